Source: an optimization exercise on an open RTL-to-GDS flow (aim: small area and a short achievable clock period). Production flows keep margins and buffers that such runs may drop. Where RTL was checked, it was by simulation tests only, not by an equivalence proof against the original. The runs stand in the order in which they began. Some may have run side by side, so a run need not build on the results above it, and the first need not be the original design. The series may have gaps, and a smaller design here may also do less where the tests do not look. Only the layout flow was run in runs 2 to 10; the RTL was not checked for function there. The flow treats the clock pin as an ideal source. Dropping or thinning the clock tree relies on that and would not hold on a real chip. No activity file was given, so power comes from the tool's default toggle rates.

==> design.v <==
`timescale 1 ns / 1 ns
module CLZ_STAGE0
          (i_WORD,
           i_RESULT,
           o_WORD,
           o_RESULT);
  input   [1:0] i_WORD;   
  input   [7:0] i_RESULT;   
  output  o_WORD;   
  output  [7:0] o_RESULT;   
  wire HighPart_out1;   
  wire Logical_Operator_out1;
  wire LowPart_out1;   
  wire Multiport_Switch_out1;   
  wire [7:0] Bit_Set_out1;   
  wire [7:0] Multiport_Switch1_out1;   
  assign HighPart_out1 = i_WORD[1];
  assign Logical_Operator_out1 =  ~ HighPart_out1;
  assign LowPart_out1 = i_WORD[0];
  assign Multiport_Switch_out1 = (Logical_Operator_out1 == 1'b0 ? HighPart_out1 :
              LowPart_out1);
  assign o_WORD = Multiport_Switch_out1;
  assign Bit_Set_out1 = i_RESULT | 8'b00000001;
  assign Multiport_Switch1_out1 = (Logical_Operator_out1 == 1'b0 ? i_RESULT :
              Bit_Set_out1);
  assign o_RESULT = Multiport_Switch1_out1;
endmodule   
`timescale 1 ns / 1 ns
module CLZ_STAGE1
          (i_WORD,
           i_RESULT,
           o_WORD,
           o_RESULT);
  input   [3:0] i_WORD;   
  input   [7:0] i_RESULT;   
  output  [1:0] o_WORD;   
  output  [7:0] o_RESULT;   
  wire [1:0] HighPart_out1;   
  wire Bit_Reduce_out1;   
  wire Logical_Operator_out1;
  wire [1:0] LowPart_out1;   
  wire [1:0] Multiport_Switch_out1;   
  wire [7:0] Bit_Set_out1;   
  wire [7:0] Multiport_Switch1_out1;   
  assign HighPart_out1 = i_WORD[3:2];
  assign Bit_Reduce_out1 = (|HighPart_out1[1:0]);
  assign Logical_Operator_out1 =  ~ Bit_Reduce_out1;
  assign LowPart_out1 = i_WORD[1:0];
  assign Multiport_Switch_out1 = (Logical_Operator_out1 == 1'b0 ? HighPart_out1 :
              LowPart_out1);
  assign o_WORD = Multiport_Switch_out1;
  assign Bit_Set_out1 = i_RESULT | 8'b00000010;
  assign Multiport_Switch1_out1 = (Logical_Operator_out1 == 1'b0 ? i_RESULT :
              Bit_Set_out1);
  assign o_RESULT = Multiport_Switch1_out1;
endmodule   
`timescale 1 ns / 1 ns
module CLZ_STAGE2
          (i_WORD,
           i_RESULT,
           o_WORD,
           o_RESULT);
  input   [7:0] i_WORD;   
  input   [7:0] i_RESULT;   
  output  [3:0] o_WORD;   
  output  [7:0] o_RESULT;   
  wire [3:0] HighPart_out1;   
  wire Bit_Reduce_out1;   
  wire Logical_Operator_out1;
  wire [3:0] LowPart_out1;   
  wire [3:0] Multiport_Switch_out1;   
  wire [7:0] Bit_Set_out1;   
  wire [7:0] Multiport_Switch1_out1;   
  assign HighPart_out1 = i_WORD[7:4];
  assign Bit_Reduce_out1 = (|HighPart_out1[3:0]);
  assign Logical_Operator_out1 =  ~ Bit_Reduce_out1;
  assign LowPart_out1 = i_WORD[3:0];
  assign Multiport_Switch_out1 = (Logical_Operator_out1 == 1'b0 ? HighPart_out1 :
              LowPart_out1);
  assign o_WORD = Multiport_Switch_out1;
  assign Bit_Set_out1 = i_RESULT | 8'b00000100;
  assign Multiport_Switch1_out1 = (Logical_Operator_out1 == 1'b0 ? i_RESULT :
              Bit_Set_out1);
  assign o_RESULT = Multiport_Switch1_out1;
endmodule   
`timescale 1 ns / 1 ns
module CLZ_STAGE3
          (i_WORD,
           i_RESULT,
           o_WORD,
           o_RESULT);
  input   [15:0] i_WORD;   
  input   [7:0] i_RESULT;   
  output  [7:0] o_WORD;   
  output  [7:0] o_RESULT;   
  wire [7:0] HighPart_out1;   
  wire Bit_Reduce_out1;   
  wire Logical_Operator_out1;
  wire [7:0] LowPart_out1;   
  wire [7:0] Multiport_Switch_out1;   
  wire [7:0] Bit_Set_out1;   
  wire [7:0] Multiport_Switch1_out1;   
  assign HighPart_out1 = i_WORD[15:8];
  assign Bit_Reduce_out1 = (|HighPart_out1[7:0]);
  assign Logical_Operator_out1 =  ~ Bit_Reduce_out1;
  assign LowPart_out1 = i_WORD[7:0];
  assign Multiport_Switch_out1 = (Logical_Operator_out1 == 1'b0 ? HighPart_out1 :
              LowPart_out1);
  assign o_WORD = Multiport_Switch_out1;
  assign Bit_Set_out1 = i_RESULT | 8'b00001000;
  assign Multiport_Switch1_out1 = (Logical_Operator_out1 == 1'b0 ? i_RESULT :
              Bit_Set_out1);
  assign o_RESULT = Multiport_Switch1_out1;
endmodule   
`timescale 1 ns / 1 ns
module CLZ_STAGE4
          (i_WORD,
           i_RESULT,
           o_WORD,
           o_RESULT);
  input   [31:0] i_WORD;   
  input   [7:0] i_RESULT;   
  output  [15:0] o_WORD;   
  output  [7:0] o_RESULT;   
  wire [15:0] HighPart_out1;   
  wire Bit_Reduce_out1;   
  wire Logical_Operator_out1;
  wire [15:0] LowPart_out1;   
  wire [15:0] Multiport_Switch_out1;   
  wire [7:0] Bit_Set_out1;   
  wire [7:0] Multiport_Switch1_out1;   
  assign HighPart_out1 = i_WORD[31:16];
  assign Bit_Reduce_out1 = (|HighPart_out1[15:0]);
  assign Logical_Operator_out1 =  ~ Bit_Reduce_out1;
  assign LowPart_out1 = i_WORD[15:0];
  assign Multiport_Switch_out1 = (Logical_Operator_out1 == 1'b0 ? HighPart_out1 :
              LowPart_out1);
  assign o_WORD = Multiport_Switch_out1;
  assign Bit_Set_out1 = i_RESULT | 8'b00010000;
  assign Multiport_Switch1_out1 = (Logical_Operator_out1 == 1'b0 ? i_RESULT :
              Bit_Set_out1);
  assign o_RESULT = Multiport_Switch1_out1;
endmodule   
`timescale 1 ns / 1 ns
module CLZ_STAGE5
          (i_WORD,
           i_RESULT,
           o_WORD,
           o_RESULT);
  input   [63:0] i_WORD;   
  input   [7:0] i_RESULT;   
  output  [31:0] o_WORD;   
  output  [7:0] o_RESULT;   
  wire [31:0] HighPart_out1;   
  wire Bit_Reduce_out1;   
  wire Logical_Operator_out1;
  wire [31:0] LowPart_out1;   
  wire [31:0] Multiport_Switch_out1;   
  wire [7:0] Bit_Set_out1;   
  wire [7:0] Multiport_Switch1_out1;   
  assign HighPart_out1 = i_WORD[63:32];
  assign Bit_Reduce_out1 = (|HighPart_out1[31:0]);
  assign Logical_Operator_out1 =  ~ Bit_Reduce_out1;
  assign LowPart_out1 = i_WORD[31:0];
  assign Multiport_Switch_out1 = (Logical_Operator_out1 == 1'b0 ? HighPart_out1 :
              LowPart_out1);
  assign o_WORD = Multiport_Switch_out1;
  assign Bit_Set_out1 = i_RESULT | 8'b00100000;
  assign Multiport_Switch1_out1 = (Logical_Operator_out1 == 1'b0 ? i_RESULT :
              Bit_Set_out1);
  assign o_RESULT = Multiport_Switch1_out1;
endmodule   
`timescale 1 ns / 1 ns
module CLZ_STAGE6
          (i_WORD,
           i_RESULT,
           o_WORD,
           o_RESULT);
  input   [127:0] i_WORD;   
  input   [7:0] i_RESULT;   
  output  [63:0] o_WORD;   
  output  [7:0] o_RESULT;   
  wire [63:0] HighPart_out1;   
  wire Bit_Reduce_out1;   
  wire Logical_Operator_out1;
  wire [63:0] LowPart_out1;   
  wire [63:0] Multiport_Switch_out1;   
  wire [7:0] Bit_Set_out1;   
  wire [7:0] Multiport_Switch1_out1;   
  assign HighPart_out1 = i_WORD[127:64];
  assign Bit_Reduce_out1 = (|HighPart_out1[63:0]);
  assign Logical_Operator_out1 =  ~ Bit_Reduce_out1;
  assign LowPart_out1 = i_WORD[63:0];
  assign Multiport_Switch_out1 = (Logical_Operator_out1 == 1'b0 ? HighPart_out1 :
              LowPart_out1);
  assign o_WORD = Multiport_Switch_out1;
  assign Bit_Set_out1 = i_RESULT | 8'b01000000;
  assign Multiport_Switch1_out1 = (Logical_Operator_out1 == 1'b0 ? i_RESULT :
              Bit_Set_out1);
  assign o_RESULT = Multiport_Switch1_out1;
endmodule   
`timescale 1 ns / 1 ns
module CLZ
          (i_CLK,
           i_RSTn,
           enb,
           i_VALID_1,
           i_DATA,
           o_VALID,
           o_CLZ,
           o_DATA);
  input   i_CLK;
  input   i_RSTn;
  input   enb;
  input   i_VALID_1;
  input   [127:0] i_DATA;   
  output  o_VALID;
  output  [7:0] o_CLZ;   
  output  [127:0] o_DATA;   
  reg  [0:7] Delay_reg;   
  wire [0:7] Delay_reg_next;   
  wire Delay_out1;
  reg [15:0] i_DATA_1;   
  wire [7:0] Constant_out1;   
  wire [63:0] CLZ_STAGE6_out1;   
  wire [7:0] CLZ_STAGE6_out2;   
  reg [63:0] Delay2_out1;   
  reg [7:0] Delay3_out1;   
  wire [31:0] CLZ_STAGE5_out1;   
  wire [7:0] CLZ_STAGE5_out2;   
  reg [31:0] Delay4_out1;   
  reg [7:0] Delay5_out1;   
  wire [15:0] CLZ_STAGE4_out1;   
  wire [7:0] CLZ_STAGE4_out2;   
  reg [15:0] Delay6_out1;   
  reg [7:0] Delay7_out1;   
  wire [7:0] CLZ_STAGE3_out1;   
  wire [7:0] CLZ_STAGE3_out2;   
  reg [7:0] Delay8_out1;   
  reg [7:0] Delay9_out1;   
  wire [3:0] CLZ_STAGE2_out1;   
  wire [7:0] CLZ_STAGE2_out2;   
  reg [3:0] Delay10_out1;   
  reg [7:0] Delay11_out1;   
  wire [1:0] CLZ_STAGE1_out1;   
  wire [7:0] CLZ_STAGE1_out2;   
  reg [1:0] Delay12_out1;   
  reg [7:0] Delay13_out1;   
  wire CLZ_STAGE0_out1;   
  wire [7:0] CLZ_STAGE0_out2;   
  wire Logical_Operator_out1;
  wire [7:0] Add_1;   
  wire [7:0] Add_out1;   
  reg [7:0] Delay14_out1;   
  reg [15:0] reduced_reg [0:6];   
  wire [15:0] reduced_reg_next [0:6];   
  wire [127:0] i_DATA_2;   
  always @(posedge i_CLK or negedge i_RSTn)
    begin : Delay_process
      if (i_RSTn == 1'b0) begin
        Delay_reg[0] <= 1'b0;
        Delay_reg[1] <= 1'b0;
        Delay_reg[2] <= 1'b0;
        Delay_reg[3] <= 1'b0;
        Delay_reg[4] <= 1'b0;
        Delay_reg[5] <= 1'b0;
        Delay_reg[6] <= 1'b0;
        Delay_reg[7] <= 1'b0;
      end
      else begin
        if (enb) begin
          Delay_reg[0] <= Delay_reg_next[0];
          Delay_reg[1] <= Delay_reg_next[1];
          Delay_reg[2] <= Delay_reg_next[2];
          Delay_reg[3] <= Delay_reg_next[3];
          Delay_reg[4] <= Delay_reg_next[4];
          Delay_reg[5] <= Delay_reg_next[5];
          Delay_reg[6] <= Delay_reg_next[6];
          Delay_reg[7] <= Delay_reg_next[7];
        end
      end
    end
  assign Delay_out1 = Delay_reg[7];
  assign Delay_reg_next[0] = i_VALID_1;
  assign Delay_reg_next[1] = Delay_reg[0];
  assign Delay_reg_next[2] = Delay_reg[1];
  assign Delay_reg_next[3] = Delay_reg[2];
  assign Delay_reg_next[4] = Delay_reg[3];
  assign Delay_reg_next[5] = Delay_reg[4];
  assign Delay_reg_next[6] = Delay_reg[5];
  assign Delay_reg_next[7] = Delay_reg[6];
  assign o_VALID = Delay_out1;
  always @(posedge i_CLK or negedge i_RSTn)
    begin : reduced_process
      if (i_RSTn == 1'b0) begin
        i_DATA_1 <= 16'h0000;
      end
      else begin
        if (enb) begin
          i_DATA_1 <= i_DATA[15:0];
        end
      end
    end
  assign Constant_out1 = 8'b00000000;
  CLZ_STAGE6 u_CLZ_STAGE6 (.i_WORD({112'b0, i_DATA_1}),   
                           .i_RESULT(Constant_out1),   
                           .o_WORD(CLZ_STAGE6_out1),   
                           .o_RESULT(CLZ_STAGE6_out2)   
                           );
  always @(posedge i_CLK or negedge i_RSTn)
    begin : Delay2_process
      if (i_RSTn == 1'b0) begin
        Delay2_out1 <= 64'h0000000000000000;
      end
      else begin
        if (enb) begin
          Delay2_out1 <= CLZ_STAGE6_out1;
        end
      end
    end
  always @(posedge i_CLK or negedge i_RSTn)
    begin : Delay3_process
      if (i_RSTn == 1'b0) begin
        Delay3_out1 <= 8'b00000000;
      end
      else begin
        if (enb) begin
          Delay3_out1 <= CLZ_STAGE6_out2;
        end
      end
    end
  CLZ_STAGE5 u_CLZ_STAGE5 (.i_WORD(Delay2_out1),   
                           .i_RESULT(Delay3_out1),   
                           .o_WORD(CLZ_STAGE5_out1),   
                           .o_RESULT(CLZ_STAGE5_out2)   
                           );
  always @(posedge i_CLK or negedge i_RSTn)
    begin : Delay4_process
      if (i_RSTn == 1'b0) begin
        Delay4_out1 <= 32'b00000000000000000000000000000000;
      end
      else begin
        if (enb) begin
          Delay4_out1 <= CLZ_STAGE5_out1;
        end
      end
    end
  always @(posedge i_CLK or negedge i_RSTn)
    begin : Delay5_process
      if (i_RSTn == 1'b0) begin
        Delay5_out1 <= 8'b00000000;
      end
      else begin
        if (enb) begin
          Delay5_out1 <= CLZ_STAGE5_out2;
        end
      end
    end
  CLZ_STAGE4 u_CLZ_STAGE4 (.i_WORD(Delay4_out1),   
                           .i_RESULT(Delay5_out1),   
                           .o_WORD(CLZ_STAGE4_out1),   
                           .o_RESULT(CLZ_STAGE4_out2)   
                           );
  always @(posedge i_CLK or negedge i_RSTn)
    begin : Delay6_process
      if (i_RSTn == 1'b0) begin
        Delay6_out1 <= 16'b0000000000000000;
      end
      else begin
        if (enb) begin
          Delay6_out1 <= CLZ_STAGE4_out1;
        end
      end
    end
  always @(posedge i_CLK or negedge i_RSTn)
    begin : Delay7_process
      if (i_RSTn == 1'b0) begin
        Delay7_out1 <= 8'b00000000;
      end
      else begin
        if (enb) begin
          Delay7_out1 <= CLZ_STAGE4_out2;
        end
      end
    end
  CLZ_STAGE3 u_CLZ_STAGE3 (.i_WORD(Delay6_out1),   
                           .i_RESULT(Delay7_out1),   
                           .o_WORD(CLZ_STAGE3_out1),   
                           .o_RESULT(CLZ_STAGE3_out2)   
                           );
  always @(posedge i_CLK or negedge i_RSTn)
    begin : Delay8_process
      if (i_RSTn == 1'b0) begin
        Delay8_out1 <= 8'b00000000;
      end
      else begin
        if (enb) begin
          Delay8_out1 <= CLZ_STAGE3_out1;
        end
      end
    end
  always @(posedge i_CLK or negedge i_RSTn)
    begin : Delay9_process
      if (i_RSTn == 1'b0) begin
        Delay9_out1 <= 8'b00000000;
      end
      else begin
        if (enb) begin
          Delay9_out1 <= CLZ_STAGE3_out2;
        end
      end
    end
  CLZ_STAGE2 u_CLZ_STAGE2 (.i_WORD(Delay8_out1),   
                           .i_RESULT(Delay9_out1),   
                           .o_WORD(CLZ_STAGE2_out1),   
                           .o_RESULT(CLZ_STAGE2_out2)   
                           );
  always @(posedge i_CLK or negedge i_RSTn)
    begin : Delay10_process
      if (i_RSTn == 1'b0) begin
        Delay10_out1 <= 4'b0000;
      end
      else begin
        if (enb) begin
          Delay10_out1 <= CLZ_STAGE2_out1;
        end
      end
    end
  always @(posedge i_CLK or negedge i_RSTn)
    begin : Delay11_process
      if (i_RSTn == 1'b0) begin
        Delay11_out1 <= 8'b00000000;
      end
      else begin
        if (enb) begin
          Delay11_out1 <= CLZ_STAGE2_out2;
        end
      end
    end
  CLZ_STAGE1 u_CLZ_STAGE1 (.i_WORD(Delay10_out1),   
                           .i_RESULT(Delay11_out1),   
                           .o_WORD(CLZ_STAGE1_out1),   
                           .o_RESULT(CLZ_STAGE1_out2)   
                           );
  always @(posedge i_CLK or negedge i_RSTn)
    begin : Delay12_process
      if (i_RSTn == 1'b0) begin
        Delay12_out1 <= 2'b00;
      end
      else begin
        if (enb) begin
          Delay12_out1 <= CLZ_STAGE1_out1;
        end
      end
    end
  always @(posedge i_CLK or negedge i_RSTn)
    begin : Delay13_process
      if (i_RSTn == 1'b0) begin
        Delay13_out1 <= 8'b00000000;
      end
      else begin
        if (enb) begin
          Delay13_out1 <= CLZ_STAGE1_out2;
        end
      end
    end
  CLZ_STAGE0 u_CLZ_STAGE0 (.i_WORD(Delay12_out1),   
                           .i_RESULT(Delay13_out1),   
                           .o_WORD(CLZ_STAGE0_out1),   
                           .o_RESULT(CLZ_STAGE0_out2)   
                           );
  assign Logical_Operator_out1 =  ~ CLZ_STAGE0_out1;
  assign Add_1 = {7'b0, Logical_Operator_out1};
  assign Add_out1 = Add_1 + CLZ_STAGE0_out2;
  always @(posedge i_CLK or negedge i_RSTn)
    begin : Delay14_process
      if (i_RSTn == 1'b0) begin
        Delay14_out1 <= 8'b00000000;
      end
      else begin
        if (enb) begin
          Delay14_out1 <= Add_out1;
        end
      end
    end
  assign o_CLZ = Delay14_out1;
  always @(posedge i_CLK or negedge i_RSTn)
    begin : reduced_1_process
      if (i_RSTn == 1'b0) begin
        reduced_reg[0] <= 16'h0000;
        reduced_reg[1] <= 16'h0000;
        reduced_reg[2] <= 16'h0000;
        reduced_reg[3] <= 16'h0000;
        reduced_reg[4] <= 16'h0000;
        reduced_reg[5] <= 16'h0000;
        reduced_reg[6] <= 16'h0000;
      end
      else begin
        if (enb) begin
          reduced_reg[0] <= reduced_reg_next[0];
          reduced_reg[1] <= reduced_reg_next[1];
          reduced_reg[2] <= reduced_reg_next[2];
          reduced_reg[3] <= reduced_reg_next[3];
          reduced_reg[4] <= reduced_reg_next[4];
          reduced_reg[5] <= reduced_reg_next[5];
          reduced_reg[6] <= reduced_reg_next[6];
        end
      end
    end
  assign i_DATA_2 = {112'b0, reduced_reg[6]};
  assign reduced_reg_next[0] = i_DATA_1;
  assign reduced_reg_next[1] = reduced_reg[0];
  assign reduced_reg_next[2] = reduced_reg[1];
  assign reduced_reg_next[3] = reduced_reg[2];
  assign reduced_reg_next[4] = reduced_reg[3];
  assign reduced_reg_next[5] = reduced_reg[4];
  assign reduced_reg_next[6] = reduced_reg[5];
  assign o_DATA = i_DATA_2;
endmodule   
`timescale 1 ns / 1 ns
module Log2Table
          (i_CLK,
           enb,
           In1,
           Out1);
  input   i_CLK;
  input   enb;
  input   [4:0] In1;   
  output  [9:0] Out1;   
  wire [4:0] alpha1_D_Lookup_Table_k;   
  wire [9:0] alpha1_D_Lookup_Table_1 [0:31];   
  wire [9:0] alpha1_D_Lookup_Table_out1;   
  reg [9:0] alpha1_D_Lookup_Table_out1_1;   
  assign alpha1_D_Lookup_Table_1[0] = 10'b0000000000;
  assign alpha1_D_Lookup_Table_1[1] = 10'b0000101101;
  assign alpha1_D_Lookup_Table_1[2] = 10'b0001011010;
  assign alpha1_D_Lookup_Table_1[3] = 10'b0010000100;
  assign alpha1_D_Lookup_Table_1[4] = 10'b0010101110;
  assign alpha1_D_Lookup_Table_1[5] = 10'b0011010110;
  assign alpha1_D_Lookup_Table_1[6] = 10'b0011111110;
  assign alpha1_D_Lookup_Table_1[7] = 10'b0100100100;
  assign alpha1_D_Lookup_Table_1[8] = 10'b0101001010;
  assign alpha1_D_Lookup_Table_1[9] = 10'b0101101110;
  assign alpha1_D_Lookup_Table_1[10] = 10'b0110010010;
  assign alpha1_D_Lookup_Table_1[11] = 10'b0110110100;
  assign alpha1_D_Lookup_Table_1[12] = 10'b0111010110;
  assign alpha1_D_Lookup_Table_1[13] = 10'b0111111000;
  assign alpha1_D_Lookup_Table_1[14] = 10'b1000011000;
  assign alpha1_D_Lookup_Table_1[15] = 10'b1000111000;
  assign alpha1_D_Lookup_Table_1[16] = 10'b1001010111;
  assign alpha1_D_Lookup_Table_1[17] = 10'b1001110101;
  assign alpha1_D_Lookup_Table_1[18] = 10'b1010010011;
  assign alpha1_D_Lookup_Table_1[19] = 10'b1010110001;
  assign alpha1_D_Lookup_Table_1[20] = 10'b1011001101;
  assign alpha1_D_Lookup_Table_1[21] = 10'b1011101001;
  assign alpha1_D_Lookup_Table_1[22] = 10'b1100000101;
  assign alpha1_D_Lookup_Table_1[23] = 10'b1100100000;
  assign alpha1_D_Lookup_Table_1[24] = 10'b1100111011;
  assign alpha1_D_Lookup_Table_1[25] = 10'b1101010101;
  assign alpha1_D_Lookup_Table_1[26] = 10'b1101101111;
  assign alpha1_D_Lookup_Table_1[27] = 10'b1110001000;
  assign alpha1_D_Lookup_Table_1[28] = 10'b1110100001;
  assign alpha1_D_Lookup_Table_1[29] = 10'b1110111001;
  assign alpha1_D_Lookup_Table_1[30] = 10'b1111010001;
  assign alpha1_D_Lookup_Table_1[31] = 10'b1111101001;
  assign alpha1_D_Lookup_Table_k = (In1 == 5'b00000 ? 5'b00000 :
              (In1 == 5'b11111 ? 5'b11111 :
              In1));
  assign alpha1_D_Lookup_Table_out1 = alpha1_D_Lookup_Table_1[alpha1_D_Lookup_Table_k];
  always @(posedge i_CLK)
    begin : PipelineRegister_process
      if (enb) begin
        alpha1_D_Lookup_Table_out1_1 <= alpha1_D_Lookup_Table_out1;
      end
    end
  assign Out1 = alpha1_D_Lookup_Table_out1_1;
endmodule   
`timescale 1 ns / 1 ns
module LOG2_FIXED_POINT
          (i_CLK,
           i_RSTn,
           i_VALID,
           i_DATA_VALID,
           i_DATA,
           o_VALID,
           o_LOG2_VALID,
           o_LOG2);
  input   i_CLK;
  input   i_RSTn;
  input   i_VALID;
  input   i_DATA_VALID;
  input   [15:0] i_DATA;   
  output  o_VALID;
  output  o_LOG2_VALID;
  output  signed [18:0] o_LOG2;   
  wire enb;
  wire [15:0] UintCast_out1;   
  wire [127:0] Data_Type_Conversion_out1;   
  wire CLZ_out1;
  wire [7:0] CLZ_out2;   
  wire [127:0] CLZ_out3;   
  reg  [0:1] delayMatch1_reg;   
  wire [0:1] delayMatch1_reg_next;   
  wire Delay_out1;
  wire [7:0] Constant_out1;   
  wire signed [8:0] Subtract_1;   
  wire signed [8:0] Subtract_2;   
  wire signed [8:0] Subtract_out1;   
  reg signed [8:0] Subtract_out1_1;   
  wire [127:0] Shift_Arithmetic_out1;   
  wire [127:0] Bit_Shift_out1;   
  wire [4:0] Data_Type_Conversion2_out1;   
  wire [9:0] Log2Table_out1;   
  wire signed [18:0] Add_add_cast;   
  wire signed [18:0] Add_add_cast_1;   
  wire signed [18:0] Add_out1;   
  wire signed [18:0] Data_Type_Conversion1_out1;   
  reg signed [18:0] Delay1_out1;   
  assign UintCast_out1 = i_DATA;
  assign Data_Type_Conversion_out1 = {112'b0, UintCast_out1};
  CLZ u_CLZ (.i_CLK(i_CLK),
             .i_RSTn(i_RSTn),
             .enb(i_VALID),
             .i_VALID_1(i_DATA_VALID),
             .i_DATA(Data_Type_Conversion_out1),   
             .o_VALID(CLZ_out1),
             .o_CLZ(CLZ_out2),   
             .o_DATA(CLZ_out3)   
             );
  assign enb = i_VALID;
  always @(posedge i_CLK or negedge i_RSTn)
    begin : delayMatch1_process
      if (i_RSTn == 1'b0) begin
        delayMatch1_reg[0] <= 1'b0;
        delayMatch1_reg[1] <= 1'b0;
      end
      else begin
        if (enb) begin
          delayMatch1_reg[0] <= delayMatch1_reg_next[0];
          delayMatch1_reg[1] <= delayMatch1_reg_next[1];
        end
      end
    end
  assign Delay_out1 = delayMatch1_reg[1];
  assign delayMatch1_reg_next[0] = CLZ_out1;
  assign delayMatch1_reg_next[1] = delayMatch1_reg[0];
  assign o_LOG2_VALID = Delay_out1;
  assign Constant_out1 = 8'b01111000;
  assign Subtract_1 = {1'b0, Constant_out1};
  assign Subtract_2 = {1'b0, CLZ_out2};
  assign Subtract_out1 = Subtract_1 - Subtract_2;
  always @(posedge i_CLK or negedge i_RSTn)
    begin : delayMatch_process
      if (i_RSTn == 1'b0) begin
        Subtract_out1_1 <= 9'sb000000000;
      end
      else begin
        if (enb) begin
          Subtract_out1_1 <= Subtract_out1;
        end
      end
    end
  assign Shift_Arithmetic_out1 = CLZ_out3 <<< CLZ_out2;
  assign Bit_Shift_out1 = Shift_Arithmetic_out1 >> 8'd122;
  assign Data_Type_Conversion2_out1 = Bit_Shift_out1[4:0];
  Log2Table u_Log2Table (.i_CLK(i_CLK),
                         .enb(i_VALID),
                         .In1(Data_Type_Conversion2_out1),   
                         .Out1(Log2Table_out1)   
                         );
  assign Add_add_cast = {Subtract_out1_1, 10'b0000000000};
  assign Add_add_cast_1 = {9'b0, Log2Table_out1};
  assign Add_out1 = Add_add_cast + Add_add_cast_1;
  assign Data_Type_Conversion1_out1 = Add_out1;
  always @(posedge i_CLK or negedge i_RSTn)
    begin : Delay1_process
      if (i_RSTn == 1'b0) begin
        Delay1_out1 <= 19'sb0000000000000000000;
      end
      else begin
        if (enb) begin
          Delay1_out1 <= Data_Type_Conversion1_out1;
        end
      end
    end
  assign o_LOG2 = Delay1_out1;
  assign o_VALID = i_VALID;
endmodule   
==> run.sh <==
#!/bin/bash
# synth_recipe.tcl (not shown) runs the flow's synth.tcl, then flattens the netlist and writes it again
# the make line also repeats each setting of config.mk as NAME=value (left out here)
make -C /OpenROAD-flow-scripts/flow DESIGN_CONFIG=/design/flow/config.mk WORK_HOME=/design/flow/orfs CLKGATE_MAP_FILE= SYNTH_SCRIPT=/design/flow/synth_recipe.tcl finish
==> config.mk <==
export PLATFORM = sky130hd
export DESIGN_NAME = LOG2_FIXED_POINT
export DESIGN_NICKNAME = LOG2_FIXED_POINT
export VERILOG_FILES = /design/flow/design.v
export SDC_FILE = /design/flow/constraint.sdc
export NUM_CORES = 4
export LEC_CHECK = 0
export CAP_MARGIN = 20
export CORE_MARGIN = 2
export CORE_UTILIZATION = 40
export SLEW_MARGIN = 20
==> constraint.sdc <==
create_clock -name core_clock -period 4.0 [get_ports {i_CLK}]
set_input_delay 0.8000 -clock core_clock [delete_from_list [all_inputs] [get_ports {i_CLK}]]
set_output_delay 0.8000 -clock core_clock [all_outputs]
set_load 0.01 [all_outputs]
==> flow_metrics.py, run 1 <==
metrics = {
    "run_status": {
        "status": "complete, no violations",
    },
    "sta": {
        "post_route_setup_tns_ps": 0,
        "max_slew_margin": 0.334,
        "period_minus_slack_ps": 3180,
        "worst_pin_slew_ps": 999,
        "max_freq_mhz": 315,
        "setup_viol_count_final": 0,
        "skew_ps": 19.2,
        "grt_setup_unrepaired": "false",
        "period_share": 0.794,
        "hold_ws_ps": 306,
        "hold_viol_final": 0,
        "timing.final.max_slew_violations": 0,
    },
    "drt": {
        "detailedRoute.firstPassIterationCount": 5,
        "drt_first_iter_violations": 307,
        "route.vias.total": 5332,
        "detail_route.wl_per_cell_um": 17.8,
        "routed_wl_um": 17600,
        "detail_route.vias_per_cell": 5.41,
        "remaining_drc_errors": 0,
        "antenna_left": 0,
    },
    "critical_path": {
        "cp_data_required_time_ps": 4250,
        "reg2regPathDepth": 6,
        "timing.critical_path.arrival_ps": 3430,
        "r2r-end": "u_Log2Table.alpha1_D_Lookup_Table_out1_1[6]",
        "slack_of_the_worst_reg_to_reg_path_ps": 820,
        "timing_worst_setup_path_type": "flip-flop to flip-flop",
        "crit-reg2reg-launch": "u_CLZ.Delay14_out1[0]",
        "path_max_fanout": 20,
        "worstSetupStartpointType": "flip-flop",
        "endpoint_class_of_the_critical_path": "flip-flop",
    },
    "power_and_ir_drop": {
        "power.share.sequential": 0.432,
        "static_leak_uw": 0.00443,
        "power_switching_uw": 2230,
        "clock_power_share": 0.301,
        "ir_worst_vdd_v": 0.000383,
        "comb_power_share": 0.267,
        "internal_power_uw": 5150,
        "pwr_density_cell_nw_per_um2": 690,
        "switching_share": 0.302,
    },
    "die": {
        "die_w_um": 156,
        "i_o_pins": 41,
        "die_area_um2": 24300,
        "floorplan.initialDensity": 0.408,
        "placement_rows": 55,
        "coreArea_um2": 22600,
        "die_height_um": 156,
    },
    "global_route": {
        "grt_overflow": 0,
        "grtUsageTotal": 0.148,
        "via_count_of_the_first_global_routing_pass": 5491,
        "grt_pass1_wl_um": 29400,
        "antenna_violations_before_repair": 0,
        "largest_net_degree_at_the_start_of_global_routing": 92,
    },
    "synthesis": {
        "asyncSetResetFlopFracSynth": 0.952,
        "netlist.area_leader.share": 0.542,
        "leading_area_contributor_after_synthesis": "sky130_fd_sc_hd__dfrtp_1",
        "netlist_top_cells_area": "sky130_fd_sc_hd__dfrtp_1, sky130_fd_sc_hd__mux2_2, sky130_fd_sc_hd__edfxtp_1",
        "mappedNetlistNets": 672,
        "synth_ff_type": "sky130_fd_sc_hd__dfrtp_1",
        "synth_warnings": 4,
        "synthCells": 650,
        "syn_area_per_cell_um2": 14.2,
        "seq_area_frac_synth": 0.574,
        "yosys.cell_types.count": 81,
        "synth_seq_cells": 210,
        "number_of_synthesized_flops_with_an_enable_pin": 10,
        "syn_area_um2": 9240,
    },
    "clock_network": {
        "clk-insertion-delay-late_ps": 530,
        "cts_post_setup_buffers_inserted": 0,
        "cts_num_sinks": 210,
        "cts.reportedPaths.clkPinSlew_ps": 60,
        "cts_max_level": 1,
        "numCtsBuffers": 24,
        "cts_hold_repair.buffers": 0,
        "cts_repair_resize_count": 0,
        "clk_root_buffer_cell": "sky130_fd_sc_hd__clkbuf_16",
        "cts.path.max_buffers": 3,
        "tritoncts": "yes",
    },
    "layout": {
        "drive_above_1_share": 0.347,
        "insertedDiodeCount": 0,
        "mostFrequentLayoutCell": "sky130_fd_sc_hd__dfrtp_1",
        "largest_reg_flops": 112,
        "design.final.nets": 705,
        "most-common-layout-cells": "sky130_fd_sc_hd__dfrtp_1, sky130_fd_sc_hd__mux2_2, sky130_fd_sc_hd__clkdlybuf4s50_1, sky130_fd_sc_hd__clkbuf_16, sky130_fd_sc_hd__nor2_1",
        "area_delta_synth_final_pct": 15.7,
    },
    "min_path": {
        "holdCritPathClass": "input port to async pin",
    },
    "place": {
        "gp_congestion": 0.777,
        "port-buffer-count": 40,
        "dp_hpwl_um": 11600,
    },
    "job": {
        "cap_violations": 0,
    },
}
==> critical path: stages (launching register included) <==
cell	delay (ps)
sky130_fd_sc_hd__dfrtp_1	860
sky130_fd_sc_hd__mux4_2	620
sky130_fd_sc_hd__a22oi_2	280
sky130_fd_sc_hd__o211a_1	530
sky130_fd_sc_hd__nor4_1	140
sky130_fd_sc_hd__a2111oi_1	380
sky130_fd_sc_hd__a211oi_1	90
==> stage by stage <==
stage	area, um^2	instances	utilization	setup slack (ps)	power [uW]
final	10700	985	0.472	823	7380
after floorplan	9240	650	-	1590	4550
after CTS	10700	985	0.472	809	7460
after global routing	10700	985	0.472	561	7810
after detailed placement	9860	942	0.436	828	5210
after global placement	9860	942	0.436	821	5190
==> power by group through the flow <==
stage               sequential, uW  combinational (uW)  clock (uW)
floorplan                     3050                1500           0
global route                  3270                2150        2380
CTS                           3200                1980        2280
finish                        3190                1970        2230
detailed placement            3240                1970           0
global placement              3230                1960           0
==> synth_stat cells (4+ instances only) <==
library cell               count
sky130_fd_sc_hd__a211oi_1      7
sky130_fd_sc_hd__a21o_1       10
sky130_fd_sc_hd__a21oi_1      16
sky130_fd_sc_hd__a221o_1      12
sky130_fd_sc_hd__and2_1       12
sky130_fd_sc_hd__buf_2         5
sky130_fd_sc_hd__buf_4         4
sky130_fd_sc_hd__clkbuf_1     27
sky130_fd_sc_hd__dfrtp_1     200
sky130_fd_sc_hd__edfxtp_1     10
sky130_fd_sc_hd__inv_1         8
sky130_fd_sc_hd__mux2_2      163
sky130_fd_sc_hd__mux4_2        8
sky130_fd_sc_hd__nand2_1      14
sky130_fd_sc_hd__nand2b_1      6
sky130_fd_sc_hd__nand3_1       7
sky130_fd_sc_hd__nand3b_1      4
sky130_fd_sc_hd__nor2_1       20
sky130_fd_sc_hd__nor2b_1       4
sky130_fd_sc_hd__nor4_1        4
sky130_fd_sc_hd__o21ai_0      11
sky130_fd_sc_hd__o21ai_1       6
sky130_fd_sc_hd__xnor2_1       8
==> metal layers <==
layer / up-vias / wire, um / global-route usage
met5: - / 0 / 0
met4: 0 / 491 / 0.0467
met3: 37 / 543 / 0.0233
met2: 107 / 8660 / 0.256
met1: 2710 / 7850 / 0.191
li1: 2478 / - / -
==> worst max-delay path by stage <==
stage                                                             end  slack (ps)                   from
after global placement    u_Log2Table.alpha1_D_Lookup_Table_out1_1[4]         820  u_CLZ.Delay14_out1[0]
after CTS                 u_Log2Table.alpha1_D_Lookup_Table_out1_1[4]         810  u_CLZ.Delay14_out1[0]
after floorplan           u_Log2Table.alpha1_D_Lookup_Table_out1_1[4]        1590  u_CLZ.Delay14_out1[0]
after global routing      u_Log2Table.alpha1_D_Lookup_Table_out1_1[4]         560  u_CLZ.Delay14_out1[0]
after detailed placement  u_Log2Table.alpha1_D_Lookup_Table_out1_1[4]         830  u_CLZ.Delay14_out1[0]
final                     u_Log2Table.alpha1_D_Lookup_Table_out1_1[6]         820  u_CLZ.Delay14_out1[0]
==> cell families after synthesis <==
family,count (synthesis),synth area share
DFF,210,0.574
muxes,178,0.229
AOI/OAI and AO/OA,105,0.0972
and+or+nand+nor,95,0.0597
buffers and inverters,49,0.0264
xor gates and xnor gates,11,0.0104
adders and majority gates,2,0.00271
==> cell type report <==
cell class,count,area (um^2)
Clock inverter,9,131
Timing Repair Buffer,48,478
Multi-Input combinational cell,391,3690
Fill cell,1956,11900
Clock buffer,34,698
Inverter,8,30.0
Tap cell,285,357
Sequential cell,210,5310
==> inputs of run 2 (changes only) <==
==> design.v (replaced) <==
module LOG2_FIXED_POINT
          (i_CLK,
           i_RSTn,
           i_VALID,
           i_DATA_VALID,
           i_DATA,
           o_VALID,
           o_LOG2_VALID,
           o_LOG2);
  input   i_CLK;
  input   i_RSTn;
  input   i_VALID;
  input   i_DATA_VALID;
  input   [15:0] i_DATA;   
  output  o_VALID;
  output  o_LOG2_VALID;
  output  signed [18:0] o_LOG2;   
  wire [15:0] x  = i_DATA;
  wire        s8 = ~|x[15:8];
  wire [15:3] y1 = s8 ? {x[7:0], 5'b0} : x[15:3];
  wire        s4 = ~|y1[15:12];
  wire [15:7] y2 = s4 ? y1[11:3] : y1[15:7];
  wire        s2 = ~|y2[15:14];
  wire [15:9] y3 = s2 ? y2[13:7] : y2[15:9];
  reg  [15:9] r_y3;    
  reg  [3:1]  r_p;     
  reg         r_vld;   
  always @(posedge i_CLK or negedge i_RSTn)
    if (!i_RSTn)
      r_vld <= 1'b0;
    else if (i_VALID)
      r_vld <= i_DATA_VALID;
  always @(posedge i_CLK)
    if (i_VALID) begin
      r_y3 <= y3;
      r_p  <= {~s8, ~s4, ~s2};
    end
  wire        s1   = ~r_y3[15];
  wire [4:0]  m    = s1 ? r_y3[13:9] : r_y3[14:10];
  wire        zero = s1 & ~r_y3[14];
  wire [3:0]  p    = {r_p, r_y3[15]};
  reg  [9:0]  t;
  always @* begin
    case (m)
      5'd0:  t = 10'd0;    5'd1:  t = 10'd45;   5'd2:  t = 10'd90;   5'd3:  t = 10'd132;
      5'd4:  t = 10'd174;  5'd5:  t = 10'd214;  5'd6:  t = 10'd254;  5'd7:  t = 10'd292;
      5'd8:  t = 10'd330;  5'd9:  t = 10'd366;  5'd10: t = 10'd402;  5'd11: t = 10'd436;
      5'd12: t = 10'd470;  5'd13: t = 10'd504;  5'd14: t = 10'd536;  5'd15: t = 10'd568;
      5'd16: t = 10'd599;  5'd17: t = 10'd629;  5'd18: t = 10'd659;  5'd19: t = 10'd689;
      5'd20: t = 10'd717;  5'd21: t = 10'd745;  5'd22: t = 10'd773;  5'd23: t = 10'd800;
      5'd24: t = 10'd827;  5'd25: t = 10'd853;  5'd26: t = 10'd879;  5'd27: t = 10'd904;
      5'd28: t = 10'd929;  5'd29: t = 10'd953;  5'd30: t = 10'd977;  default: t = 10'd1001;
    endcase
  end
  wire [4:0] ip = zero ? 5'b11000 : {1'b0, p} - 5'd7;
  assign o_LOG2       = {{4{ip[4]}}, ip, t};
  assign o_LOG2_VALID = r_vld;
  assign o_VALID      = i_VALID;
endmodule   
==> flow/run.sh (new file) <==
#!/bin/bash
# Own layout flow: synthesis with an area-oriented ABC script, then the standard flow's
# standard ORFS layout from that netlist, with minimum-size port buffers.
set -euo pipefail
here=$(pwd)
YOSYS=$FLOW_HOME/../tools/install/yosys/bin/yosys
LIB=$FLOW_HOME/platforms/sky130hd/lib/sky130_fd_sc_hd__tt_025C_1v80.lib
DU="-dont_use *probe* -dont_use *lpflow* -dont_use *clkdly* -dont_use *dlygate* -dont_use *dlymetal*"
mkdir -p syn
cat > syn/synth.ys <<EOS
read_liberty -lib $LIB
read_verilog -defer $FLOW_DESIGN
hierarchy -check -top $FLOW_TOP
synth -flatten -nofsm -noshare -top $FLOW_TOP
opt -purge
dfflibmap -liberty $LIB $DU
opt
abc -script $here/flow/area.abc -liberty $LIB $DU
setundef -zero
splitnets
opt_clean -purge
hilomap -singleton -hicell sky130_fd_sc_hd__conb_1 HI -locell sky130_fd_sc_hd__conb_1 LO
insbuf -buf sky130_fd_sc_hd__buf_1 A X
rename -hide w:*\$func\$*
check -assert -mapped
tee -o $here/syn/stat.txt stat -liberty $LIB
write_verilog -noattr -nohex -nodec $here/syn/netlist.v
EOS
$YOSYS -l syn/yosys.log -q syn/synth.ys > /dev/null
bash standard.sh SYNTH_NETLIST_FILES=$here/syn/netlist.v \
  "BUFFER_PORTS_ARGS=-buffer_cell sky130_fd_sc_hd__buf_1" \
  ${FLOW_EXTRA:-} finish > standard.log 2>&1
==> flow/area.abc (new file) <==
strash
&get -n
&deepsyn -T 60
&put
dch -f
map -a
topo
==> standard.sh (new file) <==
#!/bin/bash
# synth_recipe.tcl (not shown) runs the flow's synth.tcl, then flattens the netlist and writes it again
# the make line also repeats each setting of config.mk as NAME=value (left out here)
make -C /OpenROAD-flow-scripts/flow DESIGN_CONFIG=/design/flow/config.mk WORK_HOME=/design/flow/orfs CLKGATE_MAP_FILE= SYNTH_SCRIPT=/design/flow/synth_recipe.tcl "${@:-finish}"
--- a/config.mk
+++ b/config.mk
@@ -8,4 +8,4 @@
 export CAP_MARGIN = 20
 export CORE_MARGIN = 2
-export CORE_UTILIZATION = 40
+export CORE_UTILIZATION = 20
 export SLEW_MARGIN = 20
removed: run.sh
==> flow_metrics.py, run 2 <==
metrics = {
    "clock_network": {
        "cts_max_level": 1,
        "cts.path.max_buffers": 2,
        "cts.reportedPaths.clkPinSlew_ps": 50,
        "clk-insertion-delay-late_ps": 230,
        "tritoncts": "yes",
        "numCtsBuffers": 3,
        "cts_hold_repair.buffers": 0,
        "cts_post_setup_buffers_inserted": 0,
        "cts_repair_resize_count": 0,
        "cts_num_sinks": 11,
        "clk_root_buffer_cell": "sky130_fd_sc_hd__clkbuf_8",
    },
    "sta": {
        "max_slew_margin": 0.741,
        "hold_ws_ps": 321,
        "period_share": 0.887,
        "timing.final.max_slew_violations": 0,
        "max_freq_mhz": 282,
        "period_minus_slack_ps": 3550,
        "grt_setup_unrepaired": "false",
        "post_route_setup_tns_ps": 0,
        "hold_viol_final": 0,
        "worst_pin_slew_ps": 385,
        "setup_viol_count_final": 0,
        "skew_ps": 0,
    },
    "layout": {
        "most-common-layout-cells": "sky130_fd_sc_hd__buf_1, sky130_fd_sc_hd__clkinv_1, sky130_fd_sc_hd__nand2_1, sky130_fd_sc_hd__nor2_1, sky130_fd_sc_hd__a21oi_1",
        "fillerInstances": 512,
        "area_delta_synth_final_pct": 27.9,
        "finalInstanceArea_um2": 1220,
        "mostFrequentLayoutCell": "sky130_fd_sc_hd__buf_1",
        "design.final.nets": 212,
        "drive_above_1_share": 0.0471,
        "insertedDiodeCount": 0,
    },
    "global_route": {
        "antenna_violations_before_repair": 0,
        "grtUsageTotal": 0.0913,
        "grt_pass1_wl_um": 3910,
        "via_count_of_the_first_global_routing_pass": 981,
        "grt_overflow": 0,
        "largest_net_degree_at_the_start_of_global_routing": 13,
    },
    "drt": {
        "remaining_drc_errors": 0,
        "route.vias.total": 1085,
        "routed_wl_um": 2280,
        "detailedRoute.firstPassIterationCount": 4,
        "detail_route.vias_per_cell": 4.43,
        "drt_first_iter_violations": 47,
        "detail_route.wl_per_cell_um": 9.30,
        "antenna_left": 0,
    },
    "place": {
        "instance_area_at_placement_um2": 1180,
        "dp_hpwl_um": 1970,
        "gp_congestion": 0.828,
        "port-buffer-count": 40,
    },
    "die": {
        "placement_rows": 25,
        "floorplan.initialDensity": 0.205,
        "coreArea_um2": 4660,
        "i_o_pins": 41,
        "die_w_um": 73.1,
        "die_area_um2": 5350,
        "die_height_um": 73.1,
    },
    "synthesis": {
        "synthCells": 149,
        "mappedNetlistNets": 169,
        "syn_area_per_cell_um2": 6.42,
        "syn_area_um2": 956,
        "synth_warnings": 0,
    },
    "power_and_ir_drop": {
        "static_leak_uw": 0.000441,
        "pwr_density_cell_nw_per_um2": 362,
        "ir_worst_vdd_v": 0.0000737,
    },
    "critical_path": {
        "timing.critical_path.arrival_ps": 2750,
        "path_max_fanout": 11,
        "timing_worst_setup_path_type": "flip-flop to output port",
        "worstSetupStartpointType": "flip-flop",
        "cp_data_required_time_ps": 3200,
        "endpoint_class_of_the_critical_path": "output port",
    },
    "job": {
        "cap_violations": 0,
    },
    "min_path": {
        "holdCritPathClass": "input port to async pin",
    },
    "run_status": {
        "status": "complete, no violations",
    },
}
## run 2: metal layers
metal,GRT usage,vias to the layer above,routed length (um)
li1,-,576,-
met1,0.118,471,997
met2,0.152,36,1130
met3,0.00414,2,116
met4,0.0494,0,34
met5,0,-,0
## run 2: final timing paths
check,startpoint,to,slack [ps],cells after the start
hold reg to reg,flip-flop,flip-flop,510,1
min in group core_clock,flip-flop,flip-flop,510,1
max in group asynchronous,i_RSTn,async pin,3580,1
setup reg to reg,flip-flop,flip-flop,3260,1
setup / recovery,flip-flop,o_LOG2[8],450,12
hold / removal,i_RSTn,async pin,320,1
## run 2: power breakdown
| part | switching [uW] | leakage, uW | total (uW) | internal [uW] |
|---|---|---|---|---|
| registers | 7.55 | 0.000110 | 146 | 138 |
| logic | 124 | 0.000308 | 190 | 65.9 |
| clock network | 36.8 | 0.0000228 | 106 | 69.5 |
| total | 168 | 0.000441 | 442 | 274 |
## run 2: final cells by class
cell class / count / area [um^2] / area share
clock buffers: 4 / 45.0 / 0.0368
multi-input cells: 107 / 514 / 0.421
repair buffers: 43 / 173 / 0.141
well taps: 54 / 67.6 / 0.0553
flip-flops and latches: 11 / 325 / 0.266
inverters: 26 / 97.6 / 0.0798
## run 2: metrics by stage
stage / utilization / std cells / worst slack [ps] / power (uW)
2_1_floorplan: - / 149 / 1040 / 275
3_3_place_gp: 0.253 / 241 / 566 / 337
3_5_place_dp: 0.253 / 241 / 596 / 338
4_1_cts: 0.262 / 245 / 329 / 447
5_1_grt: 0.262 / 245 / 67.0 / 482
6_report: 0.262 / 245 / 451 / 442
## run 2: critical path, cell delays in order (launching register included)
cell and delay [ps]:
sky130_fd_sc_hd__edfxtp_1 510, sky130_fd_sc_hd__clkinv_1 210, sky130_fd_sc_hd__nor2_1 180, sky130_fd_sc_hd__a21oi_1 70, sky130_fd_sc_hd__or2_2 270, sky130_fd_sc_hd__nand2_1 160, sky130_fd_sc_hd__clkinv_1 160, sky130_fd_sc_hd__a21oi_1 160
sky130_fd_sc_hd__clkinv_1 100, sky130_fd_sc_hd__o21ai_1 250, sky130_fd_sc_hd__nand2_1 100, sky130_fd_sc_hd__xor2_1 170, sky130_fd_sc_hd__buf_1 170
==> inputs of run 3 (changes only) <==
--- a/design.v
+++ b/design.v
@@ -16,13 +16,19 @@
   output  o_LOG2_VALID;
   output  signed [18:0] o_LOG2;   
-  wire [15:0] x  = i_DATA;
-  wire        s8 = ~|x[15:8];
-  wire [15:3] y1 = s8 ? {x[7:0], 5'b0} : x[15:3];
-  wire        s4 = ~|y1[15:12];
-  wire [15:7] y2 = s4 ? y1[11:3] : y1[15:7];
-  wire        s2 = ~|y2[15:14];
-  wire [15:9] y3 = s2 ? y2[13:7] : y2[15:9];
-  reg  [15:9] r_y3;    
-  reg  [3:1]  r_p;     
+  wire [15:0] x = i_DATA;
+  wire        p3 = |x[15:8];
+  wire [7:0]  h  = p3 ? x[15:8] : x[7:0];      
+  wire        p2 = |h[7:4];
+  wire [3:0]  q  = p2 ? h[7:4] : h[3:0];       
+  wire        p1 = |q[3:2];
+  wire        p0 = p1 ? q[3] : q[1];
+  wire        zero = ~p3 & ~p2 & ~p1 & ~p0 & ~q[0];
+  wire [15:3] y1 = p3 ? x[15:3] : {x[7:0], 5'b0};
+  wire [15:7] y2 = p2 ? y1[15:7] : y1[11:3];
+  wire [14:9] y3 = p1 ? y2[14:9] : y2[12:7];
+  wire [4:0]  m  = p0 ? y3[14:10] : y3[13:9];
+  wire [4:0]  ip = zero ? 5'b11000 : {1'b0, p3, p2, p1, p0} - 5'd7;
+  reg  [4:0]  r_m;     
+  reg  [4:0]  r_ip;    
   reg         r_vld;   
   always @(posedge i_CLK or negedge i_RSTn)
@@ -33,14 +39,10 @@
   always @(posedge i_CLK)
     if (i_VALID) begin
-      r_y3 <= y3;
-      r_p  <= {~s8, ~s4, ~s2};
+      r_m  <= m;
+      r_ip <= ip;
     end
-  wire        s1   = ~r_y3[15];
-  wire [4:0]  m    = s1 ? r_y3[13:9] : r_y3[14:10];
-  wire        zero = s1 & ~r_y3[14];
-  wire [3:0]  p    = {r_p, r_y3[15]};
   reg  [9:0]  t;
   always @* begin
-    case (m)
+    case (r_m)
       5'd0:  t = 10'd0;    5'd1:  t = 10'd45;   5'd2:  t = 10'd90;   5'd3:  t = 10'd132;
       5'd4:  t = 10'd174;  5'd5:  t = 10'd214;  5'd6:  t = 10'd254;  5'd7:  t = 10'd292;
@@ -53,6 +55,5 @@
     endcase
   end
-  wire [4:0] ip = zero ? 5'b11000 : {1'b0, p} - 5'd7;
-  assign o_LOG2       = {{4{ip[4]}}, ip, t};
+  assign o_LOG2       = {{4{r_ip[4]}}, r_ip, t};
   assign o_LOG2_VALID = r_vld;
   assign o_VALID      = i_VALID;
--- a/config.mk
+++ b/config.mk
@@ -9,3 +9,4 @@
 export CORE_MARGIN = 2
 export CORE_UTILIZATION = 20
+export CTS_BUF_LIST = sky130_fd_sc_hd__clkbuf_2 sky130_fd_sc_hd__clkbuf_4
 export SLEW_MARGIN = 20
==> flow_metrics.py, run 3 <==
metrics = {
    "critical_path": {
        "worstSetupStartpointType": "input port",
        "path_max_fanout": 7,
        "endpoint_class_of_the_critical_path": "flip-flop",
        "timing_worst_setup_path_type": "input port to flip-flop",
        "cp_data_required_time_ps": 4210,
        "timing.critical_path.arrival_ps": 3770,
    },
    "layout": {
        "most-common-layout-cells": "sky130_fd_sc_hd__buf_1, sky130_fd_sc_hd__nor2_1, sky130_fd_sc_hd__clkinv_1, sky130_fd_sc_hd__nand2_1, sky130_fd_sc_hd__buf_4",
        "mostFrequentLayoutCell": "sky130_fd_sc_hd__buf_1",
        "finalNonFillerCells": 296,
        "fillerInstances": 676,
        "design.final.nets": 242,
        "finalInstanceArea_um2": 1600,
        "insertedDiodeCount": 0,
        "fin_util": 0.276,
        "drive_above_1_share": 0.154,
        "area_delta_synth_final_pct": 35.4,
    },
    "synthesis": {
        "mappedNetlistNets": 184,
        "synthCells": 164,
        "syn_area_um2": 1180,
        "synth_warnings": 0,
        "syn_area_per_cell_um2": 7.22,
    },
    "clock_network": {
        "cts_max_level": 1,
        "cts.reportedPaths.clkPinSlew_ps": 120,
        "tritoncts": "yes",
        "cts_num_sinks": 21,
        "cts_hold_repair.buffers": 0,
        "numCtsBuffers": 3,
        "cts.path.max_buffers": 2,
        "clk-insertion-delay-late_ps": 310,
        "clk_root_buffer_cell": "sky130_fd_sc_hd__clkbuf_4",
    },
    "die": {
        "placement_rows": 28,
        "floorplan.initialDensity": 0.204,
        "die_w_um": 80.9,
        "die_height_um": 80.9,
        "i_o_pins": 41,
        "die_area_um2": 6550,
        "coreArea_um2": 5820,
    },
    "drt": {
        "detail_route.vias_per_cell": 4.05,
        "drt_first_iter_violations": 49,
        "antenna_left": 0,
        "met3_wirelength_um": 144,
        "met1_length_um": 1260,
        "top_signal_layer_used": "met4",
        "remaining_drc_errors": 0,
        "routed-wl-met2_um": 1220,
        "detailedRoute.firstPassIterationCount": 4,
        "routed_wl_um": 2660,
        "detail_route.wl_per_cell_um": 8.97,
        "route.vias.total": 1199,
    },
    "global_route": {
        "grtUsageTotal": 0.0871,
        "via_count_of_the_first_global_routing_pass": 1069,
        "antenna_violations_before_repair": 0,
        "largest_net_degree_at_the_start_of_global_routing": 13,
        "grt_pass1_wl_um": 4590,
        "grt_overflow": 0,
    },
    "place": {
        "port-buffer-count": 40,
        "instance_area_at_placement_um2": 1560,
        "dp_hpwl_um": 2250,
        "place_inst": 292,
        "gp_congestion": 0.923,
    },
    "min_path": {
        "holdCritPathClass": "input port to async pin",
    },
    "power_and_ir_drop": {
        "pwr_density_cell_nw_per_um2": 364,
        "static_leak_uw": 0.000592,
        "ir_worst_vdd_v": 0.000126,
    },
    "sta": {
        "setup_viol_count_final": 0,
        "period_share": 0.891,
        "max_slew_margin": 0.644,
        "period_minus_slack_ps": 3560,
        "timing.final.max_slew_violations": 0,
        "worst_pin_slew_ps": 533,
        "post_route_setup_tns_ps": 0,
        "hold_viol_final": 0,
        "hold_ws_ps": 226,
        "skew_ps": 11.3,
        "max_freq_mhz": 281,
    },
    "job": {
        "cap_violations": 0,
    },
    "run_status": {
        "status": "complete, no violations",
    },
}
-- run 3: cell count changes in the layout (fill, tap and decap cells not counted), sizes merged, moves of 3 or more --
cell,before,now
nor2,23,29
nor3,2,5
a211oi,0,6
a21oi,22,15
dfxtp,0,10
buf,43,58
-- run 3: path summary, 6_finish.rpt --
check / from / endpoint / slack (ps) / cells after the start
hold reg to reg: flip-flop / flip-flop / 520 / 1
max in group asynchronous: i_RSTn / async pin / 3680 / 1
min in group core_clock: flip-flop / flip-flop / 520 / 1
setup / recovery: i_DATA[15] / flip-flop / 440 / 20
setup reg to reg: flip-flop / flip-flop / 2120 / 10
hold / removal: i_RSTn / async pin / 230 / 1
-- run 3: timing repair --
item | in CTS | in global routing
gates resized for setup | 0 | 9
endpoints found under the setup margin | 0 | 4
buffers inserted | 0 | 0
-- run 3: critical path, stage by stage --
cell,delay (ps)
sky130_fd_sc_hd__buf_1,140
sky130_fd_sc_hd__nor3_1,80
sky130_fd_sc_hd__nand3_1,120
sky130_fd_sc_hd__clkinv_1,210
sky130_fd_sc_hd__a21oi_1,270
sky130_fd_sc_hd__o21ai_1,140
sky130_fd_sc_hd__nor2_2,230
sky130_fd_sc_hd__mux2i_1,260
sky130_fd_sc_hd__nand2_1,70
sky130_fd_sc_hd__nand2_1,70
sky130_fd_sc_hd__nand2_1,60
sky130_fd_sc_hd__o21ai_1,230
sky130_fd_sc_hd__clkinv_1,170
sky130_fd_sc_hd__nor2_1,150
sky130_fd_sc_hd__nor2_1,90
sky130_fd_sc_hd__nor2_1,190
sky130_fd_sc_hd__nor3_2,70
sky130_fd_sc_hd__nor2_1,150
sky130_fd_sc_hd__xor2_1,200
sky130_fd_sc_hd__a21oi_1,90
-- run 3: through the flow --
stage	total power [uW]	setup WS [ps]
2_1_floorplan	399	43.9
3_3_place_gp	484	51.6
3_5_place_dp	486	-79.0
4_1_cts	592	267
5_1_grt	637	-6.43
6_report	584	438
-- run 3: final cells by class --
class	count	area [um^2]	share of cell area
clock buffer	3	22.5	0.0141
timing repair buffer	58	285	0.178
multi-input combinational	110	564	0.352
sequential	21	526	0.328
inverter	28	106	0.0664
clock inverter	1	5.00	0.00312
tap	75	93.8	0.0585
-- run 3: report_power, final --
part           internal, uW  switching, uW  total [uW]
Combinational          82.7            123         206
Sequential              266           9.15         275
Clock                  37.3           65.6         103
-- run 3: routing by layer --
metal	up-vias	global-route usage
met2	27	0.145
met5	-	0
li1	657	-
met3	4	0.0167
met4	0	0.0254
met1	511	0.115
==> inputs of run 4 (changes only) <==
==> design.v (replaced) <==
module LOG2_FIXED_POINT
          (i_CLK,
           i_RSTn,
           i_VALID,
           i_DATA_VALID,
           i_DATA,
           o_VALID,
           o_LOG2_VALID,
           o_LOG2);
  input   i_CLK;
  input   i_RSTn;
  input   i_VALID;
  input   i_DATA_VALID;
  input   [15:0] i_DATA;   
  output  o_VALID;
  output  o_LOG2_VALID;
  output  signed [18:0] o_LOG2;   
  wire [15:0] x = i_DATA;
  wire        p3 = |x[15:8];
  wire [15:3] y1 = p3 ? x[15:3] : {x[7:0], 5'b0};
  wire        p2 = |y1[15:12];
  wire [15:7] y2 = p2 ? y1[15:7] : y1[11:3];
  wire        p1 = |y2[15:14];
  wire [15:9] y3 = p1 ? y2[15:9] : y2[13:7];
  wire        p0 = y3[15];
  wire [4:0]  m  = p0 ? y3[14:10] : y3[13:9];
  wire        zero = ~p0 & ~y3[14];
  wire [4:0]  ip = zero ? 5'b11000 : {1'b0, p3, p2, p1, p0} - 5'd7;
  reg  [4:0]  r_m;     
  reg  [4:0]  r_ip;    
  reg         r_vld;   
  always @(posedge i_CLK or negedge i_RSTn)
    if (!i_RSTn)
      r_vld <= 1'b0;
    else if (i_VALID)
      r_vld <= i_DATA_VALID;
  always @(posedge i_CLK)
    if (i_VALID) begin
      r_m  <= m;
      r_ip <= ip;
    end
  localparam [31:0] TBIT0 = 32'hf77f0002;
  localparam [31:0] TBIT1 = 32'h05051774;
  localparam [31:0] TBIT2 = 32'h06531afa;
  localparam [31:0] TBIT3 = 32'had30e356;
  localparam [31:0] TBIT4 = 32'h630ffc64;
  localparam [31:0] TBIT5 = 32'hb5aaaad2;
  localparam [31:0] TBIT6 = 32'hc6333364;
  localparam [31:0] TBIT7 = 32'hf83c3c78;
  localparam [31:0] TBIT8 = 32'hffc03f80;
  localparam [31:0] TBIT9 = 32'hffffc000;
  wire [9:0] t = {TBIT9[r_m], TBIT8[r_m], TBIT7[r_m], TBIT6[r_m], TBIT5[r_m],
                  TBIT4[r_m], TBIT3[r_m], TBIT2[r_m], TBIT1[r_m], TBIT0[r_m]};
  assign o_LOG2       = {{4{r_ip[4]}}, r_ip, t};
  assign o_LOG2_VALID = r_vld;
  assign o_VALID      = i_VALID;
endmodule   
==> flow/area.abc (replaced) <==
strash; &get -n; &deepsyn -T 30; &put; dch -f; map -D 1600; topo; buffer -p; upsize -D 1600; dnsize -D 1600; topo
--- a/config.mk
+++ b/config.mk
@@ -9,4 +9,3 @@
 export CORE_MARGIN = 2
 export CORE_UTILIZATION = 20
-export CTS_BUF_LIST = sky130_fd_sc_hd__clkbuf_2 sky130_fd_sc_hd__clkbuf_4
 export SLEW_MARGIN = 20
==> flow_metrics.py, run 4 <==
metrics = {
    "sta": {
        "hold_viol_final": 0,
        "max_slew_margin": 0.576,
        "max_freq_mhz": 315,
        "grt_setup_unrepaired": "false",
        "period_share": 0.795,
        "setup_viol_count_final": 0,
        "post_route_setup_tns_ps": 0,
        "setup_slack_ps": 822,
        "period_minus_slack_ps": 3180,
        "timing.final.max_slew_violations": 0,
        "worst_pin_slew_ps": 637,
        "skew_ps": 0,
    },
    "clock_network": {
        "cts_post_setup_buffers_inserted": 0,
        "cts_max_level": 1,
        "cts.path.max_buffers": 2,
        "numCtsBuffers": 3,
        "clk_root_buffer_cell": "sky130_fd_sc_hd__clkbuf_8",
        "clk-insertion-delay-late_ps": 240,
        "tritoncts": "yes",
        "cts.reportedPaths.clkPinSlew_ps": 50,
        "cts_num_sinks": 11,
        "cts_hold_repair.buffers": 0,
        "cts_repair_resize_count": 0,
    },
    "drt": {
        "drt_first_iter_violations": 32,
        "detail_route.vias_per_cell": 4.51,
        "route.vias.total": 1019,
        "antenna_left": 0,
        "routed_wl_um": 2340,
        "remaining_drc_errors": 0,
        "detailedRoute.firstPassIterationCount": 4,
        "detail_route.wl_per_cell_um": 10.3,
    },
    "power_and_ir_drop": {
        "static_leak_uw": 0.000471,
        "pwr_density_cell_nw_per_um2": 348,
        "ir_worst_vdd_v": 0.0000683,
    },
    "die": {
        "floorplan.initialDensity": 0.205,
        "die_w_um": 72.8,
        "i_o_pins": 41,
        "die_height_um": 72.8,
        "die_area_um2": 5300,
        "coreArea_um2": 4630,
        "placement_rows": 25,
    },
    "global_route": {
        "antenna_violations_before_repair": 0,
        "grt_pass1_wl_um": 3930,
        "via_count_of_the_first_global_routing_pass": 928,
        "grtUsageTotal": 0.0939,
        "grt_overflow": 0,
        "largest_net_degree_at_the_start_of_global_routing": 13,
    },
    "synthesis": {
        "syn_area_um2": 947,
        "synthCells": 134,
        "syn_area_per_cell_um2": 7.07,
        "synth_warnings": 0,
        "mappedNetlistNets": 154,
    },
    "layout": {
        "insertedDiodeCount": 0,
        "area_delta_synth_final_pct": 24.6,
        "most-common-layout-cells": "sky130_fd_sc_hd__buf_1, sky130_fd_sc_hd__nor2_1, sky130_fd_sc_hd__a21oi_1, sky130_fd_sc_hd__inv_1, sky130_fd_sc_hd__nand2_1",
        "mostFrequentLayoutCell": "sky130_fd_sc_hd__buf_1",
        "drive_above_1_share": 0.0814,
        "design.final.nets": 193,
    },
    "critical_path": {
        "slack_of_the_worst_reg_to_reg_path_ps": 3260,
        "cp_data_required_time_ps": 3200,
        "crit_path_end": "o_LOG2[1]",
        "worstSetupStartpointType": "flip-flop",
        "timing.critical_path.arrival_ps": 2380,
        "endpoint_class_of_the_critical_path": "output port",
        "reg2regPathDepth": 1,
        "path_max_fanout": 6,
        "timing_worst_setup_path_type": "flip-flop to output port",
    },
    "run_status": {
        "status": "complete, no violations",
    },
    "job": {
        "cap_violations": 0,
    },
    "min_path": {
        "holdCritPathClass": "input port to async pin",
    },
    "place": {
        "port-buffer-count": 40,
        "place_ws_ps": 971,
        "gp_congestion": 0.840,
        "dp_hpwl_um": 1950,
    },
}
[run 4: changes by cell type in the layout (fill, tap and decap cells not counted), sizes merged, moves of 5 or more]
cell / previous run / this run
nand2: 25 / 14
inv: 1 / 20
nor2: 29 / 24
dfxtp: 10 / 0
a21oi: 15 / 23
o21ai: 17 / 11
clkinv: 28 / 0
buf: 58 / 40
[run 4: worst min-delay path by stage]
| stage | slack (ps) | start | depth (start not counted) | to |
|---|---|---|---|---|
| after detailed placement | 500 | flip-flop | 1 | flip-flop |
| after global routing | 310 | i_RSTn | 1 | async pin |
| after global placement | 490 | flip-flop | 1 | flip-flop |
| final | 310 | i_RSTn | 1 | async pin |
| after CTS | 310 | i_RSTn | 1 | async pin |
| after floorplan | 500 | i_RSTn | 0 | async pin |
[run 4: metal layers]
| layer | up-vias | routed length [um] | global-route usage |
|---|---|---|---|
| met5 | - | 0 | 0 |
| met4 | 0 | 69 | 0.0638 |
| met3 | 6 | 107 | 0.00967 |
| met2 | 34 | 1110 | 0.159 |
| met1 | 443 | 1050 | 0.112 |
| li1 | 536 | - | - |
[run 4: where the power goes]
part           internal, uW  leakage (uW)  switching (uW)
clock                  70.0     0.0000228            42.2
sequential              140      0.000109            10.6
combinational          51.5      0.000339            97.0
total                   261      0.000471             150
[run 4: metrics by stage]
step	instances	utilization	power [uW]	area (um^2)	hold slack, ps
2_1_floorplan	134	-	251	947	504
3_3_place_gp	222	0.245	300	1130	490
3_5_place_dp	222	0.245	301	1130	501
4_1_cts	226	0.255	414	1180	311
5_1_grt	226	0.255	441	1180	309
6_report	226	0.255	411	1180	312
[run 4: cell type report]
cell class | count | area [um^2]
Clock buffer | 4 | 45.0
Fill cell | 534 | 3450
Inverter | 20 | 75.1
Multi-Input combinational cell | 97 | 517
Sequential cell | 11 | 325
Tap cell | 54 | 67.6
Timing Repair Buffer | 40 | 150
[run 4: worst max-delay path, stage by stage (launching register included)]
cell	delay, ps
sky130_fd_sc_hd__edfxtp_1	460
sky130_fd_sc_hd__inv_1	180
sky130_fd_sc_hd__nor2_1	90
sky130_fd_sc_hd__nor2_1	160
sky130_fd_sc_hd__nand2_1	120
sky130_fd_sc_hd__nor2_1	130
sky130_fd_sc_hd__inv_1	50
sky130_fd_sc_hd__nand2_1	90
sky130_fd_sc_hd__inv_1	60
sky130_fd_sc_hd__nand2_1	110
sky130_fd_sc_hd__nor2_1	70
sky130_fd_sc_hd__o21ai_0	140
sky130_fd_sc_hd__nand3_1	110
sky130_fd_sc_hd__o221a_2	230
sky130_fd_sc_hd__buf_1	120
==> inputs of run 5 (changes only) <==
--- a/design.v
+++ b/design.v
@@ -16,5 +16,5 @@
   output  o_LOG2_VALID;
   output  signed [18:0] o_LOG2;   
-  wire [15:0] x = i_DATA;
+  wire [15:0] x  = i_DATA;
   wire        p3 = |x[15:8];
   wire [15:3] y1 = p3 ? x[15:3] : {x[7:0], 5'b0};
@@ -23,10 +23,6 @@
   wire        p1 = |y2[15:14];
   wire [15:9] y3 = p1 ? y2[15:9] : y2[13:7];
-  wire        p0 = y3[15];
-  wire [4:0]  m  = p0 ? y3[14:10] : y3[13:9];
-  wire        zero = ~p0 & ~y3[14];
-  wire [4:0]  ip = zero ? 5'b11000 : {1'b0, p3, p2, p1, p0} - 5'd7;
-  reg  [4:0]  r_m;     
-  reg  [4:0]  r_ip;    
+  reg  [15:9] r_y3;    
+  reg  [3:1]  r_p;     
   reg         r_vld;   
   always @(posedge i_CLK or negedge i_RSTn)
@@ -37,7 +33,11 @@
   always @(posedge i_CLK)
     if (i_VALID) begin
-      r_m  <= m;
-      r_ip <= ip;
+      r_y3 <= y3;
+      r_p  <= {p3, p2, p1};
     end
+  wire        p0   = r_y3[15];
+  wire [4:0]  r_m  = p0 ? r_y3[14:10] : r_y3[13:9];    
+  wire        zero = ~p0 & ~r_y3[14];
+  wire [4:0]  r_ip = zero ? 5'b11000 : {1'b0, r_p, p0} - 5'd7;
   localparam [31:0] TBIT0 = 32'hf77f0002;
   localparam [31:0] TBIT1 = 32'h05051774;
==> flow_metrics.py, run 5 <==
metrics = {
    "run_status": {
        "status": "complete, no violations",
    },
    "die": {
        "i_o_pins": 41,
        "floorplan.initialDensity": 0.210,
        "placement_rows": 25,
        "coreArea_um2": 4790,
        "die_area_um2": 5610,
        "die_height_um": 74.9,
        "die_w_um": 74.9,
    },
    "sta": {
        "worst_pin_slew_ps": 611,
        "setup_viol_count_final": 0,
        "grt_setup_unrepaired": "false",
        "max_freq_mhz": 279,
        "skew_ps": 0,
        "timing.final.max_slew_violations": 0,
        "max_slew_margin": 0.593,
        "post_route_setup_tns_ps": 0,
        "period_share": 0.897,
        "period_minus_slack_ps": 3590,
        "setup_slack_ps": 413,
        "hold_viol_final": 0,
        "hold_ws_ps": 326,
    },
    "layout": {
        "finalNonFillerCells": 261,
        "most-common-layout-cells": "sky130_fd_sc_hd__buf_1, sky130_fd_sc_hd__nand2_1, sky130_fd_sc_hd__inv_1, sky130_fd_sc_hd__o21ai_0",
        "insertedDiodeCount": 0,
        "mostFrequentLayoutCell": "sky130_fd_sc_hd__buf_1",
        "drive_above_1_share": 0.0928,
        "design.final.nets": 215,
        "finalInstanceArea_um2": 1320,
        "area_delta_synth_final_pct": 30.7,
    },
    "place": {
        "dp_hpwl_um": 2080,
        "place_ws_ps": 411,
        "place_inst": 254,
        "instance_area_at_placement_um2": 1230,
        "port-buffer-count": 40,
        "gp_congestion": 0.928,
    },
    "drt": {
        "drt_first_iter_violations": 122,
        "detail_route.vias_per_cell": 4.40,
        "remaining_drc_errors": 0,
        "antenna_left": 0,
        "detail_route.wl_per_cell_um": 9.59,
        "detailedRoute.firstPassIterationCount": 6,
        "route.vias.total": 1149,
        "routed_wl_um": 2500,
    },
    "clock_network": {
        "cts_num_sinks": 11,
        "clk-insertion-delay-late_ps": 230,
        "cts.reportedPaths.clkPinSlew_ps": 50,
        "clk_root_buffer_cell": "sky130_fd_sc_hd__clkbuf_8",
        "cts_max_level": 1,
        "cts.path.max_buffers": 2,
        "cts_hold_repair.buffers": 0,
        "tritoncts": "yes",
        "numCtsBuffers": 3,
    },
    "global_route": {
        "global_routing_met2_resource_utilization": 0.159,
        "largest_net_degree_at_the_start_of_global_routing": 17,
        "grt_overflow": 0,
        "grt_pass1_wl_um": 4110,
        "grtUsageTotal": 0.0917,
        "grt_busiest_layer": "met2",
        "grtUsageMet3": 0.0134,
        "antenna_violations_before_repair": 0,
        "grt_util_met1": 0.117,
        "via_count_of_the_first_global_routing_pass": 1006,
    },
    "power_and_ir_drop": {
        "ir_worst_vdd_v": 0.000122,
        "pwr_density_cell_nw_per_um2": 363,
        "static_leak_uw": 0.000561,
    },
    "synthesis": {
        "syn_area_per_cell_um2": 6.66,
        "syn_area_um2": 1010,
        "synthCells": 151,
        "synth_warnings": 0,
        "mappedNetlistNets": 171,
    },
    "critical_path": {
        "endpoint_class_of_the_critical_path": "output port",
        "path_max_fanout": 7,
        "timing_worst_setup_path_type": "flip-flop to output port",
        "cp_data_required_time_ps": 3200,
        "worstSetupStartpointType": "flip-flop",
        "slack_of_the_worst_reg_to_reg_path_ps": 3260,
        "reg2regPathDepth": 1,
        "timing.critical_path.arrival_ps": 2790,
    },
    "min_path": {
        "holdCritPathClass": "input port to async pin",
    },
    "job": {
        "cap_violations": 0,
    },
}
run 5: cell count changes in the layout (fill, tap and decap cells not counted), sizes merged, moves of 3 or more:
cell   delta
nand2    +15
inv       +3
nor2      -7
o21ai     +9
buf       +4
a21oi     -8
run 5: power by group:
group	leakage [uW]	switching [uW]	internal, uW
clock	0.0000228	36.0	69.5
sequential	0.000110	8.17	138
combinational	0.000428	145	80.5
run 5: repair_timing:
action                     CTS  global route
buffers inserted             0             3
resized for setup            0             4
setup endpoints to repair    0             2
run 5: critical path, stage by stage (launching register included):
cell                       delay, ps
sky130_fd_sc_hd__edfxtp_1        490
sky130_fd_sc_hd__clkbuf_2        220
sky130_fd_sc_hd__buf_4           140
sky130_fd_sc_hd__inv_1            50
sky130_fd_sc_hd__a21boi_0        170
sky130_fd_sc_hd__buf_4           170
sky130_fd_sc_hd__a41oi_1          50
sky130_fd_sc_hd__o21ai_1         260
sky130_fd_sc_hd__nand2_1         150
sky130_fd_sc_hd__nand2_1          80
sky130_fd_sc_hd__nand3_1         110
sky130_fd_sc_hd__nand2_1          90
sky130_fd_sc_hd__nor2_1           40
sky130_fd_sc_hd__o21ai_1         140
sky130_fd_sc_hd__nand3_1          90
sky130_fd_sc_hd__a21oi_1         120
sky130_fd_sc_hd__buf_1           170
run 5: stage by stage:
step | total power [uW] | utilization
after detailed placement | 365 | 0.258
final | 477 | 0.275
after floorplan | 293 | -
after global placement | 365 | 0.258
after global routing | 516 | 0.275
after CTS | 473 | 0.267
run 5: cell type report:
type / count / area, um^2
Fill cell: 552 / 3470
Multi-Input combinational cell: 111 / 589
Sequential cell: 11 / 325
Timing Repair Buffer: 45 / 185
Inverter: 23 / 86.3
Tap cell: 67 / 83.8
Clock buffer: 4 / 45.0
run 5: metal layers:
layer / vias up / wire length [um]
li1: 598 / -
met1: 499 / 1060
met2: 44 / 1250
met3: 8 / 162
met4: 0 / 28
met5: - / 0
run 5: worst paths after layout:
| check | from | endpoint |
|---|---|---|
| max | flip-flop | o_LOG2[0] |
| min in group core_clock | flip-flop | flip-flop |
| min reg2reg | flip-flop | flip-flop |
| min | i_RSTn | async pin |
| max in group asynchronous | i_RSTn | async pin |
| max reg2reg | flip-flop | flip-flop |
==> inputs of run 6 (changes only) <==
==> design.v (replaced) <==
module LOG2_NORM (x, m, ip);
  input  [15:0] x;
  output [4:0]  m;     
  output [4:0]  ip;    
  wire        a3 = |x[15:12];
  wire        a2 = |x[11:8];
  wire        a1 = |x[7:4];
  wire        a0 = |x[3:0];
  wire [15:7] w  = a3 ? x[15:7] :
                   a2 ? x[11:3] :
                   a1 ? {x[7:0], 1'b0} : {x[3:0], 5'b0};
  assign      m  = w[15] ? w[14:10] :
                   w[14] ? w[13:9] :
                   w[13] ? w[12:8] : w[11:7];
  wire        p3 = a3 | a2;
  wire        p2 = a3 | (~a2 & a1);
  wire        p1 = w[15] | w[14];
  wire        p0 = w[15] | (~w[14] & w[13]);
  wire        zero = ~(a3 | a2 | a1 | a0);
  assign ip = zero ? 5'b11000 : {1'b0, p3, p2, p1, p0} - 5'd7;
endmodule   
module LOG2_TABLE (m, t);
  input  [4:0] m;
  output [9:0] t;
  localparam [31:0] TBIT0 = 32'hf77f0002;
  localparam [31:0] TBIT1 = 32'h05051774;
  localparam [31:0] TBIT2 = 32'h06531afa;
  localparam [31:0] TBIT3 = 32'had30e356;
  localparam [31:0] TBIT4 = 32'h630ffc64;
  localparam [31:0] TBIT5 = 32'hb5aaaad2;
  localparam [31:0] TBIT6 = 32'hc6333364;
  localparam [31:0] TBIT7 = 32'hf83c3c78;
  localparam [31:0] TBIT8 = 32'hffc03f80;
  localparam [31:0] TBIT9 = 32'hffffc000;
  assign t = {TBIT9[m], TBIT8[m], TBIT7[m], TBIT6[m], TBIT5[m],
              TBIT4[m], TBIT3[m], TBIT2[m], TBIT1[m], TBIT0[m]};
endmodule   
module LOG2_FIXED_POINT
          (i_CLK,
           i_RSTn,
           i_VALID,
           i_DATA_VALID,
           i_DATA,
           o_VALID,
           o_LOG2_VALID,
           o_LOG2);
  input   i_CLK;
  input   i_RSTn;
  input   i_VALID;
  input   i_DATA_VALID;
  input   [15:0] i_DATA;   
  output  o_VALID;
  output  o_LOG2_VALID;
  output  signed [18:0] o_LOG2;   
  wire [4:0] m;       
  wire [4:0] ip;      
  wire [9:0] t;       
  LOG2_NORM u_norm (.x(i_DATA), .m(m), .ip(ip));
  reg  [4:0] r_m;
  reg  [4:0] r_ip;
  reg        r_vld;   
  always @(posedge i_CLK or negedge i_RSTn)
    if (!i_RSTn)
      r_vld <= 1'b0;
    else if (i_VALID)
      r_vld <= i_DATA_VALID;
  always @(posedge i_CLK)
    if (i_VALID) begin
      r_m  <= m;
      r_ip <= ip;
    end
  LOG2_TABLE u_table (.m(r_m), .t(t));
  assign o_LOG2       = {{4{r_ip[4]}}, r_ip, t};
  assign o_LOG2_VALID = r_vld;
  assign o_VALID      = i_VALID;
endmodule   
==> flow/area.abc (replaced) <==
strash; dc2; dch -f; map -D 1000; topo; buffer -p; upsize -D 1000; dnsize -D 1000; topo
==> flow_metrics.py, run 6 <==
metrics = {
    "run_status": {
        "status": "complete, no violations",
    },
    "min_path": {
        "holdCritPathClass": "input port to async pin",
    },
    "clock_network": {
        "cts.reportedPaths.clkPinSlew_ps": 50,
        "cts_hold_repair.buffers": 0,
        "cts_post_setup_buffers_inserted": 0,
        "cts_max_level": 1,
        "clk-insertion-delay-late_ps": 230,
        "cts_num_sinks": 11,
        "tritoncts": "yes",
        "numCtsBuffers": 3,
        "cts_repair_resize_count": 0,
        "cts.path.max_buffers": 2,
        "clk_root_buffer_cell": "sky130_fd_sc_hd__clkbuf_8",
    },
    "layout": {
        "finalInstanceArea_um2": 1330,
        "mostFrequentLayoutCell": "sky130_fd_sc_hd__buf_1",
        "most-common-layout-cells": "sky130_fd_sc_hd__buf_1, sky130_fd_sc_hd__nor2_1, sky130_fd_sc_hd__a21oi_1, sky130_fd_sc_hd__nand2_1, sky130_fd_sc_hd__inv_1",
        "area_delta_synth_final_pct": 23.9,
        "design.final.nets": 218,
        "drive_above_1_share": 0.0660,
        "insertedDiodeCount": 0,
        "fin_util": 0.259,
    },
    "die": {
        "die_area_um2": 5960,
        "die_w_um": 77.2,
        "floorplan.initialDensity": 0.209,
        "die_height_um": 77.2,
        "placement_rows": 26,
        "coreArea_um2": 5140,
        "i_o_pins": 41,
    },
    "drt": {
        "antenna_left": 0,
        "remaining_drc_errors": 0,
        "route.vias.total": 1264,
        "detail_route.wl_per_cell_um": 10.9,
        "routed_wl_um": 2920,
        "detailedRoute.firstPassIterationCount": 4,
        "detail_route.vias_per_cell": 4.73,
        "drt_first_iter_violations": 71,
    },
    "place": {
        "instance_area_at_placement_um2": 1280,
        "dp_hpwl_um": 2320,
        "gp_congestion": 0.899,
        "port-buffer-count": 40,
    },
    "critical_path": {
        "timing_worst_setup_path_type": "flip-flop to output port",
        "cp_data_required_time_ps": 3200,
        "endpoint_class_of_the_critical_path": "output port",
        "crit_path_end": "o_LOG2[7]",
        "slack_of_the_worst_reg_to_reg_path_ps": 3260,
        "reg2regPathDepth": 1,
        "path_max_fanout": 10,
        "timing.critical_path.arrival_ps": 1870,
        "worstSetupStartpointType": "flip-flop",
    },
    "global_route": {
        "largest_net_degree_at_the_start_of_global_routing": 14,
        "via_count_of_the_first_global_routing_pass": 1152,
        "grtUsageTotal": 0.0973,
        "grt_pass1_wl_um": 4930,
        "grt_overflow": 0,
        "antenna_violations_before_repair": 0,
    },
    "synthesis": {
        "synthCells": 160,
        "synth_warnings": 0,
        "syn_area_um2": 1070,
        "mappedNetlistNets": 180,
        "syn_area_per_cell_um2": 6.70,
    },
    "power_and_ir_drop": {
        "pwr_density_cell_nw_per_um2": 308,
        "finalPower_uw": 409,
        "ir_worst_vdd_v": 0.000104,
        "static_leak_uw": 0.000473,
    },
    "sta": {
        "setup_viol_count_final": 0,
        "grt_setup_unrepaired": "false",
        "period_share": 0.667,
        "timing.final.max_slew_violations": 0,
        "post_route_setup_tns_ps": 0,
        "hold_ws_ps": 321,
        "max_freq_mhz": 375,
        "hold_viol_final": 0,
        "period_minus_slack_ps": 2670,
        "max_slew_margin": 0.586,
        "worst_pin_slew_ps": 621,
        "skew_ps": 0,
    },
    "job": {
        "cap_violations": 0,
    },
}
==> run 6: cell types whose count changed in the layout (fill, tap and decap cells not counted), sizes merged, moves of 4 or more <==
cell / before / now
nor3: 3 / 7
a21oi: 15 / 29
inv: 23 / 15
nor2: 17 / 35
a22oi: 0 / 6
nand2: 29 / 17
buf: 44 / 40
o21ai: 20 / 10
==> run 6: how the worst min path moves through the flow <==
stage | slack (ps) | from | end | cells after the start
3_5_place_dp | 500 | flip-flop | flip-flop | 1
4_1_cts | 310 | i_RSTn | async pin | 1
3_3_place_gp | 490 | flip-flop | flip-flop | 1
6_report | 320 | i_RSTn | async pin | 1
5_1_grt | 320 | i_RSTn | async pin | 1
2_1_floorplan | 500 | i_RSTn | async pin | 0
==> run 6: report_power, final <==
part           total (uW)  internal [uW]  switching, uW
registers             152            139           13.1
logic                 151           51.5           99.4
clock network         106           69.5           36.3
total                 409            260            149
==> run 6: routing by layer <==
layer  track usage  wire [um]  part of all wire
met1         0.127       1370              0.47
met2         0.159       1290              0.44
met3        0.0118        209             0.072
met4        0.0464         46             0.016
met5             0          0                 0
==> run 6: layout make-up <==
class                   instances  area, um^2
inverters                      16        60.1
multi-input cells             126         661
fillers                       598        3810
well taps                      70        87.6
repair buffers                 40         150
clock buffers                   4        45.0
flip-flops and latches         11         325
==> run 6: per-stage QoR <==
step           cells  setup WS (ps)
6_report         267           1330
5_1_grt          267           1180
4_1_cts          267           1370
3_5_place_dp     263           1190
3_3_place_gp     263           1210
2_1_floorplan    160           1840
==> run 6: critical path, cell delays in order, from the launching register on <==
cell and delay, ps:
sky130_fd_sc_hd__edfxtp_1 550, sky130_fd_sc_hd__clkinv_1 320, sky130_fd_sc_hd__nor2_1 270, sky130_fd_sc_hd__a221oi_1 120
sky130_fd_sc_hd__nor3_1 190, sky130_fd_sc_hd__buf_1 180
==> inputs of run 7 (changes only) <==
--- a/flow/run.sh
+++ b/flow/run.sh
@@ -1,5 +1,6 @@
 #!/bin/bash
-# Own layout flow: synthesis with an area-oriented ABC script, then the standard flow's
-# standard ORFS layout from that netlist, with minimum-size port buffers.
+# Own layout flow: synthesis with a delay-targeted ABC script, then the standard flow's
+# standard ORFS layout from that netlist, with minimum-size port buffers and a
+# small clock tree.
 set -euo pipefail
 here=$(pwd)
@@ -28,5 +29,7 @@
 EOS
 $YOSYS -l syn/yosys.log -q syn/synth.ys > /dev/null
+CK=sky130_fd_sc_hd__clkbuf_4
 bash standard.sh SYNTH_NETLIST_FILES=$here/syn/netlist.v \
   "BUFFER_PORTS_ARGS=-buffer_cell sky130_fd_sc_hd__buf_1" \
-  ${FLOW_EXTRA:-} finish > standard.log 2>&1
+  "CTS_ARGS=-sink_clustering_enable -repair_clock_nets -buf_list $CK -root_buf $CK -sink_clustering_size 30 -sink_clustering_max_diameter 300 -dont_use_dummy_load" \
+  finish > standard.log 2>&1
==> flow_metrics.py, run 7 <==
metrics = {
    "synthesis": {
        "syn_area_per_cell_um2": 6.70,
        "synthCells": 160,
        "mappedNetlistNets": 180,
        "syn_area_um2": 1070,
        "synth_warnings": 0,
    },
    "layout": {
        "finalInstanceArea_um2": 1310,
        "fin_util": 0.254,
        "most-common-layout-cells": "sky130_fd_sc_hd__buf_1, sky130_fd_sc_hd__nor2_1, sky130_fd_sc_hd__a21oi_1, sky130_fd_sc_hd__nand2_1, sky130_fd_sc_hd__inv_1",
        "drive_above_1_share": 0.0663,
        "finalNonFillerCells": 266,
        "area_delta_synth_final_pct": 21.8,
        "design.final.nets": 218,
        "mostFrequentLayoutCell": "sky130_fd_sc_hd__buf_1",
        "insertedDiodeCount": 0,
    },
    "die": {
        "coreArea_um2": 5140,
        "die_area_um2": 5960,
        "floorplan.initialDensity": 0.209,
        "die_height_um": 77.2,
        "i_o_pins": 41,
        "die_w_um": 77.2,
        "placement_rows": 26,
    },
    "clock_network": {
        "tritoncts": "yes",
        "cts.reportedPaths.clkPinSlew_ps": 60,
        "cts_num_sinks": 11,
        "cts.path.max_buffers": 2,
        "numCtsBuffers": 3,
        "clk_root_buffer_cell": "sky130_fd_sc_hd__clkbuf_4",
        "cts_repair_resize_count": 0,
        "cts_hold_repair.buffers": 0,
        "clk-insertion-delay-late_ps": 260,
        "cts_post_setup_buffers_inserted": 0,
        "cts_max_level": 1,
    },
    "global_route": {
        "largest_net_degree_at_the_start_of_global_routing": 14,
        "grt_overflow": 0,
        "antenna_violations_before_repair": 0,
        "via_count_of_the_first_global_routing_pass": 1156,
        "grt_pass1_wl_um": 4910,
        "grtUsageTotal": 0.0961,
    },
    "drt": {
        "drt_first_iter_violations": 60,
        "detail_route.wl_per_cell_um": 10.9,
        "remaining_drc_errors": 0,
        "route.vias.total": 1261,
        "antenna_left": 0,
        "detailedRoute.firstPassIterationCount": 4,
        "detail_route.vias_per_cell": 4.74,
        "routed_wl_um": 2890,
    },
    "critical_path": {
        "timing_worst_setup_path_type": "flip-flop to output port",
        "slack_of_the_worst_reg_to_reg_path_ps": 3260,
        "endpoint_class_of_the_critical_path": "output port",
        "worstSetupStartpointType": "flip-flop",
        "path_max_fanout": 10,
        "timing.critical_path.arrival_ps": 1890,
        "cp_data_required_time_ps": 3200,
    },
    "sta": {
        "post_route_setup_tns_ps": 0,
        "grt_setup_unrepaired": "false",
        "period_share": 0.673,
        "timing.final.max_slew_violations": 0,
        "worst_pin_slew_ps": 601,
        "max_freq_mhz": 371,
        "max_slew_margin": 0.600,
        "skew_ps": 0,
        "hold_viol_final": 0,
        "setup_viol_count_final": 0,
        "period_minus_slack_ps": 2690,
    },
    "job": {
        "cap_violations": 0,
    },
    "place": {
        "place_inst": 263,
        "gp_congestion": 0.899,
        "port-buffer-count": 40,
        "dp_hpwl_um": 2320,
        "instance_area_at_placement_um2": 1280,
    },
    "run_status": {
        "status": "complete, no violations",
    },
    "power_and_ir_drop": {
        "static_leak_uw": 0.000464,
        "pwr_density_cell_nw_per_um2": 282,
        "ir_worst_vdd_v": 0.0000851,
        "finalPower_uw": 369,
    },
    "min_path": {
        "holdCritPathClass": "input port to async pin",
    },
}
run 7: cell types whose count changed in the layout (fill, tap and decap cells not counted), sizes merged:
| cell | before | now |
|---|---|---|
| clkbuf | 4 | 3 |
run 7: path summary, 6_finish.rpt:
check | start | end | depth (start not counted)
hold reg to reg | flip-flop | flip-flop | 1
min in group core_clock | flip-flop | flip-flop | 1
max in group asynchronous | i_RSTn | async pin | 1
setup reg to reg | flip-flop | flip-flop | 1
hold / removal | i_RSTn | async pin | 1
setup / recovery | flip-flop | o_LOG2[7] | 5
run 7: layer usage:
metal / GRT usage / vias to the layer above / wire length, um / part of all wire
met5: 0 / - / 0 / 0
met4: 0.0411 / 0 / 34 / 0.012
met3: 0.0118 / 6 / 229 / 0.079
met2: 0.159 / 58 / 1290 / 0.45
met1: 0.125 / 548 / 1330 / 0.46
li1: - / 649 / - / -
run 7: layout make-up:
cell class                      instances  area (um^2)
Inverter                               16         60.1
Clock buffer                            3         22.5
Sequential cell                        11          325
Fill cell                             602         3830
Timing Repair Buffer                   40          150
Multi-Input combinational cell        126          661
Tap cell                               70         87.6
run 7: report_power, final:
part	total, uW	switching (uW)	internal [uW]
Sequential	152	13.1	139
Clock	66.5	31.9	34.6
Combinational	150	99.0	51.5
run 7: per-stage QoR:
step                worst slack, ps  hold slack, ps
floorplan                      1840             504
global placement               1210             490
detailed placement             1190             503
CTS                            1330             278
global route                   1140             283
finish                         1310             289
run 7: worst max-delay path, cell delays in order (launching register included):
cell                       delay, ps
sky130_fd_sc_hd__edfxtp_1        550
sky130_fd_sc_hd__clkinv_1        320
sky130_fd_sc_hd__nor2_1          270
sky130_fd_sc_hd__a221oi_1        120
sky130_fd_sc_hd__nor3_1          190
sky130_fd_sc_hd__buf_1           180
==> inputs of run 8 (changes only) <==
--- a/config.mk
+++ b/config.mk
@@ -8,4 +8,5 @@
 export CAP_MARGIN = 20
 export CORE_MARGIN = 2
-export CORE_UTILIZATION = 20
+export CORE_UTILIZATION = 45
+export PLACE_DENSITY = 0.7
 export SLEW_MARGIN = 20
==> flow_metrics.py, run 8 <==
metrics = {
    "clock_network": {
        "cts_hold_repair.buffers": 0,
        "clk-insertion-delay-late_ps": 250,
        "cts_num_sinks": 11,
        "cts_post_setup_buffers_inserted": 0,
        "cts_repair_resize_count": 0,
        "clk_root_buffer_cell": "sky130_fd_sc_hd__clkbuf_4",
        "cts.reportedPaths.clkPinSlew_ps": 60,
        "cts.path.max_buffers": 2,
        "tritoncts": "yes",
        "numCtsBuffers": 3,
        "cts_max_level": 1,
    },
    "critical_path": {
        "endpoint_class_of_the_critical_path": "output port",
        "cp_data_required_time_ps": 3200,
        "worstSetupStartpointType": "flip-flop",
        "timing.critical_path.arrival_ps": 2000,
        "worst_path_largest_cell_delay_ps": 560,
        "worst_path_max_delay_cell": "sky130_fd_sc_hd__edfxtp_1",
        "path_max_fanout": 10,
        "path_cells": "clkinv_1 -> nor2_1 -> a221oi_1 -> nor3_1 -> buf_1",
        "timing_worst_setup_path_type": "flip-flop to output port",
    },
    "layout": {
        "drive_above_1_share": 0.0711,
        "design.final.nets": 219,
        "mostFrequentLayoutCell": "sky130_fd_sc_hd__buf_1",
        "insertedDiodeCount": 0,
        "area_delta_synth_final_pct": 17.6,
        "fin_util": 0.565,
        "most-common-layout-cells": "sky130_fd_sc_hd__buf_1, sky130_fd_sc_hd__nor2_1, sky130_fd_sc_hd__a21oi_1, sky130_fd_sc_hd__nand2_1, sky130_fd_sc_hd__inv_1",
    },
    "job": {
        "cap_violations": 0,
    },
    "die": {
        "floorplan.initialDensity": 0.480,
        "i_o_pins": 41,
        "coreArea_um2": 2230,
        "die_area_um2": 2790,
        "placement_rows": 17,
        "die_height_um": 52.8,
        "die_w_um": 52.8,
    },
    "min_path": {
        "holdCritPathClass": "input port to async pin",
    },
    "power_and_ir_drop": {
        "pwr_density_cell_nw_per_um2": 295,
        "power_switching_uw": 147,
        "ir_worst_vdd_v": 0.000214,
        "static_leak_uw": 0.000469,
        "comb_power_share": 0.408,
        "power.share.sequential": 0.410,
        "internal_power_uw": 225,
        "clock_power_share": 0.181,
        "switching_share": 0.394,
    },
    "sta": {
        "skew_ps": 0,
        "setup_slack_ps": 1200,
        "max_freq_mhz": 358,
        "max_slew_margin": 0.668,
        "setup_viol_count_final": 0,
        "period_share": 0.699,
        "grt_setup_unrepaired": "false",
        "period_minus_slack_ps": 2800,
        "post_route_setup_tns_ps": 0,
        "hold_viol_final": 0,
        "timing.final.max_slew_violations": 0,
        "worst_pin_slew_ps": 497,
    },
    "drt": {
        "antenna_left": 0,
        "detail_route.vias_per_cell": 5.73,
        "routed_wl_um": 2910,
        "detail_route.wl_per_cell_um": 12.9,
        "detailedRoute.firstPassIterationCount": 4,
        "drt_first_iter_violations": 62,
        "remaining_drc_errors": 0,
        "route.vias.total": 1290,
    },
    "synthesis": {
        "syn_area_um2": 1070,
        "synth_warnings": 0,
        "syn_area_per_cell_um2": 6.70,
        "synthCells": 160,
        "mappedNetlistNets": 180,
    },
    "global_route": {
        "grtUsageTotal": 0.224,
        "via_count_of_the_first_global_routing_pass": 1085,
        "grt_overflow": 0,
        "antenna_violations_before_repair": 0,
        "grt_pass1_wl_um": 4690,
        "largest_net_degree_at_the_start_of_global_routing": 14,
    },
    "place": {
        "dp_hpwl_um": 2240,
        "port-buffer-count": 40,
        "place_ws_ps": 1240,
        "gp_congestion": 0.969,
    },
    "run_status": {
        "status": "complete, no violations",
    },
}
run 8: worst paths after layout:
check                           from        end  slack (ps)  depth (start not counted)
max                        flip-flop  o_LOG2[7]        1200                          5
min                           i_RSTn  async pin         300                          1
max reg2reg                flip-flop  flip-flop        3260                          1
min reg2reg                flip-flop  flip-flop         510                          1
max in group asynchronous     i_RSTn  async pin        3610                          1
min in group core_clock    flip-flop  flip-flop         510                          1
run 8: final cells by class:
class | count | area (um^2)
Fill cell | 238 | 972
Multi-Input combinational cell | 126 | 661
Sequential cell | 11 | 325
Timing Repair Buffer | 41 | 158
Inverter | 16 | 60.1
Tap cell | 28 | 35.0
Clock buffer | 3 | 22.5
run 8: critical path: cells and delay by family, from the launching register on:
family                 cells  cell delay [ps]
buffers and inverters      2              510
DFF                        1              560
AOI/OAI and AO/OA          1              130
and+or+nand+nor            2              550
run 8: power groups by stage:
stage	Clock, uW	Sequential (uW)	Combinational [uW]
global placement	0	154	147
detailed placement	0	155	149
floorplan	0	154	99.0
global route	75.2	155	170
CTS	69.0	152	150
finish	67.5	153	152
run 8: metal layers:
layer  routed length [um]  part of all wire  vias up  GRT usage
li1                     -                 -      650          -
met1                 1240              0.43      576      0.283
met2                 1500              0.52       64      0.400
met3                  172             0.059        0     0.0429
met4                    0                 0        0     0.0342
met5                    0                 0        -          0
run 8: stage by stage:
step	std cells	total power (uW)	area (um^2)	hold WS, ps
floorplan	160	253	1070	504
global placement	222	301	1240	487
detailed placement	222	304	1240	508
CTS	225	371	1260	293
global route	225	400	1260	287
finish	225	372	1260	296
==> inputs of run 9 (changes only) <==
==> flow/area.abc (replaced) <==
strash; dc2; dch -f; map -a; topo
--- a/config.mk
+++ b/config.mk
@@ -8,5 +8,5 @@
 export CAP_MARGIN = 20
 export CORE_MARGIN = 2
-export CORE_UTILIZATION = 45
-export PLACE_DENSITY = 0.7
+export CORE_UTILIZATION = 20
+export SETUP_SLACK_MARGIN = 1.3
 export SLEW_MARGIN = 20
==> flow_metrics.py, run 9 <==
metrics = {
    "run_status": {
        "status": "complete, no violations",
    },
    "sta": {
        "timing.final.max_slew_violations": 0,
        "grt_setup_unrepaired": "false",
        "hold_viol_final": 0,
        "setup_viol_count_final": 0,
        "worst_pin_slew_ps": 565,
        "max_freq_mhz": 392,
        "hold_ws_ps": 292,
        "post_route_setup_tns_ps": 0,
        "skew_ps": 0,
        "period_share": 0.638,
        "max_slew_margin": 0.624,
        "period_minus_slack_ps": 2550,
    },
    "layout": {
        "fillerInstances": 560,
        "fin_util": 0.273,
        "design.final.nets": 223,
        "drive_above_1_share": 0.134,
        "area_delta_synth_final_pct": 34.4,
        "insertedDiodeCount": 0,
        "most-common-layout-cells": "sky130_fd_sc_hd__buf_1, sky130_fd_sc_hd__nor2_1, sky130_fd_sc_hd__a21oi_1, sky130_fd_sc_hd__clkinv_1",
        "mostFrequentLayoutCell": "sky130_fd_sc_hd__buf_1",
        "finalNonFillerCells": 271,
    },
    "power_and_ir_drop": {
        "clock_power_share": 0.174,
        "switching_share": 0.382,
        "pwr_density_cell_nw_per_um2": 276,
        "power_switching_uw": 145,
        "ir_worst_vdd_v": 0.0000868,
        "static_leak_uw": 0.000462,
        "power.share.sequential": 0.386,
        "comb_power_share": 0.440,
        "internal_power_uw": 236,
    },
    "clock_network": {
        "tritoncts": "yes",
        "cts_max_level": 1,
        "numCtsBuffers": 3,
        "clk_root_buffer_cell": "sky130_fd_sc_hd__clkbuf_4",
        "clk-insertion-delay-late_ps": 260,
        "cts.reportedPaths.clkPinSlew_ps": 60,
        "cts.path.max_buffers": 2,
        "cts_hold_repair.buffers": 0,
        "cts_num_sinks": 11,
    },
    "drt": {
        "remaining_drc_errors": 0,
        "detail_route.vias_per_cell": 4.59,
        "route.vias.total": 1245,
        "antenna_left": 0,
        "routed_wl_um": 2810,
        "detailedRoute.firstPassIterationCount": 4,
        "drt_first_iter_violations": 44,
        "detail_route.wl_per_cell_um": 10.4,
    },
    "global_route": {
        "largest_net_degree_at_the_start_of_global_routing": 13,
        "via_count_of_the_first_global_routing_pass": 1031,
        "grt_pass1_wl_um": 4310,
        "grtUsageTotal": 0.0930,
        "antenna_violations_before_repair": 0,
        "grt_overflow": 0,
    },
    "critical_path": {
        "timing_worst_setup_path_type": "flip-flop to output port",
        "path_max_fanout": 6,
        "path_cells": "clkinv_1 -> nor2_2 -> inv_2 -> nor2_1 -> clkinv_1 -> a32oi_1 -> buf_1",
        "worst_path_max_delay_cell": "sky130_fd_sc_hd__edfxtp_1",
        "endpoint_class_of_the_critical_path": "output port",
        "cp_data_required_time_ps": 3200,
        "critPathMostFrequentCell": "sky130_fd_sc_hd__clkinv_1",
        "worst_path_largest_cell_delay_ps": 400,
        "worstSetupStartpointType": "flip-flop",
        "timing.critical_path.arrival_ps": 1750,
    },
    "synthesis": {
        "synth_warnings": 0,
        "syn_area_per_cell_um2": 6.75,
        "synthCells": 152,
        "mappedNetlistNets": 172,
        "syn_area_um2": 1030,
    },
    "die": {
        "coreArea_um2": 5040,
        "floorplan.initialDensity": 0.203,
        "i_o_pins": 41,
        "placement_rows": 26,
        "die_height_um": 75.6,
        "die_area_um2": 5720,
        "die_w_um": 75.6,
    },
    "place": {
        "dp_hpwl_um": 2160,
        "port-buffer-count": 40,
        "place_inst": 258,
        "gp_congestion": 0.868,
    },
    "job": {
        "cap_violations": 0,
    },
    "min_path": {
        "holdCritPathClass": "input port to async pin",
    },
}
## run 9: what timing repair did
action | in CTS | in global routing
buffers inserted | 1 | 9
pin swaps | 1 | 1
gates resized for setup | 2 | 5
setup endpoints to repair | 8 | 13
## run 9: worst paths after layout
check,start,endpoint,slack (ps),depth (start not counted)
worst max-delay path,flip-flop,o_LOG2[6],1450,7
worst min register to register,flip-flop,flip-flop,510,1
worst max register to register,flip-flop,flip-flop,3260,1
worst min-delay path,i_RSTn,async pin,290,1
min in group core_clock,flip-flop,flip-flop,510,1
max in group asynchronous,i_RSTn,async pin,3610,1
## run 9: per-stage QoR
stage                     setup WS (ps)  area, um^2  total power, uW
after floorplan                    1330        1040              250
after global placement              941        1270              301
after detailed placement            881        1270              300
after CTS                          1290        1300              371
after global routing               1310        1380              413
final                              1450        1380              381
## run 9: layout make-up
cell class / count / area, um^2 / area share
tap: 70 / 87.6 / 0.0635
inverter: 21 / 85.1 / 0.0617
timing repair buffer: 51 / 233 / 0.169
sequential: 11 / 325 / 0.236
multi-input combinational: 115 / 626 / 0.454
clock buffer: 3 / 22.5 / 0.0163
## run 9: metal layers
metal / vias up / GRT usage / wire (um)
met3: 2 / 0.00794 / 142
met1: 552 / 0.125 / 1320
li1: 652 / - / -
met2: 39 / 0.161 / 1330
met5: - / 0 / 0
met4: 0 / 0.0234 / 15
## run 9: critical path, delay by kind of cell (launching register included)
kind	cells	cell delay [ps]
buffers and inverters	4	550
flip-flops	1	400
AND/OR/NAND/NOR	2	350
AO/OA/AOI/OAI	1	190
## run 9: power by group through the flow
stage	clock (uW)	sequential, uW	combinational (uW)
5_1_grt	74.4	148	191
3_3_place_gp	0	155	146
3_5_place_dp	0	155	145
6_report	66.3	147	168
4_1_cts	70.3	151	149
2_1_floorplan	0	154	95.7
==> inputs of run 10 (changes only) <==
==> flow/area.abc (replaced) <==
strash; dc2; dch -f; map -D 1000; topo; buffer -p; upsize -D 1000; dnsize -D 1000; topo
--- a/config.mk
+++ b/config.mk
@@ -9,4 +9,4 @@
 export CORE_MARGIN = 2
 export CORE_UTILIZATION = 20
-export SETUP_SLACK_MARGIN = 1.3
+export SETUP_SLACK_MARGIN = 1.6
 export SLEW_MARGIN = 20
==> flow_metrics.py, run 10 <==
metrics = {
    "power_and_ir_drop": {
        "ir_worst_vdd_v": 0.0000866,
        "static_leak_uw": 0.000560,
        "pwr_density_cell_nw_per_um2": 275,
    },
    "global_route": {
        "grtUsageTotal": 0.0998,
        "largest_net_degree_at_the_start_of_global_routing": 14,
        "grt_pass1_wl_um": 5110,
        "via_count_of_the_first_global_routing_pass": 1199,
        "antenna_violations_before_repair": 0,
        "grt_overflow": 0,
    },
    "clock_network": {
        "cts.reportedPaths.clkPinSlew_ps": 60,
        "tritoncts": "yes",
        "clk-insertion-delay-late_ps": 260,
        "cts_hold_repair.buffers": 0,
        "cts.path.max_buffers": 2,
        "numCtsBuffers": 3,
        "cts_num_sinks": 11,
        "clk_root_buffer_cell": "sky130_fd_sc_hd__clkbuf_4",
        "cts_max_level": 1,
    },
    "layout": {
        "design.final.nets": 232,
        "multi_input_area_um2": 743,
        "ff_latch_area_um2": 325,
        "most-common-layout-cells": "sky130_fd_sc_hd__buf_1, sky130_fd_sc_hd__a21oi_1, sky130_fd_sc_hd__nor2_1, sky130_fd_sc_hd__nand2_1, sky130_fd_sc_hd__buf_4",
        "area_delta_synth_final_pct": 40.8,
        "fin_util": 0.294,
        "finalInstanceArea_um2": 1510,
        "fillerInstances": 593,
        "mostFrequentLayoutCell": "sky130_fd_sc_hd__buf_1",
        "drive_above_1_share": 0.252,
        "insertedDiodeCount": 0,
    },
    "sta": {
        "setup_slack_ps": 1610,
        "period_share": 0.597,
        "timing.final.max_slew_violations": 0,
        "worst_pin_slew_ps": 615,
        "post_route_setup_tns_ps": 0,
        "skew_ps": 0,
        "grt_setup_unrepaired": "true",
        "hold_viol_final": 0,
        "setup_viol_count_final": 0,
        "hold_ws_ps": 289,
        "period_minus_slack_ps": 2390,
        "max_slew_margin": 0.590,
        "max_freq_mhz": 419,
    },
    "critical_path": {
        "crit_path_end": "o_LOG2[6]",
        "timing.critical_path.arrival_ps": 1590,
        "critPathMostFrequentCell": "sky130_fd_sc_hd__inv_2",
        "path_max_fanout": 6,
        "number_of_gates_on_the_worst_path_with_buffers_counted": 7,
        "worst_path_largest_cell_delay_ps": 430,
        "timing_worst_setup_path_type": "flip-flop to output port",
        "critPathBufInv": 4,
        "reg2regPathDepth": 1,
        "worstSetupStartpointType": "flip-flop",
        "cp_data_required_time_ps": 3200,
        "path_cells": "inv_2 -> nor2_4 -> inv_2 -> nor2_2 -> inv_1 -> a32oi_1 -> buf_2",
        "endpoint_class_of_the_critical_path": "output port",
        "slack_of_the_worst_reg_to_reg_path_ps": 3260,
        "worst_path_dominant_cell_family": "flip-flops",
        "worst_path_max_delay_cell": "sky130_fd_sc_hd__edfxtp_1",
    },
    "drt": {
        "drt_first_iter_violations": 63,
        "remaining_drc_errors": 0,
        "antenna_left": 0,
        "detail_route.wl_per_cell_um": 11.6,
        "routed_wl_um": 3260,
        "route.vias.total": 1340,
        "detail_route.vias_per_cell": 4.79,
        "detailedRoute.firstPassIterationCount": 4,
    },
    "place": {
        "instance_area_at_placement_um2": 1280,
        "place_ws_ps": 1190,
        "gp_congestion": 0.899,
        "port-buffer-count": 40,
        "dp_hpwl_um": 2320,
    },
    "die": {
        "i_o_pins": 41,
        "die_height_um": 77.2,
        "die_w_um": 77.2,
        "coreArea_um2": 5140,
        "placement_rows": 26,
        "die_area_um2": 5960,
        "floorplan.initialDensity": 0.209,
    },
    "synthesis": {
        "synth_warnings": 0,
        "syn_area_per_cell_um2": 6.70,
        "synthCells": 160,
        "mappedNetlistNets": 180,
        "syn_area_um2": 1070,
    },
    "job": {
        "cap_violations": 0,
    },
    "run_status": {
        "status": "complete, no violations",
    },
    "min_path": {
        "holdCritPathClass": "input port to async pin",
    },
}
==> run 10: changes by cell type in the layout (fill, tap and decap cells not counted), sizes merged, moves of 2 or more <==
cell | before | now
inv | 2 | 15
a221o | 3 | 1
nor2 | 29 | 35
clkinv | 18 | 1
a21oi | 27 | 29
nor4 | 4 | 2
o21a | 2 | 0
nand2 | 9 | 17
clkbuf | 3 | 6
==> run 10: where the power goes <==
| part | internal (uW) | switching, uW |
|---|---|---|
| combinational | 78.2 | 124 |
| clock | 34.7 | 32.4 |
| sequential | 139 | 7.17 |
==> run 10: worst min path at each step <==
| stage | end | slack [ps] |
|---|---|---|
| after detailed placement | flip-flop | 500 |
| after CTS | async pin | 280 |
| after global placement | flip-flop | 490 |
| after floorplan | async pin | 500 |
| final | async pin | 290 |
| after global routing | async pin | 280 |
==> run 10: layout make-up <==
class,count,area share
Multi-Input combinational cell,126,0.492
Sequential cell,11,0.215
Timing Repair Buffer,54,0.179
Tap cell,70,0.0580
Inverter,16,0.0406
Clock buffer,3,0.0149
==> run 10: what timing repair did <==
| item | CTS | global route |
|---|---|---|
| gates resized for setup | 5 | 33 |
| pin swaps | 0 | 6 |
| buffers inserted | 6 | 8 |
| endpoints found under the hold margin | 0 | 0 |
| endpoints found under the setup margin | 14 | 14 |
==> run 10: through the flow <==
step                std cells  total power (uW)
global placement          263               304
finish                    280               415
floorplan                 160               253
global route              280               448
CTS                       272               384
detailed placement        263               304
==> run 10: per-layer routing <==
layer	global-route usage	routed length, um	vias up
met5	0	0	-
met4	0.0375	54	0
met1	0.129	1410	598
met2	0.169	1580	59
met3	0.0118	210	8
li1	-	-	675
==> inputs of run 11 (changes only) <==
--- a/design.v
+++ b/design.v
@@ -1,5 +1,5 @@
-module LOG2_NORM (x, m, ip);
+module LOG2_NORM (x, mn, ip);
   input  [15:0] x;
-  output [4:0]  m;     
+  output [4:0]  mn;    
   output [4:0]  ip;    
   wire        a3 = |x[15:12];
@@ -10,7 +10,8 @@
                    a2 ? x[11:3] :
                    a1 ? {x[7:0], 1'b0} : {x[3:0], 5'b0};
-  assign      m  = w[15] ? w[14:10] :
+  wire [4:0]  m  = w[15] ? w[14:10] :
                    w[14] ? w[13:9] :
                    w[13] ? w[12:8] : w[11:7];
+  assign      mn = ~m;
   wire        p3 = a3 | a2;
   wire        p2 = a3 | (~a2 & a1);
@@ -20,7 +21,8 @@
   assign ip = zero ? 5'b11000 : {1'b0, p3, p2, p1, p0} - 5'd7;
 endmodule   
-module LOG2_TABLE (m, t);
-  input  [4:0] m;
+module LOG2_TABLE (mn, t);
+  input  [4:0] mn;    
   output [9:0] t;
+  wire   [4:0] m = ~mn;
   localparam [31:0] TBIT0 = 32'hf77f0002;
   localparam [31:0] TBIT1 = 32'h05051774;
@@ -53,9 +55,9 @@
   output  o_LOG2_VALID;
   output  signed [18:0] o_LOG2;   
-  wire [4:0] m;       
+  wire [4:0] mn;      
   wire [4:0] ip;      
   wire [9:0] t;       
-  LOG2_NORM u_norm (.x(i_DATA), .m(m), .ip(ip));
-  reg  [4:0] r_m;
+  LOG2_NORM u_norm (.x(i_DATA), .mn(mn), .ip(ip));
+  reg  [4:0] r_mn;
   reg  [4:0] r_ip;
   reg        r_vld;   
@@ -67,8 +69,8 @@
   always @(posedge i_CLK)
     if (i_VALID) begin
-      r_m  <= m;
+      r_mn <= mn;
       r_ip <= ip;
     end
-  LOG2_TABLE u_table (.m(r_m), .t(t));
+  LOG2_TABLE u_table (.mn(r_mn), .t(t));
   assign o_LOG2       = {{4{r_ip[4]}}, r_ip, t};
   assign o_LOG2_VALID = r_vld;
--- a/flow/run.sh
+++ b/flow/run.sh
@@ -1,6 +1,7 @@
 #!/bin/bash
-# Own layout flow: synthesis with a delay-targeted ABC script, then the standard flow's
-# standard ORFS layout from that netlist, with minimum-size port buffers and a
-# small clock tree.
+# Own layout flow. Synthesis: LOG2_NORM is taken as the cell netlist in
+# flow/norm_cells.v (the same function as rtl/CLZ.v), LOG2_TABLE is mapped by
+# ABC for speed, then the design is flattened. Layout: the standard ORFS
+# flow from that netlist, with minimum-size port buffers and a small clock tree.
 set -euo pipefail
 here=$(pwd)
@@ -12,10 +13,13 @@
 read_liberty -lib $LIB
 read_verilog -defer $FLOW_DESIGN
+read_verilog -defer -overwrite $here/flow/norm_cells.v
 hierarchy -check -top $FLOW_TOP
-synth -flatten -nofsm -noshare -top $FLOW_TOP
+synth -nofsm -noshare -top $FLOW_TOP
 opt -purge
 dfflibmap -liberty $LIB $DU
 opt
-abc -script $here/flow/area.abc -liberty $LIB $DU
+abc -script $here/flow/table.abc -liberty $LIB $DU LOG2_TABLE
+abc -script $here/flow/top.abc -liberty $LIB $DU $FLOW_TOP
+flatten
 setundef -zero
 splitnets
==> flow/norm_cells.v (new file) <==
// Generated by gen/gen_norm.py: LOG2_NORM as sky130_fd_sc_hd cells.
module LOG2_NORM (x, mn, ip);
  input  [15:0] x;
  output [4:0]  mn;
  output [4:0]  ip;
  wire a1, a2, a3, c3, h1, h2, h3, l1, l2, l3, ma0, ma1, ma2, ma3, ma4, mb0, mb1, mb2, mb3, mb4, p2, p3, s0, s1, s2, s3, t0, t1, t2, w12, w13, w14, w15, wa12, wa13, wa14, wa15, wb12, wb13, wb14, wb15, wn10, wn11, wn12, wn13, wn14, wn7, wn8, wn9, z0;
  sky130_fd_sc_hd__nor2_1 u_h3 (.A(x[15]), .B(x[14]), .Y(h3));
  sky130_fd_sc_hd__nor2_1 u_l3 (.A(x[13]), .B(x[12]), .Y(l3));
  sky130_fd_sc_hd__nand2_1 u_a3 (.A(h3), .B(l3), .Y(a3));
  sky130_fd_sc_hd__nor2_1 u_h2 (.A(x[11]), .B(x[10]), .Y(h2));
  sky130_fd_sc_hd__nor2_1 u_l2 (.A(x[9]), .B(x[8]), .Y(l2));
  sky130_fd_sc_hd__nand2_1 u_a2 (.A(h2), .B(l2), .Y(a2));
  sky130_fd_sc_hd__nor2_1 u_h1 (.A(x[7]), .B(x[6]), .Y(h1));
  sky130_fd_sc_hd__nor2_1 u_l1 (.A(x[5]), .B(x[4]), .Y(l1));
  sky130_fd_sc_hd__nand2_1 u_a1 (.A(h1), .B(l1), .Y(a1));
  sky130_fd_sc_hd__nor4_1 u_z0 (.A(x[3]), .B(x[2]), .C(x[1]), .D(x[0]), .Y(z0));
  sky130_fd_sc_hd__buf_1 u_s3 (.A(a3), .X(s3));
  sky130_fd_sc_hd__nor2b_1 u_s2 (.A(a3), .B_N(a2), .Y(s2));
  sky130_fd_sc_hd__nor3b_1 u_s1 (.A(a3), .B(a2), .C_N(a1), .Y(s1));
  sky130_fd_sc_hd__nor3_1 u_s0 (.A(a3), .B(a2), .C(a1), .Y(s0));
  sky130_fd_sc_hd__or2_0 u_p3 (.A(a3), .B(a2), .X(p3));
  sky130_fd_sc_hd__or2_0 u_p2 (.A(a3), .B(s1), .X(p2));
  sky130_fd_sc_hd__a22oi_1 u_wa15 (.A1(s3), .A2(x[15]), .B1(s2), .B2(x[11]), .Y(wa15));
  sky130_fd_sc_hd__a22oi_1 u_wb15 (.A1(s1), .A2(x[7]), .B1(s0), .B2(x[3]), .Y(wb15));
  sky130_fd_sc_hd__nand2_1 u_w15 (.A(wa15), .B(wb15), .Y(w15));
  sky130_fd_sc_hd__a22oi_1 u_wa14 (.A1(s3), .A2(x[14]), .B1(s2), .B2(x[10]), .Y(wa14));
  sky130_fd_sc_hd__a22oi_1 u_wb14 (.A1(s1), .A2(x[6]), .B1(s0), .B2(x[2]), .Y(wb14));
  sky130_fd_sc_hd__nand2_1 u_w14 (.A(wa14), .B(wb14), .Y(w14));
  sky130_fd_sc_hd__a22oi_1 u_wa13 (.A1(s3), .A2(x[13]), .B1(s2), .B2(x[9]), .Y(wa13));
  sky130_fd_sc_hd__a22oi_1 u_wb13 (.A1(s1), .A2(x[5]), .B1(s0), .B2(x[1]), .Y(wb13));
  sky130_fd_sc_hd__nand2_1 u_w13 (.A(wa13), .B(wb13), .Y(w13));
  sky130_fd_sc_hd__a22oi_1 u_wa12 (.A1(s3), .A2(x[12]), .B1(s2), .B2(x[8]), .Y(wa12));
  sky130_fd_sc_hd__a22oi_1 u_wb12 (.A1(s1), .A2(x[4]), .B1(s0), .B2(x[0]), .Y(wb12));
  sky130_fd_sc_hd__nand2_1 u_w12 (.A(wa12), .B(wb12), .Y(w12));
  sky130_fd_sc_hd__a222oi_1 u_wn11 (.A1(s3), .A2(x[11]), .B1(s2), .B2(x[7]), .C1(s1), .C2(x[3]), .Y(wn11));
  sky130_fd_sc_hd__a222oi_1 u_wn10 (.A1(s3), .A2(x[10]), .B1(s2), .B2(x[6]), .C1(s1), .C2(x[2]), .Y(wn10));
  sky130_fd_sc_hd__a222oi_1 u_wn9 (.A1(s3), .A2(x[9]), .B1(s2), .B2(x[5]), .C1(s1), .C2(x[1]), .Y(wn9));
  sky130_fd_sc_hd__a222oi_1 u_wn8 (.A1(s3), .A2(x[8]), .B1(s2), .B2(x[4]), .C1(s1), .C2(x[0]), .Y(wn8));
  sky130_fd_sc_hd__a22oi_1 u_wn7 (.A1(s3), .A2(x[7]), .B1(s2), .B2(x[3]), .Y(wn7));
  sky130_fd_sc_hd__inv_1 u_wn14 (.A(w14), .Y(wn14));
  sky130_fd_sc_hd__inv_1 u_wn13 (.A(w13), .Y(wn13));
  sky130_fd_sc_hd__inv_1 u_wn12 (.A(w12), .Y(wn12));
  sky130_fd_sc_hd__nor2_1 u_t2 (.A(w15), .B(wn14), .Y(t2));
  sky130_fd_sc_hd__nor3_1 u_t1 (.A(w15), .B(w14), .C(wn13), .Y(t1));
  sky130_fd_sc_hd__nor3_1 u_t0 (.A(w15), .B(w14), .C(w13), .Y(t0));
  sky130_fd_sc_hd__a22oi_1 u_ma4 (.A1(w15), .A2(wn14), .B1(t2), .B2(wn13), .Y(ma4));
  sky130_fd_sc_hd__a22oi_1 u_mb4 (.A1(t1), .A2(wn12), .B1(t0), .B2(wn11), .Y(mb4));
  sky130_fd_sc_hd__nand2_1 u_mn4 (.A(ma4), .B(mb4), .Y(mn[4]));
  sky130_fd_sc_hd__a22oi_1 u_ma3 (.A1(w15), .A2(wn13), .B1(t2), .B2(wn12), .Y(ma3));
  sky130_fd_sc_hd__a22oi_1 u_mb3 (.A1(t1), .A2(wn11), .B1(t0), .B2(wn10), .Y(mb3));
  sky130_fd_sc_hd__nand2_1 u_mn3 (.A(ma3), .B(mb3), .Y(mn[3]));
  sky130_fd_sc_hd__a22oi_1 u_ma2 (.A1(w15), .A2(wn12), .B1(t2), .B2(wn11), .Y(ma2));
  sky130_fd_sc_hd__a22oi_1 u_mb2 (.A1(t1), .A2(wn10), .B1(t0), .B2(wn9), .Y(mb2));
  sky130_fd_sc_hd__nand2_1 u_mn2 (.A(ma2), .B(mb2), .Y(mn[2]));
  sky130_fd_sc_hd__a22oi_1 u_ma1 (.A1(w15), .A2(wn11), .B1(t2), .B2(wn10), .Y(ma1));
  sky130_fd_sc_hd__a22oi_1 u_mb1 (.A1(t1), .A2(wn9), .B1(t0), .B2(wn8), .Y(mb1));
  sky130_fd_sc_hd__nand2_1 u_mn1 (.A(ma1), .B(mb1), .Y(mn[1]));
  sky130_fd_sc_hd__a22oi_1 u_ma0 (.A1(w15), .A2(wn10), .B1(t2), .B2(wn9), .Y(ma0));
  sky130_fd_sc_hd__a22oi_1 u_mb0 (.A1(t1), .A2(wn8), .B1(t0), .B2(wn7), .Y(mb0));
  sky130_fd_sc_hd__nand2_1 u_mn0 (.A(ma0), .B(mb0), .Y(mn[0]));
  sky130_fd_sc_hd__and2_0 u_c3 (.A(p2), .B(w15), .X(c3));
  sky130_fd_sc_hd__nor2_1 u_ip4 (.A(p3), .B(c3), .Y(ip[4]));
  sky130_fd_sc_hd__xnor2_1 u_ip3 (.A(p3), .B(c3), .Y(ip[3]));
  sky130_fd_sc_hd__xor2_1 u_ip2 (.A(p2), .B(w15), .X(ip[2]));
  sky130_fd_sc_hd__nor2_1 u_ip1 (.A(w15), .B(t0), .Y(ip[1]));
  sky130_fd_sc_hd__a211oi_1 u_ip0 (.A1(s0), .A2(z0), .B1(w15), .C1(t1), .Y(ip[0]));
endmodule
==> flow/table.abc (new file) <==
strash; dch -f; map -D 400; topo; buffer -p; upsize -D 400; dnsize -D 400; topo
==> flow/top.abc (new file) <==
strash; dch -f; map -D 1000; topo
--- a/config.mk
+++ b/config.mk
@@ -9,4 +9,4 @@
 export CORE_MARGIN = 2
 export CORE_UTILIZATION = 20
-export SETUP_SLACK_MARGIN = 1.6
+export SETUP_SLACK_MARGIN = 1.7
 export SLEW_MARGIN = 20
removed: flow/area.abc
==> flow_metrics.py, run 11 <==
metrics = {
    "run_status": {
        "status": "complete, no violations",
    },
    "place": {
        "port-buffer-count": 40,
        "place_inst": 250,
        "gp_congestion": 0.849,
        "dp_hpwl_um": 2200,
    },
    "layout": {
        "ff_latch_area_um2": 325,
        "design.final.nets": 234,
        "insertedDiodeCount": 0,
        "fillerInstances": 568,
        "area_delta_synth_final_pct": 68.0,
        "most-common-layout-cells": "sky130_fd_sc_hd__nand2_1, sky130_fd_sc_hd__buf_4, sky130_fd_sc_hd__buf_1, sky130_fd_sc_hd__a22oi_1",
        "multi_input_area_um2": 876,
        "finalNonFillerCells": 282,
        "drive_above_1_share": 0.448,
        "fin_util": 0.348,
        "mostFrequentLayoutCell": "sky130_fd_sc_hd__nand2_1",
    },
    "global_route": {
        "grtUsageTotal": 0.0995,
        "global_routing_met2_resource_utilization": 0.163,
        "grt_util_met1": 0.129,
        "grt_overflow": 0,
        "largest_net_degree_at_the_start_of_global_routing": 15,
        "grt_busiest_layer": "met2",
        "via_count_of_the_first_global_routing_pass": 1152,
        "grtUsageMet3": 0.00824,
        "grt_pass1_wl_um": 4980,
        "antenna_violations_before_repair": 0,
    },
    "synthesis": {
        "synthCells": 156,
        "synth_warnings": 0,
        "syn_area_um2": 1070,
        "syn_area_per_cell_um2": 6.83,
        "mappedNetlistNets": 176,
    },
    "drt": {
        "detailedRoute.firstPassIterationCount": 8,
        "routed_wl_um": 3700,
        "detail_route.wl_per_cell_um": 13.1,
        "remaining_drc_errors": 0,
        "antenna_left": 0,
        "detail_route.vias_per_cell": 4.98,
        "route.vias.total": 1405,
        "drt_first_iter_violations": 104,
    },
    "critical_path": {
        "cp_data_required_time_ps": 4120,
        "endpoint_class_of_the_critical_path": "flip-flop",
        "path_max_fanout": 6,
        "worstSetupStartpointType": "input port",
        "timing_worst_setup_path_type": "input port to flip-flop",
        "critPathLaunch": "i_DATA[12]",
        "worst_path_max_delay_cell": "sky130_fd_sc_hd__a222oi_1",
        "critPathBufInv": 3,
        "worst_path_largest_cell_delay_ps": 690,
        "slack_of_the_worst_reg_to_reg_path_ps": 3260,
        "path_cells": "buf_6 -> nor2_4 -> nand2_4 -> buf_4 -> buf_4 -> a222oi_1 -> a22oi_1 -> nand2_1",
        "critPathMostFrequentCell": "sky130_fd_sc_hd__buf_4",
        "timing.critical_path.arrival_ps": 2420,
        "worst_path_dominant_cell_family": "compound AO/OA/AOI/OAI gates",
    },
    "clock_network": {
        "cts.path.max_buffers": 2,
        "clk-insertion-delay-late_ps": 250,
        "cts_max_level": 1,
        "cts.reportedPaths.clkPinSlew_ps": 50,
        "clk_root_buffer_cell": "sky130_fd_sc_hd__clkbuf_4",
        "cts_num_sinks": 11,
        "tritoncts": "yes",
        "numCtsBuffers": 3,
        "cts_hold_repair.buffers": 0,
    },
    "power_and_ir_drop": {
        "power.share.sequential": 0.309,
        "pwr_density_cell_nw_per_um2": 272,
        "static_leak_uw": 0.000738,
        "ir_worst_vdd_v": 0.0000713,
        "finalPower_uw": 488,
        "switching_share": 0.398,
        "clock_power_share": 0.134,
        "power_switching_uw": 194,
        "comb_power_share": 0.557,
        "internal_power_uw": 294,
    },
    "die": {
        "i_o_pins": 41,
        "die_area_um2": 5930,
        "die_w_um": 77.0,
        "placement_rows": 26,
        "floorplan.initialDensity": 0.207,
        "coreArea_um2": 5140,
        "die_height_um": 77.0,
    },
    "sta": {
        "skew_ps": 0,
        "setup_viol_count_final": 0,
        "max_freq_mhz": 434,
        "grt_setup_unrepaired": "true",
        "hold_viol_final": 0,
        "post_route_setup_tns_ps": 0,
        "hold_ws_ps": 306,
        "period_minus_slack_ps": 2300,
        "timing.final.max_slew_violations": 0,
        "max_slew_margin": 0.485,
        "worst_pin_slew_ps": 772,
        "period_share": 0.575,
    },
    "min_path": {
        "holdCritPathClass": "input port to async pin",
    },
    "job": {
        "cap_violations": 0,
    },
}
## run 11: changes by cell type in the layout (fill, tap and decap cells not counted), moves of 9 or more
cell	previous run	this run
sky130_fd_sc_hd__buf_4	12	25
sky130_fd_sc_hd__nor2_1	24	9
sky130_fd_sc_hd__buf_1	34	22
sky130_fd_sc_hd__a21oi_1	28	3
sky130_fd_sc_hd__nand2_1	15	27
sky130_fd_sc_hd__a22oi_1	6	15
## run 11: cell type report
cell class                      count  area share
Tap cell                           70      0.0489
Sequential cell                    11       0.182
Clock buffer                        3      0.0126
Inverter                            9      0.0203
Timing Repair Buffer               69       0.247
Multi-Input combinational cell    120       0.489
## run 11: repair_timing
item,CTS,global route
endpoints found under the setup margin,17,19
buffers inserted,9,20
cloned,0,0
pin swaps,2,24
gates resized for setup,4,100
## run 11: per-stage QoR
stage	instance area (um^2)	worst slack [ps]
floorplan	1100	1700
global placement	1270	1200
detailed placement	1270	1180
CTS	1380	1700
global route	1790	1600
finish	1790	1700
## run 11: per-layer routing
| metal | up-vias | share of wire | wire, um |
|---|---|---|---|
| li1 | 679 | - | - |
| met1 | 639 | 0.37 | 1360 |
| met2 | 73 | 0.54 | 1990 |
| met3 | 14 | 0.070 | 260 |
| met4 | 0 | 0.025 | 91 |
| met5 | - | 0 | 0 |
## run 11: final timing paths
| check | to | cells after the start |
|---|---|---|
| max | flip-flop | 8 |
| min | async pin | 1 |
| max reg2reg | flip-flop | 1 |
| min reg2reg | flip-flop | 1 |
| max in group asynchronous | async pin | 1 |
| min in group core_clock | flip-flop | 1 |
## run 11: power by group through the flow
stage          registers (uW)  clock network (uW)  logic [uW]
3_5_place_dp              161                   0         159
2_1_floorplan             160                   0         119
6_report                  151                65.5         271
5_1_grt                   153                76.1         295
3_3_place_gp              161                   0         159
4_1_cts                   152                70.7         179
==> inputs of run 12 (changes only) <==
--- a/flow/run.sh
+++ b/flow/run.sh
@@ -37,3 +37,4 @@
   "BUFFER_PORTS_ARGS=-buffer_cell sky130_fd_sc_hd__buf_1" \
   "CTS_ARGS=-sink_clustering_enable -repair_clock_nets -buf_list $CK -root_buf $CK -sink_clustering_size 30 -sink_clustering_max_diameter 300 -dont_use_dummy_load" \
+  POST_CTS_TCL=$here/flow/post_cts.tcl \
   finish > standard.log 2>&1
==> flow/post_cts.tcl (new file) <==
# After CTS: the design has only a few flip-flops, so drive all of them from
# the root clock buffer and remove the buffers CTS placed below it.
set block [ord::get_db_block]
set root [$block findInst clkbuf_0_i_CLK]
if { $root != "NULL" } {
  set rootnet [[$root findITerm X] getNet]
  foreach inst [$block getInsts] {
    if { $inst == $root } { continue }
    if { ![string match "sky130_fd_sc_hd__clkbuf_*" [[$inst getMaster] getName]] } { continue }
    set in_net [[$inst findITerm A] getNet]
    if { $in_net != $rootnet } { continue }
    set out_net [[$inst findITerm X] getNet]
    foreach it [$out_net getITerms] {
      if { [$it getInst] == $inst } { continue }
      $it disconnect
      $it connect $rootnet
    }
    puts "post_cts: removed clock buffer [$inst getName]"
    odb::dbInst_destroy $inst
    odb::dbNet_destroy $out_net
  }
  estimate_parasitics -placement
  report_clock_skew
}
--- a/config.mk
+++ b/config.mk
@@ -9,4 +9,4 @@
 export CORE_MARGIN = 2
 export CORE_UTILIZATION = 20
-export SETUP_SLACK_MARGIN = 1.7
+export SETUP_SLACK_MARGIN = 1.4
 export SLEW_MARGIN = 20
==> flow_metrics.py, run 12 <==
metrics = {
    "die": {
        "die_w_um": 77.0,
        "floorplan.initialDensity": 0.207,
        "placement_rows": 26,
        "die_area_um2": 5930,
        "i_o_pins": 41,
        "die_height_um": 77.0,
        "coreArea_um2": 5140,
    },
    "drt": {
        "detail_route.vias_per_cell": 4.94,
        "remaining_drc_errors": 0,
        "routed_wl_um": 2830,
        "detailedRoute.firstPassIterationCount": 5,
        "route.vias.total": 1245,
        "detail_route.wl_per_cell_um": 11.2,
        "drt_first_iter_violations": 91,
        "antenna_left": 0,
    },
    "sta": {
        "skew_ps": 0,
        "max_slew_margin": 0.535,
        "setup_viol_count_final": 0,
        "post_route_setup_tns_ps": 0,
        "period_minus_slack_ps": 2430,
        "hold_viol_final": 0,
        "max_freq_mhz": 411,
        "timing.final.max_slew_violations": 0,
        "hold_ws_ps": 386,
        "worst_pin_slew_ps": 698,
        "grt_setup_unrepaired": "false",
        "period_share": 0.608,
    },
    "global_route": {
        "grt_util_met1": 0.120,
        "grtUsageTotal": 0.0938,
        "global_routing_met2_resource_utilization": 0.166,
        "antenna_violations_before_repair": 0,
        "grt_overflow": 0,
        "grt_pass1_wl_um": 4540,
        "via_count_of_the_first_global_routing_pass": 1028,
        "grt_busiest_layer": "met2",
        "largest_net_degree_at_the_start_of_global_routing": 16,
        "grtUsageMet3": 0.00235,
    },
    "critical_path": {
        "endpoint_class_of_the_critical_path": "flip-flop",
        "cp_data_required_time_ps": 3920,
        "path_max_fanout": 14,
        "worstSetupStartpointType": "input port",
        "timing.critical_path.arrival_ps": 2350,
        "timing_worst_setup_path_type": "input port to flip-flop",
    },
    "place": {
        "dp_hpwl_um": 2150,
        "port-buffer-count": 40,
        "gp_congestion": 0.850,
    },
    "layout": {
        "most-common-layout-cells": "sky130_fd_sc_hd__buf_1, sky130_fd_sc_hd__nand2_1, sky130_fd_sc_hd__a22oi_1, sky130_fd_sc_hd__nor2_1, sky130_fd_sc_hd__edfxtp_1",
        "multi_input_area_um2": 692,
        "insertedDiodeCount": 0,
        "fillerInstances": 620,
        "drive_above_1_share": 0.0659,
        "fin_util": 0.254,
        "area_delta_synth_final_pct": 22.3,
        "design.final.nets": 204,
        "ff_latch_area_um2": 325,
        "mostFrequentLayoutCell": "sky130_fd_sc_hd__buf_1",
    },
    "power_and_ir_drop": {
        "internal_power_uw": 210,
        "clock_power_share": 0.098,
        "power.share.sequential": 0.449,
        "static_leak_uw": 0.000485,
        "comb_power_share": 0.453,
        "pwr_density_cell_nw_per_um2": 272,
        "ir_worst_vdd_v": 0.0000773,
        "switching_share": 0.408,
        "power_switching_uw": 145,
    },
    "clock_network": {
        "cts.reportedPaths.clkPinSlew_ps": 90,
        "cts_num_sinks": 11,
        "clk-insertion-delay-late_ps": 160,
    },
    "synthesis": {
        "synth_warnings": 0,
        "syn_area_um2": 1070,
        "syn_area_per_cell_um2": 6.83,
        "mappedNetlistNets": 176,
        "synthCells": 156,
    },
    "run_status": {
        "status": "complete, no violations",
    },
    "min_path": {
        "holdCritPathClass": "input port to async pin",
    },
    "job": {
        "cap_violations": 0,
    },
}
[run 12: power groups by stage]
stage	clock network, uW	logic [uW]	registers [uW]
after global placement	0	157	162
after detailed placement	0	157	162
after floorplan	0	117	160
after global routing	40.8	180	162
final	34.6	160	159
[run 12: final timing paths]
kind	startpoint	endpoint	slack, ps	depth (start not counted)
setup / recovery	i_DATA[13]	flip-flop	1570	9
hold / removal	i_RSTn	async pin	390	1
setup reg to reg	flip-flop	flip-flop	3260	1
hold reg to reg	flip-flop	flip-flop	520	1
max in group asynchronous	i_RSTn	async pin	3510	1
min in group core_clock	flip-flop	flip-flop	520	1
[run 12: worst max-delay path: stages]
cell	delay (ps)
sky130_fd_sc_hd__buf_1	90
sky130_fd_sc_hd__nor2_1	160
sky130_fd_sc_hd__nand2_2	230
sky130_fd_sc_hd__nor3b_4	300
sky130_fd_sc_hd__a22oi_1	150
sky130_fd_sc_hd__nand2_2	220
sky130_fd_sc_hd__nor3_2	120
sky130_fd_sc_hd__a22oi_1	210
sky130_fd_sc_hd__nand2_1	80
[run 12: metrics by stage]
step | cells | setup WS, ps | cell area [um^2] | total power, uW
2_1_floorplan | 156 | 1550 | 1070 | 277
6_report | 252 | 1570 | 1300 | 354
3_3_place_gp | 250 | 952 | 1250 | 319
5_1_grt | 252 | 1440 | 1300 | 383
3_5_place_dp | 250 | 977 | 1250 | 319
[run 12: area by class of cell]
class	instances	area share
tap	70	0.0672
sequential	11	0.250
multi-input combinational	120	0.531
inverter	9	0.0259
clock buffer	1	0.00576
timing repair buffer	41	0.121
[run 12: layer usage]
| metal | wire, um | up-vias |
|---|---|---|
| li1 | - | 613 |
| met1 | 1200 | 565 |
| met2 | 1400 | 65 |
| met3 | 194 | 2 |
| met4 | 40 | 0 |
| met5 | 0 | - |
==> inputs of run 13 (changes only) <==
--- a/flow/run.sh
+++ b/flow/run.sh
@@ -10,4 +10,9 @@
 DU="-dont_use *probe* -dont_use *lpflow* -dont_use *clkdly* -dont_use *dlygate* -dont_use *dlymetal*"
 mkdir -p syn
+# The standard synthesis, run only for the names it gives the flip-flops:
+# ours are renamed to match (flow/regnames.py), pairing them by their Q nets.
+sed "s#$here/orfs#$here/refsyn#g" standard.sh > refsyn.sh
+bash refsyn.sh synth > refsyn.log 2>&1
+REF=$here/refsyn/results/sky130hd/LOG2_FIXED_POINT/base/1_2_yosys.v
 cat > syn/synth.ys <<EOS
 read_liberty -lib $LIB
@@ -33,6 +38,7 @@
 EOS
 $YOSYS -l syn/yosys.log -q syn/synth.ys > /dev/null
+python3 flow/regnames.py $REF syn/netlist.v syn/netlist_named.v > syn/regnames.log
 CK=sky130_fd_sc_hd__clkbuf_4
-bash standard.sh SYNTH_NETLIST_FILES=$here/syn/netlist.v \
+bash standard.sh SYNTH_NETLIST_FILES=$here/syn/netlist_named.v \
   "BUFFER_PORTS_ARGS=-buffer_cell sky130_fd_sc_hd__buf_1" \
   "CTS_ARGS=-sink_clustering_enable -repair_clock_nets -buf_list $CK -root_buf $CK -sink_clustering_size 30 -sink_clustering_max_diameter 300 -dont_use_dummy_load" \
==> flow/regnames.py (new file) <==
#!/usr/bin/env python3
"""Give the flip-flops of our netlist the instance names the standard
synthesis gives them, pairing them by the net on their Q pin.

usage: regnames.py STANDARD_NETLIST OUR_NETLIST OUT_NETLIST
"""
import re, sys

INST = re.compile(r'^(\s*)(sky130_fd_sc_hd__(\w+))\s+(\\\S+|\S+)\s*\((.*?)\);', re.M | re.S)

def norm(net):
    return net.strip().lstrip('\\').replace(' ', '')

def flops(text):
    out = {}
    for m in INST.finditer(text):
        typ = m.group(3)
        if not re.match(r'e?df', typ):
            continue
        q = re.search(r'\.Q\(\s*(.*?)\s*\)', m.group(5), re.S)
        out[norm(q.group(1))] = (m.group(4), typ, m)
    return out

std = flops(open(sys.argv[1]).read())
ours_text = open(sys.argv[2]).read()
ours = flops(ours_text)
if set(std) != set(ours):
    sys.exit(f"flip-flops differ: standard {sorted(std)} ours {sorted(ours)}")
pieces, last = [], 0
for q, (name, typ, m) in sorted(ours.items(), key=lambda kv: kv[1][2].start()):
    sname, styp, _ = std[q]
    if re.sub(r'_\d+$', '', styp) != re.sub(r'_\d+$', '', typ):
        sys.exit(f"flip-flop on {q}: standard cell {styp}, ours {typ}")
    new = sname if sname.startswith('\\') else sname
    if new.startswith('\\'):
        new = new + ' '
    pieces.append(ours_text[last:m.start(4)])
    pieces.append(new)
    last = m.end(4)
    print(f"{name} -> {sname} ({q})")
pieces.append(ours_text[last:])
open(sys.argv[3], 'w').write(''.join(pieces))
==> flow_metrics.py, run 13 <==
metrics = {
    "critical_path": {
        "r2r-end": "r_vld",
        "cp_data_required_time_ps": 4030,
        "path_max_fanout": 7,
        "timing.critical_path.arrival_ps": 2510,
        "crit-reg2reg-launch": "r_vld",
        "worstSetupStartpointType": "input port",
        "timing_worst_setup_path_type": "input port to flip-flop",
        "slack_of_the_worst_reg_to_reg_path_ps": 3250,
        "reg2regPathDepth": 1,
        "endpoint_class_of_the_critical_path": "flip-flop",
    },
    "drt": {
        "detail_route.wl_per_cell_um": 11.2,
        "route.vias.total": 1237,
        "drt_first_iter_violations": 93,
        "routed_wl_um": 2890,
        "detail_route.vias_per_cell": 4.79,
        "detailedRoute.firstPassIterationCount": 5,
        "remaining_drc_errors": 0,
        "antenna_left": 0,
    },
    "synthesis": {
        "syn_area_per_cell_um2": 6.83,
        "syn_area_um2": 1070,
        "synth_warnings": 0,
        "synthCells": 156,
        "mappedNetlistNets": 176,
    },
    "place": {
        "port-buffer-count": 40,
        "gp_congestion": 0.798,
        "place_ws_ps": 954,
        "dp_hpwl_um": 2130,
    },
    "run_status": {
        "status": "complete, no violations",
    },
    "clock_network": {
        "cts_num_sinks": 11,
        "clk-insertion-delay-late_ps": 160,
        "cts.reportedPaths.clkPinSlew_ps": 100,
    },
    "die": {
        "placement_rows": 26,
        "die_height_um": 77.0,
        "coreArea_um2": 5140,
        "die_w_um": 77.0,
        "die_area_um2": 5930,
        "floorplan.initialDensity": 0.207,
        "i_o_pins": 41,
    },
    "sta": {
        "skew_ps": 0,
        "max_slew_margin": 0.575,
        "worst_pin_slew_ps": 638,
        "period_share": 0.621,
        "hold_ws_ps": 385,
        "timing.final.max_slew_violations": 0,
        "max_freq_mhz": 402,
        "setup_slack_ps": 1520,
        "post_route_setup_tns_ps": 0,
        "period_minus_slack_ps": 2480,
        "hold_viol_final": 0,
        "grt_setup_unrepaired": "false",
        "setup_viol_count_final": 0,
    },
    "layout": {
        "most-common-layout-cells": "sky130_fd_sc_hd__buf_1, sky130_fd_sc_hd__nand2_1, sky130_fd_sc_hd__a22oi_1, sky130_fd_sc_hd__nor2_1, sky130_fd_sc_hd__edfxtp_1",
        "area_delta_synth_final_pct": 27.1,
        "drive_above_1_share": 0.0957,
        "design.final.nets": 210,
        "insertedDiodeCount": 0,
        "mostFrequentLayoutCell": "sky130_fd_sc_hd__buf_1",
    },
    "min_path": {
        "holdCritPathClass": "input port to async pin",
    },
    "global_route": {
        "grt_overflow": 0,
        "via_count_of_the_first_global_routing_pass": 1051,
        "grtUsageTotal": 0.0934,
        "antenna_violations_before_repair": 0,
        "largest_net_degree_at_the_start_of_global_routing": 16,
        "grt_pass1_wl_um": 4600,
    },
    "power_and_ir_drop": {
        "pwr_density_cell_nw_per_um2": 265,
        "static_leak_uw": 0.000518,
        "ir_worst_vdd_v": 0.0000650,
        "finalPower_uw": 359,
    },
    "job": {
        "cap_violations": 0,
    },
}
==> run 13: cell types whose count changed in the layout (fill, tap and decap cells not counted) <==
cell                     before  now
sky130_fd_sc_hd__buf_4        1    7
sky130_fd_sc_hd__nor3_4       1    2
sky130_fd_sc_hd__nor3_2       2    1
==> run 13: routing by layer <==
| layer | track usage | wire length, um |
|---|---|---|
| met3 | 0.00471 | 178 |
| met5 | 0 | 0 |
| met4 | 0.0268 | 27 |
| met1 | 0.115 | 1250 |
| met2 | 0.175 | 1430 |
==> run 13: critical path: stages <==
cell,delay (ps)
sky130_fd_sc_hd__buf_1,120
sky130_fd_sc_hd__nor2_1,160
sky130_fd_sc_hd__nand2_1,130
sky130_fd_sc_hd__nor3b_4,190
sky130_fd_sc_hd__buf_4,150
sky130_fd_sc_hd__a22oi_1,190
sky130_fd_sc_hd__nand2_2,150
sky130_fd_sc_hd__nor3_2,390
sky130_fd_sc_hd__a22oi_1,120
sky130_fd_sc_hd__nand2_1,110
==> run 13: area by class of cell <==
cell class,instances,area (um^2)
fillers,612,3780
multi-input cells,120,698
flip-flops and latches,11,325
well taps,70,87.6
inverters,9,33.8
repair buffers,47,203
clock buffers,1,7.51
==> run 13: how the worst max path moves through the flow <==
stage | slack, ps | to | from
floorplan | 1550 | r_mn[2] | i_DATA[13]
global placement | 940 | r_mn[1] | i_DATA[13]
detailed placement | 950 | r_mn[0] | i_DATA[13]
global route | 1350 | r_mn[3] | i_DATA[7]
finish | 1520 | r_mn[0] | i_DATA[7]
==> run 13: through the flow <==
| stage | util | cells | instance area (um^2) |
|---|---|---|---|
| floorplan | - | 156 | 1070 |
| global placement | 0.243 | 250 | 1250 |
| detailed placement | 0.243 | 250 | 1250 |
| global route | 0.264 | 258 | 1360 |
| finish | 0.264 | 258 | 1360 |
==> run 13: where the power goes <==
group / total [uW] / leakage (uW) / switching, uW / internal, uW
combinational: 165 / 0.000405 / 105 / 60.4
clock: 35.0 / 0.00000460 / 23.0 / 12.0
sequential: 159 / 0.000109 / 18.5 / 140
total: 359 / 0.000518 / 146 / 213
==> inputs of run 14 (changes only) <==
--- a/flow/norm_cells.v
+++ b/flow/norm_cells.v
@@ -4,5 +4,5 @@
   output [4:0]  mn;
   output [4:0]  ip;
-  wire a1, a2, a3, c3, h1, h2, h3, l1, l2, l3, ma0, ma1, ma2, ma3, ma4, mb0, mb1, mb2, mb3, mb4, p2, p3, s0, s1, s2, s3, t0, t1, t2, w12, w13, w14, w15, wa12, wa13, wa14, wa15, wb12, wb13, wb14, wb15, wn10, wn11, wn12, wn13, wn14, wn7, wn8, wn9, z0;
+  wire a1, a2, a3, c3, h1, h2, h3, l1, l2, l3, ma0, ma1, ma2, ma3, ma4, mb0, mb1, mb2, mb3, mb4, p2, p3, s0, s1, s2, s3, t0, t1, t2, w12, w13, w14, w15, wa12, wa13, wa14, wa15, wb12, wb13, wb14, wb15, wn10, wn11, wn12, wn13, wn14, wn7, wn8, wn9, z0, za1, za2, za3;
   sky130_fd_sc_hd__nor2_1 u_h3 (.A(x[15]), .B(x[14]), .Y(h3));
   sky130_fd_sc_hd__nor2_1 u_l3 (.A(x[13]), .B(x[12]), .Y(l3));
@@ -15,8 +15,11 @@
   sky130_fd_sc_hd__nand2_1 u_a1 (.A(h1), .B(l1), .Y(a1));
   sky130_fd_sc_hd__nor4_1 u_z0 (.A(x[3]), .B(x[2]), .C(x[1]), .D(x[0]), .Y(z0));
+  sky130_fd_sc_hd__and2_0 u_za3 (.A(h3), .B(l3), .X(za3));
+  sky130_fd_sc_hd__and2_0 u_za2 (.A(h2), .B(l2), .X(za2));
+  sky130_fd_sc_hd__and2_0 u_za1 (.A(h1), .B(l1), .X(za1));
   sky130_fd_sc_hd__buf_1 u_s3 (.A(a3), .X(s3));
-  sky130_fd_sc_hd__nor2b_1 u_s2 (.A(a3), .B_N(a2), .Y(s2));
-  sky130_fd_sc_hd__nor3b_1 u_s1 (.A(a3), .B(a2), .C_N(a1), .Y(s1));
-  sky130_fd_sc_hd__nor3_1 u_s0 (.A(a3), .B(a2), .C(a1), .Y(s0));
+  sky130_fd_sc_hd__and2_0 u_s2 (.A(za3), .B(a2), .X(s2));
+  sky130_fd_sc_hd__and3_1 u_s1 (.A(za3), .B(za2), .C(a1), .X(s1));
+  sky130_fd_sc_hd__and3_1 u_s0 (.A(za3), .B(za2), .C(za1), .X(s0));
   sky130_fd_sc_hd__or2_0 u_p3 (.A(a3), .B(a2), .X(p3));
   sky130_fd_sc_hd__or2_0 u_p2 (.A(a3), .B(s1), .X(p2));
@@ -41,7 +44,7 @@
   sky130_fd_sc_hd__inv_1 u_wn13 (.A(w13), .Y(wn13));
   sky130_fd_sc_hd__inv_1 u_wn12 (.A(w12), .Y(wn12));
-  sky130_fd_sc_hd__nor2_1 u_t2 (.A(w15), .B(wn14), .Y(t2));
-  sky130_fd_sc_hd__nor3_1 u_t1 (.A(w15), .B(w14), .C(wn13), .Y(t1));
-  sky130_fd_sc_hd__nor3_1 u_t0 (.A(w15), .B(w14), .C(w13), .Y(t0));
+  sky130_fd_sc_hd__and2b_1 u_t2 (.A_N(w15), .B(w14), .X(t2));
+  sky130_fd_sc_hd__and3b_1 u_t1 (.A_N(w15), .B(wn14), .C(w13), .X(t1));
+  sky130_fd_sc_hd__and3b_1 u_t0 (.A_N(w15), .B(wn14), .C(wn13), .X(t0));
   sky130_fd_sc_hd__a22oi_1 u_ma4 (.A1(w15), .A2(wn14), .B1(t2), .B2(wn13), .Y(ma4));
   sky130_fd_sc_hd__a22oi_1 u_mb4 (.A1(t1), .A2(wn12), .B1(t0), .B2(wn11), .Y(mb4));
==> flow_metrics.py, run 14 <==
metrics = {
    "die": {
        "coreArea_um2": 5200,
        "placement_rows": 26,
        "floorplan.initialDensity": 0.211,
        "die_w_um": 78.0,
        "die_area_um2": 6090,
        "i_o_pins": 41,
        "die_height_um": 78.0,
    },
    "global_route": {
        "grt_pass1_wl_um": 4620,
        "grtUsageTotal": 0.0953,
        "antenna_violations_before_repair": 0,
        "largest_net_degree_at_the_start_of_global_routing": 16,
        "grt_overflow": 0,
        "via_count_of_the_first_global_routing_pass": 1068,
    },
    "drt": {
        "route.vias.total": 1246,
        "top_signal_layer_used": "met4",
        "detail_route.vias_per_cell": 4.91,
        "drt_first_iter_violations": 94,
        "met3_wirelength_um": 221,
        "antenna_left": 0,
        "detailedRoute.firstPassIterationCount": 5,
        "routed-wl-met2_um": 1350,
        "routed_wl_um": 2880,
        "met1_length_um": 1290,
        "detail_route.wl_per_cell_um": 11.3,
        "remaining_drc_errors": 0,
    },
    "sta": {
        "max_slew_margin": 0.576,
        "post_route_setup_tns_ps": 0,
        "timing.final.max_slew_violations": 0,
        "setup_viol_count_final": 0,
        "max_freq_mhz": 413,
        "grt_setup_unrepaired": "false",
        "setup_slack_ps": 1580,
        "worst_pin_slew_ps": 637,
        "period_minus_slack_ps": 2420,
        "period_share": 0.605,
        "hold_viol_final": 0,
        "skew_ps": 0,
    },
    "layout": {
        "area_delta_synth_final_pct": 17.4,
        "drive_above_1_share": 0.0380,
        "most-common-layout-cells": "sky130_fd_sc_hd__buf_1, sky130_fd_sc_hd__nand2_1, sky130_fd_sc_hd__a22oi_1, sky130_fd_sc_hd__nor2_1, sky130_fd_sc_hd__edfxtp_1",
        "ff_latch_area_um2": 325,
        "fillerInstances": 624,
        "insertedDiodeCount": 0,
        "design.final.nets": 206,
        "multi_input_area_um2": 682,
        "mostFrequentLayoutCell": "sky130_fd_sc_hd__buf_1",
    },
    "place": {
        "place_ws_ps": 1190,
        "gp_congestion": 0.845,
        "dp_hpwl_um": 2200,
        "port-buffer-count": 40,
    },
    "clock_network": {
        "cts_num_sinks": 11,
        "clk-insertion-delay-late_ps": 170,
        "cts.reportedPaths.clkPinSlew_ps": 120,
    },
    "synthesis": {
        "syn_area_per_cell_um2": 6.89,
        "synth_warnings": 0,
        "syn_area_um2": 1100,
        "mappedNetlistNets": 179,
        "synthCells": 159,
    },
    "critical_path": {
        "endpoint_class_of_the_critical_path": "flip-flop",
        "cp_data_required_time_ps": 3940,
        "path_max_fanout": 12,
        "timing_worst_setup_path_type": "input port to flip-flop",
        "timing.critical_path.arrival_ps": 2360,
        "worstSetupStartpointType": "input port",
    },
    "min_path": {
        "holdCritPathClass": "input port to async pin",
    },
    "run_status": {
        "status": "complete, no violations",
    },
    "power_and_ir_drop": {
        "static_leak_uw": 0.000484,
        "pwr_density_cell_nw_per_um2": 280,
        "ir_worst_vdd_v": 0.0000964,
    },
    "job": {
        "cap_violations": 0,
    },
}
run 14: cell types whose count changed in the layout (fill, tap and decap cells not counted), sizes merged:
cell / delta
nor2: -1
and2b: +1
and3: +2
and2: +4
nor3: -3
nor2b: -1
and3b: +2
buf: -7
nor3b: -1
run 14: worst paths after layout:
| kind | slack, ps | endpoint | cells past startpoint | startpoint |
|---|---|---|---|---|
| max in group asynchronous | 3540 | r_vld | 1 | i_RSTn |
| worst min register to register | 520 | r_vld | 1 | r_vld |
| min in group core_clock | 520 | r_vld | 1 | r_vld |
| worst min-delay path | 360 | r_vld | 1 | i_RSTn |
| worst max-delay path | 1580 | r_mn[2] | 9 | i_DATA[9] |
| worst max register to register | 3260 | r_vld | 1 | r_vld |
run 14: cell type report:
class	instances	share of cell area
multi-input cells	123	0.530
clock buffers	1	0.00584
repair buffers	40	0.117
well taps	70	0.0681
inverters	9	0.0263
flip-flops and latches	11	0.253
run 14: routing by layer:
layer,GRT usage,up-vias
met5,0,-
met4,0.0105,0
met3,0.0138,2
met2,0.166,63
met1,0.129,558
li1,-,623
run 14: worst max-delay path, stage by stage:
cell	delay, ps
sky130_fd_sc_hd__buf_1	100
sky130_fd_sc_hd__nor2_1	160
sky130_fd_sc_hd__and2_0	150
sky130_fd_sc_hd__and3_2	280
sky130_fd_sc_hd__a22oi_1	120
sky130_fd_sc_hd__nand2_2	190
sky130_fd_sc_hd__and3b_1	270
sky130_fd_sc_hd__a22oi_1	210
sky130_fd_sc_hd__nand2_1	80
run 14: power breakdown:
group,internal [uW],switching (uW),leakage (uW)
registers,140,18.3,0.000109
clock network,12.0,28.9,0.00000460
logic,57.7,102,0.000371
run 14: metrics by stage:
step / power, uW / hold slack, ps / cell area, um^2 / utilization / cells
global route: 389 / 347 / 1290 / 0.247 / 254
global placement: 320 / 494 / 1270 / 0.245 / 253
detailed placement: 320 / 494 / 1270 / 0.245 / 253
floorplan: 277 / 504 / 1100 / - / 159
finish: 360 / 361 / 1290 / 0.247 / 254
==> inputs of run 15 (changes only) <==
--- a/config.mk
+++ b/config.mk
@@ -9,4 +9,4 @@
 export CORE_MARGIN = 2
 export CORE_UTILIZATION = 20
-export SETUP_SLACK_MARGIN = 1.4
+export SETUP_SLACK_MARGIN = 1.55
 export SLEW_MARGIN = 20
==> flow_metrics.py, run 15 <==
metrics = {
    "drt": {
        "route.vias.total": 1264,
        "drt_first_iter_violations": 88,
        "routed_wl_um": 2980,
        "antenna_left": 0,
        "remaining_drc_errors": 0,
        "detailedRoute.firstPassIterationCount": 4,
        "detail_route.wl_per_cell_um": 11.5,
        "detail_route.vias_per_cell": 4.88,
    },
    "layout": {
        "finalInstanceArea_um2": 1330,
        "mostFrequentLayoutCell": "sky130_fd_sc_hd__buf_1",
        "most-common-layout-cells": "sky130_fd_sc_hd__buf_1, sky130_fd_sc_hd__nand2_1, sky130_fd_sc_hd__a22oi_1, sky130_fd_sc_hd__nor2_1, sky130_fd_sc_hd__edfxtp_1",
        "design.final.nets": 211,
        "ff_latch_area_um2": 325,
        "fillerInstances": 624,
        "insertedDiodeCount": 0,
        "area_delta_synth_final_pct": 21.2,
        "drive_above_1_share": 0.0688,
        "multi_input_area_um2": 687,
    },
    "critical_path": {
        "r2r-end": "r_vld",
        "worstSetupStartpointType": "input port",
        "crit_path_end": "r_mn[4]",
        "timing.critical_path.arrival_ps": 2280,
        "timing_worst_setup_path_type": "input port to flip-flop",
        "reg2regPathDepth": 1,
        "endpoint_class_of_the_critical_path": "flip-flop",
        "cp_data_required_time_ps": 3920,
        "critPathLaunch": "i_DATA[9]",
        "path_max_fanout": 9,
        "slack_of_the_worst_reg_to_reg_path_ps": 3260,
        "crit-reg2reg-launch": "r_vld",
    },
    "synthesis": {
        "synth_warnings": 0,
        "synthCells": 159,
        "syn_area_per_cell_um2": 6.89,
        "mappedNetlistNets": 179,
        "syn_area_um2": 1100,
    },
    "global_route": {
        "largest_net_degree_at_the_start_of_global_routing": 13,
        "antenna_violations_before_repair": 0,
        "grt_overflow": 0,
        "grt_pass1_wl_um": 4660,
        "via_count_of_the_first_global_routing_pass": 1084,
        "grtUsageTotal": 0.0960,
    },
    "power_and_ir_drop": {
        "finalPower_uw": 366,
        "ir_worst_vdd_v": 0.0000925,
        "static_leak_uw": 0.000506,
        "pwr_density_cell_nw_per_um2": 276,
    },
    "sta": {
        "timing.final.max_slew_violations": 0,
        "period_share": 0.589,
        "grt_setup_unrepaired": "false",
        "max_freq_mhz": 424,
        "max_slew_margin": 0.546,
        "post_route_setup_tns_ps": 0,
        "period_minus_slack_ps": 2360,
        "setup_viol_count_final": 0,
        "setup_slack_ps": 1640,
        "skew_ps": 0,
        "hold_viol_final": 0,
        "worst_pin_slew_ps": 681,
    },
    "place": {
        "port-buffer-count": 40,
        "instance_area_at_placement_um2": 1270,
        "dp_hpwl_um": 2200,
        "gp_congestion": 0.845,
        "place_ws_ps": 1190,
    },
    "die": {
        "coreArea_um2": 5200,
        "die_height_um": 78.0,
        "die_w_um": 78.0,
        "placement_rows": 26,
        "floorplan.initialDensity": 0.211,
        "i_o_pins": 41,
        "die_area_um2": 6090,
    },
    "job": {
        "cap_violations": 0,
    },
    "min_path": {
        "holdCritPathClass": "input port to async pin",
    },
    "clock_network": {
        "cts.reportedPaths.clkPinSlew_ps": 110,
        "cts_num_sinks": 11,
        "clk-insertion-delay-late_ps": 170,
    },
    "run_status": {
        "status": "complete, no violations",
    },
}
==> run 15: area by class of cell <==
class / count / area share
Tap cell: 70 / 0.0659
Sequential cell: 11 / 0.245
Timing Repair Buffer: 45 / 0.141
Multi-Input combinational cell: 123 / 0.517
Clock buffer: 1 / 0.00565
Inverter: 9 / 0.0254
==> run 15: through the flow <==
stage / cells / utilization / hold WS [ps]
after floorplan: 159 / - / 504
after global placement: 253 / 0.245 / 494
after detailed placement: 253 / 0.245 / 494
after global routing: 259 / 0.255 / 347
final: 259 / 0.255 / 367
==> run 15: per-layer routing <==
layer / vias to the layer above / part of all wire / global-route usage
met5: - / 0 / 0
met4: 0 / 0.0047 / 0.0105
met3: 2 / 0.064 / 0.0138
met2: 57 / 0.48 / 0.170
met1: 571 / 0.45 / 0.128
li1: 634 / - / -
==> run 15: power by group <==
part | switching [uW] | leakage (uW) | internal [uW] | total, uW
registers | 14.7 | 0.000109 | 140 | 155
logic | 109 | 0.000393 | 63.7 | 172
clock network | 27.1 | 0.00000460 | 12.0 | 39.1
==> run 15: worst min-delay path by stage <==
stage / startpoint / endpoint / slack [ps] / cells after the start
after floorplan: i_RSTn / r_vld / 500 / 0
after global placement: r_vld / r_vld / 490 / 1
after detailed placement: r_vld / r_vld / 490 / 1
after global routing: i_RSTn / r_vld / 350 / 1
final: i_RSTn / r_vld / 370 / 1
==> run 15: critical path, stage by stage <==
cell	delay (ps)
sky130_fd_sc_hd__buf_1	100
sky130_fd_sc_hd__nor2_1	160
sky130_fd_sc_hd__and2_0	160
sky130_fd_sc_hd__and3_4	240
sky130_fd_sc_hd__a22oi_1	110
sky130_fd_sc_hd__nand2_2	140
sky130_fd_sc_hd__and3b_1	260
sky130_fd_sc_hd__a22oi_1	210
sky130_fd_sc_hd__nand2_1	100
==> inputs of run 16 (changes only) <==
--- a/flow/run.sh
+++ b/flow/run.sh
@@ -42,5 +42,5 @@
 bash standard.sh SYNTH_NETLIST_FILES=$here/syn/netlist_named.v \
   "BUFFER_PORTS_ARGS=-buffer_cell sky130_fd_sc_hd__buf_1" \
-  "CTS_ARGS=-sink_clustering_enable -repair_clock_nets -buf_list $CK -root_buf $CK -sink_clustering_size 30 -sink_clustering_max_diameter 300 -dont_use_dummy_load" \
+  "CTS_ARGS=-sink_clustering_enable -repair_clock_nets -buf_list $CK -root_buf sky130_fd_sc_hd__clkbuf_8 -sink_clustering_size 30 -sink_clustering_max_diameter 300 -dont_use_dummy_load" \
   POST_CTS_TCL=$here/flow/post_cts.tcl \
   finish > standard.log 2>&1
--- a/config.mk
+++ b/config.mk
@@ -9,4 +9,4 @@
 export CORE_MARGIN = 2
 export CORE_UTILIZATION = 20
-export SETUP_SLACK_MARGIN = 1.55
+export SETUP_SLACK_MARGIN = 1.4
 export SLEW_MARGIN = 20
==> flow_metrics.py, run 16 <==
metrics = {
    "layout": {
        "drive_above_1_share": 0.0484,
        "finalInstanceArea_um2": 1310,
        "most-common-layout-cells": "sky130_fd_sc_hd__buf_1, sky130_fd_sc_hd__nand2_1, sky130_fd_sc_hd__a22oi_1, sky130_fd_sc_hd__nor2_1, sky130_fd_sc_hd__edfxtp_1",
        "area_delta_synth_final_pct": 19.3,
        "design.final.nets": 208,
        "insertedDiodeCount": 0,
        "mostFrequentLayoutCell": "sky130_fd_sc_hd__buf_1",
    },
    "run_status": {
        "status": "complete, no violations",
    },
    "die": {
        "die_w_um": 78.0,
        "die_area_um2": 6090,
        "placement_rows": 26,
        "coreArea_um2": 5200,
        "i_o_pins": 41,
        "die_height_um": 78.0,
        "floorplan.initialDensity": 0.211,
    },
    "global_route": {
        "grt_pass1_wl_um": 4520,
        "via_count_of_the_first_global_routing_pass": 1053,
        "grt_overflow": 0,
        "largest_net_degree_at_the_start_of_global_routing": 16,
        "grtUsageTotal": 0.0924,
        "antenna_violations_before_repair": 0,
    },
    "sta": {
        "worst_pin_slew_ps": 618,
        "max_freq_mhz": 411,
        "hold_ws_ps": 414,
        "hold_viol_final": 0,
        "period_share": 0.608,
        "post_route_setup_tns_ps": 0,
        "skew_ps": 0,
        "timing.final.max_slew_violations": 0,
        "grt_setup_unrepaired": "false",
        "max_slew_margin": 0.588,
        "period_minus_slack_ps": 2430,
        "setup_viol_count_final": 0,
    },
    "critical_path": {
        "worstSetupStartpointType": "input port",
        "cp_data_required_time_ps": 3880,
        "path_max_fanout": 9,
        "timing_worst_setup_path_type": "input port to flip-flop",
        "slack_of_the_worst_reg_to_reg_path_ps": 3260,
        "endpoint_class_of_the_critical_path": "flip-flop",
        "reg2regPathDepth": 1,
        "timing.critical_path.arrival_ps": 2310,
    },
    "synthesis": {
        "syn_area_um2": 1100,
        "synth_warnings": 0,
        "syn_area_per_cell_um2": 6.89,
        "synthCells": 159,
        "mappedNetlistNets": 179,
    },
    "place": {
        "gp_congestion": 0.845,
        "port-buffer-count": 40,
        "instance_area_at_placement_um2": 1270,
        "dp_hpwl_um": 2200,
    },
    "drt": {
        "drt_first_iter_violations": 78,
        "antenna_left": 0,
        "routed_wl_um": 2810,
        "detail_route.wl_per_cell_um": 11.0,
        "route.vias.total": 1236,
        "detail_route.vias_per_cell": 4.83,
        "detailedRoute.firstPassIterationCount": 4,
        "remaining_drc_errors": 0,
    },
    "job": {
        "cap_violations": 0,
    },
    "clock_network": {
        "cts_num_sinks": 11,
        "clk-insertion-delay-late_ps": 130,
        "cts.reportedPaths.clkPinSlew_ps": 70,
    },
    "power_and_ir_drop": {
        "pwr_density_cell_nw_per_um2": 283,
        "finalPower_uw": 370,
        "static_leak_uw": 0.000497,
        "ir_worst_vdd_v": 0.0000989,
    },
    "min_path": {
        "holdCritPathClass": "input port to async pin",
    },
}
[run 16: cell count changes in the layout (fill, tap and decap cells not counted)]
cell                       before  now
sky130_fd_sc_hd__buf_4          5    2
sky130_fd_sc_hd__and3_1         0    1
sky130_fd_sc_hd__and3_4         1    0
sky130_fd_sc_hd__clkbuf_4       1    0
sky130_fd_sc_hd__clkbuf_8       0    1
[run 16: path summary, 6_finish.rpt]
kind / to / from
max: r_mn[4] / i_DATA[9]
min: r_vld / i_RSTn
max reg2reg: r_vld / r_vld
min reg2reg: r_vld / r_vld
max in group asynchronous: r_vld / i_RSTn
min in group core_clock: r_vld / r_vld
[run 16: cell type report]
| class | count | area (um^2) |
|---|---|---|
| Tap cell | 70 | 87.6 |
| Timing Repair Buffer | 42 | 165 |
| Sequential cell | 11 | 325 |
| Multi-Input combinational cell | 123 | 682 |
| Clock buffer | 1 | 13.8 |
| Fill cell | 620 | 3900 |
| Inverter | 9 | 33.8 |
[run 16: through the flow]
stage,worst slack [ps],instances,util
after floorplan,1560,159,-
after global placement,1230,253,0.245
after detailed placement,1190,253,0.245
after global routing,1450,256,0.251
final,1570,256,0.251
[run 16: worst max-delay path, stage by stage]
cell and delay, ps:
sky130_fd_sc_hd__buf_1 100, sky130_fd_sc_hd__nor2_1 160, sky130_fd_sc_hd__and2_0 150, sky130_fd_sc_hd__and3_2 280, sky130_fd_sc_hd__a22oi_1 120, sky130_fd_sc_hd__nand2_2 150, sky130_fd_sc_hd__and3b_1 250, sky130_fd_sc_hd__a22oi_1 200
sky130_fd_sc_hd__nand2_1 90
[run 16: per-layer routing]
metal,GRT usage,share of wire
met1,0.127,0.47
met4,0.00526,0
met5,0,0
met3,0.0138,0.062
met2,0.161,0.47
[run 16: report_power, final]
part           internal [uW]  switching (uW)  leakage (uW)  total [uW]
registers                140            18.3      0.000109         159
logic                   59.4             103      0.000380         162
clock network           22.8            26.3    0.00000719        49.1
total                    223             147      0.000497         370
==> inputs of run 17 (changes only) <==
--- a/config.mk
+++ b/config.mk
@@ -8,5 +8,5 @@
 export CAP_MARGIN = 20
 export CORE_MARGIN = 2
-export CORE_UTILIZATION = 20
+export CORE_UTILIZATION = 35
 export SETUP_SLACK_MARGIN = 1.4
 export SLEW_MARGIN = 20
==> flow_metrics.py, run 17 <==
metrics = {
    "drt": {
        "antenna_left": 0,
        "routed-wl-met2_um": 1540,
        "met3_wirelength_um": 167,
        "route.vias.total": 1275,
        "detail_route.vias_per_cell": 5.54,
        "drt_first_iter_violations": 86,
        "met1_length_um": 1150,
        "routed_wl_um": 2870,
        "detail_route.wl_per_cell_um": 12.5,
        "detailedRoute.firstPassIterationCount": 6,
        "top_signal_layer_used": "met4",
        "remaining_drc_errors": 0,
    },
    "place": {
        "place_ws_ps": 1180,
        "dp_hpwl_um": 2200,
        "gp_congestion": 0.897,
        "instance_area_at_placement_um2": 1240,
        "place_inst": 227,
        "port-buffer-count": 40,
    },
    "die": {
        "die_height_um": 60.0,
        "placement_rows": 20,
        "floorplan.initialDensity": 0.362,
        "coreArea_um2": 3030,
        "i_o_pins": 41,
        "die_w_um": 60.0,
        "die_area_um2": 3600,
    },
    "run_status": {
        "status": "complete, no violations",
    },
    "critical_path": {
        "path_cells": "buf_1 -> nor2_1 -> and2_0 -> and3_2 -> a22oi_1 -> nand2_1 -> inv_1 -> and3b_1 -> a22oi_1 -> nand2_1",
        "worst_path_dominant_cell_family": "simple AND/OR/NAND/NOR gates",
        "r2r-end": "r_vld",
        "reg2regPathDepth": 1,
        "worst_path_largest_cell_delay_ps": 280,
        "cp_data_required_time_ps": 3890,
        "timing_worst_setup_path_type": "input port to flip-flop",
        "critPathBufInv": 2,
        "path_max_fanout": 9,
        "number_of_gates_on_the_worst_path_with_buffers_counted": 10,
        "critPathLaunch": "i_DATA[11]",
        "slack_of_the_worst_reg_to_reg_path_ps": 3260,
        "worstSetupStartpointType": "input port",
        "worst_path_max_delay_cell": "sky130_fd_sc_hd__and3_2",
        "timing.critical_path.arrival_ps": 2300,
        "endpoint_class_of_the_critical_path": "flip-flop",
        "crit-reg2reg-launch": "r_vld",
    },
    "layout": {
        "insertedDiodeCount": 0,
        "finalInstanceArea_um2": 1270,
        "area_delta_synth_final_pct": 16.3,
        "most-common-layout-cells": "sky130_fd_sc_hd__buf_1, sky130_fd_sc_hd__nand2_1, sky130_fd_sc_hd__a22oi_1, sky130_fd_sc_hd__nor2_1, sky130_fd_sc_hd__edfxtp_1",
        "mostFrequentLayoutCell": "sky130_fd_sc_hd__buf_1",
        "finalNonFillerCells": 230,
        "drive_above_1_share": 0.0484,
        "design.final.nets": 208,
        "fillerInstances": 339,
    },
    "sta": {
        "hold_viol_final": 0,
        "post_route_setup_tns_ps": 0,
        "skew_ps": 0,
        "grt_setup_unrepaired": "false",
        "timing.final.max_slew_violations": 0,
        "setup_slack_ps": 1580,
        "setup_viol_count_final": 0,
        "max_freq_mhz": 414,
        "period_minus_slack_ps": 2420,
        "max_slew_margin": 0.592,
        "worst_pin_slew_ps": 613,
        "period_share": 0.604,
    },
    "synthesis": {
        "syn_area_um2": 1100,
        "syn_area_per_cell_um2": 6.89,
        "synth_warnings": 0,
        "mappedNetlistNets": 179,
        "synthCells": 159,
    },
    "global_route": {
        "grt_pass1_wl_um": 4670,
        "largest_net_degree_at_the_start_of_global_routing": 16,
        "grt_overflow": 0,
        "grtUsageTotal": 0.172,
        "antenna_violations_before_repair": 0,
        "via_count_of_the_first_global_routing_pass": 1141,
    },
    "clock_network": {
        "cts.reportedPaths.clkPinSlew_ps": 70,
        "clk-insertion-delay-late_ps": 130,
        "cts_num_sinks": 11,
    },
    "min_path": {
        "holdCritPathClass": "input port to async pin",
    },
    "power_and_ir_drop": {
        "ir_worst_vdd_v": 0.000186,
        "finalPower_uw": 370,
        "pwr_density_cell_nw_per_um2": 290,
        "static_leak_uw": 0.000497,
    },
    "job": {
        "cap_violations": 0,
    },
}
## run 17: cell counts in the layout (fill, tap and decap cells not counted)
No cell type changed its count.
## run 17: per-stage QoR
stage	util	hold WS (ps)
floorplan	-	504
global placement	0.410	488
detailed placement	0.410	505
global route	0.421	403
finish	0.421	414
## run 17: layout make-up
cell class                      count  area, um^2  area share
Sequential cell                    11         325       0.255
Multi-Input combinational cell    123         682       0.535
Timing Repair Buffer               42         165       0.130
Tap cell                           44        55.1      0.0432
Inverter                            9        33.8      0.0265
Clock buffer                        1        13.8      0.0108
## run 17: metal layers
metal  vias up  track usage
li1        625            -
met5         -            0
met4         0       0.0286
met1       590        0.203
met2        56        0.335
met3         4       0.0130
## run 17: power by group
part           internal (uW)  switching (uW)
clock network           22.8            25.3
registers                140            19.2
logic                   59.4             103
## run 17: how the worst max path moves through the flow
stage,end,slack (ps)
final,r_mn[0],1580
after global routing,r_mn[3],1440
after detailed placement,r_mn[4],1180
after global placement,r_mn[1],1270
after floorplan,r_mn[2],1560
==> inputs of run 18 (changes only) <==
--- a/config.mk
+++ b/config.mk
@@ -8,5 +8,5 @@
 export CAP_MARGIN = 20
 export CORE_MARGIN = 2
-export CORE_UTILIZATION = 35
-export SETUP_SLACK_MARGIN = 1.4
+export CORE_UTILIZATION = 20
+export SETUP_SLACK_MARGIN = 1.2
 export SLEW_MARGIN = 20
==> flow_metrics.py, run 18 <==
metrics = {
    "sta": {
        "hold_viol_final": 0,
        "max_freq_mhz": 390,
        "max_slew_margin": 0.585,
        "grt_setup_unrepaired": "false",
        "setup_viol_count_final": 0,
        "worst_pin_slew_ps": 622,
        "timing.final.max_slew_violations": 0,
        "post_route_setup_tns_ps": 0,
        "skew_ps": 0,
        "hold_ws_ps": 414,
        "period_share": 0.641,
        "setup_slack_ps": 1440,
        "period_minus_slack_ps": 2560,
    },
    "power_and_ir_drop": {
        "clock_power_share": 0.133,
        "switching_share": 0.399,
        "power.share.sequential": 0.432,
        "comb_power_share": 0.435,
        "internal_power_uw": 221,
        "static_leak_uw": 0.000487,
        "pwr_density_cell_nw_per_um2": 285,
        "power_switching_uw": 147,
        "ir_worst_vdd_v": 0.0000977,
    },
    "global_route": {
        "largest_net_degree_at_the_start_of_global_routing": 16,
        "antenna_violations_before_repair": 0,
        "via_count_of_the_first_global_routing_pass": 1053,
        "grt_util_met1": 0.127,
        "grtUsageMet3": 0.0138,
        "grt_busiest_layer": "met2",
        "global_routing_met2_resource_utilization": 0.161,
        "grtUsageTotal": 0.0924,
        "grt_pass1_wl_um": 4520,
        "grt_overflow": 0,
    },
    "drt": {
        "detail_route.vias_per_cell": 4.90,
        "remaining_drc_errors": 0,
        "antenna_left": 0,
        "detailedRoute.firstPassIterationCount": 6,
        "route.vias.total": 1244,
        "routed_wl_um": 2790,
        "drt_first_iter_violations": 65,
        "detail_route.wl_per_cell_um": 11.0,
    },
    "critical_path": {
        "path_max_fanout": 12,
        "worst_path_max_delay_cell": "sky130_fd_sc_hd__and3_1",
        "timing_worst_setup_path_type": "input port to flip-flop",
        "endpoint_class_of_the_critical_path": "flip-flop",
        "worstSetupStartpointType": "input port",
        "critPathMostFrequentCell": "sky130_fd_sc_hd__a22oi_1",
        "cp_data_required_time_ps": 3890,
        "timing.critical_path.arrival_ps": 2450,
        "worst_path_largest_cell_delay_ps": 340,
        "path_cells": "buf_1 -> nor2_1 -> and2_0 -> and3_1 -> a22oi_1 -> nand2_2 -> and3b_1 -> a22oi_1 -> nand2_1",
    },
    "die": {
        "die_w_um": 78.0,
        "floorplan.initialDensity": 0.211,
        "die_area_um2": 6090,
        "die_height_um": 78.0,
        "i_o_pins": 41,
        "coreArea_um2": 5200,
        "placement_rows": 26,
    },
    "place": {
        "port-buffer-count": 40,
        "place_ws_ps": 1190,
        "gp_congestion": 0.845,
        "dp_hpwl_um": 2200,
    },
    "synthesis": {
        "mappedNetlistNets": 179,
        "synthCells": 159,
        "synth_warnings": 0,
        "syn_area_per_cell_um2": 6.89,
        "syn_area_um2": 1100,
    },
    "layout": {
        "ff_latch_area_um2": 325,
        "fin_util": 0.248,
        "most-common-layout-cells": "sky130_fd_sc_hd__buf_1, sky130_fd_sc_hd__nand2_1, sky130_fd_sc_hd__a22oi_1, sky130_fd_sc_hd__nor2_1, sky130_fd_sc_hd__edfxtp_1",
        "drive_above_1_share": 0.0272,
        "multi_input_area_um2": 679,
        "design.final.nets": 206,
        "area_delta_synth_final_pct": 17.7,
        "mostFrequentLayoutCell": "sky130_fd_sc_hd__buf_1",
        "fillerInstances": 627,
        "insertedDiodeCount": 0,
    },
    "clock_network": {
        "cts_num_sinks": 11,
        "clk-insertion-delay-late_ps": 130,
        "cts.reportedPaths.clkPinSlew_ps": 70,
    },
    "run_status": {
        "status": "complete, no violations",
    },
    "min_path": {
        "holdCritPathClass": "input port to async pin",
    },
    "job": {
        "cap_violations": 0,
    },
}
## run 18: cell type report
| type | instances | share of cell area |
|---|---|---|
| Tap cell | 70 | 0.0679 |
| Clock buffer | 1 | 0.0107 |
| Multi-Input combinational cell | 123 | 0.527 |
| Inverter | 9 | 0.0262 |
| Sequential cell | 11 | 0.252 |
| Timing Repair Buffer | 40 | 0.116 |
## run 18: critical path, delay by kind of cell
kind	cells	cell delay (ps)
simple gates	6	1190
compound gates	2	360
buf+inv	1	100
## run 18: power groups by stage
stage	Sequential (uW)	Clock [uW]	Combinational [uW]
final	159	49.0	160
after detailed placement	161	0	159
after global routing	162	56.5	180
after floorplan	160	0	118
after global placement	161	0	159
## run 18: through the flow
stage / area [um^2] / instances / total power, uW
3_3_place_gp: 1270 / 253 / 320
2_1_floorplan: 1100 / 159 / 277
6_report: 1290 / 254 / 368
5_1_grt: 1290 / 254 / 398
3_5_place_dp: 1270 / 253 / 320
## run 18: worst paths after layout
check | start | depth (start not counted) | slack, ps | to
min in group core_clock | r_vld | 1 | 510 | r_vld
min reg2reg | r_vld | 1 | 510 | r_vld
max | i_DATA[9] | 9 | 1440 | r_mn[2]
max in group asynchronous | i_RSTn | 1 | 3490 | r_vld
min | i_RSTn | 1 | 410 | r_vld
max reg2reg | r_vld | 1 | 3260 | r_vld
## run 18: routing by layer
layer  share of wire  vias to the layer above
met5               0                        -
met4               0                        0
met3           0.071                        0
met2            0.46                       59
met1            0.46                      561
li1                -                      624
==> inputs of run 19 (changes only) <==
--- a/config.mk
+++ b/config.mk
@@ -9,4 +9,3 @@
 export CORE_MARGIN = 2
 export CORE_UTILIZATION = 20
-export SETUP_SLACK_MARGIN = 1.2
 export SLEW_MARGIN = 20
==> flow_metrics.py, run 19 <==
metrics = {
    "drt": {
        "routed_wl_um": 2780,
        "detail_route.wl_per_cell_um": 11.0,
        "drt_first_iter_violations": 65,
        "detail_route.vias_per_cell": 4.91,
        "remaining_drc_errors": 0,
        "antenna_left": 0,
        "detailedRoute.firstPassIterationCount": 6,
        "route.vias.total": 1246,
    },
    "critical_path": {
        "worst_path_dominant_cell_family": "simple AND/OR/NAND/NOR gates",
        "cp_data_required_time_ps": 3890,
        "critPathLaunch": "i_DATA[15]",
        "slack_of_the_worst_reg_to_reg_path_ps": 3260,
        "r2r-end": "r_vld",
        "worst_path_max_delay_cell": "sky130_fd_sc_hd__and2_0",
        "reg2regPathDepth": 1,
        "critPathBufInv": 1,
        "path_max_fanout": 12,
        "timing.critical_path.arrival_ps": 2570,
        "timing_worst_setup_path_type": "input port to flip-flop",
        "worstSetupStartpointType": "input port",
        "path_cells": "buf_1 -> nor2_1 -> and2_0 -> and2_0 -> a22oi_1 -> nand2_1 -> and3b_1 -> a22oi_1 -> nand2_1",
        "endpoint_class_of_the_critical_path": "flip-flop",
        "crit-reg2reg-launch": "r_vld",
        "worst_path_largest_cell_delay_ps": 390,
    },
    "die": {
        "floorplan.initialDensity": 0.211,
        "die_area_um2": 6090,
        "coreArea_um2": 5200,
        "die_height_um": 78.0,
        "placement_rows": 26,
        "die_w_um": 78.0,
        "i_o_pins": 41,
    },
    "global_route": {
        "grtUsageTotal": 0.0924,
        "via_count_of_the_first_global_routing_pass": 1053,
        "antenna_violations_before_repair": 0,
        "largest_net_degree_at_the_start_of_global_routing": 16,
        "grt_pass1_wl_um": 4520,
        "grt_overflow": 0,
    },
    "power_and_ir_drop": {
        "static_leak_uw": 0.000486,
        "pwr_density_cell_nw_per_um2": 285,
        "ir_worst_vdd_v": 0.0000976,
    },
    "place": {
        "dp_hpwl_um": 2200,
        "instance_area_at_placement_um2": 1270,
        "port-buffer-count": 40,
        "place_ws_ps": 1190,
        "gp_congestion": 0.845,
    },
    "clock_network": {
        "clk-insertion-delay-late_ps": 130,
        "cts_num_sinks": 11,
        "cts.reportedPaths.clkPinSlew_ps": 70,
    },
    "sta": {
        "post_route_setup_tns_ps": 0,
        "period_share": 0.669,
        "skew_ps": 0,
        "period_minus_slack_ps": 2680,
        "max_slew_margin": 0.575,
        "worst_pin_slew_ps": 637,
        "grt_setup_unrepaired": "false",
        "max_freq_mhz": 373,
        "timing.final.max_slew_violations": 0,
        "hold_viol_final": 0,
        "setup_slack_ps": 1320,
        "setup_viol_count_final": 0,
    },
    "layout": {
        "finalInstanceArea_um2": 1290,
        "design.final.nets": 206,
        "fillerInstances": 628,
        "mostFrequentLayoutCell": "sky130_fd_sc_hd__buf_1",
        "insertedDiodeCount": 0,
        "area_delta_synth_final_pct": 17.5,
        "drive_above_1_share": 0.0217,
        "most-common-layout-cells": "sky130_fd_sc_hd__buf_1, sky130_fd_sc_hd__nand2_1, sky130_fd_sc_hd__a22oi_1, sky130_fd_sc_hd__nor2_1, sky130_fd_sc_hd__edfxtp_1",
    },
    "synthesis": {
        "synth_warnings": 0,
        "mappedNetlistNets": 179,
        "synthCells": 159,
        "syn_area_per_cell_um2": 6.89,
        "syn_area_um2": 1100,
    },
    "run_status": {
        "status": "complete, no violations",
    },
    "job": {
        "cap_violations": 0,
    },
    "min_path": {
        "holdCritPathClass": "input port to async pin",
    },
}
run 19: cell types whose count changed in the layout (fill, tap and decap cells not counted):
cell                      before  now
sky130_fd_sc_hd__and2_0        4    5
sky130_fd_sc_hd__and2_1        1    0
sky130_fd_sc_hd__nand2_1      37   38
sky130_fd_sc_hd__nand2_2       1    0
run 19: where the power goes:
part	leakage [uW]	internal, uW	switching [uW]	total [uW]
Clock	0.00000719	22.8	26.2	49.0
Combinational	0.000370	57.5	102	159
Sequential	0.000109	140	18.8	159
run 19: worst max path at each step:
stage	endpoint	slack [ps]	cells past startpoint
detailed placement	r_mn[2]	1190	9
finish	r_mn[2]	1320	9
global placement	r_mn[0]	1230	9
floorplan	r_mn[2]	1560	8
global route	r_mn[3]	1110	9
run 19: per-layer routing:
metal	track usage	vias up	routed length, um
met1	0.127	573	1320
met4	0.00526	0	0
met2	0.161	51	1300
met3	0.0138	0	161
li1	-	622	-
met5	0	-	0
run 19: stage by stage:
step	hold WS, ps	cells	utilization	total power (uW)
after floorplan	504	159	-	277
final	414	254	0.247	367
after detailed placement	494	253	0.245	320
after global routing	406	254	0.247	398
after global placement	494	253	0.245	320
run 19: cell type report:
type,count,area [um^2],area share
Inverter,9,33.8,0.0262
Tap cell,70,87.6,0.0680
Sequential cell,11,325,0.253
Multi-Input combinational cell,123,677,0.526
Timing Repair Buffer,40,150,0.117
Clock buffer,1,13.8,0.0107
==> inputs of run 20 (changes only) <==
--- a/config.mk
+++ b/config.mk
@@ -9,3 +9,4 @@
 export CORE_MARGIN = 2
 export CORE_UTILIZATION = 20
+export SETUP_SLACK_MARGIN = 1.6
 export SLEW_MARGIN = 20
==> flow_metrics.py, run 20 <==
metrics = {
    "synthesis": {
        "syn_area_um2": 1100,
        "mappedNetlistNets": 179,
        "synthCells": 159,
        "syn_area_per_cell_um2": 6.89,
        "synth_warnings": 0,
    },
    "power_and_ir_drop": {
        "switching_share": 0.399,
        "pwr_density_cell_nw_per_um2": 276,
        "internal_power_uw": 229,
        "clock_power_share": 0.132,
        "ir_worst_vdd_v": 0.000138,
        "power.share.sequential": 0.409,
        "power_switching_uw": 152,
        "static_leak_uw": 0.000536,
        "comb_power_share": 0.459,
    },
    "die": {
        "die_area_um2": 6090,
        "floorplan.initialDensity": 0.211,
        "placement_rows": 26,
        "i_o_pins": 41,
        "coreArea_um2": 5200,
        "die_w_um": 78.0,
        "die_height_um": 78.0,
    },
    "critical_path": {
        "timing_worst_setup_path_type": "input port to flip-flop",
        "endpoint_class_of_the_critical_path": "flip-flop",
        "timing.critical_path.arrival_ps": 2220,
        "cp_data_required_time_ps": 3890,
        "worstSetupStartpointType": "input port",
        "path_max_fanout": 6,
    },
    "run_status": {
        "status": "complete, no violations",
    },
    "drt": {
        "detail_route.wl_per_cell_um": 11.8,
        "antenna_left": 0,
        "detailedRoute.firstPassIterationCount": 5,
        "route.vias.total": 1286,
        "remaining_drc_errors": 0,
        "routed_wl_um": 3090,
        "detail_route.vias_per_cell": 4.91,
        "drt_first_iter_violations": 130,
    },
    "clock_network": {
        "clk-insertion-delay-late_ps": 130,
        "cts_num_sinks": 11,
        "cts.reportedPaths.clkPinSlew_ps": 70,
    },
    "place": {
        "port-buffer-count": 40,
        "place_ws_ps": 1320,
        "gp_congestion": 0.834,
        "dp_hpwl_um": 2210,
    },
    "job": {
        "cap_violations": 0,
    },
    "sta": {
        "max_freq_mhz": 429,
        "setup_slack_ps": 1670,
        "setup_viol_count_final": 0,
        "hold_viol_final": 0,
        "grt_setup_unrepaired": "false",
        "worst_pin_slew_ps": 706,
        "max_slew_margin": 0.529,
        "period_minus_slack_ps": 2330,
        "period_share": 0.583,
        "timing.final.max_slew_violations": 0,
        "post_route_setup_tns_ps": 0,
        "skew_ps": 0,
        "hold_ws_ps": 413,
    },
    "global_route": {
        "via_count_of_the_first_global_routing_pass": 1087,
        "grt_overflow": 0,
        "largest_net_degree_at_the_start_of_global_routing": 13,
        "grt_pass1_wl_um": 4930,
        "grtUsageTotal": 0.0990,
        "antenna_violations_before_repair": 0,
    },
    "layout": {
        "drive_above_1_share": 0.141,
        "insertedDiodeCount": 0,
        "most-common-layout-cells": "sky130_fd_sc_hd__nand2_1, sky130_fd_sc_hd__buf_1, sky130_fd_sc_hd__a22oi_1, sky130_fd_sc_hd__nor2_1, sky130_fd_sc_hd__edfxtp_1",
        "fillerInstances": 608,
        "area_delta_synth_final_pct": 26.3,
        "mostFrequentLayoutCell": "sky130_fd_sc_hd__nand2_1",
        "design.final.nets": 214,
        "fin_util": 0.266,
    },
    "min_path": {
        "holdCritPathClass": "input port to async pin",
    },
}
==> run 20: changes by cell type in the layout (fill, tap and decap cells not counted), moves of 3 or more <==
cell                       before  now
sky130_fd_sc_hd__buf_4          0    7
sky130_fd_sc_hd__nor2_1        14   10
sky130_fd_sc_hd__nor2_2         0    4
sky130_fd_sc_hd__buf_1         40   37
sky130_fd_sc_hd__and2_0         5    2
sky130_fd_sc_hd__clkbuf_2       0    3
==> run 20: worst paths after layout <==
check	startpoint	end	slack, ps	cells past startpoint
worst min register to register	r_vld	r_vld	510	1
worst max-delay path	i_DATA[13]	r_mn[1]	1670	10
worst max register to register	r_vld	r_vld	3260	1
max in group asynchronous	i_RSTn	r_vld	3490	1
worst min-delay path	i_RSTn	r_vld	410	1
min in group core_clock	r_vld	r_vld	510	1
==> run 20: layout make-up <==
type                       instances  area, um^2  share of cell area
multi-input combinational        124         717               0.518
tap                               70        87.6              0.0633
timing repair buffer              47         206               0.149
inverter                           9        33.8              0.0244
clock buffer                       1        13.8             0.00995
sequential                        11         325               0.235
==> run 20: per-layer routing <==
metal | part of all wire | wire (um) | GRT usage
met1 | 0.46 | 1430 | 0.141
met2 | 0.48 | 1480 | 0.168
met4 | 0.0045 | 14 | 0.0105
met3 | 0.054 | 166 | 0.00920
met5 | 0 | 0 | 0
==> run 20: power by group through the flow <==
stage               logic (uW)  clock network (uW)  registers, uW
finish                     175                50.5            156
global placement           160                   0            162
floorplan                  118                   0            160
global route               198                55.1            159
detailed placement         159                   0            161
==> run 20: per-stage QoR <==
stage	area, um^2	total power (uW)	std cells
finish	1380	382	262
global placement	1280	321	253
global route	1380	411	262
detailed placement	1280	321	253
floorplan	1100	278	159
==> run 20: worst max-delay path, cell delays in order <==
cell and delay (ps):
sky130_fd_sc_hd__buf_1 80, sky130_fd_sc_hd__nor2_1 150, sky130_fd_sc_hd__and2_1 190, sky130_fd_sc_hd__and3_2 260
sky130_fd_sc_hd__a22oi_1 80, sky130_fd_sc_hd__nand2_1 90, sky130_fd_sc_hd__inv_1 70, sky130_fd_sc_hd__and3b_2 250
sky130_fd_sc_hd__a22oi_1 190, sky130_fd_sc_hd__nand2_1 70
==> inputs of run 21 (changes only) <==
--- a/config.mk
+++ b/config.mk
@@ -9,4 +9,4 @@
 export CORE_MARGIN = 2
 export CORE_UTILIZATION = 20
-export SETUP_SLACK_MARGIN = 1.6
+export SETUP_SLACK_MARGIN = 1.75
 export SLEW_MARGIN = 20
==> flow_metrics.py, run 21 <==
metrics = {
    "critical_path": {
        "cp_data_required_time_ps": 3890,
        "timing.critical_path.arrival_ps": 2200,
        "timing_worst_setup_path_type": "input port to flip-flop",
        "worstSetupStartpointType": "input port",
        "reg2regPathDepth": 1,
        "endpoint_class_of_the_critical_path": "flip-flop",
        "slack_of_the_worst_reg_to_reg_path_ps": 3260,
        "path_max_fanout": 7,
    },
    "layout": {
        "area_delta_synth_final_pct": 47.4,
        "insertedDiodeCount": 0,
        "most-common-layout-cells": "sky130_fd_sc_hd__nand2_1, sky130_fd_sc_hd__buf_1, sky130_fd_sc_hd__buf_4, sky130_fd_sc_hd__a22oi_1",
        "multi_input_area_um2": 813,
        "mostFrequentLayoutCell": "sky130_fd_sc_hd__nand2_1",
        "drive_above_1_share": 0.358,
        "ff_latch_area_um2": 325,
        "design.final.nets": 223,
        "fillerInstances": 595,
    },
    "job": {
        "cap_violations": 0,
    },
    "place": {
        "dp_hpwl_um": 2190,
        "port-buffer-count": 40,
        "gp_congestion": 0.848,
    },
    "global_route": {
        "grt_util_met1": 0.120,
        "grt_overflow": 0,
        "grtUsageTotal": 0.0965,
        "grtUsageMet3": 0.00230,
        "via_count_of_the_first_global_routing_pass": 1100,
        "grt_busiest_layer": "met2",
        "grt_pass1_wl_um": 4710,
        "antenna_violations_before_repair": 0,
        "global_routing_met2_resource_utilization": 0.178,
        "largest_net_degree_at_the_start_of_global_routing": 13,
    },
    "drt": {
        "routed_wl_um": 3410,
        "route.vias.total": 1334,
        "detail_route.wl_per_cell_um": 12.6,
        "antenna_left": 0,
        "detail_route.vias_per_cell": 4.92,
        "detailedRoute.firstPassIterationCount": 4,
        "drt_first_iter_violations": 110,
        "remaining_drc_errors": 0,
    },
    "run_status": {
        "status": "complete, no violations",
    },
    "sta": {
        "period_minus_slack_ps": 2310,
        "period_share": 0.577,
        "post_route_setup_tns_ps": 0,
        "max_freq_mhz": 433,
        "skew_ps": 0,
        "timing.final.max_slew_violations": 0,
        "worst_pin_slew_ps": 653,
        "setup_viol_count_final": 0,
        "hold_viol_final": 0,
        "grt_setup_unrepaired": "true",
        "max_slew_margin": 0.565,
    },
    "die": {
        "coreArea_um2": 5200,
        "i_o_pins": 41,
        "floorplan.initialDensity": 0.211,
        "die_area_um2": 6090,
        "die_w_um": 78.0,
        "placement_rows": 26,
        "die_height_um": 78.0,
    },
    "min_path": {
        "holdCritPathClass": "input port to async pin",
    },
    "power_and_ir_drop": {
        "pwr_density_cell_nw_per_um2": 265,
        "ir_worst_vdd_v": 0.000124,
        "static_leak_uw": 0.000641,
        "finalPower_uw": 428,
    },
    "synthesis": {
        "mappedNetlistNets": 179,
        "synthCells": 159,
        "syn_area_um2": 1100,
        "synth_warnings": 0,
        "syn_area_per_cell_um2": 6.89,
    },
    "clock_network": {
        "cts.reportedPaths.clkPinSlew_ps": 70,
        "cts_num_sinks": 11,
        "clk-insertion-delay-late_ps": 130,
    },
}
[run 21: changes by cell type in the layout (fill, tap and decap cells not counted), sizes merged]
cell and change:
clkbuf +7, buf +3, nand2 -1
[run 21: final timing paths]
check                           startpoint      end
worst min-delay path                i_RSTn    r_vld
worst max-delay path            i_DATA[13]  r_mn[4]
worst min register to register       r_vld    r_vld
min in group core_clock              r_vld    r_vld
max in group asynchronous           i_RSTn    r_vld
worst max register to register       r_vld    r_vld
[run 21: where the power goes]
part,internal [uW],switching [uW]
logic,95.4,132
clock network,22.8,27.1
registers,140,10.9
[run 21: per-stage QoR]
step / cells / cell area, um^2 / utilization / setup WS (ps) / hold slack [ps]
floorplan: 159 / 1120 / - / 1750 / 504
global placement: 253 / 1290 / 0.249 / 1440 / 490
detailed placement: 253 / 1290 / 0.249 / 1450 / 504
global route: 271 / 1620 / 0.310 / 1630 / 411
finish: 271 / 1620 / 0.310 / 1690 / 415
[run 21: layout make-up]
type                    instances  share of cell area
flip-flops and latches         11               0.201
multi-input cells             123               0.503
clock buffers                   1             0.00852
inverters                       9              0.0225
well taps                      70              0.0542
repair buffers                 57               0.210
[run 21: critical path, stage by stage]
cell,delay (ps)
sky130_fd_sc_hd__clkbuf_2,110
sky130_fd_sc_hd__nor2_4,100
sky130_fd_sc_hd__and2_4,160
sky130_fd_sc_hd__and3_4,240
sky130_fd_sc_hd__a22oi_2,100
sky130_fd_sc_hd__nand2_1,100
sky130_fd_sc_hd__inv_2,50
sky130_fd_sc_hd__and3b_2,270
sky130_fd_sc_hd__a22oi_2,200
sky130_fd_sc_hd__nand2_1,70
[run 21: per-layer routing]
metal / vias to the layer above / part of all wire / wire, um
met4: 0 / 0.014 / 48
met3: 4 / 0.053 / 182
met1: 615 / 0.40 / 1360
met5: - / 0 / 0
li1: 653 / - / -
met2: 62 / 0.53 / 1820
==> inputs of run 22 (changes only) <==
--- a/flow/run.sh
+++ b/flow/run.sh
@@ -24,5 +24,5 @@
 dfflibmap -liberty $LIB $DU
 opt
-abc -script $here/flow/table.abc -liberty $LIB $DU LOG2_TABLE
+abc -script $here/flow/table.abc -constr $here/flow/table.constr -liberty $LIB $DU LOG2_TABLE
 abc -script $here/flow/top.abc -liberty $LIB $DU $FLOW_TOP
 flatten
--- a/flow/norm_cells.v
+++ b/flow/norm_cells.v
@@ -4,5 +4,5 @@
   output [4:0]  mn;
   output [4:0]  ip;
-  wire a1, a2, a3, c3, h1, h2, h3, l1, l2, l3, ma0, ma1, ma2, ma3, ma4, mb0, mb1, mb2, mb3, mb4, p2, p3, s0, s1, s2, s3, t0, t1, t2, w12, w13, w14, w15, wa12, wa13, wa14, wa15, wb12, wb13, wb14, wb15, wn10, wn11, wn12, wn13, wn14, wn7, wn8, wn9, z0, za1, za2, za3;
+  wire a1, a2, a3, c3, h1, h2, h3, l1, l2, l3, ma0, ma1, ma2, ma3, ma4, mb0, mb1, mb2, mb3, mb4, p2, p3, s0, s1, s2, s3, t0, t1, t2, w12, w13, w14, w15, w15b, wa12, wa13, wa14, wa15, wb12, wb13, wb14, wb15, wn10, wn11, wn12, wn13, wn14, wn7, wn8, wn9, z0, za1, za2, za3;
   sky130_fd_sc_hd__nor2_1 u_h3 (.A(x[15]), .B(x[14]), .Y(h3));
   sky130_fd_sc_hd__nor2_1 u_l3 (.A(x[13]), .B(x[12]), .Y(l3));
@@ -15,9 +15,9 @@
   sky130_fd_sc_hd__nand2_1 u_a1 (.A(h1), .B(l1), .Y(a1));
   sky130_fd_sc_hd__nor4_1 u_z0 (.A(x[3]), .B(x[2]), .C(x[1]), .D(x[0]), .Y(z0));
-  sky130_fd_sc_hd__and2_0 u_za3 (.A(h3), .B(l3), .X(za3));
-  sky130_fd_sc_hd__and2_0 u_za2 (.A(h2), .B(l2), .X(za2));
-  sky130_fd_sc_hd__and2_0 u_za1 (.A(h1), .B(l1), .X(za1));
+  sky130_fd_sc_hd__and2_1 u_za3 (.A(h3), .B(l3), .X(za3));
+  sky130_fd_sc_hd__and2_1 u_za2 (.A(h2), .B(l2), .X(za2));
+  sky130_fd_sc_hd__and2_1 u_za1 (.A(h1), .B(l1), .X(za1));
   sky130_fd_sc_hd__buf_1 u_s3 (.A(a3), .X(s3));
-  sky130_fd_sc_hd__and2_0 u_s2 (.A(za3), .B(a2), .X(s2));
+  sky130_fd_sc_hd__and3_1 u_s2 (.A(h3), .B(l3), .C(a2), .X(s2));
   sky130_fd_sc_hd__and3_1 u_s1 (.A(za3), .B(za2), .C(a1), .X(s1));
   sky130_fd_sc_hd__and3_1 u_s0 (.A(za3), .B(za2), .C(za1), .X(s0));
@@ -36,4 +36,5 @@
   sky130_fd_sc_hd__a22oi_1 u_wb12 (.A1(s1), .A2(x[4]), .B1(s0), .B2(x[0]), .Y(wb12));
   sky130_fd_sc_hd__nand2_1 u_w12 (.A(wa12), .B(wb12), .Y(w12));
+  sky130_fd_sc_hd__nand2_1 u_w15b (.A(wa15), .B(wb15), .Y(w15b));
   sky130_fd_sc_hd__a222oi_1 u_wn11 (.A1(s3), .A2(x[11]), .B1(s2), .B2(x[7]), .C1(s1), .C2(x[3]), .Y(wn11));
   sky130_fd_sc_hd__a222oi_1 u_wn10 (.A1(s3), .A2(x[10]), .B1(s2), .B2(x[6]), .C1(s1), .C2(x[2]), .Y(wn10));
@@ -62,9 +63,9 @@
   sky130_fd_sc_hd__a22oi_1 u_mb0 (.A1(t1), .A2(wn8), .B1(t0), .B2(wn7), .Y(mb0));
   sky130_fd_sc_hd__nand2_1 u_mn0 (.A(ma0), .B(mb0), .Y(mn[0]));
-  sky130_fd_sc_hd__and2_0 u_c3 (.A(p2), .B(w15), .X(c3));
+  sky130_fd_sc_hd__and2_0 u_c3 (.A(p2), .B(w15b), .X(c3));
   sky130_fd_sc_hd__nor2_1 u_ip4 (.A(p3), .B(c3), .Y(ip[4]));
   sky130_fd_sc_hd__xnor2_1 u_ip3 (.A(p3), .B(c3), .Y(ip[3]));
-  sky130_fd_sc_hd__xor2_1 u_ip2 (.A(p2), .B(w15), .X(ip[2]));
-  sky130_fd_sc_hd__nor2_1 u_ip1 (.A(w15), .B(t0), .Y(ip[1]));
-  sky130_fd_sc_hd__a211oi_1 u_ip0 (.A1(s0), .A2(z0), .B1(w15), .C1(t1), .Y(ip[0]));
+  sky130_fd_sc_hd__xor2_1 u_ip2 (.A(p2), .B(w15b), .X(ip[2]));
+  sky130_fd_sc_hd__nor2_1 u_ip1 (.A(w15b), .B(t0), .Y(ip[1]));
+  sky130_fd_sc_hd__a211oi_1 u_ip0 (.A1(s0), .A2(z0), .B1(w15b), .C1(t1), .Y(ip[0]));
 endmodule
==> flow/table.abc (replaced) <==
strash; dch -f; map -D 600; topo; buffer -p; upsize -D 600; dnsize -D 600; topo
==> flow/table.constr (new file) <==
set_driving_cell sky130_fd_sc_hd__buf_1
set_load 0.004
--- a/config.mk
+++ b/config.mk
@@ -9,4 +9,4 @@
 export CORE_MARGIN = 2
 export CORE_UTILIZATION = 20
-export SETUP_SLACK_MARGIN = 1.75
+export SETUP_SLACK_MARGIN = 1.5
 export SLEW_MARGIN = 20
==> flow_metrics.py, run 22 <==
metrics = {
    "clock_network": {
        "cts.reportedPaths.clkPinSlew_ps": 60,
        "cts_num_sinks": 11,
        "clk-insertion-delay-late_ps": 130,
    },
    "critical_path": {
        "slack_of_the_worst_reg_to_reg_path_ps": 3260,
        "crit-reg2reg-launch": "r_vld",
        "path_max_fanout": 9,
        "cp_data_required_time_ps": 3880,
        "critPathBufInv": 1,
        "worst_path_dominant_cell_family": "simple AND/OR/NAND/NOR gates",
        "worstSetupStartpointType": "input port",
        "r2r-end": "r_vld",
        "worst_path_max_delay_cell": "sky130_fd_sc_hd__and3b_2",
        "timing.critical_path.arrival_ps": 2260,
        "worst_path_largest_cell_delay_ps": 270,
        "reg2regPathDepth": 1,
        "timing_worst_setup_path_type": "input port to flip-flop",
        "number_of_gates_on_the_worst_path_with_buffers_counted": 9,
        "path_cells": "buf_1 -> nor2_2 -> and2_1 -> and3_4 -> a22oi_1 -> nand2_2 -> and3b_2 -> a22oi_1 -> nand2_1",
        "endpoint_class_of_the_critical_path": "flip-flop",
        "critPathMostFrequentCell": "sky130_fd_sc_hd__a22oi_1",
    },
    "place": {
        "instance_area_at_placement_um2": 1270,
        "gp_congestion": 0.855,
        "dp_hpwl_um": 2230,
        "port-buffer-count": 40,
    },
    "job": {
        "cap_violations": 0,
    },
    "sta": {
        "grt_setup_unrepaired": "false",
        "max_slew_margin": 0.504,
        "timing.final.max_slew_violations": 0,
        "period_share": 0.594,
        "setup_viol_count_final": 0,
        "hold_ws_ps": 425,
        "skew_ps": 0,
        "period_minus_slack_ps": 2380,
        "max_freq_mhz": 421,
        "worst_pin_slew_ps": 743,
        "hold_viol_final": 0,
        "post_route_setup_tns_ps": 0,
    },
    "global_route": {
        "grt_pass1_wl_um": 4780,
        "via_count_of_the_first_global_routing_pass": 1123,
        "antenna_violations_before_repair": 0,
        "grt_overflow": 0,
        "grtUsageTotal": 0.0939,
        "largest_net_degree_at_the_start_of_global_routing": 13,
    },
    "die": {
        "placement_rows": 27,
        "floorplan.initialDensity": 0.204,
        "coreArea_um2": 5440,
        "die_height_um": 78.5,
        "die_area_um2": 6150,
        "i_o_pins": 41,
        "die_w_um": 78.5,
    },
    "power_and_ir_drop": {
        "power.share.sequential": 0.430,
        "internal_power_uw": 224,
        "switching_share": 0.393,
        "clock_power_share": 0.125,
        "static_leak_uw": 0.000475,
        "comb_power_share": 0.446,
        "power_switching_uw": 145,
        "ir_worst_vdd_v": 0.0000703,
        "pwr_density_cell_nw_per_um2": 278,
    },
    "synthesis": {
        "synth_warnings": 0,
        "syn_area_per_cell_um2": 7.02,
        "syn_area_um2": 1110,
        "synthCells": 158,
        "mappedNetlistNets": 178,
    },
    "layout": {
        "most-common-layout-cells": "sky130_fd_sc_hd__buf_1, sky130_fd_sc_hd__nand2_1, sky130_fd_sc_hd__a22oi_1, sky130_fd_sc_hd__nor2_1, sky130_fd_sc_hd__edfxtp_1",
        "fin_util": 0.244,
        "design.final.nets": 203,
        "insertedDiodeCount": 0,
        "finalInstanceArea_um2": 1330,
        "drive_above_1_share": 0.127,
        "area_delta_synth_final_pct": 19.9,
        "mostFrequentLayoutCell": "sky130_fd_sc_hd__buf_1",
    },
    "drt": {
        "routed-wl-met2_um": 1430,
        "detailedRoute.firstPassIterationCount": 4,
        "route.vias.total": 1235,
        "routed_wl_um": 2840,
        "met1_length_um": 1200,
        "antenna_left": 0,
        "detail_route.vias_per_cell": 4.88,
        "met3_wirelength_um": 171,
        "drt_first_iter_violations": 97,
        "top_signal_layer_used": "met4",
        "detail_route.wl_per_cell_um": 11.2,
        "remaining_drc_errors": 0,
    },
    "run_status": {
        "status": "complete, no violations",
    },
    "min_path": {
        "holdCritPathClass": "input port to async pin",
    },
}
==> run 22: power groups by stage <==
stage,Combinational [uW],Clock [uW],Sequential (uW)
2_1_floorplan,131,0,150
5_1_grt,186,52.0,161
6_report,165,46.1,159
3_5_place_dp,159,0,161
3_3_place_gp,158,0,161
==> run 22: layout make-up <==
cell class | count | area, um^2
Clock buffer | 1 | 13.8
Fill cell | 606 | 4110
Multi-Input combinational cell | 119 | 704
Tap cell | 72 | 90.1
Sequential cell | 11 | 325
Timing Repair Buffer | 42 | 165
Inverter | 8 | 30.0
==> run 22: worst max-delay path by stage <==
stage	start	end	slack (ps)
after floorplan	i_DATA[13]	r_mn[2]	1650
after global placement	i_DATA[15]	r_mn[0]	1380
after detailed placement	i_DATA[13]	r_mn[3]	1320
after global routing	i_DATA[11]	r_mn[2]	1450
final	i_DATA[13]	r_mn[2]	1620
==> run 22: stage by stage <==
step	instances	total power (uW)	worst slack, ps
2_1_floorplan	158	282	1650
3_3_place_gp	250	319	1380
3_5_place_dp	250	320	1320
5_1_grt	253	399	1450
6_report	253	370	1620
==> run 22: metal layers <==
| metal | track usage | vias up |
|---|---|---|
| li1 | - | 616 |
| met1 | 0.116 | 559 |
| met2 | 0.177 | 56 |
| met3 | 0.00920 | 4 |
| met4 | 0.0175 | 0 |
| met5 | 0 | - |
==> inputs of run 23 (changes only) <==
--- a/config.mk
+++ b/config.mk
@@ -9,4 +9,4 @@
 export CORE_MARGIN = 2
 export CORE_UTILIZATION = 20
-export SETUP_SLACK_MARGIN = 1.5
+export SETUP_SLACK_MARGIN = 1.4
 export SLEW_MARGIN = 20
==> flow_metrics.py, run 23 <==
metrics = {
    "drt": {
        "routed_wl_um": 2780,
        "detail_route.vias_per_cell": 4.79,
        "remaining_drc_errors": 0,
        "route.vias.total": 1203,
        "drt_first_iter_violations": 93,
        "antenna_left": 0,
        "detail_route.wl_per_cell_um": 11.1,
        "detailedRoute.firstPassIterationCount": 5,
    },
    "synthesis": {
        "synth_warnings": 0,
        "syn_area_per_cell_um2": 7.02,
        "syn_area_um2": 1110,
        "mappedNetlistNets": 178,
        "synthCells": 158,
    },
    "critical_path": {
        "worst_path_max_delay_cell": "sky130_fd_sc_hd__and3b_1",
        "cp_data_required_time_ps": 4000,
        "slack_of_the_worst_reg_to_reg_path_ps": 3260,
        "number_of_gates_on_the_worst_path_with_buffers_counted": 9,
        "reg2regPathDepth": 1,
        "path_cells": "buf_1 -> nor2_1 -> nand2_1 -> and3_1 -> a22oi_1 -> nand2_2 -> and3b_1 -> a22oi_1 -> nand2_1",
        "crit_path_end": "r_mn[3]",
        "critPathLaunch": "i_DATA[9]",
        "r2r-end": "r_vld",
        "worst_path_dominant_cell_family": "simple AND/OR/NAND/NOR gates",
        "crit-reg2reg-launch": "r_vld",
        "path_max_fanout": 9,
        "timing.critical_path.arrival_ps": 2400,
        "endpoint_class_of_the_critical_path": "flip-flop",
        "timing_worst_setup_path_type": "input port to flip-flop",
        "worst_path_largest_cell_delay_ps": 350,
        "critPathBufInv": 1,
        "worstSetupStartpointType": "input port",
    },
    "place": {
        "gp_congestion": 0.855,
        "place_inst": 250,
        "dp_hpwl_um": 2230,
        "place_ws_ps": 1320,
        "port-buffer-count": 40,
    },
    "sta": {
        "period_share": 0.601,
        "period_minus_slack_ps": 2400,
        "hold_viol_final": 0,
        "setup_viol_count_final": 0,
        "timing.final.max_slew_violations": 0,
        "setup_slack_ps": 1600,
        "worst_pin_slew_ps": 677,
        "post_route_setup_tns_ps": 0,
        "skew_ps": 0,
        "grt_setup_unrepaired": "false",
        "max_slew_margin": 0.549,
        "max_freq_mhz": 416,
    },
    "die": {
        "die_height_um": 78.5,
        "floorplan.initialDensity": 0.204,
        "coreArea_um2": 5440,
        "i_o_pins": 41,
        "die_w_um": 78.5,
        "die_area_um2": 6150,
        "placement_rows": 27,
    },
    "power_and_ir_drop": {
        "finalPower_uw": 364,
        "pwr_density_cell_nw_per_um2": 283,
        "ir_worst_vdd_v": 0.0000707,
        "static_leak_uw": 0.000465,
    },
    "layout": {
        "drive_above_1_share": 0.0670,
        "mostFrequentLayoutCell": "sky130_fd_sc_hd__buf_1",
        "area_delta_synth_final_pct": 16.4,
        "finalNonFillerCells": 251,
        "most-common-layout-cells": "sky130_fd_sc_hd__buf_1, sky130_fd_sc_hd__nand2_1, sky130_fd_sc_hd__a22oi_1, sky130_fd_sc_hd__nor2_1, sky130_fd_sc_hd__edfxtp_1",
        "insertedDiodeCount": 0,
        "design.final.nets": 201,
        "fillerInstances": 600,
    },
    "global_route": {
        "grt_pass1_wl_um": 4780,
        "grtUsageTotal": 0.0939,
        "via_count_of_the_first_global_routing_pass": 1123,
        "antenna_violations_before_repair": 0,
        "grt_overflow": 0,
        "largest_net_degree_at_the_start_of_global_routing": 13,
    },
    "run_status": {
        "status": "complete, no violations",
    },
    "min_path": {
        "holdCritPathClass": "input port to async pin",
    },
    "clock_network": {
        "cts.reportedPaths.clkPinSlew_ps": 70,
        "cts_num_sinks": 11,
        "clk-insertion-delay-late_ps": 130,
    },
    "job": {
        "cap_violations": 0,
    },
}
run 23: cell types whose count changed in the layout (fill, tap and decap cells not counted):
cell / delta
sky130_fd_sc_hd__nor2_1: +3
sky130_fd_sc_hd__nor2_2: -3
sky130_fd_sc_hd__a22oi_1: +2
sky130_fd_sc_hd__a22oi_2: -2
sky130_fd_sc_hd__and3b_1: +2
sky130_fd_sc_hd__and3b_2: -2
sky130_fd_sc_hd__buf_4: -2
sky130_fd_sc_hd__and3_1: +1
sky130_fd_sc_hd__and3_2: -1
sky130_fd_sc_hd__nand2_1: +1
sky130_fd_sc_hd__nand2_2: -1
run 23: worst min path at each step:
stage            from    end  slack [ps]
5_1_grt        i_RSTn  r_vld         420
3_5_place_dp    r_vld  r_vld         500
2_1_floorplan  i_RSTn  r_vld         500
3_3_place_gp    r_vld  r_vld         490
6_report       i_RSTn  r_vld         420
run 23: per-layer routing:
layer,up-vias,global-route usage,wire (um)
li1,609,-,-
met1,545,0.116,1200
met2,47,0.177,1380
met3,2,0.00920,168
met4,0,0.0175,19
met5,-,0,0
run 23: stage by stage:
stage	area [um^2]	hold WS, ps	utilization
floorplan	1110	504	-
global placement	1270	493	0.233
detailed placement	1270	498	0.233
global route	1290	419	0.237
finish	1290	424	0.237
run 23: area by class of cell:
type                    count  area, um^2  share of cell area
clock buffers               1        13.8              0.0107
repair buffers             40         150               0.116
inverters                   8        30.0              0.0233
well taps                  72        90.1              0.0698
multi-input cells         119         681               0.528
flip-flops and latches     11         325               0.252
run 23: where the power goes:
part	switching, uW	internal [uW]	total [uW]
combinational	101	58.2	159
sequential	18.4	141	159
clock	23.7	22.7	46.4
total	143	221	364
==> inputs of run 24 (changes only) <==
--- a/flow/norm_cells.v
+++ b/flow/norm_cells.v
@@ -4,5 +4,5 @@
   output [4:0]  mn;
   output [4:0]  ip;
-  wire a1, a2, a3, c3, h1, h2, h3, l1, l2, l3, ma0, ma1, ma2, ma3, ma4, mb0, mb1, mb2, mb3, mb4, p2, p3, s0, s1, s2, s3, t0, t1, t2, w12, w13, w14, w15, w15b, wa12, wa13, wa14, wa15, wb12, wb13, wb14, wb15, wn10, wn11, wn12, wn13, wn14, wn7, wn8, wn9, z0, za1, za2, za3;
+  wire a1, a2, a3, c3, h1, h2, h3, l1, l2, l3, ma0, ma1, ma2, ma3, ma4, mb0, mb1, mb2, mb3, mb4, p2, p3, s0, s1, s2, s3, t0, t1, t2, w12, w13, w14, w15, w15n, wa12, wa13, wa14, wa15, wb12, wb13, wb14, wb15, wn10, wn11, wn12, wn13, wn14, wn7, wn8, wn9, z0, za1, za2, za3;
   sky130_fd_sc_hd__nor2_1 u_h3 (.A(x[15]), .B(x[14]), .Y(h3));
   sky130_fd_sc_hd__nor2_1 u_l3 (.A(x[13]), .B(x[12]), .Y(l3));
@@ -18,13 +18,13 @@
   sky130_fd_sc_hd__and2_1 u_za2 (.A(h2), .B(l2), .X(za2));
   sky130_fd_sc_hd__and2_1 u_za1 (.A(h1), .B(l1), .X(za1));
-  sky130_fd_sc_hd__buf_1 u_s3 (.A(a3), .X(s3));
-  sky130_fd_sc_hd__and3_1 u_s2 (.A(h3), .B(l3), .C(a2), .X(s2));
-  sky130_fd_sc_hd__and3_1 u_s1 (.A(za3), .B(za2), .C(a1), .X(s1));
-  sky130_fd_sc_hd__and3_1 u_s0 (.A(za3), .B(za2), .C(za1), .X(s0));
+  sky130_fd_sc_hd__buf_2 u_s3 (.A(a3), .X(s3));
+  sky130_fd_sc_hd__and3_2 u_s2 (.A(h3), .B(l3), .C(a2), .X(s2));
+  sky130_fd_sc_hd__and3_2 u_s1 (.A(za3), .B(za2), .C(a1), .X(s1));
+  sky130_fd_sc_hd__and3_2 u_s0 (.A(za3), .B(za2), .C(za1), .X(s0));
   sky130_fd_sc_hd__or2_0 u_p3 (.A(a3), .B(a2), .X(p3));
   sky130_fd_sc_hd__or2_0 u_p2 (.A(a3), .B(s1), .X(p2));
   sky130_fd_sc_hd__a22oi_1 u_wa15 (.A1(s3), .A2(x[15]), .B1(s2), .B2(x[11]), .Y(wa15));
   sky130_fd_sc_hd__a22oi_1 u_wb15 (.A1(s1), .A2(x[7]), .B1(s0), .B2(x[3]), .Y(wb15));
-  sky130_fd_sc_hd__nand2_1 u_w15 (.A(wa15), .B(wb15), .Y(w15));
+  sky130_fd_sc_hd__nand2_2 u_w15 (.A(wa15), .B(wb15), .Y(w15));
   sky130_fd_sc_hd__a22oi_1 u_wa14 (.A1(s3), .A2(x[14]), .B1(s2), .B2(x[10]), .Y(wa14));
   sky130_fd_sc_hd__a22oi_1 u_wb14 (.A1(s1), .A2(x[6]), .B1(s0), .B2(x[2]), .Y(wb14));
@@ -36,5 +36,5 @@
   sky130_fd_sc_hd__a22oi_1 u_wb12 (.A1(s1), .A2(x[4]), .B1(s0), .B2(x[0]), .Y(wb12));
   sky130_fd_sc_hd__nand2_1 u_w12 (.A(wa12), .B(wb12), .Y(w12));
-  sky130_fd_sc_hd__nand2_1 u_w15b (.A(wa15), .B(wb15), .Y(w15b));
+  sky130_fd_sc_hd__and2_1 u_w15n (.A(wa15), .B(wb15), .X(w15n));
   sky130_fd_sc_hd__a222oi_1 u_wn11 (.A1(s3), .A2(x[11]), .B1(s2), .B2(x[7]), .C1(s1), .C2(x[3]), .Y(wn11));
   sky130_fd_sc_hd__a222oi_1 u_wn10 (.A1(s3), .A2(x[10]), .B1(s2), .B2(x[6]), .C1(s1), .C2(x[2]), .Y(wn10));
@@ -45,7 +45,7 @@
   sky130_fd_sc_hd__inv_1 u_wn13 (.A(w13), .Y(wn13));
   sky130_fd_sc_hd__inv_1 u_wn12 (.A(w12), .Y(wn12));
-  sky130_fd_sc_hd__and2b_1 u_t2 (.A_N(w15), .B(w14), .X(t2));
-  sky130_fd_sc_hd__and3b_1 u_t1 (.A_N(w15), .B(wn14), .C(w13), .X(t1));
-  sky130_fd_sc_hd__and3b_1 u_t0 (.A_N(w15), .B(wn14), .C(wn13), .X(t0));
+  sky130_fd_sc_hd__and2_2 u_t2 (.A(w15n), .B(w14), .X(t2));
+  sky130_fd_sc_hd__and3_2 u_t1 (.A(w15n), .B(wn14), .C(w13), .X(t1));
+  sky130_fd_sc_hd__and3_2 u_t0 (.A(w15n), .B(wn14), .C(wn13), .X(t0));
   sky130_fd_sc_hd__a22oi_1 u_ma4 (.A1(w15), .A2(wn14), .B1(t2), .B2(wn13), .Y(ma4));
   sky130_fd_sc_hd__a22oi_1 u_mb4 (.A1(t1), .A2(wn12), .B1(t0), .B2(wn11), .Y(mb4));
@@ -63,9 +63,9 @@
   sky130_fd_sc_hd__a22oi_1 u_mb0 (.A1(t1), .A2(wn8), .B1(t0), .B2(wn7), .Y(mb0));
   sky130_fd_sc_hd__nand2_1 u_mn0 (.A(ma0), .B(mb0), .Y(mn[0]));
-  sky130_fd_sc_hd__and2_0 u_c3 (.A(p2), .B(w15b), .X(c3));
+  sky130_fd_sc_hd__and2_0 u_c3 (.A(p2), .B(w15), .X(c3));
   sky130_fd_sc_hd__nor2_1 u_ip4 (.A(p3), .B(c3), .Y(ip[4]));
   sky130_fd_sc_hd__xnor2_1 u_ip3 (.A(p3), .B(c3), .Y(ip[3]));
-  sky130_fd_sc_hd__xor2_1 u_ip2 (.A(p2), .B(w15b), .X(ip[2]));
-  sky130_fd_sc_hd__nor2_1 u_ip1 (.A(w15b), .B(t0), .Y(ip[1]));
-  sky130_fd_sc_hd__a211oi_1 u_ip0 (.A1(s0), .A2(z0), .B1(w15b), .C1(t1), .Y(ip[0]));
+  sky130_fd_sc_hd__xor2_1 u_ip2 (.A(p2), .B(w15), .X(ip[2]));
+  sky130_fd_sc_hd__nor2_1 u_ip1 (.A(w15), .B(t0), .Y(ip[1]));
+  sky130_fd_sc_hd__a211oi_1 u_ip0 (.A1(s0), .A2(z0), .B1(w15), .C1(t1), .Y(ip[0]));
 endmodule
==> flow_metrics.py, run 24 <==
metrics = {
    "place": {
        "place_inst": 250,
        "instance_area_at_placement_um2": 1270,
        "port-buffer-count": 40,
        "place_ws_ps": 1450,
        "gp_congestion": 0.830,
        "dp_hpwl_um": 2120,
    },
    "drt": {
        "antenna_left": 0,
        "detail_route.wl_per_cell_um": 10.6,
        "drt_first_iter_violations": 82,
        "remaining_drc_errors": 0,
        "detailedRoute.firstPassIterationCount": 5,
        "route.vias.total": 1202,
        "routed_wl_um": 2660,
        "detail_route.vias_per_cell": 4.79,
    },
    "job": {
        "cap_violations": 0,
    },
    "layout": {
        "area_delta_synth_final_pct": 15.4,
        "drive_above_1_share": 0.0894,
        "finalNonFillerCells": 251,
        "finalInstanceArea_um2": 1290,
        "most-common-layout-cells": "sky130_fd_sc_hd__buf_1, sky130_fd_sc_hd__nand2_1, sky130_fd_sc_hd__a22oi_1, sky130_fd_sc_hd__nor2_1, sky130_fd_sc_hd__edfxtp_1",
        "insertedDiodeCount": 0,
        "design.final.nets": 201,
        "mostFrequentLayoutCell": "sky130_fd_sc_hd__buf_1",
    },
    "sta": {
        "timing.final.max_slew_violations": 0,
        "grt_setup_unrepaired": "false",
        "post_route_setup_tns_ps": 0,
        "setup_slack_ps": 1560,
        "setup_viol_count_final": 0,
        "worst_pin_slew_ps": 659,
        "max_freq_mhz": 410,
        "hold_viol_final": 0,
        "hold_ws_ps": 416,
        "skew_ps": 0,
        "period_share": 0.609,
        "max_slew_margin": 0.560,
        "period_minus_slack_ps": 2440,
    },
    "global_route": {
        "antenna_violations_before_repair": 0,
        "grtUsageTotal": 0.0929,
        "largest_net_degree_at_the_start_of_global_routing": 13,
        "via_count_of_the_first_global_routing_pass": 1106,
        "grt_overflow": 0,
        "grt_pass1_wl_um": 4730,
    },
    "critical_path": {
        "cp_data_required_time_ps": 3880,
        "timing.critical_path.arrival_ps": 2320,
        "worstSetupStartpointType": "input port",
        "worst_path_dominant_cell_family": "simple AND/OR/NAND/NOR gates",
        "path_max_fanout": 9,
        "timing_worst_setup_path_type": "input port to flip-flop",
        "worst_path_max_delay_cell": "sky130_fd_sc_hd__and3_2",
        "endpoint_class_of_the_critical_path": "flip-flop",
        "crit-reg2reg-launch": "r_vld",
        "slack_of_the_worst_reg_to_reg_path_ps": 3260,
        "r2r-end": "r_vld",
        "critPathBufInv": 1,
        "worst_path_largest_cell_delay_ps": 270,
        "reg2regPathDepth": 1,
        "path_cells": "buf_1 -> nor2_1 -> and2_1 -> and3_2 -> a22oi_1 -> and2_1 -> and3_2 -> a22oi_1 -> nand2_1",
    },
    "clock_network": {
        "cts.reportedPaths.clkPinSlew_ps": 70,
        "clk-insertion-delay-late_ps": 130,
        "cts_num_sinks": 11,
    },
    "synthesis": {
        "synthCells": 158,
        "syn_area_um2": 1120,
        "synth_warnings": 0,
        "mappedNetlistNets": 178,
        "syn_area_per_cell_um2": 7.06,
    },
    "power_and_ir_drop": {
        "pwr_density_cell_nw_per_um2": 284,
        "static_leak_uw": 0.000459,
        "ir_worst_vdd_v": 0.0000789,
    },
    "min_path": {
        "holdCritPathClass": "input port to async pin",
    },
    "die": {
        "die_w_um": 78.7,
        "die_area_um2": 6190,
        "floorplan.initialDensity": 0.205,
        "placement_rows": 27,
        "i_o_pins": 41,
        "coreArea_um2": 5440,
        "die_height_um": 78.7,
    },
    "run_status": {
        "status": "complete, no violations",
    },
}
[run 24: changes by cell type in the layout (fill, tap and decap cells not counted), sizes merged]
| cell | previous run | this run |
|---|---|---|
| and2 | 4 | 6 |
| and3 | 3 | 5 |
| and3b | 2 | 0 |
| and2b | 1 | 0 |
| nand2 | 33 | 32 |
[run 24: through the flow]
stage | utilization | total power [uW]
2_1_floorplan | - | 282
3_3_place_gp | 0.234 | 320
3_5_place_dp | 0.234 | 320
5_1_grt | 0.237 | 400
6_report | 0.237 | 365
[run 24: worst max path at each step]
stage	depth (start not counted)	slack (ps)	from	end
finish	9	1560	i_DATA[13]	r_mn[0]
global placement	9	1460	i_DATA[13]	r_mn[0]
floorplan	8	1750	i_DATA[13]	r_mn[3]
global route	9	1410	i_DATA[13]	r_mn[1]
detailed placement	9	1450	i_DATA[13]	r_mn[0]
[run 24: routing by layer]
| layer | GRT usage | share of wire |
|---|---|---|
| met5 | 0 | 0 |
| met4 | 0.0228 | 0.0083 |
| met3 | 0.0102 | 0.074 |
| met2 | 0.164 | 0.47 |
| met1 | 0.121 | 0.45 |
[run 24: area by class of cell]
type	instances	area, um^2
tap	72	90.1
fill	612	4150
clock buffer	1	13.8
timing repair buffer	40	150
sequential	11	325
multi-input combinational	119	678
inverter	8	30.0
[run 24: report_power, final]
group	internal (uW)	switching, uW
registers	140	18.9
logic	58.5	100
clock network	22.7	24.4
total	222	143
==> inputs of run 25 (changes only) <==
--- a/config.mk
+++ b/config.mk
@@ -9,4 +9,4 @@
 export CORE_MARGIN = 2
 export CORE_UTILIZATION = 20
-export SETUP_SLACK_MARGIN = 1.4
+export SETUP_SLACK_MARGIN = 1.5
 export SLEW_MARGIN = 20
==> flow_metrics.py, run 25 <==
metrics = {
    "run_status": {
        "status": "complete, no violations",
    },
    "drt": {
        "detailedRoute.firstPassIterationCount": 4,
        "routed_wl_um": 2710,
        "route.vias.total": 1215,
        "antenna_left": 0,
        "detail_route.wl_per_cell_um": 10.7,
        "detail_route.vias_per_cell": 4.78,
        "drt_first_iter_violations": 71,
        "remaining_drc_errors": 0,
    },
    "sta": {
        "post_route_setup_tns_ps": 0,
        "setup_viol_count_final": 0,
        "period_minus_slack_ps": 2350,
        "period_share": 0.588,
        "skew_ps": 0,
        "worst_pin_slew_ps": 669,
        "max_freq_mhz": 425,
        "max_slew_margin": 0.554,
        "hold_viol_final": 0,
        "timing.final.max_slew_violations": 0,
        "grt_setup_unrepaired": "false",
    },
    "layout": {
        "finalInstanceArea_um2": 1320,
        "most-common-layout-cells": "sky130_fd_sc_hd__buf_1, sky130_fd_sc_hd__nand2_1, sky130_fd_sc_hd__a22oi_1, sky130_fd_sc_hd__nor2_1, sky130_fd_sc_hd__edfxtp_1",
        "design.final.nets": 204,
        "insertedDiodeCount": 0,
        "area_delta_synth_final_pct": 18.2,
        "drive_above_1_share": 0.115,
        "mostFrequentLayoutCell": "sky130_fd_sc_hd__buf_1",
    },
    "critical_path": {
        "worst_path_max_delay_cell": "sky130_fd_sc_hd__and3_2",
        "critPathBufInv": 1,
        "number_of_gates_on_the_worst_path_with_buffers_counted": 9,
        "path_cells": "buf_1 -> nor2_1 -> nand2_1 -> and3_2 -> a22oi_1 -> nand2_1 -> and3_2 -> a22oi_1 -> nand2_1",
        "endpoint_class_of_the_critical_path": "flip-flop",
        "path_max_fanout": 9,
        "cp_data_required_time_ps": 3880,
        "worst_path_largest_cell_delay_ps": 280,
        "worst_path_dominant_cell_family": "simple AND/OR/NAND/NOR gates",
        "reg2regPathDepth": 1,
        "critPathMostFrequentCell": "sky130_fd_sc_hd__nand2_1",
        "timing.critical_path.arrival_ps": 2230,
        "timing_worst_setup_path_type": "input port to flip-flop",
        "worstSetupStartpointType": "input port",
        "slack_of_the_worst_reg_to_reg_path_ps": 3260,
    },
    "place": {
        "port-buffer-count": 40,
        "instance_area_at_placement_um2": 1270,
        "gp_congestion": 0.830,
        "dp_hpwl_um": 2120,
    },
    "power_and_ir_drop": {
        "pwr_density_cell_nw_per_um2": 281,
        "ir_worst_vdd_v": 0.0000815,
        "static_leak_uw": 0.000471,
    },
    "global_route": {
        "antenna_violations_before_repair": 0,
        "grtUsageTotal": 0.0929,
        "largest_net_degree_at_the_start_of_global_routing": 13,
        "via_count_of_the_first_global_routing_pass": 1106,
        "grt_pass1_wl_um": 4730,
        "grt_overflow": 0,
    },
    "die": {
        "placement_rows": 27,
        "floorplan.initialDensity": 0.205,
        "i_o_pins": 41,
        "die_height_um": 78.7,
        "coreArea_um2": 5440,
        "die_area_um2": 6190,
        "die_w_um": 78.7,
    },
    "clock_network": {
        "cts_num_sinks": 11,
        "clk-insertion-delay-late_ps": 130,
        "cts.reportedPaths.clkPinSlew_ps": 70,
    },
    "job": {
        "cap_violations": 0,
    },
    "synthesis": {
        "mappedNetlistNets": 178,
        "synthCells": 158,
        "syn_area_per_cell_um2": 7.06,
        "synth_warnings": 0,
        "syn_area_um2": 1120,
    },
    "min_path": {
        "holdCritPathClass": "input port to async pin",
    },
}
## run 25: cell count changes in the layout (fill, tap and decap cells not counted)
cell                     before  now
sky130_fd_sc_hd__nor2_1      15   13
sky130_fd_sc_hd__and3_2       5    4
sky130_fd_sc_hd__buf_4        0    3
sky130_fd_sc_hd__nor2_2       1    3
sky130_fd_sc_hd__and3_4       0    1
## run 25: final cells by class
type	count	area, um^2
Sequential cell	11	325
Fill cell	613	4120
Tap cell	72	90.1
Inverter	8	30.0
Multi-Input combinational cell	119	687
Clock buffer	1	13.8
Timing Repair Buffer	43	173
## run 25: final timing paths
path                            to       start
max                        r_mn[0]  i_DATA[11]
min                          r_vld      i_RSTn
max reg2reg                  r_vld       r_vld
min reg2reg                  r_vld       r_vld
max in group asynchronous    r_vld      i_RSTn
min in group core_clock      r_vld       r_vld
## run 25: stage by stage
stage / total power [uW] / hold WS, ps / utilization / cells / worst slack [ps]
finish: 371 / 416 / 0.242 / 254 / 1650
global route: 406 / 414 / 0.242 / 254 / 1500
detailed placement: 320 / 501 / 0.234 / 250 / 1450
global placement: 320 / 492 / 0.234 / 250 / 1460
floorplan: 282 / 504 / - / 158 / 1750
## run 25: report_power, final
part | switching [uW] | internal, uW
registers | 16.9 | 140
clock network | 24.4 | 22.7
logic | 103 | 62.9
total | 145 | 226
## run 25: routing by layer
metal	wire, um	global-route usage
met5	0	0
met4	30	0.0228
met3	179	0.0102
met2	1290	0.164
met1	1210	0.121
==> inputs of run 26 (changes only) <==
==> flow/table.abc (replaced) <==
strash; dc2; dch -f; map -D 700; topo; buffer -p; upsize -D 700; dnsize -D 700; topo
--- a/config.mk
+++ b/config.mk
@@ -9,4 +9,4 @@
 export CORE_MARGIN = 2
 export CORE_UTILIZATION = 20
-export SETUP_SLACK_MARGIN = 1.5
+export SETUP_SLACK_MARGIN = 1.4
 export SLEW_MARGIN = 20
==> flow_metrics.py, run 26 <==
metrics = {
    "drt": {
        "antenna_left": 0,
        "drt_first_iter_violations": 114,
        "route.vias.total": 1219,
        "routed_wl_um": 2750,
        "detail_route.vias_per_cell": 4.96,
        "detailedRoute.firstPassIterationCount": 5,
        "detail_route.wl_per_cell_um": 11.2,
        "remaining_drc_errors": 0,
    },
    "global_route": {
        "largest_net_degree_at_the_start_of_global_routing": 14,
        "grtUsageMet3": 0.00805,
        "grt_busiest_layer": "met2",
        "global_routing_met2_resource_utilization": 0.153,
        "grt_pass1_wl_um": 4550,
        "via_count_of_the_first_global_routing_pass": 1042,
        "antenna_violations_before_repair": 0,
        "grtUsageTotal": 0.0919,
        "grt_util_met1": 0.130,
        "grt_overflow": 0,
    },
    "min_path": {
        "holdCritPathClass": "input port to async pin",
    },
    "layout": {
        "area_delta_synth_final_pct": 16.6,
        "drive_above_1_share": 0.0682,
        "design.final.nets": 198,
        "fin_util": 0.245,
        "insertedDiodeCount": 0,
        "most-common-layout-cells": "sky130_fd_sc_hd__buf_1, sky130_fd_sc_hd__nand2_1, sky130_fd_sc_hd__a22oi_1, sky130_fd_sc_hd__nor2_1",
        "fillerInstances": 591,
        "mostFrequentLayoutCell": "sky130_fd_sc_hd__buf_1",
    },
    "clock_network": {
        "cts_num_sinks": 11,
        "clk-insertion-delay-late_ps": 130,
        "cts.reportedPaths.clkPinSlew_ps": 70,
    },
    "critical_path": {
        "endpoint_class_of_the_critical_path": "flip-flop",
        "r2r-end": "r_vld",
        "slack_of_the_worst_reg_to_reg_path_ps": 3250,
        "timing.critical_path.arrival_ps": 2300,
        "cp_data_required_time_ps": 3880,
        "crit-reg2reg-launch": "r_vld",
        "timing_worst_setup_path_type": "input port to flip-flop",
        "worst_path_largest_cell_delay_ps": 280,
        "path_cells": "buf_1 -> nor2_1 -> and2_1 -> and3_2 -> a22oi_1 -> and2_1 -> and3_2 -> a22oi_1 -> nand2_1",
        "path_max_fanout": 9,
        "worstSetupStartpointType": "input port",
        "worst_path_max_delay_cell": "sky130_fd_sc_hd__and3_2",
        "reg2regPathDepth": 1,
    },
    "sta": {
        "hold_ws_ps": 416,
        "max_slew_margin": 0.583,
        "skew_ps": 0,
        "post_route_setup_tns_ps": 0,
        "period_minus_slack_ps": 2420,
        "grt_setup_unrepaired": "false",
        "timing.final.max_slew_violations": 0,
        "max_freq_mhz": 414,
        "period_share": 0.604,
        "hold_viol_final": 0,
        "worst_pin_slew_ps": 626,
        "setup_viol_count_final": 0,
    },
    "place": {
        "dp_hpwl_um": 2260,
        "port-buffer-count": 40,
        "gp_congestion": 0.837,
    },
    "synthesis": {
        "syn_area_um2": 1100,
        "mappedNetlistNets": 173,
        "synthCells": 153,
        "synth_warnings": 0,
        "syn_area_per_cell_um2": 7.16,
    },
    "die": {
        "coreArea_um2": 5200,
        "die_w_um": 78.0,
        "die_area_um2": 6090,
        "floorplan.initialDensity": 0.211,
        "placement_rows": 26,
        "i_o_pins": 41,
        "die_height_um": 78.0,
    },
    "job": {
        "cap_violations": 0,
    },
    "run_status": {
        "status": "complete, no violations",
    },
    "power_and_ir_drop": {
        "pwr_density_cell_nw_per_um2": 282,
        "ir_worst_vdd_v": 0.0000927,
        "static_leak_uw": 0.000464,
    },
}
run 26: cell count changes in the layout (fill, tap and decap cells not counted), moves of 2 or more:
cell,delta
sky130_fd_sc_hd__buf_4,-3
sky130_fd_sc_hd__inv_1,+7
sky130_fd_sc_hd__inv_2,-2
sky130_fd_sc_hd__nand2_1,-6
sky130_fd_sc_hd__nand4_1,+2
sky130_fd_sc_hd__nor2_2,-3
sky130_fd_sc_hd__o21ai_0,+6
sky130_fd_sc_hd__o21ai_1,-4
run 26: critical path: cells and delay by family:
kind / cells / cell delay (ps)
buffers and inverters: 1 / 100
AO/OA/AOI/OAI: 2 / 310
AND/OR/NAND/NOR: 6 / 1080
run 26: report_power, final:
part	switching (uW)	internal (uW)
Clock	25.7	22.8
Sequential	15.3	140
Combinational	101	55.9
run 26: layout make-up:
| class | count | area [um^2] | share of cell area |
|---|---|---|---|
| clock buffer | 1 | 13.8 | 0.0108 |
| inverter | 13 | 48.8 | 0.0382 |
| multi-input combinational | 111 | 652 | 0.510 |
| sequential | 11 | 325 | 0.255 |
| tap | 70 | 87.6 | 0.0686 |
| timing repair buffer | 40 | 150 | 0.118 |
run 26: how the worst max path moves through the flow:
stage,start,end,slack [ps],depth (start not counted)
floorplan,i_DATA[13],r_mn[3],1750,8
global route,i_DATA[13],r_mn[2],1460,9
finish,i_DATA[11],r_mn[1],1580,9
detailed placement,i_DATA[15],r_mn[1],1480,9
global placement,i_DATA[11],r_mn[1],1500,9
run 26: routing by layer:
layer	vias up	routed length (um)
met5	-	0
li1	604	-
met2	50	1280
met3	4	176
met1	561	1260
met4	0	27
run 26: metrics by stage:
stage               instance area, um^2  setup WS [ps]  power [uW]  cells
floorplan                          1100           1750         273    153
global placement                   1260           1500         314    245
detailed placement                 1260           1480         315    245
global route                       1280           1460         389    246
finish                             1280           1580         361    246
==> inputs of run 27 (changes only) <==
==> flow/table.abc (replaced) <==
strash; dc2; dch -f; map -D 1000; topo; buffer -p; upsize -D 1000; dnsize -D 1000; topo
==> flow_metrics.py, run 27 <==
metrics = {
    "synthesis": {
        "synth_warnings": 0,
        "syn_area_per_cell_um2": 7.06,
        "synthCells": 154,
        "mappedNetlistNets": 174,
        "syn_area_um2": 1090,
    },
    "sta": {
        "worst_pin_slew_ps": 638,
        "hold_viol_final": 0,
        "period_share": 0.603,
        "post_route_setup_tns_ps": 0,
        "grt_setup_unrepaired": "false",
        "hold_ws_ps": 415,
        "timing.final.max_slew_violations": 0,
        "period_minus_slack_ps": 2410,
        "max_slew_margin": 0.574,
        "skew_ps": 0,
        "max_freq_mhz": 414,
        "setup_viol_count_final": 0,
    },
    "global_route": {
        "grt_overflow": 0,
        "global_routing_met2_resource_utilization": 0.166,
        "grtUsageMet3": 0.00116,
        "via_count_of_the_first_global_routing_pass": 1075,
        "largest_net_degree_at_the_start_of_global_routing": 13,
        "grt_pass1_wl_um": 4890,
        "grt_util_met1": 0.143,
        "grt_busiest_layer": "met2",
        "grtUsageTotal": 0.102,
        "antenna_violations_before_repair": 0,
    },
    "drt": {
        "route.vias.total": 1217,
        "detailedRoute.firstPassIterationCount": 7,
        "remaining_drc_errors": 0,
        "antenna_left": 0,
        "detail_route.vias_per_cell": 4.91,
        "detail_route.wl_per_cell_um": 11.4,
        "routed_wl_um": 2820,
        "drt_first_iter_violations": 81,
    },
    "layout": {
        "fin_util": 0.247,
        "finalInstanceArea_um2": 1280,
        "design.final.nets": 200,
        "most-common-layout-cells": "sky130_fd_sc_hd__buf_1, sky130_fd_sc_hd__nand2_1, sky130_fd_sc_hd__a22oi_1, sky130_fd_sc_hd__nor2_1, sky130_fd_sc_hd__inv_1",
        "multi_input_area_um2": 651,
        "fillerInstances": 579,
        "insertedDiodeCount": 0,
        "finalNonFillerCells": 248,
        "drive_above_1_share": 0.0562,
        "area_delta_synth_final_pct": 17.4,
        "mostFrequentLayoutCell": "sky130_fd_sc_hd__buf_1",
        "ff_latch_area_um2": 325,
    },
    "clock_network": {
        "cts_num_sinks": 11,
        "clk-insertion-delay-late_ps": 130,
        "cts.reportedPaths.clkPinSlew_ps": 70,
    },
    "critical_path": {
        "endpoint_class_of_the_critical_path": "output port",
        "critPathBufInv": 3,
        "worstSetupStartpointType": "flip-flop",
        "number_of_gates_on_the_worst_path_with_buffers_counted": 5,
        "worst_path_largest_cell_delay_ps": 540,
        "slack_of_the_worst_reg_to_reg_path_ps": 3260,
        "cp_data_required_time_ps": 3200,
        "path_cells": "inv_1 -> nor2_1 -> inv_1 -> o41ai_1 -> buf_1",
        "critPathMostFrequentCell": "sky130_fd_sc_hd__inv_1",
        "crit-reg2reg-launch": "r_vld",
        "worst_path_dominant_cell_family": "flip-flops",
        "timing.critical_path.arrival_ps": 1610,
        "timing_worst_setup_path_type": "flip-flop to output port",
        "reg2regPathDepth": 1,
        "path_max_fanout": 10,
        "r2r-end": "r_vld",
        "worst_path_max_delay_cell": "sky130_fd_sc_hd__edfxtp_1",
    },
    "min_path": {
        "holdCritPathClass": "input port to async pin",
    },
    "die": {
        "coreArea_um2": 5170,
        "die_area_um2": 6040,
        "floorplan.initialDensity": 0.210,
        "die_height_um": 77.7,
        "placement_rows": 26,
        "die_w_um": 77.7,
        "i_o_pins": 41,
    },
    "place": {
        "dp_hpwl_um": 2250,
        "instance_area_at_placement_um2": 1260,
        "place_inst": 247,
        "port-buffer-count": 40,
        "gp_congestion": 0.870,
    },
    "power_and_ir_drop": {
        "static_leak_uw": 0.000451,
        "ir_worst_vdd_v": 0.0000721,
        "pwr_density_cell_nw_per_um2": 282,
    },
    "run_status": {
        "status": "complete, no violations",
    },
    "job": {
        "cap_violations": 0,
    },
}
-- run 27: cell count changes in the layout (fill, tap and decap cells not counted), sizes merged, moves of 2 or more --
cell and change:
nor2 +6, nand3 -2, a21oi +3, nand2 -3
-- run 27: through the flow --
step	setup WS (ps)	power, uW
3_5_place_dp	1450	312
5_1_grt	1420	395
6_report	1590	360
3_3_place_gp	1490	312
2_1_floorplan	1750	271
-- run 27: where the power goes --
| part | switching (uW) | total, uW | internal, uW | leakage (uW) |
|---|---|---|---|---|
| logic | 100 | 156 | 55.6 | 0.000335 |
| clock network | 26.7 | 49.5 | 22.8 | 0.00000719 |
| registers | 14.4 | 155 | 140 | 0.000109 |
-- run 27: cell type report --
| type | instances | area share |
|---|---|---|
| multi-input combinational | 113 | 0.510 |
| sequential | 11 | 0.255 |
| timing repair buffer | 40 | 0.118 |
| tap | 70 | 0.0686 |
| inverter | 13 | 0.0382 |
| clock buffer | 1 | 0.0108 |
-- run 27: worst max path at each step --
stage	from	end	slack [ps]
floorplan	i_DATA[13]	r_mn[3]	1750
global placement	i_DATA[13]	r_mn[0]	1490
detailed placement	i_DATA[13]	r_mn[0]	1450
global route	r_mn[2]	o_LOG2[4]	1420
finish	r_mn[3]	o_LOG2[0]	1590
-- run 27: metal layers --
metal  part of all wire  up-vias
li1                   -      603
met1               0.45      552
met2               0.47       60
met3              0.066        2
met4              0.014        0
met5                  0        -
==> inputs of run 28 (changes only) <==
--- a/flow/post_cts.tcl
+++ b/flow/post_cts.tcl
@@ -23,2 +23,6 @@
   report_clock_skew
 }
+
+# Downsize gates that have timing slack to spare, keeping the setup margin.
+repair_timing -recover_power 100 -setup_margin $::env(SETUP_SLACK_MARGIN) -verbose
+report_design_area
==> flow_metrics.py, run 28 <==
metrics = {
    "global_route": {
        "via_count_of_the_first_global_routing_pass": 1075,
        "global_routing_met2_resource_utilization": 0.166,
        "grtUsageMet3": 0.00116,
        "grt_util_met1": 0.143,
        "largest_net_degree_at_the_start_of_global_routing": 13,
        "grt_overflow": 0,
        "grtUsageTotal": 0.102,
        "antenna_violations_before_repair": 0,
        "grt_busiest_layer": "met2",
        "grt_pass1_wl_um": 4890,
    },
    "clock_network": {
        "clk-insertion-delay-late_ps": 130,
        "cts.reportedPaths.clkPinSlew_ps": 70,
        "cts_num_sinks": 11,
    },
    "min_path": {
        "holdCritPathClass": "input port to async pin",
    },
    "sta": {
        "worst_pin_slew_ps": 619,
        "grt_setup_unrepaired": "false",
        "max_slew_margin": 0.588,
        "post_route_setup_tns_ps": 0,
        "setup_viol_count_final": 0,
        "period_share": 0.607,
        "skew_ps": 0,
        "setup_slack_ps": 1570,
        "timing.final.max_slew_violations": 0,
        "hold_ws_ps": 415,
        "max_freq_mhz": 412,
        "hold_viol_final": 0,
        "period_minus_slack_ps": 2430,
    },
    "drt": {
        "detailedRoute.firstPassIterationCount": 5,
        "route.vias.total": 1227,
        "routed_wl_um": 2820,
        "antenna_left": 0,
        "detail_route.vias_per_cell": 4.95,
        "detail_route.wl_per_cell_um": 11.4,
        "drt_first_iter_violations": 97,
        "remaining_drc_errors": 0,
    },
    "synthesis": {
        "syn_area_um2": 1090,
        "syn_area_per_cell_um2": 7.06,
        "synthCells": 154,
        "mappedNetlistNets": 174,
        "synth_warnings": 0,
    },
    "die": {
        "placement_rows": 26,
        "die_area_um2": 6040,
        "die_height_um": 77.7,
        "coreArea_um2": 5170,
        "die_w_um": 77.7,
        "i_o_pins": 41,
        "floorplan.initialDensity": 0.210,
    },
    "power_and_ir_drop": {
        "finalPower_uw": 360,
        "static_leak_uw": 0.000450,
        "ir_worst_vdd_v": 0.0000721,
        "pwr_density_cell_nw_per_um2": 283,
    },
    "place": {
        "port-buffer-count": 40,
        "dp_hpwl_um": 2250,
        "place_ws_ps": 1450,
        "gp_congestion": 0.870,
    },
    "layout": {
        "drive_above_1_share": 0.0393,
        "insertedDiodeCount": 0,
        "most-common-layout-cells": "sky130_fd_sc_hd__buf_1, sky130_fd_sc_hd__nand2_1, sky130_fd_sc_hd__a22oi_1, sky130_fd_sc_hd__nor2_1, sky130_fd_sc_hd__inv_1",
        "mostFrequentLayoutCell": "sky130_fd_sc_hd__buf_1",
        "fin_util": 0.246,
        "design.final.nets": 200,
        "area_delta_synth_final_pct": 16.9,
        "fillerInstances": 581,
    },
    "job": {
        "cap_violations": 0,
    },
    "critical_path": {
        "slack_of_the_worst_reg_to_reg_path_ps": 3260,
        "reg2regPathDepth": 1,
        "path_max_fanout": 9,
        "cp_data_required_time_ps": 3890,
        "endpoint_class_of_the_critical_path": "flip-flop",
        "timing_worst_setup_path_type": "input port to flip-flop",
        "timing.critical_path.arrival_ps": 2320,
        "worstSetupStartpointType": "input port",
        "r2r-end": "r_vld",
        "critPathLaunch": "i_DATA[13]",
        "crit-reg2reg-launch": "r_vld",
    },
    "run_status": {
        "status": "complete, no violations",
    },
}
run 28: metrics by stage:
| step | instance area, um^2 | cells |
|---|---|---|
| 3_5_place_dp | 1260 | 247 |
| 5_1_grt | 1270 | 248 |
| 2_1_floorplan | 1090 | 154 |
| 3_3_place_gp | 1260 | 247 |
| 6_report | 1270 | 248 |
run 28: how the worst max path moves through the flow:
stage	depth (start not counted)	end	slack, ps
6_report	9	r_mn[1]	1570
5_1_grt	6	o_LOG2[4]	1420
3_5_place_dp	9	r_mn[0]	1450
3_3_place_gp	9	r_mn[0]	1490
2_1_floorplan	8	r_mn[3]	1750
run 28: final cells by class:
cell class / instances / area (um^2) / area share
Clock buffer: 1 / 13.8 / 0.0108
Inverter: 13 / 48.8 / 0.0384
Multi-Input combinational cell: 113 / 646 / 0.508
Sequential cell: 11 / 325 / 0.256
Tap cell: 70 / 87.6 / 0.0689
Timing Repair Buffer: 40 / 150 / 0.118
run 28: routing by layer:
metal	vias to the layer above	routed length [um]
li1	603	-
met1	558	1280
met2	64	1300
met3	2	204
met4	0	40
met5	-	0
run 28: where the power goes:
part | total [uW] | internal (uW) | switching, uW
Combinational | 155 | 55.1 | 100
Sequential | 155 | 140 | 14.6
Clock | 49.5 | 22.8 | 26.7
Total | 360 | 218 | 141
run 28: critical path, cell delays in order:
cell and delay, ps:
sky130_fd_sc_hd__buf_1 100, sky130_fd_sc_hd__nor2_1 190, sky130_fd_sc_hd__and2_0 170, sky130_fd_sc_hd__and3_2 270, sky130_fd_sc_hd__a22oi_1 120, sky130_fd_sc_hd__and2_0 180, sky130_fd_sc_hd__and3_1 220, sky130_fd_sc_hd__a22oi_1 200
sky130_fd_sc_hd__nand2_1 70
==> inputs of run 29 (changes only) <==
--- a/flow/post_cts.tcl
+++ b/flow/post_cts.tcl
@@ -23,6 +23,2 @@
   report_clock_skew
 }
-
-# Downsize gates that have timing slack to spare, keeping the setup margin.
-repair_timing -recover_power 100 -setup_margin $::env(SETUP_SLACK_MARGIN) -verbose
-report_design_area
--- a/config.mk
+++ b/config.mk
@@ -8,5 +8,5 @@
 export CAP_MARGIN = 20
 export CORE_MARGIN = 2
-export CORE_UTILIZATION = 20
+export CORE_UTILIZATION = 50
 export SETUP_SLACK_MARGIN = 1.4
 export SLEW_MARGIN = 20
==> flow_metrics.py, run 29 <==
metrics = {
    "place": {
        "port-buffer-count": 40,
        "gp_congestion": 0.951,
        "instance_area_at_placement_um2": 1210,
        "dp_hpwl_um": 2020,
    },
    "drt": {
        "routed_wl_um": 2580,
        "drt_first_iter_violations": 101,
        "detailedRoute.firstPassIterationCount": 5,
        "antenna_left": 0,
        "detail_route.vias_per_cell": 6.03,
        "detail_route.wl_per_cell_um": 12.6,
        "route.vias.total": 1237,
        "remaining_drc_errors": 0,
    },
    "sta": {
        "worst_pin_slew_ps": 651,
        "grt_setup_unrepaired": "false",
        "skew_ps": 0,
        "period_minus_slack_ps": 2500,
        "hold_viol_final": 0,
        "post_route_setup_tns_ps": 0,
        "max_slew_margin": 0.566,
        "max_freq_mhz": 399,
        "timing.final.max_slew_violations": 0,
        "setup_viol_count_final": 0,
        "period_share": 0.626,
    },
    "critical_path": {
        "r2r-end": "r_vld",
        "timing.critical_path.arrival_ps": 1700,
        "cp_data_required_time_ps": 3200,
        "timing_worst_setup_path_type": "flip-flop to output port",
        "slack_of_the_worst_reg_to_reg_path_ps": 3260,
        "critPathMostFrequentCell": "sky130_fd_sc_hd__a21oi_1",
        "worst_path_largest_cell_delay_ps": 490,
        "worst_path_max_delay_cell": "sky130_fd_sc_hd__edfxtp_1",
        "path_max_fanout": 7,
        "endpoint_class_of_the_critical_path": "output port",
        "path_cells": "nor2_1 -> inv_1 -> a31oi_1 -> nand2_1 -> a21oi_1 -> a21oi_1 -> buf_1",
        "reg2regPathDepth": 1,
        "worstSetupStartpointType": "flip-flop",
        "crit-reg2reg-launch": "r_vld",
    },
    "power_and_ir_drop": {
        "ir_worst_vdd_v": 0.000175,
        "pwr_density_cell_nw_per_um2": 293,
        "static_leak_uw": 0.000451,
    },
    "synthesis": {
        "synthCells": 154,
        "syn_area_um2": 1090,
        "mappedNetlistNets": 174,
        "syn_area_per_cell_um2": 7.06,
        "synth_warnings": 0,
    },
    "layout": {
        "area_delta_synth_final_pct": 12.4,
        "most-common-layout-cells": "sky130_fd_sc_hd__buf_1, sky130_fd_sc_hd__nand2_1, sky130_fd_sc_hd__a22oi_1, sky130_fd_sc_hd__nor2_1, sky130_fd_sc_hd__inv_1",
        "fillerInstances": 191,
        "drive_above_1_share": 0.0562,
        "insertedDiodeCount": 0,
        "multi_input_area_um2": 651,
        "ff_latch_area_um2": 325,
        "design.final.nets": 200,
        "mostFrequentLayoutCell": "sky130_fd_sc_hd__buf_1",
        "finalInstanceArea_um2": 1220,
    },
    "die": {
        "die_height_um": 50.6,
        "die_area_um2": 2560,
        "placement_rows": 16,
        "i_o_pins": 41,
        "coreArea_um2": 2000,
        "floorplan.initialDensity": 0.543,
        "die_w_um": 50.6,
    },
    "clock_network": {
        "cts_num_sinks": 11,
        "cts.reportedPaths.clkPinSlew_ps": 70,
        "clk-insertion-delay-late_ps": 130,
    },
    "min_path": {
        "holdCritPathClass": "input port to async pin",
    },
    "global_route": {
        "via_count_of_the_first_global_routing_pass": 994,
        "grtUsageTotal": 0.221,
        "grt_pass1_wl_um": 4310,
        "antenna_violations_before_repair": 0,
        "grt_overflow": 0,
        "largest_net_degree_at_the_start_of_global_routing": 13,
    },
    "run_status": {
        "status": "complete, no violations",
    },
    "job": {
        "cap_violations": 0,
    },
}
run 29: cell types whose count changed in the layout (fill, tap and decap cells not counted):
cell,change
sky130_fd_sc_hd__and3_2,+2
sky130_fd_sc_hd__buf_1,+1
sky130_fd_sc_hd__and3_1,-2
sky130_fd_sc_hd__and2_1,+2
sky130_fd_sc_hd__and2_0,-2
sky130_fd_sc_hd__clkbuf_1,-1
sky130_fd_sc_hd__nand2_1,-1
sky130_fd_sc_hd__nand2_2,+1
run 29: area by class of cell:
cell class	count	area share
multi-input cells	113	0.532
repair buffers	40	0.123
inverters	13	0.0399
clock buffers	1	0.0113
well taps	27	0.0276
flip-flops and latches	11	0.266
run 29: worst max-delay path: cells and delay by family (launching register included):
kind	cells	cell delay (ps)
and+or+nand+nor	2	370
buffers and inverters	2	290
DFF	1	490
AOI/OAI and AO/OA	3	420
run 29: where the power goes:
part / switching (uW) / total, uW / internal [uW] / leakage [uW]
sequential: 13.3 / 154 / 140 / 0.000109
clock: 26.5 / 49.3 / 22.8 / 0.00000719
combinational: 99.9 / 155 / 55.6 / 0.000335
run 29: per-stage QoR:
step / instances / hold WS, ps / util / total power, uW / setup slack (ps)
final: 205 / 412 / 0.611 / 358 / 1500
after detailed placement: 204 / 495 / 0.603 / 308 / 1500
after global placement: 204 / 488 / 0.603 / 306 / 1540
after global routing: 205 / 421 / 0.611 / 385 / 1400
after floorplan: 154 / 504 / - / 271 / 1750
run 29: routing by layer:
layer | share of wire | global-route usage | wire, um
met1 | 0.42 | 0.292 | 1090
met2 | 0.49 | 0.404 | 1270
met3 | 0.080 | 0.0179 | 207
met4 | 0.0046 | 0.0270 | 12
met5 | 0 | 0 | 0
run 29: how the worst max path moves through the flow:
| stage | cells after the start | to | from |
|---|---|---|---|
| floorplan | 8 | r_mn[3] | i_DATA[13] |
| global placement | 9 | r_mn[2] | i_DATA[15] |
| detailed placement | 9 | r_mn[1] | i_DATA[15] |
| global route | 7 | o_LOG2[6] | r_mn[0] |
| finish | 7 | o_LOG2[6] | r_mn[0] |
==> inputs of run 30 (changes only) <==
--- a/flow/run.sh
+++ b/flow/run.sh
@@ -1,6 +1,6 @@
 #!/bin/bash
-# Own layout flow. Synthesis: LOG2_NORM is taken as the cell netlist in
-# flow/norm_cells.v (the same function as rtl/CLZ.v), LOG2_TABLE is mapped by
-# ABC for speed, then the design is flattened. Layout: the standard ORFS
+# Own layout flow. Synthesis: LOG2_NORM and LOG2_TABLE are taken as the cell
+# netlists in flow/norm_cells.v and flow/table_cells.v (the same functions as
+# rtl/CLZ.v and rtl/Log2Table.v), then the design is flattened. Layout: the standard ORFS
 # flow from that netlist, with minimum-size port buffers and a small clock tree.
 set -euo pipefail
@@ -19,4 +19,5 @@
 read_verilog -defer $FLOW_DESIGN
 read_verilog -defer -overwrite $here/flow/norm_cells.v
+read_verilog -defer -overwrite $here/flow/table_cells.v
 hierarchy -check -top $FLOW_TOP
 synth -nofsm -noshare -top $FLOW_TOP
@@ -24,5 +25,4 @@
 dfflibmap -liberty $LIB $DU
 opt
-abc -script $here/flow/table.abc -constr $here/flow/table.constr -liberty $LIB $DU LOG2_TABLE
 abc -script $here/flow/top.abc -liberty $LIB $DU $FLOW_TOP
 flatten
==> flow/table_cells.v (new file) <==
// Generated by gen/gen_table.sh: LOG2_TABLE (rtl/Log2Table.v) as sky130_fd_sc_hd cells.

module LOG2_TABLE(mn, t);
  input [4:0] mn;
  wire [4:0] mn;
  output [9:0] t;
  wire [9:0] t;
  wire _00_;
  wire _01_;
  wire _02_;
  wire _03_;
  wire _04_;
  wire _05_;
  wire _06_;
  wire _07_;
  wire _08_;
  wire _09_;
  wire _10_;
  wire _11_;
  wire _12_;
  wire _13_;
  wire _14_;
  wire _15_;
  wire _16_;
  wire _17_;
  wire _18_;
  wire _19_;
  wire _20_;
  wire _21_;
  wire _22_;
  wire _23_;
  wire _24_;
  wire _25_;
  wire _26_;
  wire _27_;
  wire _28_;
  wire _29_;
  wire _30_;
  wire _31_;
  wire _32_;
  wire _33_;
  wire _34_;
  wire _35_;
  wire _36_;
  wire _37_;
  wire _38_;
  wire _39_;
  wire _40_;
  wire _41_;
  wire _42_;
  wire _43_;
  sky130_fd_sc_hd__inv_2 _44_ (
    .A(mn[0]),
    .Y(_00_)
  );
  sky130_fd_sc_hd__inv_1 _45_ (
    .A(mn[3]),
    .Y(_01_)
  );
  sky130_fd_sc_hd__inv_2 _46_ (
    .A(mn[4]),
    .Y(_02_)
  );
  sky130_fd_sc_hd__nand2_2 _47_ (
    .A(_01_),
    .B(_02_),
    .Y(_03_)
  );
  sky130_fd_sc_hd__nand2_2 _48_ (
    .A(mn[3]),
    .B(mn[4]),
    .Y(_04_)
  );
  sky130_fd_sc_hd__and2_4 _49_ (
    .A(_03_),
    .B(_04_),
    .X(_05_)
  );
  sky130_fd_sc_hd__inv_1 _50_ (
    .A(mn[2]),
    .Y(_06_)
  );
  sky130_fd_sc_hd__inv_2 _51_ (
    .A(mn[1]),
    .Y(_07_)
  );
  sky130_fd_sc_hd__nor2_1 _52_ (
    .A(mn[2]),
    .B(mn[4]),
    .Y(_08_)
  );
  sky130_fd_sc_hd__nor3_2 _53_ (
    .A(mn[0]),
    .B(_07_),
    .C(_08_),
    .Y(_09_)
  );
  sky130_fd_sc_hd__o21ai_2 _54_ (
    .A1(_06_),
    .A2(_02_),
    .B1(_09_),
    .Y(_10_)
  );
  sky130_fd_sc_hd__o31ai_2 _55_ (
    .A1(_00_),
    .A2(mn[1]),
    .A3(_05_),
    .B1(_10_),
    .Y(_11_)
  );
  sky130_fd_sc_hd__inv_1 _56_ (
    .A(_11_),
    .Y(_12_)
  );
  sky130_fd_sc_hd__nand2_1 _57_ (
    .A(mn[1]),
    .B(mn[4]),
    .Y(_13_)
  );
  sky130_fd_sc_hd__nor2_1 _58_ (
    .A(mn[2]),
    .B(mn[3]),
    .Y(_14_)
  );
  sky130_fd_sc_hd__nor2_1 _59_ (
    .A(_13_),
    .B(_14_),
    .Y(_15_)
  );
  sky130_fd_sc_hd__nand2_1 _60_ (
    .A(_07_),
    .B(mn[2]),
    .Y(_16_)
  );
  sky130_fd_sc_hd__nor2_1 _61_ (
    .A(mn[3]),
    .B(_16_),
    .Y(_17_)
  );
  sky130_fd_sc_hd__a21oi_1 _62_ (
    .A1(_00_),
    .A2(_07_),
    .B1(_17_),
    .Y(_18_)
  );
  sky130_fd_sc_hd__o21ai_2 _63_ (
    .A1(_00_),
    .A2(_07_),
    .B1(_14_),
    .Y(_19_)
  );
  sky130_fd_sc_hd__nand2_1 _64_ (
    .A(_19_),
    .B(_08_),
    .Y(_20_)
  );
  sky130_fd_sc_hd__o21ai_0 _65_ (
    .A1(_05_),
    .A2(_18_),
    .B1(_20_),
    .Y(_21_)
  );
  sky130_fd_sc_hd__a21oi_1 _66_ (
    .A1(_12_),
    .A2(_15_),
    .B1(_21_),
    .Y(t[4])
  );
  sky130_fd_sc_hd__nand2_1 _67_ (
    .A(mn[2]),
    .B(mn[3]),
    .Y(_22_)
  );
  sky130_fd_sc_hd__inv_1 _68_ (
    .A(_14_),
    .Y(_23_)
  );
  sky130_fd_sc_hd__nand2_1 _69_ (
    .A(_23_),
    .B(_22_),
    .Y(_24_)
  );
  sky130_fd_sc_hd__nor3_1 _70_ (
    .A(mn[0]),
    .B(mn[1]),
    .C(_24_),
    .Y(_25_)
  );
  sky130_fd_sc_hd__o32ai_1 _71_ (
    .A1(mn[0]),
    .A2(_07_),
    .A3(_22_),
    .B1(mn[4]),
    .B2(_25_),
    .Y(t[0])
  );
  sky130_fd_sc_hd__nor2_1 _72_ (
    .A(_00_),
    .B(_05_),
    .Y(_26_)
  );
  sky130_fd_sc_hd__o211ai_1 _73_ (
    .A1(_13_),
    .A2(_22_),
    .B1(_19_),
    .C1(_26_),
    .Y(_27_)
  );
  sky130_fd_sc_hd__o21ai_0 _74_ (
    .A1(_06_),
    .A2(_03_),
    .B1(_00_),
    .Y(_28_)
  );
  sky130_fd_sc_hd__a21oi_1 _75_ (
    .A1(_10_),
    .A2(_16_),
    .B1(_04_),
    .Y(_29_)
  );
  sky130_fd_sc_hd__a21oi_1 _76_ (
    .A1(_27_),
    .A2(_28_),
    .B1(_29_),
    .Y(t[5])
  );
  sky130_fd_sc_hd__nor2_1 _77_ (
    .A(_00_),
    .B(_08_),
    .Y(_30_)
  );
  sky130_fd_sc_hd__o211ai_2 _78_ (
    .A1(_00_),
    .A2(_04_),
    .B1(_07_),
    .C1(_03_),
    .Y(_31_)
  );
  sky130_fd_sc_hd__nand2_1 _79_ (
    .A(_10_),
    .B(_31_),
    .Y(_32_)
  );
  sky130_fd_sc_hd__nand2_1 _80_ (
    .A(_32_),
    .B(_19_),
    .Y(_33_)
  );
  sky130_fd_sc_hd__o21ai_0 _81_ (
    .A1(_06_),
    .A2(_02_),
    .B1(_33_),
    .Y(_34_)
  );
  sky130_fd_sc_hd__o21ai_0 _82_ (
    .A1(_00_),
    .A2(_01_),
    .B1(_02_),
    .Y(_35_)
  );
  sky130_fd_sc_hd__o21ai_1 _83_ (
    .A1(_35_),
    .A2(_11_),
    .B1(_19_),
    .Y(_36_)
  );
  sky130_fd_sc_hd__a21oi_1 _84_ (
    .A1(_30_),
    .A2(_34_),
    .B1(_36_),
    .Y(t[2])
  );
  sky130_fd_sc_hd__nand2_1 _85_ (
    .A(_03_),
    .B(_07_),
    .Y(_37_)
  );
  sky130_fd_sc_hd__a32oi_1 _86_ (
    .A1(mn[0]),
    .A2(_24_),
    .A3(_37_),
    .B1(_32_),
    .B2(_19_),
    .Y(t[3])
  );
  sky130_fd_sc_hd__nand2_1 _87_ (
    .A(_31_),
    .B(_01_),
    .Y(_38_)
  );
  sky130_fd_sc_hd__o21ai_0 _88_ (
    .A1(_24_),
    .A2(_31_),
    .B1(_38_),
    .Y(t[8])
  );
  sky130_fd_sc_hd__o21ai_0 _89_ (
    .A1(mn[1]),
    .A2(_23_),
    .B1(mn[4]),
    .Y(t[9])
  );
  sky130_fd_sc_hd__inv_1 _90_ (
    .A(_30_),
    .Y(_39_)
  );
  sky130_fd_sc_hd__o21ai_0 _91_ (
    .A1(_13_),
    .A2(_22_),
    .B1(_19_),
    .Y(_40_)
  );
  sky130_fd_sc_hd__a21oi_1 _92_ (
    .A1(_39_),
    .A2(_13_),
    .B1(_40_),
    .Y(t[1])
  );
  sky130_fd_sc_hd__nor2_1 _93_ (
    .A(mn[1]),
    .B(_23_),
    .Y(_41_)
  );
  sky130_fd_sc_hd__o21ai_0 _94_ (
    .A1(_41_),
    .A2(_05_),
    .B1(_37_),
    .Y(_42_)
  );
  sky130_fd_sc_hd__nand2_1 _95_ (
    .A(_12_),
    .B(_42_),
    .Y(t[6])
  );
  sky130_fd_sc_hd__nand2_1 _96_ (
    .A(_31_),
    .B(_06_),
    .Y(_43_)
  );
  sky130_fd_sc_hd__o21ai_0 _97_ (
    .A1(_16_),
    .A2(_26_),
    .B1(_43_),
    .Y(t[7])
  );
endmodule
--- a/config.mk
+++ b/config.mk
@@ -8,5 +8,5 @@
 export CAP_MARGIN = 20
 export CORE_MARGIN = 2
-export CORE_UTILIZATION = 50
+export CORE_UTILIZATION = 20
 export SETUP_SLACK_MARGIN = 1.4
 export SLEW_MARGIN = 20
removed: flow/table.abc
removed: flow/table.constr
==> flow_metrics.py, run 30 <==
metrics = {
    "synthesis": {
        "syn_area_um2": 1070,
        "synthCells": 145,
        "synth_warnings": 0,
        "syn_area_per_cell_um2": 7.39,
        "mappedNetlistNets": 165,
    },
    "drt": {
        "route.vias.total": 1146,
        "detail_route.wl_per_cell_um": 10.9,
        "drt_first_iter_violations": 61,
        "detail_route.vias_per_cell": 4.78,
        "routed_wl_um": 2620,
        "remaining_drc_errors": 0,
        "detailedRoute.firstPassIterationCount": 4,
        "antenna_left": 0,
    },
    "place": {
        "place_inst": 239,
        "dp_hpwl_um": 2120,
        "gp_congestion": 0.848,
        "port-buffer-count": 40,
    },
    "critical_path": {
        "number_of_gates_on_the_worst_path_with_buffers_counted": 8,
        "crit_path_end": "o_LOG2[2]",
        "slack_of_the_worst_reg_to_reg_path_ps": 3260,
        "cp_data_required_time_ps": 3200,
        "timing_worst_setup_path_type": "flip-flop to output port",
        "worst_path_max_delay_cell": "sky130_fd_sc_hd__edfxtp_1",
        "timing.critical_path.arrival_ps": 1650,
        "critPathMostFrequentCell": "sky130_fd_sc_hd__nand2_1",
        "worstSetupStartpointType": "flip-flop",
        "path_max_fanout": 6,
        "reg2regPathDepth": 1,
        "worst_path_dominant_cell_family": "simple AND/OR/NAND/NOR gates",
        "critPathLaunch": "r_mn[4]",
        "endpoint_class_of_the_critical_path": "output port",
        "crit-reg2reg-launch": "r_vld",
        "worst_path_largest_cell_delay_ps": 490,
        "path_cells": "nor2_1 -> nor3_2 -> o21ai_2 -> nand2_1 -> nand2_1 -> o21ai_0 -> a21oi_1 -> buf_1",
        "r2r-end": "r_vld",
        "critPathBufInv": 1,
    },
    "layout": {
        "fillerInstances": 611,
        "mostFrequentLayoutCell": "sky130_fd_sc_hd__buf_1",
        "finalNonFillerCells": 240,
        "drive_above_1_share": 0.118,
        "insertedDiodeCount": 0,
        "area_delta_synth_final_pct": 17.8,
        "most-common-layout-cells": "sky130_fd_sc_hd__buf_1, sky130_fd_sc_hd__nand2_1, sky130_fd_sc_hd__a22oi_1, sky130_fd_sc_hd__nor2_1, sky130_fd_sc_hd__edfxtp_1",
        "design.final.nets": 192,
    },
    "sta": {
        "period_share": 0.612,
        "setup_viol_count_final": 0,
        "skew_ps": 0,
        "post_route_setup_tns_ps": 0,
        "grt_setup_unrepaired": "false",
        "hold_ws_ps": 416,
        "max_slew_margin": 0.540,
        "max_freq_mhz": 409,
        "period_minus_slack_ps": 2450,
        "hold_viol_final": 0,
        "timing.final.max_slew_violations": 0,
        "worst_pin_slew_ps": 689,
    },
    "power_and_ir_drop": {
        "ir_worst_vdd_v": 0.0000899,
        "clock_power_share": 0.132,
        "static_leak_uw": 0.000454,
        "pwr_density_cell_nw_per_um2": 284,
        "switching_share": 0.387,
        "power_switching_uw": 139,
        "internal_power_uw": 220,
        "power.share.sequential": 0.424,
        "comb_power_share": 0.444,
    },
    "die": {
        "die_w_um": 77.2,
        "coreArea_um2": 5140,
        "i_o_pins": 41,
        "floorplan.initialDensity": 0.208,
        "placement_rows": 26,
        "die_height_um": 77.2,
        "die_area_um2": 5960,
    },
    "min_path": {
        "holdCritPathClass": "input port to async pin",
    },
    "clock_network": {
        "cts.reportedPaths.clkPinSlew_ps": 70,
        "clk-insertion-delay-late_ps": 130,
        "cts_num_sinks": 11,
    },
    "global_route": {
        "grtUsageTotal": 0.0913,
        "via_count_of_the_first_global_routing_pass": 972,
        "grt_pass1_wl_um": 4410,
        "largest_net_degree_at_the_start_of_global_routing": 13,
        "grt_overflow": 0,
        "antenna_violations_before_repair": 0,
    },
    "run_status": {
        "status": "complete, no violations",
    },
    "job": {
        "cap_violations": 0,
    },
}
==> run 30: power groups by stage <==
stage | clock network (uW) | logic, uW | registers, uW
2_1_floorplan | 0 | 118 | 155
3_3_place_gp | 0 | 158 | 154
3_5_place_dp | 0 | 158 | 154
5_1_grt | 54.5 | 179 | 155
6_report | 47.3 | 159 | 152
==> run 30: per-layer routing <==
metal | wire (um) | share of wire | global-route usage | vias up
li1 | - | - | - | 566
met1 | 1200 | 0.46 | 0.125 | 521
met2 | 1200 | 0.46 | 0.160 | 57
met3 | 193 | 0.074 | 0.00118 | 2
met4 | 27 | 0.010 | 0.0214 | 0
met5 | 0 | 0 | 0 | -
==> run 30: how the worst min path moves through the flow <==
| stage | start | to | slack (ps) | depth (start not counted) |
|---|---|---|---|---|
| final | i_RSTn | r_vld | 420 | 1 |
| after detailed placement | r_vld | r_vld | 500 | 1 |
| after global routing | i_RSTn | r_vld | 410 | 1 |
| after floorplan | i_RSTn | r_vld | 500 | 0 |
| after global placement | r_vld | r_vld | 490 | 1 |
==> run 30: layout make-up <==
type	count	area, um^2	area share
well taps	70	87.6	0.0694
repair buffers	40	150	0.119
clock buffers	1	13.8	0.0109
multi-input cells	107	643	0.510
inverters	11	41.3	0.0327
flip-flops and latches	11	325	0.258
==> run 30: stage by stage <==
stage                     worst slack (ps)   util  cell area, um^2  total power, uW
final                                 1550  0.245             1260              358
after global routing                  1410  0.245             1260              388
after detailed placement              1450  0.243             1250              313
after global placement                1480  0.243             1250              312
after floorplan                       1750      -             1070              273
==> inputs of run 31 (changes only) <==
--- a/flow/run.sh
+++ b/flow/run.sh
@@ -1,6 +1,6 @@
 #!/bin/bash
-# Own layout flow. Synthesis: LOG2_NORM and LOG2_TABLE are taken as the cell
-# netlists in flow/norm_cells.v and flow/table_cells.v (the same functions as
-# rtl/CLZ.v and rtl/Log2Table.v), then the design is flattened. Layout: the standard ORFS
+# Own layout flow. Synthesis: LOG2_NORM is taken as the cell netlist in
+# flow/norm_cells.v (the same function as rtl/CLZ.v), LOG2_TABLE is mapped by
+# ABC for speed, then the design is flattened. Layout: the standard ORFS
 # flow from that netlist, with minimum-size port buffers and a small clock tree.
 set -euo pipefail
@@ -19,5 +19,4 @@
 read_verilog -defer $FLOW_DESIGN
 read_verilog -defer -overwrite $here/flow/norm_cells.v
-read_verilog -defer -overwrite $here/flow/table_cells.v
 hierarchy -check -top $FLOW_TOP
 synth -nofsm -noshare -top $FLOW_TOP
@@ -25,4 +24,5 @@
 dfflibmap -liberty $LIB $DU
 opt
+abc -script $here/flow/table.abc -constr $here/flow/table.constr -liberty $LIB $DU LOG2_TABLE
 abc -script $here/flow/top.abc -liberty $LIB $DU $FLOW_TOP
 flatten
==> flow/table.abc (new file) <==
strash; dc2; dch -f; map -D 1000; topo; buffer -p; upsize -D 1000; dnsize -D 1000; topo
==> flow/table.constr (new file) <==
set_driving_cell sky130_fd_sc_hd__buf_1
set_load 0.004
--- a/config.mk
+++ b/config.mk
@@ -9,4 +9,4 @@
 export CORE_MARGIN = 2
 export CORE_UTILIZATION = 20
-export SETUP_SLACK_MARGIN = 1.4
+export SETUP_SLACK_MARGIN = 1.47
 export SLEW_MARGIN = 20
removed: flow/table_cells.v
==> flow_metrics.py, run 31 <==
metrics = {
    "drt": {
        "remaining_drc_errors": 0,
        "routed-wl-met2_um": 1340,
        "met3_wirelength_um": 197,
        "met1_length_um": 1300,
        "top_signal_layer_used": "met4",
        "detailedRoute.firstPassIterationCount": 5,
        "drt_first_iter_violations": 91,
        "route.vias.total": 1256,
        "detail_route.vias_per_cell": 4.98,
        "detail_route.wl_per_cell_um": 11.4,
        "routed_wl_um": 2880,
        "antenna_left": 0,
    },
    "layout": {
        "area_delta_synth_final_pct": 20.4,
        "insertedDiodeCount": 0,
        "mostFrequentLayoutCell": "sky130_fd_sc_hd__buf_1",
        "ff_latch_area_um2": 325,
        "fillerInstances": 578,
        "drive_above_1_share": 0.0879,
        "design.final.nets": 204,
        "multi_input_area_um2": 653,
        "most-common-layout-cells": "sky130_fd_sc_hd__buf_1, sky130_fd_sc_hd__nand2_1, sky130_fd_sc_hd__a22oi_1, sky130_fd_sc_hd__nor2_1, sky130_fd_sc_hd__inv_1",
    },
    "die": {
        "die_w_um": 77.7,
        "floorplan.initialDensity": 0.210,
        "i_o_pins": 41,
        "coreArea_um2": 5170,
        "die_area_um2": 6040,
        "placement_rows": 26,
        "die_height_um": 77.7,
    },
    "clock_network": {
        "clk-insertion-delay-late_ps": 130,
        "cts.reportedPaths.clkPinSlew_ps": 70,
        "cts_num_sinks": 11,
    },
    "synthesis": {
        "mappedNetlistNets": 174,
        "synthCells": 154,
        "syn_area_um2": 1090,
        "synth_warnings": 0,
        "syn_area_per_cell_um2": 7.06,
    },
    "job": {
        "cap_violations": 0,
    },
    "place": {
        "port-buffer-count": 40,
        "dp_hpwl_um": 2250,
        "gp_congestion": 0.870,
    },
    "critical_path": {
        "worst_path_max_delay_cell": "sky130_fd_sc_hd__edfxtp_1",
        "worst_path_dominant_cell_family": "flip-flops",
        "worst_path_largest_cell_delay_ps": 470,
        "worstSetupStartpointType": "flip-flop",
        "crit-reg2reg-launch": "r_vld",
        "endpoint_class_of_the_critical_path": "output port",
        "path_max_fanout": 5,
        "number_of_gates_on_the_worst_path_with_buffers_counted": 7,
        "critPathLaunch": "r_mn[1]",
        "slack_of_the_worst_reg_to_reg_path_ps": 3260,
        "timing.critical_path.arrival_ps": 1580,
        "crit_path_end": "o_LOG2[6]",
        "r2r-end": "r_vld",
        "timing_worst_setup_path_type": "flip-flop to output port",
        "reg2regPathDepth": 1,
        "critPathBufInv": 2,
        "path_cells": "nor2_2 -> inv_1 -> a31oi_1 -> nand2_1 -> a21oi_1 -> a21oi_1 -> buf_1",
        "critPathMostFrequentCell": "sky130_fd_sc_hd__a21oi_1",
        "cp_data_required_time_ps": 3200,
    },
    "global_route": {
        "grtUsageTotal": 0.102,
        "grt_pass1_wl_um": 4890,
        "antenna_violations_before_repair": 0,
        "grt_overflow": 0,
        "via_count_of_the_first_global_routing_pass": 1075,
        "largest_net_degree_at_the_start_of_global_routing": 13,
    },
    "run_status": {
        "status": "complete, no violations",
    },
    "sta": {
        "max_freq_mhz": 420,
        "hold_viol_final": 0,
        "setup_viol_count_final": 0,
        "timing.final.max_slew_violations": 0,
        "hold_ws_ps": 416,
        "grt_setup_unrepaired": "true",
        "skew_ps": 0,
        "max_slew_margin": 0.578,
        "period_share": 0.596,
        "period_minus_slack_ps": 2380,
        "worst_pin_slew_ps": 633,
        "post_route_setup_tns_ps": 0,
    },
    "power_and_ir_drop": {
        "static_leak_uw": 0.000469,
        "ir_worst_vdd_v": 0.0000722,
        "finalPower_uw": 368,
        "pwr_density_cell_nw_per_um2": 281,
    },
    "min_path": {
        "holdCritPathClass": "input port to async pin",
    },
}
## run 31: worst min-delay path by stage
stage                     slack [ps]  startpoint    end  cells after the start
after floorplan                  500      i_RSTn  r_vld                      0
after global placement           490       r_vld  r_vld                      1
after detailed placement         500       r_vld  r_vld                      1
after global routing             400      i_RSTn  r_vld                      1
final                            420      i_RSTn  r_vld                      1
## run 31: area by class of cell
class                           count  share of cell area
Timing Repair Buffer               44               0.138
Sequential cell                    11               0.249
Clock buffer                        1              0.0105
Inverter                           13              0.0373
Tap cell                           70              0.0669
Multi-Input combinational cell    113               0.499
## run 31: per-layer routing
| layer | track usage | vias to the layer above |
|---|---|---|
| met5 | 0 | - |
| met1 | 0.143 | 574 |
| li1 | - | 613 |
| met2 | 0.166 | 65 |
| met3 | 0.00116 | 4 |
| met4 | 0.0393 | 0 |
## run 31: report_power, final
group	internal, uW	switching, uW
combinational	61.4	105
clock	22.8	26.3
sequential	140	11.8
total	225	144
## run 31: through the flow
stage                util  cells  instance area (um^2)  worst slack (ps)
floorplan               -    154                  1090              1750
global placement    0.244    247                  1260              1490
detailed placement  0.244    247                  1260              1450
global route        0.253    252                  1310              1460
finish              0.253    252                  1310              1620
==> inputs of run 32 (changes only) <==
--- a/flow/run.sh
+++ b/flow/run.sh
@@ -1,6 +1,6 @@
 #!/bin/bash
-# Own layout flow. Synthesis: LOG2_NORM is taken as the cell netlist in
-# flow/norm_cells.v (the same function as rtl/CLZ.v), LOG2_TABLE is mapped by
-# ABC for speed, then the design is flattened. Layout: the standard ORFS
+# Own layout flow. Synthesis: LOG2_NORM and LOG2_TABLE are taken as the cell
+# netlists in flow/norm_cells.v and flow/table_cells.v (the same functions as
+# rtl/CLZ.v and rtl/Log2Table.v), then the design is flattened. Layout: the standard ORFS
 # flow from that netlist, with minimum-size port buffers and a small clock tree.
 set -euo pipefail
@@ -19,4 +19,5 @@
 read_verilog -defer $FLOW_DESIGN
 read_verilog -defer -overwrite $here/flow/norm_cells.v
+read_verilog -defer -overwrite $here/flow/table_cells.v
 hierarchy -check -top $FLOW_TOP
 synth -nofsm -noshare -top $FLOW_TOP
@@ -24,5 +25,4 @@
 dfflibmap -liberty $LIB $DU
 opt
-abc -script $here/flow/table.abc -constr $here/flow/table.constr -liberty $LIB $DU LOG2_TABLE
 abc -script $here/flow/top.abc -liberty $LIB $DU $FLOW_TOP
 flatten
==> flow/table_cells.v: back to that of run 30 <==
--- a/config.mk
+++ b/config.mk
@@ -9,4 +9,4 @@
 export CORE_MARGIN = 2
 export CORE_UTILIZATION = 20
-export SETUP_SLACK_MARGIN = 1.47
+export SETUP_SLACK_MARGIN = 1.5
 export SLEW_MARGIN = 20
removed: flow/table.abc
removed: flow/table.constr
==> flow_metrics.py, run 32 <==
metrics = {
    "min_path": {
        "holdCritPathClass": "input port to async pin",
    },
    "clock_network": {
        "cts.reportedPaths.clkPinSlew_ps": 70,
        "cts_num_sinks": 11,
        "clk-insertion-delay-late_ps": 130,
    },
    "power_and_ir_drop": {
        "pwr_density_cell_nw_per_um2": 283,
        "internal_power_uw": 226,
        "clock_power_share": 0.129,
        "switching_share": 0.384,
        "finalPower_uw": 368,
        "power.share.sequential": 0.412,
        "static_leak_uw": 0.000474,
        "comb_power_share": 0.459,
        "power_switching_uw": 141,
        "ir_worst_vdd_v": 0.0000906,
    },
    "layout": {
        "drive_above_1_share": 0.155,
        "most-common-layout-cells": "sky130_fd_sc_hd__buf_1, sky130_fd_sc_hd__nand2_1, sky130_fd_sc_hd__a22oi_1, sky130_fd_sc_hd__nor2_1, sky130_fd_sc_hd__edfxtp_1",
        "insertedDiodeCount": 0,
        "mostFrequentLayoutCell": "sky130_fd_sc_hd__buf_1",
        "finalNonFillerCells": 244,
        "area_delta_synth_final_pct": 21.5,
        "design.final.nets": 196,
        "finalInstanceArea_um2": 1300,
    },
    "sta": {
        "period_minus_slack_ps": 2350,
        "max_slew_margin": 0.520,
        "max_freq_mhz": 426,
        "post_route_setup_tns_ps": 0,
        "grt_setup_unrepaired": "false",
        "timing.final.max_slew_violations": 0,
        "hold_viol_final": 0,
        "hold_ws_ps": 416,
        "setup_viol_count_final": 0,
        "period_share": 0.587,
        "skew_ps": 0,
        "worst_pin_slew_ps": 720,
    },
    "drt": {
        "route.vias.total": 1181,
        "detail_route.wl_per_cell_um": 11.0,
        "antenna_left": 0,
        "remaining_drc_errors": 0,
        "detail_route.vias_per_cell": 4.84,
        "drt_first_iter_violations": 76,
        "routed_wl_um": 2690,
        "detailedRoute.firstPassIterationCount": 4,
    },
    "synthesis": {
        "syn_area_um2": 1070,
        "synth_warnings": 0,
        "mappedNetlistNets": 165,
        "syn_area_per_cell_um2": 7.39,
        "synthCells": 145,
    },
    "global_route": {
        "grt_overflow": 0,
        "global_routing_met2_resource_utilization": 0.162,
        "grtUsageMet3": 0.00118,
        "grt_pass1_wl_um": 4420,
        "largest_net_degree_at_the_start_of_global_routing": 13,
        "grtUsageTotal": 0.0915,
        "grt_busiest_layer": "met2",
        "via_count_of_the_first_global_routing_pass": 979,
        "antenna_violations_before_repair": 0,
        "grt_util_met1": 0.124,
    },
    "critical_path": {
        "endpoint_class_of_the_critical_path": "output port",
        "timing_worst_setup_path_type": "flip-flop to output port",
        "path_max_fanout": 5,
        "crit-reg2reg-launch": "r_vld",
        "worstSetupStartpointType": "flip-flop",
        "cp_data_required_time_ps": 3200,
        "timing.critical_path.arrival_ps": 1550,
        "slack_of_the_worst_reg_to_reg_path_ps": 3260,
        "r2r-end": "r_vld",
        "reg2regPathDepth": 1,
    },
    "die": {
        "die_area_um2": 5960,
        "die_w_um": 77.2,
        "placement_rows": 26,
        "die_height_um": 77.2,
        "floorplan.initialDensity": 0.208,
        "coreArea_um2": 5140,
        "i_o_pins": 41,
    },
    "place": {
        "instance_area_at_placement_um2": 1250,
        "gp_congestion": 0.848,
        "place_inst": 239,
        "dp_hpwl_um": 2120,
        "port-buffer-count": 40,
    },
    "job": {
        "cap_violations": 0,
    },
    "run_status": {
        "status": "complete, no violations",
    },
}
run 32: cell type report:
type	count	area, um^2
Timing Repair Buffer	44	181
Tap cell	70	87.6
Fill cell	610	3840
Sequential cell	11	325
Clock buffer	1	13.8
Inverter	11	41.3
Multi-Input combinational cell	107	652
run 32: per-stage QoR:
step           worst slack (ps)  utilization
2_1_floorplan              1750            -
3_3_place_gp               1480        0.243
3_5_place_dp               1450        0.243
5_1_grt                    1510        0.253
6_report                   1650        0.253
run 32: metal layers:
layer,vias to the layer above,wire (um)
li1,575,-
met1,533,1130
met2,71,1250
met3,2,286
met4,0,27
met5,-,0
run 32: power by group through the flow:
stage | Combinational, uW | Sequential, uW | Clock (uW)
floorplan | 118 | 155 | 0
finish | 169 | 152 | 47.3
global placement | 158 | 154 | 0
detailed placement | 158 | 154 | 0
global route | 188 | 154 | 54.5
run 32: worst max-delay path by stage:
stage,from,slack [ps],cells past startpoint,end
2_1_floorplan,i_DATA[13],1750,8,r_mn[3]
3_3_place_gp,i_DATA[15],1480,9,r_mn[0]
3_5_place_dp,i_DATA[15],1450,9,r_mn[1]
5_1_grt,i_DATA[13],1510,9,r_mn[1]
6_report,r_mn[3],1650,7,o_LOG2[2]
run 32: worst max-delay path, stage by stage, from the launching register on:
cell and delay [ps]:
sky130_fd_sc_hd__edfxtp_1 450, sky130_fd_sc_hd__inv_1 130, sky130_fd_sc_hd__nand2_2 90, sky130_fd_sc_hd__and2_4 160, sky130_fd_sc_hd__o31ai_2 210, sky130_fd_sc_hd__o21ai_1 80
sky130_fd_sc_hd__a21oi_1 140, sky130_fd_sc_hd__buf_1 170
==> inputs of run 33 (changes only) <==
--- a/flow/norm_cells.v
+++ b/flow/norm_cells.v
@@ -19,7 +19,7 @@
   sky130_fd_sc_hd__and2_1 u_za1 (.A(h1), .B(l1), .X(za1));
   sky130_fd_sc_hd__buf_2 u_s3 (.A(a3), .X(s3));
-  sky130_fd_sc_hd__and3_2 u_s2 (.A(h3), .B(l3), .C(a2), .X(s2));
-  sky130_fd_sc_hd__and3_2 u_s1 (.A(za3), .B(za2), .C(a1), .X(s1));
-  sky130_fd_sc_hd__and3_2 u_s0 (.A(za3), .B(za2), .C(za1), .X(s0));
+  sky130_fd_sc_hd__and3_4 u_s2 (.A(h3), .B(l3), .C(a2), .X(s2));
+  sky130_fd_sc_hd__and3_4 u_s1 (.A(za3), .B(za2), .C(a1), .X(s1));
+  sky130_fd_sc_hd__and3_4 u_s0 (.A(za3), .B(za2), .C(za1), .X(s0));
   sky130_fd_sc_hd__or2_0 u_p3 (.A(a3), .B(a2), .X(p3));
   sky130_fd_sc_hd__or2_0 u_p2 (.A(a3), .B(s1), .X(p2));
@@ -36,5 +36,5 @@
   sky130_fd_sc_hd__a22oi_1 u_wb12 (.A1(s1), .A2(x[4]), .B1(s0), .B2(x[0]), .Y(wb12));
   sky130_fd_sc_hd__nand2_1 u_w12 (.A(wa12), .B(wb12), .Y(w12));
-  sky130_fd_sc_hd__and2_1 u_w15n (.A(wa15), .B(wb15), .X(w15n));
+  sky130_fd_sc_hd__and2_2 u_w15n (.A(wa15), .B(wb15), .X(w15n));
   sky130_fd_sc_hd__a222oi_1 u_wn11 (.A1(s3), .A2(x[11]), .B1(s2), .B2(x[7]), .C1(s1), .C2(x[3]), .Y(wn11));
   sky130_fd_sc_hd__a222oi_1 u_wn10 (.A1(s3), .A2(x[10]), .B1(s2), .B2(x[6]), .C1(s1), .C2(x[2]), .Y(wn10));
@@ -45,7 +45,7 @@
   sky130_fd_sc_hd__inv_1 u_wn13 (.A(w13), .Y(wn13));
   sky130_fd_sc_hd__inv_1 u_wn12 (.A(w12), .Y(wn12));
-  sky130_fd_sc_hd__and2_2 u_t2 (.A(w15n), .B(w14), .X(t2));
-  sky130_fd_sc_hd__and3_2 u_t1 (.A(w15n), .B(wn14), .C(w13), .X(t1));
-  sky130_fd_sc_hd__and3_2 u_t0 (.A(w15n), .B(wn14), .C(wn13), .X(t0));
+  sky130_fd_sc_hd__and2_4 u_t2 (.A(w15n), .B(w14), .X(t2));
+  sky130_fd_sc_hd__and3_4 u_t1 (.A(w15n), .B(wn14), .C(w13), .X(t1));
+  sky130_fd_sc_hd__and3_4 u_t0 (.A(w15n), .B(wn14), .C(wn13), .X(t0));
   sky130_fd_sc_hd__a22oi_1 u_ma4 (.A1(w15), .A2(wn14), .B1(t2), .B2(wn13), .Y(ma4));
   sky130_fd_sc_hd__a22oi_1 u_mb4 (.A1(t1), .A2(wn12), .B1(t0), .B2(wn11), .Y(mb4));
==> flow_metrics.py, run 33 <==
metrics = {
    "sta": {
        "setup_viol_count_final": 0,
        "hold_viol_final": 0,
        "max_slew_margin": 0.569,
        "period_share": 0.590,
        "worst_pin_slew_ps": 647,
        "skew_ps": 0,
        "max_freq_mhz": 423,
        "timing.final.max_slew_violations": 0,
        "grt_setup_unrepaired": "false",
        "period_minus_slack_ps": 2360,
        "post_route_setup_tns_ps": 0,
    },
    "layout": {
        "fillerInstances": 593,
        "mostFrequentLayoutCell": "sky130_fd_sc_hd__buf_1",
        "drive_above_1_share": 0.162,
        "finalInstanceArea_um2": 1330,
        "fin_util": 0.255,
        "design.final.nets": 195,
        "multi_input_area_um2": 683,
        "most-common-layout-cells": "sky130_fd_sc_hd__buf_1, sky130_fd_sc_hd__nand2_1, sky130_fd_sc_hd__a22oi_1, sky130_fd_sc_hd__nor2_1, sky130_fd_sc_hd__edfxtp_1",
        "area_delta_synth_final_pct": 21.4,
        "insertedDiodeCount": 0,
        "ff_latch_area_um2": 325,
    },
    "die": {
        "die_w_um": 77.9,
        "floorplan.initialDensity": 0.210,
        "die_height_um": 77.9,
        "coreArea_um2": 5200,
        "placement_rows": 26,
        "i_o_pins": 41,
        "die_area_um2": 6070,
    },
    "min_path": {
        "holdCritPathClass": "input port to async pin",
    },
    "global_route": {
        "via_count_of_the_first_global_routing_pass": 1009,
        "grtUsageTotal": 0.0919,
        "global_routing_met2_resource_utilization": 0.162,
        "grt_overflow": 0,
        "largest_net_degree_at_the_start_of_global_routing": 13,
        "antenna_violations_before_repair": 0,
        "grtUsageMet3": 0.00349,
        "grt_util_met1": 0.122,
        "grt_busiest_layer": "met2",
        "grt_pass1_wl_um": 4460,
    },
    "clock_network": {
        "clk-insertion-delay-late_ps": 130,
        "cts.reportedPaths.clkPinSlew_ps": 70,
        "cts_num_sinks": 11,
    },
    "synthesis": {
        "synthCells": 145,
        "mappedNetlistNets": 165,
        "syn_area_um2": 1090,
        "syn_area_per_cell_um2": 7.53,
        "synth_warnings": 0,
    },
    "critical_path": {
        "worst_path_dominant_cell_family": "simple AND/OR/NAND/NOR gates",
        "worst_path_largest_cell_delay_ps": 240,
        "path_cells": "buf_1 -> nor2_1 -> and2_1 -> and3_4 -> a22oi_1 -> and2_2 -> and3_4 -> a22oi_1 -> nand2_1",
        "path_max_fanout": 9,
        "endpoint_class_of_the_critical_path": "flip-flop",
        "critPathLaunch": "i_DATA[13]",
        "worstSetupStartpointType": "input port",
        "timing.critical_path.arrival_ps": 2250,
        "number_of_gates_on_the_worst_path_with_buffers_counted": 9,
        "crit-reg2reg-launch": "r_vld",
        "critPathBufInv": 1,
        "timing_worst_setup_path_type": "input port to flip-flop",
        "cp_data_required_time_ps": 3880,
        "reg2regPathDepth": 1,
        "worst_path_max_delay_cell": "sky130_fd_sc_hd__and3_4",
    },
    "drt": {
        "detail_route.vias_per_cell": 4.69,
        "detailedRoute.firstPassIterationCount": 4,
        "route.vias.total": 1139,
        "detail_route.wl_per_cell_um": 11.0,
        "drt_first_iter_violations": 65,
        "routed_wl_um": 2680,
        "remaining_drc_errors": 0,
        "antenna_left": 0,
    },
    "place": {
        "instance_area_at_placement_um2": 1270,
        "port-buffer-count": 40,
        "dp_hpwl_um": 2170,
        "gp_congestion": 0.876,
    },
    "power_and_ir_drop": {
        "pwr_density_cell_nw_per_um2": 281,
        "finalPower_uw": 372,
        "ir_worst_vdd_v": 0.000109,
        "static_leak_uw": 0.000471,
    },
    "run_status": {
        "status": "complete, no violations",
    },
    "job": {
        "cap_violations": 0,
    },
}
[run 33: cell count changes in the layout (fill, tap and decap cells not counted), sizes merged]
cell,before,now
buf,43,42
[run 33: power breakdown]
group	leakage (uW)	switching, uW	internal [uW]	total [uW]
Clock	0.00000719	25.2	22.8	48.0
Combinational	0.000355	108	65.7	174
Sequential	0.000109	10.1	140	150
[run 33: worst paths after layout]
check	end	slack, ps
setup / recovery	r_mn[0]	1640
min in group core_clock	r_vld	510
setup reg to reg	r_vld	3260
hold reg to reg	r_vld	510
max in group asynchronous	r_vld	3490
hold / removal	r_vld	410
[run 33: area by class of cell]
type / instances / share of cell area
inverter: 11 / 0.0311
multi-input combinational: 107 / 0.515
tap: 70 / 0.0660
timing repair buffer: 43 / 0.132
clock buffer: 1 / 0.0104
sequential: 11 / 0.245
[run 33: metrics by stage]
step	hold WS (ps)	instances	setup slack (ps)
2_1_floorplan	504	145	1750
3_3_place_gp	489	239	1500
3_5_place_dp	498	239	1480
5_1_grt	415	243	1500
6_report	414	243	1640
[run 33: per-layer routing]
layer | vias to the layer above | part of all wire
met3 | 2 | 0.070
li1 | 573 | -
met4 | 0 | 0.013
met2 | 49 | 0.47
met5 | - | 0
met1 | 515 | 0.45
==> inputs of run 34 (changes only) <==
--- a/flow/norm_cells.v
+++ b/flow/norm_cells.v
@@ -19,7 +19,7 @@
   sky130_fd_sc_hd__and2_1 u_za1 (.A(h1), .B(l1), .X(za1));
   sky130_fd_sc_hd__buf_2 u_s3 (.A(a3), .X(s3));
-  sky130_fd_sc_hd__and3_4 u_s2 (.A(h3), .B(l3), .C(a2), .X(s2));
-  sky130_fd_sc_hd__and3_4 u_s1 (.A(za3), .B(za2), .C(a1), .X(s1));
-  sky130_fd_sc_hd__and3_4 u_s0 (.A(za3), .B(za2), .C(za1), .X(s0));
+  sky130_fd_sc_hd__and3_2 u_s2 (.A(h3), .B(l3), .C(a2), .X(s2));
+  sky130_fd_sc_hd__and3_2 u_s1 (.A(za3), .B(za2), .C(a1), .X(s1));
+  sky130_fd_sc_hd__and3_2 u_s0 (.A(za3), .B(za2), .C(za1), .X(s0));
   sky130_fd_sc_hd__or2_0 u_p3 (.A(a3), .B(a2), .X(p3));
   sky130_fd_sc_hd__or2_0 u_p2 (.A(a3), .B(s1), .X(p2));
@@ -36,5 +36,5 @@
   sky130_fd_sc_hd__a22oi_1 u_wb12 (.A1(s1), .A2(x[4]), .B1(s0), .B2(x[0]), .Y(wb12));
   sky130_fd_sc_hd__nand2_1 u_w12 (.A(wa12), .B(wb12), .Y(w12));
-  sky130_fd_sc_hd__and2_2 u_w15n (.A(wa15), .B(wb15), .X(w15n));
+  sky130_fd_sc_hd__and2_1 u_w15n (.A(wa15), .B(wb15), .X(w15n));
   sky130_fd_sc_hd__a222oi_1 u_wn11 (.A1(s3), .A2(x[11]), .B1(s2), .B2(x[7]), .C1(s1), .C2(x[3]), .Y(wn11));
   sky130_fd_sc_hd__a222oi_1 u_wn10 (.A1(s3), .A2(x[10]), .B1(s2), .B2(x[6]), .C1(s1), .C2(x[2]), .Y(wn10));
@@ -45,7 +45,7 @@
   sky130_fd_sc_hd__inv_1 u_wn13 (.A(w13), .Y(wn13));
   sky130_fd_sc_hd__inv_1 u_wn12 (.A(w12), .Y(wn12));
-  sky130_fd_sc_hd__and2_4 u_t2 (.A(w15n), .B(w14), .X(t2));
-  sky130_fd_sc_hd__and3_4 u_t1 (.A(w15n), .B(wn14), .C(w13), .X(t1));
-  sky130_fd_sc_hd__and3_4 u_t0 (.A(w15n), .B(wn14), .C(wn13), .X(t0));
+  sky130_fd_sc_hd__and2_2 u_t2 (.A(w15n), .B(w14), .X(t2));
+  sky130_fd_sc_hd__and3_2 u_t1 (.A(w15n), .B(wn14), .C(w13), .X(t1));
+  sky130_fd_sc_hd__and3_2 u_t0 (.A(w15n), .B(wn14), .C(wn13), .X(t0));
   sky130_fd_sc_hd__a22oi_1 u_ma4 (.A1(w15), .A2(wn14), .B1(t2), .B2(wn13), .Y(ma4));
   sky130_fd_sc_hd__a22oi_1 u_mb4 (.A1(t1), .A2(wn12), .B1(t0), .B2(wn11), .Y(mb4));
--- a/config.mk
+++ b/config.mk
@@ -9,4 +9,4 @@
 export CORE_MARGIN = 2
 export CORE_UTILIZATION = 20
-export SETUP_SLACK_MARGIN = 1.5
+export SETUP_SLACK_MARGIN = 1.58
 export SLEW_MARGIN = 20
==> flow_metrics.py, run 34 <==
metrics = {
    "sta": {
        "period_share": 0.593,
        "hold_viol_final": 0,
        "period_minus_slack_ps": 2370,
        "post_route_setup_tns_ps": 0,
        "timing.final.max_slew_violations": 0,
        "setup_viol_count_final": 0,
        "max_freq_mhz": 421,
        "skew_ps": 0,
        "worst_pin_slew_ps": 710,
        "max_slew_margin": 0.527,
        "grt_setup_unrepaired": "true",
        "hold_ws_ps": 416,
    },
    "drt": {
        "drt_first_iter_violations": 59,
        "routed_wl_um": 2850,
        "remaining_drc_errors": 0,
        "route.vias.total": 1209,
        "detail_route.wl_per_cell_um": 11.6,
        "detail_route.vias_per_cell": 4.89,
        "antenna_left": 0,
        "detailedRoute.firstPassIterationCount": 5,
    },
    "die": {
        "floorplan.initialDensity": 0.208,
        "i_o_pins": 41,
        "coreArea_um2": 5140,
        "die_w_um": 77.2,
        "die_height_um": 77.2,
        "die_area_um2": 5960,
        "placement_rows": 26,
    },
    "global_route": {
        "antenna_violations_before_repair": 0,
        "grt_pass1_wl_um": 4420,
        "largest_net_degree_at_the_start_of_global_routing": 13,
        "grtUsageTotal": 0.0915,
        "grt_overflow": 0,
        "via_count_of_the_first_global_routing_pass": 980,
    },
    "critical_path": {
        "r2r-end": "r_vld",
        "slack_of_the_worst_reg_to_reg_path_ps": 3260,
        "timing_worst_setup_path_type": "input port to flip-flop",
        "timing.critical_path.arrival_ps": 2380,
        "worst_path_max_delay_cell": "sky130_fd_sc_hd__a222oi_1",
        "cp_data_required_time_ps": 4000,
        "path_cells": "buf_1 -> nor2_1 -> and2_1 -> and3_4 -> buf_4 -> a222oi_1 -> a22oi_1 -> nand2_1",
        "reg2regPathDepth": 1,
        "endpoint_class_of_the_critical_path": "flip-flop",
        "crit-reg2reg-launch": "r_vld",
        "worst_path_largest_cell_delay_ps": 550,
        "worstSetupStartpointType": "input port",
        "critPathLaunch": "i_DATA[9]",
        "path_max_fanout": 8,
    },
    "min_path": {
        "holdCritPathClass": "input port to async pin",
    },
    "synthesis": {
        "synth_warnings": 0,
        "synthCells": 145,
        "syn_area_per_cell_um2": 7.39,
        "syn_area_um2": 1070,
        "mappedNetlistNets": 165,
    },
    "layout": {
        "mostFrequentLayoutCell": "sky130_fd_sc_hd__buf_1",
        "area_delta_synth_final_pct": 30.3,
        "insertedDiodeCount": 0,
        "fillerInstances": 609,
        "drive_above_1_share": 0.249,
        "most-common-layout-cells": "sky130_fd_sc_hd__buf_1, sky130_fd_sc_hd__nand2_1, sky130_fd_sc_hd__a22oi_1, sky130_fd_sc_hd__edfxtp_1, sky130_fd_sc_hd__nor2_1",
        "design.final.nets": 199,
    },
    "power_and_ir_drop": {
        "comb_power_share": 0.482,
        "pwr_density_cell_nw_per_um2": 276,
        "ir_worst_vdd_v": 0.0000874,
        "finalPower_uw": 385,
        "power.share.sequential": 0.395,
        "switching_share": 0.391,
        "internal_power_uw": 235,
        "power_switching_uw": 151,
        "clock_power_share": 0.123,
        "static_leak_uw": 0.000500,
    },
    "place": {
        "port-buffer-count": 40,
        "gp_congestion": 0.848,
        "dp_hpwl_um": 2120,
    },
    "clock_network": {
        "cts_num_sinks": 11,
        "clk-insertion-delay-late_ps": 130,
        "cts.reportedPaths.clkPinSlew_ps": 70,
    },
    "job": {
        "cap_violations": 0,
    },
    "run_status": {
        "status": "complete, no violations",
    },
}
[run 34: cell count changes in the layout (fill, tap and decap cells not counted), moves of 3 or more]
cell	before	now
sky130_fd_sc_hd__a22oi_1	19	15
sky130_fd_sc_hd__nor2_2	1	4
sky130_fd_sc_hd__buf_4	3	7
sky130_fd_sc_hd__a22oi_2	0	4
sky130_fd_sc_hd__nor2_1	13	10
[run 34: worst max-delay path, delay by kind of cell]
family,cells,cell delay [ps]
AND/OR/NAND/NOR,4,530
buffers and inverters,2,280
AO/OA/AOI/OAI,2,750
[run 34: worst max-delay path by stage]
stage               slack [ps]        end  depth (start not counted)
detailed placement        1450    r_mn[1]                          9
global route              1570  o_LOG2[2]                          7
floorplan                 1750    r_mn[3]                          8
finish                    1630    r_mn[1]                          8
global placement          1480    r_mn[0]                          9
[run 34: power by group through the flow]
| stage | clock (uW) | sequential [uW] | combinational, uW |
|---|---|---|---|
| global placement | 0 | 154 | 158 |
| global route | 54.5 | 154 | 205 |
| finish | 47.4 | 152 | 186 |
| detailed placement | 0 | 154 | 158 |
| floorplan | 0 | 155 | 118 |
[run 34: routing by layer]
metal  global-route usage  routed length, um  vias to the layer above
met1                0.124               1240                      553
met4               0.0214                 33                        0
li1                     -                  -                      583
met3              0.00118                229                        4
met2                0.162               1350                       69
met5                    0                  0                        -
[run 34: stage by stage]
| step | cells | setup WS (ps) | instance area [um^2] | utilization |
|---|---|---|---|---|
| 2_1_floorplan | 145 | 1750 | 1070 | - |
| 3_3_place_gp | 239 | 1480 | 1250 | 0.243 |
| 3_5_place_dp | 239 | 1450 | 1250 | 0.243 |
| 5_1_grt | 247 | 1570 | 1400 | 0.271 |
| 6_report | 247 | 1630 | 1400 | 0.271 |
[run 34: area by class of cell]
type / instances / area [um^2] / area share
Clock buffer: 1 / 13.8 / 0.00987
Inverter: 11 / 41.3 / 0.0296
Tap cell: 70 / 87.6 / 0.0628
Multi-Input combinational cell: 107 / 719 / 0.516
Sequential cell: 11 / 325 / 0.233
Timing Repair Buffer: 47 / 208 / 0.149

afterwards: timing with drivers on the ports:
Ports are ideal in the flow. The routed layouts listed here were re-timed in OpenROAD. Step 1 (the two cells are an assumption about what drives the block):
set clk [get_ports {i_CLK}]
set_driving_cell -lib_cell sky130_fd_sc_hd__clkbuf_16 $clk
set_driving_cell -lib_cell sky130_fd_sc_hd__buf_2 [delete_from_list [all_inputs] $clk]
Step 2 times the ports against the registers' clock, not the clock port: input delays grow and output delays shrink by t, the midpoint of the rising clock arrivals with the driver on. Slacks: ideal / step 1 / step 2; pairs: ideal / step 1.
| run | t, ns | slack for setup (ns) | latest minus earliest clock arrival (ns) | worst register clock-pin slew, ns | worst data-port slew with drivers (ns) |
|---|---|---|---|---|---|
| run 1 | 0.567 | 0.823 / 0.823 / 0.823 | 0.024 / 0.024 | 0.06 / 0.06 | 0.04 |
| run 2 | 0.252 | 0.451 / 0.428 / 0.680 | 0.000 / 0.000 | 0.05 / 0.05 | 0.03 |
| run 3 | 0.327 | 0.438 / 0.440 / 0.114 | 0.011 / 0.011 | 0.12 / 0.12 | 0.03 |
| run 4 | 0.265 | 0.822 / 0.795 / 0.952 | 0.001 / 0.001 | 0.05 / 0.05 | 0.03 |
| run 5 | 0.252 | 0.413 / 0.390 / 0.641 | 0.001 / 0.001 | 0.05 / 0.05 | 0.03 |
| run 6 | 0.254 | 1.334 / 1.311 / 1.156 | 0.001 / 0.001 | 0.05 / 0.05 | 0.03 |
| run 7 | 0.279 | 1.307 / 1.288 / 1.164 | 0.002 / 0.001 | 0.06 / 0.06 | 0.03 |
| run 8 | 0.272 | 1.205 / 1.189 / 1.158 | 0.008 / 0.008 | 0.07 / 0.07 | 0.03 |
| run 9 | 0.277 | 1.448 / 1.430 / 1.180 | 0.005 / 0.005 | 0.06 / 0.06 | 0.03 |
| run 10 | 0.278 | 1.611 / 1.593 / 1.481 | 0.003 / 0.003 | 0.06 / 0.06 | 0.03 |
| run 11 | 0.278 | 1.698 / 1.680 / 1.409 | 0.015 / 0.016 | 0.07 / 0.07 | 0.04 |
| run 12 | 0.178 | 1.569 / 1.560 / 1.392 | 0.000 / 0.001 | 0.09 / 0.09 | 0.03 |
| run 13 | 0.177 | 1.515 / 1.513 / 1.336 | 0.000 / 0.001 | 0.10 / 0.10 | 0.03 |
| run 14 | 0.195 | 1.578 / 1.562 / 1.385 | 0.002 / 0.001 | 0.12 / 0.12 | 0.03 |
| run 15 | 0.189 | 1.644 / 1.646 / 1.457 | 0.001 / 0.000 | 0.11 / 0.11 | 0.03 |
| run 16 | 0.153 | 1.569 / 1.569 / 1.416 | 0.002 / 0.002 | 0.07 / 0.07 | 0.03 |
| run 17 | 0.150 | 1.583 / 1.582 / 1.432 | 0.001 / 0.000 | 0.07 / 0.07 | 0.03 |
| run 18 | 0.153 | 1.435 / 1.436 / 1.283 | 0.002 / 0.002 | 0.07 / 0.07 | 0.03 |
| run 19 | 0.153 | 1.322 / 1.323 / 1.170 | 0.002 / 0.002 | 0.07 / 0.07 | 0.03 |
| run 20 | 0.157 | 1.667 / 1.670 / 1.513 | 0.001 / 0.000 | 0.07 / 0.07 | 0.03 |
| run 21 | 0.158 | 1.692 / 1.677 / 1.528 | 0.001 / 0.002 | 0.07 / 0.07 | 0.05 |
| run 22 | 0.149 | 1.622 / 1.624 / 1.475 | 0.000 / 0.000 | 0.06 / 0.06 | 0.03 |
| run 23 | 0.149 | 1.595 / 1.594 / 1.445 | 0.001 / 0.000 | 0.07 / 0.07 | 0.03 |
| run 24 | 0.150 | 1.564 / 1.564 / 1.414 | 0.001 / 0.001 | 0.07 / 0.07 | 0.03 |
| run 25 | 0.150 | 1.648 / 1.648 / 1.497 | 0.001 / 0.001 | 0.07 / 0.07 | 0.03 |
| run 26 | 0.151 | 1.584 / 1.583 / 1.431 | 0.001 / 0.001 | 0.07 / 0.07 | 0.03 |
| run 27 | 0.159 | 1.587 / 1.561 / 1.434 | 0.002 / 0.002 | 0.07 / 0.07 | 0.03 |
| run 28 | 0.159 | 1.572 / 1.548 / 1.419 | 0.002 / 0.002 | 0.07 / 0.07 | 0.03 |
| run 29 | 0.155 | 1.496 / 1.474 / 1.465 | 0.001 / 0.000 | 0.07 / 0.07 | 0.04 |
| run 30 | 0.152 | 1.552 / 1.530 / 1.430 | 0.001 / 0.001 | 0.07 / 0.07 | 0.04 |
| run 31 | 0.158 | 1.618 / 1.592 / 1.470 | 0.001 / 0.002 | 0.07 / 0.07 | 0.03 |
| run 32 | 0.152 | 1.653 / 1.630 / 1.508 | 0.001 / 0.001 | 0.07 / 0.07 | 0.03 |
| run 33 | 0.154 | 1.638 / 1.632 / 1.486 | 0.001 / 0.001 | 0.07 / 0.07 | 0.03 |
| run 34 | 0.152 | 1.627 / 1.625 / 1.472 | 0.001 / 0.001 | 0.07 / 0.07 | 0.04 |
After both steps every run listed still meets setup and hold. For run 3, which loses most, drivers alone change the setup slack by +0.002 ns; drivers and shift together by -0.324 ns.
